Background: an optimization exercise with open tools, aiming at small area, a short achievable clock period and few clock cycles per item. Do not read the settings as production practice. RTL that was checked went through simulation tests only; none was proved equivalent to the original. The runs stand in the order in which they began. Some may have run side by side, so a run need not build on the results above it, and the first need not be the original design. The series may have gaps, and a smaller design here may also do less where the tests do not look. Only the layout flow was run in runs 2, 4, 5 and 7; the RTL was not checked for function there.

--- design/flow/design.v ---
module mul_simple #(     
    parameter DATA_1_WIDTH = 8,
    parameter DATA_2_WIDTH = DATA_1_WIDTH,
    parameter RES_WIDTH = DATA_1_WIDTH + DATA_2_WIDTH
)(
    input wire [DATA_1_WIDTH - 1 : 0] first,
    input wire [DATA_2_WIDTH - 1 : 0] second,
    output wire [RES_WIDTH - 1 : 0] result
);
    wire [RES_WIDTH - 1 : 0] first_byte_extended;
    assign first_byte_extended = {{(RES_WIDTH - DATA_1_WIDTH){1'b0}}, first[DATA_1_WIDTH - 1 : 0]};
    wire [RES_WIDTH - 1 : 0] mul_by_digit [DATA_2_WIDTH - 1 : 0];
    genvar i;
    generate for(i = 0; i < DATA_2_WIDTH; i = i + 1) begin : loop_mul
        assign mul_by_digit[i] = (first_byte_extended << i) & {RES_WIDTH{second[i]}};
    end
    endgenerate
    wire [RES_WIDTH - 1 : 0] mid_data [DATA_2_WIDTH - 1 : 0];
    generate for(i = 0; i < DATA_2_WIDTH; i = i + 1) begin : loop_sum
        if(i == 0)
            assign mid_data[i] = mul_by_digit[i];
        else
            assign mid_data[i] = mid_data[i - 1] + mul_by_digit[i];  
    end              
    endgenerate      
    assign result = mid_data[DATA_2_WIDTH - 1];
endmodule
module mul #(  
    parameter DATA_WIDTH = 32,
    parameter RES_WIDTH = DATA_WIDTH * 2,
    parameter PART_DATA_WIDTH = 8  
)(
    input wire clk,
    input wire reset,
    input wire rd_en,
    input wire wr_en,
    input wire [DATA_WIDTH - 1 : 0] wr_data_1,   
    input wire [DATA_WIDTH - 1 : 0] wr_data_2,
    output wire [RES_WIDTH - 1 : 0] rd_data,
    output reg wr_ready,
    output reg rd_ready,
    output reg rd_val
);
    reg [DATA_WIDTH - 1 : 0] wr_data_1_save;
    reg [DATA_WIDTH - 1 : 0] wr_data_2_save;
    reg [RES_WIDTH - 1 : 0] result;
    localparam EXT_WIDTH = DATA_WIDTH + DATA_WIDTH % PART_DATA_WIDTH;
    wire [EXT_WIDTH - 1 : 0] wr_data_2_save_extended;
    generate if(EXT_WIDTH == DATA_WIDTH) begin : gen_if_ext
        assign wr_data_2_save_extended = wr_data_2_save;
    end
    else begin
        assign wr_data_2_save_extended = {{(EXT_WIDTH - DATA_WIDTH){1'b0}}, wr_data_2_save[DATA_WIDTH - 1 : 0]};
    end  
    endgenerate
    localparam STEP_COUNT = EXT_WIDTH / PART_DATA_WIDTH;
    localparam STEP_WIDTH = $clog2(STEP_COUNT);
    reg [STEP_WIDTH- 1 : 0] step;
    wire [PART_DATA_WIDTH - 1 : 0] part_second [STEP_COUNT - 1 : 0];
    genvar i;
    generate for(i = 0; i < STEP_COUNT; i = i + 1) begin : loop_parts
        assign part_second[i] = wr_data_2_save_extended[PART_DATA_WIDTH * (i + 1) - 1 : PART_DATA_WIDTH * i];
    end      
    endgenerate
    localparam PART_RES_WIDTH = RES_WIDTH;
    wire [PART_RES_WIDTH - 1 : 0] part_res;
    mul_simple #(.DATA_1_WIDTH(DATA_WIDTH), .DATA_2_WIDTH(PART_DATA_WIDTH), .RES_WIDTH(PART_RES_WIDTH)) mul_simple_main
               (wr_data_1_save, part_second[step], part_res);
    localparam STEP_MUL_PDW_WIDTH = $clog2(STEP_COUNT * PART_DATA_WIDTH);  
    wire [STEP_MUL_PDW_WIDTH - 1 : 0] step_mul_PDW;
    localparam PDW_WIDTH = $clog2(PART_DATA_WIDTH + 1);
    generate if(PDW_WIDTH < STEP_WIDTH) begin : gen_if_compare
    mul_simple #(.DATA_1_WIDTH(STEP_WIDTH), .DATA_2_WIDTH(PDW_WIDTH), .RES_WIDTH(STEP_MUL_PDW_WIDTH))
        mul_simple_step (step, PART_DATA_WIDTH [PDW_WIDTH - 1 : 0], step_mul_PDW);
    end
    else begin : gen_else_compare
    mul_simple #(.DATA_1_WIDTH(PDW_WIDTH), .DATA_2_WIDTH(STEP_WIDTH), .RES_WIDTH(STEP_MUL_PDW_WIDTH))
        mul_simple_step (PART_DATA_WIDTH [PDW_WIDTH - 1 : 0], step, step_mul_PDW);
    end
    endgenerate
    assign rd_data = result;
    always @(posedge clk)
        if(reset)
            wr_ready <= 1;
        else
            wr_ready <= (wr_en & wr_ready) ? 0 :
                (rd_en & rd_ready) ? 1 : wr_ready;
    always @(posedge clk)
        if(reset)
            rd_ready <= 0;
        else
            rd_ready <= (rd_en & rd_ready) ? 0 :
                (~wr_ready & ~rd_ready & step == STEP_COUNT - 1) ? 1 : rd_ready;
    always @(posedge clk) begin
        if(reset) begin
            wr_data_1_save <= 0;
            wr_data_2_save <= 0;
        end
        else begin
            wr_data_1_save <= (wr_en & wr_ready) ? wr_data_1 : wr_data_1_save;
            wr_data_2_save <= (wr_en & wr_ready) ? wr_data_2 : wr_data_2_save;
        end
    end
    always @(posedge clk)
        if(reset)
            step <= 0;
        else
            step <= (step == STEP_COUNT - 1) ? 0 :
                (~wr_ready & ~rd_ready) ? step + 1 : step;
    always @(posedge clk)
        if(reset)
            result <= 0;
        else
            result <= (wr_en & wr_ready) ? 0 :
                (~rd_ready & ~wr_ready) ? result + ((part_res) << step_mul_PDW) : result;
    always @(posedge clk)
        if(reset)
            rd_val <= 0;
        else
            rd_val <= (rd_en) ? rd_ready : rd_val;
endmodule
--- design/flow/config.mk ---
export PLATFORM = sky130hd
export DESIGN_NAME = mul
export DESIGN_NICKNAME = mul
export VERILOG_FILES = /design/flow/design.v
export SDC_FILE = /design/flow/constraint.sdc
export NUM_CORES = 4
export LEC_CHECK = 0
export CAP_MARGIN = 20
export CORE_MARGIN = 2
export CORE_UTILIZATION = 40
export SLEW_MARGIN = 20
--- design/flow/constraint.sdc ---
create_clock -name core_clock -period 11.0 [get_ports {clk}]
set_input_delay 2.2000 -clock core_clock [delete_from_list [all_inputs] [get_ports {clk}]]
set_output_delay 2.2000 -clock core_clock [all_outputs]
set_load 0.01 [all_outputs]
--- design/flow/run.sh ---
#!/bin/bash
# synth_recipe.tcl (not shown) runs the flow's synth.tcl, then flattens the netlist and writes it again
# the make line also repeats each setting of config.mk as NAME=value (left out here)
make -C /OpenROAD-flow-scripts/flow DESIGN_CONFIG=/design/flow/config.mk WORK_HOME=/design/flow/orfs CLKGATE_MAP_FILE= SYNTH_SCRIPT=/design/flow/synth_recipe.tcl finish
==> out/qor.yml, run 1 <==
logic_synthesis:
  synth_edf_count: 0
  yosysUniqueCellTypes: 68
  synth_top_area_frac: 0.218
  synth-simple-area-share: 0.201
  synth_adder_area_share: 0.312
  syn_inst: 2022
  synth_xor_area_frac: 0.0443
  yosysMostFrequentCell: "nand2_1"
  synth.avg_cell_area_um2: 8.31
  synth_area_um2: 16800
  synthMuxAreaShare: 0.0261
  synth_largest_area_cell: "fa_1"
  ys_warn_count: 3
  synth-compound-area-share: 0.197
  synth_ff_type: "dfxtp_1"
  async_reset_ff_frac: 0
  synth_commonest_cells: "nand2_1 (236), and2_1 (190), fa_1 (183)"
  ys_seq_area_frac: 0.158
  synth_top_family_by_area: "adder cells"
  synth_area_leaders: "fa_1 (22%), dfxtp_1 (16%), ha_1 (9.4%)"
  yosys_register_bits: 133
worst_setup_path:
  endpoint_kind: "flop"
  cp.arrival_ps: 10560
  path_max_fanout: 57
  critPathMaxStageDelay_ps: 730
  startpoint_type: "flop"
  slowest_stage: "mux2i_2"
  path_class: "flop to flop"
  regToRegSetupSlack_ps: 780
  required_ps: 11340
die:
  die_area_um2: 43700
  die_x_um: 209
  core_area_um2: 41700
  start_util: 0.403
  core.rowCount: 75
  ioPinCount: 135
  fp.dieH_um: 209
finish:
  nets: 2453
  fin_util: 0.459
  drive_gt1_frac: 0.0402
  syn2layout_area_growth_pct: 13.8
  n_antenna_cell: 0
  final_area_um2: 19100
global_routing:
  grt_max_degree: 70
  antenna_found_initial: 0
  grt_usage: 0.234
  grt_pass1_wl_um: 80700
  grt.overflow.total: 0
  first_global_vias: 14600
status:
  status: "timing/DRC/antenna clean"
placed_design:
  portBuffers: 134
  hpwl_um: 39300
  gp_congestion: 0.921
  dpl_cell_area_um2: 18600
drt:
  wl_um: 50600
  vias_per_cell: 5.61
  dr.pass1.iters: 6
  wire_per_inst_um: 19.3
  drt_iter0_markers: 954
  routed-via-count: 14700
  ant_nets: 0
  drcViolationCount: 0
timing:
  min_period_over_period: 0.929
  grt_setup_unrepaired: "no"
  fin_tns_setup_ps: 0
  fmax_mhz: 97.8
  tightest_slew_ps: 889
  maxSlewHeadroom: 0.395
  clock_skew_ps: 21.1
  slew_viol_final: 0
  hold_viol_final: 0
  final-setup-viol-count: 0
  period_minus_slack_ps: 10220
clocking:
  clock-sinks: 133
  cts-resized-gates: 0
  post_cts_buffers: 0
  root_buffer: "clkbuf_16"
  clk_path_buf_depth: 2
  cts_tree: "built"
  cts_made_buffers: 17
  clock_latency_ps: 470
  htree_levels: 4
  hold_buffers: 0
  clk_pin_slew_worst_paths_ps: 70
hold_path:
  worst_hold_path_type: "flop to flop"
job:
  cap_violations: 0
==> kinds of logic after synthesis <==
kind of cell / count (synthesis)
compound gates: 501
xor+xnor: 85
fa+ha+maj: 309
buf+inv: 272
flops: 133
mux: 42
simple gates: 680
==> path summary, 6_finish.rpt <==
path                                 from          to  cells after the start
worst max-delay path              step[1]  result[59]                     36
worst min-delay path            result[9]   result[9]                      2
worst max register to register    step[1]  result[59]                     36
worst min register to register  result[9]   result[9]                      2
==> stage by stage <==
| step | setup WS, ps | cells | hold slack (ps) |
|---|---|---|---|
| floorplan | 1590 | 2022 | 448 |
| global placement | 965 | 2596 | 468 |
| detailed placement | 822 | 2596 | 467 |
| CTS | 825 | 2628 | 478 |
| global route | 124 | 2628 | 502 |
| finish | 776 | 2628 | 472 |
==> cell type report <==
type                    instances  area (µm²)
fillers                      4138       22500
clock buffers                  19         443
multi-input cells            1617       13200
inverters                     157         589
well taps                     539         674
clock inverters                13         124
flip-flops and latches        133        2660
repair buffers                150        1460
==> routing by layer <==
metal  global-route usage  vias up  wire, µm
met5                    0        -         0
met4               0.0709        0      1130
met3               0.0379       64      2520
met2                0.389      425     24300
met1                0.313     7263     22600
li1                     -     6987         -
==> state kept, by name, indices dropped and copies added, names as in the netlist <==
signal	count
step	2
result	64
wr_data_1_save	32
wr_ready	1
rd_val	1
rd_ready	1
wr_data_2_save	32
==> cell usage in the layout (no fill, tap or decap), types with 32 or more instances in the layout <==
cell type        netlist  final
nand2_1              236    236
and2_1               190    190
fa_1                 183    183
a21oi_1              164    163
inv_1                155    155
clkdlybuf4s50_1        0    134
dfxtp_1              133    132
ha_1                 126    126
nor2_1                93     91
o21ai_0               76     76
a21o_1                72     72
a22o_1                59     59
xnor2_1               53     53
nand3_1               41     41
xor2_1                32     32
==> critical path: cells and delay by family, from the launching register on <==
family / cells / cell delay [ps]
DFF: 1 / 330
muxes: 1 / 730
and+or+nand+nor: 3 / 580
AOI/OAI and AO/OA: 20 / 4200
adders and majority gates: 8 / 3220
xor gates and xnor gates: 2 / 520
buffers and inverters: 2 / 490
Testbench counts, summed over its fixed seeds: cycles 3,072, items 512.
Power of run 1 is not shown: the default activity estimate is doubtful for this run.
--- run 2: outline of the changes from run 1 ---
design/flow/design.v: 121 -> 1748 lines; modules unchanged: 0
  mul_simple: edited, 27 -> 1685 lines, shown in part
  mul: edited, 94 -> 63 lines
==> module mul_simple, changes in run 2, first 43 of 1711 lines <==
@@ -1,27 +1,1685 @@
-module mul_simple #(     
-    parameter DATA_1_WIDTH = 8,
-    parameter DATA_2_WIDTH = DATA_1_WIDTH,
-    parameter RES_WIDTH = DATA_1_WIDTH + DATA_2_WIDTH
-)(
-    input wire [DATA_1_WIDTH - 1 : 0] first,
-    input wire [DATA_2_WIDTH - 1 : 0] second,
-    output wire [RES_WIDTH - 1 : 0] result
+module mul_simple (
+    input wire [31:0] a,
+    input wire [31:0] b,
+    output wire [63:0] x,
+    output wire [63:0] y
 );
-    wire [RES_WIDTH - 1 : 0] first_byte_extended;
-    assign first_byte_extended = {{(RES_WIDTH - DATA_1_WIDTH){1'b0}}, first[DATA_1_WIDTH - 1 : 0]};
-    wire [RES_WIDTH - 1 : 0] mul_by_digit [DATA_2_WIDTH - 1 : 0];
-    genvar i;
-    generate for(i = 0; i < DATA_2_WIDTH; i = i + 1) begin : loop_mul
-        assign mul_by_digit[i] = (first_byte_extended << i) & {RES_WIDTH{second[i]}};
-    end
-    endgenerate
-    wire [RES_WIDTH - 1 : 0] mid_data [DATA_2_WIDTH - 1 : 0];
-    generate for(i = 0; i < DATA_2_WIDTH; i = i + 1) begin : loop_sum
-        if(i == 0)
-            assign mid_data[i] = mul_by_digit[i];
-        else
-            assign mid_data[i] = mid_data[i - 1] + mul_by_digit[i];  
-    end              
-    endgenerate      
-    assign result = mid_data[DATA_2_WIDTH - 1];
+    wire t0 = b[0] ^ 1'b0;
+    wire t1 = (b[1] & ~b[0] & ~1'b0) | (~b[1] & b[0] & 1'b0);
+    wire t2 = ((t0 & a[0])) ^ b[1];
+    wire t3 = ((t0 & a[1]) | (t1 & a[0])) ^ b[1];
+    wire t4 = ((t0 & a[2]) | (t1 & a[1])) ^ b[1];
+    wire t5 = ((t0 & a[3]) | (t1 & a[2])) ^ b[1];
+    wire t6 = ((t0 & a[4]) | (t1 & a[3])) ^ b[1];
+    wire t7 = ((t0 & a[5]) | (t1 & a[4])) ^ b[1];
+    wire t8 = ((t0 & a[6]) | (t1 & a[5])) ^ b[1];
+    wire t9 = ((t0 & a[7]) | (t1 & a[6])) ^ b[1];
+    wire t10 = ((t0 & a[8]) | (t1 & a[7])) ^ b[1];
==> module mul as of run 2 <==
module mul (
    input wire clk,
    input wire reset,
    input wire rd_en,
    input wire wr_en,
    input wire [31:0] wr_data_1,
    input wire [31:0] wr_data_2,
    output wire [63:0] rd_data,
    output reg wr_ready,
    output reg rd_ready,
    output reg rd_val
);
    reg sk_v, v1, v2;
    reg [31:0] sk_a, sk_b;
    reg [31:0] a1, b1;
    reg [63:0] x2, y2;
    reg [63:0] p3;
    wire wfire = wr_en & wr_ready;
    wire en3 = ~rd_ready | rd_en;
    wire en2 = ~v2 | en3;
    wire en1 = ~v1 | en2;
    wire [63:0] x, y;
    mul_simple tree (.a(a1), .b(b1), .x(x), .y(y));
    wire sk_v_n = en1 ? (sk_v & wfire) : (sk_v | wfire);
    wire v1_n = en1 ? (sk_v | wfire) : v1;
    wire v2_n = en2 ? v1 : v2;
    wire v3_n = en3 ? v2 : rd_ready;
    always @(posedge clk) begin
        if (reset) begin
            sk_v <= 1'b0;
            v1 <= 1'b0;
            v2 <= 1'b0;
            rd_ready <= 1'b0;
            wr_ready <= 1'b1;
            rd_val <= 1'b0;
        end else begin
            sk_v <= sk_v_n;
            v1 <= v1_n;
            v2 <= v2_n;
            rd_ready <= v3_n;
            wr_ready <= ~(sk_v_n & v1_n & v2_n & v3_n);
            if (rd_en)
                rd_val <= rd_ready;
        end
    end
    always @(posedge clk) begin
        if (wfire & (sk_v | ~en1)) begin
            sk_a <= wr_data_1;
            sk_b <= wr_data_2;
        end
        if (en1) begin
            a1 <= sk_v ? sk_a : wr_data_1;
            b1 <= sk_v ? sk_b : wr_data_2;
        end
        if (en2) begin
            x2 <= x;
            y2 <= y;
        end
        if (en3)
            p3 <= x2 + y2;
    end
    assign rd_data = p3;
endmodule
==> out/qor.yml, run 2 <==
logic_synthesis:
  async_reset_ff_frac: 0  # unchanged
  synth_ff_type: "edfxtp_1"
  ys_warn_count: 1  # -2
  syn_inst: 5617  # +180%
  synth_largest_area_cell: "edfxtp_1"
  yosysMostFrequentCell: "a21oi_1"
  synth_top_area_frac: 0.211  # -0.00704
  synth_commonest_cells: "a21oi_1 (583), inv_1 (556), nor2_1 (534)"
  synth.avg_cell_area_um2: 8.08  # -2.7%
  yosys_register_bits: 325  # +140%
  ys_seq_area_frac: 0.214  # +0.0552
  synth_area_um2: 45400  # +170%
  yosysUniqueCellTypes: 59  # -13%
  synth_area_leaders: "edfxtp_1 (21%), fa_1 (21%), a21oi_1 (6.4%)"
  synth_edf_count: 319  # +319
worst_setup_path:
  cpMostUsedCell: "fa_1"
  required_ps: 11330  # about the same
  path_class: "flop to flop"
  path_cells: "buf_4 > inv_1 > nor2_1 > nand2_1 > o21ai_0 > nand2_1 > o221ai_1 > fa_1 > fa_1 > inv_1 > fa_1 > fa_1 > inv_1 > fa_1 > inv_1 > fa_1"
  cp.arrival_ps: 6510  # -4050 ps
  slowest_stage: "nor2_1"
  startpoint_type: "flop"
  critPathMaxStageDelay_ps: 930  # +200 ps
  path_max_fanout: 47  # -18%
  r2r_cells: 16  # -56%
  endpoint_kind: "flop"
job:
  cap_violations: 0  # unchanged
timing:
  period_minus_slack_ps: 6180  # -4040 ps
  tightest_slew_ps: 1040  # +153 ps
  maxSlewHeadroom: 0.298  # -0.0973
  fmax_mhz: 162  # +65%
  fin_tns_setup_ps: 0  # unchanged
  min_period_over_period: 0.562  # -0.368
  hold_viol_final: 0  # unchanged
  slew_viol_final: 0  # unchanged
  final-setup-viol-count: 0  # unchanged
  clock_skew_ps: 39.0  # +17.9 ps
  grt_setup_unrepaired: "no"
hold_path:
  hold_depth: 2  # unchanged
  worst_hold_path_type: "flop to flop"
global_routing:
  grt_usage: 0.281  # +0.0474
  grt_pass1_wl_um: 252000  # +210%
  grt.overflow.total: 0  # unchanged
  first_global_vias: 38600  # +160%
  antenna_found_initial: 10  # +10
  grt_max_degree: 186  # +170%
clocking:
  htree_levels: 2  # -2
  cts-resized-gates: 0  # unchanged
  cts_made_buffers: 41  # +24
  hold_buffers: 0  # unchanged
  clk_path_buf_depth: 3  # +1
  post_cts_buffers: 0  # unchanged
  clock-sinks: 325  # +140%
  cts_tree: "built"
  clock_latency_ps: 630  # +160 ps
  clk_pin_slew_worst_paths_ps: 60  # about the same
  root_buffer: "clkbuf_16"
drt:
  drt_iter0_markers: 6379  # +570%
  routed-via-count: 42200  # +190%
  drcViolationCount: 0  # unchanged
  wire_per_inst_um: 24.6  # +28%
  wl_um: 167000  # +230%
  ant_nets: 0  # unchanged
  dr.pass1.iters: 7  # +1
  vias_per_cell: 6.22  # +11%
finish:
  syn2layout_area_growth_pct: 6.80
  drive_gt1_frac: 0.0542  # +0.0140
  nets: 5898  # +140%
  layout_common_cells: "a21oi_1 (583), inv_1 (554), nor2_1 (522), fa_1 (468), nand2_1 (457)"
  reg_top3: "p3 x64, x2 x64, y2 x63"
  fin_cells: 6779  # +160%
  final_common_cell: "a21oi_1"
  n_antenna_cell: 0  # unchanged
placed_design:
  portBuffers: 134  # unchanged
  gp_congestion: 0.971  # +5.5%
  place_inst: 6703  # +160%
  hpwl_um: 112000  # +180%
die:
  core.rowCount: 123  # +64%
  fp.dieH_um: 341  # +63%
  ioPinCount: 135  # unchanged
  core_area_um2: 112000  # +170%
  start_util: 0.404  # about the same
  die_area_um2: 116000  # +170%
  die_x_um: 341  # +63%
status:
  status: "timing/DRC/antenna clean"
## run 2: cell families (layout without fill, tap and decap cells)
logic type | after synthesis | count (layout) | share of synthesized area
and+or+nand+nor | 1246 | 1246 | 0.115
muxes | 67 | 67 | 0.0165
DFF | 325 | 325 | 0.214
adders and majority gates | 693 | 693 | 0.262
buffers and inverters | 1248 | 910 | 0.103
xor gates and xnor gates | 124 | 124 | 0.0239
AOI/OAI and AO/OA | 1914 | 1914 | 0.265
## run 2: area by class of cell
cell class | count | area, µm²
multi-input cells | 4044 | 31100
clock buffers | 47 | 1070
inverters | 569 | 2140
fillers | 11100 | 64000
clock inverters | 28 | 225
well taps | 1500 | 1880
repair buffers | 266 | 2390
flip-flops and latches | 325 | 9700
## run 2: final timing paths
check / start / endpoint / slack [ps]
worst max-delay path: b1[17] / y2[36] / 4820
worst min-delay path: rd_val / rd_val / 500
worst max register to register: b1[17] / y2[36] / 4820
worst min register to register: rd_val / rd_val / 500
## run 2: metal layers
layer / GRT usage / part of all wire / vias up
met4: 0.0866 / 0.034 / 6
met1: 0.412 / 0.42 / 20300
li1: - / - / 18900
met3: 0.0857 / 0.14 / 318
met2: 0.394 / 0.41 / 2607
met5: 0 / 0.00025 / -
## run 2: through the flow
| stage | hold slack (ps) | cell area [µm²] | util | worst slack, ps |
|---|---|---|---|---|
| floorplan | 501 | 45400 | - | 5180 |
| global placement | 482 | 47100 | 0.419 | 5130 |
| detailed placement | 490 | 47200 | 0.419 | 5050 |
| CTS | 502 | 48500 | 0.431 | 5010 |
| global route | 517 | 48500 | 0.431 | 4710 |
| finish | 498 | 48500 | 0.431 | 4820 |
## run 2: worst max-delay path, delay by kind of cell, from the launching register on
family                     cells  cell delay [ps]
and+or+nand+nor                3             1100
DFF                            1              330
AOI/OAI and AO/OA              2              310
buffers and inverters          5             1270
adders and majority gates      6             2810
Power of run 2 is not shown: the default activity estimate is doubtful for this run.
--- run 3: outline of the changes from run 2 ---
design/flow/design.v: 1748 -> 1733 lines; modules unchanged: 0
  mul_fa: new, 4 lines
  mul_ha: new, 4 lines
  mul: edited, 63 -> 1725 lines, shown in part
  removed: mul_simple
==> module mul_fa as of run 3 <==
module mul_fa (input wire a, input wire b, input wire c, output wire s, output wire co);
    assign s = a ^ b ^ c;
    assign co = (a & b) | (a & c) | (b & c);
endmodule
==> module mul_ha as of run 3 <==
module mul_ha (input wire a, input wire b, output wire s, output wire co);
    assign s = a ^ b;
    assign co = a & b;
endmodule
==> module mul, changes in run 3, first 42 of 1689 lines <==
@@ -12,15 +12,1674 @@
 );
     reg sk_v, v1, v2;
     reg [31:0] sk_a, sk_b;
-    reg [31:0] a1, b1;
+    reg [31:0] a1;
+    reg [15:0] e1, e2, en;    
+    reg d16;                  
     reg [63:0] x2, y2;
     reg [63:0] p3;
     wire wfire = wr_en & wr_ready;
     wire en3 = ~rd_ready | rd_en;
     wire en2 = ~v2 | en3;
     wire en1 = ~v1 | en2;
+    wire [31:0] b_in = sk_v ? sk_b : wr_data_2;
+    wire [33:0] b_ext = {1'b0, b_in, 1'b0};
+    reg [15:0] b_one, b_two, b_neg;
+    integer k;
+    always @(*)
+        for (k = 0; k < 16; k = k + 1) begin
+            b_one[k] = b_ext[2 * k + 1] ^ b_ext[2 * k];
+            b_two[k] = (b_ext[2 * k + 2] & ~b_ext[2 * k + 1] & ~b_ext[2 * k])
+                     | (~b_ext[2 * k + 2] & b_ext[2 * k + 1] & b_ext[2 * k]);
+            b_neg[k] = b_ext[2 * k + 2];
+        end
     wire [63:0] x, y;
-    mul_simple tree (.a(a1), .b(b1), .x(x), .y(y));
+    wire [31:0] a = a1;
+    wire t0 = ((e1[0] & a[0])) ^ en[0];
+    wire t1 = ((e1[0] & a[1]) | (e2[0] & a[0])) ^ en[0];
+    wire t2 = ((e1[0] & a[2]) | (e2[0] & a[1])) ^ en[0];
+    wire t3 = ((e1[0] & a[3]) | (e2[0] & a[2])) ^ en[0];
+    wire t4 = ((e1[0] & a[4]) | (e2[0] & a[3])) ^ en[0];
+    wire t5 = ((e1[0] & a[5]) | (e2[0] & a[4])) ^ en[0];
+    wire t6 = ((e1[0] & a[6]) | (e2[0] & a[5])) ^ en[0];
+    wire t7 = ((e1[0] & a[7]) | (e2[0] & a[6])) ^ en[0];
+    wire t8 = ((e1[0] & a[8]) | (e2[0] & a[7])) ^ en[0];
+    wire t9 = ((e1[0] & a[9]) | (e2[0] & a[8])) ^ en[0];
+    wire t10 = ((e1[0] & a[10]) | (e2[0] & a[9])) ^ en[0];
+    wire t11 = ((e1[0] & a[11]) | (e2[0] & a[10])) ^ en[0];
+    wire t12 = ((e1[0] & a[12]) | (e2[0] & a[11])) ^ en[0];
+    wire t13 = ((e1[0] & a[13]) | (e2[0] & a[12])) ^ en[0];
removed: design/flow/run.sh
==> design/flow/flow/run.sh (new file) <==
#!/bin/bash
set -euo pipefail
MARGIN=7.5
bash standard.sh SETUP_SLACK_MARGIN=$MARGIN finish > standard_flow.log 2>&1
==> design/flow/standard.sh (new file) <==
#!/bin/bash
# synth_recipe.tcl (not shown) runs the flow's synth.tcl, then flattens the netlist and writes it again
# the make line also repeats each setting of config.mk as NAME=value (left out here)
make -C /OpenROAD-flow-scripts/flow DESIGN_CONFIG=/design/flow/config.mk WORK_HOME=/design/flow/orfs CLKGATE_MAP_FILE= SYNTH_SCRIPT=/design/flow/synth_recipe.tcl "${@:-finish}"
--- a/design/flow/config.mk
+++ b/design/flow/config.mk
@@ -5,7 +5,9 @@
 export SDC_FILE = /design/flow/constraint.sdc
 export NUM_CORES = 4
 export LEC_CHECK = 0
+export ABC_AREA = 1
 export CAP_MARGIN = 20
 export CORE_MARGIN = 2
 export CORE_UTILIZATION = 40
 export SLEW_MARGIN = 20
+export SYNTH_HIERARCHICAL = 1
==> out/qor.yml, run 3 <==
status:
  status: "timing/DRC/antenna clean"
placed_design:
  hpwl_um: 83900  # -25%
  gp_congestion: 0.953  # -1.9%
  portBuffers: 134  # unchanged
logic_synthesis:
  ys_warn_count: 7  # +6
  synthMuxAreaShare: 0.00538  # -0.0112
  synth_area_leaders: "edfxtp_1 (27%), fa_1 (26%), xor2_1 (14%)"
  synth_top_family_by_area: "adder cells"
  synth_largest_area_cell: "edfxtp_1"
  synth_area_um2: 37000  # -18%
  yosysMostFrequentCell: "nand2_1"
  async_reset_ff_frac: 0  # unchanged
  synth_xor_area_frac: 0.136  # +0.112
  synth-simple-area-share: 0.112  # -0.00284
  yosys_register_bits: 341  # +4.9%
  synth.avg_cell_area_um2: 9.59  # +19%
  syn_inst: 3860  # -31%
  synth_edf_count: 335  # +5.0%
  synth_adder_area_share: 0.297  # +0.0342
  synth-compound-area-share: 0.0980  # -0.167
  ys_seq_area_frac: 0.275  # +0.0614
  synth_top_area_frac: 0.272  # +0.0608
  yosysUniqueCellTypes: 45  # -24%
  synth_ff_type: "edfxtp_1"
  synth_commonest_cells: "nand2_1 (772), xor2_1 (574), o22ai_1 (496)"
drt:
  ant_nets: 0  # unchanged
  vias_per_cell: 5.92  # -4.9%
  wire_per_inst_um: 27.3  # +11%
  drcViolationCount: 0  # unchanged
  routed-via-count: 31500  # -25%
  drt_iter0_markers: 4129  # -35%
  wl_um: 146000  # -13%
  dr.pass1.iters: 6  # -1
timing:
  maxSlewHeadroom: 0.387  # +0.0892
  grt_setup_unrepaired: "yes"
  hold_viol_final: 0  # unchanged
  final-setup-viol-count: 0  # unchanged
  period_minus_slack_ps: 4320  # -1860 ps
  slew_viol_final: 0  # unchanged
  min_period_over_period: 0.392  # -0.170
  fmax_mhz: 232  # +43%
  fin_tns_setup_ps: 0  # unchanged
  whs_ps: 500  # +1.80 ps
  clock_skew_ps: 34.3  # -4.71 ps
  tightest_slew_ps: 913  # -129 ps
worst_setup_path:
  path_class: "flop to flop"
  required_ps: 11350  # +20 ps
  cpMostUsedCell: "fa_2"
  cp.arrival_ps: 4670  # -1840 ps
  slowest_stage: "fa_2"
  path_max_fanout: 16  # -66%
  r2r_start: "a1[18]"
  endpoint_kind: "flop"
  path_cells: "bufinv_16 > o22ai_1 > xor2_1 > fa_1 > fa_2 > fa_2 > fa_2 > fa_2 > fa_2"
  startpoint: "a1[18]"
  startpoint_type: "flop"
  critPathMaxStageDelay_ps: 580  # -350 ps
finish:
  fin_util: 0.511  # +0.0796
  drive_gt1_frac: 0.209  # +0.155
  reg_top3: "p3 x64, x2 x64, y2 x63"
  final_common_cell: "nand2_1"
  layout_common_cells: "nand2_1 (765), xor2_1 (532), o22ai_1 (399), inv_1 (389), edfxtp_1 (335)"
  syn2layout_area_growth_pct: 26.5
  nets: 4768  # -19%
clocking:
  clock_latency_ps: 600  # -30 ps
  clk_path_buf_depth: 3  # unchanged
  cts_tree: "built"
  cts_made_buffers: 42  # +2.4%
  root_buffer: "clkbuf_16"
  clk_pin_slew_worst_paths_ps: 70  # about the same
  htree_levels: 2  # unchanged
  hold_buffers: 0  # unchanged
  clock-sinks: 341  # +4.9%
global_routing:
  grt_usage: 0.295  # +0.0138
  grt_pass1_wl_um: 205000  # -19%
  antenna_found_initial: 8  # -2
  first_global_vias: 31000  # -20%
  grt.overflow.total: 0  # unchanged
  grt_max_degree: 80  # -57%
job:
  cap_violations: 0  # unchanged
die:
  core_area_um2: 91700  # -19%
  die_area_um2: 95000  # -18%
  ioPinCount: 135  # unchanged
  fp.dieH_um: 308  # -9.6%
  core.rowCount: 111  # -9.8%
  die_x_um: 308  # -9.6%
  start_util: 0.404  # about the same
hold_path:
  worst_hold_path_type: "flop to flop"
  worstHoldStart: "rd_val"
[run 3: changes by cell type after synthesis, moves of 157 or more]
cell,before,now
buf_1,158,1
a21oi_1,583,46
clkbuf_1,518,211
o22ai_1,248,496
a22oi_1,161,0
xor2_1,45,574
a211oi_1,182,15
o21ai_0,366,10
nand2_1,459,772
nor2_1,534,132
[run 3: logic make-up after synthesis]
| group | count (synthesis) |
|---|---|
| buf+inv | 726 |
| compound gates | 585 |
| xor+xnor | 575 |
| flops | 341 |
| simple gates | 1028 |
| mux | 15 |
| fa+ha+maj | 589 |
| other cells | 1 |
[run 3: repair_timing]
item	4_1_cts	5_1_grt
gates resized for setup	574	181
setup buffers	159	37
gates cloned	55	10
setup endpoints to repair	432	337
pin swaps	112	141
[run 3: final cells by class]
class                           instances  area, µm²
Timing Repair inverter                 25        268
Multi-Input combinational cell       2812      25800
Fill cell                            8151      44900
Antenna cell                            3       7.51
Sequential cell                       341      10200
Timing Repair Buffer                  434       5430
Inverter                              455       2270
Clock inverter                         28        309
Tap cell                             1186       1480
Clock buffer                           48       1070
[run 3: through the flow]
step / instances / setup slack, ps / area (µm²)
final: 5332 / 6680 / 46800
after global routing: 5330 / 6680 / 46800
after floorplan: 3875 / 4610 / 38400
after CTS: 5282 / 6850 / 45400
after global placement: 4992 / 4820 / 39700
after detailed placement: 4992 / 4800 / 39700
[run 3: Yosys stat by module, one instance, submodules excluded]
module	cells	flip-flops and latches	times used	cell area, µm²
mul	3334	341	1	26800
mul_fa	1	0	480	20.0
mul_ha	1	0	46	12.5
[run 3: routing by layer]
layer  vias to the layer above  global-route usage  part of all wire
li1                      13100                   -                 -
met1                     15100               0.368              0.36
met2                      2576               0.429              0.42
met3                       688               0.126              0.15
met4                        14               0.164             0.068
met5                         -                   0            0.0013
[run 3: final timing paths]
check	end	slack (ps)	cells past startpoint
worst max-delay path	y2[36]	6680	9
worst min-delay path	rd_val	500	2
worst min register to register	rd_val	500	2
worst max register to register	y2[36]	6680	9
[run 3: worst max-delay path, delay by kind of cell (launching register included)]
kind / cells / cell delay, ps
xor gates and xnor gates: 1 / 280
buffers and inverters: 1 / 230
adders and majority gates: 6 / 2870
AOI/OAI and AO/OA: 1 / 270
DFF: 1 / 410
Testbench counts for the RTL of run 3, summed over its fixed seeds: cycles 536, items 512.
Power of run 3 is not shown: the default activity estimate is doubtful for this run.
==> run 4: changes to the inputs <==
--- a/design/flow/design.v
+++ b/design/flow/design.v
@@ -23,7 +23,7 @@
     reg [31:0] a1;
     reg [15:0] e1, e2, en;    
     reg d16;                  
-    reg [63:0] x2, y2;
+    reg [187:0] cs2;       
     reg [63:0] p3;
     wire wfire = wr_en & wr_ready;
     wire en3 = ~rd_ready | rd_en;
@@ -40,7 +40,6 @@
                      | (~b_ext[2 * k + 2] & b_ext[2 * k + 1] & b_ext[2 * k]);
             b_neg[k] = b_ext[2 * k + 2];
         end
-    wire [63:0] x, y;
     wire [31:0] a = a1;
     wire t0 = ((e1[0] & a[0])) ^ en[0];
     wire t1 = ((e1[0] & a[1]) | (e2[0] & a[0])) ^ en[0];
@@ -1562,172 +1561,542 @@
     mul_fa u1518 (t524, t589, t1401, t1516, t1517);
     wire t1518, t1519;
     mul_ha u1520 (1'b1, t590, t1518, t1519);
+    wire [187:0] cs = {t591, t559, t1519, t557, t1518, t1517, t556, t1516, t1515, t1399, t1514, t1513, t1398, t1512, t1511, t1394, t1510, t1509, t1389, t1508, t1507, t1388, t1506, t1505, t1384, t1504, t1503, t1380, t1502, t1501, t1376, t1500, t1499, t1369, t1498, t1497, t1368, t1496, t1495, t1364, t1494, t1493, t1360, t1492, t1491, t1356, t1490, t1489, t1352, t1488, t1487, t1348, t1486, t1485, t1344, t1484, t1483, t1337, t1482, t1481, t1333, t1480, t1479, t1332, t1478, t1477, t1328, t1476, t1475, t1324, t1474, t1473, t1320, t1472, t1471, t1316, t1470, t1469, t1312, t1468, t1467, t1308, t1466, t1465, t1304, t1464, t1463, t1300, t1462, t1461, t1296, t1460, t1459, t1292, t1458, t1457, t1288, t1456, t1455, t1284, t1454, t1453, t1280, t1452, t1451, t1276, t1450, t1449, t1272, t1448, t1447, t1268, t1446, t1445, t1264, t1444, t1443, t1260, t1442, t1441, t1256, t1440, t1439, t1252, t1438, t1437, t1248, t1436, t1435, t1244, t1434, t1433, t1240, t1432, t1431, t1236, t1430, t1429, t1232, t1428, t1427, t1228, t1426, t1425, t1224, t1424, t1423, t1220, t1422, t1421, t1216, t1420, t1419, t1212, t1418, t1417, t1208, t1416, t1415, t1204, t1414, t1413, t1198, t1412, t1411, t1194, t1410, t1409, t1192, t1408, t1407, t1190, t1406, t1405, t71, t1404, t1403, t70, t37, t1402, t36, t3, t35, t2, t68, t1, t0, t33};
+    wire sk_v_n = en1 ? (sk_v & wfire) : (sk_v | wfire);
+    wire v1_n = en1 ? (sk_v | wfire) : v1;
+    wire v2_n = en2 ? v1 : v2;
+    wire v3_n = en3 ? v2 : rd_ready;
+    always @(posedge clk) begin
+        if (reset) begin
+            sk_v <= 1'b0;
+            v1 <= 1'b0;
+            v2 <= 1'b0;
+            rd_ready <= 1'b0;
+            wr_ready <= 1'b1;
+            rd_val <= 1'b0;
+        end else begin
+            sk_v <= sk_v_n;
+            v1 <= v1_n;
+            v2 <= v2_n;
+            rd_ready <= v3_n;
+            wr_ready <= ~(sk_v_n & v1_n & v2_n & v3_n);
+            if (rd_en)
+                rd_val <= rd_ready;
+        end
+    end
+    always @(posedge clk) begin
+        if (wfire) begin
+            sk_a <= wr_data_1;
+            sk_b <= wr_data_2;
+        end
+        if (en1) begin
+            a1 <= sk_v ? sk_a : wr_data_1;
+            e1 <= b_one;
+            e2 <= b_two;
+            en <= b_neg;
+            d16 <= b_in[31];
+        end
+        if (en2) begin
+            cs2 <= cs;
+        end
+        if (en3)
+            p3 <= ps;
+    end
     wire t1520, t1521;
-    mul_ha u1522 (t68, t2, t1520, t1521);
+    mul_ha u1522 (cs2[3], cs2[4], t1520, t1521);
     wire t1522, t1523;
-    mul_ha u1524 (t3, t36, t1522, t1523);
+    mul_ha u1524 (cs2[6], cs2[7], t1522, t1523);
     wire t1524, t1525;
-    mul_fa u1526 (t37, t70, t1402, t1524, t1525);
+    mul_fa u1526 (cs2[8], cs2[9], cs2[10], t1524, t1525);
     wire t1526, t1527;
-    mul_fa u1528 (t71, t1403, t1404, t1526, t1527);
+    mul_fa u1528 (cs2[11], cs2[12], cs2[13], t1526, t1527);
     wire t1528, t1529;
-    mul_fa u1530 (t1405, t1190, t1406, t1528, t1529);
+    mul_fa u1530 (cs2[14], cs2[15], cs2[16], t1528, t1529);
     wire t1530, t1531;
-    mul_fa u1532 (t1192, t1407, t1408, t1530, t1531);
+    mul_fa u1532 (cs2[17], cs2[18], cs2[19], t1530, t1531);
     wire t1532, t1533;
-    mul_fa u1534 (t1194, t1409, t1410, t1532, t1533);
+    mul_fa u1534 (cs2[20], cs2[21], cs2[22], t1532, t1533);
     wire t1534, t1535;
-    mul_fa u1536 (t1198, t1411, t1412, t1534, t1535);
+    mul_fa u1536 (cs2[23], cs2[24], cs2[25], t1534, t1535);
     wire t1536, t1537;
-    mul_fa u1538 (t1204, t1413, t1414, t1536, t1537);
+    mul_fa u1538 (cs2[26], cs2[27], cs2[28], t1536, t1537);
     wire t1538, t1539;
-    mul_fa u1540 (t1208, t1415, t1416, t1538, t1539);
+    mul_fa u1540 (cs2[29], cs2[30], cs2[31], t1538, t1539);
     wire t1540, t1541;
-    mul_fa u1542 (t1212, t1417, t1418, t1540, t1541);
+    mul_fa u1542 (cs2[32], cs2[33], cs2[34], t1540, t1541);
     wire t1542, t1543;
-    mul_fa u1544 (t1216, t1419, t1420, t1542, t1543);
+    mul_fa u1544 (cs2[35], cs2[36], cs2[37], t1542, t1543);
     wire t1544, t1545;
-    mul_fa u1546 (t1220, t1421, t1422, t1544, t1545);
+    mul_fa u1546 (cs2[38], cs2[39], cs2[40], t1544, t1545);
     wire t1546, t1547;
-    mul_fa u1548 (t1224, t1423, t1424, t1546, t1547);
+    mul_fa u1548 (cs2[41], cs2[42], cs2[43], t1546, t1547);
     wire t1548, t1549;
-    mul_fa u1550 (t1228, t1425, t1426, t1548, t1549);
+    mul_fa u1550 (cs2[44], cs2[45], cs2[46], t1548, t1549);
     wire t1550, t1551;
-    mul_fa u1552 (t1232, t1427, t1428, t1550, t1551);
+    mul_fa u1552 (cs2[47], cs2[48], cs2[49], t1550, t1551);
     wire t1552, t1553;
-    mul_fa u1554 (t1236, t1429, t1430, t1552, t1553);
+    mul_fa u1554 (cs2[50], cs2[51], cs2[52], t1552, t1553);
     wire t1554, t1555;
-    mul_fa u1556 (t1240, t1431, t1432, t1554, t1555);
+    mul_fa u1556 (cs2[53], cs2[54], cs2[55], t1554, t1555);
     wire t1556, t1557;
-    mul_fa u1558 (t1244, t1433, t1434, t1556, t1557);
+    mul_fa u1558 (cs2[56], cs2[57], cs2[58], t1556, t1557);
     wire t1558, t1559;
-    mul_fa u1560 (t1248, t1435, t1436, t1558, t1559);
+    mul_fa u1560 (cs2[59], cs2[60], cs2[61], t1558, t1559);
     wire t1560, t1561;
-    mul_fa u1562 (t1252, t1437, t1438, t1560, t1561);
+    mul_fa u1562 (cs2[62], cs2[63], cs2[64], t1560, t1561);
     wire t1562, t1563;
-    mul_fa u1564 (t1256, t1439, t1440, t1562, t1563);
+    mul_fa u1564 (cs2[65], cs2[66], cs2[67], t1562, t1563);
     wire t1564, t1565;
-    mul_fa u1566 (t1260, t1441, t1442, t1564, t1565);
+    mul_fa u1566 (cs2[68], cs2[69], cs2[70], t1564, t1565);
     wire t1566, t1567;
-    mul_fa u1568 (t1264, t1443, t1444, t1566, t1567);
+    mul_fa u1568 (cs2[71], cs2[72], cs2[73], t1566, t1567);
     wire t1568, t1569;
-    mul_fa u1570 (t1268, t1445, t1446, t1568, t1569);
+    mul_fa u1570 (cs2[74], cs2[75], cs2[76], t1568, t1569);
     wire t1570, t1571;
-    mul_fa u1572 (t1272, t1447, t1448, t1570, t1571);
+    mul_fa u1572 (cs2[77], cs2[78], cs2[79], t1570, t1571);
     wire t1572, t1573;
-    mul_fa u1574 (t1276, t1449, t1450, t1572, t1573);
+    mul_fa u1574 (cs2[80], cs2[81], cs2[82], t1572, t1573);
     wire t1574, t1575;
-    mul_fa u1576 (t1280, t1451, t1452, t1574, t1575);
+    mul_fa u1576 (cs2[83], cs2[84], cs2[85], t1574, t1575);
     wire t1576, t1577;
-    mul_fa u1578 (t1284, t1453, t1454, t1576, t1577);
+    mul_fa u1578 (cs2[86], cs2[87], cs2[88], t1576, t1577);
     wire t1578, t1579;
-    mul_fa u1580 (t1288, t1455, t1456, t1578, t1579);
+    mul_fa u1580 (cs2[89], cs2[90], cs2[91], t1578, t1579);
     wire t1580, t1581;
-    mul_fa u1582 (t1292, t1457, t1458, t1580, t1581);
+    mul_fa u1582 (cs2[92], cs2[93], cs2[94], t1580, t1581);
     wire t1582, t1583;
-    mul_fa u1584 (t1296, t1459, t1460, t1582, t1583);
+    mul_fa u1584 (cs2[95], cs2[96], cs2[97], t1582, t1583);
     wire t1584, t1585;
-    mul_fa u1586 (t1300, t1461, t1462, t1584, t1585);
+    mul_fa u1586 (cs2[98], cs2[99], cs2[100], t1584, t1585);
     wire t1586, t1587;
-    mul_fa u1588 (t1304, t1463, t1464, t1586, t1587);
+    mul_fa u1588 (cs2[101], cs2[102], cs2[103], t1586, t1587);
     wire t1588, t1589;
-    mul_fa u1590 (t1308, t1465, t1466, t1588, t1589);
+    mul_fa u1590 (cs2[104], cs2[105], cs2[106], t1588, t1589);
     wire t1590, t1591;
-    mul_fa u1592 (t1312, t1467, t1468, t1590, t1591);
+    mul_fa u1592 (cs2[107], cs2[108], cs2[109], t1590, t1591);
     wire t1592, t1593;
-    mul_fa u1594 (t1316, t1469, t1470, t1592, t1593);
+    mul_fa u1594 (cs2[110], cs2[111], cs2[112], t1592, t1593);
     wire t1594, t1595;
-    mul_fa u1596 (t1320, t1471, t1472, t1594, t1595);
+    mul_fa u1596 (cs2[113], cs2[114], cs2[115], t1594, t1595);
     wire t1596, t1597;
-    mul_fa u1598 (t1324, t1473, t1474, t1596, t1597);
+    mul_fa u1598 (cs2[116], cs2[117], cs2[118], t1596, t1597);
     wire t1598, t1599;
-    mul_fa u1600 (t1328, t1476, t1475, t1598, t1599);
+    mul_fa u1600 (cs2[119], cs2[120], cs2[121], t1598, t1599);
     wire t1600, t1601;
-    mul_fa u1602 (t1332, t1477, t1478, t1600, t1601);
+    mul_fa u1602 (cs2[122], cs2[123], cs2[124], t1600, t1601);
     wire t1602, t1603;
-    mul_fa u1604 (t1333, t1480, t1479, t1602, t1603);
+    mul_fa u1604 (cs2[125], cs2[126], cs2[127], t1602, t1603);
     wire t1604, t1605;
-    mul_fa u1606 (t1337, t1482, t1481, t1604, t1605);
+    mul_fa u1606 (cs2[128], cs2[129], cs2[130], t1604, t1605);
     wire t1606, t1607;
-    mul_fa u1608 (t1344, t1483, t1484, t1606, t1607);
+    mul_fa u1608 (cs2[131], cs2[132], cs2[133], t1606, t1607);
     wire t1608, t1609;
-    mul_fa u1610 (t1348, t1485, t1486, t1608, t1609);
+    mul_fa u1610 (cs2[134], cs2[135], cs2[136], t1608, t1609);
     wire t1610, t1611;
-    mul_fa u1612 (t1352, t1487, t1488, t1610, t1611);
+    mul_fa u1612 (cs2[137], cs2[138], cs2[139], t1610, t1611);
     wire t1612, t1613;
-    mul_fa u1614 (t1356, t1489, t1490, t1612, t1613);
+    mul_fa u1614 (cs2[140], cs2[141], cs2[142], t1612, t1613);
     wire t1614, t1615;
-    mul_fa u1616 (t1360, t1491, t1492, t1614, t1615);
+    mul_fa u1616 (cs2[143], cs2[144], cs2[145], t1614, t1615);
     wire t1616, t1617;
-    mul_fa u1618 (t1364, t1493, t1494, t1616, t1617);
+    mul_fa u1618 (cs2[146], cs2[147], cs2[148], t1616, t1617);
     wire t1618, t1619;
-    mul_fa u1620 (t1368, t1495, t1496, t1618, t1619);
+    mul_fa u1620 (cs2[149], cs2[150], cs2[151], t1618, t1619);
     wire t1620, t1621;
-    mul_fa u1622 (t1369, t1498, t1497, t1620, t1621);
+    mul_fa u1622 (cs2[152], cs2[153], cs2[154], t1620, t1621);
     wire t1622, t1623;
-    mul_fa u1624 (t1376, t1499, t1500, t1622, t1623);
+    mul_fa u1624 (cs2[155], cs2[156], cs2[157], t1622, t1623);
     wire t1624, t1625;
-    mul_fa u1626 (t1380, t1501, t1502, t1624, t1625);
+    mul_fa u1626 (cs2[158], cs2[159], cs2[160], t1624, t1625);
     wire t1626, t1627;
-    mul_fa u1628 (t1384, t1503, t1504, t1626, t1627);
+    mul_fa u1628 (cs2[161], cs2[162], cs2[163], t1626, t1627);
     wire t1628, t1629;
-    mul_fa u1630 (t1388, t1505, t1506, t1628, t1629);
+    mul_fa u1630 (cs2[164], cs2[165], cs2[166], t1628, t1629);
     wire t1630, t1631;
-    mul_fa u1632 (t1389, t1508, t1507, t1630, t1631);
+    mul_fa u1632 (cs2[167], cs2[168], cs2[169], t1630, t1631);
     wire t1632, t1633;
-    mul_fa u1634 (t1394, t1509, t1510, t1632, t1633);
+    mul_fa u1634 (cs2[170], cs2[171], cs2[172], t1632, t1633);
     wire t1634, t1635;
-    mul_fa u1636 (t1398, t1511, t1512, t1634, t1635);
+    mul_fa u1636 (cs2[173], cs2[174], cs2[175], t1634, t1635);
     wire t1636, t1637;
-    mul_fa u1638 (t1399, t1514, t1513, t1636, t1637);
+    mul_fa u1638 (cs2[176], cs2[177], cs2[178], t1636, t1637);
     wire t1638, t1639;
-    mul_fa u1640 (t556, t1516, t1515, t1638, t1639);
+    mul_fa u1640 (cs2[179], cs2[180], cs2[181], t1638, t1639);
     wire t1640, t1641;
-    mul_fa u1642 (t1518, t557, t1517, t1640, t1641);
+    mul_fa u1642 (cs2[182], cs2[183], cs2[184], t1640, t1641);
     wire t1642, t1643;
-    mul_fa u1644 (t559, t591, t1519, t1642, t1643);
-    assign x = {t1642, t1640, t1638, t1635, t1633, t1632, t1629, t1627, t1625, t1623, t1622, t1619, t1618, t1615, t1613, t1611, t1609, t1607, t1606, t1604, t1601, t1599, t1597, t1595, t1593, t1591, t1589, t1587, t1585, t1583, t1581, t1579, t1577, t1575, t1573, t1571, t1569, t1567, t1565, t1563, t1561, t1559, t1557, t1555, t1553, t1551, t1549, t1547, t1545, t1543, t1541, t1539, t1537, t1535, t1533, t1531, t1529, t1527, t1525, t1523, t1521, t35, t1, t33};
-    assign y = {t1641, t1639, t1637, t1636, t1634, t1631, t1630, t1628, t1626, t1624, t1621, t1620, t1617, t1616, t1614, t1612, t1610, t1608, t1605, t1603, t1602, t1600, t1598, t1596, t1594, t1592, t1590, t1588, t1586, t1584, t1582, t1580, t1578, t1576, t1574, t1572, t1570, t1568, t1566, t1564, t1562, t1560, t1558, t1556, t1554, t1552, t1550, t1548, t1546, t1544, t1542, t1540, t1538, t1536, t1534, t1532, t1530, t1528, t1526, t1524, t1522, t1520, 1'b0, t0};
-    wire sk_v_n = en1 ? (sk_v & wfire) : (sk_v | wfire);
-    wire v1_n = en1 ? (sk_v | wfire) : v1;
-    wire v2_n = en2 ? v1 : v2;
-    wire v3_n = en3 ? v2 : rd_ready;
-    always @(posedge clk) begin
-        if (reset) begin
-            sk_v <= 1'b0;
-            v1 <= 1'b0;
-            v2 <= 1'b0;
-            rd_ready <= 1'b0;
-            wr_ready <= 1'b1;
-            rd_val <= 1'b0;
-        end else begin
-            sk_v <= sk_v_n;
-            v1 <= v1_n;
-            v2 <= v2_n;
-            rd_ready <= v3_n;
-            wr_ready <= ~(sk_v_n & v1_n & v2_n & v3_n);
-            if (rd_en)
-                rd_val <= rd_ready;
-        end
-    end
-    always @(posedge clk) begin
-        if (wfire & (sk_v | ~en1)) begin
-            sk_a <= wr_data_1;
-            sk_b <= wr_data_2;
-        end
-        if (en1) begin
-            a1 <= sk_v ? sk_a : wr_data_1;
-            e1 <= b_one;
-            e2 <= b_two;
-            en <= b_neg;
-            d16 <= b_in[31];
-        end
-        if (en2) begin
-            x2 <= x;
-            y2 <= y;
-        end
-        if (en3)
-            p3 <= x2 + y2;
-    end
+    mul_fa u1644 (cs2[185], cs2[186], cs2[187], t1642, t1643);
+    wire [63:0] x3 = {t1641, t1639, t1637, t1635, t1633, t1631, t1629, t1627, t1625, t1623, t1621, t1619, t1617, t1615, t1613, t1611, t1609, t1607, t1605, t1603, t1601, t1599, t1597, t1595, t1593, t1591, t1589, t1587, t1585, t1583, t1581, t1579, t1577, t1575, t1573, t1571, t1569, t1567, t1565, t1563, t1561, t1559, t1557, t1555, t1553, t1551, t1549, t1547, t1545, t1543, t1541, t1539, t1537, t1535, t1533, t1531, t1529, t1527, t1525, t1523, t1521, t1520, cs2[2], cs2[0]};
+    wire [63:0] y3 = {t1642, t1640, t1638, t1636, t1634, t1632, t1630, t1628, t1626, t1624, t1622, t1620, t1618, t1616, t1614, t1612, t1610, t1608, t1606, t1604, t1602, t1600, t1598, t1596, t1594, t1592, t1590, t1588, t1586, t1584, t1582, t1580, t1578, t1576, t1574, t1572, t1570, t1568, t1566, t1564, t1562, t1560, t1558, t1556, t1554, t1552, t1550, t1548, t1546, t1544, t1542, t1540, t1538, t1536, t1534, t1532, t1530, t1528, t1526, t1524, t1522, cs2[5], 1'b0, cs2[1]};
+    wire cg0_0 = x3[0] & y3[0];
+    wire cp0_0 = x3[0] ^ y3[0];
+    wire cg1_1 = x3[1] & y3[1];
+    wire cp1_1 = x3[1] ^ y3[1];
+    wire cg2_2 = x3[2] & y3[2];
+    wire cp2_2 = x3[2] ^ y3[2];
+    wire cg3_3 = x3[3] & y3[3];
+    wire cp3_3 = x3[3] ^ y3[3];
+    wire cg4_4 = x3[4] & y3[4];
+    wire cp4_4 = x3[4] ^ y3[4];
+    wire cg5_5 = x3[5] & y3[5];
+    wire cp5_5 = x3[5] ^ y3[5];
+    wire cg6_6 = x3[6] & y3[6];
+    wire cp6_6 = x3[6] ^ y3[6];
+    wire cg7_7 = x3[7] & y3[7];
+    wire cp7_7 = x3[7] ^ y3[7];
+    wire cg8_8 = x3[8] & y3[8];
+    wire cp8_8 = x3[8] ^ y3[8];
+    wire cg9_9 = x3[9] & y3[9];
+    wire cp9_9 = x3[9] ^ y3[9];
+    wire cg10_10 = x3[10] & y3[10];
+    wire cp10_10 = x3[10] ^ y3[10];
+    wire cg11_11 = x3[11] & y3[11];
+    wire cp11_11 = x3[11] ^ y3[11];
+    wire cg12_12 = x3[12] & y3[12];
+    wire cp12_12 = x3[12] ^ y3[12];
+    wire cg13_13 = x3[13] & y3[13];
+    wire cp13_13 = x3[13] ^ y3[13];
+    wire cg14_14 = x3[14] & y3[14];
+    wire cp14_14 = x3[14] ^ y3[14];
+    wire cg15_15 = x3[15] & y3[15];
+    wire cp15_15 = x3[15] ^ y3[15];
+    wire cg16_16 = x3[16] & y3[16];
+    wire cp16_16 = x3[16] ^ y3[16];
+    wire cg17_17 = x3[17] & y3[17];
+    wire cp17_17 = x3[17] ^ y3[17];
+    wire cg18_18 = x3[18] & y3[18];
+    wire cp18_18 = x3[18] ^ y3[18];
+    wire cg19_19 = x3[19] & y3[19];
+    wire cp19_19 = x3[19] ^ y3[19];
+    wire cg20_20 = x3[20] & y3[20];
+    wire cp20_20 = x3[20] ^ y3[20];
+    wire cg21_21 = x3[21] & y3[21];
+    wire cp21_21 = x3[21] ^ y3[21];
+    wire cg22_22 = x3[22] & y3[22];
+    wire cp22_22 = x3[22] ^ y3[22];
+    wire cg23_23 = x3[23] & y3[23];
+    wire cp23_23 = x3[23] ^ y3[23];
+    wire cg24_24 = x3[24] & y3[24];
+    wire cp24_24 = x3[24] ^ y3[24];
+    wire cg25_25 = x3[25] & y3[25];
+    wire cp25_25 = x3[25] ^ y3[25];
+    wire cg26_26 = x3[26] & y3[26];
+    wire cp26_26 = x3[26] ^ y3[26];
+    wire cg27_27 = x3[27] & y3[27];
+    wire cp27_27 = x3[27] ^ y3[27];
+    wire cg28_28 = x3[28] & y3[28];
+    wire cp28_28 = x3[28] ^ y3[28];
+    wire cg29_29 = x3[29] & y3[29];
+    wire cp29_29 = x3[29] ^ y3[29];
+    wire cg30_30 = x3[30] & y3[30];
+    wire cp30_30 = x3[30] ^ y3[30];
+    wire cg31_31 = x3[31] & y3[31];
+    wire cp31_31 = x3[31] ^ y3[31];
+    wire cg32_32 = x3[32] & y3[32];
+    wire cp32_32 = x3[32] ^ y3[32];
+    wire cg33_33 = x3[33] & y3[33];
+    wire cp33_33 = x3[33] ^ y3[33];
+    wire cg34_34 = x3[34] & y3[34];
+    wire cp34_34 = x3[34] ^ y3[34];
+    wire cg35_35 = x3[35] & y3[35];
+    wire cp35_35 = x3[35] ^ y3[35];
+    wire cg36_36 = x3[36] & y3[36];
+    wire cp36_36 = x3[36] ^ y3[36];
+    wire cg37_37 = x3[37] & y3[37];
+    wire cp37_37 = x3[37] ^ y3[37];
+    wire cg38_38 = x3[38] & y3[38];
+    wire cp38_38 = x3[38] ^ y3[38];
+    wire cg39_39 = x3[39] & y3[39];
+    wire cp39_39 = x3[39] ^ y3[39];
+    wire cg40_40 = x3[40] & y3[40];
+    wire cp40_40 = x3[40] ^ y3[40];
+    wire cg41_41 = x3[41] & y3[41];
+    wire cp41_41 = x3[41] ^ y3[41];
+    wire cg42_42 = x3[42] & y3[42];
+    wire cp42_42 = x3[42] ^ y3[42];
+    wire cg43_43 = x3[43] & y3[43];
+    wire cp43_43 = x3[43] ^ y3[43];
+    wire cg44_44 = x3[44] & y3[44];
+    wire cp44_44 = x3[44] ^ y3[44];
+    wire cg45_45 = x3[45] & y3[45];
+    wire cp45_45 = x3[45] ^ y3[45];
+    wire cg46_46 = x3[46] & y3[46];
+    wire cp46_46 = x3[46] ^ y3[46];
+    wire cg47_47 = x3[47] & y3[47];
+    wire cp47_47 = x3[47] ^ y3[47];
+    wire cg48_48 = x3[48] & y3[48];
+    wire cp48_48 = x3[48] ^ y3[48];
+    wire cg49_49 = x3[49] & y3[49];
+    wire cp49_49 = x3[49] ^ y3[49];
+    wire cg50_50 = x3[50] & y3[50];
+    wire cp50_50 = x3[50] ^ y3[50];
+    wire cg51_51 = x3[51] & y3[51];
+    wire cp51_51 = x3[51] ^ y3[51];
+    wire cg52_52 = x3[52] & y3[52];
+    wire cp52_52 = x3[52] ^ y3[52];
+    wire cg53_53 = x3[53] & y3[53];
+    wire cp53_53 = x3[53] ^ y3[53];
+    wire cg54_54 = x3[54] & y3[54];
+    wire cp54_54 = x3[54] ^ y3[54];
+    wire cg55_55 = x3[55] & y3[55];
+    wire cp55_55 = x3[55] ^ y3[55];
+    wire cg56_56 = x3[56] & y3[56];
+    wire cp56_56 = x3[56] ^ y3[56];
+    wire cg57_57 = x3[57] & y3[57];
+    wire cp57_57 = x3[57] ^ y3[57];
+    wire cg58_58 = x3[58] & y3[58];
+    wire cp58_58 = x3[58] ^ y3[58];
+    wire cg59_59 = x3[59] & y3[59];
+    wire cp59_59 = x3[59] ^ y3[59];
+    wire cg60_60 = x3[60] & y3[60];
+    wire cp60_60 = x3[60] ^ y3[60];
+    wire cg61_61 = x3[61] & y3[61];
+    wire cp61_61 = x3[61] ^ y3[61];
+    wire cg62_62 = x3[62] & y3[62];
+    wire cp62_62 = x3[62] ^ y3[62];
+    wire cg63_63 = x3[63] & y3[63];
+    wire cp63_63 = x3[63] ^ y3[63];
+    wire cg1_0 = cg1_1 | (cp1_1 & cg0_0);
+    wire cg3_2 = cg3_3 | (cp3_3 & cg2_2);
+    wire cp3_2 = cp3_3 & cp2_2;
+    wire cg5_4 = cg5_5 | (cp5_5 & cg4_4);
+    wire cp5_4 = cp5_5 & cp4_4;
+    wire cg7_6 = cg7_7 | (cp7_7 & cg6_6);
+    wire cp7_6 = cp7_7 & cp6_6;
+    wire cg9_8 = cg9_9 | (cp9_9 & cg8_8);
+    wire cp9_8 = cp9_9 & cp8_8;
+    wire cg11_10 = cg11_11 | (cp11_11 & cg10_10);
+    wire cp11_10 = cp11_11 & cp10_10;
+    wire cg13_12 = cg13_13 | (cp13_13 & cg12_12);
+    wire cp13_12 = cp13_13 & cp12_12;
+    wire cg15_14 = cg15_15 | (cp15_15 & cg14_14);
+    wire cp15_14 = cp15_15 & cp14_14;
+    wire cg17_16 = cg17_17 | (cp17_17 & cg16_16);
+    wire cp17_16 = cp17_17 & cp16_16;
+    wire cg19_18 = cg19_19 | (cp19_19 & cg18_18);
+    wire cp19_18 = cp19_19 & cp18_18;
+    wire cg21_20 = cg21_21 | (cp21_21 & cg20_20);
+    wire cp21_20 = cp21_21 & cp20_20;
+    wire cg23_22 = cg23_23 | (cp23_23 & cg22_22);
+    wire cp23_22 = cp23_23 & cp22_22;
+    wire cg25_24 = cg25_25 | (cp25_25 & cg24_24);
+    wire cp25_24 = cp25_25 & cp24_24;
+    wire cg27_26 = cg27_27 | (cp27_27 & cg26_26);
+    wire cp27_26 = cp27_27 & cp26_26;
+    wire cg29_28 = cg29_29 | (cp29_29 & cg28_28);
+    wire cp29_28 = cp29_29 & cp28_28;
+    wire cg31_30 = cg31_31 | (cp31_31 & cg30_30);
+    wire cp31_30 = cp31_31 & cp30_30;
+    wire cg33_32 = cg33_33 | (cp33_33 & cg32_32);
+    wire cp33_32 = cp33_33 & cp32_32;
+    wire cg35_34 = cg35_35 | (cp35_35 & cg34_34);
+    wire cp35_34 = cp35_35 & cp34_34;
+    wire cg37_36 = cg37_37 | (cp37_37 & cg36_36);
+    wire cp37_36 = cp37_37 & cp36_36;
+    wire cg39_38 = cg39_39 | (cp39_39 & cg38_38);
+    wire cp39_38 = cp39_39 & cp38_38;
+    wire cg41_40 = cg41_41 | (cp41_41 & cg40_40);
+    wire cp41_40 = cp41_41 & cp40_40;
+    wire cg43_42 = cg43_43 | (cp43_43 & cg42_42);
+    wire cp43_42 = cp43_43 & cp42_42;
+    wire cg45_44 = cg45_45 | (cp45_45 & cg44_44);
+    wire cp45_44 = cp45_45 & cp44_44;
+    wire cg47_46 = cg47_47 | (cp47_47 & cg46_46);
+    wire cp47_46 = cp47_47 & cp46_46;
+    wire cg49_48 = cg49_49 | (cp49_49 & cg48_48);
+    wire cp49_48 = cp49_49 & cp48_48;
+    wire cg51_50 = cg51_51 | (cp51_51 & cg50_50);
+    wire cp51_50 = cp51_51 & cp50_50;
+    wire cg53_52 = cg53_53 | (cp53_53 & cg52_52);
+    wire cp53_52 = cp53_53 & cp52_52;
+    wire cg55_54 = cg55_55 | (cp55_55 & cg54_54);
+    wire cp55_54 = cp55_55 & cp54_54;
+    wire cg57_56 = cg57_57 | (cp57_57 & cg56_56);
+    wire cp57_56 = cp57_57 & cp56_56;
+    wire cg59_58 = cg59_59 | (cp59_59 & cg58_58);
+    wire cp59_58 = cp59_59 & cp58_58;
+    wire cg61_60 = cg61_61 | (cp61_61 & cg60_60);
+    wire cp61_60 = cp61_61 & cp60_60;
+    wire cg63_62 = cg63_63 | (cp63_63 & cg62_62);
+    wire cp63_62 = cp63_63 & cp62_62;
+    wire cg3_0 = cg3_2 | (cp3_2 & cg1_0);
+    wire cg7_4 = cg7_6 | (cp7_6 & cg5_4);
+    wire cp7_4 = cp7_6 & cp5_4;
+    wire cg11_8 = cg11_10 | (cp11_10 & cg9_8);
+    wire cp11_8 = cp11_10 & cp9_8;
+    wire cg15_12 = cg15_14 | (cp15_14 & cg13_12);
+    wire cp15_12 = cp15_14 & cp13_12;
+    wire cg19_16 = cg19_18 | (cp19_18 & cg17_16);
+    wire cp19_16 = cp19_18 & cp17_16;
+    wire cg23_20 = cg23_22 | (cp23_22 & cg21_20);
+    wire cp23_20 = cp23_22 & cp21_20;
+    wire cg27_24 = cg27_26 | (cp27_26 & cg25_24);
+    wire cp27_24 = cp27_26 & cp25_24;
+    wire cg31_28 = cg31_30 | (cp31_30 & cg29_28);
+    wire cp31_28 = cp31_30 & cp29_28;
+    wire cg35_32 = cg35_34 | (cp35_34 & cg33_32);
+    wire cp35_32 = cp35_34 & cp33_32;
+    wire cg39_36 = cg39_38 | (cp39_38 & cg37_36);
+    wire cp39_36 = cp39_38 & cp37_36;
+    wire cg43_40 = cg43_42 | (cp43_42 & cg41_40);
+    wire cp43_40 = cp43_42 & cp41_40;
+    wire cg47_44 = cg47_46 | (cp47_46 & cg45_44);
+    wire cp47_44 = cp47_46 & cp45_44;
+    wire cg51_48 = cg51_50 | (cp51_50 & cg49_48);
+    wire cp51_48 = cp51_50 & cp49_48;
+    wire cg55_52 = cg55_54 | (cp55_54 & cg53_52);
+    wire cp55_52 = cp55_54 & cp53_52;
+    wire cg59_56 = cg59_58 | (cp59_58 & cg57_56);
+    wire cp59_56 = cp59_58 & cp57_56;
+    wire cg63_60 = cg63_62 | (cp63_62 & cg61_60);
+    wire cp63_60 = cp63_62 & cp61_60;
+    wire cg7_0 = cg7_4 | (cp7_4 & cg3_0);
+    wire cg15_8 = cg15_12 | (cp15_12 & cg11_8);
+    wire cp15_8 = cp15_12 & cp11_8;
+    wire cg23_16 = cg23_20 | (cp23_20 & cg19_16);
+    wire cp23_16 = cp23_20 & cp19_16;
+    wire cg31_24 = cg31_28 | (cp31_28 & cg27_24);
+    wire cp31_24 = cp31_28 & cp27_24;
+    wire cg39_32 = cg39_36 | (cp39_36 & cg35_32);
+    wire cp39_32 = cp39_36 & cp35_32;
+    wire cg47_40 = cg47_44 | (cp47_44 & cg43_40);
+    wire cp47_40 = cp47_44 & cp43_40;
+    wire cg55_48 = cg55_52 | (cp55_52 & cg51_48);
+    wire cp55_48 = cp55_52 & cp51_48;
+    wire cg63_56 = cg63_60 | (cp63_60 & cg59_56);
+    wire cp63_56 = cp63_60 & cp59_56;
+    wire cg15_0 = cg15_8 | (cp15_8 & cg7_0);
+    wire cg31_16 = cg31_24 | (cp31_24 & cg23_16);
+    wire cp31_16 = cp31_24 & cp23_16;
+    wire cg47_32 = cg47_40 | (cp47_40 & cg39_32);
+    wire cp47_32 = cp47_40 & cp39_32;
+    wire cg63_48 = cg63_56 | (cp63_56 & cg55_48);
+    wire cp63_48 = cp63_56 & cp55_48;
+    wire cg31_0 = cg31_16 | (cp31_16 & cg15_0);
+    wire cg63_32 = cg63_48 | (cp63_48 & cg47_32);
+    wire cp63_32 = cp63_48 & cp47_32;
+    wire cg63_0 = cg63_32 | (cp63_32 & cg31_0);
+    wire cg47_0 = cg47_32 | (cp47_32 & cg31_0);
+    wire cg23_0 = cg23_16 | (cp23_16 & cg15_0);
+    wire cg39_0 = cg39_32 | (cp39_32 & cg31_0);
+    wire cg55_0 = cg55_48 | (cp55_48 & cg47_0);
+    wire cg11_0 = cg11_8 | (cp11_8 & cg7_0);
+    wire cg19_0 = cg19_16 | (cp19_16 & cg15_0);
+    wire cg27_0 = cg27_24 | (cp27_24 & cg23_0);
+    wire cg35_0 = cg35_32 | (cp35_32 & cg31_0);
+    wire cg43_0 = cg43_40 | (cp43_40 & cg39_0);
+    wire cg51_0 = cg51_48 | (cp51_48 & cg47_0);
+    wire cg59_0 = cg59_56 | (cp59_56 & cg55_0);
+    wire cg5_0 = cg5_4 | (cp5_4 & cg3_0);
+    wire cg9_0 = cg9_8 | (cp9_8 & cg7_0);
+    wire cg13_0 = cg13_12 | (cp13_12 & cg11_0);
+    wire cg17_0 = cg17_16 | (cp17_16 & cg15_0);
+    wire cg21_0 = cg21_20 | (cp21_20 & cg19_0);
+    wire cg25_0 = cg25_24 | (cp25_24 & cg23_0);
+    wire cg29_0 = cg29_28 | (cp29_28 & cg27_0);
+    wire cg33_0 = cg33_32 | (cp33_32 & cg31_0);
+    wire cg37_0 = cg37_36 | (cp37_36 & cg35_0);
+    wire cg41_0 = cg41_40 | (cp41_40 & cg39_0);
+    wire cg45_0 = cg45_44 | (cp45_44 & cg43_0);
+    wire cg49_0 = cg49_48 | (cp49_48 & cg47_0);
+    wire cg53_0 = cg53_52 | (cp53_52 & cg51_0);
+    wire cg57_0 = cg57_56 | (cp57_56 & cg55_0);
+    wire cg61_0 = cg61_60 | (cp61_60 & cg59_0);
+    wire cg2_0 = cg2_2 | (cp2_2 & cg1_0);
+    wire cg4_0 = cg4_4 | (cp4_4 & cg3_0);
+    wire cg6_0 = cg6_6 | (cp6_6 & cg5_0);
+    wire cg8_0 = cg8_8 | (cp8_8 & cg7_0);
+    wire cg10_0 = cg10_10 | (cp10_10 & cg9_0);
+    wire cg12_0 = cg12_12 | (cp12_12 & cg11_0);
+    wire cg14_0 = cg14_14 | (cp14_14 & cg13_0);
+    wire cg16_0 = cg16_16 | (cp16_16 & cg15_0);
+    wire cg18_0 = cg18_18 | (cp18_18 & cg17_0);
+    wire cg20_0 = cg20_20 | (cp20_20 & cg19_0);
+    wire cg22_0 = cg22_22 | (cp22_22 & cg21_0);
+    wire cg24_0 = cg24_24 | (cp24_24 & cg23_0);
+    wire cg26_0 = cg26_26 | (cp26_26 & cg25_0);
+    wire cg28_0 = cg28_28 | (cp28_28 & cg27_0);
+    wire cg30_0 = cg30_30 | (cp30_30 & cg29_0);
+    wire cg32_0 = cg32_32 | (cp32_32 & cg31_0);
+    wire cg34_0 = cg34_34 | (cp34_34 & cg33_0);
+    wire cg36_0 = cg36_36 | (cp36_36 & cg35_0);
+    wire cg38_0 = cg38_38 | (cp38_38 & cg37_0);
+    wire cg40_0 = cg40_40 | (cp40_40 & cg39_0);
+    wire cg42_0 = cg42_42 | (cp42_42 & cg41_0);
+    wire cg44_0 = cg44_44 | (cp44_44 & cg43_0);
+    wire cg46_0 = cg46_46 | (cp46_46 & cg45_0);
+    wire cg48_0 = cg48_48 | (cp48_48 & cg47_0);
+    wire cg50_0 = cg50_50 | (cp50_50 & cg49_0);
+    wire cg52_0 = cg52_52 | (cp52_52 & cg51_0);
+    wire cg54_0 = cg54_54 | (cp54_54 & cg53_0);
+    wire cg56_0 = cg56_56 | (cp56_56 & cg55_0);
+    wire cg58_0 = cg58_58 | (cp58_58 & cg57_0);
+    wire cg60_0 = cg60_60 | (cp60_60 & cg59_0);
+    wire cg62_0 = cg62_62 | (cp62_62 & cg61_0);
+    wire [63:0] ps;
+    assign ps[0] = cp0_0;
+    assign ps[1] = cp1_1 ^ cg0_0;
+    assign ps[2] = cp2_2 ^ cg1_0;
+    assign ps[3] = cp3_3 ^ cg2_0;
+    assign ps[4] = cp4_4 ^ cg3_0;
+    assign ps[5] = cp5_5 ^ cg4_0;
+    assign ps[6] = cp6_6 ^ cg5_0;
+    assign ps[7] = cp7_7 ^ cg6_0;
+    assign ps[8] = cp8_8 ^ cg7_0;
+    assign ps[9] = cp9_9 ^ cg8_0;
+    assign ps[10] = cp10_10 ^ cg9_0;
+    assign ps[11] = cp11_11 ^ cg10_0;
+    assign ps[12] = cp12_12 ^ cg11_0;
+    assign ps[13] = cp13_13 ^ cg12_0;
+    assign ps[14] = cp14_14 ^ cg13_0;
+    assign ps[15] = cp15_15 ^ cg14_0;
+    assign ps[16] = cp16_16 ^ cg15_0;
+    assign ps[17] = cp17_17 ^ cg16_0;
+    assign ps[18] = cp18_18 ^ cg17_0;
+    assign ps[19] = cp19_19 ^ cg18_0;
+    assign ps[20] = cp20_20 ^ cg19_0;
+    assign ps[21] = cp21_21 ^ cg20_0;
+    assign ps[22] = cp22_22 ^ cg21_0;
+    assign ps[23] = cp23_23 ^ cg22_0;
+    assign ps[24] = cp24_24 ^ cg23_0;
+    assign ps[25] = cp25_25 ^ cg24_0;
+    assign ps[26] = cp26_26 ^ cg25_0;
+    assign ps[27] = cp27_27 ^ cg26_0;
+    assign ps[28] = cp28_28 ^ cg27_0;
+    assign ps[29] = cp29_29 ^ cg28_0;
+    assign ps[30] = cp30_30 ^ cg29_0;
+    assign ps[31] = cp31_31 ^ cg30_0;
+    assign ps[32] = cp32_32 ^ cg31_0;
+    assign ps[33] = cp33_33 ^ cg32_0;
+    assign ps[34] = cp34_34 ^ cg33_0;
+    assign ps[35] = cp35_35 ^ cg34_0;
+    assign ps[36] = cp36_36 ^ cg35_0;
+    assign ps[37] = cp37_37 ^ cg36_0;
+    assign ps[38] = cp38_38 ^ cg37_0;
+    assign ps[39] = cp39_39 ^ cg38_0;
+    assign ps[40] = cp40_40 ^ cg39_0;
+    assign ps[41] = cp41_41 ^ cg40_0;
+    assign ps[42] = cp42_42 ^ cg41_0;
+    assign ps[43] = cp43_43 ^ cg42_0;
+    assign ps[44] = cp44_44 ^ cg43_0;
+    assign ps[45] = cp45_45 ^ cg44_0;
+    assign ps[46] = cp46_46 ^ cg45_0;
+    assign ps[47] = cp47_47 ^ cg46_0;
+    assign ps[48] = cp48_48 ^ cg47_0;
+    assign ps[49] = cp49_49 ^ cg48_0;
+    assign ps[50] = cp50_50 ^ cg49_0;
+    assign ps[51] = cp51_51 ^ cg50_0;
+    assign ps[52] = cp52_52 ^ cg51_0;
+    assign ps[53] = cp53_53 ^ cg52_0;
+    assign ps[54] = cp54_54 ^ cg53_0;
+    assign ps[55] = cp55_55 ^ cg54_0;
+    assign ps[56] = cp56_56 ^ cg55_0;
+    assign ps[57] = cp57_57 ^ cg56_0;
+    assign ps[58] = cp58_58 ^ cg57_0;
+    assign ps[59] = cp59_59 ^ cg58_0;
+    assign ps[60] = cp60_60 ^ cg59_0;
+    assign ps[61] = cp61_61 ^ cg60_0;
+    assign ps[62] = cp62_62 ^ cg61_0;
+    assign ps[63] = cp63_63 ^ cg62_0;
     assign rd_data = p3;
 endmodule
==> design/flow/flow/run.sh (replaced) <==
#!/bin/bash
set -euo pipefail
MARGIN=7.0
bash standard.sh SETUP_SLACK_MARGIN=$MARGIN finish > standard_flow.log 2>&1
==> out/qor.yml, run 4 <==
timing:
  clock_skew_ps: 61.4  # +27.1 ps
  grt_setup_unrepaired: "yes"
  whs_ps: 468  # -32.0 ps
  min_period_over_period: 0.360  # -0.0322
  maxSlewHeadroom: 0.431  # +0.0438
  slew_viol_final: 0  # unchanged
  fin_tns_setup_ps: 0  # unchanged
  tightest_slew_ps: 853  # -59.1 ps
  fmax_mhz: 252  # +8.9%
  period_minus_slack_ps: 3960  # -354 ps
  final-setup-viol-count: 0  # unchanged
  hold_viol_final: 0  # unchanged
status:
  status: "timing/DRC/antenna clean"
die:
  ioPinCount: 135  # unchanged
  core_area_um2: 88200  # -3.7%
  die_x_um: 302  # -1.9%
  start_util: 0.403  # about the same
  core.rowCount: 109  # -1.8%
  die_area_um2: 91400  # -3.8%
  fp.dieH_um: 302  # -1.9%
global_routing:
  grt_pass1_wl_um: 164000  # -20%
  grt.overflow.total: 0  # unchanged
  grt_max_degree: 76  # -5.0%
  antenna_found_initial: 3  # -5
  grt_usage: 0.241  # -0.0539
  first_global_vias: 25400  # -18%
clocking:
  cts_tree: "built"
  htree_levels: 2  # unchanged
  clk_pin_slew_worst_paths_ps: 60  # about the same
  hold_buffers: 0  # unchanged
  cts_made_buffers: 46  # +9.5%
  clock_latency_ps: 630  # +30 ps
  root_buffer: "clkbuf_16"
  clock-sinks: 402  # +18%
  clk_path_buf_depth: 3  # unchanged
logic_synthesis:
  synth_edf_count: 396  # +18%
  synth_area_um2: 35600  # -3.8%
  syn_inst: 2987  # -23%
  synth_ff_type: "edfxtp_1"
  async_reset_ff_frac: 0  # unchanged
  yosysMostFrequentCell: "xor2_1"
  synth_area_leaders: "edfxtp_1 (33%), fa_1 (29%), xor2_1 (14%)"
  ys_seq_area_frac: 0.337  # +0.0623
  yosys_register_bits: 402  # +18%
  synth_largest_area_cell: "edfxtp_1"
  synth_commonest_cells: "xor2_1 (565), fa_1 (511), o22ai_1 (496)"
  synth_top_area_frac: 0.334  # +0.0622
  synth.avg_cell_area_um2: 11.9  # +24%
  ys_warn_count: 7  # unchanged
  yosysUniqueCellTypes: 41  # -8.9%
finish:
  final_common_cell: "xor2_1"
  fin_util: 0.455  # -0.0558
  nets: 3707  # -22%
  largest-register: "cs2"
  reg_top3: "cs2 x188, p3 x64"
  layout_common_cells: "xor2_1 (563), fa_1 (509), o22ai_1 (496), edfxtp_1 (396), nand2_1 (232)"
  fill_cells: 8033  # -1.4%
  drive_gt1_frac: 0.0743  # -0.135
  largest_reg_flops: 188
  syn2layout_area_growth_pct: 12.7
worst_setup_path:
  r2r_start: "e1[1]"
  path_class: "flop to flop"
  required_ps: 11310  # -40 ps
  path_buf_inv: 2  # +1
  cp.arrival_ps: 4270  # -400 ps
  slowest_stage: "fa_1"
  critPathMaxStageDelay_ps: 640  # +60 ps
  path_cells: "inv_1 > buf_4 > o22ai_1 > xor2_1 > fa_1 > fa_1 > fa_1 > fa_1 > fa_1"
  endpoint_kind: "flop"
  cpMostUsedCell: "fa_1"
  startpoint_type: "flop"
  path_max_fanout: 31  # +15
  startpoint: "e1[1]"
  cp_top_family: "adder cells"
drt:
  routed-via-count: 24400  # -23%
  vias_per_cell: 5.78  # -2.3%
  dr.pass1.iters: 7  # +1
  wl_um: 109000  # -25%
  drcViolationCount: 0  # unchanged
  wire_per_inst_um: 25.8  # -5.4%
  drt_iter0_markers: 2599  # -37%
  ant_nets: 0  # unchanged
placed_design:
  portBuffers: 134  # unchanged
  hpwl_um: 68900  # -18%
  gp_congestion: 0.887  # -6.9%
hold_path:
  worst_hold_path_type: "flop to flop"
  worstHoldStart: "rd_val"
job:
  cap_violations: 0  # unchanged
run 4: changes by cell type after synthesis, moves of 13 or more:
cell and change:
nand3_1 -34, fa_1 +31, mux2i_2 -13, a21oi_1 -24, nor2_1 -81, edfxtp_1 +61, clkbuf_1 +20, nand2_1 -538
buf_2 -17, mux2i_1 +13, inv_1 -256
run 4: through the flow:
step,std cells,cell area [µm²],worst slack [ps]
after floorplan,3002,35700,6920
after global placement,4115,38100,5650
after detailed placement,4115,38100,5650
after CTS,4210,39800,6870
after global routing,4221,40100,6960
final,4223,40100,7040
run 4: worst paths after layout:
kind	endpoint	slack [ps]	cells after the start
max	cs2[96]	7040	9
min	rd_val	470	2
max reg2reg	cs2[96]	7040	9
min reg2reg	rd_val	470	2
run 4: modules after synthesis, one instance, submodules excluded:
module / flip-flops and latches / area, µm²
mul_fa: 0 / 20.0
mul_ha: 0 / 12.5
mul: 402 / 25400
run 4: repair_timing:
action                     in CTS  in global routing
cloned                          3                  0
pin swaps                       2                  0
buffers inserted                8                 11
resized for setup              26                 68
setup endpoints to repair     249                216
run 4: worst register-to-register path, stage by stage, from the launching register on:
cell      delay [ps]
edfxtp_1         380
inv_1             60
buf_4            380
o22ai_1          160
xor2_1           200
fa_1             490
fa_1             640
fa_1             460
fa_1             430
fa_1             450
run 4: cells by family (layout without fill, tap and decap cells):
| family | count (synthesis) | after routing | share of synthesized area |
|---|---|---|---|
| other | 1 | 18 | 0.000105 |
| buffers and inverters | 464 | 515 | 0.0502 |
| adder cells (fa/ha/maj) | 619 | 619 | 0.325 |
| AND/OR/NAND/NOR | 335 | 338 | 0.0390 |
| XOR/XNOR | 575 | 575 | 0.141 |
| AO/OA/AOI/OAI | 576 | 576 | 0.102 |
| multiplexers | 15 | 15 | 0.00422 |
| flip-flops | 402 | 402 | 0.337 |
run 4: cell type report:
cell class                 instances  area [µm²]  share of cell area
multi-input combinational       2139       22000               0.547
sequential                       402       12000               0.299
timing repair buffer             238        2410              0.0600
tap                             1165        1460              0.0363
clock buffer                      55        1180              0.0295
inverter                         193         754              0.0188
clock inverter                    29         349             0.00870
antenna                            2        5.00            0.000125
run 4: layer usage:
layer / up-vias / GRT usage / share of wire
met5: - / 0 / 0.00025
met3: 281 / 0.0855 / 0.12
met1: 12300 / 0.317 / 0.39
li1: 10300 / - / -
met2: 1516 / 0.365 / 0.45
met4: 4 / 0.0951 / 0.041
Power of run 4 is not shown: the default activity estimate is doubtful for this run.
==> run 5: changes to the inputs <==
--- a/design/flow/design.v
+++ b/design/flow/design.v
@@ -23,7 +23,7 @@
     reg [31:0] a1;
     reg [15:0] e1, e2, en;    
     reg d16;                  
-    reg [187:0] cs2;       
+    reg [242:0] cs2;       
     reg [63:0] p3;
     wire wfire = wr_en & wr_ready;
     wire en3 = ~rd_ready | rd_en;
@@ -1443,289 +1443,289 @@
     mul_fa u1400 (t489, t587, t521, t1398, t1399);
     wire t1400, t1401;
     mul_ha u1402 (1'b1, t588, t1400, t1401);
+    wire [242:0] cs = {t591, t559, t557, t590, t556, t589, t524, t1401, t555, t522, t1400, t1399, t554, t1398, t1397, t1395, t1396, t1394, t1393, t1391, t1392, t1390, t1389, t1387, t1388, t1386, t1385, t1383, t1384, t1382, t1381, t1379, t1380, t1378, t1377, t1375, t1376, t1374, t1373, t1371, t1372, t1370, t1369, t1367, t1368, t1366, t1365, t1363, t1364, t1362, t1361, t1359, t1360, t1358, t1357, t1355, t1356, t1354, t1353, t1351, t1352, t1350, t1349, t1347, t1348, t1346, t1345, t1343, t1344, t1342, t1341, t1339, t1340, t1338, t1337, t1335, t1336, t1334, t1333, t1331, t1332, t1330, t1329, t1327, t1328, t1326, t1325, t1323, t1324, t1322, t1321, t1319, t1320, t1318, t1317, t1315, t1316, t1314, t1313, t1311, t1312, t1310, t1309, t1307, t1308, t1306, t1305, t1303, t1304, t1302, t1301, t1299, t1300, t1298, t1297, t1295, t1296, t1294, t1293, t1291, t1292, t1290, t1289, t1287, t1288, t1286, t1285, t1283, t1284, t1282, t1281, t1279, t1280, t1278, t1277, t1275, t1276, t1274, t1273, t1271, t1272, t1270, t1269, t1267, t1268, t1266, t1265, t1263, t1264, t1262, t1261, t1259, t1260, t1258, t1257, t1255, t1256, t1254, t1253, t1251, t1252, t1250, t1249, t1247, t1248, t1246, t1245, t1243, t1244, t1242, t1241, t1239, t1240, t1238, t1237, t1235, t1236, t1234, t1233, t1231, t1232, t1230, t1229, t1227, t1228, t1226, t1225, t1223, t1224, t1222, t1221, t1219, t1220, t1218, t1217, t1215, t1216, t1214, t1213, t1211, t1212, t1210, t1209, t1207, t1208, t1206, t1205, t1203, t1204, t1202, t1201, t1199, t1200, t1198, t1197, t1195, t140, t1196, t1194, t1193, t106, t73, t1192, t1191, t105, t72, t39, t1190, t71, t38, t5, t70, t37, t4, t103, t36, t3, t35, t2, t68, t1, t0, t33};
+    wire sk_v_n = en1 ? (sk_v & wfire) : (sk_v | wfire);
+    wire v1_n = en1 ? (sk_v | wfire) : v1;
+    wire v2_n = en2 ? v1 : v2;
+    wire v3_n = en3 ? v2 : rd_ready;
+    always @(posedge clk) begin
+        if (reset) begin
+            sk_v <= 1'b0;
+            v1 <= 1'b0;
+            v2 <= 1'b0;
+            rd_ready <= 1'b0;
+            wr_ready <= 1'b1;
+            rd_val <= 1'b0;
+        end else begin
+            sk_v <= sk_v_n;
+            v1 <= v1_n;
+            v2 <= v2_n;
+            rd_ready <= v3_n;
+            wr_ready <= ~(sk_v_n & v1_n & v2_n & v3_n);
+            if (rd_en)
+                rd_val <= rd_ready;
+        end
+    end
+    always @(posedge clk) begin
+        if (wfire) begin
+            sk_a <= wr_data_1;
+            sk_b <= wr_data_2;
+        end
+        if (en1) begin
+            a1 <= sk_v ? sk_a : wr_data_1;
+            e1 <= b_one;
+            e2 <= b_two;
+            en <= b_neg;
+            d16 <= b_in[31];
+        end
+        if (en2) begin
+            cs2 <= cs;
+        end
+        if (en3)
+            p3 <= ps;
+    end
     wire t1402, t1403;
-    mul_ha u1404 (t103, t4, t1402, t1403);
+    mul_ha u1404 (cs2[8], cs2[9], t1402, t1403);
     wire t1404, t1405;
-    mul_ha u1406 (t5, t38, t1404, t1405);
+    mul_ha u1406 (cs2[12], cs2[13], t1404, t1405);
     wire t1406, t1407;
-    mul_fa u1408 (t39, t72, t105, t1406, t1407);
+    mul_fa u1408 (cs2[15], cs2[16], cs2[17], t1406, t1407);
     wire t1408, t1409;
-    mul_fa u1410 (t73, t106, t1191, t1408, t1409);
+    mul_fa u1410 (cs2[19], cs2[20], cs2[21], t1408, t1409);
     wire t1410, t1411;
-    mul_fa u1412 (t140, t1193, t1196, t1410, t1411);
+    mul_fa u1412 (cs2[23], cs2[24], cs2[25], t1410, t1411);
     wire t1412, t1413;
-    mul_fa u1414 (t1197, t1200, t1195, t1412, t1413);
+    mul_fa u1414 (cs2[27], cs2[28], cs2[29], t1412, t1413);
     wire t1414, t1415;
-    mul_fa u1416 (t1201, t1199, t1202, t1414, t1415);
+    mul_fa u1416 (cs2[31], cs2[32], cs2[33], t1414, t1415);
     wire t1416, t1417;
-    mul_fa u1418 (t1203, t1206, t1205, t1416, t1417);
+    mul_fa u1418 (cs2[35], cs2[36], cs2[37], t1416, t1417);
     wire t1418, t1419;
-    mul_fa u1420 (t1207, t1210, t1209, t1418, t1419);
+    mul_fa u1420 (cs2[39], cs2[40], cs2[41], t1418, t1419);
     wire t1420, t1421;
-    mul_fa u1422 (t1211, t1214, t1213, t1420, t1421);
+    mul_fa u1422 (cs2[43], cs2[44], cs2[45], t1420, t1421);
     wire t1422, t1423;
-    mul_fa u1424 (t1215, t1218, t1217, t1422, t1423);
+    mul_fa u1424 (cs2[47], cs2[48], cs2[49], t1422, t1423);
     wire t1424, t1425;
-    mul_fa u1426 (t1219, t1221, t1222, t1424, t1425);
+    mul_fa u1426 (cs2[51], cs2[52], cs2[53], t1424, t1425);
     wire t1426, t1427;
-    mul_fa u1428 (t1223, t1225, t1226, t1426, t1427);
+    mul_fa u1428 (cs2[55], cs2[56], cs2[57], t1426, t1427);
     wire t1428, t1429;
-    mul_fa u1430 (t1227, t1230, t1229, t1428, t1429);
+    mul_fa u1430 (cs2[59], cs2[60], cs2[61], t1428, t1429);
     wire t1430, t1431;
-    mul_fa u1432 (t1231, t1234, t1233, t1430, t1431);
+    mul_fa u1432 (cs2[63], cs2[64], cs2[65], t1430, t1431);
     wire t1432, t1433;
-    mul_fa u1434 (t1235, t1238, t1237, t1432, t1433);
+    mul_fa u1434 (cs2[67], cs2[68], cs2[69], t1432, t1433);
     wire t1434, t1435;
-    mul_fa u1436 (t1239, t1242, t1241, t1434, t1435);
+    mul_fa u1436 (cs2[71], cs2[72], cs2[73], t1434, t1435);
     wire t1436, t1437;
-    mul_fa u1438 (t1243, t1246, t1245, t1436, t1437);
+    mul_fa u1438 (cs2[75], cs2[76], cs2[77], t1436, t1437);
     wire t1438, t1439;
-    mul_fa u1440 (t1247, t1250, t1249, t1438, t1439);
+    mul_fa u1440 (cs2[79], cs2[80], cs2[81], t1438, t1439);
     wire t1440, t1441;
-    mul_fa u1442 (t1251, t1254, t1253, t1440, t1441);
+    mul_fa u1442 (cs2[83], cs2[84], cs2[85], t1440, t1441);
     wire t1442, t1443;
-    mul_fa u1444 (t1255, t1257, t1258, t1442, t1443);
+    mul_fa u1444 (cs2[87], cs2[88], cs2[89], t1442, t1443);
     wire t1444, t1445;
-    mul_fa u1446 (t1259, t1261, t1262, t1444, t1445);
+    mul_fa u1446 (cs2[91], cs2[92], cs2[93], t1444, t1445);
     wire t1446, t1447;
-    mul_fa u1448 (t1263, t1266, t1265, t1446, t1447);
+    mul_fa u1448 (cs2[95], cs2[96], cs2[97], t1446, t1447);
     wire t1448, t1449;
-    mul_fa u1450 (t1267, t1270, t1269, t1448, t1449);
+    mul_fa u1450 (cs2[99], cs2[100], cs2[101], t1448, t1449);
     wire t1450, t1451;
-    mul_fa u1452 (t1271, t1274, t1273, t1450, t1451);
+    mul_fa u1452 (cs2[103], cs2[104], cs2[105], t1450, t1451);
     wire t1452, t1453;
-    mul_fa u1454 (t1275, t1278, t1277, t1452, t1453);
+    mul_fa u1454 (cs2[107], cs2[108], cs2[109], t1452, t1453);
     wire t1454, t1455;
-    mul_fa u1456 (t1279, t1282, t1281, t1454, t1455);
+    mul_fa u1456 (cs2[111], cs2[112], cs2[113], t1454, t1455);
     wire t1456, t1457;
-    mul_fa u1458 (t1283, t1286, t1285, t1456, t1457);
+    mul_fa u1458 (cs2[115], cs2[116], cs2[117], t1456, t1457);
     wire t1458, t1459;
-    mul_fa u1460 (t1287, t1290, t1289, t1458, t1459);
+    mul_fa u1460 (cs2[119], cs2[120], cs2[121], t1458, t1459);
     wire t1460, t1461;
-    mul_fa u1462 (t1291, t1294, t1293, t1460, t1461);
+    mul_fa u1462 (cs2[123], cs2[124], cs2[125], t1460, t1461);
     wire t1462, t1463;
-    mul_fa u1464 (t1295, t1298, t1297, t1462, t1463);
+    mul_fa u1464 (cs2[127], cs2[128], cs2[129], t1462, t1463);
     wire t1464, t1465;
-    mul_fa u1466 (t1299, t1302, t1301, t1464, t1465);
+    mul_fa u1466 (cs2[131], cs2[132], cs2[133], t1464, t1465);
     wire t1466, t1467;
-    mul_fa u1468 (t1303, t1306, t1305, t1466, t1467);
+    mul_fa u1468 (cs2[135], cs2[136], cs2[137], t1466, t1467);
     wire t1468, t1469;
-    mul_fa u1470 (t1310, t1307, t1309, t1468, t1469);
+    mul_fa u1470 (cs2[139], cs2[140], cs2[141], t1468, t1469);
     wire t1470, t1471;
-    mul_fa u1472 (t1311, t1314, t1313, t1470, t1471);
+    mul_fa u1472 (cs2[143], cs2[144], cs2[145], t1470, t1471);
     wire t1472, t1473;
-    mul_fa u1474 (t1318, t1315, t1317, t1472, t1473);
+    mul_fa u1474 (cs2[147], cs2[148], cs2[149], t1472, t1473);
     wire t1474, t1475;
-    mul_fa u1476 (t1322, t1319, t1321, t1474, t1475);
+    mul_fa u1476 (cs2[151], cs2[152], cs2[153], t1474, t1475);
     wire t1476, t1477;
-    mul_fa u1478 (t1323, t1326, t1325, t1476, t1477);
+    mul_fa u1478 (cs2[155], cs2[156], cs2[157], t1476, t1477);
     wire t1478, t1479;
-    mul_fa u1480 (t1327, t1330, t1329, t1478, t1479);
+    mul_fa u1480 (cs2[159], cs2[160], cs2[161], t1478, t1479);
     wire t1480, t1481;
-    mul_fa u1482 (t1331, t1334, t1336, t1480, t1481);
+    mul_fa u1482 (cs2[163], cs2[164], cs2[165], t1480, t1481);
     wire t1482, t1483;
-    mul_fa u1484 (t1335, t1338, t1340, t1482, t1483);
+    mul_fa u1484 (cs2[167], cs2[168], cs2[169], t1482, t1483);
     wire t1484, t1485;
-    mul_fa u1486 (t1339, t1342, t1341, t1484, t1485);
+    mul_fa u1486 (cs2[171], cs2[172], cs2[173], t1484, t1485);
     wire t1486, t1487;
-    mul_fa u1488 (t1343, t1346, t1345, t1486, t1487);
+    mul_fa u1488 (cs2[175], cs2[176], cs2[177], t1486, t1487);
     wire t1488, t1489;
-    mul_fa u1490 (t1347, t1350, t1349, t1488, t1489);
+    mul_fa u1490 (cs2[179], cs2[180], cs2[181], t1488, t1489);
     wire t1490, t1491;
-    mul_fa u1492 (t1354, t1351, t1353, t1490, t1491);
+    mul_fa u1492 (cs2[183], cs2[184], cs2[185], t1490, t1491);
     wire t1492, t1493;
-    mul_fa u1494 (t1358, t1355, t1357, t1492, t1493);
+    mul_fa u1494 (cs2[187], cs2[188], cs2[189], t1492, t1493);
     wire t1494, t1495;
-    mul_fa u1496 (t1359, t1362, t1361, t1494, t1495);
+    mul_fa u1496 (cs2[191], cs2[192], cs2[193], t1494, t1495);
     wire t1496, t1497;
-    mul_fa u1498 (t1363, t1366, t1365, t1496, t1497);
+    mul_fa u1498 (cs2[195], cs2[196], cs2[197], t1496, t1497);
     wire t1498, t1499;
-    mul_fa u1500 (t1367, t1370, t1372, t1498, t1499);
+    mul_fa u1500 (cs2[199], cs2[200], cs2[201], t1498, t1499);
     wire t1500, t1501;
-    mul_fa u1502 (t1371, t1373, t1374, t1500, t1501);
+    mul_fa u1502 (cs2[203], cs2[204], cs2[205], t1500, t1501);
     wire t1502, t1503;
-    mul_fa u1504 (t1378, t1375, t1377, t1502, t1503);
+    mul_fa u1504 (cs2[207], cs2[208], cs2[209], t1502, t1503);
     wire t1504, t1505;
-    mul_fa u1506 (t1382, t1379, t1381, t1504, t1505);
+    mul_fa u1506 (cs2[211], cs2[212], cs2[213], t1504, t1505);
     wire t1506, t1507;
-    mul_fa u1508 (t1383, t1386, t1385, t1506, t1507);
+    mul_fa u1508 (cs2[215], cs2[216], cs2[217], t1506, t1507);
     wire t1508, t1509;
-    mul_fa u1510 (t1390, t1387, t1392, t1508, t1509);
+    mul_fa u1510 (cs2[219], cs2[220], cs2[221], t1508, t1509);
     wire t1510, t1511;
-    mul_fa u1512 (t1396, t1391, t1393, t1510, t1511);
+    mul_fa u1512 (cs2[223], cs2[224], cs2[225], t1510, t1511);
     wire t1512, t1513;
-    mul_fa u1514 (t554, t1397, t1395, t1512, t1513);
+    mul_fa u1514 (cs2[227], cs2[228], cs2[229], t1512, t1513);
     wire t1514, t1515;
-    mul_fa u1516 (t1400, t522, t555, t1514, t1515);
+    mul_fa u1516 (cs2[231], cs2[232], cs2[233], t1514, t1515);
     wire t1516, t1517;
-    mul_fa u1518 (t524, t589, t1401, t1516, t1517);
+    mul_fa u1518 (cs2[235], cs2[236], cs2[237], t1516, t1517);
     wire t1518, t1519;
-    mul_ha u1520 (1'b1, t590, t1518, t1519);
-    wire [187:0] cs = {t591, t559, t1519, t557, t1518, t1517, t556, t1516, t1515, t1399, t1514, t1513, t1398, t1512, t1511, t1394, t1510, t1509, t1389, t1508, t1507, t1388, t1506, t1505, t1384, t1504, t1503, t1380, t1502, t1501, t1376, t1500, t1499, t1369, t1498, t1497, t1368, t1496, t1495, t1364, t1494, t1493, t1360, t1492, t1491, t1356, t1490, t1489, t1352, t1488, t1487, t1348, t1486, t1485, t1344, t1484, t1483, t1337, t1482, t1481, t1333, t1480, t1479, t1332, t1478, t1477, t1328, t1476, t1475, t1324, t1474, t1473, t1320, t1472, t1471, t1316, t1470, t1469, t1312, t1468, t1467, t1308, t1466, t1465, t1304, t1464, t1463, t1300, t1462, t1461, t1296, t1460, t1459, t1292, t1458, t1457, t1288, t1456, t1455, t1284, t1454, t1453, t1280, t1452, t1451, t1276, t1450, t1449, t1272, t1448, t1447, t1268, t1446, t1445, t1264, t1444, t1443, t1260, t1442, t1441, t1256, t1440, t1439, t1252, t1438, t1437, t1248, t1436, t1435, t1244, t1434, t1433, t1240, t1432, t1431, t1236, t1430, t1429, t1232, t1428, t1427, t1228, t1426, t1425, t1224, t1424, t1423, t1220, t1422, t1421, t1216, t1420, t1419, t1212, t1418, t1417, t1208, t1416, t1415, t1204, t1414, t1413, t1198, t1412, t1411, t1194, t1410, t1409, t1192, t1408, t1407, t1190, t1406, t1405, t71, t1404, t1403, t70, t37, t1402, t36, t3, t35, t2, t68, t1, t0, t33};
-    wire sk_v_n = en1 ? (sk_v & wfire) : (sk_v | wfire);
-    wire v1_n = en1 ? (sk_v | wfire) : v1;
-    wire v2_n = en2 ? v1 : v2;
-    wire v3_n = en3 ? v2 : rd_ready;
-    always @(posedge clk) begin
-        if (reset) begin
-            sk_v <= 1'b0;
-            v1 <= 1'b0;
-            v2 <= 1'b0;
-            rd_ready <= 1'b0;
-            wr_ready <= 1'b1;
-            rd_val <= 1'b0;
-        end else begin
-            sk_v <= sk_v_n;
-            v1 <= v1_n;
-            v2 <= v2_n;
-            rd_ready <= v3_n;
-            wr_ready <= ~(sk_v_n & v1_n & v2_n & v3_n);
-            if (rd_en)
-                rd_val <= rd_ready;
-        end
-    end
-    always @(posedge clk) begin
-        if (wfire) begin
-            sk_a <= wr_data_1;
-            sk_b <= wr_data_2;
-        end
-        if (en1) begin
-            a1 <= sk_v ? sk_a : wr_data_1;
-            e1 <= b_one;
-            e2 <= b_two;
-            en <= b_neg;
-            d16 <= b_in[31];
-        end
-        if (en2) begin
-            cs2 <= cs;
-        end
-        if (en3)
-            p3 <= ps;
-    end
+    mul_ha u1520 (1'b1, cs2[239], t1518, t1519);
     wire t1520, t1521;
     mul_ha u1522 (cs2[3], cs2[4], t1520, t1521);
     wire t1522, t1523;
     mul_ha u1524 (cs2[6], cs2[7], t1522, t1523);
     wire t1524, t1525;
-    mul_fa u1526 (cs2[8], cs2[9], cs2[10], t1524, t1525);
+    mul_fa u1526 (cs2[10], cs2[11], t1402, t1524, t1525);
     wire t1526, t1527;
-    mul_fa u1528 (cs2[11], cs2[12], cs2[13], t1526, t1527);
+    mul_fa u1528 (cs2[14], t1403, t1404, t1526, t1527);
     wire t1528, t1529;
-    mul_fa u1530 (cs2[14], cs2[15], cs2[16], t1528, t1529);
+    mul_fa u1530 (cs2[18], t1405, t1406, t1528, t1529);
     wire t1530, t1531;
-    mul_fa u1532 (cs2[17], cs2[18], cs2[19], t1530, t1531);
+    mul_fa u1532 (cs2[22], t1407, t1408, t1530, t1531);
     wire t1532, t1533;
-    mul_fa u1534 (cs2[20], cs2[21], cs2[22], t1532, t1533);
+    mul_fa u1534 (cs2[26], t1409, t1410, t1532, t1533);
     wire t1534, t1535;
-    mul_fa u1536 (cs2[23], cs2[24], cs2[25], t1534, t1535);
+    mul_fa u1536 (cs2[30], t1411, t1412, t1534, t1535);
     wire t1536, t1537;
-    mul_fa u1538 (cs2[26], cs2[27], cs2[28], t1536, t1537);
+    mul_fa u1538 (cs2[34], t1413, t1414, t1536, t1537);
     wire t1538, t1539;
-    mul_fa u1540 (cs2[29], cs2[30], cs2[31], t1538, t1539);
+    mul_fa u1540 (cs2[38], t1415, t1416, t1538, t1539);
     wire t1540, t1541;
-    mul_fa u1542 (cs2[32], cs2[33], cs2[34], t1540, t1541);
+    mul_fa u1542 (cs2[42], t1417, t1418, t1540, t1541);
     wire t1542, t1543;
-    mul_fa u1544 (cs2[35], cs2[36], cs2[37], t1542, t1543);
+    mul_fa u1544 (cs2[46], t1419, t1420, t1542, t1543);
     wire t1544, t1545;
-    mul_fa u1546 (cs2[38], cs2[39], cs2[40], t1544, t1545);
+    mul_fa u1546 (cs2[50], t1421, t1422, t1544, t1545);
     wire t1546, t1547;
-    mul_fa u1548 (cs2[41], cs2[42], cs2[43], t1546, t1547);
+    mul_fa u1548 (cs2[54], t1423, t1424, t1546, t1547);
     wire t1548, t1549;
-    mul_fa u1550 (cs2[44], cs2[45], cs2[46], t1548, t1549);
+    mul_fa u1550 (cs2[58], t1425, t1426, t1548, t1549);
     wire t1550, t1551;
-    mul_fa u1552 (cs2[47], cs2[48], cs2[49], t1550, t1551);
+    mul_fa u1552 (cs2[62], t1427, t1428, t1550, t1551);
     wire t1552, t1553;
-    mul_fa u1554 (cs2[50], cs2[51], cs2[52], t1552, t1553);
+    mul_fa u1554 (cs2[66], t1429, t1430, t1552, t1553);
     wire t1554, t1555;
-    mul_fa u1556 (cs2[53], cs2[54], cs2[55], t1554, t1555);
+    mul_fa u1556 (cs2[70], t1431, t1432, t1554, t1555);
     wire t1556, t1557;
-    mul_fa u1558 (cs2[56], cs2[57], cs2[58], t1556, t1557);
+    mul_fa u1558 (cs2[74], t1433, t1434, t1556, t1557);
     wire t1558, t1559;
-    mul_fa u1560 (cs2[59], cs2[60], cs2[61], t1558, t1559);
+    mul_fa u1560 (cs2[78], t1435, t1436, t1558, t1559);
     wire t1560, t1561;
-    mul_fa u1562 (cs2[62], cs2[63], cs2[64], t1560, t1561);
+    mul_fa u1562 (cs2[82], t1437, t1438, t1560, t1561);
     wire t1562, t1563;
-    mul_fa u1564 (cs2[65], cs2[66], cs2[67], t1562, t1563);
+    mul_fa u1564 (cs2[86], t1439, t1440, t1562, t1563);
     wire t1564, t1565;
-    mul_fa u1566 (cs2[68], cs2[69], cs2[70], t1564, t1565);
+    mul_fa u1566 (cs2[90], t1441, t1442, t1564, t1565);
     wire t1566, t1567;
-    mul_fa u1568 (cs2[71], cs2[72], cs2[73], t1566, t1567);
+    mul_fa u1568 (cs2[94], t1443, t1444, t1566, t1567);
     wire t1568, t1569;
-    mul_fa u1570 (cs2[74], cs2[75], cs2[76], t1568, t1569);
+    mul_fa u1570 (cs2[98], t1445, t1446, t1568, t1569);
     wire t1570, t1571;
-    mul_fa u1572 (cs2[77], cs2[78], cs2[79], t1570, t1571);
+    mul_fa u1572 (cs2[102], t1447, t1448, t1570, t1571);
     wire t1572, t1573;
-    mul_fa u1574 (cs2[80], cs2[81], cs2[82], t1572, t1573);
+    mul_fa u1574 (cs2[106], t1449, t1450, t1572, t1573);
     wire t1574, t1575;
-    mul_fa u1576 (cs2[83], cs2[84], cs2[85], t1574, t1575);
+    mul_fa u1576 (cs2[110], t1451, t1452, t1574, t1575);
     wire t1576, t1577;
-    mul_fa u1578 (cs2[86], cs2[87], cs2[88], t1576, t1577);
+    mul_fa u1578 (cs2[114], t1453, t1454, t1576, t1577);
     wire t1578, t1579;
-    mul_fa u1580 (cs2[89], cs2[90], cs2[91], t1578, t1579);
+    mul_fa u1580 (cs2[118], t1455, t1456, t1578, t1579);
     wire t1580, t1581;
-    mul_fa u1582 (cs2[92], cs2[93], cs2[94], t1580, t1581);
+    mul_fa u1582 (cs2[122], t1457, t1458, t1580, t1581);
     wire t1582, t1583;
-    mul_fa u1584 (cs2[95], cs2[96], cs2[97], t1582, t1583);
+    mul_fa u1584 (cs2[126], t1459, t1460, t1582, t1583);
     wire t1584, t1585;
-    mul_fa u1586 (cs2[98], cs2[99], cs2[100], t1584, t1585);
+    mul_fa u1586 (cs2[130], t1461, t1462, t1584, t1585);
     wire t1586, t1587;
-    mul_fa u1588 (cs2[101], cs2[102], cs2[103], t1586, t1587);
+    mul_fa u1588 (cs2[134], t1463, t1464, t1586, t1587);
     wire t1588, t1589;
-    mul_fa u1590 (cs2[104], cs2[105], cs2[106], t1588, t1589);
+    mul_fa u1590 (cs2[138], t1465, t1466, t1588, t1589);
     wire t1590, t1591;
-    mul_fa u1592 (cs2[107], cs2[108], cs2[109], t1590, t1591);
+    mul_fa u1592 (cs2[142], t1467, t1468, t1590, t1591);
     wire t1592, t1593;
-    mul_fa u1594 (cs2[110], cs2[111], cs2[112], t1592, t1593);
+    mul_fa u1594 (cs2[146], t1469, t1470, t1592, t1593);
     wire t1594, t1595;
-    mul_fa u1596 (cs2[113], cs2[114], cs2[115], t1594, t1595);
+    mul_fa u1596 (cs2[150], t1471, t1472, t1594, t1595);
     wire t1596, t1597;
-    mul_fa u1598 (cs2[116], cs2[117], cs2[118], t1596, t1597);
+    mul_fa u1598 (cs2[154], t1473, t1474, t1596, t1597);
     wire t1598, t1599;
-    mul_fa u1600 (cs2[119], cs2[120], cs2[121], t1598, t1599);
+    mul_fa u1600 (cs2[158], t1475, t1476, t1598, t1599);
     wire t1600, t1601;
-    mul_fa u1602 (cs2[122], cs2[123], cs2[124], t1600, t1601);
+    mul_fa u1602 (cs2[162], t1477, t1478, t1600, t1601);
     wire t1602, t1603;
-    mul_fa u1604 (cs2[125], cs2[126], cs2[127], t1602, t1603);
+    mul_fa u1604 (cs2[166], t1479, t1480, t1602, t1603);
     wire t1604, t1605;
-    mul_fa u1606 (cs2[128], cs2[129], cs2[130], t1604, t1605);
+    mul_fa u1606 (cs2[170], t1481, t1482, t1604, t1605);
     wire t1606, t1607;
-    mul_fa u1608 (cs2[131], cs2[132], cs2[133], t1606, t1607);
+    mul_fa u1608 (cs2[174], t1483, t1484, t1606, t1607);
     wire t1608, t1609;
-    mul_fa u1610 (cs2[134], cs2[135], cs2[136], t1608, t1609);
+    mul_fa u1610 (cs2[178], t1485, t1486, t1608, t1609);
     wire t1610, t1611;
-    mul_fa u1612 (cs2[137], cs2[138], cs2[139], t1610, t1611);
+    mul_fa u1612 (cs2[182], t1487, t1488, t1610, t1611);
     wire t1612, t1613;
-    mul_fa u1614 (cs2[140], cs2[141], cs2[142], t1612, t1613);
+    mul_fa u1614 (cs2[186], t1489, t1490, t1612, t1613);
     wire t1614, t1615;
-    mul_fa u1616 (cs2[143], cs2[144], cs2[145], t1614, t1615);
+    mul_fa u1616 (cs2[190], t1491, t1492, t1614, t1615);
     wire t1616, t1617;
-    mul_fa u1618 (cs2[146], cs2[147], cs2[148], t1616, t1617);
+    mul_fa u1618 (cs2[194], t1493, t1494, t1616, t1617);
     wire t1618, t1619;
-    mul_fa u1620 (cs2[149], cs2[150], cs2[151], t1618, t1619);
+    mul_fa u1620 (cs2[198], t1495, t1496, t1618, t1619);
     wire t1620, t1621;
-    mul_fa u1622 (cs2[152], cs2[153], cs2[154], t1620, t1621);
+    mul_fa u1622 (cs2[202], t1497, t1498, t1620, t1621);
     wire t1622, t1623;
-    mul_fa u1624 (cs2[155], cs2[156], cs2[157], t1622, t1623);
+    mul_fa u1624 (cs2[206], t1499, t1500, t1622, t1623);
     wire t1624, t1625;
-    mul_fa u1626 (cs2[158], cs2[159], cs2[160], t1624, t1625);
+    mul_fa u1626 (cs2[210], t1501, t1502, t1624, t1625);
     wire t1626, t1627;
-    mul_fa u1628 (cs2[161], cs2[162], cs2[163], t1626, t1627);
+    mul_fa u1628 (cs2[214], t1503, t1504, t1626, t1627);
     wire t1628, t1629;
-    mul_fa u1630 (cs2[164], cs2[165], cs2[166], t1628, t1629);
+    mul_fa u1630 (cs2[218], t1505, t1506, t1628, t1629);
     wire t1630, t1631;
-    mul_fa u1632 (cs2[167], cs2[168], cs2[169], t1630, t1631);
+    mul_fa u1632 (cs2[222], t1507, t1508, t1630, t1631);
     wire t1632, t1633;
-    mul_fa u1634 (cs2[170], cs2[171], cs2[172], t1632, t1633);
+    mul_fa u1634 (cs2[226], t1509, t1510, t1632, t1633);
     wire t1634, t1635;
-    mul_fa u1636 (cs2[173], cs2[174], cs2[175], t1634, t1635);
+    mul_fa u1636 (cs2[230], t1511, t1512, t1634, t1635);
     wire t1636, t1637;
-    mul_fa u1638 (cs2[176], cs2[177], cs2[178], t1636, t1637);
+    mul_fa u1638 (cs2[234], t1513, t1514, t1636, t1637);
     wire t1638, t1639;
-    mul_fa u1640 (cs2[179], cs2[180], cs2[181], t1638, t1639);
+    mul_fa u1640 (cs2[238], t1515, t1516, t1638, t1639);
     wire t1640, t1641;
-    mul_fa u1642 (cs2[182], cs2[183], cs2[184], t1640, t1641);
+    mul_fa u1642 (cs2[240], t1518, t1517, t1640, t1641);
     wire t1642, t1643;
-    mul_fa u1644 (cs2[185], cs2[186], cs2[187], t1642, t1643);
+    mul_fa u1644 (cs2[241], cs2[242], t1519, t1642, t1643);
     wire [63:0] x3 = {t1641, t1639, t1637, t1635, t1633, t1631, t1629, t1627, t1625, t1623, t1621, t1619, t1617, t1615, t1613, t1611, t1609, t1607, t1605, t1603, t1601, t1599, t1597, t1595, t1593, t1591, t1589, t1587, t1585, t1583, t1581, t1579, t1577, t1575, t1573, t1571, t1569, t1567, t1565, t1563, t1561, t1559, t1557, t1555, t1553, t1551, t1549, t1547, t1545, t1543, t1541, t1539, t1537, t1535, t1533, t1531, t1529, t1527, t1525, t1523, t1521, t1520, cs2[2], cs2[0]};
     wire [63:0] y3 = {t1642, t1640, t1638, t1636, t1634, t1632, t1630, t1628, t1626, t1624, t1622, t1620, t1618, t1616, t1614, t1612, t1610, t1608, t1606, t1604, t1602, t1600, t1598, t1596, t1594, t1592, t1590, t1588, t1586, t1584, t1582, t1580, t1578, t1576, t1574, t1572, t1570, t1568, t1566, t1564, t1562, t1560, t1558, t1556, t1554, t1552, t1550, t1548, t1546, t1544, t1542, t1540, t1538, t1536, t1534, t1532, t1530, t1528, t1526, t1524, t1522, cs2[5], 1'b0, cs2[1]};
     wire cg0_0 = x3[0] & y3[0];
@@ -1919,120 +1919,264 @@
     wire cp61_60 = cp61_61 & cp60_60;
     wire cg63_62 = cg63_63 | (cp63_63 & cg62_62);
     wire cp63_62 = cp63_63 & cp62_62;
+    wire cg2_0 = cg2_2 | (cp2_2 & cg1_0);
     wire cg3_0 = cg3_2 | (cp3_2 & cg1_0);
+    wire cg6_4 = cg6_6 | (cp6_6 & cg5_4);
+    wire cp6_4 = cp6_6 & cp5_4;
     wire cg7_4 = cg7_6 | (cp7_6 & cg5_4);
     wire cp7_4 = cp7_6 & cp5_4;
+    wire cg10_8 = cg10_10 | (cp10_10 & cg9_8);
+    wire cp10_8 = cp10_10 & cp9_8;
     wire cg11_8 = cg11_10 | (cp11_10 & cg9_8);
     wire cp11_8 = cp11_10 & cp9_8;
+    wire cg14_12 = cg14_14 | (cp14_14 & cg13_12);
+    wire cp14_12 = cp14_14 & cp13_12;
     wire cg15_12 = cg15_14 | (cp15_14 & cg13_12);
     wire cp15_12 = cp15_14 & cp13_12;
+    wire cg18_16 = cg18_18 | (cp18_18 & cg17_16);
+    wire cp18_16 = cp18_18 & cp17_16;
     wire cg19_16 = cg19_18 | (cp19_18 & cg17_16);
     wire cp19_16 = cp19_18 & cp17_16;
+    wire cg22_20 = cg22_22 | (cp22_22 & cg21_20);
+    wire cp22_20 = cp22_22 & cp21_20;
     wire cg23_20 = cg23_22 | (cp23_22 & cg21_20);
     wire cp23_20 = cp23_22 & cp21_20;
+    wire cg26_24 = cg26_26 | (cp26_26 & cg25_24);
+    wire cp26_24 = cp26_26 & cp25_24;
     wire cg27_24 = cg27_26 | (cp27_26 & cg25_24);
     wire cp27_24 = cp27_26 & cp25_24;
+    wire cg30_28 = cg30_30 | (cp30_30 & cg29_28);
+    wire cp30_28 = cp30_30 & cp29_28;
     wire cg31_28 = cg31_30 | (cp31_30 & cg29_28);
     wire cp31_28 = cp31_30 & cp29_28;
+    wire cg34_32 = cg34_34 | (cp34_34 & cg33_32);
+    wire cp34_32 = cp34_34 & cp33_32;
     wire cg35_32 = cg35_34 | (cp35_34 & cg33_32);
     wire cp35_32 = cp35_34 & cp33_32;
+    wire cg38_36 = cg38_38 | (cp38_38 & cg37_36);
+    wire cp38_36 = cp38_38 & cp37_36;
     wire cg39_36 = cg39_38 | (cp39_38 & cg37_36);
     wire cp39_36 = cp39_38 & cp37_36;
+    wire cg42_40 = cg42_42 | (cp42_42 & cg41_40);
+    wire cp42_40 = cp42_42 & cp41_40;
     wire cg43_40 = cg43_42 | (cp43_42 & cg41_40);
     wire cp43_40 = cp43_42 & cp41_40;
+    wire cg46_44 = cg46_46 | (cp46_46 & cg45_44);
+    wire cp46_44 = cp46_46 & cp45_44;
     wire cg47_44 = cg47_46 | (cp47_46 & cg45_44);
     wire cp47_44 = cp47_46 & cp45_44;
+    wire cg50_48 = cg50_50 | (cp50_50 & cg49_48);
+    wire cp50_48 = cp50_50 & cp49_48;
     wire cg51_48 = cg51_50 | (cp51_50 & cg49_48);
     wire cp51_48 = cp51_50 & cp49_48;
+    wire cg54_52 = cg54_54 | (cp54_54 & cg53_52);
+    wire cp54_52 = cp54_54 & cp53_52;
     wire cg55_52 = cg55_54 | (cp55_54 & cg53_52);
     wire cp55_52 = cp55_54 & cp53_52;
+    wire cg58_56 = cg58_58 | (cp58_58 & cg57_56);
+    wire cp58_56 = cp58_58 & cp57_56;
     wire cg59_56 = cg59_58 | (cp59_58 & cg57_56);
     wire cp59_56 = cp59_58 & cp57_56;
+    wire cg62_60 = cg62_62 | (cp62_62 & cg61_60);
+    wire cp62_60 = cp62_62 & cp61_60;
     wire cg63_60 = cg63_62 | (cp63_62 & cg61_60);
     wire cp63_60 = cp63_62 & cp61_60;
+    wire cg4_0 = cg4_4 | (cp4_4 & cg3_0);
+    wire cg5_0 = cg5_4 | (cp5_4 & cg3_0);
+    wire cg6_0 = cg6_4 | (cp6_4 & cg3_0);
     wire cg7_0 = cg7_4 | (cp7_4 & cg3_0);
+    wire cg12_8 = cg12_12 | (cp12_12 & cg11_8);
+    wire cp12_8 = cp12_12 & cp11_8;
+    wire cg13_8 = cg13_12 | (cp13_12 & cg11_8);
+    wire cp13_8 = cp13_12 & cp11_8;
+    wire cg14_8 = cg14_12 | (cp14_12 & cg11_8);
+    wire cp14_8 = cp14_12 & cp11_8;
     wire cg15_8 = cg15_12 | (cp15_12 & cg11_8);
     wire cp15_8 = cp15_12 & cp11_8;
+    wire cg20_16 = cg20_20 | (cp20_20 & cg19_16);
+    wire cp20_16 = cp20_20 & cp19_16;
+    wire cg21_16 = cg21_20 | (cp21_20 & cg19_16);
+    wire cp21_16 = cp21_20 & cp19_16;
+    wire cg22_16 = cg22_20 | (cp22_20 & cg19_16);
+    wire cp22_16 = cp22_20 & cp19_16;
     wire cg23_16 = cg23_20 | (cp23_20 & cg19_16);
     wire cp23_16 = cp23_20 & cp19_16;
+    wire cg28_24 = cg28_28 | (cp28_28 & cg27_24);
+    wire cp28_24 = cp28_28 & cp27_24;
+    wire cg29_24 = cg29_28 | (cp29_28 & cg27_24);
+    wire cp29_24 = cp29_28 & cp27_24;
+    wire cg30_24 = cg30_28 | (cp30_28 & cg27_24);
+    wire cp30_24 = cp30_28 & cp27_24;
     wire cg31_24 = cg31_28 | (cp31_28 & cg27_24);
     wire cp31_24 = cp31_28 & cp27_24;
+    wire cg36_32 = cg36_36 | (cp36_36 & cg35_32);
+    wire cp36_32 = cp36_36 & cp35_32;
+    wire cg37_32 = cg37_36 | (cp37_36 & cg35_32);
+    wire cp37_32 = cp37_36 & cp35_32;
+    wire cg38_32 = cg38_36 | (cp38_36 & cg35_32);
+    wire cp38_32 = cp38_36 & cp35_32;
     wire cg39_32 = cg39_36 | (cp39_36 & cg35_32);
     wire cp39_32 = cp39_36 & cp35_32;
+    wire cg44_40 = cg44_44 | (cp44_44 & cg43_40);
+    wire cp44_40 = cp44_44 & cp43_40;
+    wire cg45_40 = cg45_44 | (cp45_44 & cg43_40);
+    wire cp45_40 = cp45_44 & cp43_40;
+    wire cg46_40 = cg46_44 | (cp46_44 & cg43_40);
+    wire cp46_40 = cp46_44 & cp43_40;
     wire cg47_40 = cg47_44 | (cp47_44 & cg43_40);
     wire cp47_40 = cp47_44 & cp43_40;
+    wire cg52_48 = cg52_52 | (cp52_52 & cg51_48);
+    wire cp52_48 = cp52_52 & cp51_48;
+    wire cg53_48 = cg53_52 | (cp53_52 & cg51_48);
+    wire cp53_48 = cp53_52 & cp51_48;
+    wire cg54_48 = cg54_52 | (cp54_52 & cg51_48);
+    wire cp54_48 = cp54_52 & cp51_48;
     wire cg55_48 = cg55_52 | (cp55_52 & cg51_48);
     wire cp55_48 = cp55_52 & cp51_48;
+    wire cg60_56 = cg60_60 | (cp60_60 & cg59_56);
+    wire cp60_56 = cp60_60 & cp59_56;
+    wire cg61_56 = cg61_60 | (cp61_60 & cg59_56);
+    wire cp61_56 = cp61_60 & cp59_56;
+    wire cg62_56 = cg62_60 | (cp62_60 & cg59_56);
+    wire cp62_56 = cp62_60 & cp59_56;
     wire cg63_56 = cg63_60 | (cp63_60 & cg59_56);
     wire cp63_56 = cp63_60 & cp59_56;
+    wire cg8_0 = cg8_8 | (cp8_8 & cg7_0);
+    wire cg9_0 = cg9_8 | (cp9_8 & cg7_0);
+    wire cg10_0 = cg10_8 | (cp10_8 & cg7_0);
+    wire cg11_0 = cg11_8 | (cp11_8 & cg7_0);
+    wire cg12_0 = cg12_8 | (cp12_8 & cg7_0);
+    wire cg13_0 = cg13_8 | (cp13_8 & cg7_0);
+    wire cg14_0 = cg14_8 | (cp14_8 & cg7_0);
     wire cg15_0 = cg15_8 | (cp15_8 & cg7_0);
+    wire cg24_16 = cg24_24 | (cp24_24 & cg23_16);
+    wire cp24_16 = cp24_24 & cp23_16;
+    wire cg25_16 = cg25_24 | (cp25_24 & cg23_16);
+    wire cp25_16 = cp25_24 & cp23_16;
+    wire cg26_16 = cg26_24 | (cp26_24 & cg23_16);
+    wire cp26_16 = cp26_24 & cp23_16;
+    wire cg27_16 = cg27_24 | (cp27_24 & cg23_16);
+    wire cp27_16 = cp27_24 & cp23_16;
+    wire cg28_16 = cg28_24 | (cp28_24 & cg23_16);
+    wire cp28_16 = cp28_24 & cp23_16;
+    wire cg29_16 = cg29_24 | (cp29_24 & cg23_16);
+    wire cp29_16 = cp29_24 & cp23_16;
+    wire cg30_16 = cg30_24 | (cp30_24 & cg23_16);
+    wire cp30_16 = cp30_24 & cp23_16;
     wire cg31_16 = cg31_24 | (cp31_24 & cg23_16);
     wire cp31_16 = cp31_24 & cp23_16;
+    wire cg40_32 = cg40_40 | (cp40_40 & cg39_32);
+    wire cp40_32 = cp40_40 & cp39_32;
+    wire cg41_32 = cg41_40 | (cp41_40 & cg39_32);
+    wire cp41_32 = cp41_40 & cp39_32;
+    wire cg42_32 = cg42_40 | (cp42_40 & cg39_32);
+    wire cp42_32 = cp42_40 & cp39_32;
+    wire cg43_32 = cg43_40 | (cp43_40 & cg39_32);
+    wire cp43_32 = cp43_40 & cp39_32;
+    wire cg44_32 = cg44_40 | (cp44_40 & cg39_32);
+    wire cp44_32 = cp44_40 & cp39_32;
+    wire cg45_32 = cg45_40 | (cp45_40 & cg39_32);
+    wire cp45_32 = cp45_40 & cp39_32;
+    wire cg46_32 = cg46_40 | (cp46_40 & cg39_32);
+    wire cp46_32 = cp46_40 & cp39_32;
     wire cg47_32 = cg47_40 | (cp47_40 & cg39_32);
     wire cp47_32 = cp47_40 & cp39_32;
+    wire cg56_48 = cg56_56 | (cp56_56 & cg55_48);
+    wire cp56_48 = cp56_56 & cp55_48;
+    wire cg57_48 = cg57_56 | (cp57_56 & cg55_48);
+    wire cp57_48 = cp57_56 & cp55_48;
+    wire cg58_48 = cg58_56 | (cp58_56 & cg55_48);
+    wire cp58_48 = cp58_56 & cp55_48;
+    wire cg59_48 = cg59_56 | (cp59_56 & cg55_48);
+    wire cp59_48 = cp59_56 & cp55_48;
+    wire cg60_48 = cg60_56 | (cp60_56 & cg55_48);
+    wire cp60_48 = cp60_56 & cp55_48;
+    wire cg61_48 = cg61_56 | (cp61_56 & cg55_48);
+    wire cp61_48 = cp61_56 & cp55_48;
+    wire cg62_48 = cg62_56 | (cp62_56 & cg55_48);
+    wire cp62_48 = cp62_56 & cp55_48;
     wire cg63_48 = cg63_56 | (cp63_56 & cg55_48);
     wire cp63_48 = cp63_56 & cp55_48;
+    wire cg16_0 = cg16_16 | (cp16_16 & cg15_0);
+    wire cg17_0 = cg17_16 | (cp17_16 & cg15_0);
+    wire cg18_0 = cg18_16 | (cp18_16 & cg15_0);
+    wire cg19_0 = cg19_16 | (cp19_16 & cg15_0);
+    wire cg20_0 = cg20_16 | (cp20_16 & cg15_0);
+    wire cg21_0 = cg21_16 | (cp21_16 & cg15_0);
+    wire cg22_0 = cg22_16 | (cp22_16 & cg15_0);
+    wire cg23_0 = cg23_16 | (cp23_16 & cg15_0);
+    wire cg24_0 = cg24_16 | (cp24_16 & cg15_0);
+    wire cg25_0 = cg25_16 | (cp25_16 & cg15_0);
+    wire cg26_0 = cg26_16 | (cp26_16 & cg15_0);
+    wire cg27_0 = cg27_16 | (cp27_16 & cg15_0);
+    wire cg28_0 = cg28_16 | (cp28_16 & cg15_0);
+    wire cg29_0 = cg29_16 | (cp29_16 & cg15_0);
+    wire cg30_0 = cg30_16 | (cp30_16 & cg15_0);
     wire cg31_0 = cg31_16 | (cp31_16 & cg15_0);
+    wire cg48_32 = cg48_48 | (cp48_48 & cg47_32);
+    wire cp48_32 = cp48_48 & cp47_32;
+    wire cg49_32 = cg49_48 | (cp49_48 & cg47_32);
+    wire cp49_32 = cp49_48 & cp47_32;
+    wire cg50_32 = cg50_48 | (cp50_48 & cg47_32);
+    wire cp50_32 = cp50_48 & cp47_32;
+    wire cg51_32 = cg51_48 | (cp51_48 & cg47_32);
+    wire cp51_32 = cp51_48 & cp47_32;
+    wire cg52_32 = cg52_48 | (cp52_48 & cg47_32);
+    wire cp52_32 = cp52_48 & cp47_32;
+    wire cg53_32 = cg53_48 | (cp53_48 & cg47_32);
+    wire cp53_32 = cp53_48 & cp47_32;
+    wire cg54_32 = cg54_48 | (cp54_48 & cg47_32);
+    wire cp54_32 = cp54_48 & cp47_32;
+    wire cg55_32 = cg55_48 | (cp55_48 & cg47_32);
+    wire cp55_32 = cp55_48 & cp47_32;
+    wire cg56_32 = cg56_48 | (cp56_48 & cg47_32);
+    wire cp56_32 = cp56_48 & cp47_32;
+    wire cg57_32 = cg57_48 | (cp57_48 & cg47_32);
+    wire cp57_32 = cp57_48 & cp47_32;
+    wire cg58_32 = cg58_48 | (cp58_48 & cg47_32);
+    wire cp58_32 = cp58_48 & cp47_32;
+    wire cg59_32 = cg59_48 | (cp59_48 & cg47_32);
+    wire cp59_32 = cp59_48 & cp47_32;
+    wire cg60_32 = cg60_48 | (cp60_48 & cg47_32);
+    wire cp60_32 = cp60_48 & cp47_32;
+    wire cg61_32 = cg61_48 | (cp61_48 & cg47_32);
+    wire cp61_32 = cp61_48 & cp47_32;
+    wire cg62_32 = cg62_48 | (cp62_48 & cg47_32);
+    wire cp62_32 = cp62_48 & cp47_32;
     wire cg63_32 = cg63_48 | (cp63_48 & cg47_32);
     wire cp63_32 = cp63_48 & cp47_32;
-    wire cg63_0 = cg63_32 | (cp63_32 & cg31_0);
-    wire cg47_0 = cg47_32 | (cp47_32 & cg31_0);
-    wire cg23_0 = cg23_16 | (cp23_16 & cg15_0);
-    wire cg39_0 = cg39_32 | (cp39_32 & cg31_0);
-    wire cg55_0 = cg55_48 | (cp55_48 & cg47_0);
-    wire cg11_0 = cg11_8 | (cp11_8 & cg7_0);
-    wire cg19_0 = cg19_16 | (cp19_16 & cg15_0);
-    wire cg27_0 = cg27_24 | (cp27_24 & cg23_0);
-    wire cg35_0 = cg35_32 | (cp35_32 & cg31_0);
-    wire cg43_0 = cg43_40 | (cp43_40 & cg39_0);
-    wire cg51_0 = cg51_48 | (cp51_48 & cg47_0);
-    wire cg59_0 = cg59_56 | (cp59_56 & cg55_0);
-    wire cg5_0 = cg5_4 | (cp5_4 & cg3_0);
-    wire cg9_0 = cg9_8 | (cp9_8 & cg7_0);
-    wire cg13_0 = cg13_12 | (cp13_12 & cg11_0);
-    wire cg17_0 = cg17_16 | (cp17_16 & cg15_0);
-    wire cg21_0 = cg21_20 | (cp21_20 & cg19_0);
-    wire cg25_0 = cg25_24 | (cp25_24 & cg23_0);
-    wire cg29_0 = cg29_28 | (cp29_28 & cg27_0);
-    wire cg33_0 = cg33_32 | (cp33_32 & cg31_0);
-    wire cg37_0 = cg37_36 | (cp37_36 & cg35_0);
-    wire cg41_0 = cg41_40 | (cp41_40 & cg39_0);
-    wire cg45_0 = cg45_44 | (cp45_44 & cg43_0);
-    wire cg49_0 = cg49_48 | (cp49_48 & cg47_0);
-    wire cg53_0 = cg53_52 | (cp53_52 & cg51_0);
-    wire cg57_0 = cg57_56 | (cp57_56 & cg55_0);
-    wire cg61_0 = cg61_60 | (cp61_60 & cg59_0);
-    wire cg2_0 = cg2_2 | (cp2_2 & cg1_0);
-    wire cg4_0 = cg4_4 | (cp4_4 & cg3_0);
-    wire cg6_0 = cg6_6 | (cp6_6 & cg5_0);
-    wire cg8_0 = cg8_8 | (cp8_8 & cg7_0);
-    wire cg10_0 = cg10_10 | (cp10_10 & cg9_0);
-    wire cg12_0 = cg12_12 | (cp12_12 & cg11_0);
-    wire cg14_0 = cg14_14 | (cp14_14 & cg13_0);
-    wire cg16_0 = cg16_16 | (cp16_16 & cg15_0);
-    wire cg18_0 = cg18_18 | (cp18_18 & cg17_0);
-    wire cg20_0 = cg20_20 | (cp20_20 & cg19_0);
-    wire cg22_0 = cg22_22 | (cp22_22 & cg21_0);
-    wire cg24_0 = cg24_24 | (cp24_24 & cg23_0);
-    wire cg26_0 = cg26_26 | (cp26_26 & cg25_0);
-    wire cg28_0 = cg28_28 | (cp28_28 & cg27_0);
-    wire cg30_0 = cg30_30 | (cp30_30 & cg29_0);
     wire cg32_0 = cg32_32 | (cp32_32 & cg31_0);
-    wire cg34_0 = cg34_34 | (cp34_34 & cg33_0);
-    wire cg36_0 = cg36_36 | (cp36_36 & cg35_0);
-    wire cg38_0 = cg38_38 | (cp38_38 & cg37_0);
-    wire cg40_0 = cg40_40 | (cp40_40 & cg39_0);
-    wire cg42_0 = cg42_42 | (cp42_42 & cg41_0);
-    wire cg44_0 = cg44_44 | (cp44_44 & cg43_0);
-    wire cg46_0 = cg46_46 | (cp46_46 & cg45_0);
-    wire cg48_0 = cg48_48 | (cp48_48 & cg47_0);
-    wire cg50_0 = cg50_50 | (cp50_50 & cg49_0);
-    wire cg52_0 = cg52_52 | (cp52_52 & cg51_0);
-    wire cg54_0 = cg54_54 | (cp54_54 & cg53_0);
-    wire cg56_0 = cg56_56 | (cp56_56 & cg55_0);
-    wire cg58_0 = cg58_58 | (cp58_58 & cg57_0);
-    wire cg60_0 = cg60_60 | (cp60_60 & cg59_0);
-    wire cg62_0 = cg62_62 | (cp62_62 & cg61_0);
+    wire cg33_0 = cg33_32 | (cp33_32 & cg31_0);
+    wire cg34_0 = cg34_32 | (cp34_32 & cg31_0);
+    wire cg35_0 = cg35_32 | (cp35_32 & cg31_0);
+    wire cg36_0 = cg36_32 | (cp36_32 & cg31_0);
+    wire cg37_0 = cg37_32 | (cp37_32 & cg31_0);
+    wire cg38_0 = cg38_32 | (cp38_32 & cg31_0);
+    wire cg39_0 = cg39_32 | (cp39_32 & cg31_0);
+    wire cg40_0 = cg40_32 | (cp40_32 & cg31_0);
+    wire cg41_0 = cg41_32 | (cp41_32 & cg31_0);
+    wire cg42_0 = cg42_32 | (cp42_32 & cg31_0);
+    wire cg43_0 = cg43_32 | (cp43_32 & cg31_0);
+    wire cg44_0 = cg44_32 | (cp44_32 & cg31_0);
+    wire cg45_0 = cg45_32 | (cp45_32 & cg31_0);
+    wire cg46_0 = cg46_32 | (cp46_32 & cg31_0);
+    wire cg47_0 = cg47_32 | (cp47_32 & cg31_0);
+    wire cg48_0 = cg48_32 | (cp48_32 & cg31_0);
+    wire cg49_0 = cg49_32 | (cp49_32 & cg31_0);
+    wire cg50_0 = cg50_32 | (cp50_32 & cg31_0);
+    wire cg51_0 = cg51_32 | (cp51_32 & cg31_0);
+    wire cg52_0 = cg52_32 | (cp52_32 & cg31_0);
+    wire cg53_0 = cg53_32 | (cp53_32 & cg31_0);
+    wire cg54_0 = cg54_32 | (cp54_32 & cg31_0);
+    wire cg55_0 = cg55_32 | (cp55_32 & cg31_0);
+    wire cg56_0 = cg56_32 | (cp56_32 & cg31_0);
+    wire cg57_0 = cg57_32 | (cp57_32 & cg31_0);
+    wire cg58_0 = cg58_32 | (cp58_32 & cg31_0);
+    wire cg59_0 = cg59_32 | (cp59_32 & cg31_0);
+    wire cg60_0 = cg60_32 | (cp60_32 & cg31_0);
+    wire cg61_0 = cg61_32 | (cp61_32 & cg31_0);
+    wire cg62_0 = cg62_32 | (cp62_32 & cg31_0);
+    wire cg63_0 = cg63_32 | (cp63_32 & cg31_0);
     wire [63:0] ps;
     assign ps[0] = cp0_0;
     assign ps[1] = cp1_1 ^ cg0_0;
==> design/flow/flow/run.sh (replaced) <==
#!/bin/bash
set -euo pipefail
MARGIN=7.4
bash standard.sh SETUP_SLACK_MARGIN=$MARGIN finish > standard_flow.log 2>&1
==> out/qor.yml, run 5 <==
status:
  status: "timing/DRC/antenna clean"
placed_design:
  gp_congestion: 0.908  # +2.4%
  hpwl_um: 74400  # +8.0%
  portBuffers: 134  # unchanged
logic_synthesis:
  synth_area_leaders: "edfxtp_1 (35%), fa_1 (25%), xor2_1 (13%)"
  synth_ff_type: "edfxtp_1"
  synth_commonest_cells: "xor2_1 (554), o22ai_1 (496), fa_1 (485)"
  synth_largest_area_cell: "edfxtp_1"
  async_reset_ff_frac: 0  # unchanged
  ys_seq_area_frac: 0.358  # +0.0207
  yosys_register_bits: 457  # +14%
  yosysUniqueCellTypes: 36  # -12%
  yosysMostFrequentCell: "xor2_1"
  syn_inst: 3411  # +14%
  synth_edf_count: 451  # +14%
  synth_top_area_frac: 0.355  # +0.0209
  ys_warn_count: 7  # unchanged
  synth.avg_cell_area_um2: 11.2  # -6.1%
  synth_area_um2: 38200  # +7.2%
finish:
  reg_top3: "cs2 x243, p3 x64"
  n_antenna_cell: 0  # -2
  fill_cells: 8765  # +9.1%
  multi_input_area_um2: 22900  # +4.1%
  largest-register: "cs2"
  regArea_um2: 13700  # +14%
  nets: 4135  # +12%
  drive_gt1_frac: 0.0935  # +0.0193
  layout_common_cells: "xor2_1 (550), o22ai_1 (496), fa_1 (483), edfxtp_1 (451), nand2_1 (428)"
  largest_reg_flops: 243  # +29%
  final_common_cell: "xor2_1"
  syn2layout_area_growth_pct: 14.2
global_routing:
  grt_max_degree: 66  # -13%
  antenna_found_initial: 1  # -2
  grt.overflow.total: 0  # unchanged
  first_global_vias: 28100  # +11%
  grt_usage: 0.241  # about the same
  grt_pass1_wl_um: 178000  # +8.5%
job:
  cap_violations: 0  # unchanged
hold_path:
  hold_depth: 2  # unchanged
  hold_end: "rd_val"
  worst_hold_path_type: "flop to flop"
  worstHoldStart: "rd_val"
clocking:
  cts_tree: "built"
  cts_made_buffers: 53  # +15%
  clock_latency_ps: 650  # +20 ps
  clk_path_buf_depth: 3  # unchanged
  clk_pin_slew_worst_paths_ps: 60  # about the same
  htree_levels: 2  # unchanged
  root_buffer: "clkbuf_16"
  clock-sinks: 457  # +14%
timing:
  clock_skew_ps: 25.1  # -36.3 ps
  tightest_slew_ps: 1150  # +301 ps
  period_minus_slack_ps: 3600  # -358 ps
  min_period_over_period: 0.328  # -0.0326
  final-setup-viol-count: 0  # unchanged
  slew_viol_final: 0  # unchanged
  hold_viol_final: 0  # unchanged
  whs_ps: 465  # -2.48 ps
  grt_setup_unrepaired: "yes"
  maxSlewHeadroom: 0.229  # -0.202
  fmax_mhz: 277  # +9.9%
  fin_tns_setup_ps: 0  # unchanged
worst_setup_path:
  slowest_stage: "fa_1"
  path_buf_inv: 2  # unchanged
  r2r_cells: 8  # -1
  regToRegSetupSlack_ps: 7400  # +360 ps
  path_class: "flop to flop"
  cpMostUsedCell: "fa_1"
  endpoint_kind: "flop"
  path_cells: "inv_1 > buf_4 > o22ai_1 > xor2_1 > fa_1 > fa_1 > fa_1 > fa_1"
  timing.rr.end: "cs2[148]"
  startpoint_type: "flop"
  required_ps: 11340  # +30 ps
  cp.arrival_ps: 3940  # -330 ps
  cp_top_family: "adder cells"
  r2r_start: "e2[9]"
  path_max_fanout: 31  # unchanged
  critPathMaxStageDelay_ps: 550  # -90 ps
drt:
  drt_iter0_markers: 3158  # +22%
  ant_nets: 0  # unchanged
  wire_per_inst_um: 24.9  # -3.6%
  dr.pass1.iters: 6  # -1
  wl_um: 119000  # +9.1%
  routed-via-count: 27500  # +13%
  vias_per_cell: 5.75  # -0.59%
  drcViolationCount: 0  # unchanged
die:
  start_util: 0.403  # -0.000644
  die_area_um2: 97900  # +7.1%
  die_x_um: 313  # +3.5%
  ioPinCount: 135  # unchanged
  core.rowCount: 113  # +3.7%
  core_area_um2: 94700  # +7.4%
  fp.dieH_um: 313  # +3.5%
## run 5: changes by cell type after synthesis, moves of 26 or more
| cell | before | now |
|---|---|---|
| a21oi_1 | 22 | 62 |
| nor2_1 | 51 | 95 |
| edfxtp_1 | 396 | 451 |
| buf_2 | 37 | 9 |
| fa_1 | 511 | 485 |
| clkbuf_1 | 231 | 264 |
| nand3_1 | 14 | 51 |
| inv_1 | 190 | 264 |
| nand2_1 | 234 | 445 |
## run 5: per-layer routing
layer | GRT usage | wire length (µm) | vias to the layer above
met5 | 0.00822 | 124 | -
met4 | 0.0908 | 4890 | 4
met3 | 0.0640 | 12800 | 314
met2 | 0.377 | 53500 | 1623
met1 | 0.322 | 47800 | 13800
li1 | - | - | 11700
## run 5: final cells by class
class,instances,area share
multi-input combinational,2432,0.524
sequential,457,0.314
timing repair buffer,264,0.0599
tap,1265,0.0363
clock buffer,57,0.0308
inverter,265,0.0245
clock inverter,42,0.0106
## run 5: tightest hold or removal path: cells and delay by family (launching register included)
family           cells  cell delay (ps)
flip-flops           1              310
AND/OR/NAND/NOR      1               60
AO/OA/AOI/OAI        1               50
## run 5: kinds of logic after synthesis
logic type               share of synthesized area
buffers and inverters                       0.0543
other                                    0.0000983
adder cells (fa/ha/maj)                      0.290
flip-flops                                   0.358
AND/OR/NAND/NOR                             0.0664
multiplexers                               0.00393
AO/OA/AOI/OAI                               0.0980
XOR/XNOR                                     0.129
## run 5: worst max-delay path by stage
stage                       start     endpoint  slack, ps  cells after the start
after floorplan             rd_en       cs2[0]       6710                      4
after global placement      rd_en     cs2[130]       5440                      6
after detailed placement    rd_en     cs2[130]       5380                      6
after CTS                  p3[37]  rd_data[37]       7400                      1
after global routing      cs2[35]       p3[41]       7330                     17
final                       e2[9]     cs2[148]       7400                      8
## run 5: stage by stage
step            util  std cells  setup WS, ps  instance area (µm²)
6_report       0.460       4782          7400                43600
5_1_grt        0.460       4782          7330                43600
4_1_cts        0.456       4772          7400                43200
3_5_place_dp   0.431       4636          5380                40800
3_3_place_gp   0.431       4636          5440                40800
2_1_floorplan      -       3426          6710                38300
## run 5: Yosys stat by module (local to each module, per instance)
module  area (µm²)  flip-flops and latches  copies in the design
mul_ha        12.5                       0                    46
mul_fa        20.0                       0                   480
mul          28000                     457                     1
## run 5: timing repair
action                                  in CTS  in global routing
endpoints found under the setup margin     492                 66
hold buffers                                 0                  0
cloned                                      10                  0
hold endpoints to repair                     0                  0
resized for setup                          130                 96
setup buffers                               27                 10
pin swaps                                    6                  9
Power of run 5 is not shown: the default activity estimate is doubtful for this run.
==> run 6: changes to the inputs <==
==> design/flow/design.v: back to that of run 3 <==
==> design/flow/flow/run.sh (replaced) <==
#!/bin/bash
set -euo pipefail
MARGIN=6.5
bash standard.sh SETUP_SLACK_MARGIN=$MARGIN finish > standard_flow.log 2>&1
==> out/qor.yml, run 6 <==
finish:
  layout_common_cells: "nand2_1 (770), xor2_1 (570), o22ai_1 (496), fa_1 (480), inv_1 (415)"
  n_antenna_cell: 0  # unchanged
  fin_util: 0.450  # -0.0101
  regArea_um2: 10200  # -26%
  syn2layout_area_growth_pct: 11.5
  drive_gt1_frac: 0.0703  # -0.0232
  multi_input_area_um2: 24200  # +5.7%
  fill_cells: 8762  # -0.034%
  nets: 4551  # +10%
  reg_top3: "p3 x64, x2 x64, y2 x63"
  fin_cells: 5111  # +6.9%
  final_common_cell: "nand2_1"
logic_synthesis:
  yosysUniqueCellTypes: 45  # +25%
  synthMuxAreaShare: 0.00538  # +0.00144
  synth.avg_cell_area_um2: 9.59  # -14%
  synth_largest_area_cell: "edfxtp_1"
  synth_edf_count: 335  # -26%
  ys_warn_count: 7  # unchanged
  synth-simple-area-share: 0.112  # +0.0459
  synth_area_leaders: "edfxtp_1 (27%), fa_1 (26%), xor2_1 (14%)"
  synth-compound-area-share: 0.0980  # about the same
  synth_area_um2: 37000  # -3.0%
  syn_inst: 3860  # +13%
  yosysMostFrequentCell: "nand2_1"
  synth_ff_type: "edfxtp_1"
  synth_top_family_by_area: "adder cells"
  synth_adder_area_share: 0.297  # +0.00631
  yosys_register_bits: 341  # -25%
  ys_seq_area_frac: 0.275  # -0.0830
  synth_commonest_cells: "nand2_1 (772), xor2_1 (574), o22ai_1 (496)"
  synth_xor_area_frac: 0.136  # +0.00708
  async_reset_ff_frac: 0  # unchanged
  synth_top_area_frac: 0.272  # -0.0831
timing:
  clock_skew_ps: 33.7  # +8.56 ps
  grt_setup_unrepaired: "no"
  final-setup-viol-count: 0  # unchanged
  slew_viol_final: 0  # unchanged
  hold_viol_final: 0  # unchanged
  fin_tns_setup_ps: 0  # unchanged
  min_period_over_period: 0.401  # +0.0731
  period_minus_slack_ps: 4410  # +804 ps
  tightest_slew_ps: 987  # -167 ps
  maxSlewHeadroom: 0.341  # +0.112
  fmax_mhz: 227  # -18%
worst_setup_path:
  endpoint_kind: "flop"
  path_class: "flop to flop"
  cpMostUsedCell: "fa_1"
  cp.arrival_ps: 4720  # +780 ps
  path_cells: "inv_1 > buf_4 > o22ai_1 > xor2_1 > fa_1 > fa_1 > fa_1 > fa_1 > fa_1 > fa_1"
  slowest_stage: "fa_1"
  required_ps: 11310  # -30 ps
  path_max_fanout: 31  # unchanged
  startpoint_type: "flop"
  critPathMaxStageDelay_ps: 620  # +70 ps
clocking:
  clk_path_buf_depth: 3  # unchanged
  clock_latency_ps: 600  # -50 ps
  hold_buffers: 0  # unchanged
  cts_made_buffers: 43  # -19%
  htree_levels: 2  # unchanged
  cts_tree: "built"
  root_buffer: "clkbuf_16"
  clock-sinks: 341  # -25%
  clk_pin_slew_worst_paths_ps: 60  # about the same
status:
  status: "timing/DRC/antenna clean"
die:
  start_util: 0.404  # +0.000927
  core.rowCount: 111  # -1.8%
  die_x_um: 308  # -1.5%
  die_area_um2: 95000  # -3.0%
  fp.dieH_um: 308  # -1.5%
  ioPinCount: 135  # unchanged
  core_area_um2: 91700  # -3.2%
global_routing:
  first_global_vias: 29400  # +4.7%
  grt_pass1_wl_um: 188000  # +5.5%
  grt_usage: 0.267  # +0.0257
  antenna_found_initial: 2  # +1
  grt.overflow.total: 0  # unchanged
  grt_max_degree: 72  # +9.1%
drt:
  drt_iter0_markers: 3233  # +2.4%
  wl_um: 127000  # +6.9%
  vias_per_cell: 5.69  # -0.99%
  routed-via-count: 29100  # +5.8%
  ant_nets: 0  # unchanged
  dr.pass1.iters: 6  # unchanged
  wire_per_inst_um: 24.9  # about the same
  drcViolationCount: 0  # unchanged
hold_path:
  worst_hold_path_type: "flop to flop"
placed_design:
  portBuffers: 134  # unchanged
  place_inst: 5006  # +8.0%
  gp_congestion: 0.964  # +6.2%
  hpwl_um: 86200  # +16%
job:
  cap_violations: 0  # unchanged
run 6: what timing repair did:
| action | 4_1_cts | 5_1_grt |
|---|---|---|
| buffers inserted | 9 | 17 |
| endpoints found under the hold margin | 0 | 0 |
| resized for setup | 22 | 35 |
| pin swaps | 1 | 1 |
| cloned | 1 | 2 |
| setup endpoints to repair | 180 | 247 |
run 6: path summary, 6_finish.rpt:
path | from | slack [ps] | cells after the start | endpoint
setup / recovery | e1[3] | 6590 | 10 | y2[31]
hold / removal | sk_a[13] | 510 | 2 | a1[13]
setup reg to reg | e1[3] | 6590 | 10 | y2[31]
hold reg to reg | sk_a[13] | 510 | 2 | a1[13]
run 6: layout make-up:
cell class              count  share of cell area
inverters                 455              0.0428
well taps                1186              0.0360
clock buffers              58              0.0287
flip-flops and latches    341               0.247
multi-input cells        2811               0.586
repair buffers            242              0.0564
clock inverters            18             0.00343
run 6: cells by family (layout without fill, tap and decap cells):
family,Yosys count,after routing
other,1,16
buffers and inverters,726,773
multiplexers,15,15
adder cells (fa/ha/maj),589,589
AND/OR/NAND/NOR,1028,1031
flip-flops,341,341
AO/OA/AOI/OAI,585,585
XOR/XNOR,575,575
run 6: per-layer routing:
metal / wire [µm] / up-vias / track usage / part of all wire
met3: 15500 / 392 / 0.0922 / 0.12
met4: 6650 / 2 / 0.123 / 0.052
met5: 13 / - / 0 / 0.00010
met2: 54200 / 1885 / 0.394 / 0.43
met1: 51000 / 14100 / 0.352 / 0.40
li1: - / 12700 / - / -
run 6: metrics by stage:
stage,setup slack (ps),area [µm²],hold WS [ps]
after global placement,5500,39400,497
after floorplan,4610,37100,424
final,6590,41300,513
after detailed placement,5480,39400,503
after global routing,6500,41300,548
after CTS,6460,40900,516
run 6: modules after synthesis, one instance, submodules excluded:
module  copies in the design  flops+latches
mul                        1            341
mul_fa                   480              0
mul_ha                    46              0
run 6: critical path: cells and delay by family, from the launching register on:
kind,cells,cell delay (ps)
fa+ha+maj,6,2910
buf+inv,2,490
flops,1,390
xor+xnor,1,190
compound gates,1,150
Testbench counts for the RTL of run 6, summed over its fixed seeds: cycles 536, items 512.
Power of run 6 is not shown: the default activity estimate is doubtful for this run.
==> run 7: changes to the inputs <==
==> design/flow/design.v: back to that of run 5 <==
==> design/flow/flow/run.sh (replaced) <==
#!/bin/bash
set -euo pipefail
MARGIN=7.4
bash standard.sh SETUP_SLACK_MARGIN=$MARGIN finish > standard_flow.log 2>&1
--- a/design/flow/config.mk
+++ b/design/flow/config.mk
@@ -8,6 +8,6 @@
 export ABC_AREA = 1
 export CAP_MARGIN = 20
 export CORE_MARGIN = 2
-export CORE_UTILIZATION = 40
+export CORE_UTILIZATION = 65
 export SLEW_MARGIN = 20
 export SYNTH_HIERARCHICAL = 1
==> out/qor.yml, run 7 <==
worst_setup_path:
  required_ps: 11320  # about the same
  cp.arrival_ps: 3960  # -760 ps
  r2r_cells: 7  # -3
  path_max_fanout: 33  # +6.5%
  timing.rr.end: "cs2[130]"
  endpoint_kind: "flop"
  startpoint: "en[1]"
  regToRegSetupSlack_ps: 7360  # +770 ps
  path_class: "flop to flop"
  r2r_start: "en[1]"
  startpoint_type: "flop"
  crit_end: "cs2[130]"
logic_synthesis:
  synth_top_area_frac: 0.355  # +0.0831
  yosysMostFrequentCell: "xor2_1"
  synth_area_leaders: "edfxtp_1 (35%), fa_1 (25%), xor2_1 (13%)"
  ys_warn_count: 7  # unchanged
  yosysUniqueCellTypes: 36  # -20%
  synth_ff_type: "edfxtp_1"
  ys_seq_area_frac: 0.358  # +0.0830
  synth_edf_count: 451  # +35%
  synth_area_um2: 38200  # +3.1%
  syn_inst: 3411  # -12%
  async_reset_ff_frac: 0  # unchanged
  synth_commonest_cells: "xor2_1 (554), o22ai_1 (496), fa_1 (485)"
  synth.avg_cell_area_um2: 11.2  # +17%
  synth_largest_area_cell: "edfxtp_1"
  yosys_register_bits: 457  # +34%
timing:
  grt_setup_unrepaired: "yes"
  hold_viol_final: 0  # unchanged
  final-setup-viol-count: 0  # unchanged
  maxSlewHeadroom: 0.151  # -0.190
  slew_viol_final: 0  # unchanged
  min_period_over_period: 0.331  # -0.0696
  setup_slack_ps: 7360  # +766 ps
  clock_skew_ps: 37.0  # +3.37 ps
  tightest_slew_ps: 1270  # +285 ps
  fin_tns_setup_ps: 0  # unchanged
  period_minus_slack_ps: 3640  # -766 ps
  fmax_mhz: 275  # +21%
finish:
  drive_gt1_frac: 0.0844  # +0.0140
  nets: 4120  # -9.5%
  regArea_um2: 13700  # +34%
  reg_top3: "cs2 x243, p3 x64"
  layout_common_cells: "xor2_1 (550), o22ai_1 (494), fa_1 (478), edfxtp_1 (451), nand2_1 (430)"
  largest_reg_flops: 243
  largest-register: "cs2"
  final_common_cell: "xor2_1"
  fill_cells: 3856  # -56%
  multi_input_area_um2: 23000  # -5.0%
  syn2layout_area_growth_pct: 13.0
die:
  ioPinCount: 135  # unchanged
  core.rowCount: 88  # -21%
  fp.dieH_um: 246  # -20%
  die_x_um: 246  # -20%
  start_util: 0.659  # +0.255
  die_area_um2: 60700  # -36%
  core_area_um2: 57900  # -37%
global_routing:
  first_global_vias: 29500  # +0.24%
  grt.overflow.total: 0  # unchanged
  grt_max_degree: 67  # -6.9%
  antenna_found_initial: 3  # +1
  grt_pass1_wl_um: 176000  # -6.1%
  grt_usage: 0.389  # +0.123
placed_design:
  gp_congestion: 0.930  # -3.6%
  portBuffers: 134  # unchanged
  pre_cts_ws_ps: 5120  # -357 ps
  hpwl_um: 71400  # -17%
job:
  cap_violations: 0  # unchanged
clocking:
  clock-sinks: 457  # +34%
  clk_pin_slew_worst_paths_ps: 60  # about the same
  cts_tree: "built"
  clk_path_buf_depth: 3  # unchanged
  htree_levels: 2  # unchanged
  cts_made_buffers: 48  # +12%
  clock_latency_ps: 630  # +30 ps
  root_buffer: "clkbuf_16"
  hold_buffers: 0  # unchanged
drt:
  ant_nets: 0  # unchanged
  wire_per_inst_um: 27.2  # +9.4%
  vias_per_cell: 6.69  # +18%
  drt_iter0_markers: 4241  # +31%
  routed-via-count: 28500  # -1.9%
  drcViolationCount: 0  # unchanged
  dr.pass1.iters: 8  # +2
  wl_um: 116000  # -8.7%
status:
  status: "timing/DRC/antenna clean"
hold_path:
  worst_hold_path_type: "flop to flop"
==> run 7: cell types whose count changed in the layout (fill, tap and decap cells not counted), sizes merged, moves of 6 or more <==
cell           before  now
edfxtp            335  451
a21oi              47   63
clkinv             29   18
clkdlybuf4s50     134   67
nor2              145  100
nand2             791  457
xnor2               1    8
bufinv              1   12
inv               429  260
dlygate4sd2         0   67
buf               106  112
xor2              574  554
nand4               9    3
==> run 7: logic make-up after synthesis <==
family | share of synthesized area
other cells | 0.0000983
fa+ha+maj | 0.290
simple gates | 0.0664
mux | 0.00393
xor+xnor | 0.129
compound gates | 0.0980
flops | 0.358
buf+inv | 0.0543
==> run 7: modules after synthesis (local to each module, per instance) <==
module | copies in the design | cell area, µm² | flops+latches | cells inside
mul | 1 | 28000 | 457 | 2885
mul_fa | 480 | 20.0 | 0 | 1
mul_ha | 46 | 12.5 | 0 | 1
==> run 7: area by class of cell <==
class | count | area share
sequential | 457 | 0.317
multi-input combinational | 2432 | 0.532
tap | 765 | 0.0222
antenna | 3 | 0.000174
timing repair buffer | 254 | 0.0639
clock inverter | 34 | 0.0123
inverter | 265 | 0.0237
clock buffer | 55 | 0.0285
==> run 7: through the flow <==
step	cells	hold WS (ps)	cell area, µm²	util
after global routing	4262	511	43100	0.745
final	4265	476	43100	0.745
after CTS	4251	478	42500	0.733
after floorplan	3426	424	38300	-
after detailed placement	4133	470	40100	0.693
after global placement	4133	471	40100	0.693
==> run 7: timing repair <==
action | 4_1_cts | 5_1_grt
cloned | 9 | 3
setup endpoints to repair | 480 | 57
buffers inserted | 20 | 8
pin swaps | 4 | 11
hold endpoints to repair | 0 | 0
gates resized for setup | 138 | 128
==> run 7: worst min-delay path by stage <==
| stage | from | to | slack (ps) | depth (start not counted) |
|---|---|---|---|---|
| after floorplan | en[0] | cs2[0] | 420 | 0 |
| after global placement | rd_val | rd_val | 470 | 2 |
| after detailed placement | rd_val | rd_val | 470 | 2 |
| after CTS | rd_val | rd_val | 480 | 2 |
| after global routing | rd_val | rd_val | 510 | 2 |
| final | rd_val | rd_val | 480 | 2 |
==> run 7: worst max-delay path, cell delays in order, from the launching register on <==
cell      delay, ps
edfxtp_1        380
buf_12          280
inv_1           260
xor2_1          340
fa_1            520
fa_1            530
fa_2            550
fa_1            460
==> run 7: routing by layer <==
layer | share of wire | up-vias | wire length [µm] | track usage
met1 | 0.36 | 14100 | 42400 | 0.512
met4 | 0.050 | 4 | 5830 | 0.167
met3 | 0.14 | 519 | 16500 | 0.148
li1 | - | 11700 | - | -
met2 | 0.44 | 2295 | 51500 | 0.582
met5 | 0.00023 | - | 27 | 0
Power of run 7 is not shown: the default activity estimate is doubtful for this run.
==> run 8: changes to the inputs <==
--- a/design/flow/design.v
+++ b/design/flow/design.v
@@ -20,10 +20,12 @@
 );
     reg sk_v, v1, v2;
     reg [31:0] sk_a, sk_b;
-    reg [31:0] a1;
-    reg [15:0] e1, e2, en;    
+    reg [31:0] a1_n;
+    reg [15:0] e1_n, e2_n, en;
     reg d16;                  
-    reg [242:0] cs2;       
+    wire [15:0] e1 = ~e1_n;
+    wire [15:0] e2 = ~e2_n;
+    reg [177:0] cs2;       
     reg [63:0] p3;
     wire wfire = wr_en & wr_ready;
     wire en3 = ~rd_ready | rd_en;
@@ -40,7 +42,7 @@
                      | (~b_ext[2 * k + 2] & b_ext[2 * k + 1] & b_ext[2 * k]);
             b_neg[k] = b_ext[2 * k + 2];
         end
-    wire [31:0] a = a1;
+    wire [31:0] a = ~a1_n;
     wire t0 = ((e1[0] & a[0])) ^ en[0];
     wire t1 = ((e1[0] & a[1]) | (e2[0] & a[0])) ^ en[0];
     wire t2 = ((e1[0] & a[2]) | (e2[0] & a[1])) ^ en[0];
@@ -682,7 +684,7 @@
     wire t638, t639;
     mul_fa u640 (t296, t329, t362, t638, t639);
     wire t640, t641;
-    mul_fa u642 (t34, 1'b1, t561, t640, t641);
+    mul_fa u642 (1'b1, t34, t561, t640, t641);
     wire t642, t643;
     mul_fa u644 (t66, t99, t132, t642, t643);
     wire t644, t645;
@@ -742,992 +744,992 @@
     wire t698, t699;
     mul_ha u700 (1'b1, t570, t698, t699);
     wire t700, t701;
-    mul_ha u702 (t313, t16, t700, t701);
+    mul_fa u702 (t68, t2, t35, t700, t701);
     wire t702, t703;
-    mul_ha u704 (t17, t50, t702, t703);
+    mul_fa u704 (t3, t36, t701, t702, t703);
     wire t704, t705;
-    mul_fa u706 (t348, t18, t51, t704, t705);
+    mul_fa u706 (t103, t37, t4, t704, t705);
     wire t706, t707;
-    mul_ha u708 (t84, t117, t706, t707);
+    mul_fa u708 (t70, t704, t703, t706, t707);
     wire t708, t709;
-    mul_fa u710 (t19, t52, t85, t708, t709);
+    mul_fa u710 (t38, t5, t71, t708, t709);
     wire t710, t711;
-    mul_ha u712 (t118, t151, t710, t711);
+    mul_fa u712 (t705, t708, t707, t710, t711);
     wire t712, t713;
-    mul_fa u714 (t383, t20, t53, t712, t713);
+    mul_fa u714 (t138, t105, t39, t712, t713);
     wire t714, t715;
-    mul_fa u716 (t86, t119, t152, t714, t715);
+    mul_fa u716 (t6, t72, t709, t714, t715);
     wire t716, t717;
-    mul_ha u718 (t185, t218, t716, t717);
+    mul_fa u718 (t106, t40, t7, t716, t717);
     wire t718, t719;
-    mul_fa u720 (t21, t54, t87, t718, t719);
+    mul_fa u720 (t73, t713, t716, t718, t719);
     wire t720, t721;
-    mul_fa u722 (t120, t153, t186, t720, t721);
+    mul_fa u722 (t173, t107, t140, t720, t721);
     wire t722, t723;
-    mul_ha u724 (t219, t252, t722, t723);
+    mul_fa u724 (t41, t74, t8, t722, t723);
     wire t724, t725;
-    mul_fa u726 (t418, t22, t55, t724, t725);
+    mul_fa u726 (t717, t720, t722, t724, t725);
     wire t726, t727;
-    mul_fa u728 (t88, t121, t154, t726, t727);
+    mul_fa u728 (t108, t141, t42, t726, t727);
     wire t728, t729;
-    mul_fa u730 (t187, t220, t253, t728, t729);
+    mul_fa u730 (t75, t9, t721, t728, t729);
     wire t730, t731;
-    mul_ha u732 (t286, t319, t730, t731);
+    mul_fa u732 (t723, t726, t725, t730, t731);
     wire t732, t733;
-    mul_fa u734 (t23, t56, t89, t732, t733);
+    mul_fa u734 (t208, t10, t109, t732, t733);
     wire t734, t735;
-    mul_fa u736 (t122, t155, t188, t734, t735);
+    mul_fa u736 (t142, t175, t43, t734, t735);
     wire t736, t737;
-    mul_fa u738 (t221, t254, t287, t736, t737);
+    mul_fa u738 (t76, t727, t732, t736, t737);
     wire t738, t739;
-    mul_ha u740 (t320, t353, t738, t739);
+    mul_fa u740 (t734, t729, t736, t738, t739);
     wire t740, t741;
-    mul_fa u742 (t57, t90, t123, t740, t741);
+    mul_fa u742 (t11, t110, t143, t740, t741);
     wire t742, t743;
-    mul_fa u744 (t156, t189, t222, t742, t743);
+    mul_fa u744 (t176, t44, t77, t742, t743);
     wire t744, t745;
-    mul_fa u746 (t255, t288, t321, t744, t745);
+    mul_fa u746 (t733, t735, t740, t744, t745);
     wire t746, t747;
-    mul_fa u748 (t354, t387, t420, t746, t747);
+    mul_fa u748 (t742, t737, t744, t746, t747);
     wire t748, t749;
-    mul_fa u750 (t91, t124, t157, t748, t749);
+    mul_fa u750 (t243, t111, t12, t748, t749);
     wire t750, t751;
-    mul_fa u752 (t190, t223, t256, t750, t751);
+    mul_fa u752 (t144, t177, t210, t750, t751);
     wire t752, t753;
-    mul_fa u754 (t289, t322, t355, t752, t753);
+    mul_fa u754 (t45, t78, t741, t752, t753);
     wire t754, t755;
-    mul_fa u756 (t388, t421, t593, t754, t755);
+    mul_fa u756 (t743, t748, t750, t754, t755);
     wire t756, t757;
-    mul_fa u758 (t158, t191, t224, t756, t757);
+    mul_fa u758 (t745, t752, t754, t756, t757);
     wire t758, t759;
-    mul_fa u760 (t257, t290, t323, t758, t759);
+    mul_fa u760 (t112, t13, t145, t758, t759);
     wire t760, t761;
-    mul_fa u762 (t356, t389, t422, t760, t761);
+    mul_fa u762 (t178, t211, t46, t760, t761);
     wire t762, t763;
-    mul_fa u764 (t455, t595, t598, t762, t763);
+    mul_fa u764 (t79, t749, t751, t762, t763);
     wire t764, t765;
-    mul_fa u766 (t192, t225, t258, t764, t765);
+    mul_fa u766 (t758, t760, t753, t764, t765);
     wire t766, t767;
-    mul_fa u768 (t291, t324, t357, t766, t767);
+    mul_fa u768 (t755, t762, t764, t766, t767);
     wire t768, t769;
-    mul_fa u770 (t390, t423, t456, t768, t769);
+    mul_fa u770 (t278, t113, t14, t768, t769);
     wire t770, t771;
-    mul_fa u772 (t599, t602, t597, t770, t771);
+    mul_fa u772 (t146, t179, t212, t770, t771);
     wire t772, t773;
-    mul_fa u774 (t259, t292, t325, t772, t773);
+    mul_fa u774 (t245, t47, t80, t772, t773);
     wire t774, t775;
-    mul_fa u776 (t358, t391, t424, t774, t775);
+    mul_fa u776 (t759, t761, t768, t774, t775);
     wire t776, t777;
-    mul_fa u778 (t457, t490, t603, t776, t777);
+    mul_fa u778 (t770, t772, t763, t776, t777);
     wire t778, t779;
-    mul_fa u780 (t608, t601, t604, t778, t779);
+    mul_fa u780 (t774, t765, t776, t778, t779);
     wire t780, t781;
-    mul_fa u782 (t293, t326, t359, t780, t781);
+    mul_fa u782 (t114, t147, t15, t780, t781);
     wire t782, t783;
-    mul_fa u784 (t392, t425, t458, t782, t783);
+    mul_fa u784 (t180, t213, t246, t782, t783);
     wire t784, t785;
-    mul_fa u786 (t491, t609, t614, t784, t785);
+    mul_fa u786 (t48, t81, t769, t784, t785);
     wire t786, t787;
-    mul_fa u788 (t605, t607, t610, t786, t787);
+    mul_fa u788 (t771, t773, t780, t786, t787);
     wire t788, t789;
-    mul_fa u790 (t360, t393, t426, t788, t789);
+    mul_fa u790 (t782, t775, t784, t788, t789);
     wire t790, t791;
-    mul_fa u792 (t459, t492, t525, t790, t791);
+    mul_fa u792 (t786, t777, t788, t790, t791);
     wire t792, t793;
-    mul_fa u794 (t615, t622, t611, t792, t793);
+    mul_fa u794 (t313, t115, t148, t792, t793);
     wire t794, t795;
-    mul_fa u796 (t613, t616, t618, t794, t795);
+    mul_fa u796 (t16, t181, t214, t794, t795);
     wire t796, t797;
-    mul_fa u798 (t394, t427, t460, t796, t797);
+    mul_fa u798 (t247, t280, t49, t796, t797);
     wire t798, t799;
-    mul_fa u800 (t493, t526, t623, t798, t799);
+    mul_fa u800 (t82, t781, t783, t798, t799);
     wire t800, t801;
-    mul_fa u802 (t630, t617, t619, t800, t801);
+    mul_fa u802 (t792, t794, t796, t800, t801);
     wire t802, t803;
-    mul_fa u804 (t621, t624, t626, t802, t803);
+    mul_fa u804 (t785, t787, t798, t802, t803);
     wire t804, t805;
-    mul_fa u806 (t395, t428, t461, t804, t805);
+    mul_fa u806 (t800, t789, t802, t804, t805);
     wire t806, t807;
-    mul_fa u808 (t494, t527, t631, t806, t807);
+    mul_fa u808 (t116, t149, t17, t806, t807);
     wire t808, t809;
-    mul_fa u810 (t625, t627, t629, t808, t809);
+    mul_fa u810 (t182, t215, t248, t808, t809);
     wire t810, t811;
-    mul_fa u812 (t632, t634, t636, t810, t811);
+    mul_fa u812 (t281, t50, t83, t810, t811);
     wire t812, t813;
-    mul_fa u814 (t429, t462, t495, t812, t813);
+    mul_fa u814 (t793, t795, t797, t812, t813);
     wire t814, t815;
-    mul_fa u816 (t528, t640, t648, t814, t815);
+    mul_fa u816 (t806, t808, t810, t814, t815);
     wire t816, t817;
-    mul_fa u818 (t633, t635, t637, t816, t817);
+    mul_fa u818 (t799, t801, t812, t816, t817);
     wire t818, t819;
-    mul_fa u820 (t639, t642, t644, t818, t819);
+    mul_fa u820 (t814, t803, t816, t818, t819);
     wire t820, t821;
-    mul_fa u822 (t463, t496, t529, t820, t821);
+    mul_fa u822 (t348, t117, t150, t820, t821);
     wire t822, t823;
-    mul_fa u824 (t641, t649, t658, t822, t823);
+    mul_fa u824 (t18, t183, t216, t822, t823);
     wire t824, t825;
-    mul_fa u826 (t643, t645, t647, t824, t825);
+    mul_fa u826 (t249, t282, t315, t824, t825);
     wire t826, t827;
-    mul_fa u828 (t650, t652, t654, t826, t827);
+    mul_fa u828 (t51, t84, t807, t826, t827);
     wire t828, t829;
-    mul_fa u830 (t431, t464, t497, t828, t829);
+    mul_fa u830 (t809, t811, t820, t828, t829);
     wire t830, t831;
-    mul_fa u832 (t530, t659, t651, t830, t831);
+    mul_fa u832 (t822, t824, t813, t830, t831);
     wire t832, t833;
-    mul_fa u834 (t653, t655, t657, t832, t833);
+    mul_fa u834 (t815, t826, t828, t832, t833);
     wire t834, t835;
-    mul_fa u836 (t660, t662, t664, t834, t835);
+    mul_fa u836 (t817, t830, t832, t834, t835);
     wire t836, t837;
-    mul_fa u838 (t399, t432, t465, t836, t837);
+    mul_fa u838 (t118, t151, t184, t836, t837);
     wire t838, t839;
-    mul_fa u840 (t498, t531, t674, t838, t839);
+    mul_fa u840 (t19, t217, t250, t838, t839);
     wire t840, t841;
-    mul_fa u842 (t661, t663, t665, t840, t841);
+    mul_fa u842 (t283, t316, t52, t840, t841);
     wire t842, t843;
-    mul_fa u844 (t667, t668, t670, t842, t843);
+    mul_fa u844 (t85, t821, t823, t842, t843);
     wire t844, t845;
-    mul_fa u846 (t367, t400, t433, t844, t845);
+    mul_fa u846 (t825, t836, t838, t844, t845);
     wire t846, t847;
-    mul_fa u848 (t466, t499, t532, t846, t847);
+    mul_fa u848 (t840, t827, t829, t846, t847);
     wire t848, t849;
-    mul_fa u850 (t675, t669, t671, t848, t849);
+    mul_fa u850 (t842, t844, t831, t848, t849);
     wire t850, t851;
-    mul_fa u852 (t673, t676, t678, t850, t851);
+    mul_fa u852 (t383, t119, t152, t850, t851);
     wire t852, t853;
-    mul_fa u854 (t335, t368, t401, t852, t853);
+    mul_fa u854 (t185, t20, t218, t852, t853);
     wire t854, t855;
-    mul_fa u856 (t434, t467, t500, t854, t855);
+    mul_fa u856 (t251, t284, t317, t854, t855);
     wire t856, t857;
-    mul_fa u858 (t533, t686, t677, t856, t857);
+    mul_fa u858 (t350, t53, t86, t856, t857);
     wire t858, t859;
-    mul_fa u860 (t679, t681, t682, t858, t859);
+    mul_fa u860 (t837, t839, t841, t858, t859);
     wire t860, t861;
-    mul_fa u862 (t303, t336, t369, t860, t861);
+    mul_fa u862 (t850, t852, t854, t860, t861);
     wire t862, t863;
-    mul_fa u864 (t402, t435, t468, t862, t863);
+    mul_fa u864 (t856, t843, t845, t862, t863);
     wire t864, t865;
-    mul_fa u866 (t501, t534, t687, t864, t865);
+    mul_fa u866 (t858, t860, t847, t864, t865);
     wire t866, t867;
-    mul_fa u868 (t683, t685, t688, t866, t867);
+    mul_fa u868 (t120, t153, t186, t866, t867);
     wire t868, t869;
-    mul_fa u870 (t271, t304, t337, t868, t869);
+    mul_fa u870 (t21, t219, t252, t868, t869);
     wire t870, t871;
-    mul_fa u872 (t370, t403, t436, t870, t871);
+    mul_fa u872 (t285, t318, t351, t870, t871);
     wire t872, t873;
-    mul_fa u874 (t469, t502, t535, t872, t873);
+    mul_fa u874 (t54, t87, t851, t872, t873);
     wire t874, t875;
-    mul_fa u876 (t694, t689, t691, t874, t875);
+    mul_fa u876 (t853, t855, t857, t874, t875);
     wire t876, t877;
-    mul_fa u878 (t239, t272, t305, t876, t877);
+    mul_fa u878 (t866, t868, t870, t876, t877);
     wire t878, t879;
-    mul_fa u880 (t338, t371, t404, t878, t879);
+    mul_fa u880 (t859, t861, t872, t878, t879);
     wire t880, t881;
-    mul_fa u882 (t437, t470, t503, t880, t881);
+    mul_fa u882 (t874, t876, t863, t880, t881);
     wire t882, t883;
-    mul_fa u884 (t536, t695, t693, t882, t883);
+    mul_fa u884 (t418, t121, t154, t882, t883);
     wire t884, t885;
-    mul_fa u886 (t698, t207, t240, t884, t885);
+    mul_fa u886 (t187, t22, t220, t884, t885);
     wire t886, t887;
-    mul_fa u888 (t273, t306, t339, t886, t887);
+    mul_fa u888 (t253, t286, t319, t886, t887);
     wire t888, t889;
-    mul_fa u890 (t372, t405, t438, t888, t889);
+    mul_fa u890 (t352, t385, t55, t888, t889);
     wire t890, t891;
-    mul_fa u892 (t471, t504, t537, t890, t891);
+    mul_fa u892 (t88, t867, t869, t890, t891);
     wire t892, t893;
-    mul_fa u894 (t209, t571, t699, t892, t893);
+    mul_fa u894 (t871, t882, t884, t892, t893);
     wire t894, t895;
-    mul_fa u896 (t241, t274, t307, t894, t895);
+    mul_fa u896 (t886, t888, t873, t894, t895);
     wire t896, t897;
-    mul_fa u898 (t340, t373, t406, t896, t897);
+    mul_fa u898 (t875, t877, t890, t896, t897);
     wire t898, t899;
-    mul_fa u900 (t439, t472, t505, t898, t899);
+    mul_fa u900 (t892, t879, t894, t898, t899);
     wire t900, t901;
-    mul_fa u902 (1'b1, t572, t242, t900, t901);
+    mul_fa u902 (t122, t155, t188, t900, t901);
     wire t902, t903;
-    mul_fa u904 (t275, t308, t341, t902, t903);
+    mul_fa u904 (t221, t23, t254, t902, t903);
     wire t904, t905;
-    mul_fa u906 (t374, t407, t440, t904, t905);
+    mul_fa u906 (t287, t320, t353, t904, t905);
     wire t906, t907;
-    mul_ha u908 (t473, t506, t906, t907);
+    mul_fa u908 (t386, t56, t89, t906, t907);
     wire t908, t909;
-    mul_fa u910 (t244, t573, t276, t908, t909);
+    mul_fa u910 (t883, t885, t887, t908, t909);
     wire t910, t911;
-    mul_fa u912 (t309, t342, t375, t910, t911);
+    mul_fa u912 (t889, t900, t902, t910, t911);
     wire t912, t913;
-    mul_fa u914 (t408, t441, t474, t912, t913);
+    mul_fa u914 (t904, t906, t891, t912, t913);
     wire t914, t915;
-    mul_fa u916 (1'b1, t574, t277, t914, t915);
+    mul_fa u916 (t893, t908, t910, t914, t915);
     wire t916, t917;
-    mul_fa u918 (t310, t343, t376, t916, t917);
+    mul_fa u918 (t895, t897, t912, t916, t917);
     wire t918, t919;
-    mul_ha u920 (t409, t442, t918, t919);
+    mul_fa u920 (t123, t156, t189, t918, t919);
     wire t920, t921;
-    mul_fa u922 (t279, t575, t311, t920, t921);
+    mul_fa u922 (t222, t255, t288, t920, t921);
     wire t922, t923;
-    mul_fa u924 (t344, t377, t410, t922, t923);
+    mul_fa u924 (t321, t354, t387, t922, t923);
     wire t924, t925;
-    mul_fa u926 (1'b1, t576, t312, t924, t925);
+    mul_fa u926 (t420, t57, t90, t924, t925);
     wire t926, t927;
-    mul_ha u928 (t345, t378, t926, t927);
+    mul_fa u928 (t901, t903, t905, t926, t927);
     wire t928, t929;
-    mul_fa u930 (t314, t577, t346, t928, t929);
+    mul_fa u930 (t907, t918, t920, t928, t929);
     wire t930, t931;
-    mul_ha u932 (1'b1, t578, t930, t931);
+    mul_fa u932 (t922, t924, t592, t930, t931);
     wire t932, t933;
-    mul_ha u934 (t208, t10, t932, t933);
+    mul_fa u934 (t909, t911, t926, t932, t933);
     wire t934, t935;
-    mul_ha u936 (t11, t44, t934, t935);
+    mul_fa u936 (t928, t930, t913, t934, t935);
     wire t936, t937;
-    mul_fa u938 (t243, t12, t45, t936, t937);
+    mul_fa u938 (t124, t157, t190, t936, t937);
     wire t938, t939;
-    mul_ha u940 (t78, t111, t938, t939);
+    mul_fa u940 (t223, t256, t289, t938, t939);
     wire t940, t941;
-    mul_fa u942 (t13, t46, t79, t940, t941);
+    mul_fa u942 (t322, t355, t388, t940, t941);
     wire t942, t943;
-    mul_ha u944 (t112, t145, t942, t943);
+    mul_fa u944 (t421, t91, t919, t942, t943);
     wire t944, t945;
-    mul_fa u946 (t278, t14, t47, t944, t945);
+    mul_fa u946 (t921, t923, t925, t944, t945);
     wire t946, t947;
-    mul_fa u948 (t80, t113, t146, t946, t947);
+    mul_fa u948 (t936, t938, t940, t946, t947);
     wire t948, t949;
-    mul_ha u950 (t179, t212, t948, t949);
+    mul_fa u950 (t593, t594, t927, t948, t949);
     wire t950, t951;
-    mul_fa u952 (t15, t48, t81, t950, t951);
+    mul_fa u952 (t929, t942, t944, t950, t951);
     wire t952, t953;
-    mul_fa u954 (t114, t147, t180, t952, t953);
+    mul_fa u954 (t946, t931, t933, t952, t953);
     wire t954, t955;
-    mul_ha u956 (t213, t246, t954, t955);
+    mul_fa u956 (t158, t191, t224, t954, t955);
     wire t956, t957;
-    mul_fa u958 (t49, t82, t115, t956, t957);
+    mul_fa u958 (t257, t290, t323, t956, t957);
     wire t958, t959;
-    mul_fa u960 (t148, t181, t214, t958, t959);
+    mul_fa u960 (t356, t389, t422, t958, t959);
     wire t960, t961;
-    mul_fa u962 (t247, t280, t700, t960, t961);
+    mul_fa u962 (t455, t937, t939, t960, t961);
     wire t962, t963;
-    mul_fa u964 (t83, t116, t149, t962, t963);
+    mul_fa u964 (t941, t596, t954, t962, t963);
     wire t964, t965;
-    mul_fa u966 (t182, t215, t248, t964, t965);
+    mul_fa u966 (t956, t958, t595, t964, t965);
     wire t966, t967;
-    mul_fa u968 (t281, t701, t702, t966, t967);
+    mul_fa u968 (t598, t943, t945, t966, t967);
     wire t968, t969;
-    mul_fa u970 (t150, t183, t216, t968, t969);
+    mul_fa u970 (t947, t960, t962, t968, t969);
     wire t970, t971;
-    mul_fa u972 (t249, t282, t315, t970, t971);
+    mul_fa u972 (t964, t949, t951, t970, t971);
     wire t972, t973;
-    mul_fa u974 (t703, t706, t704, t972, t973);
+    mul_fa u974 (t192, t225, t258, t972, t973);
     wire t974, t975;
-    mul_fa u976 (t184, t217, t250, t974, t975);
+    mul_fa u976 (t291, t324, t357, t974, t975);
     wire t976, t977;
-    mul_fa u978 (t283, t316, t707, t976, t977);
+    mul_fa u978 (t390, t423, t456, t976, t977);
     wire t978, t979;
-    mul_fa u980 (t710, t705, t708, t978, t979);
+    mul_fa u980 (t597, t955, t957, t978, t979);
     wire t980, t981;
-    mul_fa u982 (t251, t284, t317, t980, t981);
+    mul_fa u982 (t959, t600, t972, t980, t981);
     wire t982, t983;
-    mul_fa u984 (t350, t711, t716, t982, t983);
+    mul_fa u984 (t974, t976, t599, t982, t983);
     wire t984, t985;
-    mul_fa u986 (t709, t712, t714, t984, t985);
+    mul_fa u986 (t602, t961, t963, t984, t985);
     wire t986, t987;
-    mul_fa u988 (t285, t318, t351, t986, t987);
+    mul_fa u988 (t978, t965, t980, t986, t987);
     wire t988, t989;
-    mul_fa u990 (t717, t722, t713, t988, t989);
+    mul_fa u990 (t982, t967, t984, t988, t989);
     wire t990, t991;
-    mul_fa u992 (t715, t718, t720, t990, t991);
+    mul_fa u992 (t259, t292, t325, t990, t991);
     wire t992, t993;
-    mul_fa u994 (t352, t385, t723, t992, t993);
+    mul_fa u994 (t358, t391, t424, t992, t993);
     wire t994, t995;
-    mul_fa u996 (t730, t719, t721, t994, t995);
+    mul_fa u996 (t457, t490, t601, t994, t995);
     wire t996, t997;
-    mul_fa u998 (t724, t726, t728, t996, t997);
+    mul_fa u998 (t973, t975, t977, t996, t997);
     wire t998, t999;
-    mul_fa u1000 (t386, t731, t738, t998, t999);
+    mul_fa u1000 (t604, t606, t990, t998, t999);
     wire t1000, t1001;
-    mul_fa u1002 (t725, t727, t729, t1000, t1001);
+    mul_fa u1002 (t992, t603, t608, t1000, t1001);
     wire t1002, t1003;
-    mul_fa u1004 (t732, t734, t736, t1002, t1003);
+    mul_fa u1004 (t979, t981, t994, t1002, t1003);
     wire t1004, t1005;
-    mul_fa u1006 (t739, t592, t733, t1004, t1005);
+    mul_fa u1006 (t996, t983, t998, t1004, t1005);
     wire t1006, t1007;
-    mul_fa u1008 (t735, t737, t740, t1006, t1007);
+    mul_fa u1008 (t1000, t985, t1002, t1006, t1007);
     wire t1008, t1009;
-    mul_fa u1010 (t742, t744, t746, t1008, t1009);
+    mul_fa u1010 (t293, t326, t359, t1008, t1009);
     wire t1010, t1011;
-    mul_fa u1012 (t594, t741, t743, t1010, t1011);
+    mul_fa u1012 (t392, t425, t458, t1010, t1011);
     wire t1012, t1013;
-    mul_fa u1014 (t745, t747, t748, t1012, t1013);
+    mul_fa u1014 (t491, t605, t607, t1012, t1013);
     wire t1014, t1015;
-    mul_fa u1016 (t750, t752, t754, t1014, t1015);
+    mul_fa u1016 (t991, t993, t1008, t1014, t1015);
     wire t1016, t1017;
-    mul_fa u1018 (t749, t751, t753, t1016, t1017);
+    mul_fa u1018 (t1010, t610, t612, t1016, t1017);
     wire t1018, t1019;
-    mul_fa u1020 (t756, t758, t760, t1018, t1019);
+    mul_fa u1020 (t609, t614, t995, t1018, t1019);
     wire t1020, t1021;
-    mul_fa u1022 (t596, t755, t762, t1020, t1021);
+    mul_fa u1022 (t997, t999, t1012, t1020, t1021);
     wire t1022, t1023;
-    mul_fa u1024 (t757, t759, t761, t1022, t1023);
+    mul_fa u1024 (t1014, t1016, t1001, t1022, t1023);
     wire t1024, t1025;
-    mul_fa u1026 (t764, t766, t768, t1024, t1025);
+    mul_fa u1026 (t1003, t1018, t1005, t1024, t1025);
     wire t1026, t1027;
-    mul_fa u1028 (t600, t763, t770, t1026, t1027);
+    mul_fa u1028 (t360, t393, t426, t1026, t1027);
     wire t1028, t1029;
-    mul_fa u1030 (t765, t767, t769, t1028, t1029);
+    mul_fa u1030 (t459, t492, t525, t1028, t1029);
     wire t1030, t1031;
-    mul_fa u1032 (t772, t774, t606, t1030, t1031);
+    mul_fa u1032 (t1009, t1011, t611, t1030, t1031);
     wire t1032, t1033;
-    mul_fa u1034 (t776, t771, t778, t1032, t1033);
+    mul_fa u1034 (t613, t1026, t1028, t1032, t1033);
     wire t1034, t1035;
-    mul_fa u1036 (t773, t775, t780, t1034, t1035);
+    mul_fa u1036 (t616, t618, t620, t1034, t1035);
     wire t1036, t1037;
-    mul_fa u1038 (t782, t612, t777, t1036, t1037);
+    mul_fa u1038 (t615, t622, t1013, t1036, t1037);
     wire t1038, t1039;
-    mul_fa u1040 (t784, t779, t786, t1038, t1039);
+    mul_fa u1040 (t1015, t1017, t1030, t1038, t1039);
     wire t1040, t1041;
-    mul_fa u1042 (t781, t783, t788, t1040, t1041);
+    mul_fa u1042 (t1032, t1034, t1019, t1040, t1041);
     wire t1042, t1043;
-    mul_fa u1044 (t790, t620, t785, t1042, t1043);
+    mul_fa u1044 (t1021, t1036, t1038, t1042, t1043);
     wire t1044, t1045;
-    mul_fa u1046 (t787, t792, t794, t1044, t1045);
+    mul_fa u1046 (t394, t427, t460, t1044, t1045);
     wire t1046, t1047;
-    mul_fa u1048 (t789, t791, t796, t1046, t1047);
+    mul_fa u1048 (t493, t526, t1027, t1046, t1047);
     wire t1048, t1049;
-    mul_fa u1050 (t628, t798, t793, t1048, t1049);
+    mul_fa u1050 (t1029, t617, t619, t1048, t1049);
     wire t1050, t1051;
-    mul_fa u1052 (t795, t800, t802, t1050, t1051);
+    mul_fa u1052 (t621, t1044, t624, t1050, t1051);
     wire t1052, t1053;
-    mul_fa u1054 (t797, t804, t638, t1052, t1053);
+    mul_fa u1054 (t626, t628, t623, t1052, t1053);
     wire t1054, t1055;
-    mul_fa u1056 (t799, t806, t801, t1054, t1055);
+    mul_fa u1056 (t630, t1031, t1033, t1054, t1055);
     wire t1056, t1057;
-    mul_fa u1058 (t803, t808, t810, t1056, t1057);
+    mul_fa u1058 (t1035, t1046, t1048, t1056, t1057);
     wire t1058, t1059;
-    mul_fa u1060 (t805, t812, t646, t1058, t1059);
+    mul_fa u1060 (t1050, t1052, t1037, t1058, t1059);
     wire t1060, t1061;
-    mul_fa u1062 (t807, t814, t809, t1060, t1061);
+    mul_fa u1062 (t1039, t1054, t1056, t1060, t1061);
     wire t1062, t1063;
-    mul_fa u1064 (t811, t816, t818, t1062, t1063);
+    mul_fa u1064 (t395, t428, t461, t1062, t1063);
     wire t1064, t1065;
-    mul_fa u1066 (t813, t820, t656, t1064, t1065);
+    mul_fa u1066 (t494, t527, t1045, t1064, t1065);
     wire t1066, t1067;
-    mul_fa u1068 (t815, t822, t817, t1066, t1067);
+    mul_fa u1068 (t625, t627, t629, t1066, t1067);
     wire t1068, t1069;
-    mul_fa u1070 (t819, t824, t826, t1068, t1069);
+    mul_fa u1070 (t1062, t632, t634, t1068, t1069);
     wire t1070, t1071;
-    mul_fa u1072 (t821, t828, t666, t1070, t1071);
+    mul_fa u1072 (t636, t638, t631, t1070, t1071);
     wire t1072, t1073;
-    mul_fa u1074 (t823, t825, t827, t1072, t1073);
+    mul_fa u1074 (t1047, t1049, t1051, t1072, t1073);
     wire t1074, t1075;
-    mul_fa u1076 (t830, t832, t834, t1074, t1075);
+    mul_fa u1076 (t1064, t1066, t1053, t1074, t1075);
     wire t1076, t1077;
-    mul_fa u1078 (t829, t836, t672, t1076, t1077);
+    mul_fa u1078 (t1068, t1070, t1055, t1076, t1077);
     wire t1078, t1079;
-    mul_fa u1080 (t838, t831, t833, t1078, t1079);
+    mul_fa u1080 (t1057, t1072, t1074, t1078, t1079);
     wire t1080, t1081;
-    mul_fa u1082 (t835, t840, t842, t1080, t1081);
+    mul_fa u1082 (t429, t462, t495, t1080, t1081);
     wire t1082, t1083;
-    mul_fa u1084 (t837, t844, t846, t1082, t1083);
+    mul_fa u1084 (t528, t640, t1063, t1082, t1083);
     wire t1084, t1085;
-    mul_fa u1086 (t680, t839, t841, t1084, t1085);
+    mul_fa u1086 (t633, t635, t637, t1084, t1085);
     wire t1086, t1087;
-    mul_fa u1088 (t843, t848, t850, t1086, t1087);
+    mul_fa u1088 (t639, t1080, t642, t1086, t1087);
     wire t1088, t1089;
-    mul_fa u1090 (t845, t847, t852, t1088, t1089);
+    mul_fa u1090 (t644, t646, t648, t1088, t1089);
     wire t1090, t1091;
-    mul_fa u1092 (t854, t684, t849, t1090, t1091);
+    mul_fa u1092 (t1065, t1067, t1069, t1090, t1091);
     wire t1092, t1093;
-    mul_fa u1094 (t851, t856, t858, t1092, t1093);
+    mul_fa u1094 (t1082, t1084, t1071, t1092, t1093);
     wire t1094, t1095;
-    mul_fa u1096 (t853, t855, t860, t1094, t1095);
+    mul_fa u1096 (t1086, t1088, t1073, t1094, t1095);
     wire t1096, t1097;
-    mul_fa u1098 (t862, t690, t864, t1096, t1097);
+    mul_fa u1098 (t1075, t1090, t1092, t1096, t1097);
     wire t1098, t1099;
-    mul_fa u1100 (t857, t859, t866, t1098, t1099);
+    mul_fa u1100 (t463, t496, t529, t1098, t1099);
     wire t1100, t1101;
-    mul_fa u1102 (t861, t863, t868, t1100, t1101);
+    mul_fa u1102 (t641, t1081, t643, t1100, t1101);
     wire t1102, t1103;
-    mul_fa u1104 (t870, t872, t692, t1102, t1103);
+    mul_fa u1104 (t645, t647, t1098, t1102, t1103);
     wire t1104, t1105;
-    mul_fa u1106 (t865, t867, t874, t1104, t1105);
+    mul_fa u1106 (t650, t652, t654, t1104, t1105);
     wire t1106, t1107;
-    mul_fa u1108 (t869, t871, t873, t1106, t1107);
+    mul_fa u1108 (t656, t649, t658, t1106, t1107);
     wire t1108, t1109;
-    mul_fa u1110 (t876, t878, t880, t1108, t1109);
+    mul_fa u1110 (t1083, t1085, t1087, t1108, t1109);
     wire t1110, t1111;
-    mul_fa u1112 (t696, t875, t882, t1110, t1111);
+    mul_fa u1112 (t1100, t1102, t1104, t1110, t1111);
     wire t1112, t1113;
-    mul_fa u1114 (t877, t879, t881, t1112, t1113);
+    mul_fa u1114 (t1089, t1106, t1091, t1112, t1113);
     wire t1114, t1115;
-    mul_fa u1116 (t697, t884, t886, t1114, t1115);
+    mul_fa u1116 (t1093, t1108, t1110, t1114, t1115);
     wire t1116, t1117;
-    mul_fa u1118 (t888, t890, t883, t1116, t1117);
+    mul_fa u1118 (t431, t464, t497, t1116, t1117);
     wire t1118, t1119;
-    mul_fa u1120 (t538, t892, t885, t1118, t1119);
+    mul_fa u1120 (t530, t1099, t651, t1118, t1119);
     wire t1120, t1121;
-    mul_fa u1122 (t887, t889, t891, t1120, t1121);
+    mul_fa u1122 (t653, t655, t657, t1120, t1121);
     wire t1122, t1123;
-    mul_fa u1124 (t894, t896, t898, t1122, t1123);
+    mul_fa u1124 (t1116, t660, t662, t1122, t1123);
     wire t1124, t1125;
-    mul_fa u1126 (t539, t906, t893, t1124, t1125);
+    mul_fa u1126 (t664, t666, t659, t1124, t1125);
     wire t1126, t1127;
-    mul_fa u1128 (t895, t897, t899, t1126, t1127);
+    mul_fa u1128 (t1101, t1103, t1105, t1126, t1127);
     wire t1128, t1129;
-    mul_fa u1130 (t900, t902, t904, t1128, t1129);
+    mul_fa u1130 (t1118, t1120, t1122, t1128, t1129);
     wire t1130, t1131;
-    mul_fa u1132 (t507, t540, t907, t1130, t1131);
+    mul_fa u1132 (t1124, t1107, t1109, t1130, t1131);
     wire t1132, t1133;
-    mul_fa u1134 (t901, t903, t905, t1132, t1133);
+    mul_fa u1134 (t1126, t1111, t1128, t1132, t1133);
     wire t1134, t1135;
-    mul_fa u1136 (t908, t910, t912, t1134, t1135);
+    mul_fa u1136 (t399, t432, t465, t1134, t1135);
     wire t1136, t1137;
-    mul_fa u1138 (t475, t508, t541, t1136, t1137);
+    mul_fa u1138 (t498, t531, t1117, t1136, t1137);
     wire t1138, t1139;
-    mul_fa u1140 (t918, t909, t911, t1138, t1139);
+    mul_fa u1140 (t661, t663, t665, t1138, t1139);
     wire t1140, t1141;
-    mul_fa u1142 (t913, t914, t916, t1140, t1141);
+    mul_fa u1142 (t667, t1134, t668, t1140, t1141);
     wire t1142, t1143;
-    mul_fa u1144 (t443, t476, t509, t1142, t1143);
+    mul_fa u1144 (t670, t672, t674, t1142, t1143);
     wire t1144, t1145;
-    mul_fa u1146 (t542, t919, t915, t1144, t1145);
+    mul_fa u1146 (t1119, t1121, t1123, t1144, t1145);
     wire t1146, t1147;
-    mul_fa u1148 (t917, t920, t922, t1146, t1147);
+    mul_fa u1148 (t1136, t1138, t1125, t1146, t1147);
     wire t1148, t1149;
-    mul_fa u1150 (t411, t444, t477, t1148, t1149);
+    mul_fa u1150 (t1140, t1142, t1127, t1148, t1149);
     wire t1150, t1151;
-    mul_fa u1152 (t510, t543, t926, t1150, t1151);
+    mul_fa u1152 (t1144, t1129, t1146, t1150, t1151);
     wire t1152, t1153;
-    mul_fa u1154 (t921, t923, t924, t1152, t1153);
+    mul_fa u1154 (t367, t400, t433, t1152, t1153);
     wire t1154, t1155;
-    mul_fa u1156 (t379, t412, t445, t1154, t1155);
+    mul_fa u1156 (t466, t499, t532, t1154, t1155);
     wire t1156, t1157;
-    mul_fa u1158 (t478, t511, t544, t1156, t1157);
+    mul_fa u1158 (t1135, t669, t671, t1156, t1157);
     wire t1158, t1159;
-    mul_fa u1160 (t927, t925, t928, t1158, t1159);
+    mul_fa u1160 (t673, t1152, t1154, t1158, t1159);
     wire t1160, t1161;
-    mul_fa u1162 (t930, t347, t380, t1160, t1161);
+    mul_fa u1162 (t676, t678, t680, t1160, t1161);
     wire t1162, t1163;
-    mul_fa u1164 (t413, t446, t479, t1162, t1163);
+    mul_fa u1164 (t675, t1137, t1139, t1162, t1163);
     wire t1164, t1165;
-    mul_fa u1166 (t512, t545, t929, t1164, t1165);
+    mul_fa u1166 (t1141, t1156, t1158, t1164, t1165);
     wire t1166, t1167;
-    mul_fa u1168 (t349, t579, t931, t1166, t1167);
+    mul_fa u1168 (t1160, t1143, t1145, t1166, t1167);
     wire t1168, t1169;
-    mul_fa u1170 (t381, t414, t447, t1168, t1169);
+    mul_fa u1170 (t1162, t1147, t1164, t1168, t1169);
     wire t1170, t1171;
-    mul_fa u1172 (t480, t513, t546, t1170, t1171);
+    mul_fa u1172 (t335, t368, t401, t1170, t1171);
     wire t1172, t1173;
-    mul_fa u1174 (1'b1, t580, t382, t1172, t1173);
+    mul_fa u1174 (t434, t467, t500, t1172, t1173);
     wire t1174, t1175;
-    mul_fa u1176 (t415, t448, t481, t1174, t1175);
+    mul_fa u1176 (t533, t1153, t1155, t1174, t1175);
     wire t1176, t1177;
-    mul_ha u1178 (t514, t547, t1176, t1177);
+    mul_fa u1178 (t677, t679, t681, t1176, t1177);
     wire t1178, t1179;
-    mul_fa u1180 (t384, t581, t416, t1178, t1179);
+    mul_fa u1180 (t1170, t1172, t682, t1178, t1179);
     wire t1180, t1181;
-    mul_fa u1182 (t449, t482, t515, t1180, t1181);
+    mul_fa u1182 (t684, t686, t1157, t1180, t1181);
     wire t1182, t1183;
-    mul_fa u1184 (1'b1, t582, t417, t1182, t1183);
+    mul_fa u1184 (t1159, t1161, t1174, t1182, t1183);
     wire t1184, t1185;
-    mul_ha u1186 (t450, t483, t1184, t1185);
+    mul_fa u1186 (t1176, t1178, t1163, t1184, t1185);
     wire t1186, t1187;
-    mul_fa u1188 (t419, t583, t451, t1186, t1187);
+    mul_fa u1188 (t1180, t1165, t1182, t1186, t1187);
     wire t1188, t1189;
-    mul_ha u1190 (1'b1, t584, t1188, t1189);
+    mul_fa u1190 (t303, t336, t369, t1188, t1189);
     wire t1190, t1191;
-    mul_ha u1192 (t138, t6, t1190, t1191);
+    mul_fa u1192 (t402, t435, t468, t1190, t1191);
     wire t1192, t1193;
-    mul_ha u1194 (t7, t40, t1192, t1193);
+    mul_fa u1194 (t501, t534, t1171, t1192, t1193);
     wire t1194, t1195;
-    mul_fa u1196 (t173, t8, t41, t1194, t1195);
+    mul_fa u1196 (t1173, t683, t685, t1194, t1195);
     wire t1196, t1197;
-    mul_ha u1198 (t74, t107, t1196, t1197);
+    mul_fa u1198 (t1188, t1190, t688, t1196, t1197);
     wire t1198, t1199;
-    mul_fa u1200 (t9, t42, t75, t1198, t1199);
+    mul_fa u1200 (t690, t687, t1175, t1198, t1199);
     wire t1200, t1201;
-    mul_ha u1202 (t108, t141, t1200, t1201);
+    mul_fa u1202 (t1177, t1179, t1192, t1200, t1201);
     wire t1202, t1203;
-    mul_fa u1204 (t43, t76, t109, t1202, t1203);
+    mul_fa u1204 (t1194, t1196, t1181, t1202, t1203);
     wire t1204, t1205;
-    mul_fa u1206 (t142, t175, t932, t1204, t1205);
+    mul_fa u1206 (t1183, t1198, t1200, t1204, t1205);
     wire t1206, t1207;
-    mul_fa u1208 (t77, t110, t143, t1206, t1207);
+    mul_fa u1208 (t271, t304, t337, t1206, t1207);
     wire t1208, t1209;
-    mul_fa u1210 (t176, t933, t934, t1208, t1209);
+    mul_fa u1210 (t370, t403, t436, t1208, t1209);
     wire t1210, t1211;
-    mul_fa u1212 (t144, t177, t210, t1210, t1211);
+    mul_fa u1212 (t469, t502, t535, t1210, t1211);
     wire t1212, t1213;
-    mul_fa u1214 (t935, t938, t936, t1212, t1213);
+    mul_fa u1214 (t1189, t1191, t689, t1212, t1213);
     wire t1214, t1215;
-    mul_fa u1216 (t178, t211, t939, t1214, t1215);
+    mul_fa u1216 (t691, t1206, t1208, t1214, t1215);
     wire t1216, t1217;
-    mul_fa u1218 (t942, t937, t940, t1216, t1217);
+    mul_fa u1218 (t1210, t692, t694, t1216, t1217);
     wire t1218, t1219;
-    mul_fa u1220 (t245, t943, t948, t1218, t1219);
+    mul_fa u1220 (t1193, t1195, t1197, t1218, t1219);
     wire t1220, t1221;
-    mul_fa u1222 (t941, t944, t946, t1220, t1221);
+    mul_fa u1222 (t1212, t1214, t1216, t1220, t1221);
     wire t1222, t1223;
-    mul_fa u1224 (t949, t954, t945, t1222, t1223);
+    mul_fa u1224 (t1199, t1201, t1218, t1222, t1223);
     wire t1224, t1225;
-    mul_fa u1226 (t947, t950, t952, t1224, t1225);
+    mul_fa u1226 (t239, t272, t305, t1224, t1225);
     wire t1226, t1227;
-    mul_fa u1228 (t955, t951, t953, t1226, t1227);
+    mul_fa u1228 (t338, t371, t404, t1226, t1227);
     wire t1228, t1229;
-    mul_fa u1230 (t956, t958, t960, t1228, t1229);
+    mul_fa u1230 (t437, t470, t503, t1228, t1229);
     wire t1230, t1231;
-    mul_fa u1232 (t957, t959, t962, t1230, t1231);
+    mul_fa u1232 (t536, t1207, t1209, t1230, t1231);
     wire t1232, t1233;
-    mul_fa u1234 (t964, t961, t966, t1232, t1233);
+    mul_fa u1234 (t1211, t693, t1224, t1232, t1233);
     wire t1234, t1235;
-    mul_fa u1236 (t963, t965, t968, t1234, t1235);
+    mul_fa u1236 (t1226, t1228, t696, t1234, t1235);
     wire t1236, t1237;
-    mul_fa u1238 (t970, t967, t972, t1236, t1237);
+    mul_fa u1238 (t695, t1213, t1215, t1236, t1237);
     wire t1238, t1239;
-    mul_fa u1240 (t969, t971, t974, t1238, t1239);
+    mul_fa u1240 (t1230, t1232, t1234, t1238, t1239);
     wire t1240, t1241;
-    mul_fa u1242 (t976, t973, t978, t1240, t1241);
+    mul_fa u1242 (t1217, t1219, t1236, t1240, t1241);
     wire t1242, t1243;
-    mul_fa u1244 (t975, t980, t977, t1242, t1243);
+    mul_fa u1244 (t207, t240, t273, t1242, t1243);
     wire t1244, t1245;
-    mul_fa u1246 (t982, t979, t984, t1244, t1245);
+    mul_fa u1246 (t306, t339, t372, t1244, t1245);
     wire t1246, t1247;
-    mul_fa u1248 (t981, t986, t983, t1246, t1247);
+    mul_fa u1248 (t405, t438, t471, t1246, t1247);
     wire t1248, t1249;
-    mul_fa u1250 (t985, t988, t990, t1248, t1249);
+    mul_fa u1250 (t504, t537, t698, t1248, t1249);
     wire t1250, t1251;
-    mul_fa u1252 (t987, t992, t989, t1250, t1251);
+    mul_fa u1252 (t1225, t1227, t1229, t1250, t1251);
     wire t1252, t1253;
-    mul_fa u1254 (t991, t994, t996, t1252, t1253);
+    mul_fa u1254 (t697, t1242, t1244, t1252, t1253);
     wire t1254, t1255;
-    mul_fa u1256 (t993, t998, t995, t1254, t1255);
+    mul_fa u1256 (t1246, t1248, t1231, t1254, t1255);
     wire t1256, t1257;
-    mul_fa u1258 (t997, t1000, t1002, t1256, t1257);
+    mul_fa u1258 (t1233, t1235, t1250, t1256, t1257);
     wire t1258, t1259;
-    mul_fa u1260 (t999, t1001, t1003, t1258, t1259);
+    mul_fa u1260 (t1252, t1237, t1254, t1258, t1259);
     wire t1260, t1261;
-    mul_fa u1262 (t1004, t1006, t1008, t1260, t1261);
+    mul_fa u1262 (t209, t571, t241, t1260, t1261);
     wire t1262, t1263;
-    mul_fa u1264 (t1005, t1007, t1009, t1262, t1263);
+    mul_fa u1264 (t274, t307, t340, t1262, t1263);
     wire t1264, t1265;
-    mul_fa u1266 (t1010, t1012, t1014, t1264, t1265);
+    mul_fa u1266 (t373, t406, t439, t1264, t1265);
     wire t1266, t1267;
-    mul_fa u1268 (t1011, t1013, t1016, t1266, t1267);
+    mul_fa u1268 (t472, t505, t538, t1266, t1267);
     wire t1268, t1269;
-    mul_fa u1270 (t1018, t1015, t1020, t1268, t1269);
+    mul_fa u1270 (t699, t1243, t1245, t1268, t1269);
     wire t1270, t1271;
-    mul_fa u1272 (t1017, t1019, t1022, t1270, t1271);
+    mul_fa u1272 (t1247, t1260, t1262, t1270, t1271);
     wire t1272, t1273;
-    mul_fa u1274 (t1024, t1021, t1026, t1272, t1273);
+    mul_fa u1274 (t1264, t1266, t1249, t1272, t1273);
     wire t1274, t1275;
-    mul_fa u1276 (t1023, t1025, t1028, t1274, t1275);
+    mul_fa u1276 (t1251, t1253, t1268, t1274, t1275);
     wire t1276, t1277;
-    mul_fa u1278 (t1030, t1027, t1032, t1276, t1277);
+    mul_fa u1278 (t1270, t1272, t1255, t1276, t1277);
     wire t1278, t1279;
-    mul_fa u1280 (t1029, t1031, t1034, t1278, t1279);
+    mul_fa u1280 (1'b1, t572, t242, t1278, t1279);
     wire t1280, t1281;
-    mul_fa u1282 (t1036, t1033, t1038, t1280, t1281);
+    mul_fa u1282 (t275, t308, t341, t1280, t1281);
     wire t1282, t1283;
-    mul_fa u1284 (t1035, t1040, t1037, t1282, t1283);
+    mul_fa u1284 (t374, t407, t440, t1282, t1283);
     wire t1284, t1285;
-    mul_fa u1286 (t1042, t1039, t1044, t1284, t1285);
+    mul_fa u1286 (t473, t506, t539, t1284, t1285);
     wire t1286, t1287;
-    mul_fa u1288 (t1041, t1046, t1043, t1286, t1287);
+    mul_fa u1288 (t1261, t1263, t1265, t1286, t1287);
     wire t1288, t1289;
-    mul_fa u1290 (t1048, t1045, t1050, t1288, t1289);
+    mul_fa u1290 (t1267, t1278, t1280, t1288, t1289);
     wire t1290, t1291;
-    mul_fa u1292 (t1047, t1052, t1049, t1290, t1291);
+    mul_fa u1292 (t1282, t1284, t1269, t1290, t1291);
     wire t1292, t1293;
-    mul_fa u1294 (t1054, t1051, t1056, t1292, t1293);
+    mul_fa u1294 (t1271, t1286, t1288, t1292, t1293);
     wire t1294, t1295;
-    mul_fa u1296 (t1053, t1058, t1055, t1294, t1295);
+    mul_fa u1296 (t1273, t1275, t1290, t1294, t1295);
     wire t1296, t1297;
-    mul_fa u1298 (t1060, t1057, t1062, t1296, t1297);
+    mul_fa u1298 (t244, t573, t276, t1296, t1297);
     wire t1298, t1299;
-    mul_fa u1300 (t1059, t1064, t1061, t1298, t1299);
+    mul_fa u1300 (t309, t342, t375, t1298, t1299);
     wire t1300, t1301;
-    mul_fa u1302 (t1066, t1063, t1068, t1300, t1301);
+    mul_fa u1302 (t408, t441, t474, t1300, t1301);
     wire t1302, t1303;
-    mul_fa u1304 (t1065, t1070, t1067, t1302, t1303);
+    mul_fa u1304 (t507, t540, t1279, t1302, t1303);
     wire t1304, t1305;
-    mul_fa u1306 (t1069, t1072, t1074, t1304, t1305);
+    mul_fa u1306 (t1281, t1283, t1285, t1304, t1305);
     wire t1306, t1307;
-    mul_fa u1308 (t1071, t1076, t1073, t1306, t1307);
+    mul_fa u1308 (t1296, t1298, t1300, t1306, t1307);
     wire t1308, t1309;
-    mul_fa u1310 (t1078, t1075, t1080, t1308, t1309);
+    mul_fa u1310 (t1287, t1289, t1302, t1308, t1309);
     wire t1310, t1311;
-    mul_fa u1312 (t1077, t1082, t1079, t1310, t1311);
+    mul_fa u1312 (t1304, t1306, t1291, t1310, t1311);
     wire t1312, t1313;
-    mul_fa u1314 (t1084, t1081, t1086, t1312, t1313);
+    mul_fa u1314 (1'b1, t574, t277, t1312, t1313);
     wire t1314, t1315;
-    mul_fa u1316 (t1083, t1088, t1085, t1314, t1315);
+    mul_fa u1316 (t310, t343, t376, t1314, t1315);
     wire t1316, t1317;
-    mul_fa u1318 (t1090, t1087, t1092, t1316, t1317);
+    mul_fa u1318 (t409, t442, t475, t1316, t1317);
     wire t1318, t1319;
-    mul_fa u1320 (t1089, t1094, t1096, t1318, t1319);
+    mul_fa u1320 (t508, t541, t1297, t1318, t1319);
     wire t1320, t1321;
-    mul_fa u1322 (t1091, t1093, t1098, t1320, t1321);
+    mul_fa u1322 (t1299, t1301, t1312, t1320, t1321);
     wire t1322, t1323;
-    mul_fa u1324 (t1095, t1100, t1102, t1322, t1323);
+    mul_fa u1324 (t1314, t1316, t1303, t1322, t1323);
     wire t1324, t1325;
-    mul_fa u1326 (t1097, t1099, t1104, t1324, t1325);
+    mul_fa u1326 (t1305, t1307, t1318, t1324, t1325);
     wire t1326, t1327;
-    mul_fa u1328 (t1101, t1103, t1106, t1326, t1327);
+    mul_fa u1328 (t1320, t1309, t1322, t1326, t1327);
     wire t1328, t1329;
-    mul_fa u1330 (t1108, t1105, t1110, t1328, t1329);
+    mul_fa u1330 (t279, t575, t311, t1328, t1329);
     wire t1330, t1331;
-    mul_fa u1332 (t1107, t1109, t1112, t1330, t1331);
+    mul_fa u1332 (t344, t377, t410, t1330, t1331);
     wire t1332, t1333;
-    mul_fa u1334 (t1114, t1111, t1116, t1332, t1333);
+    mul_fa u1334 (t443, t476, t509, t1332, t1333);
     wire t1334, t1335;
-    mul_fa u1336 (t1113, t1115, t1118, t1334, t1335);
+    mul_fa u1336 (t542, t1313, t1315, t1334, t1335);
     wire t1336, t1337;
-    mul_fa u1338 (t1120, t1122, t1117, t1336, t1337);
+    mul_fa u1338 (t1317, t1328, t1330, t1336, t1337);
     wire t1338, t1339;
-    mul_fa u1340 (t1124, t1119, t1121, t1338, t1339);
+    mul_fa u1340 (t1332, t1319, t1321, t1338, t1339);
     wire t1340, t1341;
-    mul_fa u1342 (t1123, t1126, t1128, t1340, t1341);
+    mul_fa u1342 (t1334, t1336, t1323, t1340, t1341);
     wire t1342, t1343;
-    mul_fa u1344 (t1130, t1125, t1127, t1342, t1343);
+    mul_fa u1344 (1'b1, t576, t312, t1342, t1343);
     wire t1344, t1345;
-    mul_fa u1346 (t1129, t1132, t1134, t1344, t1345);
+    mul_fa u1346 (t345, t378, t411, t1344, t1345);
     wire t1346, t1347;
-    mul_fa u1348 (t1136, t1131, t1133, t1346, t1347);
+    mul_fa u1348 (t444, t477, t510, t1346, t1347);
     wire t1348, t1349;
-    mul_fa u1350 (t1135, t1138, t1140, t1348, t1349);
+    mul_fa u1350 (t543, t1329, t1331, t1348, t1349);
     wire t1350, t1351;
-    mul_fa u1352 (t1137, t1142, t1139, t1350, t1351);
+    mul_fa u1352 (t1333, t1342, t1344, t1350, t1351);
     wire t1352, t1353;
-    mul_fa u1354 (t1141, t1144, t1146, t1352, t1353);
+    mul_fa u1354 (t1346, t1335, t1337, t1352, t1353);
     wire t1354, t1355;
-    mul_fa u1356 (t1143, t1148, t1150, t1354, t1355);
+    mul_fa u1356 (t1348, t1350, t1339, t1354, t1355);
     wire t1356, t1357;
-    mul_fa u1358 (t1145, t1147, t1152, t1356, t1357);
+    mul_fa u1358 (t314, t577, t346, t1356, t1357);
     wire t1358, t1359;
-    mul_fa u1360 (t1149, t1154, t1156, t1358, t1359);
+    mul_fa u1360 (t379, t412, t445, t1358, t1359);
     wire t1360, t1361;
-    mul_fa u1362 (t1151, t1153, t1158, t1360, t1361);
+    mul_fa u1362 (t478, t511, t544, t1360, t1361);
     wire t1362, t1363;
-    mul_fa u1364 (t1155, t1157, t1160, t1362, t1363);
+    mul_fa u1364 (t1343, t1345, t1347, t1362, t1363);
     wire t1364, t1365;
-    mul_fa u1366 (t1162, t1159, t1164, t1364, t1365);
+    mul_fa u1366 (t1356, t1358, t1360, t1364, t1365);
     wire t1366, t1367;
-    mul_fa u1368 (t1166, t1161, t1163, t1366, t1367);
+    mul_fa u1368 (t1349, t1351, t1362, t1366, t1367);
     wire t1368, t1369;
-    mul_fa u1370 (t1168, t1170, t1165, t1368, t1369);
+    mul_fa u1370 (t1364, t1353, t1366, t1368, t1369);
     wire t1370, t1371;
-    mul_fa u1372 (t1176, t1167, t1169, t1370, t1371);
+    mul_fa u1372 (1'b1, t578, t347, t1370, t1371);
     wire t1372, t1373;
-    mul_fa u1374 (t1171, t1172, t1174, t1372, t1373);
+    mul_fa u1374 (t380, t413, t446, t1372, t1373);
     wire t1374, t1375;
-    mul_fa u1376 (t548, t1177, t1173, t1374, t1375);
+    mul_fa u1376 (t479, t512, t545, t1374, t1375);
     wire t1376, t1377;
-    mul_fa u1378 (t1175, t1178, t1180, t1376, t1377);
+    mul_fa u1378 (t1357, t1359, t1361, t1376, t1377);
     wire t1378, t1379;
-    mul_fa u1380 (t516, t549, t1184, t1378, t1379);
+    mul_fa u1380 (t1370, t1372, t1374, t1378, t1379);
     wire t1380, t1381;
-    mul_fa u1382 (t1179, t1181, t1182, t1380, t1381);
+    mul_fa u1382 (t1363, t1365, t1376, t1380, t1381);
     wire t1382, t1383;
-    mul_fa u1384 (t484, t517, t550, t1382, t1383);
+    mul_fa u1384 (t1378, t1367, t1380, t1382, t1383);
     wire t1384, t1385;
-    mul_fa u1386 (t1185, t1183, t1186, t1384, t1385);
+    mul_fa u1386 (t349, t579, t381, t1384, t1385);
     wire t1386, t1387;
-    mul_fa u1388 (t1188, t452, t485, t1386, t1387);
+    mul_fa u1388 (t414, t447, t480, t1386, t1387);
     wire t1388, t1389;
-    mul_fa u1390 (t518, t551, t1187, t1388, t1389);
+    mul_fa u1390 (t513, t546, t1371, t1388, t1389);
     wire t1390, t1391;
-    mul_fa u1392 (t454, t585, t1189, t1390, t1391);
+    mul_fa u1392 (t1373, t1375, t1384, t1390, t1391);
     wire t1392, t1393;
-    mul_fa u1394 (t486, t519, t552, t1392, t1393);
+    mul_fa u1394 (t1386, t1377, t1379, t1392, t1393);
     wire t1394, t1395;
-    mul_fa u1396 (1'b1, t586, t487, t1394, t1395);
+    mul_fa u1396 (t1388, t1390, t1381, t1394, t1395);
     wire t1396, t1397;
-    mul_ha u1398 (t520, t553, t1396, t1397);
+    mul_fa u1398 (1'b1, t580, t382, t1396, t1397);
     wire t1398, t1399;
-    mul_fa u1400 (t489, t587, t521, t1398, t1399);
+    mul_fa u1400 (t415, t448, t481, t1398, t1399);
     wire t1400, t1401;
-    mul_ha u1402 (1'b1, t588, t1400, t1401);
-    wire [242:0] cs = {t591, t559, t557, t590, t556, t589, t524, t1401, t555, t522, t1400, t1399, t554, t1398, t1397, t1395, t1396, t1394, t1393, t1391, t1392, t1390, t1389, t1387, t1388, t1386, t1385, t1383, t1384, t1382, t1381, t1379, t1380, t1378, t1377, t1375, t1376, t1374, t1373, t1371, t1372, t1370, t1369, t1367, t1368, t1366, t1365, t1363, t1364, t1362, t1361, t1359, t1360, t1358, t1357, t1355, t1356, t1354, t1353, t1351, t1352, t1350, t1349, t1347, t1348, t1346, t1345, t1343, t1344, t1342, t1341, t1339, t1340, t1338, t1337, t1335, t1336, t1334, t1333, t1331, t1332, t1330, t1329, t1327, t1328, t1326, t1325, t1323, t1324, t1322, t1321, t1319, t1320, t1318, t1317, t1315, t1316, t1314, t1313, t1311, t1312, t1310, t1309, t1307, t1308, t1306, t1305, t1303, t1304, t1302, t1301, t1299, t1300, t1298, t1297, t1295, t1296, t1294, t1293, t1291, t1292, t1290, t1289, t1287, t1288, t1286, t1285, t1283, t1284, t1282, t1281, t1279, t1280, t1278, t1277, t1275, t1276, t1274, t1273, t1271, t1272, t1270, t1269, t1267, t1268, t1266, t1265, t1263, t1264, t1262, t1261, t1259, t1260, t1258, t1257, t1255, t1256, t1254, t1253, t1251, t1252, t1250, t1249, t1247, t1248, t1246, t1245, t1243, t1244, t1242, t1241, t1239, t1240, t1238, t1237, t1235, t1236, t1234, t1233, t1231, t1232, t1230, t1229, t1227, t1228, t1226, t1225, t1223, t1224, t1222, t1221, t1219, t1220, t1218, t1217, t1215, t1216, t1214, t1213, t1211, t1212, t1210, t1209, t1207, t1208, t1206, t1205, t1203, t1204, t1202, t1201, t1199, t1200, t1198, t1197, t1195, t140, t1196, t1194, t1193, t106, t73, t1192, t1191, t105, t72, t39, t1190, t71, t38, t5, t70, t37, t4, t103, t36, t3, t35, t2, t68, t1, t0, t33};
-    wire sk_v_n = en1 ? (sk_v & wfire) : (sk_v | wfire);
-    wire v1_n = en1 ? (sk_v | wfire) : v1;
-    wire v2_n = en2 ? v1 : v2;
-    wire v3_n = en3 ? v2 : rd_ready;
-    always @(posedge clk) begin
-        if (reset) begin
-            sk_v <= 1'b0;
-            v1 <= 1'b0;
-            v2 <= 1'b0;
-            rd_ready <= 1'b0;
-            wr_ready <= 1'b1;
-            rd_val <= 1'b0;
-        end else begin
-            sk_v <= sk_v_n;
-            v1 <= v1_n;
-            v2 <= v2_n;
-            rd_ready <= v3_n;
-            wr_ready <= ~(sk_v_n & v1_n & v2_n & v3_n);
-            if (rd_en)
-                rd_val <= rd_ready;
-        end
-    end
-    always @(posedge clk) begin
-        if (wfire) begin
-            sk_a <= wr_data_1;
-            sk_b <= wr_data_2;
-        end
-        if (en1) begin
-            a1 <= sk_v ? sk_a : wr_data_1;
-            e1 <= b_one;
-            e2 <= b_two;
-            en <= b_neg;
-            d16 <= b_in[31];
-        end
-        if (en2) begin
-            cs2 <= cs;
-        end
-        if (en3)
-            p3 <= ps;
-    end
+    mul_fa u1402 (t514, t547, t1385, t1400, t1401);
     wire t1402, t1403;
-    mul_ha u1404 (cs2[8], cs2[9], t1402, t1403);
+    mul_fa u1404 (t1387, t1396, t1398, t1402, t1403);
     wire t1404, t1405;
-    mul_ha u1406 (cs2[12], cs2[13], t1404, t1405);
+    mul_fa u1406 (t1389, t1391, t1400, t1404, t1405);
     wire t1406, t1407;
-    mul_fa u1408 (cs2[15], cs2[16], cs2[17], t1406, t1407);
+    mul_fa u1408 (t1402, t1393, t1404, t1406, t1407);
     wire t1408, t1409;
-    mul_fa u1410 (cs2[19], cs2[20], cs2[21], t1408, t1409);
+    mul_fa u1410 (t384, t581, t416, t1408, t1409);
     wire t1410, t1411;
-    mul_fa u1412 (cs2[23], cs2[24], cs2[25], t1410, t1411);
+    mul_fa u1412 (t449, t482, t515, t1410, t1411);
     wire t1412, t1413;
-    mul_fa u1414 (cs2[27], cs2[28], cs2[29], t1412, t1413);
+    mul_fa u1414 (t548, t1397, t1399, t1412, t1413);
     wire t1414, t1415;
-    mul_fa u1416 (cs2[31], cs2[32], cs2[33], t1414, t1415);
+    mul_fa u1416 (t1408, t1410, t1401, t1414, t1415);
     wire t1416, t1417;
-    mul_fa u1418 (cs2[35], cs2[36], cs2[37], t1416, t1417);
+    mul_fa u1418 (t1403, t1412, t1405, t1416, t1417);
     wire t1418, t1419;
-    mul_fa u1420 (cs2[39], cs2[40], cs2[41], t1418, t1419);
+    mul_fa u1420 (1'b1, t582, t417, t1418, t1419);
     wire t1420, t1421;
-    mul_fa u1422 (cs2[43], cs2[44], cs2[45], t1420, t1421);
+    mul_fa u1422 (t450, t483, t516, t1420, t1421);
     wire t1422, t1423;
-    mul_fa u1424 (cs2[47], cs2[48], cs2[49], t1422, t1423);
+    mul_fa u1424 (t549, t1409, t1411, t1422, t1423);
     wire t1424, t1425;
-    mul_fa u1426 (cs2[51], cs2[52], cs2[53], t1424, t1425);
+    mul_fa u1426 (t1418, t1420, t1413, t1424, t1425);
     wire t1426, t1427;
-    mul_fa u1428 (cs2[55], cs2[56], cs2[57], t1426, t1427);
+    mul_fa u1428 (t1422, t1415, t1424, t1426, t1427);
     wire t1428, t1429;
-    mul_fa u1430 (cs2[59], cs2[60], cs2[61], t1428, t1429);
+    mul_fa u1430 (t419, t583, t451, t1428, t1429);
     wire t1430, t1431;
-    mul_fa u1432 (cs2[63], cs2[64], cs2[65], t1430, t1431);
+    mul_fa u1432 (t484, t517, t550, t1430, t1431);
     wire t1432, t1433;
-    mul_fa u1434 (cs2[67], cs2[68], cs2[69], t1432, t1433);
+    mul_fa u1434 (t1419, t1421, t1428, t1432, t1433);
     wire t1434, t1435;
-    mul_fa u1436 (cs2[71], cs2[72], cs2[73], t1434, t1435);
+    mul_fa u1436 (t1430, t1423, t1432, t1434, t1435);
     wire t1436, t1437;
-    mul_fa u1438 (cs2[75], cs2[76], cs2[77], t1436, t1437);
+    mul_fa u1438 (1'b1, t584, t452, t1436, t1437);
     wire t1438, t1439;
-    mul_fa u1440 (cs2[79], cs2[80], cs2[81], t1438, t1439);
+    mul_fa u1440 (t485, t518, t551, t1438, t1439);
     wire t1440, t1441;
-    mul_fa u1442 (cs2[83], cs2[84], cs2[85], t1440, t1441);
+    mul_fa u1442 (t1429, t1431, t1436, t1440, t1441);
     wire t1442, t1443;
-    mul_fa u1444 (cs2[87], cs2[88], cs2[89], t1442, t1443);
+    mul_fa u1444 (t1438, t1433, t1440, t1442, t1443);
     wire t1444, t1445;
-    mul_fa u1446 (cs2[91], cs2[92], cs2[93], t1444, t1445);
+    mul_fa u1446 (t454, t585, t486, t1444, t1445);
     wire t1446, t1447;
-    mul_fa u1448 (cs2[95], cs2[96], cs2[97], t1446, t1447);
+    mul_fa u1448 (t519, t552, t1437, t1446, t1447);
     wire t1448, t1449;
-    mul_fa u1450 (cs2[99], cs2[100], cs2[101], t1448, t1449);
+    mul_fa u1450 (t1439, t1444, t1441, t1448, t1449);
     wire t1450, t1451;
-    mul_fa u1452 (cs2[103], cs2[104], cs2[105], t1450, t1451);
+    mul_fa u1452 (t1446, t1448, t1443, t1450, t1451);
     wire t1452, t1453;
-    mul_fa u1454 (cs2[107], cs2[108], cs2[109], t1452, t1453);
+    mul_fa u1454 (1'b1, t586, t487, t1452, t1453);
     wire t1454, t1455;
-    mul_fa u1456 (cs2[111], cs2[112], cs2[113], t1454, t1455);
+    mul_fa u1456 (t520, t553, t1445, t1454, t1455);
     wire t1456, t1457;
-    mul_fa u1458 (cs2[115], cs2[116], cs2[117], t1456, t1457);
+    mul_fa u1458 (t1452, t1447, t1454, t1456, t1457);
     wire t1458, t1459;
-    mul_fa u1460 (cs2[119], cs2[120], cs2[121], t1458, t1459);
+    mul_fa u1460 (t489, t587, t521, t1458, t1459);
     wire t1460, t1461;
-    mul_fa u1462 (cs2[123], cs2[124], cs2[125], t1460, t1461);
+    mul_fa u1462 (t554, t1453, t1458, t1460, t1461);
     wire t1462, t1463;
-    mul_fa u1464 (cs2[127], cs2[128], cs2[129], t1462, t1463);
+    mul_fa u1464 (t1455, t1460, t1457, t1462, t1463);
     wire t1464, t1465;
-    mul_fa u1466 (cs2[131], cs2[132], cs2[133], t1464, t1465);
+    mul_fa u1466 (1'b1, t588, t522, t1464, t1465);
     wire t1466, t1467;
-    mul_fa u1468 (cs2[135], cs2[136], cs2[137], t1466, t1467);
+    mul_fa u1468 (t555, t1459, t1464, t1466, t1467);
     wire t1468, t1469;
-    mul_fa u1470 (cs2[139], cs2[140], cs2[141], t1468, t1469);
+    mul_fa u1470 (t524, t589, t556, t1468, t1469);
     wire t1470, t1471;
-    mul_fa u1472 (cs2[143], cs2[144], cs2[145], t1470, t1471);
+    mul_fa u1472 (t1465, t1468, t1467, t1470, t1471);
     wire t1472, t1473;
-    mul_fa u1474 (cs2[147], cs2[148], cs2[149], t1472, t1473);
+    mul_fa u1474 (1'b1, t590, t557, t1472, t1473);
     wire t1474, t1475;
-    mul_fa u1476 (cs2[151], cs2[152], cs2[153], t1474, t1475);
+    mul_fa u1476 (t1469, t1472, t1471, t1474, t1475);
     wire t1476, t1477;
-    mul_fa u1478 (cs2[155], cs2[156], cs2[157], t1476, t1477);
+    mul_fa u1478 (t559, t591, t1473, t1476, t1477);
+    wire [177:0] cs = {t1475, t1476, t1474, t1470, t1463, t1466, t1461, t1462, t1451, t1456, t1449, t1450, t1442, t1435, t1427, t1434, t1425, t1426, t1417, t1416, t1407, t1414, t1406, t1395, t1394, t1383, t1392, t1382, t1369, t1368, t1355, t1354, t1341, t1352, t1327, t1340, t1338, t1325, t1326, t1311, t1324, t1295, t1310, t1308, t1293, t1294, t1277, t1292, t1259, t1276, t1274, t1257, t1258, t1241, t1256, t1239, t1240, t1223, t1221, t1238, t1222, t1205, t1203, t1220, t1204, t1187, t1202, t1185, t1186, t1169, t1184, t1167, t1168, t1151, t1166, t1149, t1150, t1133, t1148, t1131, t1132, t1115, t1130, t1113, t1114, t1097, t1112, t1095, t1096, t1079, t1094, t1077, t1078, t1076, t1061, t1059, t1060, t1043, t1058, t1041, t1042, t1025, t1040, t1023, t1024, t1007, t1022, t1020, t1006, t989, t1004, t987, t988, t971, t986, t969, t970, t953, t968, t966, t952, t935, t950, t948, t917, t934, t932, t915, t916, t899, t914, t898, t881, t896, t880, t865, t878, t864, t849, t862, t835, t848, t833, t846, t834, t819, t818, t805, t804, t791, t790, t779, t778, t767, t766, t757, t756, t747, t746, t739, t738, t731, t730, t728, t724, t719, t718, t715, t711, t714, t712, t710, t706, t702, t700, t1, t0, t33};
+    wire sk_v_n = en1 ? (sk_v & wfire) : (sk_v | wfire);
+    wire v1_n = en1 ? (sk_v | wfire) : v1;
+    wire v2_n = en2 ? v1 : v2;
+    wire v3_n = en3 ? v2 : rd_ready;
+    always @(posedge clk) begin
+        if (reset) begin
+            sk_v <= 1'b0;
+            v1 <= 1'b0;
+            v2 <= 1'b0;
+            rd_ready <= 1'b0;
+            wr_ready <= 1'b1;
+            rd_val <= 1'b0;
+        end else begin
+            sk_v <= sk_v_n;
+            v1 <= v1_n;
+            v2 <= v2_n;
+            rd_ready <= v3_n;
+            wr_ready <= ~(sk_v_n & v1_n & v2_n & v3_n);
+            if (rd_en)
+                rd_val <= rd_ready;
+        end
+    end
+    always @(posedge clk) begin
+        if (wfire) begin
+            sk_a <= wr_data_1;
+            sk_b <= wr_data_2;
+        end
+        if (en1) begin
+            a1_n <= ~(sk_v ? sk_a : wr_data_1);
+            e1_n <= ~b_one;
+            e2_n <= ~b_two;
+            en <= b_neg;
+            d16 <= b_in[31];
+        end
+        if (en2) begin
+            cs2 <= cs;
+        end
+        if (en3)
+            p3 <= ps;
+    end
     wire t1478, t1479;
-    mul_fa u1480 (cs2[159], cs2[160], cs2[161], t1478, t1479);
+    mul_ha u1480 (cs2[34], cs2[35], t1478, t1479);
     wire t1480, t1481;
-    mul_fa u1482 (cs2[163], cs2[164], cs2[165], t1480, t1481);
+    mul_ha u1482 (cs2[38], cs2[39], t1480, t1481);
     wire t1482, t1483;
-    mul_fa u1484 (cs2[167], cs2[168], cs2[169], t1482, t1483);
+    mul_ha u1484 (cs2[41], cs2[42], t1482, t1483);
     wire t1484, t1485;
-    mul_fa u1486 (cs2[171], cs2[172], cs2[173], t1484, t1485);
+    mul_ha u1486 (cs2[44], cs2[45], t1484, t1485);
     wire t1486, t1487;
-    mul_fa u1488 (cs2[175], cs2[176], cs2[177], t1486, t1487);
+    mul_ha u1488 (cs2[47], cs2[48], t1486, t1487);
     wire t1488, t1489;
-    mul_fa u1490 (cs2[179], cs2[180], cs2[181], t1488, t1489);
+    mul_fa u1490 (cs2[50], cs2[51], cs2[52], t1488, t1489);
     wire t1490, t1491;
-    mul_fa u1492 (cs2[183], cs2[184], cs2[185], t1490, t1491);
+    mul_fa u1492 (cs2[54], cs2[55], cs2[56], t1490, t1491);
     wire t1492, t1493;
-    mul_fa u1494 (cs2[187], cs2[188], cs2[189], t1492, t1493);
+    mul_fa u1494 (cs2[58], cs2[59], cs2[60], t1492, t1493);
     wire t1494, t1495;
-    mul_fa u1496 (cs2[191], cs2[192], cs2[193], t1494, t1495);
+    mul_fa u1496 (cs2[62], cs2[63], cs2[64], t1494, t1495);
     wire t1496, t1497;
-    mul_fa u1498 (cs2[195], cs2[196], cs2[197], t1496, t1497);
+    mul_fa u1498 (cs2[66], cs2[67], cs2[68], t1496, t1497);
     wire t1498, t1499;
-    mul_fa u1500 (cs2[199], cs2[200], cs2[201], t1498, t1499);
+    mul_fa u1500 (cs2[70], cs2[71], cs2[72], t1498, t1499);
     wire t1500, t1501;
-    mul_fa u1502 (cs2[203], cs2[204], cs2[205], t1500, t1501);
+    mul_fa u1502 (cs2[74], cs2[75], cs2[76], t1500, t1501);
     wire t1502, t1503;
-    mul_fa u1504 (cs2[207], cs2[208], cs2[209], t1502, t1503);
+    mul_fa u1504 (cs2[78], cs2[79], cs2[80], t1502, t1503);
     wire t1504, t1505;
-    mul_fa u1506 (cs2[211], cs2[212], cs2[213], t1504, t1505);
+    mul_fa u1506 (cs2[82], cs2[83], cs2[84], t1504, t1505);
     wire t1506, t1507;
-    mul_fa u1508 (cs2[215], cs2[216], cs2[217], t1506, t1507);
+    mul_fa u1508 (cs2[86], cs2[87], cs2[88], t1506, t1507);
     wire t1508, t1509;
-    mul_fa u1510 (cs2[219], cs2[220], cs2[221], t1508, t1509);
+    mul_fa u1510 (cs2[90], cs2[91], cs2[92], t1508, t1509);
     wire t1510, t1511;
-    mul_fa u1512 (cs2[223], cs2[224], cs2[225], t1510, t1511);
+    mul_fa u1512 (cs2[94], cs2[95], cs2[96], t1510, t1511);
     wire t1512, t1513;
-    mul_fa u1514 (cs2[227], cs2[228], cs2[229], t1512, t1513);
+    mul_fa u1514 (cs2[98], cs2[99], cs2[100], t1512, t1513);
     wire t1514, t1515;
-    mul_fa u1516 (cs2[231], cs2[232], cs2[233], t1514, t1515);
+    mul_fa u1516 (cs2[102], cs2[103], cs2[104], t1514, t1515);
     wire t1516, t1517;
-    mul_fa u1518 (cs2[235], cs2[236], cs2[237], t1516, t1517);
+    mul_fa u1518 (cs2[106], cs2[107], cs2[108], t1516, t1517);
     wire t1518, t1519;
-    mul_ha u1520 (1'b1, cs2[239], t1518, t1519);
+    mul_fa u1520 (cs2[110], cs2[111], cs2[112], t1518, t1519);
     wire t1520, t1521;
-    mul_ha u1522 (cs2[3], cs2[4], t1520, t1521);
+    mul_fa u1522 (cs2[114], cs2[115], cs2[116], t1520, t1521);
     wire t1522, t1523;
-    mul_ha u1524 (cs2[6], cs2[7], t1522, t1523);
+    mul_fa u1524 (cs2[118], cs2[119], cs2[120], t1522, t1523);
     wire t1524, t1525;
-    mul_fa u1526 (cs2[10], cs2[11], t1402, t1524, t1525);
+    mul_fa u1526 (cs2[122], cs2[123], cs2[124], t1524, t1525);
     wire t1526, t1527;
-    mul_fa u1528 (cs2[14], t1403, t1404, t1526, t1527);
+    mul_fa u1528 (cs2[126], cs2[127], cs2[128], t1526, t1527);
     wire t1528, t1529;
-    mul_fa u1530 (cs2[18], t1405, t1406, t1528, t1529);
+    mul_ha u1530 (cs2[130], cs2[131], t1528, t1529);
     wire t1530, t1531;
-    mul_fa u1532 (cs2[22], t1407, t1408, t1530, t1531);
+    mul_fa u1532 (cs2[133], cs2[134], cs2[135], t1530, t1531);
     wire t1532, t1533;
-    mul_fa u1534 (cs2[26], t1409, t1410, t1532, t1533);
+    mul_ha u1534 (cs2[137], cs2[138], t1532, t1533);
     wire t1534, t1535;
-    mul_fa u1536 (cs2[30], t1411, t1412, t1534, t1535);
+    mul_fa u1536 (cs2[140], cs2[141], cs2[142], t1534, t1535);
     wire t1536, t1537;
-    mul_fa u1538 (cs2[34], t1413, t1414, t1536, t1537);
+    mul_ha u1538 (cs2[144], cs2[145], t1536, t1537);
     wire t1538, t1539;
-    mul_fa u1540 (cs2[38], t1415, t1416, t1538, t1539);
+    mul_ha u1540 (cs2[7], cs2[8], t1538, t1539);
     wire t1540, t1541;
-    mul_fa u1542 (cs2[42], t1417, t1418, t1540, t1541);
+    mul_ha u1542 (cs2[10], cs2[11], t1540, t1541);
     wire t1542, t1543;
-    mul_fa u1544 (cs2[46], t1419, t1420, t1542, t1543);
+    mul_ha u1544 (cs2[12], cs2[13], t1542, t1543);
     wire t1544, t1545;
-    mul_fa u1546 (cs2[50], t1421, t1422, t1544, t1545);
+    mul_ha u1546 (cs2[14], cs2[15], t1544, t1545);
     wire t1546, t1547;
-    mul_fa u1548 (cs2[54], t1423, t1424, t1546, t1547);
+    mul_ha u1548 (cs2[16], cs2[17], t1546, t1547);
     wire t1548, t1549;
-    mul_fa u1550 (cs2[58], t1425, t1426, t1548, t1549);
+    mul_ha u1550 (cs2[18], cs2[19], t1548, t1549);
     wire t1550, t1551;
-    mul_fa u1552 (cs2[62], t1427, t1428, t1550, t1551);
+    mul_ha u1552 (cs2[20], cs2[21], t1550, t1551);
     wire t1552, t1553;
-    mul_fa u1554 (cs2[66], t1429, t1430, t1552, t1553);
+    mul_ha u1554 (cs2[22], cs2[23], t1552, t1553);
     wire t1554, t1555;
-    mul_fa u1556 (cs2[70], t1431, t1432, t1554, t1555);
+    mul_ha u1556 (cs2[24], cs2[25], t1554, t1555);
     wire t1556, t1557;
-    mul_fa u1558 (cs2[74], t1433, t1434, t1556, t1557);
+    mul_ha u1558 (cs2[26], cs2[27], t1556, t1557);
     wire t1558, t1559;
-    mul_fa u1560 (cs2[78], t1435, t1436, t1558, t1559);
+    mul_ha u1560 (cs2[28], cs2[29], t1558, t1559);
     wire t1560, t1561;
-    mul_fa u1562 (cs2[82], t1437, t1438, t1560, t1561);
+    mul_ha u1562 (cs2[30], cs2[31], t1560, t1561);
     wire t1562, t1563;
-    mul_fa u1564 (cs2[86], t1439, t1440, t1562, t1563);
+    mul_ha u1564 (cs2[32], cs2[33], t1562, t1563);
     wire t1564, t1565;
-    mul_fa u1566 (cs2[90], t1441, t1442, t1564, t1565);
+    mul_fa u1566 (cs2[36], cs2[37], t1478, t1564, t1565);
     wire t1566, t1567;
-    mul_fa u1568 (cs2[94], t1443, t1444, t1566, t1567);
+    mul_fa u1568 (cs2[40], t1479, t1480, t1566, t1567);
     wire t1568, t1569;
-    mul_fa u1570 (cs2[98], t1445, t1446, t1568, t1569);
+    mul_fa u1570 (cs2[43], t1481, t1482, t1568, t1569);
     wire t1570, t1571;
-    mul_fa u1572 (cs2[102], t1447, t1448, t1570, t1571);
+    mul_fa u1572 (cs2[46], t1483, t1484, t1570, t1571);
     wire t1572, t1573;
-    mul_fa u1574 (cs2[106], t1449, t1450, t1572, t1573);
+    mul_fa u1574 (cs2[49], t1485, t1486, t1572, t1573);
     wire t1574, t1575;
-    mul_fa u1576 (cs2[110], t1451, t1452, t1574, t1575);
+    mul_fa u1576 (cs2[53], t1488, t1487, t1574, t1575);
     wire t1576, t1577;
-    mul_fa u1578 (cs2[114], t1453, t1454, t1576, t1577);
+    mul_fa u1578 (cs2[57], t1489, t1490, t1576, t1577);
     wire t1578, t1579;
-    mul_fa u1580 (cs2[118], t1455, t1456, t1578, t1579);
+    mul_fa u1580 (cs2[61], t1491, t1492, t1578, t1579);
     wire t1580, t1581;
-    mul_fa u1582 (cs2[122], t1457, t1458, t1580, t1581);
+    mul_fa u1582 (cs2[65], t1493, t1494, t1580, t1581);
     wire t1582, t1583;
-    mul_fa u1584 (cs2[126], t1459, t1460, t1582, t1583);
+    mul_fa u1584 (cs2[69], t1495, t1496, t1582, t1583);
     wire t1584, t1585;
-    mul_fa u1586 (cs2[130], t1461, t1462, t1584, t1585);
+    mul_fa u1586 (cs2[73], t1497, t1498, t1584, t1585);
     wire t1586, t1587;
-    mul_fa u1588 (cs2[134], t1463, t1464, t1586, t1587);
+    mul_fa u1588 (cs2[77], t1499, t1500, t1586, t1587);
     wire t1588, t1589;
-    mul_fa u1590 (cs2[138], t1465, t1466, t1588, t1589);
+    mul_fa u1590 (cs2[81], t1501, t1502, t1588, t1589);
     wire t1590, t1591;
-    mul_fa u1592 (cs2[142], t1467, t1468, t1590, t1591);
+    mul_fa u1592 (cs2[85], t1503, t1504, t1590, t1591);
     wire t1592, t1593;
-    mul_fa u1594 (cs2[146], t1469, t1470, t1592, t1593);
+    mul_fa u1594 (cs2[89], t1505, t1506, t1592, t1593);
     wire t1594, t1595;
-    mul_fa u1596 (cs2[150], t1471, t1472, t1594, t1595);
+    mul_fa u1596 (cs2[93], t1507, t1508, t1594, t1595);
     wire t1596, t1597;
-    mul_fa u1598 (cs2[154], t1473, t1474, t1596, t1597);
+    mul_fa u1598 (cs2[97], t1509, t1510, t1596, t1597);
     wire t1598, t1599;
-    mul_fa u1600 (cs2[158], t1475, t1476, t1598, t1599);
+    mul_fa u1600 (cs2[101], t1511, t1512, t1598, t1599);
     wire t1600, t1601;
-    mul_fa u1602 (cs2[162], t1477, t1478, t1600, t1601);
+    mul_fa u1602 (cs2[105], t1513, t1514, t1600, t1601);
     wire t1602, t1603;
-    mul_fa u1604 (cs2[166], t1479, t1480, t1602, t1603);
+    mul_fa u1604 (cs2[109], t1515, t1516, t1602, t1603);
     wire t1604, t1605;
-    mul_fa u1606 (cs2[170], t1481, t1482, t1604, t1605);
+    mul_fa u1606 (cs2[113], t1517, t1518, t1604, t1605);
     wire t1606, t1607;
-    mul_fa u1608 (cs2[174], t1483, t1484, t1606, t1607);
+    mul_fa u1608 (cs2[117], t1519, t1520, t1606, t1607);
     wire t1608, t1609;
-    mul_fa u1610 (cs2[178], t1485, t1486, t1608, t1609);
+    mul_fa u1610 (cs2[121], t1521, t1522, t1608, t1609);
     wire t1610, t1611;
-    mul_fa u1612 (cs2[182], t1487, t1488, t1610, t1611);
+    mul_fa u1612 (cs2[125], t1523, t1524, t1610, t1611);
     wire t1612, t1613;
-    mul_fa u1614 (cs2[186], t1489, t1490, t1612, t1613);
+    mul_fa u1614 (cs2[129], t1525, t1526, t1612, t1613);
     wire t1614, t1615;
-    mul_fa u1616 (cs2[190], t1491, t1492, t1614, t1615);
+    mul_fa u1616 (cs2[132], t1527, t1528, t1614, t1615);
     wire t1616, t1617;
-    mul_fa u1618 (cs2[194], t1493, t1494, t1616, t1617);
+    mul_fa u1618 (cs2[136], t1530, t1529, t1616, t1617);
     wire t1618, t1619;
-    mul_fa u1620 (cs2[198], t1495, t1496, t1618, t1619);
+    mul_fa u1620 (cs2[139], t1531, t1532, t1618, t1619);
     wire t1620, t1621;
-    mul_fa u1622 (cs2[202], t1497, t1498, t1620, t1621);
+    mul_fa u1622 (cs2[143], t1534, t1533, t1620, t1621);
     wire t1622, t1623;
-    mul_fa u1624 (cs2[206], t1499, t1500, t1622, t1623);
+    mul_fa u1624 (cs2[146], t1535, t1536, t1622, t1623);
     wire t1624, t1625;
-    mul_fa u1626 (cs2[210], t1501, t1502, t1624, t1625);
+    mul_fa u1626 (cs2[147], cs2[148], t1537, t1624, t1625);
     wire t1626, t1627;
-    mul_fa u1628 (cs2[214], t1503, t1504, t1626, t1627);
+    mul_ha u1628 (cs2[149], cs2[150], t1626, t1627);
     wire t1628, t1629;
-    mul_fa u1630 (cs2[218], t1505, t1506, t1628, t1629);
+    mul_fa u1630 (cs2[151], cs2[152], cs2[153], t1628, t1629);
     wire t1630, t1631;
-    mul_fa u1632 (cs2[222], t1507, t1508, t1630, t1631);
+    mul_ha u1632 (cs2[154], cs2[155], t1630, t1631);
     wire t1632, t1633;
-    mul_fa u1634 (cs2[226], t1509, t1510, t1632, t1633);
+    mul_fa u1634 (cs2[156], cs2[157], cs2[158], t1632, t1633);
     wire t1634, t1635;
-    mul_fa u1636 (cs2[230], t1511, t1512, t1634, t1635);
+    mul_ha u1636 (cs2[159], cs2[160], t1634, t1635);
     wire t1636, t1637;
-    mul_fa u1638 (cs2[234], t1513, t1514, t1636, t1637);
+    mul_fa u1638 (cs2[161], cs2[162], cs2[163], t1636, t1637);
     wire t1638, t1639;
-    mul_fa u1640 (cs2[238], t1515, t1516, t1638, t1639);
+    mul_ha u1640 (cs2[164], cs2[165], t1638, t1639);
     wire t1640, t1641;
-    mul_fa u1642 (cs2[240], t1518, t1517, t1640, t1641);
+    mul_ha u1642 (cs2[167], cs2[168], t1640, t1641);
     wire t1642, t1643;
-    mul_fa u1644 (cs2[241], cs2[242], t1519, t1642, t1643);
-    wire [63:0] x3 = {t1641, t1639, t1637, t1635, t1633, t1631, t1629, t1627, t1625, t1623, t1621, t1619, t1617, t1615, t1613, t1611, t1609, t1607, t1605, t1603, t1601, t1599, t1597, t1595, t1593, t1591, t1589, t1587, t1585, t1583, t1581, t1579, t1577, t1575, t1573, t1571, t1569, t1567, t1565, t1563, t1561, t1559, t1557, t1555, t1553, t1551, t1549, t1547, t1545, t1543, t1541, t1539, t1537, t1535, t1533, t1531, t1529, t1527, t1525, t1523, t1521, t1520, cs2[2], cs2[0]};
-    wire [63:0] y3 = {t1642, t1640, t1638, t1636, t1634, t1632, t1630, t1628, t1626, t1624, t1622, t1620, t1618, t1616, t1614, t1612, t1610, t1608, t1606, t1604, t1602, t1600, t1598, t1596, t1594, t1592, t1590, t1588, t1586, t1584, t1582, t1580, t1578, t1576, t1574, t1572, t1570, t1568, t1566, t1564, t1562, t1560, t1558, t1556, t1554, t1552, t1550, t1548, t1546, t1544, t1542, t1540, t1538, t1536, t1534, t1532, t1530, t1528, t1526, t1524, t1522, cs2[5], 1'b0, cs2[1]};
+    mul_ha u1644 (cs2[171], cs2[172], t1642, t1643);
+    wire [63:0] x3 = {cs2[176], cs2[175], t1643, t1642, t1641, t1640, t1639, t1637, t1635, t1633, t1631, t1629, t1627, t1625, t1623, t1621, t1619, t1617, t1615, t1613, t1611, t1609, t1607, t1605, t1603, t1601, t1599, t1597, t1595, t1593, t1591, t1589, t1587, t1585, t1583, t1581, t1579, t1577, t1575, t1573, t1571, t1569, t1567, t1565, t1563, t1561, t1559, t1557, t1555, t1553, t1551, t1549, t1547, t1545, t1543, t1541, t1539, t1538, cs2[6], cs2[5], cs2[4], cs2[3], cs2[2], cs2[0]};
+    wire [63:0] y3 = {cs2[177], 1'b0, cs2[174], cs2[173], cs2[170], cs2[169], cs2[166], t1638, t1636, t1634, t1632, t1630, t1628, t1626, t1624, t1622, t1620, t1618, t1616, t1614, t1612, t1610, t1608, t1606, t1604, t1602, t1600, t1598, t1596, t1594, t1592, t1590, t1588, t1586, t1584, t1582, t1580, t1578, t1576, t1574, t1572, t1570, t1568, t1566, t1564, t1562, t1560, t1558, t1556, t1554, t1552, t1550, t1548, t1546, t1544, t1542, t1540, cs2[9], 1'b0, 1'b0, 1'b0, 1'b0, 1'b0, cs2[1]};
     wire cg0_0 = x3[0] & y3[0];
     wire cp0_0 = x3[0] ^ y3[0];
     wire cg1_1 = x3[1] & y3[1];
==> design/flow/flow/run.sh (replaced) <==
#!/bin/bash
set -euo pipefail
MARGIN=7.5
bash standard.sh SETUP_SLACK_MARGIN=$MARGIN \
  "BUFFER_PORTS_ARGS=-buffer_cell sky130_fd_sc_hd__buf_2" \
  finish > standard_flow.log 2>&1
--- a/design/flow/config.mk
+++ b/design/flow/config.mk
@@ -8,6 +8,8 @@
 export ABC_AREA = 1
 export CAP_MARGIN = 20
 export CORE_MARGIN = 2
-export CORE_UTILIZATION = 65
+export CORE_UTILIZATION = 40
+export CTS_BUF_LIST = sky130_fd_sc_hd__clkbuf_8
+export CTS_CLUSTER_SIZE = 24
 export SLEW_MARGIN = 20
 export SYNTH_HIERARCHICAL = 1
==> out/qor.yml, run 8 <==
status:
  status: "timing/DRC/antenna clean"
drt:
  dr.pass1.iters: 6  # -2
  wire_per_inst_um: 25.3  # -7.1%
  vias_per_cell: 5.91  # -12%
  ant_nets: 0  # unchanged
  drt_iter0_markers: 3339  # -21%
  routed-via-count: 26300  # -8.0%
  wl_um: 113000  # -3.2%
  drcViolationCount: 0  # unchanged
global_routing:
  grt_usage: 0.239  # -0.150
  grt_pass1_wl_um: 168000  # -4.7%
  grt.overflow.total: 0  # unchanged
  grt_max_degree: 74  # +10%
  antenna_found_initial: 5  # +2
  first_global_vias: 27100  # -7.9%
logic_synthesis:
  async_reset_ff_frac: 0  # unchanged
  ys_seq_area_frac: 0.326  # -0.0325
  ys_warn_count: 7  # unchanged
  synth_area_leaders: "edfxtp_1 (32%), fa_1 (27%), xor2_1 (13%)"
  synth_ff_type: "edfxtp_1"
  yosys_register_bits: 392  # -14%
  synth_area_um2: 36000  # -5.7%
  syn_inst: 3209  # -5.9%
  synth.avg_cell_area_um2: 11.2  # +0.19%
  synth_commonest_cells: "xor2_1 (540), o22ai_1 (496), fa_1 (488)"
  yosysUniqueCellTypes: 39  # +8.3%
  yosysMostFrequentCell: "xor2_1"
  synth_largest_area_cell: "edfxtp_1"
  synth_edf_count: 386  # -14%
  synth_top_area_frac: 0.322  # -0.0326
die:
  ioPinCount: 135  # unchanged
  die_area_um2: 92300  # +52%
  start_util: 0.405  # -0.254
  core.rowCount: 109  # +24%
  fp.dieH_um: 304  # +23%
  die_x_um: 304  # +23%
  core_area_um2: 88800  # +53%
worst_setup_path:
  endpoint_kind: "flop"
  startpoint_type: "flop"
  path_max_fanout: 33  # unchanged
  required_ps: 11360  # +40 ps
  path_class: "flop to flop"
  cp.arrival_ps: 3890  # -70 ps
finish:
  fin_util: 0.447  # -0.298
  multi_input_area_um2: 22600  # -1.4%
  layout_common_cells: "xor2_1 (540), o22ai_1 (496), fa_1 (487), edfxtp_1 (386), nand2_1 (303)"
  largest-register: "cs2"
  fill_cells: 8119  # +110%
  reg_top3: "cs2 x178, p3 x64"
  regArea_um2: 11700  # -14%
  largest_reg_flops: 178  # -27%
  final_common_cell: "xor2_1"
  nets: 3885  # -5.7%
  syn2layout_area_growth_pct: 10.3
  drive_gt1_frac: 0.126  # +0.0420
job:
  cap_violations: 0  # unchanged
timing:
  slew_viol_final: 0  # unchanged
  grt_setup_unrepaired: "yes"
  period_minus_slack_ps: 3530  # -112 ps
  clock_skew_ps: 36.5  # -0.504 ps
  fmax_mhz: 283  # +3.2%
  final-setup-viol-count: 0  # unchanged
  maxSlewHeadroom: 0.313  # +0.162
  fin_tns_setup_ps: 0  # unchanged
  min_period_over_period: 0.321  # -0.0101
  hold_viol_final: 0  # unchanged
  tightest_slew_ps: 1030  # -242 ps
placed_design:
  hpwl_um: 64000  # -10%
  portBuffers: 134  # unchanged
  gp_congestion: 0.871  # -6.3%
clocking:
  cts_made_buffers: 70  # +46%
  clk_path_buf_depth: 3  # unchanged
  cts_tree: "built"
  hold_buffers: 0  # unchanged
  root_buffer: "clkbuf_8"
  htree_levels: 3  # +1
  clock_latency_ps: 690  # +60 ps
  clk_pin_slew_worst_paths_ps: 60  # about the same
  clock-sinks: 392  # -14%
hold_path:
  worst_hold_path_type: "flop to flop"
==> run 8: timing repair <==
item / 4_1_cts / 5_1_grt
cloned: 3 / 3
setup buffers: 6 / 5
gates resized for setup: 37 / 86
pin swaps: 2 / 1
endpoints found under the setup margin: 346 / 185
==> run 8: worst paths after layout <==
kind / startpoint / to / slack, ps / depth (start not counted)
hold reg to reg: rd_val / rd_val / 470 / 2
setup / recovery: a1_n[12] / cs2[81] / 7470 / 7
hold / removal: rd_val / rd_val / 470 / 2
setup reg to reg: a1_n[12] / cs2[81] / 7470 / 7
==> run 8: worst max-delay path, cell delays in order, from the launching register on <==
cell and delay [ps]:
edfxtp_1 350, buf_6 420, o22ai_1 190, xor2_1 190
fa_1 500, fa_1 530, fa_1 420, fa_1 620
==> run 8: area by class of cell <==
cell class                      count  share of cell area
Clock inverter                     50              0.0108
Tap cell                         1165              0.0367
Antenna cell                        4            0.000252
Sequential cell                   392               0.295
Multi-Input combinational cell   2367               0.571
Timing Repair Buffer              231              0.0456
Inverter                          166              0.0160
Clock buffer                       71              0.0246
==> run 8: cells by family after synthesis <==
logic type,synth area share
XOR/XNOR,0.134
flip-flops,0.326
other,0.000104
multiplexers,0.0136
AND/OR/NAND/NOR,0.0652
adder cells (fa/ha/maj),0.307
AO/OA/AOI/OAI,0.103
buffers and inverters,0.0520
==> run 8: stage by stage <==
stage | hold WS, ps | instance area, µm² | cells | setup WS, ps
6_report | 471 | 39700 | 4446 | 7470
5_1_grt | 511 | 39700 | 4445 | 7440
4_1_cts | 472 | 39300 | 4434 | 7400
3_5_place_dp | 462 | 37600 | 4304 | 5760
3_3_place_gp | 472 | 37600 | 4304 | 5800
2_1_floorplan | 424 | 36100 | 3224 | 6960
==> run 8: routing by layer <==
metal / part of all wire / global-route usage
met5: 0.0012 / 0.00775
met4: 0.045 / 0.104
met3: 0.14 / 0.0954
met2: 0.43 / 0.353
met1: 0.39 / 0.311
==> run 8: per-module statistics from Yosys, one instance, submodules excluded <==
module,times used,cells inside
mul,1,2683
mul_fa,485,1
mul_ha,41,1
Testbench counts for the RTL of run 8, summed over its fixed seeds: cycles 536, items 512.
Power of run 8 is not shown: the default activity estimate is doubtful for this run.
==> run 9: changes to the inputs <==
--- a/design/flow/config.mk
+++ b/design/flow/config.mk
@@ -9,7 +9,5 @@
 export CAP_MARGIN = 20
 export CORE_MARGIN = 2
 export CORE_UTILIZATION = 40
-export CTS_BUF_LIST = sky130_fd_sc_hd__clkbuf_8
-export CTS_CLUSTER_SIZE = 24
 export SLEW_MARGIN = 20
 export SYNTH_HIERARCHICAL = 1
==> out/qor.yml, run 9 <==
worst_setup_path:
  path_class: "flop to flop"
  cp_top_family: "adder cells"
  path_cells: "buf_6 > o22ai_1 > xor2_1 > fa_1 > fa_1 > fa_1 > fa_1"
  endpoint_kind: "flop"
  required_ps: 11300  # -60 ps
  path_max_fanout: 33  # unchanged
  critPathMaxStageDelay_ps: 590  # -30 ps
  cpMostUsedCell: "fa_1"
  path_buf_inv: 1  # unchanged
  cp.arrival_ps: 3800  # -90 ps
  slowest_stage: "fa_1"
  startpoint_type: "flop"
timing:
  whs_ps: 470  # -0.393 ps
  slew_viol_final: 0  # unchanged
  final-setup-viol-count: 0  # unchanged
  period_minus_slack_ps: 3500  # -34.9 ps
  hold_viol_final: 0  # unchanged
  tightest_slew_ps: 756  # -274 ps
  fmax_mhz: 286  # +1.0%
  grt_setup_unrepaired: "yes"
  fin_tns_setup_ps: 0  # unchanged
  clock_skew_ps: 21.8  # -14.8 ps
  min_period_over_period: 0.318  # -0.00317
  maxSlewHeadroom: 0.495  # +0.183
die:
  die_area_um2: 92300  # unchanged
  start_util: 0.405  # unchanged
  fp.dieH_um: 304  # unchanged
  core_area_um2: 88800  # unchanged
  ioPinCount: 135  # unchanged
  core.rowCount: 109  # unchanged
  die_x_um: 304  # unchanged
logic_synthesis:
  synth_area_leaders: "edfxtp_1 (32%), fa_1 (27%), xor2_1 (13%)"
  synth_area_um2: 36000  # unchanged
  synth_top_area_frac: 0.322  # unchanged
  async_reset_ff_frac: 0  # unchanged
  yosysMostFrequentCell: "xor2_1"
  synth.avg_cell_area_um2: 11.2  # unchanged
  synth_largest_area_cell: "edfxtp_1"
  synth_edf_count: 386  # unchanged
  synth_commonest_cells: "xor2_1 (540), o22ai_1 (496), fa_1 (488)"
  ys_warn_count: 7  # unchanged
  synth_ff_type: "edfxtp_1"
  ys_seq_area_frac: 0.326  # unchanged
  yosysUniqueCellTypes: 39  # unchanged
  syn_inst: 3209  # unchanged
  yosys_register_bits: 392  # unchanged
clocking:
  clk_pin_slew_worst_paths_ps: 60  # about the same
  cts_tree: "built"
  cts_made_buffers: 46  # -34%
  hold_buffers: 0  # unchanged
  clk_path_buf_depth: 3  # unchanged
  htree_levels: 2  # -1
  clock-sinks: 392  # unchanged
  clock_latency_ps: 610  # -80 ps
  root_buffer: "clkbuf_16"
drt:
  dr.pass1.iters: 8  # +2
  ant_nets: 0  # unchanged
  wire_per_inst_um: 25.4  # +0.27%
  drt_iter0_markers: 3075  # -7.9%
  wl_um: 112000  # -0.65%
  vias_per_cell: 5.94  # +0.54%
  drcViolationCount: 0  # unchanged
  routed-via-count: 26200  # -0.39%
global_routing:
  antenna_found_initial: 2  # -3
  grt_max_degree: 74  # unchanged
  grt_pass1_wl_um: 167000  # -0.64%
  first_global_vias: 26700  # -1.5%
  grt.overflow.total: 0  # unchanged
  grt_usage: 0.237  # -0.00257
placed_design:
  hpwl_um: 64000  # unchanged
  portBuffers: 134  # unchanged
  gp_congestion: 0.871  # unchanged
finish:
  nets: 3861  # -0.62%
  syn2layout_area_growth_pct: 10.5
  largest-register: "cs2"
  largest_reg_flops: 178  # unchanged
  reg_top3: "cs2 x178, p3 x64"
  final_common_cell: "xor2_1"
  drive_gt1_frac: 0.120  # -0.00624
  layout_common_cells: "xor2_1 (540), o22ai_1 (496), fa_1 (486), edfxtp_1 (386), nand2_1 (303)"
job:
  cap_violations: 0  # unchanged
status:
  status: "timing/DRC/antenna clean"
hold_path:
  worst_hold_path_type: "flop to flop"
==> run 9: worst paths after layout <==
check,start,to,slack [ps],depth (start not counted)
worst max-delay path,a1_n[13],cs2[81],7500,7
worst min-delay path,rd_val,rd_val,470,2
worst max register to register,a1_n[13],cs2[81],7500,7
worst min register to register,rd_val,rd_val,470,2
==> run 9: cell type report <==
cell class                      count  area [µm²]
Antenna cell                        1        2.50
Clock buffer                       54        1220
Clock inverter                     29         287
Fill cell                        8073       49000
Inverter                          166         636
Multi-Input combinational cell   2366       22600
Sequential cell                   392       11700
Tap cell                         1165        1460
Timing Repair Buffer              232        1780
==> run 9: timing repair <==
item | 4_1_cts | 5_1_grt
setup endpoints to repair | 341 | 57
pin swaps | 2 | 4
cloned | 3 | 2
setup buffers | 7 | 5
resized for setup | 32 | 85
==> run 9: per-module statistics from Yosys (local to each module, per instance) <==
module,copies in the design,cells
mul_fa,485,1
mul,1,2683
mul_ha,41,1
==> run 9: per-layer routing <==
layer / vias up / part of all wire / track usage
met1: 12900 / 0.39 / 0.312
met3: 433 / 0.14 / 0.0890
met5: - / 0.0016 / 0.00775
li1: 11000 / - / -
met2: 1919 / 0.43 / 0.352
met4: 8 / 0.047 / 0.0938
==> run 9: logic make-up after synthesis <==
kind of cell	Yosys count	share of synthesized area
compound gates	601	0.103
xor+xnor	549	0.134
fa+ha+maj	589	0.307
buf+inv	470	0.0520
flops	392	0.326
mux	49	0.0136
other cells	1	0.000104
simple gates	558	0.0652
==> run 9: worst register-to-register path, stage by stage (launching register included) <==
cell and delay, ps:
edfxtp_1 340, buf_6 410, o22ai_1 190, xor2_1 190
fa_1 500, fa_1 480, fa_1 490, fa_1 590
==> run 9: metrics by stage <==
step / worst slack, ps / instances / util / area (µm²)
2_1_floorplan: 6960 / 3224 / - / 36100
3_3_place_gp: 5800 / 4304 / 0.424 / 37600
3_5_place_dp: 5760 / 4304 / 0.424 / 37600
4_1_cts: 7500 / 4397 / 0.443 / 39300
5_1_grt: 7470 / 4405 / 0.448 / 39700
6_report: 7500 / 4405 / 0.448 / 39700
Power of run 9 is not shown: the default activity estimate is doubtful for this run.
==> run 10: changes to the inputs <==
==> design/flow/flow/run.sh (replaced) <==
#!/bin/bash
set -euo pipefail
MARGIN=7.4
bash standard.sh SETUP_SLACK_MARGIN=$MARGIN \
  "BUFFER_PORTS_ARGS=-buffer_cell sky130_fd_sc_hd__buf_2" \
  finish > standard_flow.log 2>&1
==> out/qor.yml, run 10 <==
timing:
  grt_setup_unrepaired: "no"
  min_period_over_period: 0.329  # +0.0113
  clock_skew_ps: 29.0  # +7.21 ps
  setup_slack_ps: 7380  # -125 ps
  final-setup-viol-count: 0  # unchanged
  hold_viol_final: 0  # unchanged
  maxSlewHeadroom: 0.329  # -0.166
  tightest_slew_ps: 1000  # +249 ps
  fin_tns_setup_ps: 0  # unchanged
  fmax_mhz: 276  # -3.4%
  period_minus_slack_ps: 3620  # +125 ps
  slew_viol_final: 0  # unchanged
worst_setup_path:
  required_ps: 11310  # about the same
  path_class: "flop to flop"
  startpoint: "a1_n[11]"
  startpoint_type: "flop"
  r2r_start: "a1_n[11]"
  critPathMaxStageDelay_ps: 580  # about the same
  slowest_stage: "fa_1"
  endpoint_kind: "flop"
  path_max_fanout: 33  # unchanged
  cpMostUsedCell: "fa_1"
  cp.arrival_ps: 3930  # +130 ps
  path_cells: "buf_4 > o22ai_1 > xor2_1 > fa_1 > fa_1 > fa_1 > fa_1"
logic_synthesis:
  synth_largest_area_cell: "edfxtp_1"
  synth_area_um2: 36000  # unchanged
  synth_top_area_frac: 0.322  # unchanged
  synth_commonest_cells: "xor2_1 (540), o22ai_1 (496), fa_1 (488)"
  yosys_register_bits: 392  # unchanged
  yosysUniqueCellTypes: 39  # unchanged
  synth_area_leaders: "edfxtp_1 (32%), fa_1 (27%), xor2_1 (13%)"
  syn_inst: 3209  # unchanged
  synth_ff_type: "edfxtp_1"
  ys_warn_count: 7  # unchanged
  yosysMostFrequentCell: "xor2_1"
  ys_seq_area_frac: 0.326  # unchanged
  synth.avg_cell_area_um2: 11.2  # unchanged
  synth_edf_count: 386  # unchanged
  async_reset_ff_frac: 0  # unchanged
global_routing:
  grt_max_degree: 81  # +9.5%
  grt_usage: 0.237  # about the same
  grt.overflow.total: 0  # unchanged
  grt_pass1_wl_um: 166000  # -0.17%
  first_global_vias: 27000  # +1.0%
  antenna_found_initial: 4  # +2
clocking:
  clk_path_buf_depth: 3  # unchanged
  cts_tree: "built"
  clock-sinks: 392  # unchanged
  root_buffer: "clkbuf_16"
  hold_buffers: 0  # unchanged
  clk_pin_slew_worst_paths_ps: 60  # about the same
  htree_levels: 2  # unchanged
  cts_made_buffers: 44  # -4.3%
  clock_latency_ps: 610  # about the same
drt:
  dr.pass1.iters: 9  # +1
  drt_iter0_markers: 3267  # +6.2%
  routed-via-count: 26400  # +0.96%
  wl_um: 112000  # +0.27%
  ant_nets: 0  # unchanged
  drcViolationCount: 0  # unchanged
  wire_per_inst_um: 25.5  # +0.41%
  vias_per_cell: 6.01  # +1.1%
die:
  core.rowCount: 109  # unchanged
  core_area_um2: 88800  # unchanged
  ioPinCount: 135  # unchanged
  fp.dieH_um: 304  # unchanged
  die_area_um2: 92300  # unchanged
  die_x_um: 304  # unchanged
  start_util: 0.405  # unchanged
job:
  cap_violations: 0  # unchanged
finish:
  drive_gt1_frac: 0.116  # -0.00376
  final_common_cell: "xor2_1"
  syn2layout_area_growth_pct: 9.97
  reg_top3: "cs2 x178, p3 x64"
  fin_cells: 4399  # -0.14%
  largest_reg_flops: 178  # unchanged
  nets: 3856  # -0.13%
  layout_common_cells: "xor2_1 (540), o22ai_1 (496), fa_1 (486), edfxtp_1 (386), nand2_1 (304)"
  largest-register: "cs2"
placed_design:
  hpwl_um: 63700  # -0.36%
  gp_congestion: 0.867  # -0.45%
  place_inst: 4303  # -0.023%
  portBuffers: 134  # unchanged
  pre_cts_ws_ps: 5710  # -43.8 ps
status:
  status: "timing/DRC/antenna clean"
hold_path:
  worst_hold_path_type: "flop to flop"
  worstHoldStart: "rd_val"
[run 10: cell counts after synthesis]
No cell type changed its count.
[run 10: area by class of cell]
class,count,area [µm²]
Antenna cell,2,5.00
Clock buffer,53,1150
Clock inverter,26,427
Fill cell,8127,49200
Inverter,166,636
Multi-Input combinational cell,2367,22600
Sequential cell,392,11700
Tap cell,1165,1460
Timing Repair Buffer,228,1570
[run 10: cells by family (layout without fill, tap and decap cells)]
logic type / count (synthesis) / count (layout) / share of synthesized area
and+or+nand+nor: 558 / 563 / 0.0652
AOI/OAI and AO/OA: 601 / 601 / 0.103
buffers and inverters: 470 / 473 / 0.0520
other: 1 / 18 / 0.000104
adders and majority gates: 589 / 589 / 0.307
muxes: 49 / 49 / 0.0136
DFF: 392 / 392 / 0.326
xor gates and xnor gates: 549 / 549 / 0.134
[run 10: path summary, 6_finish.rpt]
path	end	slack, ps	cells after the start
worst max-delay path	cs2[77]	7380	7
worst min-delay path	rd_val	470	2
worst max register to register	cs2[77]	7380	7
worst min register to register	rd_val	470	2
[run 10: through the flow]
| stage | cell area, µm² | util | hold slack [ps] |
|---|---|---|---|
| 2_1_floorplan | 36100 | - | 424 |
| 3_3_place_gp | 37600 | 0.423 | 466 |
| 3_5_place_dp | 37600 | 0.423 | 458 |
| 4_1_cts | 39300 | 0.442 | 469 |
| 5_1_grt | 39600 | 0.445 | 504 |
| 6_report | 39600 | 0.446 | 469 |
[run 10: critical path: cells and delay by family, from the launching register on]
| family | cells | cell delay (ps) |
|---|---|---|
| adders and majority gates | 4 | 2050 |
| buffers and inverters | 1 | 520 |
| DFF | 1 | 320 |
| AOI/OAI and AO/OA | 1 | 210 |
| xor gates and xnor gates | 1 | 200 |
[run 10: repair_timing]
action / in CTS / in global routing
buffers inserted: 2 / 8
setup endpoints to repair: 282 / 272
pin swaps: 2 / 2
gates resized for setup: 11 / 43
gates cloned: 3 / 2
[run 10: metal layers]
layer / routed length (µm) / up-vias / global-route usage
met5: 13 / - / 0.00724
met2: 47400 / 2045 / 0.352
met4: 5710 / 2 / 0.101
li1: - / 10900 / -
met1: 43100 / 12900 / 0.309
met3: 15900 / 501 / 0.0904
[run 10: modules after synthesis, one instance, submodules excluded]
module	flip-flops and latches	cells inside	times used	cell area, µm²
mul_ha	0	1	41	12.5
mul	392	2683	1	25700
mul_fa	0	1	485	20.0
Power of run 10 is not shown: the default activity estimate is doubtful for this run.
==> run 11: changes to the inputs <==
==> design/flow/flow/run.sh (replaced) <==
#!/bin/bash
set -euo pipefail
MARGIN=7.5
bash standard.sh SETUP_SLACK_MARGIN=$MARGIN \
  "BUFFER_PORTS_ARGS=-buffer_cell sky130_fd_sc_hd__buf_2" \
  finish > standard_flow.log 2>&1
--- a/design/flow/config.mk
+++ b/design/flow/config.mk
@@ -8,6 +8,6 @@
 export ABC_AREA = 1
 export CAP_MARGIN = 20
 export CORE_MARGIN = 2
-export CORE_UTILIZATION = 40
+export CORE_UTILIZATION = 50
 export SLEW_MARGIN = 20
 export SYNTH_HIERARCHICAL = 1
==> out/qor.yml, run 11 <==
worst_setup_path:
  cp.arrival_ps: 3840  # -90 ps
  path_class: "flop to flop"
  r2r_cells: 7  # unchanged
  endpoint_kind: "flop"
  timing.rr.end: "cs2[97]"
  startpoint: "e1_n[4]"
  crit_end: "cs2[97]"
  r2r_start: "e1_n[4]"
  startpoint_type: "flop"
  required_ps: 11310  # about the same
  regToRegSetupSlack_ps: 7470  # +90 ps
  path_max_fanout: 32  # -3.0%
global_routing:
  first_global_vias: 28600  # +6.0%
  grt_max_degree: 76  # -6.2%
  grt_pass1_wl_um: 170000  # +2.1%
  grt.overflow.total: 0  # unchanged
  grt_usage: 0.303  # +0.0657
  antenna_found_initial: 1  # -3
finish:
  largest_reg_flops: 178  # unchanged
  layout_common_cells: "xor2_1 (539), o22ai_1 (495), fa_1 (488), edfxtp_1 (386), nand2_1 (303)"
  drive_gt1_frac: 0.122  # +0.00554
  nets: 3863  # +0.18%
  final_common_cell: "xor2_1"
  largest-register: "cs2"
  reg_top3: "cs2 x178, p3 x64"
  syn2layout_area_growth_pct: 10.1
logic_synthesis:
  synth_largest_area_cell: "edfxtp_1"
  synth_top_area_frac: 0.322  # unchanged
  yosysUniqueCellTypes: 39  # unchanged
  synth_edf_count: 386  # unchanged
  synth_area_leaders: "edfxtp_1 (32%), fa_1 (27%), xor2_1 (13%)"
  ys_seq_area_frac: 0.326  # unchanged
  synth_adder_area_share: 0.307  # unchanged
  synth-simple-area-share: 0.0652  # unchanged
  syn_inst: 3209  # unchanged
  yosysMostFrequentCell: "xor2_1"
  synth.avg_cell_area_um2: 11.2  # unchanged
  yosys_register_bits: 392  # unchanged
  synth_commonest_cells: "xor2_1 (540), o22ai_1 (496), fa_1 (488)"
  synthMuxAreaShare: 0.0136  # unchanged
  synth_ff_type: "edfxtp_1"
  ys_warn_count: 7  # unchanged
  synth_area_um2: 36000  # unchanged
  synth-compound-area-share: 0.103  # unchanged
  synth_xor_area_frac: 0.134  # unchanged
  async_reset_ff_frac: 0  # unchanged
  synth_top_family_by_area: "adder cells"
clocking:
  root_buffer: "clkbuf_16"
  cts_tree: "built"
  cts_made_buffers: 45  # +2.3%
  clk_pin_slew_worst_paths_ps: 60  # about the same
  hold_buffers: 0  # unchanged
  clk_path_buf_depth: 3  # unchanged
  clock_latency_ps: 610  # about the same
  clock-sinks: 392  # unchanged
  htree_levels: 2  # unchanged
die:
  die_area_um2: 74100  # -20%
  ioPinCount: 135  # unchanged
  core_area_um2: 71400  # -20%
  die_x_um: 272  # -10%
  core.rowCount: 98  # -10%
  start_util: 0.504  # +0.0989
  fp.dieH_um: 272  # -10%
placed_design:
  portBuffers: 134  # unchanged
  gp_congestion: 0.895  # +3.3%
  hpwl_um: 64700  # +1.5%
drt:
  wire_per_inst_um: 26.9  # +5.6%
  vias_per_cell: 6.41  # +6.8%
  drcViolationCount: 0  # unchanged
  routed-via-count: 26900  # +1.8%
  drt_iter0_markers: 3684  # +13%
  ant_nets: 0  # unchanged
  dr.pass1.iters: 8  # -1
  wl_um: 113000  # +0.66%
hold_path:
  worstHoldStart: "rd_val"
  worst_hold_path_type: "flop to flop"
timing:
  final-setup-viol-count: 0  # unchanged
  slew_viol_final: 0  # unchanged
  fin_tns_setup_ps: 0  # unchanged
  min_period_over_period: 0.321  # -0.00823
  grt_setup_unrepaired: "yes"
  period_minus_slack_ps: 3530  # -90.5 ps
  fmax_mhz: 283  # +2.6%
  maxSlewHeadroom: 0.291  # -0.0381
  clock_skew_ps: 17.9  # -11.1 ps
  hold_viol_final: 0  # unchanged
  tightest_slew_ps: 1060  # +57.0 ps
status:
  status: "timing/DRC/antenna clean"
job:
  cap_violations: 0  # unchanged
[run 11: cell counts after synthesis]
Identical to the previous run, type by type.
[run 11: repair_timing]
action | in CTS | in global routing
gates cloned | 5 | 2
gates resized for setup | 24 | 84
setup endpoints to repair | 374 | 61
endpoints found under the hold margin | 0 | 0
pin swaps | 2 | 1
setup buffers | 10 | 4
[run 11: stage by stage]
| step | utilization | worst slack [ps] | area, µm² | std cells | hold slack (ps) |
|---|---|---|---|---|---|
| finish | 0.555 | 7470 | 39600 | 4193 | 467 |
| global route | 0.555 | 7440 | 39600 | 4191 | 493 |
| CTS | 0.549 | 7410 | 39200 | 4185 | 473 |
| detailed placement | 0.524 | 5740 | 37400 | 4088 | 462 |
| global placement | 0.523 | 5850 | 37300 | 4087 | 456 |
| floorplan | - | 6960 | 36100 | 3224 | 424 |
[run 11: final cells by class]
class	count	area, µm²
Tap cell	950	1190
Fill cell	6031	31800
Inverter	166	636
Clock buffer	58	1250
Clock inverter	24	317
Multi-Input combinational cell	2368	22700
Timing Repair Buffer	233	1790
Sequential cell	392	11700
Antenna cell	2	5.00
[run 11: layer usage]
| metal | global-route usage | vias up | routed length [µm] |
|---|---|---|---|
| li1 | - | 10900 | - |
| met1 | 0.402 | 13300 | 43200 |
| met2 | 0.442 | 2129 | 48300 |
| met3 | 0.116 | 508 | 15600 |
| met4 | 0.134 | 2 | 5740 |
| met5 | 0 | - | 11 |
[run 11: modules after synthesis, one instance, submodules excluded]
module	cells inside	area, µm²	flops+latches	times used
mul	2683	25700	392	1
mul_ha	1	12.5	0	41
mul_fa	1	20.0	0	485
[run 11: critical path: stages, from the launching register on]
cell	delay (ps)
edfxtp_1	320
buf_4	490
o22ai_1	160
xor2_1	200
fa_1	590
fa_1	460
fa_1	520
fa_1	480
[run 11: worst min-delay path by stage]
| stage | depth (start not counted) | to | slack [ps] |
|---|---|---|---|
| floorplan | 0 | cs2[0] | 420 |
| global placement | 2 | rd_val | 460 |
| detailed placement | 2 | rd_val | 460 |
| CTS | 2 | rd_val | 470 |
| global route | 2 | rd_val | 490 |
| finish | 2 | rd_val | 470 |
[run 11: cells by family (layout without fill, tap and decap cells)]
logic type | after synthesis | count (layout)
AOI/OAI and AO/OA | 601 | 601
xor gates and xnor gates | 549 | 549
adders and majority gates | 589 | 589
buffers and inverters | 470 | 481
DFF | 392 | 392
muxes | 49 | 49
other | 1 | 18
and+or+nand+nor | 558 | 564
Power of run 11 is not shown: the default activity estimate is doubtful for this run.
==> run 12: changes to the inputs <==
--- a/design/flow/config.mk
+++ b/design/flow/config.mk
@@ -8,6 +8,8 @@
 export ABC_AREA = 1
 export CAP_MARGIN = 20
 export CORE_MARGIN = 2
-export CORE_UTILIZATION = 50
+export CORE_UTILIZATION = 40
+export CTS_CLUSTER_DIAMETER = 150
+export CTS_CLUSTER_SIZE = 30
 export SLEW_MARGIN = 20
 export SYNTH_HIERARCHICAL = 1
==> out/qor.yml, run 12 <==
worst_setup_path:
  startpoint_type: "flop"
  critPathMaxStageDelay_ps: 630  # +40 ps
  path_cells: "buf_6 > o22ai_1 > xor2_1 > fa_1 > fa_1 > fa_1 > fa_1"
  path_buf_inv: 1  # unchanged
  endpoint_kind: "flop"
  path_class: "flop to flop"
  cp_top_family: "adder cells"
  cp.arrival_ps: 3800  # -40 ps
  slowest_stage: "fa_1"
  required_ps: 11280  # -30 ps
  path_max_fanout: 33  # +3.1%
  cpMostUsedCell: "fa_1"
global_routing:
  grt.overflow.total: 0  # unchanged
  antenna_found_initial: 2  # +1
  grt_pass1_wl_um: 165000  # -2.7%
  grt_usage: 0.234  # -0.0689
  first_global_vias: 26400  # -7.6%
  grt_max_degree: 74  # -2.6%
finish:
  drive_gt1_frac: 0.105  # -0.0168
  final_common_cell: "xor2_1"
  reg_top3: "cs2 x178, p3 x64"
  largest_reg_flops: 178  # unchanged
  fill_cells: 8175  # +36%
  layout_common_cells: "xor2_1 (540), o22ai_1 (496), fa_1 (487), edfxtp_1 (386), nand2_1 (304)"
  syn2layout_area_growth_pct: 7.73
  largest-register: "cs2"
  nets: 3830  # -0.85%
logic_synthesis:
  synth_ff_type: "edfxtp_1"
  synth_largest_area_cell: "edfxtp_1"
  synth_area_leaders: "edfxtp_1 (32%), fa_1 (27%), xor2_1 (13%)"
  ys_seq_area_frac: 0.326  # unchanged
  synth_commonest_cells: "xor2_1 (540), o22ai_1 (496), fa_1 (488)"
  synth_top_area_frac: 0.322  # unchanged
  syn_inst: 3209  # unchanged
  synth_area_um2: 36000  # unchanged
  yosysMostFrequentCell: "xor2_1"
  yosys_register_bits: 392  # unchanged
  async_reset_ff_frac: 0  # unchanged
  yosysUniqueCellTypes: 39  # unchanged
  synth_edf_count: 386  # unchanged
  ys_warn_count: 7  # unchanged
  synth.avg_cell_area_um2: 11.2  # unchanged
drt:
  routed-via-count: 26000  # -3.5%
  dr.pass1.iters: 6  # -2
  drt_iter0_markers: 3036  # -18%
  vias_per_cell: 5.97  # -6.9%
  wl_um: 111000  # -1.8%
  ant_nets: 0  # unchanged
  drcViolationCount: 0  # unchanged
  wire_per_inst_um: 25.5  # -5.3%
clocking:
  clk_pin_slew_worst_paths_ps: 110  # +50 ps
  cts_tree: "built"
  root_buffer: "clkbuf_16"
  clock-sinks: 392  # unchanged
  cts_made_buffers: 17  # -62%
  clk_path_buf_depth: 3  # unchanged
  htree_levels: 1  # -1
  clock_latency_ps: 580  # -30 ps
die:
  ioPinCount: 135  # unchanged
  core.rowCount: 109  # +11%
  start_util: 0.405  # -0.0989
  die_area_um2: 92300  # +25%
  die_x_um: 304  # +12%
  fp.dieH_um: 304  # +12%
  core_area_um2: 88800  # +24%
timing:
  fmax_mhz: 284  # +0.41%
  grt_setup_unrepaired: "yes"
  clock_skew_ps: 45.4  # +27.5 ps
  period_minus_slack_ps: 3520  # -14.5 ps
  min_period_over_period: 0.320  # -0.00132
  final-setup-viol-count: 0  # unchanged
  maxSlewHeadroom: 0.471  # +0.179
  hold_viol_final: 0  # unchanged
  slew_viol_final: 0  # unchanged
  tightest_slew_ps: 793  # -269 ps
  fin_tns_setup_ps: 0  # unchanged
placed_design:
  gp_congestion: 0.871  # -2.7%
  hpwl_um: 64000  # -1.1%
  portBuffers: 134  # unchanged
job:
  cap_violations: 0  # unchanged
status:
  status: "timing/DRC/antenna clean"
hold_path:
  worst_hold_path_type: "flop to flop"
## run 12: cell counts after synthesis
No cell type changed its count.
## run 12: modules after synthesis, one instance, submodules excluded
module | flip-flops and latches | cells inside
mul | 392 | 2683
mul_ha | 0 | 1
mul_fa | 0 | 1
## run 12: worst reg2reg max path: stages, from the launching register on
cell      delay [ps]
edfxtp_1         360
buf_6            410
o22ai_1          190
xor2_1           190
fa_1             500
fa_1             530
fa_1             420
fa_1             630
## run 12: worst paths after layout
path                            startpoint      end  slack, ps  cells past startpoint
worst max-delay path              a1_n[13]  cs2[81]       7480                      7
worst max register to register    a1_n[13]  cs2[81]       7480                      7
worst min-delay path                rd_val   rd_val        480                      2
worst min register to register      rd_val   rd_val        480                      2
## run 12: cell type report
type,instances,area (µm²),area share
diodes,1,2.50,0.0000646
multi-input cells,2366,22700,0.585
clock inverters,2,38.8,0.00100
flip-flops and latches,392,11700,0.302
repair buffers,230,1780,0.0460
well taps,1165,1460,0.0376
clock buffers,23,448,0.0116
inverters,166,636,0.0164
## run 12: repair_timing
action	in CTS	in global routing
pin swaps	2	1
hold buffers	0	0
setup buffers	6	4
gates resized for setup	31	89
gates cloned	3	2
setup endpoints to repair	338	48
## run 12: cell families (layout without fill, tap and decap cells)
group,after synthesis,count (layout),share of synthesized area
other cells,1,17,0.000104
xor+xnor,549,549,0.134
compound gates,601,601,0.103
fa+ha+maj,589,589,0.307
mux,49,49,0.0136
flops,392,392,0.326
simple gates,558,562,0.0652
buf+inv,470,421,0.0520
## run 12: routing by layer
metal	global-route usage	routed length, µm
met1	0.311	43000
met2	0.352	47600
met3	0.0806	14900
met4	0.0868	5130
met5	0.0140	170
## run 12: through the flow
| step | worst slack [ps] | utilization | hold slack, ps | cells | cell area [µm²] |
|---|---|---|---|---|---|
| floorplan | 6960 | - | 424 | 3224 | 36100 |
| CTS | 7350 | 0.432 | 479 | 4338 | 38300 |
| global route | 7460 | 0.436 | 519 | 4345 | 38700 |
| finish | 7480 | 0.436 | 477 | 4345 | 38700 |
| detailed placement | 5760 | 0.424 | 462 | 4304 | 37600 |
| global placement | 5800 | 0.424 | 472 | 4304 | 37600 |
Power of run 12 is not shown: the default activity estimate is doubtful for this run.
==> run 13: changes to the inputs <==
--- a/design/flow/config.mk
+++ b/design/flow/config.mk
@@ -9,7 +9,7 @@
 export CAP_MARGIN = 20
 export CORE_MARGIN = 2
 export CORE_UTILIZATION = 40
-export CTS_CLUSTER_DIAMETER = 150
-export CTS_CLUSTER_SIZE = 30
+export CTS_CLUSTER_DIAMETER = 110
+export CTS_CLUSTER_SIZE = 22
 export SLEW_MARGIN = 20
 export SYNTH_HIERARCHICAL = 1
==> out/qor.yml, run 13 <==
worst_setup_path:
  timing.rr.end: "cs2[101]"
  path_max_fanout: 33  # unchanged
  endpoint_kind: "flop"
  startpoint_type: "flop"
  r2r_start: "a1_n[23]"
  cp.arrival_ps: 3830  # +30 ps
  required_ps: 11340  # +60 ps
  path_class: "flop to flop"
  regToRegSetupSlack_ps: 7510  # +30 ps
  r2r_cells: 7  # unchanged
drt:
  wire_per_inst_um: 25.4  # -0.17%
  drt_iter0_markers: 3144  # +3.6%
  vias_per_cell: 5.94  # -0.59%
  routed-via-count: 25900  # -0.24%
  wl_um: 111000  # +0.18%
  drcViolationCount: 0  # unchanged
  ant_nets: 0  # unchanged
  dr.pass1.iters: 10  # +4
logic_synthesis:
  synth_area_um2: 36000  # unchanged
  synth_largest_area_cell: "edfxtp_1"
  synth_top_area_frac: 0.322  # unchanged
  ys_seq_area_frac: 0.326  # unchanged
  syn_inst: 3209  # unchanged
  yosysMostFrequentCell: "xor2_1"
  async_reset_ff_frac: 0  # unchanged
  yosys_register_bits: 392  # unchanged
  synth_ff_type: "edfxtp_1"
  synth.avg_cell_area_um2: 11.2  # unchanged
  yosysUniqueCellTypes: 39  # unchanged
  synth_commonest_cells: "xor2_1 (540), o22ai_1 (496), fa_1 (488)"
  synth_edf_count: 386  # unchanged
  ys_warn_count: 7  # unchanged
  synth_area_leaders: "edfxtp_1 (32%), fa_1 (27%), xor2_1 (13%)"
clocking:
  cts_made_buffers: 23  # +6
  clk_pin_slew_worst_paths_ps: 90  # -20 ps
  root_buffer: "clkbuf_16"
  clk_path_buf_depth: 3  # unchanged
  clock_latency_ps: 610  # +30 ps
  htree_levels: 1  # unchanged
  clock-sinks: 392  # unchanged
  cts_tree: "built"
finish:
  multi_input_area_um2: 22700  # about the same
  fin_cells: 4360  # +0.35%
  largest-register: "cs2"
  syn2layout_area_growth_pct: 8.33
  final_common_cell: "xor2_1"
  nets: 3839  # +0.23%
  drive_gt1_frac: 0.108  # +0.00330
  regArea_um2: 11700  # unchanged
  largest_reg_flops: 178  # unchanged
  layout_common_cells: "xor2_1 (540), o22ai_1 (496), fa_1 (488), edfxtp_1 (386), nand2_1 (303)"
  reg_top3: "cs2 x178, p3 x64"
  fill_cells: 8150  # -0.31%
hold_path:
  worst_hold_path_type: "flop to flop"
  hold_end: "rd_val"
  hold_depth: 2  # unchanged
  worstHoldStart: "rd_val"
timing:
  maxSlewHeadroom: 0.283  # -0.188
  slew_viol_final: 0  # unchanged
  fmax_mhz: 287  # +0.73%
  fin_tns_setup_ps: 0  # unchanged
  setup_slack_ps: 7510  # +25.4 ps
  hold_viol_final: 0  # unchanged
  period_minus_slack_ps: 3490  # -25.4 ps
  min_period_over_period: 0.317  # -0.00231
  final-setup-viol-count: 0  # unchanged
  tightest_slew_ps: 1070  # +281 ps
  whs_ps: 474  # -2.80 ps
  clock_skew_ps: 44.7  # -0.692 ps
  grt_setup_unrepaired: "yes"
die:
  core.rowCount: 109  # unchanged
  start_util: 0.405  # unchanged
  ioPinCount: 135  # unchanged
  fp.dieH_um: 304  # unchanged
  core_area_um2: 88800  # unchanged
  die_x_um: 304  # unchanged
  die_area_um2: 92300  # unchanged
placed_design:
  hpwl_um: 64000  # unchanged
  place_inst: 4304  # unchanged
  pre_cts_ws_ps: 5760  # unchanged
  portBuffers: 134  # unchanged
  gp_congestion: 0.871  # unchanged
global_routing:
  antenna_found_initial: 3  # +1
  grt_max_degree: 74  # unchanged
  grt_usage: 0.235  # +0.00136
  first_global_vias: 26600  # +0.44%
  grt_pass1_wl_um: 166000  # +0.49%
  grt.overflow.total: 0  # unchanged
job:
  cap_violations: 0  # unchanged
status:
  status: "timing/DRC/antenna clean"
-- run 13: cell count changes in the layout (fill, tap and decap cells not counted), moves of 2 or more --
cell	delta
clkbuf_16	+6
buf_6	+3
buf_8	-3
nor3_2	+2
nor3_1	-2
ha_1	+2
ha_4	-2
clkinv_8	+2
buf_4	+2
-- run 13: worst max-delay path, cell delays in order (launching register included) --
cell and delay [ps]:
edfxtp_1 370, buf_6 350, o22ai_1 170, xor2_1 190, fa_1 630, fa_1 530, fa_1 520, fa_1 480
-- run 13: timing repair --
item	in CTS	in global routing
hold buffers	0	0
setup endpoints to repair	338	232
gates resized for setup	27	83
gates cloned	4	2
buffers inserted	6	6
pin swaps	2	1
-- run 13: routing by layer --
| metal | vias to the layer above | routed length, µm | GRT usage |
|---|---|---|---|
| met3 | 422 | 14800 | 0.0864 |
| met4 | 6 | 5220 | 0.0916 |
| met5 | - | 104 | 0.00465 |
| li1 | 10900 | - | - |
| met1 | 12700 | 43300 | 0.311 |
| met2 | 1871 | 47500 | 0.351 |
-- run 13: metrics by stage --
| step | utilization | instance area, µm² |
|---|---|---|
| floorplan | - | 36100 |
| global placement | 0.424 | 37600 |
| detailed placement | 0.424 | 37600 |
| CTS | 0.434 | 38500 |
| global route | 0.439 | 39000 |
| finish | 0.439 | 39000 |
-- run 13: how the worst max path moves through the flow --
stage,start,to,slack (ps),depth (start not counted)
2_1_floorplan,rd_en,wr_ready,6960,6
3_3_place_gp,rd_en,cs2[105],5800,6
3_5_place_dp,rd_en,cs2[105],5760,6
4_1_cts,a1_n[13],cs2[81],7500,7
5_1_grt,cs2[86],p3[60],7460,15
6_report,a1_n[23],cs2[101],7510,7
-- run 13: Yosys stat by module, one instance, submodules excluded --
module / flops+latches / cells inside / area, µm²
mul: 392 / 2683 / 25700
mul_fa: 0 / 1 / 20.0
mul_ha: 0 / 1 / 12.5
-- run 13: final cells by class --
| type | instances | share of cell area |
|---|---|---|
| Antenna cell | 2 | 0.000128 |
| Clock buffer | 30 | 0.0157 |
| Tap cell | 1165 | 0.0374 |
| Sequential cell | 392 | 0.301 |
| Clock inverter | 6 | 0.00234 |
| Multi-Input combinational cell | 2367 | 0.581 |
| Timing Repair Buffer | 232 | 0.0460 |
| Inverter | 166 | 0.0163 |
-- run 13: cells by family (layout without fill, tap and decap cells) --
logic type,after synthesis,in the layout,share of synthesized area
XOR/XNOR,549,549,0.134
flip-flops,392,392,0.326
buffers and inverters,470,434,0.0520
other,1,18,0.000104
adder cells (fa/ha/maj),589,589,0.307
AND/OR/NAND/NOR,558,563,0.0652
AO/OA/AOI/OAI,601,601,0.103
multiplexers,49,49,0.0136
Power of run 13 is not shown: the default activity estimate is doubtful for this run.
## Run 14: large edit since run 13, in outline
design/flow/design.v: 2248 -> 2247 lines; modules unchanged: 2
  mul: edited, 2240 -> 2239 lines, shown in part
==> module mul, changes in run 14, first 54 of 1963 lines <==
@@ -675,8 +675,8 @@
     mul_fa u638 (t197, t230, t263, t636, t637);
     wire t638, t639;
     mul_fa u640 (t296, t329, t362, t638, t639);
-    wire t640, t641;
-    mul_fa u642 (1'b1, t34, t561, t640, t641);
+    wire t640 = ~(t34 ^ t561);
+    wire t641 = t34 | t561;
     wire t642, t643;
     mul_fa u644 (t66, t99, t132, t642, t643);
     wire t644, t645;
@@ -685,8 +685,8 @@
     mul_fa u648 (t264, t297, t330, t646, t647);
     wire t648, t649;
     mul_ha u650 (t363, t396, t648, t649);
-    wire t650, t651;
-    mul_fa u652 (1'b1, t562, t67, t650, t651);
+    wire t650 = ~(t562 ^ t67);
+    wire t651 = t562 | t67;
     wire t652, t653;
     mul_fa u654 (t100, t133, t166, t652, t653);
     wire t654, t655;
@@ -703,8 +703,8 @@
     mul_fa u666 (t233, t266, t299, t664, t665);
     wire t666, t667;
     mul_fa u668 (t332, t365, t398, t666, t667);
-    wire t668, t669;
-    mul_fa u670 (1'b1, t564, t102, t668, t669);
+    wire t668 = ~(t564 ^ t102);
+    wire t669 = t564 | t102;
     wire t670, t671;
     mul_fa u672 (t135, t168, t201, t670, t671);
     wire t672, t673;
@@ -717,8 +717,8 @@
     mul_fa u680 (t169, t202, t235, t678, t679);
     wire t680, t681;
     mul_fa u682 (t268, t301, t334, t680, t681);
-    wire t682, t683;
-    mul_fa u684 (1'b1, t566, t137, t682, t683);
+    wire t682 = ~(t566 ^ t137);
+    wire t683 = t566 | t137;
     wire t684, t685;
     mul_fa u686 (t170, t203, t236, t684, t685);
     wire t686, t687;
@@ -727,793 +727,792 @@
     mul_fa u690 (t139, t567, t171, t688, t689);
     wire t690, t691;
     mul_fa u692 (t204, t237, t270, t690, t691);
-    wire t692, t693;
-    mul_fa u694 (1'b1, t568, t172, t692, t693);
+    wire t692 = ~(t568 ^ t172);
+    wire t693 = t568 | t172;
     wire t694, t695;
     mul_ha u696 (t205, t238, t694, t695);
--- a/design/flow/config.mk
+++ b/design/flow/config.mk
@@ -9,7 +9,7 @@
 export CAP_MARGIN = 20
 export CORE_MARGIN = 2
 export CORE_UTILIZATION = 40
-export CTS_CLUSTER_DIAMETER = 110
-export CTS_CLUSTER_SIZE = 22
+export CTS_CLUSTER_DIAMETER = 120
+export CTS_CLUSTER_SIZE = 26
 export SLEW_MARGIN = 20
 export SYNTH_HIERARCHICAL = 1
==> out/qor.yml, run 14 <==
status:
  status: "timing/DRC/antenna clean"
drt:
  vias_per_cell: 5.96  # +0.28%
  wl_um: 110000  # -0.47%
  ant_nets: 0  # unchanged
  dr.pass1.iters: 8  # -2
  drt_iter0_markers: 2919  # -7.2%
  routed-via-count: 26000  # +0.49%
  drcViolationCount: 0  # unchanged
  wire_per_inst_um: 25.3  # -0.67%
logic_synthesis:
  synth_top_area_frac: 0.323  # +0.00122
  ys_warn_count: 7  # unchanged
  syn_inst: 3235  # +0.81%
  synth_commonest_cells: "xor2_1 (540), o22ai_1 (496), fa_1 (473)"
  synth_area_leaders: "edfxtp_1 (32%), fa_1 (26%), xor2_1 (13%)"
  synth_area_um2: 35800  # -0.38%
  async_reset_ff_frac: 0  # unchanged
  yosysMostFrequentCell: "xor2_1"
  synth_largest_area_cell: "edfxtp_1"
  yosys_register_bits: 392  # unchanged
  synth.avg_cell_area_um2: 11.1  # -1.2%
  synth_edf_count: 386  # unchanged
  synth_ff_type: "edfxtp_1"
  yosysUniqueCellTypes: 34  # -13%
  ys_seq_area_frac: 0.327  # +0.00123
finish:
  syn2layout_area_growth_pct: 7.99
  fill_cells: 8262  # +1.4%
  layout_common_cells: "xor2_1 (540), o22ai_1 (496), fa_1 (473), edfxtp_1 (386), nand2_1 (308)"
  largest-register: "cs2"
  largest_reg_flops: 178  # unchanged
  reg_top3: "cs2 x178, p3 x64"
  drive_gt1_frac: 0.110  # +0.00157
  final_common_cell: "xor2_1"
  nets: 3850  # +0.29%
hold_path:
  hold_depth: 2  # unchanged
  worst_hold_path_type: "flop to flop"
global_routing:
  grt_max_degree: 81  # +9.5%
  use_met2: 0.374  # +0.0237
  grt_pass1_wl_um: 166000  # -0.12%
  met1_usage: 0.311  # -0.000355
  antenna_found_initial: 2  # -1
  grt.busiest_layer: "met2"
  met3_usage: 0.0665  # -0.0198
  grt_usage: 0.239  # +0.00399
  first_global_vias: 26900  # +1.5%
  grt.overflow.total: 0  # unchanged
placed_design:
  portBuffers: 134  # unchanged
  hpwl_um: 64500  # +0.82%
  gp_congestion: 0.874  # +0.37%
timing:
  fin_tns_setup_ps: 0  # unchanged
  fmax_mhz: 285  # -0.41%
  final-setup-viol-count: 0  # unchanged
  period_minus_slack_ps: 3500  # +14.3 ps
  min_period_over_period: 0.319  # +0.00130
  clock_skew_ps: 30.9  # -13.8 ps
  maxSlewHeadroom: 0.314  # +0.0309
  whs_ps: 471  # -3.03 ps
  tightest_slew_ps: 1030  # -46.3 ps
  grt_setup_unrepaired: "no"
  hold_viol_final: 0  # unchanged
  slew_viol_final: 0  # unchanged
worst_setup_path:
  cpMostUsedCell: "fa_1"
  slowest_stage: "fa_1"
  cp_top_family: "adder cells"
  path_depth: 7  # unchanged
  cp.arrival_ps: 3840  # about the same
  r2r_cells: 7  # unchanged
  required_ps: 11340  # about the same
  path_max_fanout: 32  # -3.0%
  path_class: "flop to flop"
  path_buf_inv: 1  # unchanged
  critPathMaxStageDelay_ps: 630  # about the same
  endpoint_kind: "flop"
  startpoint_type: "flop"
  regToRegSetupSlack_ps: 7500  # about the same
  path_cells: "buf_4 > o22ai_1 > xor2_1 > fa_1 > fa_1 > fa_1 > fa_1"
die:
  ioPinCount: 135  # unchanged
  core_area_um2: 88600  # -0.15%
  fp.dieH_um: 303  # -0.18%
  die_area_um2: 92000  # -0.37%
  die_x_um: 303  # -0.18%
  core.rowCount: 109  # unchanged
  start_util: 0.404  # -0.000901
job:
  cap_violations: 0  # unchanged
clocking:
  clock_latency_ps: 600  # about the same
  hold_buffers: 0  # unchanged
  cts_made_buffers: 19  # -17%
  cts_tree: "built"
  root_buffer: "clkbuf_16"
  clk_path_buf_depth: 3  # unchanged
  clk_pin_slew_worst_paths_ps: 100  # about the same
  htree_levels: 1  # unchanged
  clock-sinks: 392  # unchanged
==> run 14: per-module statistics from Yosys (local to each module, per instance) <==
module	area [µm²]	cells
mul_fa	20.0	1
mul_ha	12.5	1
mul	25900	2725
==> run 14: metrics by stage <==
stage | setup WS, ps | cells | util | area [µm²]
6_report | 7500 | 4369 | 0.437 | 38700
5_1_grt | 7490 | 4367 | 0.436 | 38700
4_1_cts | 7260 | 4356 | 0.431 | 38200
3_5_place_dp | 5700 | 4314 | 0.423 | 37500
3_3_place_gp | 5760 | 4313 | 0.422 | 37400
2_1_floorplan | 6960 | 3235 | - | 35900
==> run 14: what timing repair did <==
item                       in CTS  in global routing
pin swaps                       3                  7
resized for setup              23                 85
setup endpoints to repair     321                306
gates cloned                    5                  2
buffers inserted                8                  9
==> run 14: area by class of cell <==
class / instances / area (µm²) / share of cell area
flip-flops and latches: 392 / 11700 / 0.303
inverters: 196 / 747 / 0.0193
multi-input cells: 2349 / 22400 / 0.580
well taps: 1165 / 1460 / 0.0377
clock buffers: 26 / 502 / 0.0130
repair buffers: 236 / 1780 / 0.0461
clock inverters: 3 / 33.8 / 0.000873
diodes: 2 / 5.00 / 0.000129
==> run 14: kinds of logic after synthesis <==
group                    after synthesis  synth area share
adder cells (fa/ha/maj)              588             0.304
multiplexers                          49            0.0137
flip-flops                           392             0.327
XOR/XNOR                             549             0.134
AND/OR/NAND/NOR                      556            0.0642
buffers and inverters                501            0.0547
AO/OA/AOI/OAI                        600             0.102
==> run 14: path summary, 6_finish.rpt <==
check                           endpoint     from
worst max-delay path             cs2[65]  e2_n[9]
worst min-delay path              rd_val   rd_val
worst max register to register   cs2[65]  e2_n[9]
worst min register to register    rd_val   rd_val
==> run 14: metal layers <==
| layer | wire, µm | vias up |
|---|---|---|
| li1 | - | 10900 |
| met1 | 42400 | 13000 |
| met2 | 49500 | 1746 |
| met3 | 13300 | 385 |
| met4 | 5170 | 2 |
| met5 | 8 | - |
==> run 14: worst register-to-register path, cell delays in order (launching register included) <==
cell and delay, ps:
edfxtp_1 330, buf_4 460, o22ai_1 200, xor2_1 190
fa_1 480, fa_1 470, fa_1 630, fa_1 480
Testbench counts for the RTL of run 14, summed over its fixed seeds: cycles 536, items 512.
Power of run 14 is not shown: the default activity estimate is doubtful for this run.
==> run 15: changes to the inputs <==
--- a/design/flow/config.mk
+++ b/design/flow/config.mk
@@ -9,7 +9,7 @@
 export CAP_MARGIN = 20
 export CORE_MARGIN = 2
 export CORE_UTILIZATION = 40
-export CTS_CLUSTER_DIAMETER = 120
-export CTS_CLUSTER_SIZE = 26
+export CTS_CLUSTER_DIAMETER = 110
+export CTS_CLUSTER_SIZE = 22
 export SLEW_MARGIN = 20
 export SYNTH_HIERARCHICAL = 1
==> out/qor.yml, run 15 <==
job:
  cap_violations: 0  # unchanged
drt:
  drcViolationCount: 0  # unchanged
  drt_iter0_markers: 2868  # -1.7%
  ant_nets: 0  # unchanged
  dr.pass1.iters: 6  # -2
  wire_per_inst_um: 25.2  # -0.12%
  vias_per_cell: 5.95  # about the same
  wl_um: 111000  # about the same
  routed-via-count: 26100  # +0.19%
finish:
  layout_common_cells: "xor2_1 (540), o22ai_1 (496), fa_1 (471), edfxtp_1 (386), nand2_1 (309)"
  nets: 3854  # +0.10%
  reg_top3: "cs2 x178, p3 x64"
  final_common_cell: "xor2_1"
  drive_gt1_frac: 0.113  # +0.00346
  syn2layout_area_growth_pct: 8.56
  largest-register: "cs2"
  largest_reg_flops: 178  # unchanged
logic_synthesis:
  yosys_register_bits: 392  # unchanged
  synth_largest_area_cell: "edfxtp_1"
  synth_xor_area_frac: 0.134  # unchanged
  synth_top_area_frac: 0.323  # unchanged
  synthMuxAreaShare: 0.0137  # unchanged
  synth_commonest_cells: "xor2_1 (540), o22ai_1 (496), fa_1 (473)"
  yosysMostFrequentCell: "xor2_1"
  synth_top_family_by_area: "adder cells"
  synth_adder_area_share: 0.304  # unchanged
  synth_edf_count: 386  # unchanged
  synth-compound-area-share: 0.102  # unchanged
  ys_warn_count: 7  # unchanged
  synth.avg_cell_area_um2: 11.1  # unchanged
  yosysUniqueCellTypes: 34  # unchanged
  synth_area_leaders: "edfxtp_1 (32%), fa_1 (26%), xor2_1 (13%)"
  syn_inst: 3235  # unchanged
  async_reset_ff_frac: 0  # unchanged
  synth_area_um2: 35800  # unchanged
  ys_seq_area_frac: 0.327  # unchanged
  synth-simple-area-share: 0.0642  # unchanged
  synth_ff_type: "edfxtp_1"
die:
  die_x_um: 303  # unchanged
  die_area_um2: 92000  # unchanged
  ioPinCount: 135  # unchanged
  core.rowCount: 109  # unchanged
  core_area_um2: 88600  # unchanged
  fp.dieH_um: 303  # unchanged
  start_util: 0.404  # unchanged
worst_setup_path:
  cpMostUsedCell: "fa_1"
  timing.rr.end: "cs2[65]"
  path_cells: "buf_6 > o22ai_1 > xor2_1 > fa_1 > fa_1 > fa_1 > fa_1"
  path_class: "flop to flop"
  crit_end: "cs2[65]"
  regToRegSetupSlack_ps: 7540  # +40 ps
  critPathMaxStageDelay_ps: 670  # +40 ps
  cp_top_family: "adder cells"
  slowest_stage: "fa_1"
  path_max_fanout: 34  # +6.3%
  endpoint_kind: "flop"
  startpoint_type: "flop"
  cp.arrival_ps: 3790  # -50 ps
  r2r_cells: 7  # unchanged
  startpoint: "a1_n[19]"
  required_ps: 11330  # about the same
  path_buf_inv: 1  # unchanged
  r2r_start: "a1_n[19]"
  path_depth: 7  # unchanged
clocking:
  hold_buffers: 0  # unchanged
  htree_levels: 1  # unchanged
  clk_path_buf_depth: 3  # unchanged
  clock-sinks: 392  # unchanged
  root_buffer: "clkbuf_16"
  clk_pin_slew_worst_paths_ps: 90  # about the same
  cts_made_buffers: 23  # +4
  cts_tree: "built"
  clock_latency_ps: 610  # about the same
global_routing:
  first_global_vias: 26900  # -0.16%
  grt_usage: 0.240  # +0.000802
  grt_max_degree: 67  # -17%
  antenna_found_initial: 2  # unchanged
  grt_pass1_wl_um: 167000  # +0.37%
  grt.overflow.total: 0  # unchanged
timing:
  fmax_mhz: 289  # +1.2%
  period_minus_slack_ps: 3460  # -40.7 ps
  grt_setup_unrepaired: "yes"
  min_period_over_period: 0.315  # -0.00370
  setup_slack_ps: 7540  # +40.7 ps
  fin_tns_setup_ps: 0  # unchanged
  tightest_slew_ps: 1030  # +4.62 ps
  final-setup-viol-count: 0  # unchanged
  slew_viol_final: 0  # unchanged
  clock_skew_ps: 29.7  # -1.21 ps
  maxSlewHeadroom: 0.312  # -0.00214
  hold_viol_final: 0  # unchanged
hold_path:
  worst_hold_path_type: "flop to flop"
placed_design:
  gp_congestion: 0.874  # unchanged
  pre_cts_ws_ps: 5700  # unchanged
  hpwl_um: 64500  # unchanged
  portBuffers: 134  # unchanged
status:
  status: "timing/DRC/antenna clean"
-- run 15: cell count changes in the layout (fill, tap and decap cells not counted), sizes merged --
cell	change
clkbuf	+4
clkinv	+2
bufbuf	+1
bufinv	+1
clkinvlp	+1
diode	+1
inv	-1
-- run 15: how the worst min path moves through the flow --
stage	start	to	slack (ps)	cells after the start
after floorplan	en[0]	cs2[0]	450	0
after global placement	rd_val	rd_val	470	2
after detailed placement	rd_val	rd_val	450	2
after CTS	rd_val	rd_val	470	2
after global routing	rd_val	rd_val	500	2
final	rd_val	rd_val	470	2
-- run 15: kinds of logic after synthesis --
| logic type | count (synthesis) |
|---|---|
| AOI/OAI and AO/OA | 600 |
| xor gates and xnor gates | 549 |
| and+or+nand+nor | 556 |
| DFF | 392 |
| adders and majority gates | 588 |
| buffers and inverters | 501 |
| muxes | 49 |
-- run 15: final cells by class --
type / instances / area [µm²]
Multi-Input combinational cell: 2349 / 22500
Inverter: 196 / 747
Antenna cell: 3 / 7.51
Sequential cell: 392 / 11700
Clock buffer: 31 / 606
Fill cell: 8241 / 49700
Timing Repair Buffer: 236 / 1780
Clock inverter: 6 / 106
Tap cell: 1165 / 1460
-- run 15: modules after synthesis (local to each module, per instance) --
module / copies in the design / cell area, µm² / cells
mul: 1 / 25900 / 2725
mul_ha: 40 / 12.5 / 1
mul_fa: 470 / 20.0 / 1
-- run 15: routing by layer --
metal | up-vias | track usage | share of wire
met5 | - | 0 | 0
met2 | 1729 | 0.375 | 0.44
met4 | 0 | 0.110 | 0.050
met3 | 421 | 0.0668 | 0.12
met1 | 13000 | 0.311 | 0.39
li1 | 11000 | - | -
-- run 15: tightest hold or removal path, delay by kind of cell (launching register included) --
kind	cells	cell delay, ps
DFF	1	320
and+or+nand+nor	1	60
AOI/OAI and AO/OA	1	50
-- run 15: timing repair --
action | CTS | global route
hold endpoints to repair | 0 | 0
cloned | 7 | 1
resized for setup | 24 | 92
buffers inserted | 10 | 6
setup endpoints to repair | 320 | 66
pin swaps | 4 | 4
-- run 15: per-stage QoR --
| step | hold WS (ps) | instance area, µm² | cells | utilization |
|---|---|---|---|---|
| 2_1_floorplan | 455 | 35900 | 3235 | - |
| 4_1_cts | 466 | 38500 | 4368 | 0.434 |
| 5_1_grt | 497 | 38900 | 4375 | 0.439 |
| 3_3_place_gp | 466 | 37400 | 4313 | 0.422 |
| 6_report | 469 | 38900 | 4378 | 0.439 |
| 3_5_place_dp | 455 | 37500 | 4314 | 0.423 |
Power of run 15 is not shown: the default activity estimate is doubtful for this run.
==> run 16: changes to the inputs <==
==> design/flow/flow/run.sh (replaced) <==
#!/bin/bash
set -euo pipefail
MARGIN=7.56
bash standard.sh SETUP_SLACK_MARGIN=$MARGIN \
  "BUFFER_PORTS_ARGS=-buffer_cell sky130_fd_sc_hd__buf_2" \
  finish > standard_flow.log 2>&1
==> out/qor.yml, run 16 <==
clocking:
  root_buffer: "clkbuf_16"
  cts_made_buffers: 23  # unchanged
  clock-sinks: 392  # unchanged
  htree_levels: 1  # unchanged
  cts_tree: "built"
  clock_latency_ps: 610  # about the same
  clk_pin_slew_worst_paths_ps: 100  # about the same
  clk_path_buf_depth: 3  # unchanged
  hold_buffers: 0  # unchanged
finish:
  largest-register: "cs2"
  fill_cells: 8219  # -0.27%
  final_common_cell: "xor2_1"
  syn2layout_area_growth_pct: 9.04
  layout_common_cells: "xor2_1 (540), o22ai_1 (491), fa_1 (464), edfxtp_1 (386), nand2_1 (305)"
  reg_top3: "cs2 x178, p3 x64"
  drive_gt1_frac: 0.119  # +0.00564
  nets: 3853  # -0.026%
  multi_input_area_um2: 22600  # +0.45%
  fin_cells: 4374  # -0.091%
  n_antenna_cell: 0  # -3
  largest_reg_flops: 178  # unchanged
  regArea_um2: 11700  # unchanged
worst_setup_path:
  required_ps: 11340  # about the same
  r2r_start: "a1_n[23]"
  cpMostUsedCell: "fa_1"
  slowest_stage: "fa_2"
  path_buf_inv: 1  # unchanged
  timing.rr.end: "cs2[81]"
  startpoint_type: "flop"
  critPathMaxStageDelay_ps: 660  # about the same
  path_max_fanout: 33  # -2.9%
  regToRegSetupSlack_ps: 7550  # about the same
  startpoint: "a1_n[23]"
  cp_top_family: "adder cells"
  endpoint_kind: "flop"
  cp.arrival_ps: 3790  # about the same
  r2r_cells: 7  # unchanged
  path_class: "flop to flop"
  path_cells: "buf_6 > o22ai_1 > xor2_1 > fa_1 > fa_1 > fa_2 > fa_1"
logic_synthesis:
  yosys_register_bits: 392  # unchanged
  synth_ff_type: "edfxtp_1"
  synth_area_um2: 35800  # unchanged
  synth_largest_area_cell: "edfxtp_1"
  synth_top_area_frac: 0.323  # unchanged
  ys_seq_area_frac: 0.327  # unchanged
  ys_warn_count: 7  # unchanged
  synth_area_leaders: "edfxtp_1 (32%), fa_1 (26%), xor2_1 (13%)"
  synth_commonest_cells: "xor2_1 (540), o22ai_1 (496), fa_1 (473)"
  async_reset_ff_frac: 0  # unchanged
  syn_inst: 3235  # unchanged
  synth.avg_cell_area_um2: 11.1  # unchanged
  yosysUniqueCellTypes: 34  # unchanged
  yosysMostFrequentCell: "xor2_1"
  synth_edf_count: 386  # unchanged
hold_path:
  worst_hold_path_type: "flop to flop"
  hold_depth: 2  # unchanged
  worstHoldStart: "rd_val"
  hold_end: "rd_val"
drt:
  wl_um: 111000  # +0.11%
  top_layer_used: "met4"
  drcViolationCount: 0  # unchanged
  vias_per_cell: 5.94  # -0.26%
  dr_wl_met3_um: 12700  # about the same
  route.met2.wl_um: 49500  # +0.93%
  drt_iter0_markers: 3136  # +9.3%
  wire_per_inst_um: 25.3  # +0.20%
  wl_met1_um: 42800  # -1.0%
  ant_nets: 0  # unchanged
  dr.pass1.iters: 7  # +1
  routed-via-count: 26000  # -0.35%
timing:
  tightest_slew_ps: 1020  # -9.58 ps
  hold_viol_final: 0  # unchanged
  maxSlewHeadroom: 0.318  # +0.00638
  fin_tns_setup_ps: 0  # unchanged
  clock_skew_ps: 32.3  # +2.64 ps
  fmax_mhz: 290  # +0.35%
  min_period_over_period: 0.314  # -0.00110
  grt_setup_unrepaired: "yes"
  period_minus_slack_ps: 3450  # -12.2 ps
  slew_viol_final: 0  # unchanged
  final-setup-viol-count: 0  # unchanged
die:
  start_util: 0.404  # unchanged
  die_x_um: 303  # unchanged
  core_area_um2: 88600  # unchanged
  die_area_um2: 92000  # unchanged
  core.rowCount: 109  # unchanged
  ioPinCount: 135  # unchanged
  fp.dieH_um: 303  # unchanged
status:
  status: "timing/DRC/antenna clean"
placed_design:
  gp_congestion: 0.874  # unchanged
  place_inst: 4314  # unchanged
  portBuffers: 134  # unchanged
  hpwl_um: 64500  # unchanged
job:
  cap_violations: 0  # unchanged
global_routing:
  grt_usage: 0.240  # about the same
  antenna_found_initial: 1  # -1
  grt.overflow.total: 0  # unchanged
  grt_max_degree: 67  # unchanged
  first_global_vias: 26900  # +0.015%
  grt_pass1_wl_um: 166000  # about the same
run 16: kinds of logic (layout without fill, tap and decap cells):
family	count (synthesis)	in the layout	share of synthesized area
fa+ha+maj	588	588	0.304
simple gates	556	562	0.0642
compound gates	600	600	0.102
buf+inv	501	469	0.0547
flops	392	392	0.327
mux	49	49	0.0137
xor+xnor	549	549	0.134
run 16: metal layers:
metal,GRT usage,vias up
met2,0.375,1737
met4,0.110,0
met5,0,-
met3,0.0646,411
met1,0.312,12900
li1,-,10900
run 16: worst reg2reg max path, stage by stage, from the launching register on:
cell,delay (ps)
edfxtp_1,360
buf_6,350
o22ai_1,210
xor2_1,180
fa_1,530
fa_1,450
fa_2,660
fa_1,430
run 16: area by class of cell:
cell class,count,share of cell area
Clock buffer,31,0.0155
Clock inverter,6,0.00272
Inverter,196,0.0192
Multi-Input combinational cell,2348,0.578
Sequential cell,392,0.300
Tap cell,1165,0.0373
Timing Repair Buffer,236,0.0477
run 16: how the worst max path moves through the flow:
stage	end	slack (ps)	depth (start not counted)
6_report	cs2[81]	7550	7
2_1_floorplan	wr_ready	6960	6
3_3_place_gp	cs2[97]	5760	6
4_1_cts	rd_data[34]	7540	1
5_1_grt	cs2[97]	7530	7
3_5_place_dp	cs2[91]	5700	6
run 16: repair_timing:
action	CTS	global route
endpoints found under the setup margin	339	80
gates resized for setup	59	112
cloned	7	0
pin swaps	4	16
buffers inserted	10	6
run 16: through the flow:
stage,cell area (µm²),hold WS (ps),setup WS [ps],util
after detailed placement,37500,455,5700,0.423
after floorplan,35900,455,6960,-
final,39100,469,7550,0.441
after global placement,37400,466,5760,0.422
after global routing,39100,497,7530,0.441
after CTS,38600,466,7540,0.436
run 16: modules after synthesis (local to each module, per instance):
module / cells / cell area (µm²) / flops+latches
mul: 2725 / 25900 / 392
mul_fa: 1 / 20.0 / 0
mul_ha: 1 / 12.5 / 0
Power of run 16 is not shown: the default activity estimate is doubtful for this run.
==> run 17: changes to the inputs <==
==> design/flow/flow/run.sh (replaced) <==
#!/bin/bash
set -euo pipefail
MARGIN=7.44
bash standard.sh SETUP_SLACK_MARGIN=$MARGIN \
  "BUFFER_PORTS_ARGS=-buffer_cell sky130_fd_sc_hd__buf_2" \
  finish > standard_flow.log 2>&1
==> out/qor.yml, run 17 <==
status:
  status: "timing/DRC/antenna clean"
die:
  fp.dieH_um: 303  # unchanged
  ioPinCount: 135  # unchanged
  die_x_um: 303  # unchanged
  core.rowCount: 109  # unchanged
  core_area_um2: 88600  # unchanged
  start_util: 0.404  # unchanged
  die_area_um2: 92000  # unchanged
logic_synthesis:
  synth_edf_count: 386  # unchanged
  yosys_register_bits: 392  # unchanged
  synth_area_um2: 35800  # unchanged
  synth_largest_area_cell: "edfxtp_1"
  yosysMostFrequentCell: "xor2_1"
  synth_area_leaders: "edfxtp_1 (32%), fa_1 (26%), xor2_1 (13%)"
  synth.avg_cell_area_um2: 11.1  # unchanged
  synth_ff_type: "edfxtp_1"
  syn_inst: 3235  # unchanged
  yosysUniqueCellTypes: 34  # unchanged
  ys_warn_count: 7  # unchanged
  async_reset_ff_frac: 0  # unchanged
  ys_seq_area_frac: 0.327  # unchanged
  synth_top_area_frac: 0.323  # unchanged
  synth_commonest_cells: "xor2_1 (540), o22ai_1 (496), fa_1 (473)"
clocking:
  clk_path_buf_depth: 3  # unchanged
  clk_pin_slew_worst_paths_ps: 90  # about the same
  clock-sinks: 392  # unchanged
  root_buffer: "clkbuf_16"
  htree_levels: 1  # unchanged
  clock_latency_ps: 610  # about the same
  cts_tree: "built"
  cts_made_buffers: 23  # unchanged
timing:
  min_period_over_period: 0.324  # +0.00980
  maxSlewHeadroom: 0.316  # -0.00264
  tightest_slew_ps: 1030  # +3.97 ps
  whs_ps: 469  # -0.384 ps
  grt_setup_unrepaired: "no"
  period_minus_slack_ps: 3560  # +108 ps
  fmax_mhz: 281  # -3.0%
  fin_tns_setup_ps: 0  # unchanged
  slew_viol_final: 0  # unchanged
  final-setup-viol-count: 0  # unchanged
  hold_viol_final: 0  # unchanged
  clock_skew_ps: 33.0  # +0.734 ps
finish:
  nets: 3845  # -0.21%
  layout_common_cells: "xor2_1 (540), o22ai_1 (496), fa_1 (473), edfxtp_1 (386), nand2_1 (311)"
  largest_reg_flops: 178  # unchanged
  fin_cells: 4366  # -0.18%
  reg_top3: "cs2 x178, p3 x64"
  final_area_um2: 38600  # -1.2%
  n_antenna_cell: 0  # unchanged
  final_common_cell: "xor2_1"
  syn2layout_area_growth_pct: 7.79
  drive_gt1_frac: 0.107  # -0.0116
  largest-register: "cs2"
hold_path:
  worst_hold_path_type: "flop to flop"
worst_setup_path:
  endpoint_kind: "flop"
  startpoint_type: "flop"
  path_max_fanout: 32  # -3.0%
  required_ps: 11340  # about the same
  path_class: "flop to flop"
  cp.arrival_ps: 3900  # +110 ps
placed_design:
  place_inst: 4314  # unchanged
  portBuffers: 134  # unchanged
  hpwl_um: 64500  # unchanged
  dpl_cell_area_um2: 37500  # unchanged
  gp_congestion: 0.874  # unchanged
global_routing:
  grt.overflow.total: 0  # unchanged
  grt_pass1_wl_um: 166000  # about the same
  grt_usage: 0.240  # about the same
  antenna_found_initial: 2  # +1
  grt_max_degree: 81  # +21%
  first_global_vias: 26900  # -0.15%
drt:
  wl_um: 110000  # -0.75%
  vias_per_cell: 5.94  # about the same
  drt_iter0_markers: 2978  # -5.0%
  drcViolationCount: 0  # unchanged
  wire_per_inst_um: 25.2  # -0.57%
  routed-via-count: 25900  # -0.17%
  ant_nets: 0  # unchanged
  dr.pass1.iters: 5  # -2
job:
  cap_violations: 0  # unchanged
-- run 17: layout make-up --
cell class / instances / area (µm²)
clock buffer: 31 / 606
clock inverter: 6 / 106
fill: 8255 / 50000
inverter: 196 / 747
multi-input combinational: 2348 / 22400
sequential: 392 / 11700
tap: 1165 / 1460
timing repair buffer: 228 / 1590
-- run 17: metrics by stage --
stage / utilization / setup slack [ps]
2_1_floorplan: - / 6960
3_3_place_gp: 0.422 / 5760
3_5_place_dp: 0.423 / 5700
4_1_cts: 0.433 / 7340
5_1_grt: 0.436 / 7440
6_report: 0.436 / 7440
-- run 17: path summary, 6_finish.rpt --
check,start,endpoint,slack (ps),depth (start not counted)
max,e1_n[2],cs2[81],7440,7
min,rd_val,rd_val,470,2
max reg2reg,e1_n[2],cs2[81],7440,7
min reg2reg,rd_val,rd_val,470,2
-- run 17: kinds of logic after synthesis --
family	synth area share
compound gates	0.102
xor+xnor	0.134
fa+ha+maj	0.304
buf+inv	0.0547
flops	0.327
mux	0.0137
simple gates	0.0642
-- run 17: timing repair --
item | 4_1_cts | 5_1_grt
hold buffers | 0 | 0
cloned | 6 | 0
buffers inserted | 8 | 1
pin swaps | 3 | 1
endpoints found under the hold margin | 0 | 0
endpoints found under the setup margin | 297 | 153
gates resized for setup | 13 | 58
-- run 17: layer usage --
layer,global-route usage,vias up,share of wire
li1,-,10900,-
met1,0.311,12900,0.39
met2,0.375,1766,0.45
met3,0.0660,379,0.12
met4,0.108,0,0.048
met5,0,-,0
-- run 17: worst max-delay path: stages, from the launching register on --
cell and delay, ps:
edfxtp_1 340, buf_4 460, o22ai_1 160, xor2_1 190, fa_1 560, fa_1 440
fa_1 690, fa_1 450
-- run 17: Yosys stat by module, one instance, submodules excluded --
module / flops+latches / cells / copies in the design / cell area (µm²)
mul_fa: 0 / 1 / 470 / 20.0
mul_ha: 0 / 1 / 40 / 12.5
mul: 392 / 2725 / 1 / 25900
Power of run 17 is not shown: the default activity estimate is doubtful for this run.
==> run 18: changes to the inputs <==
==> design/flow/flow/run.sh (replaced) <==
#!/bin/bash
set -euo pipefail
MARGIN=7.5
bash standard.sh SETUP_SLACK_MARGIN=$MARGIN \
  "BUFFER_PORTS_ARGS=-buffer_cell sky130_fd_sc_hd__buf_2" \
  finish > standard_flow.log 2>&1
--- a/design/flow/config.mk
+++ b/design/flow/config.mk
@@ -13,3 +13,4 @@
 export CTS_CLUSTER_SIZE = 22
 export SLEW_MARGIN = 20
 export SYNTH_HIERARCHICAL = 1
+export TNS_END_PERCENT = 10
==> out/qor.yml, run 18 <==
status:
  status: "timing/DRC/antenna clean"
clocking:
  cts_tree: "built"
  root_buffer: "clkbuf_16"
  clk_pin_slew_worst_paths_ps: 90  # about the same
  clock-sinks: 392  # unchanged
  htree_levels: 1  # unchanged
  cts_made_buffers: 22  # -4.3%
  clock_latency_ps: 620  # about the same
  clk_path_buf_depth: 3  # unchanged
drt:
  wl_um: 111000  # +1.3%
  dr.pass1.iters: 8  # +3
  drcViolationCount: 0  # unchanged
  ant_nets: 0  # unchanged
  vias_per_cell: 5.97  # +0.50%
  wire_per_inst_um: 25.4  # +0.90%
  drt_iter0_markers: 3115  # +4.6%
  routed-via-count: 26200  # +0.89%
hold_path:
  worst_hold_path_type: "flop to flop"
  hold_depth: 2  # unchanged
  hold_end: "rd_val"
  worstHoldStart: "rd_val"
worst_setup_path:
  path_max_fanout: 5  # -84%
  path_buf_inv: 1  # unchanged
  regToRegSetupSlack_ps: 7480  # +40 ps
  cp_top_family: "flip-flops"
  startpoint_type: "flop"
  cp.arrival_ps: 1370  # -2530 ps
  required_ps: 8800  # -2540 ps
  path_cells: "buf_2"
  r2r_start: "en[4]"
  critPathMaxStageDelay_ps: 560  # -130 ps
  endpoint_kind: "primary output"
  timing.rr.end: "cs2[81]"
  startpoint: "rd_ready"
  path_class: "flop to primary output"
  slowest_stage: "dfxtp_4"
  r2r_cells: 6  # -1
logic_synthesis:
  syn_inst: 3235  # unchanged
  synth_top_family_by_area: "adder cells"
  ys_seq_area_frac: 0.327  # unchanged
  synth-simple-area-share: 0.0642  # unchanged
  synth_area_leaders: "edfxtp_1 (32%), fa_1 (26%), xor2_1 (13%)"
  yosys_register_bits: 392  # unchanged
  synth_area_um2: 35800  # unchanged
  synth.avg_cell_area_um2: 11.1  # unchanged
  synth-compound-area-share: 0.102  # unchanged
  synth_edf_count: 386  # unchanged
  synth_top_area_frac: 0.323  # unchanged
  async_reset_ff_frac: 0  # unchanged
  ys_warn_count: 7  # unchanged
  synth_xor_area_frac: 0.134  # unchanged
  yosysMostFrequentCell: "xor2_1"
  synthMuxAreaShare: 0.0137  # unchanged
  synth_largest_area_cell: "edfxtp_1"
  yosysUniqueCellTypes: 34  # unchanged
  synth_adder_area_share: 0.304  # unchanged
  synth_commonest_cells: "xor2_1 (540), o22ai_1 (496), fa_1 (473)"
  synth_ff_type: "edfxtp_1"
timing:
  min_period_over_period: 0.324  # +0.000687
  period_minus_slack_ps: 3570  # +7.56 ps
  hold_viol_final: 0  # unchanged
  grt_setup_unrepaired: "yes"
  fmax_mhz: 280  # -0.21%
  fin_tns_setup_ps: 0  # unchanged
  clock_skew_ps: 28.7  # -4.30 ps
  tightest_slew_ps: 989  # -37.7 ps
  slew_viol_final: 0  # unchanged
  final-setup-viol-count: 0  # unchanged
  maxSlewHeadroom: 0.340  # +0.0243
global_routing:
  antenna_found_initial: 1  # -1
  grt_usage: 0.237  # -0.00214
  grt_pass1_wl_um: 165000  # -0.86%
  grt_max_degree: 70  # -14%
  first_global_vias: 26600  # -1.1%
  grt.overflow.total: 0  # unchanged
finish:
  largest_reg_flops: 178  # unchanged
  drive_gt1_frac: 0.111  # +0.00354
  reg_top3: "cs2 x178, p3 x64"
  layout_common_cells: "xor2_1 (540), o22ai_1 (496), fa_1 (472), edfxtp_1 (386), nand2_1 (311)"
  largest-register: "cs2"
  final_area_um2: 38700  # +0.33%
  final_common_cell: "xor2_1"
  nets: 3860  # +0.39%
  syn2layout_area_growth_pct: 8.14
die:
  ioPinCount: 135  # unchanged
  die_area_um2: 92000  # unchanged
  die_x_um: 303  # unchanged
  fp.dieH_um: 303  # unchanged
  core.rowCount: 109  # unchanged
  start_util: 0.404  # unchanged
  core_area_um2: 88600  # unchanged
placed_design:
  hpwl_um: 65000  # +0.72%
  gp_congestion: 0.881  # +0.73%
  portBuffers: 134  # unchanged
  dpl_cell_area_um2: 37500  # about the same
job:
  cap_violations: 0  # unchanged
## run 18: cell types whose count changed in the layout (fill, tap and decap cells not counted), sizes merged
| cell | previous run | this run |
|---|---|---|
| clkinv | 2 | 4 |
| bufinv | 1 | 0 |
| clkbuf | 31 | 30 |
| diode | 0 | 2 |
| buf | 228 | 244 |
| inv | 195 | 194 |
## run 18: how the worst max path moves through the flow
stage | end | cells after the start
after floorplan | wr_ready | 6
after global placement | cs2[151] | 6
after detailed placement | cs2[151] | 6
final | rd_ready | 1
after CTS | cs2[77] | 6
after global routing | p3[57] | 14
## run 18: cell type report
class,count,area [µm²]
fill,8373,49900
multi-input combinational,2348,22400
sequential,392,11700
timing repair buffer,244,1790
tap,1165,1460
inverter,196,747
clock buffer,30,581
clock inverter,6,67.6
antenna,2,5.00
## run 18: through the flow
stage                util  cells  hold WS (ps)  setup WS [ps]
floorplan               -   3235           455           6960
global placement    0.422   4314           460           5720
detailed placement  0.423   4316           462           5650
CTS                 0.431   4359           476           7150
global route        0.437   4381           493           7400
finish              0.437   4383           469           7430
## run 18: what timing repair did
item	4_1_cts	5_1_grt
endpoints found under the setup margin	362	301
hold buffers	0	0
gates resized for setup	6	75
gates cloned	3	3
setup buffers	4	19
endpoints found under the hold margin	0	0
pin swaps	2	5
## run 18: worst register-to-register path, cell delays in order (launching register included)
cell	delay [ps]
edfxtp_1	330
buf_4	610
xor2_1	270
fa_1	500
fa_1	450
fa_2	660
fa_1	420
## run 18: logic make-up (layout without fill, tap and decap cells)
| family | Yosys count | after routing |
|---|---|---|
| buffers and inverters | 501 | 476 |
| multiplexers | 49 | 49 |
| other | 0 | 2 |
| AO/OA/AOI/OAI | 600 | 600 |
| AND/OR/NAND/NOR | 556 | 562 |
| flip-flops | 392 | 392 |
| adder cells (fa/ha/maj) | 588 | 588 |
| XOR/XNOR | 549 | 549 |
## run 18: Yosys stat by module (local to each module, per instance)
| module | cells | copies in the design | flops+latches |
|---|---|---|---|
| mul | 2725 | 1 | 392 |
| mul_fa | 1 | 470 | 0 |
| mul_ha | 1 | 40 | 0 |
## run 18: metal layers
layer  share of wire  vias up  GRT usage  wire length [µm]
met5               0        -          0                 0
met2            0.44     1810      0.367             49300
met4           0.051        0      0.108              5680
met1            0.39    13000      0.312             42900
met3            0.12      429     0.0651             13300
li1                -    11000          -                 -
Power of run 18 is not shown: the default activity estimate is doubtful for this run.
==> run 19: changes to the inputs <==
--- a/design/flow/config.mk
+++ b/design/flow/config.mk
@@ -13,4 +13,4 @@
 export CTS_CLUSTER_SIZE = 22
 export SLEW_MARGIN = 20
 export SYNTH_HIERARCHICAL = 1
-export TNS_END_PERCENT = 10
+export TNS_END_PERCENT = 0
==> out/qor.yml, run 19 <==
status:
  status: "timing/DRC/antenna clean"
worst_setup_path:
  endpoint_kind: "flop"
  path_class: "flop to flop"
  cp.arrival_ps: 3940  # +2570 ps
  required_ps: 11340  # +2540 ps
  cpMostUsedCell: "fa_1"
  critPathMaxStageDelay_ps: 700  # +140 ps
  path_max_fanout: 33  # +28
  startpoint_type: "flop"
  slowest_stage: "fa_1"
  path_cells: "buf_4 > o22ai_1 > xor2_1 > fa_1 > fa_1 > fa_1 > fa_1"
logic_synthesis:
  yosysUniqueCellTypes: 34  # unchanged
  synth_edf_count: 386  # unchanged
  yosys_register_bits: 392  # unchanged
  synth_area_leaders: "edfxtp_1 (32%), fa_1 (26%), xor2_1 (13%)"
  syn_inst: 3235  # unchanged
  synth_area_um2: 35800  # unchanged
  synth_ff_type: "edfxtp_1"
  ys_warn_count: 7  # unchanged
  ys_seq_area_frac: 0.327  # unchanged
  synth.avg_cell_area_um2: 11.1  # unchanged
  yosysMostFrequentCell: "xor2_1"
  synth_largest_area_cell: "edfxtp_1"
  async_reset_ff_frac: 0  # unchanged
  synth_top_area_frac: 0.323  # unchanged
  synth_commonest_cells: "xor2_1 (540), o22ai_1 (496), fa_1 (473)"
die:
  start_util: 0.404  # unchanged
  core.rowCount: 109  # unchanged
  ioPinCount: 135  # unchanged
  core_area_um2: 88600  # unchanged
  die_area_um2: 92000  # unchanged
  fp.dieH_um: 303  # unchanged
  die_x_um: 303  # unchanged
drt:
  drt_iter0_markers: 3090  # -0.80%
  wl_um: 111000  # -0.15%
  vias_per_cell: 5.93  # -0.69%
  drcViolationCount: 0  # unchanged
  routed-via-count: 26000  # -0.74%
  wire_per_inst_um: 25.4  # -0.10%
  ant_nets: 0  # unchanged
  dr.pass1.iters: 7  # -1
clocking:
  root_buffer: "clkbuf_16"
  clock_latency_ps: 620  # about the same
  cts_made_buffers: 22  # unchanged
  cts_tree: "built"
  htree_levels: 1  # unchanged
  clk_path_buf_depth: 3  # unchanged
  clk_pin_slew_worst_paths_ps: 90  # about the same
  clock-sinks: 392  # unchanged
  hold_buffers: 0  # unchanged
finish:
  layout_common_cells: "xor2_1 (540), o22ai_1 (496), fa_1 (473), edfxtp_1 (386), nand2_1 (312)"
  largest-register: "cs2"
  reg_top3: "cs2 x178, p3 x64"
  nets: 3859  # -0.026%
  largest_reg_flops: 178  # unchanged
  syn2layout_area_growth_pct: 7.67
  regArea_um2: 11700  # unchanged
  fill_cells: 8387  # +0.17%
  final_common_cell: "xor2_1"
  drive_gt1_frac: 0.109  # -0.00152
  multi_input_area_um2: 22400  # -0.13%
global_routing:
  grt.overflow.total: 0  # unchanged
  first_global_vias: 26600  # unchanged
  grt_pass1_wl_um: 165000  # unchanged
  antenna_found_initial: 1  # unchanged
  grt_usage: 0.237  # unchanged
  grt_max_degree: 70  # unchanged
timing:
  hold_viol_final: 0  # unchanged
  maxSlewHeadroom: 0.362  # +0.0217
  min_period_over_period: 0.327  # +0.00285
  slew_viol_final: 0  # unchanged
  clock_skew_ps: 31.5  # +2.80 ps
  final-setup-viol-count: 0  # unchanged
  fin_tns_setup_ps: 0  # unchanged
  tightest_slew_ps: 956  # -32.5 ps
  period_minus_slack_ps: 3600  # +31.3 ps
  grt_setup_unrepaired: "yes"
  fmax_mhz: 278  # -0.87%
placed_design:
  portBuffers: 134  # unchanged
  hpwl_um: 65000  # unchanged
  gp_congestion: 0.881  # unchanged
hold_path:
  worst_hold_path_type: "flop to flop"
job:
  cap_violations: 0  # unchanged
==> run 19: changes by cell type in the layout (fill, tap and decap cells not counted), sizes merged <==
| cell | delta |
|---|---|
| buf | -1 |
| diode | -1 |
==> run 19: per-stage QoR <==
stage / instances / area [µm²] / util / hold slack, ps / setup WS (ps)
floorplan: 3235 / 35900 / - / 455 / 6960
global placement: 4314 / 37400 / 0.422 / 460 / 5720
global route: 4380 / 38600 / 0.435 / 493 / 7380
CTS: 4359 / 38200 / 0.431 / 476 / 7150
finish: 4381 / 38600 / 0.435 / 472 / 7400
detailed placement: 4316 / 37500 / 0.423 / 462 / 5650
==> run 19: repair_timing <==
action / CTS / global route
endpoints found under the setup margin: 362 / 301
setup buffers: 4 / 18
endpoints found under the hold margin: 0 / 0
pin swaps: 2 / 2
gates cloned: 3 / 3
gates resized for setup: 6 / 40
==> run 19: final timing paths <==
kind	start	depth (start not counted)	endpoint	slack (ps)
max	a1_n[17]	7	cs2[81]	7400
min	rd_val	2	rd_val	470
max reg2reg	a1_n[17]	7	cs2[81]	7400
min reg2reg	rd_val	2	rd_val	470
==> run 19: modules after synthesis (local to each module, per instance) <==
module / copies in the design / flops+latches / cell area, µm² / cells inside
mul: 1 / 392 / 25900 / 2725
mul_fa: 470 / 0 / 20.0 / 1
mul_ha: 40 / 0 / 12.5 / 1
==> run 19: worst max-delay path: cells and delay by family (launching register included) <==
kind,cells,cell delay [ps]
fa+ha+maj,4,2030
buf+inv,1,520
flops,1,330
xor+xnor,1,240
compound gates,1,200
==> run 19: final cells by class <==
cell class / count / share of cell area
Inverter: 196 / 0.0194
Sequential cell: 392 / 0.304
Tap cell: 1165 / 0.0378
Clock inverter: 6 / 0.00175
Clock buffer: 30 / 0.0150
Antenna cell: 1 / 0.0000649
Multi-Input combinational cell: 2348 / 0.579
Timing Repair Buffer: 243 / 0.0427
==> run 19: kinds of logic after synthesis <==
logic type	synth area share
AO/OA/AOI/OAI	0.102
adder cells (fa/ha/maj)	0.304
multiplexers	0.0137
AND/OR/NAND/NOR	0.0642
flip-flops	0.327
buffers and inverters	0.0547
XOR/XNOR	0.134
==> run 19: routing by layer <==
layer	vias to the layer above	GRT usage	share of wire
met1	12800	0.312	0.39
met2	1771	0.367	0.44
li1	10900	-	-
met4	0	0.108	0.050
met5	-	0	0
met3	413	0.0651	0.12
Power of run 19 is not shown: the default activity estimate is doubtful for this run.
==> run 20: changes to the inputs <==
--- a/design/flow/config.mk
+++ b/design/flow/config.mk
@@ -11,6 +11,6 @@
 export CORE_UTILIZATION = 40
 export CTS_CLUSTER_DIAMETER = 110
 export CTS_CLUSTER_SIZE = 22
+export PLACE_DENSITY = 0.75
 export SLEW_MARGIN = 20
 export SYNTH_HIERARCHICAL = 1
-export TNS_END_PERCENT = 0
==> out/qor.yml, run 20 <==
drt:
  dr.pass1.iters: 8  # +1
  wl_um: 108000  # -3.2%
  drt_iter0_markers: 4167  # +35%
  wire_per_inst_um: 24.6  # -3.1%
  routed-via-count: 27300  # +5.0%
  drcViolationCount: 0  # unchanged
  vias_per_cell: 6.23  # +5.1%
  ant_nets: 0  # unchanged
die:
  die_x_um: 303  # unchanged
  fp.dieH_um: 303  # unchanged
  ioPinCount: 135  # unchanged
  die_area_um2: 92000  # unchanged
  core_area_um2: 88600  # unchanged
  core.rowCount: 109  # unchanged
  start_util: 0.404  # unchanged
job:
  cap_violations: 0  # unchanged
logic_synthesis:
  synth-simple-area-share: 0.0642  # unchanged
  synth.avg_cell_area_um2: 11.1  # unchanged
  synth_edf_count: 386  # unchanged
  synth_area_leaders: "edfxtp_1 (32%), fa_1 (26%), xor2_1 (13%)"
  synthMuxAreaShare: 0.0137  # unchanged
  synth_top_family_by_area: "adder cells"
  synth_adder_area_share: 0.304  # unchanged
  synth-compound-area-share: 0.102  # unchanged
  yosys_register_bits: 392  # unchanged
  synth_ff_type: "edfxtp_1"
  synth_commonest_cells: "xor2_1 (540), o22ai_1 (496), fa_1 (473)"
  async_reset_ff_frac: 0  # unchanged
  synth_xor_area_frac: 0.134  # unchanged
  syn_inst: 3235  # unchanged
  synth_top_area_frac: 0.323  # unchanged
  yosysMostFrequentCell: "xor2_1"
  yosysUniqueCellTypes: 34  # unchanged
  synth_area_um2: 35800  # unchanged
  synth_largest_area_cell: "edfxtp_1"
  ys_seq_area_frac: 0.327  # unchanged
  ys_warn_count: 7  # unchanged
global_routing:
  grt_max_degree: 83  # +19%
  first_global_vias: 28500  # +7.3%
  antenna_found_initial: 8  # +7
  grt_usage: 0.229  # -0.00812
  grt_pass1_wl_um: 162000  # -1.8%
  grt.overflow.total: 0  # unchanged
worst_setup_path:
  startpoint_type: "flop"
  r2r_cells: 6  # -1
  path_max_fanout: 34  # +3.0%
  timing.rr.end: "cs2[81]"
  required_ps: 11310  # -30 ps
  path_class: "flop to flop"
  cp.arrival_ps: 3850  # -90 ps
  endpoint_kind: "flop"
  r2r_start: "en[4]"
  regToRegSetupSlack_ps: 7460  # +60 ps
finish:
  syn2layout_area_growth_pct: 8.38
  largest_reg_flops: 178  # unchanged
  final_common_cell: "xor2_1"
  nets: 3855  # -0.10%
  largest-register: "cs2"
  layout_common_cells: "xor2_1 (540), o22ai_1 (494), fa_1 (473), edfxtp_1 (386), nand2_1 (309)"
  final_area_um2: 38800  # +0.66%
  reg_top3: "cs2 x178, p3 x64"
  fill_cells: 8042  # -4.1%
  drive_gt1_frac: 0.114  # +0.00422
timing:
  grt_setup_unrepaired: "yes"
  final-setup-viol-count: 0  # unchanged
  maxSlewHeadroom: 0.417  # +0.0555
  hold_viol_final: 0  # unchanged
  clock_skew_ps: 22.0  # -9.52 ps
  tightest_slew_ps: 873  # -83.1 ps
  period_minus_slack_ps: 3540  # -60.0 ps
  fmax_mhz: 283  # +1.7%
  whs_ps: 468  # -3.60 ps
  setup_slack_ps: 7460  # +60.0 ps
  fin_tns_setup_ps: 0  # unchanged
  min_period_over_period: 0.322  # -0.00546
  slew_viol_final: 0  # unchanged
placed_design:
  portBuffers: 134  # unchanged
  pre_cts_ws_ps: 5760  # +113 ps
  hpwl_um: 63100  # -2.8%
  gp_congestion: 0.932  # +5.8%
  dpl_cell_area_um2: 37500  # about the same
clocking:
  clk_pin_slew_worst_paths_ps: 90  # about the same
  clock_latency_ps: 600  # -20 ps
  cts_made_buffers: 22  # unchanged
  cts_tree: "built"
  clock-sinks: 392  # unchanged
  htree_levels: 1  # unchanged
  root_buffer: "clkbuf_16"
  clk_path_buf_depth: 3  # unchanged
hold_path:
  worst_hold_path_type: "flop to flop"
  hold_depth: 2  # unchanged
  hold_end: "rd_val"
  worstHoldStart: "rd_val"
status:
  status: "timing/DRC/antenna clean"
==> run 20: critical path, stage by stage, from the launching register on <==
cell and delay, ps:
edfxtp_1 330, buf_4 580, xor2_1 300, fa_1 480, fa_1 430, fa_1 580, fa_1 510
==> run 20: through the flow <==
| step | instances | util |
|---|---|---|
| after floorplan | 3235 | - |
| after CTS | 4365 | 0.433 |
| after global routing | 4377 | 0.438 |
| after detailed placement | 4315 | 0.423 |
| final | 4378 | 0.438 |
| after global placement | 4315 | 0.423 |
==> run 20: worst max-delay path by stage <==
| stage | startpoint | slack, ps | to | depth (start not counted) |
|---|---|---|---|---|
| after floorplan | rd_en | 6960 | wr_ready | 6 |
| after global placement | rd_en | 5860 | cs2[125] | 6 |
| after detailed placement | rd_en | 5760 | cs2[120] | 6 |
| after CTS | a1_n[14] | 7500 | cs2[81] | 7 |
| after global routing | cs2[41] | 7470 | p3[55] | 15 |
| final | en[4] | 7460 | cs2[81] | 6 |
==> run 20: modules after synthesis, one instance, submodules excluded <==
module | flip-flops and latches | cells inside | times used | cell area (µm²)
mul | 392 | 2725 | 1 | 25900
mul_fa | 0 | 1 | 470 | 20.0
mul_ha | 0 | 1 | 40 | 12.5
==> run 20: layout make-up <==
cell class              instances  area (µm²)  area share
well taps                    1165        1460      0.0375
diodes                          3        7.51    0.000193
clock buffers                  31         584      0.0150
multi-input cells            2347       22500       0.579
repair buffers                239        1780      0.0458
flip-flops and latches        392       11700       0.302
inverters                     196         751      0.0193
repair inverters                1        5.00    0.000129
clock inverters                 4        58.8     0.00151
==> run 20: logic make-up (layout without fill, tap and decap cells) <==
kind of cell | Yosys count | after routing
AO/OA/AOI/OAI | 600 | 600
AND/OR/NAND/NOR | 556 | 561
flip-flops | 392 | 392
buffers and inverters | 501 | 471
other | 0 | 3
multiplexers | 49 | 49
adder cells (fa/ha/maj) | 588 | 588
XOR/XNOR | 549 | 549
==> run 20: repair_timing <==
action,4_1_cts,5_1_grt
cloned,5,2
resized for setup,23,82
hold buffers,0,0
pin swaps,2,5
buffers inserted,10,8
endpoints found under the setup margin,366,159
==> run 20: layer usage <==
layer / track usage / share of wire / routed length [µm]
met5: 0.00207 / 0.0011 / 113
met4: 0.126 / 0.069 / 7420
met3: 0.0855 / 0.14 / 15000
met2: 0.360 / 0.44 / 47700
met1: 0.273 / 0.35 / 37400
Power of run 20 is not shown: the default activity estimate is doubtful for this run.
==> run 21: changes to the inputs <==
--- a/design/flow/config.mk
+++ b/design/flow/config.mk
@@ -11,6 +11,6 @@
 export CORE_UTILIZATION = 40
 export CTS_CLUSTER_DIAMETER = 110
 export CTS_CLUSTER_SIZE = 22
-export PLACE_DENSITY = 0.75
+export PLACE_DENSITY = 0.5
 export SLEW_MARGIN = 20
 export SYNTH_HIERARCHICAL = 1
==> out/qor.yml, run 21 <==
worst_setup_path:
  path_cells: "buf_6 > o22ai_1 > xor2_1 > fa_1 > fa_1 > fa_2 > fa_1"
  endpoint_kind: "flop"
  startpoint_type: "flop"
  regToRegSetupSlack_ps: 7500  # +40 ps
  path_class: "flop to flop"
  cp.arrival_ps: 3870  # +20 ps
  r2r_cells: 7  # +1
  slowest_stage: "fa_2"
  r2r_start: "a1_n[10]"
  critPathMaxStageDelay_ps: 680  # +100 ps
  path_max_fanout: 33  # -2.9%
  cpMostUsedCell: "fa_1"
  required_ps: 11370  # +60 ps
  timing.rr.end: "cs2[31]"
logic_synthesis:
  synth_largest_area_cell: "edfxtp_1"
  synth.avg_cell_area_um2: 11.1  # unchanged
  synth_top_area_frac: 0.323  # unchanged
  ys_seq_area_frac: 0.327  # unchanged
  syn_inst: 3235  # unchanged
  yosys_register_bits: 392  # unchanged
  synth_area_um2: 35800  # unchanged
  synth_edf_count: 386  # unchanged
  synth_ff_type: "edfxtp_1"
  async_reset_ff_frac: 0  # unchanged
  yosysUniqueCellTypes: 34  # unchanged
  ys_warn_count: 7  # unchanged
  yosysMostFrequentCell: "xor2_1"
  synth_area_leaders: "edfxtp_1 (32%), fa_1 (26%), xor2_1 (13%)"
  synth_commonest_cells: "xor2_1 (540), o22ai_1 (496), fa_1 (473)"
die:
  ioPinCount: 135  # unchanged
  die_x_um: 303  # unchanged
  core_area_um2: 88600  # unchanged
  fp.dieH_um: 303  # unchanged
  core.rowCount: 109  # unchanged
  start_util: 0.404  # unchanged
  die_area_um2: 92000  # unchanged
timing:
  final-setup-viol-count: 0  # unchanged
  grt_setup_unrepaired: "yes"
  hold_viol_final: 0  # unchanged
  slew_viol_final: 0  # unchanged
  setup_slack_ps: 7500  # +42.8 ps
  fin_tns_setup_ps: 0  # unchanged
  fmax_mhz: 286  # +1.2%
  whs_ps: 473  # +4.95 ps
  clock_skew_ps: 39.2  # +17.2 ps
  maxSlewHeadroom: 0.338  # -0.0787
  min_period_over_period: 0.318  # -0.00389
  period_minus_slack_ps: 3500  # -42.8 ps
  tightest_slew_ps: 993  # +119 ps
drt:
  ant_nets: 0  # unchanged
  wire_per_inst_um: 27.0  # +10%
  drt_iter0_markers: 2703  # -35%
  dr.pass1.iters: 7  # -1
  wl_um: 118000  # +10%
  drcViolationCount: 0  # unchanged
  vias_per_cell: 5.92  # -4.9%
  routed-via-count: 25900  # -4.8%
finish:
  nets: 3855  # unchanged
  layout_common_cells: "xor2_1 (540), o22ai_1 (489), fa_1 (468), edfxtp_1 (386), nand2_1 (307)"
  largest_reg_flops: 178  # unchanged
  syn2layout_area_growth_pct: 9.31
  drive_gt1_frac: 0.120  # +0.00604
  reg_top3: "cs2 x178, p3 x64"
  n_antenna_cell: 0  # -3
  final_common_cell: "xor2_1"
  largest-register: "cs2"
clocking:
  cts_made_buffers: 24  # +9.1%
  clock_latency_ps: 630  # +30 ps
  root_buffer: "clkbuf_16"
  hold_buffers: 0  # unchanged
  clock-sinks: 392  # unchanged
  cts_tree: "built"
  htree_levels: 1  # unchanged
  clk_pin_slew_worst_paths_ps: 90  # about the same
  clk_path_buf_depth: 3  # unchanged
hold_path:
  worstHoldStart: "rd_val"
  hold_depth: 2  # unchanged
  worst_hold_path_type: "flop to flop"
  hold_end: "rd_val"
placed_design:
  gp_congestion: 0.875  # -6.1%
  pre_cts_ws_ps: 5970  # +204 ps
  portBuffers: 134  # unchanged
  hpwl_um: 70200  # +11%
job:
  cap_violations: 0  # unchanged
global_routing:
  antenna_found_initial: 3  # -5
  grt_max_degree: 71  # -14%
  grt_pass1_wl_um: 177000  # +9.2%
  first_global_vias: 28100  # -1.5%
  grt_usage: 0.256  # +0.0267
  grt.overflow.total: 0  # unchanged
status:
  status: "timing/DRC/antenna clean"
run 21: cell counts after synthesis:
Identical to the previous run, type by type.
run 21: through the flow:
stage / util / cell area (µm²) / cells
floorplan: - / 35900 / 3235
global placement: 0.423 / 37500 / 4315
detailed placement: 0.423 / 37500 / 4316
CTS: 0.436 / 38700 / 4370
global route: 0.442 / 39200 / 4380
finish: 0.442 / 39200 / 4380
run 21: kinds of logic after synthesis:
group | after synthesis | synth area share
fa+ha+maj | 588 | 0.304
buf+inv | 501 | 0.0547
xor+xnor | 549 | 0.134
compound gates | 600 | 0.102
mux | 49 | 0.0137
simple gates | 556 | 0.0642
flops | 392 | 0.327
run 21: worst max-delay path by stage:
stage,start,endpoint,cells after the start,slack (ps)
floorplan,rd_en,wr_ready,6,6960
global placement,rd_en,cs2[94],6,6060
detailed placement,rd_en,cs2[95],6,5970
CTS,rd_en,e1_n[5],7,7260
global route,cs2[56],p3[32],13,7470
finish,a1_n[10],cs2[31],7,7500
run 21: layer usage:
metal	vias up	track usage	wire length (µm)
met1	13100	0.343	47800
met3	314	0.0601	12400
met5	-	0.00104	13
met2	1568	0.406	53200
li1	11000	-	-
met4	2	0.0947	5030
run 21: final cells by class:
| class | count | area, µm² |
|---|---|---|
| clock inverters | 9 | 138 |
| repair buffers | 238 | 1930 |
| well taps | 1165 | 1460 |
| fillers | 8289 | 49500 |
| inverters | 196 | 753 |
| clock buffers | 33 | 644 |
| multi-input cells | 2347 | 22500 |
| flip-flops and latches | 392 | 11700 |
run 21: repair_timing:
action | 4_1_cts | 5_1_grt
gates resized for setup | 56 | 113
pin swaps | 5 | 17
cloned | 4 | 2
buffers inserted | 8 | 8
endpoints found under the setup margin | 370 | 293
endpoints found under the hold margin | 0 | 0
run 21: modules after synthesis, one instance, submodules excluded:
module / area [µm²] / flops+latches / copies in the design
mul_fa: 20.0 / 0 / 470
mul_ha: 12.5 / 0 / 40
mul: 25900 / 392 / 1
run 21: critical path: cells and delay by family (launching register included):
| family | cells | cell delay, ps |
|---|---|---|
| adder cells (fa/ha/maj) | 4 | 2130 |
| buffers and inverters | 1 | 390 |
| flip-flops | 1 | 350 |
| XOR/XNOR | 1 | 180 |
| AO/OA/AOI/OAI | 1 | 170 |
Power of run 21 is not shown: the default activity estimate is doubtful for this run.
==> run 22: changes to the inputs <==
--- a/design/flow/config.mk
+++ b/design/flow/config.mk
@@ -6,11 +6,10 @@
 export NUM_CORES = 4
 export LEC_CHECK = 0
 export ABC_AREA = 1
-export CAP_MARGIN = 20
+export CAP_MARGIN = 5
 export CORE_MARGIN = 2
 export CORE_UTILIZATION = 40
 export CTS_CLUSTER_DIAMETER = 110
 export CTS_CLUSTER_SIZE = 22
-export PLACE_DENSITY = 0.5
-export SLEW_MARGIN = 20
+export SLEW_MARGIN = 5
 export SYNTH_HIERARCHICAL = 1
==> out/qor.yml, run 22 <==
logic_synthesis:
  yosysMostFrequentCell: "xor2_1"
  ys_warn_count: 7  # unchanged
  synth_top_area_frac: 0.323  # unchanged
  synth_edf_count: 386  # unchanged
  ys_seq_area_frac: 0.327  # unchanged
  synth_area_um2: 35800  # unchanged
  syn_inst: 3235  # unchanged
  yosysUniqueCellTypes: 34  # unchanged
  async_reset_ff_frac: 0  # unchanged
  synth_commonest_cells: "xor2_1 (540), o22ai_1 (496), fa_1 (473)"
  synth_ff_type: "edfxtp_1"
  synth.avg_cell_area_um2: 11.1  # unchanged
  synth_largest_area_cell: "edfxtp_1"
  synth_area_leaders: "edfxtp_1 (32%), fa_1 (26%), xor2_1 (13%)"
  yosys_register_bits: 392  # unchanged
clocking:
  cts_made_buffers: 23  # -4.2%
  root_buffer: "clkbuf_16"
  clock-sinks: 392  # unchanged
  cts_tree: "built"
  htree_levels: 1  # unchanged
  clk_path_buf_depth: 3  # unchanged
  clock_latency_ps: 600  # -30 ps
  hold_buffers: 0  # unchanged
  clk_pin_slew_worst_paths_ps: 90  # about the same
drt:
  wire_per_inst_um: 25.4  # -6.0%
  routed-via-count: 26000  # +0.077%
  drcViolationCount: 0  # unchanged
  wl_um: 111000  # -6.2%
  vias_per_cell: 5.94  # +0.26%
  drt_iter0_markers: 2887  # +6.8%
  dr.pass1.iters: 6  # -1
  ant_nets: 0  # unchanged
hold_path:
  worst_hold_path_type: "flop to flop"
  hold_depth: 2  # unchanged
die:
  core_area_um2: 88600  # unchanged
  start_util: 0.404  # unchanged
  fp.dieH_um: 303  # unchanged
  die_x_um: 303  # unchanged
  ioPinCount: 135  # unchanged
  core.rowCount: 109  # unchanged
  die_area_um2: 92000  # unchanged
timing:
  slew_viol_final: 0  # unchanged
  fin_tns_setup_ps: 0  # unchanged
  grt_setup_unrepaired: "no"
  clock_skew_ps: 29.6  # -9.54 ps
  min_period_over_period: 0.317  # -0.00111
  tightest_slew_ps: 1470  # +475 ps
  hold_viol_final: 0  # unchanged
  period_minus_slack_ps: 3480  # -12.2 ps
  final-setup-viol-count: 0  # unchanged
  maxSlewHeadroom: 0.0206  # -0.318
  fmax_mhz: 287  # +0.35%
global_routing:
  grt.busiest_layer: "met2"
  grt.overflow.total: 0  # unchanged
  met1_usage: 0.312  # -0.0306
  use_met2: 0.376  # -0.0297
  met3_usage: 0.0689  # +0.00878
  first_global_vias: 26900  # -4.3%
  antenna_found_initial: 1  # -2
  grt_max_degree: 81  # +14%
  grt_usage: 0.241  # -0.0151
  grt_pass1_wl_um: 167000  # -5.5%
placed_design:
  gp_congestion: 0.874  # about the same
  hpwl_um: 64500  # -8.1%
  portBuffers: 134  # unchanged
finish:
  drive_gt1_frac: 0.112  # -0.00777
  final_common_cell: "xor2_1"
  largest_reg_flops: 178  # unchanged
  syn2layout_area_growth_pct: 8.35
  largest-register: "cs2"
  reg_top3: "cs2 x178, p3 x64"
  nets: 3850  # -0.13%
  layout_common_cells: "xor2_1 (540), o22ai_1 (495), fa_1 (470), edfxtp_1 (386), nand2_1 (309)"
worst_setup_path:
  path_max_fanout: 33  # unchanged
  startpoint_type: "flop"
  r2r_cells: 7  # unchanged
  endpoint_kind: "flop"
  cp.arrival_ps: 3790  # -80 ps
  required_ps: 11310  # -60 ps
  path_class: "flop to flop"
status:
  status: "timing/DRC/antenna clean"
job:
  cap_violations: 0  # unchanged
[run 22: cells by family (layout without fill, tap and decap cells)]
family                     after synthesis  count (layout)  synth area share
adders and majority gates              588             588             0.304
DFF                                    392             392             0.327
buffers and inverters                  501             462            0.0547
other                                    0               1                 0
and+or+nand+nor                        556             566            0.0642
AOI/OAI and AO/OA                      600             600             0.102
muxes                                   49              49            0.0137
xor gates and xnor gates               549             549             0.134
[run 22: path summary, 6_finish.rpt]
path                            endpoint  slack (ps)  startpoint
worst min register to register    rd_val         470      rd_val
worst max register to register   cs2[69]        7520    a1_n[17]
worst max-delay path             cs2[69]        7520    a1_n[17]
worst min-delay path              rd_val         470      rd_val
[run 22: through the flow]
| step | hold WS, ps | utilization | instance area, µm² | worst slack [ps] | instances |
|---|---|---|---|---|---|
| after floorplan | 455 | - | 35900 | 6960 | 3235 |
| after global placement | 466 | 0.422 | 37400 | 5760 | 4313 |
| after detailed placement | 461 | 0.422 | 37400 | 5700 | 4313 |
| after CTS | 472 | 0.433 | 38400 | 7500 | 4366 |
| after global routing | 497 | 0.438 | 38800 | 7500 | 4371 |
| final | 473 | 0.438 | 38800 | 7520 | 4372 |
[run 22: worst max-delay path, cell delays in order (launching register included)]
cell      delay [ps]
edfxtp_1         350
buf_6            390
o22ai_1          180
xor2_1           190
fa_1             480
fa_1             480
fa_1             580
fa_1             500
[run 22: modules after synthesis (local to each module, per instance)]
module	times used	cells	area, µm²
mul	1	2725	25900
mul_fa	470	1	20.0
mul_ha	40	1	12.5
[run 22: routing by layer]
metal  part of all wire  routed length (µm)
met1               0.39               43000
met2               0.45               49600
met3               0.12               13000
met4              0.050                5580
met5                  0                   0
[run 22: cell type report]
type | count | area (µm²)
Antenna cell | 1 | 2.50
Clock buffer | 31 | 606
Clock inverter | 6 | 83.8
Fill cell | 8235 | 49800
Inverter | 196 | 747
Multi-Input combinational cell | 2352 | 22500
Sequential cell | 392 | 11700
Tap cell | 1165 | 1460
Timing Repair Buffer | 229 | 1690
[run 22: repair_timing]
| item | CTS | global route |
|---|---|---|
| buffers inserted | 8 | 3 |
| endpoints found under the setup margin | 318 | 68 |
| gates resized for setup | 27 | 83 |
| pin swaps | 3 | 3 |
| cloned | 8 | 2 |
Power of run 22 is not shown: the default activity estimate is doubtful for this run.
==> run 23: changes to the inputs <==
==> design/flow/config.mk (replaced) <==
export PLATFORM = sky130hd
export DESIGN_NAME = mul
export DESIGN_NICKNAME = mul
export VERILOG_FILES = /design/flow/design.v
export SDC_FILE = /design/flow/constraint.sdc
export NUM_CORES = 4
export LEC_CHECK = 0
export ABC_AREA = 1
export CAP_MARGIN = 20
export CORE_MARGIN = 2
export CORE_UTILIZATION = 40
export CTS_CLUSTER_DIAMETER = 100
export CTS_CLUSTER_SIZE = 20
export SLEW_MARGIN = 20
export SYNTH_HIERARCHICAL = 1
==> out/qor.yml, run 23 <==
timing:
  hold_viol_final: 0  # unchanged
  min_period_over_period: 0.317  # +0.000753
  period_minus_slack_ps: 3490  # +8.28 ps
  whs_ps: 471  # -2.90 ps
  grt_setup_unrepaired: "no"
  tightest_slew_ps: 1030  # -433 ps
  slew_viol_final: 0  # unchanged
  fin_tns_setup_ps: 0  # unchanged
  final-setup-viol-count: 0  # unchanged
  maxSlewHeadroom: 0.311  # +0.290
  clock_skew_ps: 31.1  # +1.42 ps
  fmax_mhz: 286  # -0.24%
finish:
  nets: 3857  # +0.18%
  layout_common_cells: "xor2_1 (540), o22ai_1 (496), fa_1 (472), edfxtp_1 (386), nand2_1 (308)"
  reg_top3: "cs2 x178, p3 x64"
  syn2layout_area_growth_pct: 8.67
  largest_reg_flops: 178  # unchanged
  largest-register: "cs2"
  final_common_cell: "xor2_1"
  drive_gt1_frac: 0.113  # +0.00131
  fill_cells: 8235  # unchanged
drt:
  dr.pass1.iters: 6  # unchanged
  routed-via-count: 26000  # +0.31%
  drt_iter0_markers: 2808  # -2.7%
  ant_nets: 0  # unchanged
  drcViolationCount: 0  # unchanged
  vias_per_cell: 5.95  # +0.15%
  wire_per_inst_um: 25.3  # -0.58%
  wl_um: 111000  # -0.42%
clocking:
  root_buffer: "clkbuf_16"
  clock_latency_ps: 610  # about the same
  clock-sinks: 392  # unchanged
  cts_tree: "built"
  clk_pin_slew_worst_paths_ps: 90  # about the same
  htree_levels: 1  # unchanged
  cts_made_buffers: 24  # +4.3%
  clk_path_buf_depth: 3  # unchanged
global_routing:
  grt.overflow.total: 0  # unchanged
  antenna_found_initial: 1  # unchanged
  grt_usage: 0.240  # -0.000681
  first_global_vias: 27000  # +0.60%
  grt_pass1_wl_um: 167000  # -0.38%
  grt_max_degree: 81  # unchanged
logic_synthesis:
  yosysMostFrequentCell: "xor2_1"
  syn_inst: 3235  # unchanged
  async_reset_ff_frac: 0  # unchanged
  synth_top_area_frac: 0.323  # unchanged
  synth_largest_area_cell: "edfxtp_1"
  synth.avg_cell_area_um2: 11.1  # unchanged
  ys_warn_count: 7  # unchanged
  synth_ff_type: "edfxtp_1"
  synth_area_leaders: "edfxtp_1 (32%), fa_1 (26%), xor2_1 (13%)"
  ys_seq_area_frac: 0.327  # unchanged
  synth_commonest_cells: "xor2_1 (540), o22ai_1 (496), fa_1 (473)"
  yosysUniqueCellTypes: 34  # unchanged
  synth_area_um2: 35800  # unchanged
  yosys_register_bits: 392  # unchanged
  synth_edf_count: 386  # unchanged
placed_design:
  gp_congestion: 0.874  # unchanged
  portBuffers: 134  # unchanged
  hpwl_um: 64500  # about the same
worst_setup_path:
  slowest_stage: "fa_2"
  cp.arrival_ps: 3850  # +60 ps
  endpoint_kind: "flop"
  startpoint_type: "flop"
  path_class: "flop to flop"
  path_cells: "buf_4 > o22ai_1 > xor2_1 > fa_1 > fa_1 > fa_2 > fa_1"
  cp_top_family: "adder cells"
  required_ps: 11360  # +50 ps
  path_buf_inv: 1  # unchanged
  critPathMaxStageDelay_ps: 650  # +70 ps
  path_max_fanout: 32  # -3.0%
  cpMostUsedCell: "fa_1"
die:
  core.rowCount: 109  # unchanged
  core_area_um2: 88600  # unchanged
  die_area_um2: 92000  # unchanged
  start_util: 0.404  # unchanged
  die_x_um: 303  # unchanged
  fp.dieH_um: 303  # unchanged
  ioPinCount: 135  # unchanged
job:
  cap_violations: 0  # unchanged
hold_path:
  worst_hold_path_type: "flop to flop"
status:
  status: "timing/DRC/antenna clean"
==> run 23: worst min-delay path: stages (launching register included) <==
cell     delay (ps)
dfxtp_1         320
nand2_1          60
a21oi_1          50
==> run 23: path summary, 6_finish.rpt <==
check	slack (ps)	cells past startpoint	start	to
max	7510	7	e1_n[2]	cs2[81]
min	470	2	rd_val	rd_val
max reg2reg	7510	7	e1_n[2]	cs2[81]
min reg2reg	470	2	rd_val	rd_val
==> run 23: layer usage <==
metal / share of wire / track usage
met5: 0 / 0
met4: 0.055 / 0.116
met3: 0.13 / 0.0697
met2: 0.44 / 0.371
met1: 0.38 / 0.311
==> run 23: area by class of cell <==
cell class                      count  area, µm²  share of cell area
Multi-Input combinational cell   2349      22500               0.577
Sequential cell                   392      11700               0.301
Timing Repair Buffer              238       1810              0.0465
Tap cell                         1165       1460              0.0374
Inverter                          196        747              0.0192
Clock buffer                       33        644              0.0165
Clock inverter                      5       87.6             0.00225
Antenna cell                        1       2.50           0.0000643
==> run 23: cell families (layout without fill, tap and decap cells) <==
family | after synthesis | count (layout) | share of synthesized area
AO/OA/AOI/OAI | 600 | 600 | 0.102
adder cells (fa/ha/maj) | 588 | 588 | 0.304
AND/OR/NAND/NOR | 556 | 563 | 0.0642
XOR/XNOR | 549 | 549 | 0.134
buffers and inverters | 501 | 472 | 0.0547
flip-flops | 392 | 392 | 0.327
multiplexers | 49 | 49 | 0.0137
other | 0 | 1 | 0
==> run 23: metrics by stage <==
stage                     worst slack, ps  area [µm²]  instances  utilization
after floorplan                      6960       35900       3235            -
after global placement               5760       37400       4313        0.422
after detailed placement             5700       37500       4314        0.423
after CTS                            7500       38500       4370        0.434
after global routing                 7480       38900       4378        0.439
final                                7510       38900       4379        0.439
==> run 23: Yosys stat by module, one instance, submodules excluded <==
module | cells inside | flops+latches | copies in the design
mul | 2725 | 392 | 1
mul_fa | 1 | 0 | 470
mul_ha | 1 | 0 | 40
==> run 23: what timing repair did <==
item,4_1_cts,5_1_grt
buffers inserted,12,6
gates cloned,6,2
resized for setup,25,86
hold buffers,0,0
setup endpoints to repair,324,211
pin swaps,3,8
Power of run 23 is not shown: the default activity estimate is doubtful for this run.

re-timing with driven ports:
No port has a modelled driver above. Below, the same layouts with a new extraction and two added sets of constraints. Step 1 (the two cells are an assumption about what drives the block):
set clk [get_ports {clk}]
set_driving_cell -lib_cell sky130_fd_sc_hd__clkbuf_16 $clk
set_driving_cell -lib_cell sky130_fd_sc_hd__buf_2 [delete_from_list [all_inputs] $clk]
Step 2 also shifts input and output timing later by t, the mid clock arrival at the registers, as if the neighbouring blocks saw the same clock. Three values: ideal, step 1, step 2; two values: the first two.
run | shift t [ns] | setup WS [ns] | worst setup path after step 2
run 1 | 0.514 | 0.776 / 0.776 / 0.776 | register to register
run 2 | 0.685 | 4.819 / 4.819 / 4.819 | register to register
run 3 | 0.655 | 6.684 / 6.684 / 6.684 | register to register
run 4 | 0.665 | 7.038 / 7.038 / 6.632 | input to register
run 5 | 0.708 | 7.396 / 7.396 / 6.859 | input to register
run 6 | 0.647 | 6.592 / 6.592 / 6.161 | input to register
run 7 | 0.673 | 7.358 / 7.358 / 6.834 | input to register
run 8 | 0.732 | 7.470 / 7.470 / 7.005 | input to register
run 9 | 0.664 | 7.504 / 7.488 / 7.048 | input to register
run 10 | 0.663 | 7.380 / 7.380 / 6.899 | input to register
run 11 | 0.667 | 7.470 / 7.470 / 7.186 | input to register
run 12 | 0.625 | 7.485 / 7.439 / 7.103 | input to register
run 13 | 0.659 | 7.510 / 7.468 / 7.114 | input to register
run 14 | 0.651 | 7.496 / 7.496 / 7.051 | input to register
run 15 | 0.653 | 7.537 / 7.537 / 7.040 | input to register
run 16 | 0.653 | 7.549 / 7.539 / 7.168 | input to register
run 17 | 0.656 | 7.441 / 7.418 / 7.026 | input to register
run 18 | 0.667 | 7.433 / 7.370 / 6.992 | input to register
run 19 | 0.669 | 7.402 / 7.374 / 7.011 | input to register
run 20 | 0.651 | 7.462 / 7.462 / 7.220 | input to register
run 21 | 0.684 | 7.505 / 7.505 / 6.998 | input to register
run 22 | 0.655 | 7.517 / 7.517 / 6.969 | input to register
run 23 | 0.658 | 7.509 / 7.509 / 7.047 | input to register
After both steps every run listed still meets setup and hold. For run 22, which loses most, drivers alone change the setup slack by 0.000 ns; drivers and shift together by -0.548 ns.
